From an optimization exercise on the open Yosys and OpenROAD flow, aimed at small area; shortcuts taken in it are not production practice. In this exercise RTL edits were held to simulation tests only and were not proved equivalent to the original. Order is by start time. A run may have started before the one above it ended, and the first run may already hold edits. The series may have gaps, and a smaller design here may also do less where the tests do not look. Power figures rest on the tool's default switching activity, not on a simulated workload.

<file path="flow/config.mk">
export PLATFORM = sky130hd
export DESIGN_NAME = riscv_dift_core
export DESIGN_NICKNAME = riscv_dift_core
export VERILOG_FILES = /design/flow/design.v
export SDC_FILE = /design/flow/constraint.sdc
export NUM_CORES = 8
export LEC_CHECK = 0
export CAP_MARGIN = 50
export CORE_MARGIN = 2
export CORE_UTILIZATION = 35
export PLACE_DENSITY = 0.55
export SLEW_MARGIN = 30
</file>
<file path="flow/constraint.sdc">
create_clock -name core_clock -period 20.0 [get_ports {clk_i}]
set_input_delay 4.0000 -clock core_clock [delete_from_list [all_inputs] [get_ports {clk_i}]]
set_output_delay 4.0000 -clock core_clock [all_outputs]
set_load 0.01 [all_outputs]
</file>
<file path="flow/design.v">
package riscv_defines;
parameter OPCODE_SYSTEM    = 7'h73;
parameter OPCODE_FENCE     = 7'h0f;
parameter OPCODE_OP        = 7'h33;
parameter OPCODE_OPIMM     = 7'h13;
parameter OPCODE_STORE     = 7'h23;
parameter OPCODE_LOAD      = 7'h03;
parameter OPCODE_BRANCH    = 7'h63;
parameter OPCODE_JALR      = 7'h67;
parameter OPCODE_JAL       = 7'h6f;
parameter OPCODE_AUIPC     = 7'h17;
parameter OPCODE_LUI       = 7'h37;
parameter OPCODE_LOAD_POST  = 7'h0b;
parameter OPCODE_STORE_POST = 7'h2b;
parameter OPCODE_PULP_OP    = 7'h5b;
parameter OPCODE_VECOP      = 7'h57;
parameter OPCODE_HWLOOP     = 7'h7b;
parameter REGC_S1   = 2'b10;
parameter REGC_RD   = 2'b01;
parameter REGC_ZERO = 2'b11;
parameter ALU_OP_WIDTH = 6;
parameter ALU_ADD   = 6'b011000;
parameter ALU_SUB   = 6'b011001;
parameter ALU_ADDU  = 6'b011010;
parameter ALU_SUBU  = 6'b011011;
parameter ALU_ADDR  = 6'b011100;
parameter ALU_SUBR  = 6'b011101;
parameter ALU_ADDUR = 6'b011110;
parameter ALU_SUBUR = 6'b011111;
parameter ALU_XOR   = 6'b101111;
parameter ALU_OR    = 6'b101110;
parameter ALU_AND   = 6'b010101;
parameter ALU_SRA   = 6'b100100;
parameter ALU_SRL   = 6'b100101;
parameter ALU_ROR   = 6'b100110;
parameter ALU_SLL   = 6'b100111;
parameter ALU_BEXT  = 6'b101000;
parameter ALU_BEXTU = 6'b101001;
parameter ALU_BINS  = 6'b101010;
parameter ALU_BCLR  = 6'b101011;
parameter ALU_BSET  = 6'b101100;
parameter ALU_FF1   = 6'b110110;
parameter ALU_FL1   = 6'b110111;
parameter ALU_CNT   = 6'b110100;
parameter ALU_CLB   = 6'b110101;
parameter ALU_EXTS  = 6'b111110;
parameter ALU_EXT   = 6'b111111;
parameter ALU_LTS   = 6'b000000;
parameter ALU_LTU   = 6'b000001;
parameter ALU_LES   = 6'b000100;
parameter ALU_LEU   = 6'b000101;
parameter ALU_GTS   = 6'b001000;
parameter ALU_GTU   = 6'b001001;
parameter ALU_GES   = 6'b001010;
parameter ALU_GEU   = 6'b001011;
parameter ALU_EQ    = 6'b001100;
parameter ALU_NE    = 6'b001101;
parameter ALU_SLTS  = 6'b000010;
parameter ALU_SLTU  = 6'b000011;
parameter ALU_SLETS = 6'b000110;
parameter ALU_SLETU = 6'b000111;
parameter ALU_ABS   = 6'b010100;
parameter ALU_CLIP  = 6'b010110;
parameter ALU_CLIPU = 6'b010111;
parameter ALU_INS   = 6'b101101;
parameter ALU_MIN   = 6'b010000;
parameter ALU_MINU  = 6'b010001;
parameter ALU_MAX   = 6'b010010;
parameter ALU_MAXU  = 6'b010011;
parameter ALU_DIVU  = 6'b110000;  
parameter ALU_DIV   = 6'b110001;  
parameter ALU_REMU  = 6'b110010;  
parameter ALU_REM   = 6'b110011;  
parameter ALU_SHUF  = 6'b111010;
parameter ALU_SHUF2 = 6'b111011;
parameter ALU_PCKLO = 6'b111000;
parameter ALU_PCKHI = 6'b111001;
parameter MUL_MAC32 = 3'b000;
parameter MUL_MSU32 = 3'b001;
parameter MUL_I     = 3'b010;
parameter MUL_IR    = 3'b011;
parameter MUL_DOT8  = 3'b100;
parameter MUL_DOT16 = 3'b101;
parameter MUL_H     = 3'b110;
parameter VEC_MODE32 = 2'b00;
parameter VEC_MODE16 = 2'b10;
parameter VEC_MODE8  = 2'b11;
parameter INTEGER_CHECK_S1      = 0;
parameter INTEGER_CHECK_S2      = 1;
parameter INTEGER_CHECK_D       = 2;
parameter BRANCH_CHECK_S1       = 3;
parameter BRANCH_CHECK_S2       = 4;
parameter JUMP_CHECK_S1         = 5;
parameter JUMP_CHECK_S2         = 6;
parameter JUMP_CHECK_D          = 7;
parameter SHIFT_CHECK_S1        = 8;
parameter SHIFT_CHECK_S2        = 9;
parameter SHIFT_CHECK_D         = 10;
parameter COMPARISON_CHECK_S1   = 11;
parameter COMPARISON_CHECK_S2   = 12;
parameter COMPARISON_CHECK_D    = 13;
parameter LOGICAL_CHECK_S1      = 14;
parameter LOGICAL_CHECK_S2      = 15;
parameter LOGICAL_CHECK_D       = 16;
parameter LOADSTORE_CHECK_S     = 17;
parameter LOADSTORE_CHECK_SA    = 18;
parameter LOADSTORE_CHECK_D     = 19;
parameter LOADSTORE_CHECK_DA    = 20;
parameter EXECUTE_PC            = 21;
parameter LOADSTORE_EN_SOURCE      = 15;
parameter LOADSTORE_EN_SOURCE_ADDR = 16;
parameter LOADSTORE_EN_DEST_ADDR   = 17;
parameter ALU_MODE_WIDTH = 2;
parameter ALU_MODE_OLD    = 2'b00;
parameter ALU_MODE_AND    = 2'b01;
parameter ALU_MODE_OR     = 2'b10;
parameter ALU_MODE_CLEAR  = 2'b11;
parameter INTEGER_LOW      = 0;
parameter INTEGER_HIGH     = 1;
parameter BRANCH_LOW       = 2;
parameter BRANCH_HIGH      = 3;
parameter JUMP_LOW         = 4;
parameter JUMP_HIGH        = 5;
parameter SHIFT_LOW        = 6;
parameter SHIFT_HIGH       = 7;
parameter COMPARISON_LOW   = 8;
parameter COMPARISON_HIGH  = 9;
parameter LOGICAL_LOW      = 10;
parameter LOGICAL_HIGH     = 11;
parameter LOADSTORE_LOW    = 12;
parameter LOADSTORE_HIGH   = 13;
parameter CSR_OP_NONE  = 2'b00;
parameter CSR_OP_WRITE = 2'b01;
parameter CSR_OP_SET   = 2'b10;
parameter CSR_OP_CLEAR = 2'b11;
parameter SP_DVR0       = 16'h3000;
parameter SP_DCR0       = 16'h3008;
parameter SP_DMR1       = 16'h3010;
parameter SP_DMR2       = 16'h3011;
parameter SP_DVR_MSB = 8'h00;
parameter SP_DCR_MSB = 8'h01;
parameter SP_DMR_MSB = 8'h02;
parameter SP_DSR_MSB = 8'h04;
parameter SEL_REGFILE      = 2'b00;
parameter SEL_FW_EX        = 2'b01;
parameter SEL_FW_WB        = 2'b10;
parameter OP_A_REGA_OR_FWD = 2'b00;
parameter OP_A_CURRPC      = 2'b01;
parameter OP_A_IMM         = 2'b10;
parameter OP_A_REGB_OR_FWD = 2'b11;
parameter IMMA_Z      = 1'b0;
parameter IMMA_ZERO   = 1'b1;
parameter OP_B_REGB_OR_FWD = 2'b00;
parameter OP_B_REGC_OR_FWD = 2'b01;
parameter OP_B_IMM         = 2'b10;
parameter IMMB_I      = 4'b0000;
parameter IMMB_S      = 4'b0001;
parameter IMMB_U      = 4'b0010;
parameter IMMB_PCINCR = 4'b0011;
parameter IMMB_S2     = 4'b0100;
parameter IMMB_S3     = 4'b0101;
parameter IMMB_VS     = 4'b0110;
parameter IMMB_VU     = 4'b0111;
parameter IMMB_SHUF   = 4'b1000;
parameter IMMB_CLIP   = 4'b1001;
parameter IMMB_BI     = 4'b1011;
parameter BMASK_A_ZERO = 1'b0;
parameter BMASK_A_S3   = 1'b1;
parameter BMASK_B_S2   = 2'b00;
parameter BMASK_B_S3   = 2'b01;
parameter BMASK_B_ZERO = 2'b10;
parameter BMASK_B_ONE  = 2'b11;
parameter MIMM_ZERO    = 1'b0;
parameter MIMM_S3      = 1'b1;
parameter OP_C_REGC_OR_FWD = 2'b00;
parameter OP_C_REGB_OR_FWD = 2'b01;
parameter OP_C_JT          = 2'b10;
parameter BRANCH_NONE = 2'b00;
parameter BRANCH_JAL  = 2'b01;
parameter BRANCH_JALR = 2'b10;
parameter BRANCH_COND = 2'b11;  
parameter JT_JAL  = 2'b01;
parameter JT_JALR = 2'b10;
parameter JT_COND = 2'b11;
parameter PC_BOOT          = 3'b000;
parameter PC_JUMP          = 3'b010;
parameter PC_BRANCH        = 3'b011;
parameter PC_EXCEPTION     = 3'b100;
parameter PC_ERET          = 3'b101;
parameter PC_DBG_NPC       = 3'b111;
parameter EXC_PC_ILLINSN   = 2'b00;
parameter EXC_PC_ECALL     = 2'b01;
parameter EXC_PC_LOAD      = 2'b10;
parameter EXC_PC_STORE     = 2'b10;
parameter EXC_PC_IRQ       = 2'b11;
parameter EXC_OFF_RST      = 8'h80;
parameter EXC_OFF_ILLINSN  = 8'h84;
parameter EXC_OFF_ECALL    = 8'h88;
parameter EXC_OFF_LSUERR   = 8'h8c;
parameter DBG_SETS_W = 6;
parameter DBG_SETS_IRQ    = 5;
parameter DBG_SETS_ECALL  = 4;
parameter DBG_SETS_EILL   = 3;
parameter DBG_SETS_ELSU   = 2;
parameter DBG_SETS_EBRK   = 1;
parameter DBG_SETS_SSTE   = 0;
parameter DBG_CAUSE_HALT   = 6'h1F;
endpackage
import riscv_defines::*;
module riscv_alu
(
  input  logic                     clk,
  input  logic                     rst_n,
  input  logic [ALU_OP_WIDTH-1:0] operator_i,
  input  logic [31:0]              operand_a_i,
  input  logic [31:0]              operand_b_i,
  input  logic [31:0]              operand_c_i,
  input  logic [ 1:0]              vector_mode_i,
  input  logic [ 4:0]              bmask_a_i,
  input  logic [ 4:0]              bmask_b_i,
  input  logic [ 1:0]              imm_vec_ext_i,
  output logic [31:0]              result_o,
  output logic                     comparison_result_o,
  output logic                     ready_o,
  input  logic                     ex_ready_i
);
  logic [31:0] operand_a_rev;
  logic [31:0] operand_a_neg;
  logic [31:0] operand_a_neg_rev;
  assign operand_a_neg = ~operand_a_i;
  generate
    genvar k;
    for(k = 0; k < 32; k++)
    begin
      assign operand_a_rev[k] = operand_a_i[31-k];
    end
  endgenerate
  generate
    genvar m;
    for(m = 0; m < 32; m++)
    begin
      assign operand_a_neg_rev[m] = operand_a_neg[31-m];
    end
  endgenerate
  logic [31:0] operand_b_neg;
  assign operand_b_neg = ~operand_b_i;
  logic [5:0]  div_shift;
  logic        div_valid;
  logic [31:0] bmask;
  logic        adder_op_b_negate;
  logic [31:0] adder_op_a, adder_op_b;
  logic [35:0] adder_in_a, adder_in_b;
  logic [31:0] adder_result;
  logic [35:0] adder_result_expanded;
  assign adder_op_b_negate = (operator_i == ALU_SUB) || (operator_i == ALU_SUBR) ||
                             (operator_i == ALU_SUBU) || (operator_i == ALU_SUBR);
  assign adder_op_a = (operator_i == ALU_ABS) ? operand_a_neg : operand_a_i;
  assign adder_op_b = adder_op_b_negate ? operand_b_neg : operand_b_i;
  always_comb
  begin
    adder_in_a[    0] = 1'b1;
    adder_in_a[ 8: 1] = adder_op_a[ 7: 0];
    adder_in_a[    9] = 1'b1;
    adder_in_a[17:10] = adder_op_a[15: 8];
    adder_in_a[   18] = 1'b1;
    adder_in_a[26:19] = adder_op_a[23:16];
    adder_in_a[   27] = 1'b1;
    adder_in_a[35:28] = adder_op_a[31:24];
    adder_in_b[    0] = 1'b0;
    adder_in_b[ 8: 1] = adder_op_b[ 7: 0];
    adder_in_b[    9] = 1'b0;
    adder_in_b[17:10] = adder_op_b[15: 8];
    adder_in_b[   18] = 1'b0;
    adder_in_b[26:19] = adder_op_b[23:16];
    adder_in_b[   27] = 1'b0;
    adder_in_b[35:28] = adder_op_b[31:24];
    if (adder_op_b_negate || (operator_i == ALU_ABS)) begin
      adder_in_b[0] = 1'b1;
      case (vector_mode_i)
        VEC_MODE16: begin
          adder_in_b[18] = 1'b1;
        end
        VEC_MODE8: begin
          adder_in_b[ 9] = 1'b1;
          adder_in_b[18] = 1'b1;
          adder_in_b[27] = 1'b1;
        end
      endcase
    end else begin
      case (vector_mode_i)
        VEC_MODE16: begin
          adder_in_a[18] = 1'b0;
        end
        VEC_MODE8: begin
          adder_in_a[ 9] = 1'b0;
          adder_in_a[18] = 1'b0;
          adder_in_a[27] = 1'b0;
        end
      endcase
    end
  end
  assign adder_result_expanded = adder_in_a + adder_in_b;
  assign adder_result = {adder_result_expanded[35:28],
                         adder_result_expanded[26:19],
                         adder_result_expanded[17:10],
                         adder_result_expanded[8:1]};
  logic [31:0] adder_round_value;
  logic [31:0] adder_round_result;
  assign adder_round_value  = ((operator_i == ALU_ADDR) || (operator_i == ALU_SUBR) ||
                               (operator_i == ALU_ADDUR) || (operator_i == ALU_SUBUR)) ?
                                {1'b0, bmask[31:1]} : '0;
  assign adder_round_result = adder_result + adder_round_value;
  logic        shift_left;          
  logic        shift_use_round;
  logic        shift_arithmetic;
  logic [31:0] shift_amt_left;      
  logic [31:0] shift_amt;           
  logic [31:0] shift_amt_int;       
  logic [31:0] shift_amt_norm;      
  logic [31:0] shift_op_a;          
  logic [31:0] shift_result;
  logic [31:0] shift_right_result;
  logic [31:0] shift_left_result;
  assign shift_amt = div_valid ? div_shift : operand_b_i;
  always_comb
  begin
    case(vector_mode_i)
      VEC_MODE16:
      begin
        shift_amt_left[15: 0] = shift_amt[31:16];
        shift_amt_left[31:16] = shift_amt[15: 0];
      end
      VEC_MODE8:
      begin
        shift_amt_left[ 7: 0] = shift_amt[31:24];
        shift_amt_left[15: 8] = shift_amt[23:16];
        shift_amt_left[23:16] = shift_amt[15: 8];
        shift_amt_left[31:24] = shift_amt[ 7: 0];
      end
      default:  
      begin
        shift_amt_left[31: 0] = shift_amt[31: 0];
      end
    endcase
  end
  assign shift_left = (operator_i == ALU_SLL) || (operator_i == ALU_BINS) ||
                      (operator_i == ALU_FL1) || (operator_i == ALU_CLB) ||
                      (operator_i == ALU_DIV) || (operator_i == ALU_DIVU) ||
                      (operator_i == ALU_REM) || (operator_i == ALU_REMU);
  assign shift_use_round = (operator_i == ALU_ADD)   || (operator_i == ALU_SUB)   ||
                           (operator_i == ALU_ADDR)  || (operator_i == ALU_SUBR)  ||
                           (operator_i == ALU_ADDU)  || (operator_i == ALU_SUBU)  ||
                           (operator_i == ALU_ADDUR) || (operator_i == ALU_SUBUR);
  assign shift_arithmetic = (operator_i == ALU_SRA)  ||
                            (operator_i == ALU_ADD)  || (operator_i == ALU_SUB)  ||
                            (operator_i == ALU_ADDR) || (operator_i == ALU_SUBR);
  assign shift_op_a    = shift_left ? operand_a_rev :
                          (shift_use_round ? adder_round_result : operand_a_i);
  assign shift_amt_int = shift_use_round ? shift_amt_norm :
                          (shift_left ? shift_amt_left : shift_amt);
  assign shift_amt_norm = {4{3'b000, bmask_b_i}};
  always_comb
  begin
    case(vector_mode_i)
      VEC_MODE16:
      begin
        if(shift_arithmetic)
        begin
          shift_right_result[31:16] = $unsigned( $signed(shift_op_a[31:16]) >>> shift_amt_int[19:16] );
          shift_right_result[15: 0] = $unsigned( $signed(shift_op_a[15: 0]) >>> shift_amt_int[ 3: 0] );
        end
        else
        begin
          shift_right_result[31:16] = shift_op_a[31:16]  >> shift_amt_int[19:16];
          shift_right_result[15: 0] = shift_op_a[15: 0]  >> shift_amt_int[ 3: 0];
        end
      end
      VEC_MODE8:
      begin
        if(shift_arithmetic)
        begin
          shift_right_result[31:24] = $unsigned( $signed(shift_op_a[31:24]) >>> shift_amt_int[26:24] );
          shift_right_result[23:16] = $unsigned( $signed(shift_op_a[23:16]) >>> shift_amt_int[18:16] );
          shift_right_result[15: 8] = $unsigned( $signed(shift_op_a[15: 8]) >>> shift_amt_int[10: 8] );
          shift_right_result[ 7: 0] = $unsigned( $signed(shift_op_a[ 7: 0]) >>> shift_amt_int[ 2: 0] );
        end
        else
        begin
          shift_right_result[31:24] = shift_op_a[31:24]  >> shift_amt_int[26:24];
          shift_right_result[23:16] = shift_op_a[23:16]  >> shift_amt_int[18:16];
          shift_right_result[15: 8] = shift_op_a[15: 8]  >> shift_amt_int[10: 8];
          shift_right_result[ 7: 0] = shift_op_a[ 7: 0]  >> shift_amt_int[ 2: 0];
        end
      end
      default:  
      begin
        if(shift_arithmetic)
          shift_right_result = $unsigned( $signed(shift_op_a) >>> shift_amt_int[4:0] );
        else if(operator_i == ALU_ROR)
          shift_right_result = {shift_op_a, shift_op_a}       >>  shift_amt_int[4:0];
        else
          shift_right_result = shift_op_a                     >>  shift_amt_int[4:0];
      end
    endcase;  
  end
  genvar       j;
  generate
    for(j = 0; j < 32; j++)
    begin
      assign shift_left_result[j] = shift_right_result[31-j];
    end
  endgenerate
  assign shift_result = shift_left ? shift_left_result : shift_right_result;
  logic [3:0] is_equal;
  logic [3:0] is_greater;   
  logic [3:0] cmp_signed;
  logic [3:0] is_equal_vec;
  logic [3:0] is_greater_vec;
  always_comb
  begin
    cmp_signed = 4'b0;
    unique case (operator_i)
      ALU_GTS,
      ALU_GES,
      ALU_LTS,
      ALU_LES,
      ALU_SLTS,
      ALU_SLETS,
      ALU_MIN,
      ALU_MAX,
      ALU_ABS,
      ALU_CLIP,
      ALU_CLIPU: begin
        case (vector_mode_i)
          VEC_MODE8:  cmp_signed[3:0] = 4'b1111;
          VEC_MODE16: cmp_signed[3:0] = 4'b1010;
          default:     cmp_signed[3:0] = 4'b1000;
        endcase
      end
      default:;
    endcase
  end
  genvar i;
  generate
    for(i = 0; i < 4; i++)
    begin
      assign is_equal_vec[i]   = (operand_a_i[8*i+7:8*i] == operand_b_i[8*i+7:i*8]);
      assign is_greater_vec[i] = $signed({operand_a_i[8*i+7] & cmp_signed[i], operand_a_i[8*i+7:8*i]})
                                  >
                                 $signed({operand_b_i[8*i+7] & cmp_signed[i], operand_b_i[8*i+7:i*8]});
    end
  endgenerate
  always_comb
  begin
    is_equal[3:0]   = {4{is_equal_vec[3] & is_equal_vec[2] & is_equal_vec[1] & is_equal_vec[0]}};
    is_greater[3:0] = {4{is_greater_vec[3] | (is_equal_vec[3] & (is_greater_vec[2]
                                            | (is_equal_vec[2] & (is_greater_vec[1]
                                             | (is_equal_vec[1] & (is_greater_vec[0]))))))}};
    case(vector_mode_i)
      VEC_MODE16:
      begin
        is_equal[1:0]   = {2{is_equal_vec[0]   & is_equal_vec[1]}};
        is_equal[3:2]   = {2{is_equal_vec[2]   & is_equal_vec[3]}};
        is_greater[1:0] = {2{is_greater_vec[1] | (is_equal_vec[1] & is_greater_vec[0])}};
        is_greater[3:2] = {2{is_greater_vec[3] | (is_equal_vec[3] & is_greater_vec[2])}};
      end
      VEC_MODE8:
      begin
        is_equal[3:0]   = is_equal_vec[3:0];
        is_greater[3:0] = is_greater_vec[3:0];
      end
      default:;  
    endcase
  end
  logic [3:0] cmp_result;
  always_comb
  begin
    cmp_result = is_equal;
    unique case (operator_i)
      ALU_EQ:            cmp_result = is_equal;
      ALU_NE:            cmp_result = ~is_equal;
      ALU_GTS, ALU_GTU:  cmp_result = is_greater;
      ALU_GES, ALU_GEU:  cmp_result = is_greater | is_equal;
      ALU_LTS, ALU_SLTS,
      ALU_LTU, ALU_SLTU: cmp_result = ~(is_greater | is_equal);
      ALU_SLETS,
      ALU_SLETU,
      ALU_LES, ALU_LEU:  cmp_result = ~is_greater;
      default: ;
    endcase
  end
  assign comparison_result_o = cmp_result[3];
  logic [31:0] result_minmax;
  logic [ 3:0] sel_minmax;
  logic        do_min;
  logic [31:0] minmax_b;
  assign minmax_b = (operator_i == ALU_ABS) ? adder_result : operand_b_i;
  assign do_min   = (operator_i == ALU_MIN)  || (operator_i == ALU_MINU) ||
                    (operator_i == ALU_CLIP) || (operator_i == ALU_CLIPU);
  assign sel_minmax[3:0]      = is_greater ^ {4{do_min}};
  assign result_minmax[31:24] = (sel_minmax[3] == 1'b1) ? operand_a_i[31:24] : minmax_b[31:24];
  assign result_minmax[23:16] = (sel_minmax[2] == 1'b1) ? operand_a_i[23:16] : minmax_b[23:16];
  assign result_minmax[15: 8] = (sel_minmax[1] == 1'b1) ? operand_a_i[15: 8] : minmax_b[15: 8];
  assign result_minmax[ 7: 0] = (sel_minmax[0] == 1'b1) ? operand_a_i[ 7: 0] : minmax_b[ 7: 0];
  logic [31:0] clip_result;         
  logic        clip_is_lower_neg;   
  logic        clip_is_lower_u;     
  assign clip_is_lower_neg = $signed(operand_a_i) < $signed(operand_b_neg);
  assign clip_is_lower_u   = (operator_i == ALU_CLIPU) && operand_a_i[31];
  assign clip_result       = clip_is_lower_u ? '0 : (clip_is_lower_neg ? operand_b_neg : result_minmax);
  logic [ 3: 0][1:0] shuffle_byte_sel;  
  logic [ 3: 0]      shuffle_reg_sel;   
  logic [ 1: 0]      shuffle_reg1_sel;  
  logic [ 1: 0]      shuffle_reg0_sel;
  logic [ 3: 0]      shuffle_through;
  logic [31: 0]      shuffle_r1, shuffle_r0;
  logic [31: 0]      shuffle_r1_in, shuffle_r0_in;
  logic [31: 0]      shuffle_result;
  logic [31: 0]      pack_result;
  always_comb
  begin
    shuffle_reg_sel  = '0;
    shuffle_reg1_sel = 2'b01;
    shuffle_reg0_sel = 2'b10;
    shuffle_through  = '1;
    unique case(operator_i)
      ALU_EXT, ALU_EXTS: begin
        if (operator_i == ALU_EXTS)
          shuffle_reg1_sel = 2'b11;
        if (vector_mode_i == VEC_MODE8) begin
          shuffle_reg_sel[3:1] = 3'b111;
          shuffle_reg_sel[0]   = 1'b0;
        end else begin
          shuffle_reg_sel[3:2] = 2'b11;
          shuffle_reg_sel[1:0] = 2'b00;
        end
      end
      ALU_PCKLO: begin
        shuffle_reg1_sel = 2'b00;
        if (vector_mode_i == VEC_MODE8) begin
          shuffle_through = 4'b0011;
          shuffle_reg_sel = 4'b0001;
        end else begin
          shuffle_reg_sel = 4'b0011;
        end
      end
      ALU_PCKHI: begin
        shuffle_reg1_sel = 2'b00;
        shuffle_reg_sel = 4'b0100;
        shuffle_through = 4'b1100;
      end
      ALU_SHUF2: begin
        unique case (vector_mode_i)
          VEC_MODE8: begin
            shuffle_reg_sel[3] = ~operand_b_i[26];
            shuffle_reg_sel[2] = ~operand_b_i[18];
            shuffle_reg_sel[1] = ~operand_b_i[10];
            shuffle_reg_sel[0] = ~operand_b_i[ 2];
          end
          VEC_MODE16: begin
            shuffle_reg_sel[3] = ~operand_b_i[17];
            shuffle_reg_sel[2] = ~operand_b_i[17];
            shuffle_reg_sel[1] = ~operand_b_i[ 1];
            shuffle_reg_sel[0] = ~operand_b_i[ 1];
          end
          default:;
        endcase
      end
      ALU_INS: begin
        unique case (vector_mode_i)
          VEC_MODE8: begin
            shuffle_reg0_sel = 2'b00;
            unique case (imm_vec_ext_i)
              2'b00: begin
                shuffle_reg_sel[3:0] = 4'b1110;
              end
              2'b01: begin
                shuffle_reg_sel[3:0] = 4'b1101;
              end
              2'b10: begin
                shuffle_reg_sel[3:0] = 4'b1011;
              end
              2'b11: begin
                shuffle_reg_sel[3:0] = 4'b0111;
              end
              default:;
            endcase
          end
          VEC_MODE16: begin
            shuffle_reg0_sel = 2'b01;
            shuffle_reg_sel[3] = ~imm_vec_ext_i[ 0];
            shuffle_reg_sel[2] = ~imm_vec_ext_i[ 0];
            shuffle_reg_sel[1] =  imm_vec_ext_i[ 0];
            shuffle_reg_sel[0] =  imm_vec_ext_i[ 0];
          end
          default:;
        endcase
      end
      default:;
    endcase
  end
  always_comb
  begin
    shuffle_byte_sel = '0;
    unique case (operator_i)
      ALU_EXTS,
      ALU_EXT: begin
        unique case (vector_mode_i)
          VEC_MODE8: begin
            shuffle_byte_sel[3] = imm_vec_ext_i[1:0];
            shuffle_byte_sel[2] = imm_vec_ext_i[1:0];
            shuffle_byte_sel[1] = imm_vec_ext_i[1:0];
            shuffle_byte_sel[0] = imm_vec_ext_i[1:0];
          end
          VEC_MODE16: begin
            shuffle_byte_sel[3] = {imm_vec_ext_i[0], 1'b1};
            shuffle_byte_sel[2] = {imm_vec_ext_i[0], 1'b1};
            shuffle_byte_sel[1] = {imm_vec_ext_i[0], 1'b1};
            shuffle_byte_sel[0] = {imm_vec_ext_i[0], 1'b0};
          end
          default:;
        endcase
      end
      ALU_PCKLO,
      ALU_PCKHI: begin
        unique case (vector_mode_i)
          VEC_MODE8: begin
            shuffle_byte_sel[3] = 2'b00;
            shuffle_byte_sel[2] = 2'b00;
            shuffle_byte_sel[1] = 2'b00;
            shuffle_byte_sel[0] = 2'b00;
          end
          VEC_MODE16: begin
            shuffle_byte_sel[3] = 2'b01;
            shuffle_byte_sel[2] = 2'b00;
            shuffle_byte_sel[1] = 2'b01;
            shuffle_byte_sel[0] = 2'b00;
          end
          default:;
        endcase
      end
      ALU_SHUF2,
      ALU_SHUF: begin
        unique case (vector_mode_i)
          VEC_MODE8: begin
            shuffle_byte_sel[3] = operand_b_i[25:24];
            shuffle_byte_sel[2] = operand_b_i[17:16];
            shuffle_byte_sel[1] = operand_b_i[ 9: 8];
            shuffle_byte_sel[0] = operand_b_i[ 1: 0];
          end
          VEC_MODE16: begin
            shuffle_byte_sel[3] = {operand_b_i[16], 1'b1};
            shuffle_byte_sel[2] = {operand_b_i[16], 1'b0};
            shuffle_byte_sel[1] = {operand_b_i[ 0], 1'b1};
            shuffle_byte_sel[0] = {operand_b_i[ 0], 1'b0};
          end
          default:;
        endcase
      end
      ALU_INS: begin
        shuffle_byte_sel[3] = 2'b11;
        shuffle_byte_sel[2] = 2'b10;
        shuffle_byte_sel[1] = 2'b01;
        shuffle_byte_sel[0] = 2'b00;
      end
      default:;
    endcase
  end
  assign shuffle_r0_in = shuffle_reg0_sel[1] ?
                          operand_a_i :
                          (shuffle_reg0_sel[0] ? {2{operand_a_i[15:0]}} : {4{operand_a_i[7:0]}});
  assign shuffle_r1_in = shuffle_reg1_sel[1] ?
                                 {{8{operand_a_i[31]}}, {8{operand_a_i[23]}}, {8{operand_a_i[15]}}, {8{operand_a_i[7]}}} :
                                 (shuffle_reg1_sel[0] ? operand_c_i : operand_b_i);
  assign shuffle_r0[31:24] = shuffle_byte_sel[3][1] ?
                              (shuffle_byte_sel[3][0] ? shuffle_r0_in[31:24] : shuffle_r0_in[23:16]) :
                              (shuffle_byte_sel[3][0] ? shuffle_r0_in[15: 8] : shuffle_r0_in[ 7: 0]);
  assign shuffle_r0[23:16] = shuffle_byte_sel[2][1] ?
                              (shuffle_byte_sel[2][0] ? shuffle_r0_in[31:24] : shuffle_r0_in[23:16]) :
                              (shuffle_byte_sel[2][0] ? shuffle_r0_in[15: 8] : shuffle_r0_in[ 7: 0]);
  assign shuffle_r0[15: 8] = shuffle_byte_sel[1][1] ?
                              (shuffle_byte_sel[1][0] ? shuffle_r0_in[31:24] : shuffle_r0_in[23:16]) :
                              (shuffle_byte_sel[1][0] ? shuffle_r0_in[15: 8] : shuffle_r0_in[ 7: 0]);
  assign shuffle_r0[ 7: 0] = shuffle_byte_sel[0][1] ?
                              (shuffle_byte_sel[0][0] ? shuffle_r0_in[31:24] : shuffle_r0_in[23:16]) :
                              (shuffle_byte_sel[0][0] ? shuffle_r0_in[15: 8] : shuffle_r0_in[ 7: 0]);
  assign shuffle_r1[31:24] = shuffle_byte_sel[3][1] ?
                              (shuffle_byte_sel[3][0] ? shuffle_r1_in[31:24] : shuffle_r1_in[23:16]) :
                              (shuffle_byte_sel[3][0] ? shuffle_r1_in[15: 8] : shuffle_r1_in[ 7: 0]);
  assign shuffle_r1[23:16] = shuffle_byte_sel[2][1] ?
                              (shuffle_byte_sel[2][0] ? shuffle_r1_in[31:24] : shuffle_r1_in[23:16]) :
                              (shuffle_byte_sel[2][0] ? shuffle_r1_in[15: 8] : shuffle_r1_in[ 7: 0]);
  assign shuffle_r1[15: 8] = shuffle_byte_sel[1][1] ?
                              (shuffle_byte_sel[1][0] ? shuffle_r1_in[31:24] : shuffle_r1_in[23:16]) :
                              (shuffle_byte_sel[1][0] ? shuffle_r1_in[15: 8] : shuffle_r1_in[ 7: 0]);
  assign shuffle_r1[ 7: 0] = shuffle_byte_sel[0][1] ?
                              (shuffle_byte_sel[0][0] ? shuffle_r1_in[31:24] : shuffle_r1_in[23:16]) :
                              (shuffle_byte_sel[0][0] ? shuffle_r1_in[15: 8] : shuffle_r1_in[ 7: 0]);
  assign shuffle_result[31:24] = shuffle_reg_sel[3] ? shuffle_r1[31:24] : shuffle_r0[31:24];
  assign shuffle_result[23:16] = shuffle_reg_sel[2] ? shuffle_r1[23:16] : shuffle_r0[23:16];
  assign shuffle_result[15: 8] = shuffle_reg_sel[1] ? shuffle_r1[15: 8] : shuffle_r0[15: 8];
  assign shuffle_result[ 7: 0] = shuffle_reg_sel[0] ? shuffle_r1[ 7: 0] : shuffle_r0[ 7: 0];
  assign pack_result[31:24] = shuffle_through[3] ? shuffle_result[31:24] : operand_c_i[31:24];
  assign pack_result[23:16] = shuffle_through[2] ? shuffle_result[23:16] : operand_c_i[23:16];
  assign pack_result[15: 8] = shuffle_through[1] ? shuffle_result[15: 8] : operand_c_i[15: 8];
  assign pack_result[ 7: 0] = shuffle_through[0] ? shuffle_result[ 7: 0] : operand_c_i[ 7: 0];
  logic [31:0] ff_input;    
  logic [5:0]  cnt_result;  
  logic [5:0]  clb_result;  
  logic [4:0]  ff1_result;  
  logic        ff_no_one;   
  logic [4:0]  fl1_result;  
  logic [5:0]  bitop_result;  
  alu_popcnt alu_popcnt_i
  (
    .in_i        ( operand_a_i ),
    .result_o    ( cnt_result  )
  );
  always_comb
  begin
    ff_input = '0;
    case (operator_i)
      ALU_FF1: ff_input = operand_a_i;
      ALU_DIVU,
      ALU_REMU,
      ALU_FL1: ff_input = operand_a_rev;
      ALU_DIV,
      ALU_REM,
      ALU_CLB: begin
        if (operand_a_i[31])
          ff_input = operand_a_neg_rev;
        else
          ff_input = operand_a_rev;
      end
    endcase
  end
  alu_ff alu_ff_i
  (
    .in_i        ( ff_input   ),
    .first_one_o ( ff1_result ),
    .no_ones_o   ( ff_no_one  )
  );
  assign fl1_result  = 5'd31 - ff1_result;
  assign clb_result  = ff1_result - 5'd1;
  always_comb
  begin
    bitop_result = '0;
    case (operator_i)
      ALU_FF1: bitop_result = ff_no_one ? 6'd32 : {1'b0, ff1_result};
      ALU_FL1: bitop_result = ff_no_one ? 6'd32 : {1'b0, fl1_result};
      ALU_CNT: bitop_result = cnt_result;
      ALU_CLB: begin
        if (ff_no_one) begin
          if (operand_a_i[31])
            bitop_result = 6'd31;
          else
            bitop_result = '0;
        end else begin
          bitop_result = clb_result;
        end
      end
      default:;
    endcase
  end
  logic        extract_is_signed;
  logic        extract_sign;
  logic [31:0] bmask_first, bmask_inv;
  logic [31:0] bextins_and;
  logic [31:0] bextins_result, bclr_result, bset_result;
  assign bmask_first = {32'hFFFFFFFE} << bmask_a_i;
  assign bmask       = (~bmask_first) << bmask_b_i;
  assign bmask_inv   = ~bmask;
  assign bextins_and = (operator_i == ALU_BINS) ? operand_c_i : {32{extract_sign}};
  assign extract_is_signed = (operator_i == ALU_BEXT);
  assign extract_sign = extract_is_signed & shift_result[bmask_a_i];
  assign bextins_result = (bmask & shift_result) | (bextins_and & bmask_inv);
  assign bclr_result = operand_a_i & bmask_inv;
  assign bset_result = operand_a_i | bmask;
  logic [31:0] result_div;
  logic        div_ready;
  logic        div_signed;
  logic        div_op_a_signed;
  logic        div_op_b_signed;
  logic [5:0]  div_shift_int;
  assign div_signed = operator_i[0];
  assign div_op_a_signed = operand_a_i[31] & div_signed;
  assign div_op_b_signed = operand_b_i[31] & div_signed;
  assign div_shift_int = ff_no_one ? 6'd31 : clb_result;
  assign div_shift = div_shift_int + (div_op_a_signed ? 6'd0 : 6'd1);
  assign div_valid = (operator_i == ALU_DIV) || (operator_i == ALU_DIVU) ||
                     (operator_i == ALU_REM) || (operator_i == ALU_REMU);
  riscv_alu_div div_i
  (
    .Clk_CI       ( clk               ),
    .Rst_RBI      ( rst_n             ),
    .OpA_DI       ( operand_b_i       ),
    .OpB_DI       ( shift_left_result ),
    .OpBShift_DI  ( div_shift         ),
    .OpBIsZero_SI ( (cnt_result == 0) ),
    .OpBSign_SI   ( div_op_a_signed   ),
    .OpCode_SI    ( operator_i[1:0]   ),
    .Res_DO       ( result_div        ),
    .InVld_SI     ( div_valid         ),
    .OutRdy_SI    ( ex_ready_i        ),
    .OutVld_SO    ( div_ready         )
  );
  always_comb
  begin
    result_o   = '0;
    unique case (operator_i)
      ALU_AND:  result_o = operand_a_i & operand_b_i;
      ALU_OR:   result_o = operand_a_i | operand_b_i;
      ALU_XOR:  result_o = operand_a_i ^ operand_b_i;
      ALU_ADD, ALU_ADDR, ALU_ADDU, ALU_ADDUR,
      ALU_SUB, ALU_SUBR, ALU_SUBU, ALU_SUBUR,
      ALU_SLL,
      ALU_SRL, ALU_SRA,
      ALU_ROR:  result_o = shift_result;
      ALU_BINS,
      ALU_BEXT,
      ALU_BEXTU: result_o = bextins_result;
      ALU_BCLR:  result_o = bclr_result;
      ALU_BSET:  result_o = bset_result;
      ALU_SHUF,  ALU_SHUF2,
      ALU_PCKLO, ALU_PCKHI,
      ALU_EXT,   ALU_EXTS,
      ALU_INS: result_o = pack_result;
      ALU_MIN, ALU_MINU,
      ALU_MAX, ALU_MAXU,
      ALU_ABS: result_o = result_minmax;
      ALU_CLIP, ALU_CLIPU: result_o = clip_result;
      ALU_EQ,    ALU_NE,
      ALU_GTU,   ALU_GEU,
      ALU_LTU,   ALU_LEU,
      ALU_GTS,   ALU_GES,
      ALU_LTS,   ALU_LES: begin
          result_o[31:24] = {8{cmp_result[3]}};
          result_o[23:16] = {8{cmp_result[2]}};
          result_o[15: 8] = {8{cmp_result[1]}};
          result_o[ 7: 0] = {8{cmp_result[0]}};
       end
      ALU_SLTS,  ALU_SLTU,
      ALU_SLETS, ALU_SLETU: result_o = {31'b0, comparison_result_o};
      ALU_FF1, ALU_FL1, ALU_CLB, ALU_CNT: result_o = {26'h0, bitop_result[5:0]};
      ALU_DIV, ALU_DIVU,
      ALU_REM, ALU_REMU: result_o = result_div;
      default: ;  
    endcase
  end
  assign ready_o = div_ready;
endmodule
module alu_ff
#(
  parameter LEN = 32
)
(
  input  logic [LEN-1:0]         in_i,
  output logic [$clog2(LEN)-1:0] first_one_o,
  output logic                   no_ones_o
);
  localparam NUM_LEVELS = $clog2(LEN);
  logic [LEN-1:0] [NUM_LEVELS-1:0]           index_lut;
  logic [2**NUM_LEVELS-1:0]                  sel_nodes;
  logic [2**NUM_LEVELS-1:0] [NUM_LEVELS-1:0] index_nodes;
  generate
    genvar j;
    for (j = 0; j < LEN; j++) begin
      assign index_lut[j] = $unsigned(j);
    end
  endgenerate
  generate
    genvar k;
    genvar l;
    genvar level;
    for (level = 0; level < NUM_LEVELS; level++) begin
    if (level < NUM_LEVELS-1) begin
      for (l = 0; l < 2**level; l++) begin
        assign sel_nodes[2**level-1+l]   = sel_nodes[2**(level+1)-1+l*2] | sel_nodes[2**(level+1)-1+l*2+1];
        assign index_nodes[2**level-1+l] = (sel_nodes[2**(level+1)-1+l*2] == 1'b1) ?
                                           index_nodes[2**(level+1)-1+l*2] : index_nodes[2**(level+1)-1+l*2+1];
      end
    end
    if (level == NUM_LEVELS-1) begin
      for (k = 0; k < 2**level; k++) begin
        if (k * 2 < LEN) begin
          assign sel_nodes[2**level-1+k]   = in_i[k*2] | in_i[k*2+1];
          assign index_nodes[2**level-1+k] = (in_i[k*2] == 1'b1) ? index_lut[k*2] : index_lut[k*2+1];
        end
        if (k * 2 == LEN) begin
          assign sel_nodes[2**level-1+k]   = in_i[k*2];
          assign index_nodes[2**level-1+k] = index_lut[k*2];
        end
        if (k * 2 > LEN) begin
          assign sel_nodes[2**level-1+k]   = 1'b0;
          assign index_nodes[2**level-1+k] = '0;
        end
      end
    end
    end
  endgenerate
  assign first_one_o = index_nodes[0];
  assign no_ones_o   = ~sel_nodes[0];
endmodule
module alu_popcnt
(
  input  logic [31:0]  in_i,
  output logic [5: 0]  result_o
);
  logic [15:0][1:0] cnt_l1;
  logic [ 7:0][2:0] cnt_l2;
  logic [ 3:0][3:0] cnt_l3;
  logic [ 1:0][4:0] cnt_l4;
  genvar      l, m, n, p;
  generate for(l = 0; l < 16; l++)
    begin
      assign cnt_l1[l] = {1'b0, in_i[2*l]} + {1'b0, in_i[2*l + 1]};
    end
  endgenerate
  generate for(m = 0; m < 8; m++)
    begin
      assign cnt_l2[m] = {1'b0, cnt_l1[2*m]} + {1'b0, cnt_l1[2*m + 1]};
    end
  endgenerate
  generate for(n = 0; n < 4; n++)
    begin
      assign cnt_l3[n] = {1'b0, cnt_l2[2*n]} + {1'b0, cnt_l2[2*n + 1]};
    end
  endgenerate
  generate for(p = 0; p < 2; p++)
    begin
      assign cnt_l4[p] = {1'b0, cnt_l3[2*p]} + {1'b0, cnt_l3[2*p + 1]};
    end
  endgenerate
  assign result_o = {1'b0, cnt_l4[0]} + {1'b0, cnt_l4[1]};
endmodule
module riscv_alu_div
#(
   parameter C_WIDTH     = 32,
   parameter C_LOG_WIDTH = 6
)
(
    input  logic                    Clk_CI,
    input  logic                    Rst_RBI,
    input  logic [C_WIDTH-1:0]      OpA_DI,
    input  logic [C_WIDTH-1:0]      OpB_DI,
    input  logic [C_LOG_WIDTH-1:0]  OpBShift_DI,
    input  logic                    OpBIsZero_SI,
    input  logic                    OpBSign_SI,  
    input  logic [1:0]              OpCode_SI,   
    input  logic                    InVld_SI,
    input  logic                    OutRdy_SI,
    output logic                    OutVld_SO,
    output logic [C_WIDTH-1:0]      Res_DO
  );
  logic [C_WIDTH-1:0] ResReg_DP, ResReg_DN;
  logic [C_WIDTH-1:0] ResReg_DP_rev;
  logic [C_WIDTH-1:0] AReg_DP, AReg_DN;
  logic [C_WIDTH-1:0] BReg_DP, BReg_DN;
  logic RemSel_SN, RemSel_SP;
  logic CompInv_SN, CompInv_SP;
  logic ResInv_SN, ResInv_SP;
  logic [C_WIDTH-1:0] AddMux_D;
  logic [C_WIDTH-1:0] AddOut_D;
  logic [C_WIDTH-1:0] AddTmp_D;
  logic [C_WIDTH-1:0] BMux_D;
  logic [C_WIDTH-1:0] OutMux_D;
  logic [C_LOG_WIDTH-1:0] Cnt_DP, Cnt_DN;
  logic CntZero_S;
  logic ARegEn_S, BRegEn_S, ResRegEn_S, ABComp_S, PmSel_S, LoadEn_S;
  enum logic [1:0] {IDLE, DIVIDE, FINISH} State_SN, State_SP;
  assign PmSel_S     = LoadEn_S & ~(OpCode_SI[0] & (OpA_DI[$high(OpA_DI)] ^ OpBSign_SI));
  assign AddMux_D    = (LoadEn_S) ? OpA_DI  : BReg_DP;
  assign BMux_D      = (LoadEn_S) ? OpB_DI : {CompInv_SP, (BReg_DP[$high(BReg_DP):1])};
  genvar k;
  generate
    for (k = 0; k < C_WIDTH; k++) begin : g_res_rev
      assign ResReg_DP_rev[k] = ResReg_DP[C_WIDTH-1-k];
    end
  endgenerate
  assign OutMux_D    = (RemSel_SP) ? AReg_DP : ResReg_DP_rev;
  assign Res_DO      = (ResInv_SP) ? -$signed(OutMux_D) : OutMux_D;
  assign ABComp_S    = ((AReg_DP == BReg_DP) | ((AReg_DP > BReg_DP) ^ CompInv_SP)) & ((|AReg_DP) | OpBIsZero_SI);
  assign AddTmp_D    = (LoadEn_S) ? 0 : AReg_DP;
  assign AddOut_D    = (PmSel_S)  ? AddTmp_D + AddMux_D : AddTmp_D - $signed(AddMux_D);
  assign Cnt_DN      = (LoadEn_S)   ? OpBShift_DI :
                       (~CntZero_S) ? Cnt_DP - 1  : Cnt_DP;
  assign CntZero_S   = ~(|Cnt_DP);
  always_comb
  begin : p_fsm
    State_SN       = State_SP;
    OutVld_SO      = 1'b0;
    LoadEn_S       = 1'b0;
    ARegEn_S       = 1'b0;
    BRegEn_S       = 1'b0;
    ResRegEn_S     = 1'b0;
    case (State_SP)
      IDLE: begin
        OutVld_SO    = 1'b1;
        if(InVld_SI) begin
          OutVld_SO  = 1'b0;
          ARegEn_S   = 1'b1;
          BRegEn_S   = 1'b1;
          LoadEn_S   = 1'b1;
          State_SN   = DIVIDE;
        end
      end
      DIVIDE: begin
        ARegEn_S     = ABComp_S;
        BRegEn_S     = 1'b1;
        ResRegEn_S   = 1'b1;
        if (CntZero_S) begin
          State_SN   = FINISH;
        end
      end
      FINISH: begin
        OutVld_SO = 1'b1;
        if(OutRdy_SI) begin
          State_SN  = IDLE;
        end
      end
      default :   ;
    endcase
  end
  assign RemSel_SN  = (LoadEn_S) ? OpCode_SI[1] : RemSel_SP;
  assign CompInv_SN = (LoadEn_S) ? OpBSign_SI   : CompInv_SP;
  assign ResInv_SN  = (LoadEn_S) ? (~OpBIsZero_SI | OpCode_SI[1]) & OpCode_SI[0] & (OpA_DI[$high(OpA_DI)] ^ OpBSign_SI) : ResInv_SP;
  assign AReg_DN   = (ARegEn_S)   ? AddOut_D : AReg_DP;
  assign BReg_DN   = (BRegEn_S)   ? BMux_D   : BReg_DP;
  assign ResReg_DN = (LoadEn_S)   ? '0       :
                     (ResRegEn_S) ? {ABComp_S, ResReg_DP[$high(ResReg_DP):1]} : ResReg_DP;
  always_ff @(posedge Clk_CI or negedge Rst_RBI) begin : p_regs
    if(~Rst_RBI) begin
       State_SP   <= IDLE;
       AReg_DP    <= '0;
       BReg_DP    <= '0;
       ResReg_DP  <= '0;
       Cnt_DP     <= '0;
       RemSel_SP  <= 1'b0;
       CompInv_SP <= 1'b0;
       ResInv_SP  <= 1'b0;
    end else begin
       State_SP   <= State_SN;
       AReg_DP    <= AReg_DN;
       BReg_DP    <= BReg_DN;
       ResReg_DP  <= ResReg_DN;
       Cnt_DP     <= Cnt_DN;
       RemSel_SP  <= RemSel_SN;
       CompInv_SP <= CompInv_SN;
       ResInv_SP  <= ResInv_SN;
    end
  end
endmodule  
import riscv_defines::*;
module riscv_check_tag
(
  input  logic [31:0] instr_rdata_i,
  input  logic [31:0] tcr_i,
  output logic        source_1_o,
  output logic        source_2_o,
  output logic        dest_o,
  output logic        execute_pc_o
);
  always_comb
  begin
    source_1_o   = 1'b0;
    source_2_o   = 1'b0;
    dest_o       = 1'b0;
    execute_pc_o = tcr_i[EXECUTE_PC];
    unique case (instr_rdata_i[6:0])
      OPCODE_JAL,
      OPCODE_JALR: begin    
        source_1_o = tcr_i[JUMP_CHECK_S1];
        source_2_o = tcr_i[JUMP_CHECK_S2];
        dest_o     = tcr_i[JUMP_CHECK_D];
      end
      OPCODE_BRANCH: begin  
        source_1_o = tcr_i[BRANCH_CHECK_S1];
        source_2_o = tcr_i[BRANCH_CHECK_S2];
        dest_o     = 1'b0;
      end
      OPCODE_STORE,
      OPCODE_STORE_POST,
      OPCODE_LUI,
      OPCODE_AUIPC
      : begin
        source_1_o = tcr_i[LOADSTORE_CHECK_DA];
        source_2_o = tcr_i[LOADSTORE_CHECK_S];
        dest_o     = tcr_i[LOADSTORE_CHECK_D];
      end
      OPCODE_OPIMM: begin
        unique case (instr_rdata_i[14:12])
          3'b000: begin   
            source_1_o = tcr_i[INTEGER_CHECK_S1];
            source_2_o = tcr_i[INTEGER_CHECK_S2];
            dest_o     = tcr_i[INTEGER_CHECK_D];
          end
          3'b001: begin
            unique case (instr_rdata_i[31:25])
              7'b0000000: begin  
                source_1_o = tcr_i[SHIFT_CHECK_S1];
                source_2_o = tcr_i[SHIFT_CHECK_S2];
                dest_o     = tcr_i[SHIFT_CHECK_D];
              end
              default: ;
            endcase
          end
          3'b010, 3'b011: begin   
            source_1_o = tcr_i[COMPARISON_CHECK_S1];
            source_2_o = tcr_i[COMPARISON_CHECK_S2];
            dest_o     = tcr_i[COMPARISON_CHECK_D];
          end
          3'b100, 3'b110, 3'b111: begin   
            source_1_o = tcr_i[LOGICAL_CHECK_S1];
            source_2_o = tcr_i[LOGICAL_CHECK_S2];
            dest_o     = tcr_i[LOGICAL_CHECK_D];
          end
          3'b101: begin
            unique case (instr_rdata_i[31:25])
              7'b0000000, 7'b0100000: begin  
                source_1_o = tcr_i[SHIFT_CHECK_S1];
                source_2_o = tcr_i[SHIFT_CHECK_S2];
                dest_o     = tcr_i[SHIFT_CHECK_D];
              end
              default: ;
            endcase
          end
          default: ;
        endcase
      end
      OPCODE_OP: begin
        unique case (instr_rdata_i[14:12])
          3'b000: begin
            unique case (instr_rdata_i[31:25])
              7'b0000000, 7'b0100000: begin  
                source_1_o = tcr_i[INTEGER_CHECK_S1];
                source_2_o = tcr_i[INTEGER_CHECK_S2];
                dest_o     = tcr_i[INTEGER_CHECK_D];
              end
              7'b0000001: begin  
                source_1_o = tcr_i[INTEGER_CHECK_S1];
                source_2_o = tcr_i[INTEGER_CHECK_S2];
                dest_o     = tcr_i[INTEGER_CHECK_D];
              end
              default: ;
            endcase
          end
          3'b001: begin
            unique case (instr_rdata_i[31:25])
              7'b0000000: begin  
                source_1_o = tcr_i[SHIFT_CHECK_S1];
                source_2_o = tcr_i[SHIFT_CHECK_S2];
                dest_o     = tcr_i[SHIFT_CHECK_D];
              end
              7'b0000001: begin  
                source_1_o = tcr_i[INTEGER_CHECK_S1];
                source_2_o = tcr_i[INTEGER_CHECK_S2];
                dest_o     = tcr_i[INTEGER_CHECK_D];
              end
              default: ;
            endcase
          end
          3'b010: begin
            unique case (instr_rdata_i[31:25])
              7'b0000000: begin  
                source_1_o = tcr_i[COMPARISON_CHECK_S1];
                source_2_o = tcr_i[COMPARISON_CHECK_S2];
                dest_o     = tcr_i[COMPARISON_CHECK_D];
              end
              7'b0000001: begin  
                source_1_o = tcr_i[INTEGER_CHECK_S1];
                source_2_o = tcr_i[INTEGER_CHECK_S2];
                dest_o     = tcr_i[INTEGER_CHECK_D];
              end
              default: ;
            endcase
          end
          3'b011: begin
            unique case (instr_rdata_i[31:25])
              7'b0000000: begin  
                source_1_o = tcr_i[COMPARISON_CHECK_S1];
                source_2_o = tcr_i[COMPARISON_CHECK_S2];
                dest_o     = tcr_i[COMPARISON_CHECK_D];
              end
              7'b0000001: begin  
                source_1_o = tcr_i[INTEGER_CHECK_S1];
                source_2_o = tcr_i[INTEGER_CHECK_S2];
                dest_o     = tcr_i[INTEGER_CHECK_D];
              end
              default: ;
            endcase
          end
          3'b100: begin
            unique case (instr_rdata_i[31:25])
              7'b0000000: begin  
                source_1_o = tcr_i[LOGICAL_CHECK_S1];
                source_2_o = tcr_i[LOGICAL_CHECK_S2];
                dest_o     = tcr_i[LOGICAL_CHECK_D];
              end
              7'b0000001: begin  
                source_1_o = tcr_i[INTEGER_CHECK_S1];
                source_2_o = tcr_i[INTEGER_CHECK_S2];
                dest_o     = tcr_i[INTEGER_CHECK_D];
              end
              default: ;
            endcase
          end
          3'b101: begin
            unique case (instr_rdata_i[31:25])
              7'b0000000, 7'b0100000: begin  
                source_1_o = tcr_i[SHIFT_CHECK_S1];
                source_2_o = tcr_i[SHIFT_CHECK_S2];
                dest_o     = tcr_i[SHIFT_CHECK_D];
              end
              7'b0000001: begin  
                source_1_o = tcr_i[INTEGER_CHECK_S1];
                source_2_o = tcr_i[INTEGER_CHECK_S2];
                dest_o     = tcr_i[INTEGER_CHECK_D];
              end
              default: ;
            endcase
          end
          3'b110: begin
            unique case (instr_rdata_i[31:25])
              7'b0000000: begin  
                source_1_o = tcr_i[LOGICAL_CHECK_S1];
                source_2_o = tcr_i[LOGICAL_CHECK_S2];
                dest_o     = tcr_i[LOGICAL_CHECK_D];
              end
              7'b0000001: begin  
                source_1_o = tcr_i[INTEGER_CHECK_S1];
                source_2_o = tcr_i[INTEGER_CHECK_S2];
                dest_o     = tcr_i[INTEGER_CHECK_D];
              end
              default: ;
            endcase
          end
          3'b111: begin
            unique case (instr_rdata_i[31:25])
              7'b0000000: begin  
                source_1_o = tcr_i[LOGICAL_CHECK_S1];
                source_2_o = tcr_i[LOGICAL_CHECK_S2];
                dest_o     = tcr_i[LOGICAL_CHECK_D];
              end
              7'b0000001: begin  
                source_1_o = tcr_i[INTEGER_CHECK_S1];
                source_2_o = tcr_i[INTEGER_CHECK_S2];
                dest_o     = tcr_i[INTEGER_CHECK_D];
              end
              default: ;
            endcase
          end
          default: ;
        endcase
      end
      default: ;
    endcase
  end
endmodule
import riscv_defines::*;
module riscv_compressed_decoder
(
  input  logic [31:0] instr_i,
  output logic [31:0] instr_o,
  output logic        is_compressed_o,
  output logic        illegal_instr_o
);
  always_comb
  begin
    illegal_instr_o = 1'b0;
    instr_o         = '0;
    unique case (instr_i[1:0])
      2'b00: begin
        unique case (instr_i[15:13])
          3'b000: begin
            instr_o = {2'b0, instr_i[10:7], instr_i[12:11], instr_i[5], instr_i[6], 2'b00, 5'h02, 3'b000, 2'b01, instr_i[4:2], OPCODE_OPIMM};
            if (instr_i[12:5] == 8'b0)  illegal_instr_o = 1'b1;
          end
          3'b010: begin
            instr_o = {5'b0, instr_i[5], instr_i[12:10], instr_i[6], 2'b00, 2'b01, instr_i[9:7], 3'b010, 2'b01, instr_i[4:2], OPCODE_LOAD};
          end
          3'b110: begin
            instr_o = {5'b0, instr_i[5], instr_i[12], 2'b01, instr_i[4:2], 2'b01, instr_i[9:7], 3'b010, instr_i[11:10], instr_i[6], 2'b00, OPCODE_STORE};
          end
          default: begin
            illegal_instr_o = 1'b1;
          end
        endcase
      end
      2'b01: begin
        unique case (instr_i[15:13])
          3'b000: begin
            instr_o = {{6 {instr_i[12]}}, instr_i[12], instr_i[6:2], instr_i[11:7], 3'b0, instr_i[11:7], OPCODE_OPIMM};
          end
          3'b001, 3'b101: begin
            instr_o = {instr_i[12], instr_i[8], instr_i[10:9], instr_i[6], instr_i[7], instr_i[2], instr_i[11], instr_i[5:3], {9 {instr_i[12]}}, 4'b0, ~instr_i[15], OPCODE_JAL};
          end
          3'b010: begin
            instr_o = {{6 {instr_i[12]}}, instr_i[12], instr_i[6:2], 5'b0, 3'b0, instr_i[11:7], OPCODE_OPIMM};
            if (instr_i[11:7] == 5'b0)  illegal_instr_o = 1'b1;
          end
          3'b011: begin
            instr_o = {{15 {instr_i[12]}}, instr_i[6:2], instr_i[11:7], OPCODE_LUI};
            if (instr_i[11:7] == 5'h02) begin
              instr_o = {{3 {instr_i[12]}}, instr_i[4:3], instr_i[5], instr_i[2], instr_i[6], 4'b0, 5'h02, 3'b000, 5'h02, OPCODE_OPIMM};
            end else if (instr_i[11:7] == 5'b0) begin
              illegal_instr_o = 1'b1;
            end
            if ({instr_i[12], instr_i[6:2]} == 6'b0) illegal_instr_o = 1'b1;
          end
          3'b100: begin
            unique case (instr_i[11:10])
              2'b00,
              2'b01: begin
                instr_o = {1'b0, instr_i[10], 5'b0, instr_i[6:2], 2'b01, instr_i[9:7], 3'b101, 2'b01, instr_i[9:7], OPCODE_OPIMM};
                if (instr_i[12] == 1'b1)  illegal_instr_o = 1'b1;
                if (instr_i[6:2] == 5'b0) illegal_instr_o = 1'b1;
              end
              2'b10: begin
                instr_o = {{6 {instr_i[12]}}, instr_i[12], instr_i[6:2], 2'b01, instr_i[9:7], 3'b111, 2'b01, instr_i[9:7], OPCODE_OPIMM};
              end
              2'b11: begin
                unique case ({instr_i[12], instr_i[6:5]})
                  3'b000: begin
                    instr_o = {2'b01, 5'b0, 2'b01, instr_i[4:2], 2'b01, instr_i[9:7], 3'b000, 2'b01, instr_i[9:7], OPCODE_OP};
                  end
                  3'b001: begin
                    instr_o = {7'b0, 2'b01, instr_i[4:2], 2'b01, instr_i[9:7], 3'b100, 2'b01, instr_i[9:7], OPCODE_OP};
                  end
                  3'b010: begin
                    instr_o = {7'b0, 2'b01, instr_i[4:2], 2'b01, instr_i[9:7], 3'b110, 2'b01, instr_i[9:7], OPCODE_OP};
                  end
                  3'b011: begin
                    instr_o = {7'b0, 2'b01, instr_i[4:2], 2'b01, instr_i[9:7], 3'b111, 2'b01, instr_i[9:7], OPCODE_OP};
                  end
                  3'b100,
                  3'b101,
                  3'b110,
                  3'b111: begin
                    illegal_instr_o = 1'b1;
                  end
                endcase
              end
            endcase
          end
          3'b110, 3'b111: begin
            instr_o = {{4 {instr_i[12]}}, instr_i[6:5], instr_i[2], 5'b0, 2'b01, instr_i[9:7], 2'b00, instr_i[13], instr_i[11:10], instr_i[4:3], instr_i[12], OPCODE_BRANCH};
          end
          default: begin
            illegal_instr_o = 1'b1;
          end
        endcase
      end
      2'b10: begin
        unique case (instr_i[15:13])
          3'b000: begin
            instr_o = {7'b0, instr_i[6:2], instr_i[11:7], 3'b001, instr_i[11:7], OPCODE_OPIMM};
            if (instr_i[11:7] == 5'b0)  illegal_instr_o = 1'b1;
            if (instr_i[12] == 1'b1 || instr_i[6:2] == 5'b0)  illegal_instr_o = 1'b1;
          end
          3'b010: begin
            instr_o = {4'b0, instr_i[3:2], instr_i[12], instr_i[6:4], 2'b00, 5'h02, 3'b010, instr_i[11:7], OPCODE_LOAD};
            if (instr_i[11:7] == 5'b0)  illegal_instr_o = 1'b1;
          end
          3'b100: begin
            if (instr_i[12] == 1'b0) begin
              instr_o = {7'b0, instr_i[6:2], 5'b0, 3'b0, instr_i[11:7], OPCODE_OP};
              if (instr_i[6:2] == 5'b0) begin
                instr_o = {12'b0, instr_i[11:7], 3'b0, 5'b0, OPCODE_JALR};
              end
            end else begin
              instr_o = {7'b0, instr_i[6:2], instr_i[11:7], 3'b0, instr_i[11:7], OPCODE_OP};
              if (instr_i[11:7] == 5'b0) begin
                instr_o = {32'h00_10_00_73};
                if (instr_i[6:2] != 5'b0)
                  illegal_instr_o = 1'b1;
              end else if (instr_i[6:2] == 5'b0) begin
                instr_o = {12'b0, instr_i[11:7], 3'b000, 5'b00001, OPCODE_JALR};
              end
            end
          end
          3'b110: begin
            instr_o = {4'b0, instr_i[8:7], instr_i[12], instr_i[6:2], 5'h02, 3'b010, instr_i[11:9], 2'b00, OPCODE_STORE};
          end
          default: begin
            illegal_instr_o = 1'b1;
          end
        endcase
      end
      default: begin
        instr_o = instr_i;
      end
    endcase
  end
  assign is_compressed_o = (instr_i[1:0] != 2'b11);
endmodule
import riscv_defines::*;
module riscv_controller
(
  input  logic        clk,
  input  logic        rst_n,
  input  logic        fetch_enable_i,              
  output logic        ctrl_busy_o,                 
  output logic        is_decoding_o,               
  output logic        deassert_we_o,               
  input  logic        illegal_insn_i,              
  input  logic        eret_insn_i,                 
  input  logic        pipe_flush_i,                
  input  logic        rega_used_i,                 
  input  logic        regb_used_i,                 
  input  logic        regc_used_i,                 
  input  logic        instr_valid_i,               
  input  logic [31:0] instr_rdata_i,               
  output logic        instr_req_o,                 
  output logic        pc_set_o,                    
  output logic [2:0]  pc_mux_o,                    
  input  logic        data_req_ex_i,               
  input  logic        data_misaligned_i,
  input  logic        data_load_event_i,
  input  logic        mult_multicycle_i,           
  input  logic        branch_taken_ex_i,           
  input  logic [1:0]  jump_in_id_i,                
  input  logic [1:0]  jump_in_dec_i,               
  input  logic        exc_req_i,
  output logic        exc_ack_o,
  output logic        exc_save_if_o,
  output logic        exc_save_id_o,
  output logic        exc_restore_id_o,
  input  logic        dbg_req_i,                   
  output logic        dbg_ack_o,                   
  input  logic        dbg_stall_i,                 
  input  logic        dbg_jump_req_i,              
  input  logic [4:0]  regfile_waddr_ex_i,          
  input  logic        regfile_we_ex_i,             
  input  logic [4:0]  regfile_waddr_wb_i,          
  input  logic        regfile_we_wb_i,             
  input  logic [4:0]  regfile_alu_waddr_fw_i,      
  input  logic        regfile_alu_we_fw_i,         
  output logic [1:0]  operand_a_fw_mux_sel_o,      
  output logic [1:0]  operand_b_fw_mux_sel_o,      
  output logic [1:0]  operand_c_fw_mux_sel_o,      
  input logic         reg_d_ex_is_reg_a_i,
  input logic         reg_d_ex_is_reg_b_i,
  input logic         reg_d_ex_is_reg_c_i,
  input logic         reg_d_wb_is_reg_a_i,
  input logic         reg_d_wb_is_reg_b_i,
  input logic         reg_d_wb_is_reg_c_i,
  input logic         reg_d_alu_is_reg_a_i,
  input logic         reg_d_alu_is_reg_b_i,
  input logic         reg_d_alu_is_reg_c_i,
  output logic        halt_if_o,
  output logic        halt_id_o,
  output logic        misaligned_stall_o,
  output logic        jr_stall_o,
  output logic        load_stall_o,
  input  logic        id_ready_i,                  
  input  logic        if_valid_i,                  
  input  logic        ex_valid_i,                  
  input  logic        wb_valid_i,                  
  output logic        perf_jump_o,                 
  output logic        perf_jr_stall_o,             
  output logic        perf_ld_stall_o              
  ,
  input  logic        branch_taken_ex_i_tag,
  output logic        pc_set_o_tag
);
  enum  logic [3:0] { RESET, BOOT_SET, SLEEP, FIRST_FETCH,
                      DECODE,
                      FLUSH_EX, FLUSH_WB,
                      DBG_SIGNAL, DBG_SIGNAL_SLEEP, DBG_WAIT, DBG_WAIT_BRANCH, DBG_WAIT_SLEEP } ctrl_fsm_cs, ctrl_fsm_ns;
  logic jump_done, jump_done_q;
  always_comb
  begin
    instr_req_o      = 1'b1;
    exc_ack_o        = 1'b0;
    exc_save_if_o    = 1'b0;
    exc_save_id_o    = 1'b0;
    exc_restore_id_o = 1'b0;
    pc_mux_o         = PC_BOOT;
    pc_set_o         = 1'b0;
    pc_set_o_tag     = 1'b0;
    jump_done        = jump_done_q;
    ctrl_fsm_ns      = ctrl_fsm_cs;
    ctrl_busy_o      = 1'b1;
    is_decoding_o    = 1'b0;
    halt_if_o        = 1'b0;
    halt_id_o        = 1'b0;
    dbg_ack_o        = 1'b0;
    unique case (ctrl_fsm_cs)
      RESET:
      begin
        ctrl_busy_o   = 1'b0;
        instr_req_o   = 1'b0;
        if (fetch_enable_i == 1'b1)
          ctrl_fsm_ns = BOOT_SET;
        else if (dbg_req_i) begin
          ctrl_fsm_ns = DBG_SIGNAL;
        end
      end
      BOOT_SET:
      begin
        instr_req_o   = 1'b1;
        pc_mux_o      = PC_BOOT;
        pc_set_o      = 1'b1;
        pc_set_o_tag  = 1'b1;
        ctrl_fsm_ns = FIRST_FETCH;
      end
      SLEEP:
      begin
        ctrl_busy_o   = 1'b0;
        instr_req_o   = 1'b0;
        halt_if_o = 1'b1;
        halt_id_o = 1'b1;
        if (dbg_req_i) begin
          if (fetch_enable_i || exc_req_i)
            ctrl_fsm_ns = DBG_SIGNAL;
          else
            ctrl_fsm_ns = DBG_SIGNAL_SLEEP;
        end else begin
          if (fetch_enable_i || exc_req_i)
          begin
            ctrl_fsm_ns  = FIRST_FETCH;
          end
        end
      end
      FIRST_FETCH:
      begin
        if ((id_ready_i == 1'b1) && (dbg_stall_i == 1'b0))
        begin
          ctrl_fsm_ns = DECODE;
        end
        if (exc_req_i) begin
          pc_mux_o     = PC_EXCEPTION;
          pc_set_o     = 1'b1;
          exc_ack_o    = 1'b1;
          exc_save_if_o = 1'b1;
        end
      end
      DECODE:
      begin
        is_decoding_o = 1'b0;
        if (instr_valid_i && (~branch_taken_ex_i))
        begin  
          is_decoding_o = 1'b1;
          if (jump_in_dec_i == BRANCH_JALR || jump_in_dec_i == BRANCH_JAL) begin
            pc_mux_o = PC_JUMP;
            if ((~jr_stall_o) && (~jump_done_q)) begin
              pc_set_o     = 1'b1;
              pc_set_o_tag = 1'b1;
              jump_done    = 1'b1;
            end
          end else begin
            if (exc_req_i) begin
              pc_mux_o      = PC_EXCEPTION;
              pc_set_o      = 1'b1;
              pc_set_o_tag  = 1'b1;
              exc_ack_o     = 1'b1;
              halt_id_o     = 1'b1;  
              exc_save_id_o = 1'b1;
            end
          end
          if (eret_insn_i) begin
            pc_mux_o         = PC_ERET;
            exc_restore_id_o = 1'b1;
            if ((~jump_done_q)) begin
              pc_set_o    = 1'b1;
              jump_done   = 1'b1;
            end
          end
          if (pipe_flush_i || (eret_insn_i && (~fetch_enable_i)))
          begin
            halt_if_o = 1'b1;
            halt_id_o = 1'b1;
            ctrl_fsm_ns = FLUSH_EX;
          end
          else if (dbg_req_i)
          begin
            halt_if_o = 1'b1;
            if (id_ready_i) begin
              if (jump_in_id_i == BRANCH_COND)
                ctrl_fsm_ns = DBG_WAIT_BRANCH;
              else
                ctrl_fsm_ns = DBG_SIGNAL;
            end else if (data_load_event_i) begin
              ctrl_fsm_ns = DBG_SIGNAL;
            end
          end
        end
        if (branch_taken_ex_i) begin
          pc_mux_o      = PC_BRANCH;
          pc_set_o      = 1'b1;
          is_decoding_o = 1'b0;  
          if (dbg_req_i)
          begin
            ctrl_fsm_ns = DBG_SIGNAL;
          end
        end
        if (branch_taken_ex_i_tag) begin
          pc_set_o_tag  = 1'b1;
        end
      end
      DBG_WAIT_BRANCH:
      begin
        halt_if_o = 1'b1;
        if (branch_taken_ex_i) begin
          pc_mux_o = PC_BRANCH;
          pc_set_o = 1'b1;
        end
        if (branch_taken_ex_i_tag) begin
          pc_set_o_tag = 1'b1;
        end
        ctrl_fsm_ns = DBG_SIGNAL;
      end
      DBG_SIGNAL:
      begin
        dbg_ack_o  = 1'b1;
        halt_if_o  = 1'b1;
        ctrl_fsm_ns = DBG_WAIT;
      end
      DBG_SIGNAL_SLEEP:
      begin
        dbg_ack_o  = 1'b1;
        halt_if_o  = 1'b1;
        ctrl_fsm_ns = DBG_WAIT_SLEEP;
      end
      DBG_WAIT_SLEEP:
      begin
        halt_if_o = 1'b1;
        if (dbg_jump_req_i) begin
          pc_mux_o     = PC_DBG_NPC;
          pc_set_o     = 1'b1;
          ctrl_fsm_ns  = DBG_WAIT;
        end
        if (dbg_stall_i == 1'b0) begin
          ctrl_fsm_ns = SLEEP;
        end
      end
      DBG_WAIT:
      begin
        halt_if_o = 1'b1;
        if (dbg_jump_req_i) begin
          pc_mux_o     = PC_DBG_NPC;
          pc_set_o     = 1'b1;
          ctrl_fsm_ns  = DBG_WAIT;
        end
        if (dbg_stall_i == 1'b0) begin
          ctrl_fsm_ns = DECODE;
        end
      end
      FLUSH_EX:
      begin
        halt_if_o = 1'b1;
        halt_id_o = 1'b1;
        if (ex_valid_i)
          ctrl_fsm_ns = FLUSH_WB;
      end
      FLUSH_WB:
      begin
        halt_if_o = 1'b1;
        halt_id_o = 1'b1;
        if(fetch_enable_i) begin
          if (dbg_req_i) begin
            ctrl_fsm_ns = DBG_SIGNAL;
          end else begin
            ctrl_fsm_ns = DECODE;
            halt_if_o   = 1'b0;
          end
        end else begin
          if (dbg_req_i) begin
            ctrl_fsm_ns = DBG_SIGNAL_SLEEP;
          end else begin
            ctrl_fsm_ns = SLEEP;
          end
        end
      end
      default: begin
        instr_req_o = 1'b0;
        ctrl_fsm_ns = RESET;
      end
    endcase
  end
  always_comb
  begin
    load_stall_o   = 1'b0;
    jr_stall_o     = 1'b0;
    deassert_we_o  = 1'b0;
    if (~is_decoding_o)
      deassert_we_o = 1'b1;
    if (illegal_insn_i)
      deassert_we_o = 1'b1;
    if ((data_req_ex_i == 1'b1) && (regfile_we_ex_i == 1'b1) &&
        ((reg_d_ex_is_reg_a_i == 1'b1) || (reg_d_ex_is_reg_b_i == 1'b1) || (reg_d_ex_is_reg_c_i == 1'b1)) )
    begin
      deassert_we_o   = 1'b1;
      load_stall_o    = 1'b1;
    end
    if ((jump_in_dec_i == BRANCH_JALR) &&
        (((regfile_we_wb_i == 1'b1) && (reg_d_wb_is_reg_a_i == 1'b1)) ||
         ((regfile_we_ex_i == 1'b1) && (reg_d_ex_is_reg_a_i == 1'b1)) ||
         ((regfile_alu_we_fw_i == 1'b1) && (reg_d_alu_is_reg_a_i == 1'b1))) )
    begin
      jr_stall_o      = 1'b1;
      deassert_we_o     = 1'b1;
    end
  end
  assign misaligned_stall_o = data_misaligned_i;
  always_comb
  begin
    operand_a_fw_mux_sel_o = SEL_REGFILE;
    operand_b_fw_mux_sel_o = SEL_REGFILE;
    operand_c_fw_mux_sel_o = SEL_REGFILE;
    if (regfile_we_wb_i == 1'b1)
    begin
      if (reg_d_wb_is_reg_a_i == 1'b1)
        operand_a_fw_mux_sel_o = SEL_FW_WB;
      if (reg_d_wb_is_reg_b_i == 1'b1)
        operand_b_fw_mux_sel_o = SEL_FW_WB;
      if (reg_d_wb_is_reg_c_i == 1'b1)
        operand_c_fw_mux_sel_o = SEL_FW_WB;
    end
    if (regfile_alu_we_fw_i == 1'b1)
    begin
     if (reg_d_alu_is_reg_a_i == 1'b1)
       operand_a_fw_mux_sel_o = SEL_FW_EX;
     if (reg_d_alu_is_reg_b_i == 1'b1)
       operand_b_fw_mux_sel_o = SEL_FW_EX;
     if (reg_d_alu_is_reg_c_i == 1'b1)
       operand_c_fw_mux_sel_o = SEL_FW_EX;
    end
    if (data_misaligned_i)
    begin
      operand_a_fw_mux_sel_o  = SEL_FW_EX;
      operand_b_fw_mux_sel_o  = SEL_REGFILE;
    end else if (mult_multicycle_i) begin
      operand_c_fw_mux_sel_o  = SEL_FW_EX;
    end
  end
  always_ff @(posedge clk , negedge rst_n)
  begin : UPDATE_REGS
    if ( rst_n == 1'b0 )
    begin
      ctrl_fsm_cs <= RESET;
      jump_done_q <= 1'b0;
    end
    else
    begin
      ctrl_fsm_cs <= ctrl_fsm_ns;
      jump_done_q <= jump_done & (~id_ready_i);
    end
  end
  assign perf_jump_o      = (jump_in_id_i == BRANCH_JAL || jump_in_id_i == BRANCH_JALR);
  assign perf_jr_stall_o  = jr_stall_o;
  assign perf_ld_stall_o  = load_stall_o;
endmodule  
import riscv_defines::*;
module riscv_cs_registers
#(
  parameter N_HWLP       = 2,
  parameter N_HWLP_BITS  = $clog2(N_HWLP),
  parameter N_EXT_CNT    = 0
)
(
  input  logic        clk,
  input  logic        rst_n,
  input  logic  [3:0] core_id_i,
  input  logic  [5:0] cluster_id_i,
  input  logic        csr_access_i,
  input  logic [11:0] csr_addr_i,
  input  logic [31:0] csr_wdata_i,
  input  logic  [1:0] csr_op_i,
  output logic [31:0] csr_rdata_o,
  output logic        irq_enable_o,
  output logic [31:0] mepc_o,
  output logic [31:0] tpr_o,
  output logic [31:0] tcr_o,
  input  logic [31:0] pc_if_i,
  input  logic [31:0] pc_id_i,
  input  logic [31:0] pc_ex_i,
  input  logic        data_load_event_ex_i,
  input  logic        exc_save_if_i,
  input  logic        exc_save_id_i,
  input  logic        exc_restore_i,
  input  logic [5:0]  exc_cause_i,
  input  logic        save_exc_cause_i,
  input  logic [N_HWLP-1:0] [31:0] hwlp_start_i,
  input  logic [N_HWLP-1:0] [31:0] hwlp_end_i,
  input  logic [N_HWLP-1:0] [31:0] hwlp_cnt_i,
  output logic [31:0]              hwlp_data_o,
  output logic [N_HWLP_BITS-1:0]   hwlp_regid_o,
  output logic [2:0]               hwlp_we_o,
  input  logic                 id_valid_i,         
  input  logic                 is_compressed_i,    
  input  logic                 is_decoding_i,      
  input  logic                 imiss_i,            
  input  logic                 pc_set_i,           
  input  logic                 jump_i,             
  input  logic                 branch_i,           
  input  logic                 branch_taken_i,     
  input  logic                 ld_stall_i,         
  input  logic                 jr_stall_i,         
  input  logic                 mem_load_i,         
  input  logic                 mem_store_i,        
  input  logic [N_EXT_CNT-1:0] ext_counters_i
);
  localparam N_PERF_COUNTERS = 11 + N_EXT_CNT;
  localparam N_PERF_REGS     = 1;
  logic                          id_valid_q;
  logic [N_PERF_COUNTERS-1:0]    PCCR_in;   
  logic [N_PERF_COUNTERS-1:0]    PCCR_inc, PCCR_inc_q;  
  logic [N_PERF_REGS-1:0] [31:0] PCCR_q, PCCR_n;  
  logic [1:0]                    PCMR_n, PCMR_q;  
  logic [N_PERF_COUNTERS-1:0]    PCER_n, PCER_q;  
  logic [31:0]                   perf_rdata;
  logic [4:0]                    pccr_index;
  logic                          pccr_all_sel;
  logic                          is_pccr;
  logic                          is_pcer;
  logic                          is_pcmr;
  logic [31:0] csr_wdata_int;
  logic [31:0] csr_rdata_int;
  logic        csr_we_int;
  logic [31:0] mepc_q, mepc_n;
  logic [ 0:0] mestatus_q, mestatus_n;
  logic [ 0:0] mstatus_q, mstatus_n;
  logic [ 5:0] exc_cause, exc_cause_n;
  logic [31:0] tpr_q, tpr_n;
  logic [31:0] tcr_q, tcr_n;
  always_comb
  begin
    csr_rdata_int = '0;
    case (csr_addr_i)
      12'h300: csr_rdata_int = {29'b0, 2'b11, mstatus_q};
      12'h341: csr_rdata_int = mepc_q;
      12'h342: csr_rdata_int = {exc_cause[5], 26'b0, exc_cause[4:0]};
      12'hF00: csr_rdata_int = 32'h00_80_11_00;
      12'hF01: csr_rdata_int = 32'h00_00_80_00;
      12'hF10: csr_rdata_int = {21'b0, cluster_id_i[5:0], 1'b0, core_id_i[3:0]};
      12'h7B0: csr_rdata_int = hwlp_start_i[0];
      12'h7B1: csr_rdata_int = hwlp_end_i[0];
      12'h7B2: csr_rdata_int = hwlp_cnt_i[0];
      12'h7B4: csr_rdata_int = hwlp_start_i[1];
      12'h7B5: csr_rdata_int = hwlp_end_i[1];
      12'h7B6: csr_rdata_int = hwlp_cnt_i[1];
      12'h700: csr_rdata_int = tpr_q;
      12'h701: csr_rdata_int = tcr_q;
      12'h7C0: csr_rdata_int = {29'b0, 2'b11, mestatus_q};
    endcase
  end
  always_comb
  begin
    mepc_n       = mepc_q;
    mestatus_n   = mestatus_q;
    mstatus_n    = mstatus_q;
    exc_cause_n  = exc_cause;
    hwlp_we_o    = '0;
    hwlp_regid_o = '0;
    tpr_n = tpr_q;
    tcr_n = tcr_q;
    case (csr_addr_i)
      12'h300: if (csr_we_int) mstatus_n = csr_wdata_int[0];
      12'h341: if (csr_we_int) mepc_n = csr_wdata_int;
      12'h342: if (csr_we_int) exc_cause_n = {csr_wdata_int[5], csr_wdata_int[4:0]};
      12'h7B0: if (csr_we_int) begin hwlp_we_o = 3'b001; hwlp_regid_o = 1'b0; end
      12'h7B1: if (csr_we_int) begin hwlp_we_o = 3'b010; hwlp_regid_o = 1'b0; end
      12'h7B2: if (csr_we_int) begin hwlp_we_o = 3'b100; hwlp_regid_o = 1'b0; end
      12'h7B4: if (csr_we_int) begin hwlp_we_o = 3'b001; hwlp_regid_o = 1'b1; end
      12'h7B5: if (csr_we_int) begin hwlp_we_o = 3'b010; hwlp_regid_o = 1'b1; end
      12'h7B6: if (csr_we_int) begin hwlp_we_o = 3'b100; hwlp_regid_o = 1'b1; end
      12'h700: if (csr_we_int) tpr_n = csr_wdata_int;
      12'h701: if (csr_we_int) tcr_n = csr_wdata_int;
      12'h7C0: if (csr_we_int) mestatus_n = csr_wdata_int[0];
    endcase
    if (exc_save_if_i || exc_save_id_i) begin
      mestatus_n = mstatus_q;
      mstatus_n  = 1'b0;
      if (data_load_event_ex_i) begin
        mepc_n = pc_ex_i;
      end else begin
        if (exc_save_if_i)
          mepc_n = pc_if_i;
        else
          mepc_n = pc_id_i;
      end
    end
    if (save_exc_cause_i)
      exc_cause_n = exc_cause_i;
    if (exc_restore_i) begin
      mstatus_n = mestatus_q;
    end
  end
  assign hwlp_data_o = csr_wdata_int;
  always_comb
  begin
    csr_wdata_int = csr_wdata_i;
    csr_we_int    = 1'b1;
    unique case (csr_op_i)
      CSR_OP_WRITE: csr_wdata_int = csr_wdata_i;
      CSR_OP_SET:   csr_wdata_int = csr_wdata_i | csr_rdata_o;
      CSR_OP_CLEAR: csr_wdata_int = (~csr_wdata_i) & csr_rdata_o;
      CSR_OP_NONE: begin
        csr_wdata_int = csr_wdata_i;
        csr_we_int    = 1'b0;
      end
      default:;
    endcase
  end
  always_comb
  begin
    csr_rdata_o = csr_rdata_int;
    if (is_pccr || is_pcer || is_pcmr)
      csr_rdata_o = perf_rdata;
  end
  assign irq_enable_o = mstatus_q[0];
  assign mepc_o       = mepc_q;
  assign tpr_o = tpr_q;
  assign tcr_o = tcr_q;
  always_ff @(posedge clk, negedge rst_n)
  begin
    if (rst_n == 1'b0)
    begin
      mstatus_q  <= '0;
      mepc_q     <= '0;
      mestatus_q <= '0;
      exc_cause  <= '0;
      tpr_q <= 32'b00000000000000001010100010100010;
      tcr_q <= 32'b00000000001101000001100000000000;
    end
    else
    begin
      mstatus_q  <= mstatus_n;
      mepc_q     <= mepc_n;
      mestatus_q <= mestatus_n;
      exc_cause  <= exc_cause_n;
      tpr_q <= tpr_n;
      tcr_q <= tcr_n;
    end
  end
  assign PCCR_in[0]  = 1'b1;                           
  assign PCCR_in[1]  = id_valid_i & is_decoding_i;     
  assign PCCR_in[2]  = ld_stall_i & id_valid_q;        
  assign PCCR_in[3]  = jr_stall_i & id_valid_q;        
  assign PCCR_in[4]  = imiss_i & (~pc_set_i);          
  assign PCCR_in[5]  = mem_load_i;                     
  assign PCCR_in[6]  = mem_store_i;                    
  assign PCCR_in[7]  = jump_i                     & id_valid_q;  
  assign PCCR_in[8]  = branch_i                   & id_valid_q;  
  assign PCCR_in[9]  = branch_i & branch_taken_i  & id_valid_q;  
  assign PCCR_in[10] = id_valid_i & is_decoding_i & is_compressed_i;   
  generate
    genvar i;
    for(i = 0; i < N_EXT_CNT; i++)
    begin
      assign PCCR_in[N_PERF_COUNTERS - N_EXT_CNT + i] = ext_counters_i[i];
    end
  endgenerate
  always_comb
  begin
    is_pccr      = 1'b0;
    is_pcmr      = 1'b0;
    is_pcer      = 1'b0;
    pccr_all_sel = 1'b0;
    pccr_index   = '0;
    perf_rdata   = '0;
    if (csr_access_i) begin
      unique case (csr_addr_i)
        12'h7A0: begin
          is_pcer = 1'b1;
          perf_rdata[N_PERF_COUNTERS-1:0] = PCER_q;
        end
        12'h7A1: begin
          is_pcmr = 1'b1;
          perf_rdata[1:0] = PCMR_q;
        end
        12'h79F: begin
          is_pccr = 1'b1;
          pccr_all_sel = 1'b1;
        end
        default:;
      endcase
      if (csr_addr_i[11:5] == 7'b0111100) begin
        is_pccr     = 1'b1;
        pccr_index = csr_addr_i[4:0];
        perf_rdata = PCCR_q[0];
      end
    end
  end
  assign PCCR_inc[0] = (|(PCCR_in & PCER_q)) & PCMR_q[0];
  always_comb
  begin
    PCCR_n[0]   = PCCR_q[0];
    if ((PCCR_inc_q[0] == 1'b1) && ((PCCR_q[0] != 32'hFFFFFFFF) || (PCMR_q[1] == 1'b0)))
      PCCR_n[0] = PCCR_q[0] + 1;
    if (is_pccr == 1'b1) begin
      unique case (csr_op_i)
        CSR_OP_NONE:   ;
        CSR_OP_WRITE:  PCCR_n[0] = csr_wdata_i;
        CSR_OP_SET:    PCCR_n[0] = csr_wdata_i | PCCR_q[0];
        CSR_OP_CLEAR:  PCCR_n[0] = csr_wdata_i & ~(PCCR_q[0]);
      endcase
    end
  end
  always_comb
  begin
    PCMR_n = PCMR_q;
    PCER_n = PCER_q;
    if (is_pcmr) begin
      unique case (csr_op_i)
        CSR_OP_NONE:   ;
        CSR_OP_WRITE:  PCMR_n = csr_wdata_i[1:0];
        CSR_OP_SET:    PCMR_n = csr_wdata_i[1:0] | PCMR_q;
        CSR_OP_CLEAR:  PCMR_n = csr_wdata_i[1:0] & ~(PCMR_q);
      endcase
    end
    if (is_pcer) begin
      unique case (csr_op_i)
        CSR_OP_NONE:   ;
        CSR_OP_WRITE:  PCER_n = csr_wdata_i[N_PERF_COUNTERS-1:0];
        CSR_OP_SET:    PCER_n = csr_wdata_i[N_PERF_COUNTERS-1:0] | PCER_q;
        CSR_OP_CLEAR:  PCER_n = csr_wdata_i[N_PERF_COUNTERS-1:0] & ~(PCER_q);
      endcase
    end
  end
  always_ff @(posedge clk, negedge rst_n)
  begin
    if (rst_n == 1'b0)
    begin
      id_valid_q <= 1'b0;
      PCER_q <= '0;
      PCMR_q <= 2'h3;
      for(int i = 0; i < N_PERF_REGS; i++)
      begin
        PCCR_q[i]     <= '0;
        PCCR_inc_q[i] <= '0;
      end
    end
    else
    begin
      id_valid_q <= id_valid_i;
      PCER_q <= PCER_n;
      PCMR_q <= PCMR_n;
      for(int i = 0; i < N_PERF_REGS; i++)
      begin
        PCCR_q[i]     <= PCCR_n[i];
        PCCR_inc_q[i] <= PCCR_inc[i];
      end
    end
  end
endmodule
import riscv_defines::*;
module riscv_debug_unit
(
  input logic         clk,
  input logic         rst_n,
  input  logic        debug_req_i,
  output logic        debug_gnt_o,
  output logic        debug_rvalid_o,
  input  logic [14:0] debug_addr_i,
  input  logic        debug_we_i,
  input  logic [31:0] debug_wdata_i,
  output logic [31:0] debug_rdata_o,
  output logic        debug_halted_o,
  input  logic        debug_halt_i,
  input  logic        debug_resume_i,
  output logic [DBG_SETS_W-1:0] settings_o,
  input  logic        trap_i,       
  input  logic [5:0]  exc_cause_i,  
  output logic        stall_o,      
  output logic        dbg_req_o,
  input  logic        dbg_ack_i,
  output logic        regfile_rreq_o,
  output logic [ 4:0] regfile_raddr_o,
  input  logic [31:0] regfile_rdata_i,
  output logic        regfile_wreq_o,
  output logic [ 4:0] regfile_waddr_o,
  output logic [31:0] regfile_wdata_o,
  output logic        csr_req_o,
  output logic [11:0] csr_addr_o,
  output logic        csr_we_o,
  output logic [31:0] csr_wdata_o,
  input  logic [31:0] csr_rdata_i,
  input  logic [31:0] pc_if_i,
  input  logic [31:0] pc_id_i,
  input  logic [31:0] pc_ex_i,
  input  logic        data_load_event_i,
  input  logic        instr_valid_id_i,
  input  logic        sleeping_i,
  input  logic        branch_in_ex_i,
  input  logic        branch_taken_i,
  output logic        jump_req_o,
  output logic [31:0] jump_addr_o
);
  enum logic [2:0] {RD_NONE, RD_CSR, RD_GPR, RD_DBGA, RD_DBGS} rdata_sel_q, rdata_sel_n;
  enum logic [0:0] {FIRST, SECOND} state_q, state_n;
  logic [DBG_SETS_W-1:0] settings_q, settings_n;
  logic [14:0] addr_q;
  logic [31:0] wdata_q;  
  logic        regfile_rreq_q, regfile_rreq_n;
  logic        jump_req_q, jump_req_n;
  logic        csr_req_q, csr_req_n;
  logic        regfile_wreq;
  enum logic [1:0] {RUNNING, HALT_REQ, HALT} stall_cs, stall_ns;
  logic [31:0] dbg_rdata;
  logic        dbg_resume;
  logic        dbg_halt;
  logic [5:0]  dbg_cause_q, dbg_cause_n;
  logic        dbg_ssth_q,  dbg_ssth_n;
  logic        ssth_clear;
  enum logic [1:0] {IFID, IFEX, IDEX} pc_tracking_fsm_cs, pc_tracking_fsm_ns;
  logic [31:0] ppc_int, npc_int;
  always_comb
  begin
    rdata_sel_n    = RD_NONE;
    state_n        = FIRST;
    debug_gnt_o    = 1'b0;
    regfile_rreq_n = 1'b0;
    regfile_wreq   = 1'b0;
    csr_req_n      = 1'b0;
    csr_we_o       = 1'b0;
    jump_req_n     = 1'b0;
    dbg_resume     = 1'b0;
    dbg_halt       = 1'b0;
    settings_n     = settings_q;
    ssth_clear     = 1'b0;
    if (debug_req_i) begin
      if (debug_we_i) begin
        if (debug_addr_i[14]) begin
          if (state_q == FIRST) begin
            debug_gnt_o = 1'b0;
            state_n     = SECOND;
            if (debug_halted_o) begin
              csr_req_n = 1'b1;
            end
          end else begin
            debug_gnt_o = 1'b1;  
            state_n     = FIRST;
            csr_we_o    = 1'b1;
          end
        end else begin
          unique case (debug_addr_i[13:8])
            6'b00_0000: begin  
              debug_gnt_o = 1'b1;
              unique case (debug_addr_i[6:2])
                5'b0_0000: begin  
                  if (debug_wdata_i[16]) begin
                    if (~debug_halted_o) begin
                      dbg_halt = 1'b1;
                    end
                  end else begin
                    if (debug_halted_o) begin
                      dbg_resume = 1'b1;
                    end
                  end
                  settings_n[DBG_SETS_SSTE] = debug_wdata_i[0];
                end
                5'b0_0001: begin  
                  ssth_clear = debug_wdata_i[0];
                end
                5'b0_0010: begin  
                  settings_n[DBG_SETS_ECALL] = debug_wdata_i[11];
                  settings_n[DBG_SETS_ELSU]  = debug_wdata_i[7] | debug_wdata_i[5];
                  settings_n[DBG_SETS_EBRK]  = debug_wdata_i[3];
                  settings_n[DBG_SETS_EILL]  = debug_wdata_i[2];
                end
                default:;
              endcase
            end
            6'b10_0000: begin  
              debug_gnt_o = 1'b1;  
              if (debug_halted_o) begin
                unique case (debug_addr_i[6:2])
                  5'b0_0000: jump_req_n = 1'b1;  
                  default:;
                endcase
              end
            end
            6'b00_0100: begin  
              debug_gnt_o = 1'b1;  
              if (debug_halted_o) begin
                regfile_wreq = 1'b1;
              end
            end
            default: debug_gnt_o = 1'b1;  
          endcase
        end
      end else begin
        if (debug_addr_i[14]) begin
          debug_gnt_o = 1'b1;  
          if (debug_halted_o) begin
            csr_req_n   = 1'b1;
            rdata_sel_n = RD_CSR;
          end
        end else begin
          unique case (debug_addr_i[13:8])
            6'b00_0000: begin  
              debug_gnt_o = 1'b1;
              rdata_sel_n = RD_DBGA;
            end
            6'b10_0000: begin  
              debug_gnt_o = 1'b1;  
              rdata_sel_n = RD_DBGS;
            end
            6'b00_0100: begin  
              debug_gnt_o = 1'b1;  
              if (debug_halted_o) begin
                regfile_rreq_n = 1'b1;
                rdata_sel_n    = RD_GPR;
              end
            end
            default: debug_gnt_o = 1'b1;  
          endcase
        end
      end
    end
  end
  always_comb
  begin
    dbg_rdata = '0;
    case (rdata_sel_q)
      RD_DBGA: begin
        unique case (addr_q[6:2])
          5'h00: dbg_rdata[31:0] = {15'b0, debug_halted_o, 15'b0, settings_q[DBG_SETS_SSTE]};  
          5'h01: dbg_rdata[31:0] = {15'b0, sleeping_i, 15'b0, dbg_ssth_q};  
          5'h02: begin  
            dbg_rdata[31:16] = '0;
            dbg_rdata[15:12] = '0;
            dbg_rdata[11]    = settings_q[DBG_SETS_ECALL];
            dbg_rdata[10: 8] = '0;
            dbg_rdata[ 7]    = settings_q[DBG_SETS_ELSU];
            dbg_rdata[ 6]    = 1'b0;
            dbg_rdata[ 5]    = settings_q[DBG_SETS_ELSU];
            dbg_rdata[ 4]    = 1'b0;
            dbg_rdata[ 3]    = settings_q[DBG_SETS_EBRK];
            dbg_rdata[ 2]    = settings_q[DBG_SETS_EILL];
            dbg_rdata[ 1: 0] = '0;
          end
          5'h03: dbg_rdata = {dbg_cause_q[5], 26'b0, dbg_cause_q[4:0]};  
          5'h10: dbg_rdata = '0;  
          5'h12: dbg_rdata = '0;  
          5'h14: dbg_rdata = '0;  
          5'h16: dbg_rdata = '0;  
          5'h18: dbg_rdata = '0;  
          5'h1A: dbg_rdata = '0;  
          5'h1C: dbg_rdata = '0;  
          5'h1E: dbg_rdata = '0;  
          default:;
        endcase
      end
      RD_DBGS: begin
        unique case (addr_q[2:2])
          1'b0: dbg_rdata = npc_int;  
          1'b1: dbg_rdata = ppc_int;  
          default:;
        endcase
      end
      default:;
    endcase
  end
  always_comb
  begin
    debug_rdata_o = '0;
    case (rdata_sel_q)
      RD_CSR:  debug_rdata_o = csr_rdata_i;
      RD_GPR:  debug_rdata_o = regfile_rdata_i;
      RD_DBGA: debug_rdata_o = dbg_rdata;
      RD_DBGS: debug_rdata_o = dbg_rdata;
    endcase
  end
  always_ff @(posedge clk, negedge rst_n)
  begin
    if (~rst_n) begin
      debug_rvalid_o <= 1'b0;
    end else begin
      debug_rvalid_o <= debug_gnt_o;  
    end
  end
  always_comb
  begin
    stall_ns       = stall_cs;
    dbg_req_o      = 1'b0;
    stall_o        = 1'b0;
    debug_halted_o = 1'b0;
    dbg_cause_n    = dbg_cause_q;
    dbg_ssth_n     = dbg_ssth_q;
    case (stall_cs)
      RUNNING: begin
        dbg_ssth_n = 1'b0;
        if (dbg_halt | debug_halt_i | trap_i) begin
          dbg_req_o   = 1'b1;
          stall_ns    = HALT_REQ;
          if (trap_i) begin
            if (settings_q[DBG_SETS_SSTE])
              dbg_ssth_n = 1'b1;
            dbg_cause_n = exc_cause_i;
          end else begin
            dbg_cause_n = DBG_CAUSE_HALT;
          end
        end
      end
      HALT_REQ: begin
        dbg_req_o = 1'b1;
        if (dbg_ack_i)
          stall_ns = HALT;
        if (dbg_resume | debug_resume_i)
          stall_ns = RUNNING;
      end
      HALT: begin
        stall_o        = 1'b1;
        debug_halted_o = 1'b1;
        if (dbg_resume | debug_resume_i) begin
          stall_ns = RUNNING;
          stall_o  = 1'b0;
        end
      end
    endcase
    if (ssth_clear)
      dbg_ssth_n = 1'b0;
  end
  always_ff @(posedge clk, negedge rst_n)
  begin
    if (~rst_n) begin
      stall_cs    <= RUNNING;
      dbg_cause_q <= DBG_CAUSE_HALT;
      dbg_ssth_q  <= 1'b0;
    end else begin
      stall_cs    <= stall_ns;
      dbg_cause_q <= dbg_cause_n;
      dbg_ssth_q  <= dbg_ssth_n;
    end
  end
  always_comb
  begin
    pc_tracking_fsm_ns = pc_tracking_fsm_cs;
    ppc_int = pc_id_i;
    npc_int = pc_if_i;
    unique case (pc_tracking_fsm_cs)
      IFID: begin
        ppc_int = pc_id_i;
        npc_int = pc_if_i;
      end
      IFEX: begin
        ppc_int = pc_ex_i;
        npc_int = pc_if_i;
      end
      IDEX: begin
        ppc_int = pc_ex_i;
        npc_int = pc_id_i;
        if (jump_req_o)
          pc_tracking_fsm_ns = IFEX;
      end
      default: begin
        pc_tracking_fsm_ns = IFID;
      end
    endcase
    if (dbg_ack_i) begin
      pc_tracking_fsm_ns = IFID;
      if (branch_in_ex_i) begin
        if (branch_taken_i)
          pc_tracking_fsm_ns = IFEX;
        else
          pc_tracking_fsm_ns = IDEX;
      end else if (data_load_event_i) begin
        if (instr_valid_id_i)
           pc_tracking_fsm_ns = IDEX;
        else
           pc_tracking_fsm_ns = IFEX;
      end
    end
  end
  always_ff @(posedge clk, negedge rst_n)
  begin
    if (~rst_n) begin
      pc_tracking_fsm_cs <= IFID;
      addr_q             <= '0;
      wdata_q            <= '0;
      state_q            <= FIRST;
      rdata_sel_q        <= RD_NONE;
      regfile_rreq_q     <= 1'b0;
      csr_req_q          <= 1'b0;
      jump_req_q         <= 1'b0;
      settings_q         <= 1'b0;
    end else begin
      pc_tracking_fsm_cs <= pc_tracking_fsm_ns;
      settings_q         <= settings_n;
      if (debug_req_i) begin
        addr_q  <= debug_addr_i;
        wdata_q <= debug_wdata_i;
        state_q <= state_n;
      end
      if (debug_req_i | debug_rvalid_o) begin
        regfile_rreq_q <= regfile_rreq_n;
        csr_req_q      <= csr_req_n;
        jump_req_q     <= jump_req_n;
        rdata_sel_q    <= rdata_sel_n;
      end
    end
  end
  assign regfile_rreq_o  = regfile_rreq_q;
  assign regfile_raddr_o = addr_q[6:2];
  assign regfile_wreq_o  = regfile_wreq;
  assign regfile_waddr_o = debug_addr_i[6:2];
  assign regfile_wdata_o = debug_wdata_i;
  assign csr_req_o       = csr_req_q;
  assign csr_addr_o      = addr_q[13:2];
  assign csr_wdata_o     = wdata_q;
  assign jump_req_o      = jump_req_q;
  assign jump_addr_o     = wdata_q;
  assign settings_o      = settings_q;
endmodule  
import riscv_defines::*;
module riscv_decoder
(
  input  logic        deassert_we_i,            
  input  logic        data_misaligned_i,        
  input  logic        mult_multicycle_i,        
  output logic        illegal_insn_o,           
  output logic        ebrk_insn_o,              
  output logic        eret_insn_o,              
  output logic        ecall_insn_o,             
  output logic        pipe_flush_o,             
  output logic        rega_used_o,              
  output logic        regb_used_o,              
  output logic        regc_used_o,              
  output logic        bmask_needed_o,           
  output logic [ 0:0] bmask_a_mux_o,            
  output logic [ 1:0] bmask_b_mux_o,            
  input  logic [31:0] instr_rdata_i,            
  input  logic        illegal_c_insn_i,         
  output logic [ALU_OP_WIDTH-1:0] alu_operator_o,  
  output logic [1:0]  alu_op_a_mux_sel_o,       
  output logic [1:0]  alu_op_b_mux_sel_o,       
  output logic [1:0]  alu_op_c_mux_sel_o,       
  output logic [1:0]  alu_vec_mode_o,           
  output logic        scalar_replication_o,     
  output logic [0:0]  imm_a_mux_sel_o,          
  output logic [3:0]  imm_b_mux_sel_o,          
  output logic [1:0]  regc_mux_o,               
  output logic [2:0]  mult_operator_o,          
  output logic        mult_int_en_o,            
  output logic        mult_dot_en_o,            
  output logic [0:0]  mult_imm_mux_o,           
  output logic        mult_sel_subword_o,       
  output logic [1:0]  mult_signed_mode_o,       
  output logic [1:0]  mult_dot_signed_o,        
  output logic        regfile_mem_we_o,         
  output logic        regfile_alu_we_o,         
  output logic        regfile_alu_waddr_sel_o,  
  output logic        csr_access_o,             
  output logic [1:0]  csr_op_o,                 
  output logic        data_req_o,               
  output logic        data_we_o,                
  output logic        prepost_useincr_o,        
  output logic [1:0]  data_type_o,              
  output logic        data_sign_extension_o,    
  output logic [1:0]  data_reg_offset_o,        
  output logic        data_load_event_o,        
  output logic [2:0]  hwloop_we_o,              
  output logic        hwloop_target_mux_sel_o,  
  output logic        hwloop_start_mux_sel_o,   
  output logic        hwloop_cnt_mux_sel_o,     
  output logic [1:0]  jump_in_dec_o,            
  output logic [1:0]  jump_in_id_o,             
  output logic [1:0]  jump_target_mux_sel_o     
);
  logic       regfile_mem_we;
  logic       regfile_alu_we;
  logic       data_req;
  logic [2:0] hwloop_we;
  logic       ebrk_insn;
  logic       eret_insn;
  logic       pipe_flush;
  logic [1:0] jump_in_id;
  logic [1:0] csr_op;
  always_comb
  begin
    jump_in_id                  = BRANCH_NONE;
    jump_target_mux_sel_o       = JT_JAL;
    alu_operator_o              = ALU_SLTU;
    alu_op_a_mux_sel_o          = OP_A_REGA_OR_FWD;
    alu_op_b_mux_sel_o          = OP_B_REGB_OR_FWD;
    alu_op_c_mux_sel_o          = OP_C_REGC_OR_FWD;
    alu_vec_mode_o              = VEC_MODE32;
    scalar_replication_o        = 1'b0;
    regc_mux_o                  = REGC_ZERO;
    imm_a_mux_sel_o             = IMMA_ZERO;
    imm_b_mux_sel_o             = IMMB_I;
    mult_operator_o             = MUL_I;
    mult_int_en_o               = 1'b0;
    mult_dot_en_o               = 1'b0;
    mult_imm_mux_o              = MIMM_ZERO;
    mult_signed_mode_o          = 2'b00;
    mult_sel_subword_o          = 1'b0;
    mult_dot_signed_o           = 2'b00;
    regfile_mem_we              = 1'b0;
    regfile_alu_we              = 1'b0;
    regfile_alu_waddr_sel_o     = 1'b1;
    prepost_useincr_o           = 1'b1;
    hwloop_we                   = 3'b0;
    hwloop_target_mux_sel_o     = 1'b0;
    hwloop_start_mux_sel_o      = 1'b0;
    hwloop_cnt_mux_sel_o        = 1'b0;
    csr_access_o                = 1'b0;
    csr_op                      = CSR_OP_NONE;
    data_we_o                   = 1'b0;
    data_type_o                 = 2'b00;
    data_sign_extension_o       = 1'b0;
    data_reg_offset_o           = 2'b00;
    data_req                    = 1'b0;
    data_load_event_o           = 1'b0;
    illegal_insn_o              = 1'b0;
    ebrk_insn                   = 1'b0;
    eret_insn                   = 1'b0;
    ecall_insn_o                = 1'b0;
    pipe_flush                  = 1'b0;
    rega_used_o                 = 1'b0;
    regb_used_o                 = 1'b0;
    regc_used_o                 = 1'b0;
    bmask_needed_o              = 1'b1;  
    bmask_a_mux_o               = BMASK_A_ZERO;
    bmask_b_mux_o               = BMASK_B_ZERO;
    unique case (instr_rdata_i[6:0])
      OPCODE_JAL: begin    
        jump_target_mux_sel_o = JT_JAL;
        jump_in_id            = BRANCH_JAL;
        alu_op_a_mux_sel_o  = OP_A_CURRPC;
        alu_op_b_mux_sel_o  = OP_B_IMM;
        imm_b_mux_sel_o     = IMMB_PCINCR;
        alu_operator_o      = ALU_ADD;
        regfile_alu_we      = 1'b1;
      end
      OPCODE_JALR: begin   
        jump_target_mux_sel_o = JT_JALR;
        jump_in_id            = BRANCH_JALR;
        alu_op_a_mux_sel_o  = OP_A_CURRPC;
        alu_op_b_mux_sel_o  = OP_B_IMM;
        imm_b_mux_sel_o     = IMMB_PCINCR;
        alu_operator_o      = ALU_ADD;
        regfile_alu_we      = 1'b1;
        rega_used_o         = 1'b1;
        if (instr_rdata_i[14:12] != 3'b0) begin
          jump_in_id       = BRANCH_NONE;
          regfile_alu_we   = 1'b0;
          illegal_insn_o   = 1'b1;
        end
      end
      OPCODE_BRANCH: begin  
        jump_target_mux_sel_o = JT_COND;
        jump_in_id            = BRANCH_COND;
        alu_op_c_mux_sel_o    = OP_C_JT;
        rega_used_o           = 1'b1;
        regb_used_o           = 1'b1;
        unique case (instr_rdata_i[14:12])
          3'b000: alu_operator_o = ALU_EQ;
          3'b001: alu_operator_o = ALU_NE;
          3'b100: alu_operator_o = ALU_LTS;
          3'b101: alu_operator_o = ALU_GES;
          3'b110: alu_operator_o = ALU_LTU;
          3'b111: alu_operator_o = ALU_GEU;
          3'b010: begin
            alu_operator_o      = ALU_EQ;
            regb_used_o         = 1'b0;
            alu_op_b_mux_sel_o  = OP_B_IMM;
            imm_b_mux_sel_o     = IMMB_BI;
          end
          3'b011: begin
            alu_operator_o      = ALU_NE;
            regb_used_o         = 1'b0;
            alu_op_b_mux_sel_o  = OP_B_IMM;
            imm_b_mux_sel_o     = IMMB_BI;
          end
          default: begin
            illegal_insn_o = 1'b1;
          end
        endcase
      end
      OPCODE_STORE,
      OPCODE_STORE_POST: begin
        if(instr_rdata_i[14:12] != 3'b111) begin
          data_req       = 1'b1;
          data_we_o      = 1'b1;
          rega_used_o    = 1'b1;
          regb_used_o    = 1'b1;
          alu_operator_o = ALU_ADD;
          alu_op_c_mux_sel_o = OP_C_REGB_OR_FWD;
          if (instr_rdata_i[6:0] == OPCODE_STORE_POST) begin
            prepost_useincr_o       = 1'b0;
            regfile_alu_waddr_sel_o = 1'b0;
            regfile_alu_we          = 1'b1;
          end
          if (instr_rdata_i[14] == 1'b0) begin
            imm_b_mux_sel_o     = IMMB_S;
            alu_op_b_mux_sel_o  = OP_B_IMM;
          end else begin
            regc_used_o        = 1'b1;
            alu_op_b_mux_sel_o = OP_B_REGC_OR_FWD;
            regc_mux_o         = REGC_RD;
          end
          unique case (instr_rdata_i[13:12])
            2'b00: data_type_o = 2'b10;  
            2'b01: data_type_o = 2'b01;  
            2'b10: data_type_o = 2'b00;  
            default: begin
              data_req       = 1'b0;
              data_we_o      = 1'b0;
              illegal_insn_o = 1'b1;
            end
          endcase
        end else begin
          data_req       = 1'b1;
          rega_used_o    = 1'b1;
          regb_used_o    = 1'b1;
          alu_operator_o = ALU_ADD;
          alu_op_c_mux_sel_o = OP_C_REGB_OR_FWD;
          imm_b_mux_sel_o     = IMMB_S;
          alu_op_b_mux_sel_o  = OP_B_IMM;
          data_type_o = 2'b00;  
        end
      end
      OPCODE_LOAD,
      OPCODE_LOAD_POST: begin
        data_req        = 1'b1;
        regfile_mem_we  = 1'b1;
        rega_used_o     = 1'b1;
        data_type_o     = 2'b00;
        alu_operator_o      = ALU_ADD;
        alu_op_b_mux_sel_o  = OP_B_IMM;
        imm_b_mux_sel_o     = IMMB_I;
        if (instr_rdata_i[6:0] == OPCODE_LOAD_POST) begin
          prepost_useincr_o       = 1'b0;
          regfile_alu_waddr_sel_o = 1'b0;
          regfile_alu_we          = 1'b1;
        end
        data_sign_extension_o = ~instr_rdata_i[14];
        unique case (instr_rdata_i[13:12])
          2'b00:   data_type_o = 2'b10;  
          2'b01:   data_type_o = 2'b01;  
          2'b10:   data_type_o = 2'b00;  
          default: data_type_o = 2'b00;  
        endcase
        if (instr_rdata_i[14:12] == 3'b111) begin
          regb_used_o        = 1'b1;
          alu_op_b_mux_sel_o = OP_B_REGB_OR_FWD;
          data_sign_extension_o = ~instr_rdata_i[30];
          unique case (instr_rdata_i[31:25])
            7'b0000_000,
            7'b0100_000: data_type_o = 2'b10;  
            7'b0001_000,
            7'b0101_000: data_type_o = 2'b01;  
            7'b0010_000: data_type_o = 2'b00;  
            default: begin
              illegal_insn_o = 1'b1;
            end
          endcase
        end
        if (instr_rdata_i[14:12] == 3'b110)
          data_load_event_o = 1'b1;
        if (instr_rdata_i[14:12] == 3'b011) begin
          illegal_insn_o = 1'b1;
        end
      end
      OPCODE_LUI: begin   
        alu_op_a_mux_sel_o  = OP_A_IMM;
        alu_op_b_mux_sel_o  = OP_B_IMM;
        imm_a_mux_sel_o     = IMMA_ZERO;
        imm_b_mux_sel_o     = IMMB_U;
        alu_operator_o      = ALU_ADD;
        regfile_alu_we      = 1'b1;
      end
      OPCODE_AUIPC: begin   
        alu_op_a_mux_sel_o  = OP_A_CURRPC;
        alu_op_b_mux_sel_o  = OP_B_IMM;
        imm_b_mux_sel_o     = IMMB_U;
        alu_operator_o      = ALU_ADD;
        regfile_alu_we      = 1'b1;
      end
      OPCODE_OPIMM: begin  
        alu_op_b_mux_sel_o  = OP_B_IMM;
        imm_b_mux_sel_o     = IMMB_I;
        regfile_alu_we      = 1'b1;
        rega_used_o         = 1'b1;
        unique case (instr_rdata_i[14:12])
          3'b000: alu_operator_o = ALU_ADD;   
          3'b010: alu_operator_o = ALU_SLTS;  
          3'b011: alu_operator_o = ALU_SLTU;  
          3'b100: alu_operator_o = ALU_XOR;   
          3'b110: alu_operator_o = ALU_OR;    
          3'b111: alu_operator_o = ALU_AND;   
          3'b001: begin
            alu_operator_o = ALU_SLL;   
            if (instr_rdata_i[31:25] != 7'b0)
              illegal_insn_o = 1'b1;
          end
          3'b101: begin
            if (instr_rdata_i[31:25] == 7'b0)
              alu_operator_o = ALU_SRL;   
            else if (instr_rdata_i[31:25] == 7'b010_0000)
              alu_operator_o = ALU_SRA;   
            else
              illegal_insn_o = 1'b1;
          end
          default: illegal_insn_o = 1'b1;
        endcase
      end
      OPCODE_OP: begin   
        if(instr_rdata_i[31:25] != 7'b1011010) begin
          regfile_alu_we = 1'b1;
          rega_used_o    = 1'b1;
          if (instr_rdata_i[31]) begin
            alu_op_b_mux_sel_o  = OP_B_IMM;
            bmask_needed_o      = 1'b1;
            bmask_a_mux_o       = BMASK_A_S3;
            bmask_b_mux_o       = BMASK_B_S2;
            unique case (instr_rdata_i[14:12])
              3'b000: begin
                alu_operator_o  = ALU_BEXT;
                imm_b_mux_sel_o = IMMB_S2;
                bmask_b_mux_o   = BMASK_B_ZERO;
              end
              3'b001: begin
                alu_operator_o  = ALU_BEXTU;
                imm_b_mux_sel_o = IMMB_S2;
                bmask_b_mux_o   = BMASK_B_ZERO;
              end
              3'b010: begin
                alu_operator_o      = ALU_BINS;
                imm_b_mux_sel_o     = IMMB_S2;
                regc_used_o         = 1'b1;
                regc_mux_o          = REGC_RD;
              end
              3'b011: begin alu_operator_o = ALU_BCLR; end
              3'b100: begin alu_operator_o = ALU_BSET; end
              default: illegal_insn_o = 1'b1;
            endcase
          end
          else
          begin  
            if (~instr_rdata_i[28])
              regb_used_o = 1'b1;
            unique case ({instr_rdata_i[30:25], instr_rdata_i[14:12]})
              {6'b00_0000, 3'b000}: alu_operator_o = ALU_ADD;    
              {6'b10_0000, 3'b000}: alu_operator_o = ALU_SUB;    
              {6'b00_0000, 3'b010}: alu_operator_o = ALU_SLTS;   
              {6'b00_0000, 3'b011}: alu_operator_o = ALU_SLTU;   
              {6'b00_0000, 3'b100}: alu_operator_o = ALU_XOR;    
              {6'b00_0000, 3'b110}: alu_operator_o = ALU_OR;     
              {6'b00_0000, 3'b111}: alu_operator_o = ALU_AND;    
              {6'b00_0000, 3'b001}: alu_operator_o = ALU_SLL;    
              {6'b00_0000, 3'b101}: alu_operator_o = ALU_SRL;    
              {6'b10_0000, 3'b101}: alu_operator_o = ALU_SRA;    
              {6'b00_0001, 3'b000}: begin  
                mult_int_en_o   = 1'b1;
                mult_operator_o = MUL_MAC32;
                regc_mux_o      = REGC_ZERO;
              end
              {6'b00_0001, 3'b001}: begin  
                regc_used_o        = 1'b1;
                regc_mux_o         = REGC_ZERO;
                mult_signed_mode_o = 2'b11;
                mult_int_en_o      = 1'b1;
                mult_operator_o    = MUL_H;
              end
              {6'b00_0001, 3'b010}: begin  
                regc_used_o        = 1'b1;
                regc_mux_o         = REGC_ZERO;
                mult_signed_mode_o = 2'b01;
                mult_int_en_o      = 1'b1;
                mult_operator_o    = MUL_H;
              end
              {6'b00_0001, 3'b011}: begin  
                regc_used_o        = 1'b1;
                regc_mux_o         = REGC_ZERO;
                mult_signed_mode_o = 2'b00;
                mult_int_en_o      = 1'b1;
                mult_operator_o    = MUL_H;
              end
              {6'b00_0001, 3'b100}: begin  
                alu_op_a_mux_sel_o = OP_A_REGB_OR_FWD;
                alu_op_b_mux_sel_o = OP_B_REGC_OR_FWD;
                regc_mux_o         = REGC_S1;
                regc_used_o        = 1'b1;
                regb_used_o        = 1'b1;
                rega_used_o        = 1'b0;
                alu_operator_o     = ALU_DIV;
              end
              {6'b00_0001, 3'b101}: begin  
                alu_op_a_mux_sel_o = OP_A_REGB_OR_FWD;
                alu_op_b_mux_sel_o = OP_B_REGC_OR_FWD;
                regc_mux_o         = REGC_S1;
                regc_used_o        = 1'b1;
                regb_used_o        = 1'b1;
                rega_used_o        = 1'b0;
                alu_operator_o = ALU_DIVU;
              end
              {6'b00_0001, 3'b110}: begin  
                alu_op_a_mux_sel_o = OP_A_REGB_OR_FWD;
                alu_op_b_mux_sel_o = OP_B_REGC_OR_FWD;
                regc_mux_o         = REGC_S1;
                regc_used_o        = 1'b1;
                regb_used_o        = 1'b1;
                rega_used_o        = 1'b0;
                alu_operator_o = ALU_REM;
              end
              {6'b00_0001, 3'b111}: begin  
                alu_op_a_mux_sel_o = OP_A_REGB_OR_FWD;
                alu_op_b_mux_sel_o = OP_B_REGC_OR_FWD;
                regc_mux_o         = REGC_S1;
                regc_used_o        = 1'b1;
                regb_used_o        = 1'b1;
                rega_used_o        = 1'b0;
                alu_operator_o = ALU_REMU;
              end
              {6'b10_0001, 3'b000}: begin  
                regc_used_o     = 1'b1;
                regc_mux_o      = REGC_RD;
                mult_int_en_o   = 1'b1;
                mult_operator_o = MUL_MAC32;
              end
              {6'b10_0001, 3'b001}: begin  
                regc_used_o     = 1'b1;
                regc_mux_o      = REGC_RD;
                mult_int_en_o   = 1'b1;
                mult_operator_o = MUL_MSU32;
              end
              {6'b00_0010, 3'b010}: alu_operator_o = ALU_SLETS;  
              {6'b00_0010, 3'b011}: alu_operator_o = ALU_SLETU;  
              {6'b00_0010, 3'b100}: alu_operator_o = ALU_MIN;    
              {6'b00_0010, 3'b101}: alu_operator_o = ALU_MINU;   
              {6'b00_0010, 3'b110}: alu_operator_o = ALU_MAX;    
              {6'b00_0010, 3'b111}: alu_operator_o = ALU_MAXU;   
              {6'b00_0100, 3'b101}: alu_operator_o = ALU_ROR;    
              {6'b00_1000, 3'b000}: alu_operator_o = ALU_FF1;    
              {6'b00_1000, 3'b001}: alu_operator_o = ALU_FL1;    
              {6'b00_1000, 3'b010}: alu_operator_o = ALU_CLB;    
              {6'b00_1000, 3'b011}: alu_operator_o = ALU_CNT;    
              {6'b00_1000, 3'b100}: begin alu_operator_o = ALU_EXTS; alu_vec_mode_o = VEC_MODE16; end  
              {6'b00_1000, 3'b101}: begin alu_operator_o = ALU_EXT;  alu_vec_mode_o = VEC_MODE16; end  
              {6'b00_1000, 3'b110}: begin alu_operator_o = ALU_EXTS; alu_vec_mode_o = VEC_MODE8;  end  
              {6'b00_1000, 3'b111}: begin alu_operator_o = ALU_EXT;  alu_vec_mode_o = VEC_MODE8;  end  
              {6'b00_0010, 3'b000}: alu_operator_o = ALU_ABS;    
              {6'b00_1010, 3'b001}: begin  
                alu_operator_o     = ALU_CLIP;
                alu_op_b_mux_sel_o = OP_A_IMM;
                imm_b_mux_sel_o    = IMMB_CLIP;
              end
              {6'b00_1010, 3'b010}: begin  
                alu_operator_o     = ALU_CLIPU;
                alu_op_b_mux_sel_o = OP_A_IMM;
                imm_b_mux_sel_o    = IMMB_CLIP;
              end
              default: begin
                illegal_insn_o = 1'b1;
              end
            endcase
          end
        end
      end
      OPCODE_PULP_OP: begin   
        regfile_alu_we = 1'b1;
        rega_used_o    = 1'b1;
        regb_used_o    = 1'b1;
        case (instr_rdata_i[13:12])
          2'b00: begin  
            mult_sel_subword_o = instr_rdata_i[30];
            mult_signed_mode_o = {2{instr_rdata_i[31]}};
            mult_imm_mux_o = MIMM_S3;
            regc_mux_o     = REGC_ZERO;
            mult_int_en_o  = 1'b1;
            if (instr_rdata_i[14])
              mult_operator_o = MUL_IR;
            else
              mult_operator_o = MUL_I;
          end
          2'b01: begin  
            mult_sel_subword_o = instr_rdata_i[30];
            mult_signed_mode_o = {2{instr_rdata_i[31]}};
            regc_used_o     = 1'b1;
            regc_mux_o      = REGC_RD;
            mult_imm_mux_o  = MIMM_S3;
            mult_int_en_o   = 1'b1;
            if (instr_rdata_i[14])
              mult_operator_o = MUL_IR;
            else
              mult_operator_o = MUL_I;
          end
          2'b10: begin  
            case ({instr_rdata_i[31],instr_rdata_i[14]})
              2'b00: alu_operator_o = ALU_ADD;
              2'b01: alu_operator_o = ALU_ADDR;
              2'b10: alu_operator_o = ALU_ADDU;
              2'b11: alu_operator_o = ALU_ADDUR;
            endcase
            bmask_a_mux_o = BMASK_A_ZERO;
            bmask_b_mux_o = BMASK_B_S3;
          end
          2'b11: begin  
            case ({instr_rdata_i[31],instr_rdata_i[14]})
              2'b00: alu_operator_o = ALU_SUB;
              2'b01: alu_operator_o = ALU_SUBR;
              2'b10: alu_operator_o = ALU_SUBU;
              2'b11: alu_operator_o = ALU_SUBUR;
            endcase
            bmask_a_mux_o = BMASK_A_ZERO;
            bmask_b_mux_o = BMASK_B_S3;
          end
          default: begin
            regfile_alu_we = 1'b0;
            illegal_insn_o = 1'b1;
          end
        endcase
      end
      OPCODE_VECOP: begin
        regfile_alu_we      = 1'b1;
        rega_used_o         = 1'b1;
        imm_b_mux_sel_o     = IMMB_VS;
        if (instr_rdata_i[12]) begin
          alu_vec_mode_o  = VEC_MODE8;
          mult_operator_o = MUL_DOT8;
        end else begin
          alu_vec_mode_o = VEC_MODE16;
          mult_operator_o = MUL_DOT16;
        end
        if (instr_rdata_i[14]) begin
          scalar_replication_o = 1'b1;
          if (instr_rdata_i[13]) begin
            alu_op_b_mux_sel_o = OP_B_IMM;
          end else begin
            regb_used_o = 1'b1;
          end
        end else begin
          regb_used_o = 1'b1;
        end
        unique case (instr_rdata_i[31:26])
          6'b00000_0: begin alu_operator_o = ALU_ADD;  imm_b_mux_sel_o = IMMB_VS; end  
          6'b00001_0: begin alu_operator_o = ALU_SUB;  imm_b_mux_sel_o = IMMB_VS; end  
          6'b00010_0: begin alu_operator_o = ALU_ADD;  imm_b_mux_sel_o = IMMB_VS; bmask_b_mux_o = BMASK_B_ONE; end  
          6'b00011_0: begin alu_operator_o = ALU_ADDU; imm_b_mux_sel_o = IMMB_VU; bmask_b_mux_o = BMASK_B_ONE; end  
          6'b00100_0: begin alu_operator_o = ALU_MIN;  imm_b_mux_sel_o = IMMB_VS; end  
          6'b00101_0: begin alu_operator_o = ALU_MINU; imm_b_mux_sel_o = IMMB_VU; end  
          6'b00110_0: begin alu_operator_o = ALU_MAX;  imm_b_mux_sel_o = IMMB_VS; end  
          6'b00111_0: begin alu_operator_o = ALU_MAXU; imm_b_mux_sel_o = IMMB_VU; end  
          6'b01000_0: begin alu_operator_o = ALU_SRL;  imm_b_mux_sel_o = IMMB_VS; end  
          6'b01001_0: begin alu_operator_o = ALU_SRA;  imm_b_mux_sel_o = IMMB_VS; end  
          6'b01010_0: begin alu_operator_o = ALU_SLL;  imm_b_mux_sel_o = IMMB_VS; end  
          6'b01011_0: begin alu_operator_o = ALU_OR;   imm_b_mux_sel_o = IMMB_VS; end  
          6'b01100_0: begin alu_operator_o = ALU_XOR;  imm_b_mux_sel_o = IMMB_VS; end  
          6'b01101_0: begin alu_operator_o = ALU_AND;  imm_b_mux_sel_o = IMMB_VS; end  
          6'b01110_0: begin alu_operator_o = ALU_ABS;  imm_b_mux_sel_o = IMMB_VS; end  
          6'b11101_0,        
          6'b11110_0,        
          6'b11111_0,        
          6'b11000_0: begin  
            alu_operator_o       = ALU_SHUF;
            imm_b_mux_sel_o      = IMMB_SHUF;
            regb_used_o          = 1'b1;
            scalar_replication_o = 1'b0;
          end
          6'b11001_0: begin  
            alu_operator_o       = ALU_SHUF2;
            regb_used_o          = 1'b1;
            regc_used_o          = 1'b1;
            regc_mux_o           = REGC_RD;
            scalar_replication_o = 1'b0;
          end
          6'b11010_0: begin  
            alu_operator_o = ALU_PCKLO;
            regb_used_o    = 1'b1;
          end
          6'b11011_0: begin  
            alu_operator_o = ALU_PCKHI;
            regb_used_o    = 1'b1;
            regc_used_o    = 1'b1;
            regc_mux_o     = REGC_RD;
          end
          6'b11100_0: begin  
            alu_operator_o = ALU_PCKLO;
            regb_used_o    = 1'b1;
            regc_used_o    = 1'b1;
            regc_mux_o     = REGC_RD;
          end
          6'b01111_0: begin  
            alu_operator_o = ALU_EXTS;
          end
          6'b10010_0: begin  
            alu_operator_o = ALU_EXT;
          end
          6'b10110_0: begin  
            alu_operator_o     = ALU_INS;
            regc_used_o        = 1'b1;
            regc_mux_o         = REGC_RD;
            alu_op_b_mux_sel_o = OP_B_REGC_OR_FWD;
          end
          6'b10000_0: begin  
            mult_dot_en_o     = 1'b1;
            mult_dot_signed_o = 2'b00;
          end
          6'b10001_0: begin  
            mult_dot_en_o     = 1'b1;
            mult_dot_signed_o = 2'b01;
          end
          6'b10011_0: begin  
            mult_dot_en_o     = 1'b1;
            mult_dot_signed_o = 2'b11;
          end
          6'b10100_0: begin  
            mult_dot_en_o     = 1'b1;
            mult_dot_signed_o = 2'b00;
            regc_used_o       = 1'b1;
            regc_mux_o        = REGC_RD;
          end
          6'b10101_0: begin  
            mult_dot_en_o     = 1'b1;
            mult_dot_signed_o = 2'b01;
            regc_used_o       = 1'b1;
            regc_mux_o        = REGC_RD;
          end
          6'b10111_0: begin  
            mult_dot_en_o     = 1'b1;
            mult_dot_signed_o = 2'b11;
            regc_used_o       = 1'b1;
            regc_mux_o        = REGC_RD;
          end
          6'b00000_1: begin alu_operator_o = ALU_EQ;  imm_b_mux_sel_o     = IMMB_VS; end  
          6'b00001_1: begin alu_operator_o = ALU_NE;  imm_b_mux_sel_o     = IMMB_VS; end  
          6'b00010_1: begin alu_operator_o = ALU_GTS; imm_b_mux_sel_o     = IMMB_VS; end  
          6'b00011_1: begin alu_operator_o = ALU_GES; imm_b_mux_sel_o     = IMMB_VS; end  
          6'b00100_1: begin alu_operator_o = ALU_LTS; imm_b_mux_sel_o     = IMMB_VS; end  
          6'b00101_1: begin alu_operator_o = ALU_LES; imm_b_mux_sel_o     = IMMB_VS; end  
          6'b00110_1: begin alu_operator_o = ALU_GTU; imm_b_mux_sel_o     = IMMB_VU; end  
          6'b00111_1: begin alu_operator_o = ALU_GEU; imm_b_mux_sel_o     = IMMB_VU; end  
          6'b01000_1: begin alu_operator_o = ALU_LTU; imm_b_mux_sel_o     = IMMB_VU; end  
          6'b01001_1: begin alu_operator_o = ALU_LEU; imm_b_mux_sel_o     = IMMB_VU; end  
          default: illegal_insn_o = 1'b1;
        endcase
      end
      OPCODE_SYSTEM: begin
        if (instr_rdata_i[14:12] == 3'b000)
        begin
          unique case (instr_rdata_i[31:0])
            32'h00_00_00_73:   
            begin
              ecall_insn_o = 1'b1;
            end
            32'h00_10_00_73:   
            begin
              ebrk_insn = 1'b1;
            end
            32'h10_00_00_73:   
            begin
              eret_insn = 1'b1;
            end
            32'h10_20_00_73:   
            begin
              pipe_flush = 1'b1;
            end
            default:
            begin
              illegal_insn_o = 1'b1;
            end
          endcase
        end
        else
        begin
          csr_access_o        = 1'b1;
          regfile_alu_we      = 1'b1;
          alu_op_b_mux_sel_o  = OP_B_IMM;
          imm_a_mux_sel_o     = IMMA_Z;
          imm_b_mux_sel_o     = IMMB_I;     
          if (instr_rdata_i[14] == 1'b1) begin
            alu_op_a_mux_sel_o = OP_A_IMM;
          end else begin
            rega_used_o        = 1'b1;
            alu_op_a_mux_sel_o = OP_A_REGA_OR_FWD;
          end
          unique case (instr_rdata_i[13:12])
            2'b01:   csr_op   = CSR_OP_WRITE;
            2'b10:   csr_op   = CSR_OP_SET;
            2'b11:   csr_op   = CSR_OP_CLEAR;
            default: illegal_insn_o = 1'b1;
          endcase
        end
      end
      OPCODE_HWLOOP: begin
        hwloop_target_mux_sel_o = 1'b0;
        unique case (instr_rdata_i[14:12])
          3'b000: begin
            hwloop_we[0]           = 1'b1;
            hwloop_start_mux_sel_o = 1'b0;
          end
          3'b001: begin
            hwloop_we[1]         = 1'b1;
          end
          3'b010: begin
            hwloop_we[2]         = 1'b1;
            hwloop_cnt_mux_sel_o = 1'b1;
            rega_used_o          = 1'b1;
          end
          3'b011: begin
            hwloop_we[2]         = 1'b1;
            hwloop_cnt_mux_sel_o = 1'b0;
          end
          3'b100: begin
            hwloop_we              = 3'b111;
            hwloop_start_mux_sel_o = 1'b1;
            hwloop_cnt_mux_sel_o   = 1'b1;
            rega_used_o            = 1'b1;
          end
          3'b101: begin
            hwloop_we               = 3'b111;
            hwloop_target_mux_sel_o = 1'b1;
            hwloop_start_mux_sel_o  = 1'b1;
            hwloop_cnt_mux_sel_o    = 1'b0;
          end
          default: begin
            illegal_insn_o = 1'b1;
          end
        endcase
      end
      default: begin
        illegal_insn_o = 1'b1;
      end
    endcase
    if (illegal_c_insn_i) begin
      illegal_insn_o = 1'b1;
    end
    if (data_misaligned_i == 1'b1)
    begin
      alu_op_a_mux_sel_o  = OP_A_REGA_OR_FWD;
      alu_op_b_mux_sel_o  = OP_B_IMM;
      imm_b_mux_sel_o     = IMMB_PCINCR;
      regfile_alu_we = 1'b0;
      prepost_useincr_o = 1'b1;
      scalar_replication_o = 1'b0;
    end else if (mult_multicycle_i) begin
      alu_op_c_mux_sel_o = OP_C_REGC_OR_FWD;
    end
  end
  assign regfile_mem_we_o  = (deassert_we_i) ? 1'b0          : regfile_mem_we;
  assign regfile_alu_we_o  = (deassert_we_i) ? 1'b0          : regfile_alu_we;
  assign data_req_o        = (deassert_we_i) ? 1'b0          : data_req;
  assign hwloop_we_o       = (deassert_we_i) ? 3'b0          : hwloop_we;
  assign csr_op_o          = (deassert_we_i) ? CSR_OP_NONE   : csr_op;
  assign jump_in_id_o      = (deassert_we_i) ? BRANCH_NONE   : jump_in_id;
  assign ebrk_insn_o       = (deassert_we_i) ? 1'b0          : ebrk_insn;
  assign eret_insn_o       = (deassert_we_i) ? 1'b0          : eret_insn;   
  assign pipe_flush_o      = (deassert_we_i) ? 1'b0          : pipe_flush;  
  assign jump_in_dec_o     = jump_in_id;
endmodule  
import riscv_defines::*;
module riscv_enable_tag
(
  input  logic [31:0] instr_rdata_i,
  input  logic [31:0] tpr_i,
  output logic        is_store_o,
  output logic        enable_a_o,
  output logic        enable_b_o
);
  always_comb
  begin
    enable_a_o = 1'b0;
    enable_b_o = 1'b0;
    is_store_o = 1'b0;
    unique case (instr_rdata_i[6:0])
      OPCODE_STORE,
      OPCODE_STORE_POST
      : begin
        enable_a_o  = tpr_i[LOADSTORE_EN_DEST_ADDR];
        enable_b_o  = tpr_i[LOADSTORE_EN_SOURCE];
        is_store_o  = 1'b1;
      end
      default: ;
    endcase
  end
endmodule
import riscv_defines::*;
module riscv_exc_controller
(
  input  logic        clk,
  input  logic        rst_n,
  output logic        req_o,
  input  logic        ack_i,
  output logic        trap_o,
  output logic  [1:0] pc_mux_o,        
  output logic  [4:0] vec_pc_mux_o,    
  input  logic [31:0] irq_i,           
  input  logic        irq_enable_i,    
  input  logic        ebrk_insn_i,     
  input  logic        illegal_insn_i,  
  input  logic        ecall_insn_i,    
  input  logic        eret_insn_i,     
  input  logic        lsu_load_err_i,
  input  logic        lsu_store_err_i,
  output logic [5:0]  cause_o,
  output logic        save_cause_o,
  input  logic [DBG_SETS_W-1:0] dbg_settings_i
);
  enum logic [0:0] { IDLE, WAIT_CONTROLLER } exc_ctrl_cs, exc_ctrl_ns;
  logic req_int;
  logic [1:0] pc_mux_int, pc_mux_int_q;
  logic [5:0] cause_int, cause_int_q;
  assign trap_o =       (dbg_settings_i[DBG_SETS_SSTE])
                      | (ecall_insn_i            & dbg_settings_i[DBG_SETS_ECALL])
                      | (lsu_load_err_i          & dbg_settings_i[DBG_SETS_ELSU])
                      | (lsu_store_err_i         & dbg_settings_i[DBG_SETS_ELSU])
                      | (ebrk_insn_i             & dbg_settings_i[DBG_SETS_EBRK])
                      | (illegal_insn_i          & dbg_settings_i[DBG_SETS_EILL])
                      | (irq_enable_i & (|irq_i) & dbg_settings_i[DBG_SETS_IRQ]);
  assign req_int =   ecall_insn_i
                   | lsu_load_err_i
                   | lsu_store_err_i
                   | illegal_insn_i
                   | (irq_enable_i & (|irq_i));
  always_comb
  begin
    cause_int  = 6'b0;
    pc_mux_int = '0;
    if (irq_enable_i) begin
      if (|irq_i)
        pc_mux_int = EXC_PC_IRQ;
      for (int i = 31; i >= 0; i--)
      begin
        if (irq_i[i]) begin
          cause_int[5]   = 1'b1;
          cause_int[4:0] = $unsigned(i);
        end
      end
    end
    if (ebrk_insn_i) begin
      cause_int  = 6'b0_00011;
    end
    if (ecall_insn_i) begin
      cause_int  = 6'b0_01011;
      pc_mux_int = EXC_PC_ECALL;
    end
    if (illegal_insn_i) begin
      cause_int  = 6'b0_00010;
      pc_mux_int = EXC_PC_ILLINSN;
    end
    if (lsu_load_err_i) begin
      cause_int  = 6'b0_00101;
      pc_mux_int = EXC_PC_LOAD;
    end
    if (lsu_store_err_i) begin
      cause_int  = 6'b0_00111;
      pc_mux_int = EXC_PC_STORE;
    end
  end
  always_ff @(posedge clk, negedge rst_n)
  begin
    if (rst_n == 1'b0) begin
      cause_int_q  <= '0;
      pc_mux_int_q <= '0;
    end else if (exc_ctrl_cs == IDLE && req_int) begin
      cause_int_q  <= cause_int;
      pc_mux_int_q <= pc_mux_int;
    end
  end
  assign cause_o      = ((exc_ctrl_cs == IDLE && req_int) || ebrk_insn_i) ? cause_int  : cause_int_q;
  assign pc_mux_o     = (exc_ctrl_cs == IDLE && req_int) ? pc_mux_int : pc_mux_int_q;
  assign vec_pc_mux_o = cause_o[4:0];
  always_comb
  begin
    exc_ctrl_ns  = exc_ctrl_cs;
    req_o        = 1'b0;
    save_cause_o = 1'b0;
    unique case (exc_ctrl_cs)
      IDLE:
      begin
        req_o = req_int;
        if (req_int) begin
          exc_ctrl_ns = WAIT_CONTROLLER;
          if (ack_i) begin
            save_cause_o = 1'b1;
            exc_ctrl_ns  = IDLE;
          end
        end
      end
      WAIT_CONTROLLER:
      begin
        req_o = 1'b1;
        if (ack_i) begin
          save_cause_o = 1'b1;
          exc_ctrl_ns  = IDLE;
        end
      end
      default:
      begin
        exc_ctrl_ns = IDLE;
      end
    endcase
  end
  always_ff @(posedge clk, negedge rst_n)
  begin
    if (rst_n == 1'b0)
      exc_ctrl_cs <= IDLE;
    else
      exc_ctrl_cs <= exc_ctrl_ns;
  end
endmodule
import riscv_defines::*;
module riscv_ex_stage
(
  input  logic        clk,
  input  logic        rst_n,
  input  logic [ALU_OP_WIDTH-1:0] alu_operator_i,
  input  logic [31:0] alu_operand_a_i,
  input  logic [31:0] alu_operand_b_i,
  input  logic [31:0] alu_operand_c_i,
  input  logic [ 4:0] bmask_a_i,
  input  logic [ 4:0] bmask_b_i,
  input  logic [ 1:0] imm_vec_ext_i,
  input  logic [ 1:0] alu_vec_mode_i,
  input  logic [ 2:0] mult_operator_i,
  input  logic [31:0] mult_operand_a_i,
  input  logic [31:0] mult_operand_b_i,
  input  logic [31:0] mult_operand_c_i,
  input  logic        mult_en_i,
  input  logic        mult_sel_subword_i,
  input  logic [ 1:0] mult_signed_mode_i,
  input  logic [ 4:0] mult_imm_i,
  input  logic [31:0] mult_dot_op_a_i,
  input  logic [31:0] mult_dot_op_b_i,
  input  logic [31:0] mult_dot_op_c_i,
  input  logic [ 1:0] mult_dot_signed_i,
  output logic        mult_multicycle_o,
  input  logic        branch_in_ex_i,
  input  logic [4:0]  regfile_alu_waddr_i,
  input  logic        regfile_alu_we_i,
  input  logic        regfile_we_i,
  input  logic [4:0]  regfile_waddr_i,
  input  logic        csr_access_i,
  input  logic [31:0] csr_rdata_i,
  output logic [4:0]  regfile_waddr_wb_o,
  output logic        regfile_we_wb_o,
  output logic  [4:0] regfile_alu_waddr_fw_o,
  output logic        regfile_alu_we_fw_o,
  output logic [31:0] regfile_alu_wdata_fw_o,     
  output logic [31:0] jump_target_o,
  output logic        branch_decision_o,
  input  logic        lsu_ready_ex_i,  
  output logic        ex_ready_o,  
  output logic        ex_valid_o,  
  input  logic        wb_ready_i   
  ,
  input  logic [ALU_MODE_WIDTH-1:0] alu_operator_i_mode,
  input  logic        alu_operand_a_i_tag,
  input  logic        alu_operand_b_i_tag,
  input  logic        alu_operand_c_i_tag,
  input  logic        data_we_ex_i,
  input  logic        check_s1_i_tag,
  input  logic        check_s2_i_tag,
  input  logic        check_d_i_tag,
  input  logic        register_set_i_tag,
  input  logic        memory_set_i_tag,
  input  logic        is_store_post_i_tag,
  input  logic [4:0]  regfile_alu_waddr_i_tag,
  input  logic        store_dest_addr_i_tag,
  input  logic        store_source_i_tag,
  input  logic        use_store_ops_i,
  output logic        regfile_alu_wdata_fw_o_tag,
  output logic        regfile_alu_we_fw_o_tag,
  output logic [4:0]  regfile_alu_waddr_fw_o_tag,
  output logic        jump_target_o_tag,
  output logic        pc_enable_o_tag,
  output logic        data_wdata_ex_o_tag,
  output logic        data_we_ex_o_tag,
  output logic        rs1_o_tag,
  output logic        exception_o_tag
);
  logic [31:0] alu_result;
  logic [31:0] alu_csr_result;
  logic [31:0] mult_result;
  logic        alu_cmp_result;
  logic        alu_ready;
  logic        mult_ready;
  logic        alu_result_tag;
  logic        rf_enable_tag;
  logic        pc_enable_tag;
  logic        check_a;
  logic        check_b;
  assign alu_csr_result         = csr_access_i ? csr_rdata_i : alu_result;
  assign regfile_alu_wdata_fw_o = mult_en_i ? mult_result : alu_csr_result;
  assign regfile_alu_we_fw_o    = regfile_alu_we_i;
  assign regfile_alu_waddr_fw_o = regfile_alu_waddr_i;
  assign branch_decision_o      = alu_cmp_result;
  assign jump_target_o          = alu_operand_c_i;
  always_comb begin
    if (register_set_i_tag) begin
      regfile_alu_wdata_fw_o_tag = 1'b1;
      regfile_alu_we_fw_o_tag    = 1'b1;
    end else begin
      regfile_alu_wdata_fw_o_tag = alu_result_tag;
      regfile_alu_we_fw_o_tag    = rf_enable_tag & regfile_alu_we_i & ~(is_store_post_i_tag);
    end
  end
  assign regfile_alu_waddr_fw_o_tag = regfile_alu_waddr_i_tag;
  always_comb begin
    if (memory_set_i_tag) begin
      data_wdata_ex_o_tag        = 1'b1;   
      data_we_ex_o_tag           = 1'b1;
    end else begin
      data_wdata_ex_o_tag        = alu_result_tag;   
      data_we_ex_o_tag           = data_we_ex_i & rf_enable_tag;
    end
  end
  always_comb
  begin
    if (~alu_cmp_result) begin
      pc_enable_o_tag   = 1'b0;
      jump_target_o_tag = 1'b0;   
    end else begin
      if (alu_operand_c_i_tag) begin
        pc_enable_o_tag   = 1'b1;
        jump_target_o_tag = alu_operand_c_i_tag;
      end else begin
        pc_enable_o_tag   = pc_enable_tag;
        jump_target_o_tag = alu_result_tag;
      end
    end
  end
  riscv_alu alu_i
  (
    .clk                 ( clk             ),
    .rst_n               ( rst_n           ),
    .operator_i          ( alu_operator_i  ),
    .operand_a_i         ( alu_operand_a_i ),
    .operand_b_i         ( alu_operand_b_i ),
    .operand_c_i         ( alu_operand_c_i ),
    .vector_mode_i       ( alu_vec_mode_i  ),
    .bmask_a_i           ( bmask_a_i       ),
    .bmask_b_i           ( bmask_b_i       ),
    .imm_vec_ext_i       ( imm_vec_ext_i   ),
    .result_o            ( alu_result      ),
    .comparison_result_o ( alu_cmp_result  ),
    .ready_o             ( alu_ready       ),
    .ex_ready_i          ( ex_ready_o      )
  );
  riscv_tag_propagation_logic tag_propagation_logic_i
  (
    .operator_i           ( alu_operator_i_mode     ),
    .operand_a_i          ( alu_operand_a_i_tag     ),
    .operand_b_i          ( alu_operand_b_i_tag     ),
    .result_o             ( alu_result_tag          ),
    .rf_enable_tag        ( rf_enable_tag           ),
    .pc_enable_tag        ( pc_enable_tag           )
  );
  assign check_a = use_store_ops_i ? store_dest_addr_i_tag : alu_operand_a_i_tag;
  assign check_b = use_store_ops_i ? store_source_i_tag : alu_operand_b_i_tag;
  riscv_tag_check_logic tag_check_logic_i
  (
    .operand_a_i          ( check_a                 ),
    .operand_b_i          ( check_b                 ),
    .result_i             ( alu_result_tag          ),
    .check_s1_i           ( check_s1_i_tag          ),
    .check_s2_i           ( check_s2_i_tag          ),
    .check_d_i            ( check_d_i_tag           ),
    .is_load_i            ( regfile_we_i            ),
    .exception_o          ( exception_o_tag         )
  );
  riscv_mult mult_i
  (
    .clk             ( clk                  ),
    .rst_n           ( rst_n                ),
    .enable_i        ( mult_en_i            ),
    .operator_i      ( mult_operator_i      ),
    .short_subword_i ( mult_sel_subword_i   ),
    .short_signed_i  ( mult_signed_mode_i   ),
    .op_a_i          ( mult_operand_a_i     ),
    .op_b_i          ( mult_operand_b_i     ),
    .op_c_i          ( mult_operand_c_i     ),
    .imm_i           ( mult_imm_i           ),
    .dot_op_a_i      ( mult_dot_op_a_i      ),
    .dot_op_b_i      ( mult_dot_op_b_i      ),
    .dot_op_c_i      ( mult_dot_op_c_i      ),
    .dot_signed_i    ( mult_dot_signed_i    ),
    .result_o        ( mult_result          ),
    .multicycle_o    ( mult_multicycle_o    ),
    .ready_o         ( mult_ready           ),
    .ex_ready_i      ( ex_ready_o           )
  );
  always_ff @(posedge clk, negedge rst_n)
  begin : EX_WB_Pipeline_Register
    if (~rst_n)
    begin
      regfile_waddr_wb_o   <= '0;
      regfile_we_wb_o      <= 1'b0;
    end
    else
    begin
      if (ex_valid_o)  
      begin
        regfile_we_wb_o      <= regfile_we_i;
        if (regfile_we_i) begin
          regfile_waddr_wb_o <= regfile_waddr_i;
        end
      end else if (wb_ready_i) begin
        regfile_we_wb_o      <= 1'b0;
      end
    end
  end
  always_ff @(posedge clk, negedge rst_n)
  begin
    if (~rst_n)
    begin
      rs1_o_tag            <= 1'b0;
    end
    else
    begin
      if (ex_valid_o)
      begin
        if (regfile_we_i) begin
          rs1_o_tag        <= alu_operand_a_i_tag;
        end
      end
    end
  end
  assign ex_ready_o = (alu_ready & mult_ready & lsu_ready_ex_i & wb_ready_i) | branch_in_ex_i;
  assign ex_valid_o = (alu_ready & mult_ready & lsu_ready_ex_i & wb_ready_i);
endmodule
module riscv_hwloop_controller
#(
  parameter N_REGS = 2
)
(
  input  logic [31:0]              current_pc_i,
  input  logic [N_REGS-1:0] [31:0] hwlp_start_addr_i,
  input  logic [N_REGS-1:0] [31:0] hwlp_end_addr_i,
  input  logic [N_REGS-1:0] [31:0] hwlp_counter_i,
  output logic [N_REGS-1:0]        hwlp_dec_cnt_o,
  input  logic [N_REGS-1:0]        hwlp_dec_cnt_id_i,
  output logic                     hwlp_jump_o,
  output logic [31:0]              hwlp_targ_addr_o
);
  logic [N_REGS-1:0] pc_is_end_addr;
  genvar i;
  generate
    for (i = 0; i < N_REGS; i++) begin : g_end_cmp
      logic [31:0] cnt;
      assign cnt = hwlp_counter_i[i];
      always @(*)
      begin
        pc_is_end_addr[i] = 1'b0;
        if (current_pc_i == hwlp_end_addr_i[i]) begin
          if (cnt[31:2] != 30'h0) begin
            pc_is_end_addr[i] = 1'b1;
          end else begin
            case (cnt[1:0])
              2'b11:        pc_is_end_addr[i] = 1'b1;
              2'b10:        pc_is_end_addr[i] = ~hwlp_dec_cnt_id_i[i];  
              2'b01, 2'b00: pc_is_end_addr[i] = 1'b0;
            endcase
          end
        end
      end
    end
  endgenerate
  always_comb
  begin
    hwlp_targ_addr_o = '0;
    hwlp_dec_cnt_o   = '0;
    for (int j = N_REGS-1; j >= 0; j--) begin
      if (pc_is_end_addr[j]) begin
        hwlp_targ_addr_o  = hwlp_start_addr_i[j];
        hwlp_dec_cnt_o    = '0;
        hwlp_dec_cnt_o[j] = 1'b1;
      end
    end
  end
  assign hwlp_jump_o = (|pc_is_end_addr);
endmodule
module riscv_hwloop_regs
#(
  parameter N_REGS     = 2,
  parameter N_REG_BITS = $clog2(N_REGS)
)
(
  input  logic                     clk,
  input  logic                     rst_n,
  input  logic           [31:0]    hwlp_start_data_i,
  input  logic           [31:0]    hwlp_end_data_i,
  input  logic           [31:0]    hwlp_cnt_data_i,
  input  logic            [2:0]    hwlp_we_i,
  input  logic [N_REG_BITS-1:0]    hwlp_regid_i,          
  input  logic                     valid_i,
  input  logic [N_REGS-1:0]        hwlp_dec_cnt_i,
  output logic [N_REGS-1:0] [31:0] hwlp_start_addr_o,
  output logic [N_REGS-1:0] [31:0] hwlp_end_addr_o,
  output logic [N_REGS-1:0] [31:0] hwlp_counter_o
);
  logic [N_REGS-1:0] [31:0] hwlp_start_q;
  logic [N_REGS-1:0] [31:0] hwlp_end_q;
  logic [N_REGS-1:0] [31:0] hwlp_counter_q, hwlp_counter_n;
  assign hwlp_start_addr_o = hwlp_start_q;
  assign hwlp_end_addr_o   = hwlp_end_q;
  assign hwlp_counter_o    = hwlp_counter_q;
  always_ff @(posedge clk, negedge rst_n)
  begin : HWLOOP_REGS_START
    if (rst_n == 1'b0)
    begin
      hwlp_start_q <= '0;
    end
    else if (hwlp_we_i[0] == 1'b1)
    begin
      hwlp_start_q[hwlp_regid_i] <= hwlp_start_data_i;
    end
  end
  always_ff @(posedge clk, negedge rst_n)
  begin : HWLOOP_REGS_END
    if (rst_n == 1'b0)
    begin
      hwlp_end_q <= '0;
    end
    else if (hwlp_we_i[1] == 1'b1)
    begin
      hwlp_end_q[hwlp_regid_i] <= hwlp_end_data_i;
    end
  end
  genvar k;
  for (k = 0; k < N_REGS; k++) begin
    assign hwlp_counter_n[k] = hwlp_counter_q[k] - 1;
  end
  always_ff @(posedge clk, negedge rst_n)
  begin : HWLOOP_REGS_COUNTER
    if (rst_n == 1'b0)
    begin
      hwlp_counter_q <= '0;
    end
    else
    begin
      for (int i = 0; i < N_REGS; i++)
      begin
        if ((hwlp_we_i[2] == 1'b1) && (i == hwlp_regid_i)) begin
          hwlp_counter_q[i] <= hwlp_cnt_data_i;
        end else begin
          if (hwlp_dec_cnt_i[i] && valid_i)
            hwlp_counter_q[i] <= hwlp_counter_n[i];
        end
      end
    end
  end
endmodule
import riscv_defines::*;
module riscv_id_stage
#(
  parameter N_HWLP      = 2,
  parameter N_HWLP_BITS = $clog2(N_HWLP)
)
(
    input  logic        clk,
    input  logic        rst_n,
    input  logic        test_en_i,
    input  logic        fetch_enable_i,
    output logic        ctrl_busy_o,
    output logic        is_decoding_o,
    input  logic [N_HWLP-1:0] hwlp_dec_cnt_i,
    input  logic              is_hwlp_i,
    input  logic              instr_valid_i,
    input  logic       [31:0] instr_rdata_i,       
    output logic              instr_req_o,
    output logic        branch_in_ex_o,
    input  logic        branch_decision_i,
    output logic [31:0] jump_target_o,
    output logic        clear_instr_valid_o,
    output logic        pc_set_o,
    output logic [2:0]  pc_mux_o,
    output logic [1:0]  exc_pc_mux_o,
    output logic [4:0]  exc_vec_pc_mux_o,
    input  logic        illegal_c_insn_i,
    input  logic        is_compressed_i,
    input  logic [31:0] pc_if_i,
    input  logic [31:0] pc_id_i,
    output logic        halt_if_o,       
    output logic        id_ready_o,      
    input  logic        ex_ready_i,      
    input  logic        if_ready_i,      
    input  logic        if_valid_i,      
    output logic        id_valid_o,      
    input  logic        ex_valid_i,      
    input  logic        wb_valid_i,      
    output logic [31:0] pc_ex_o,
    output logic [31:0] alu_operand_a_ex_o,
    output logic [31:0] alu_operand_b_ex_o,
    output logic [31:0] alu_operand_c_ex_o,
    output logic [ 4:0] bmask_a_ex_o,
    output logic [ 4:0] bmask_b_ex_o,
    output logic [ 1:0] imm_vec_ext_ex_o,
    output logic [ 1:0] alu_vec_mode_ex_o,
    output logic [4:0]  regfile_waddr_ex_o,
    output logic        regfile_we_ex_o,
    output logic [4:0]  regfile_alu_waddr_ex_o,
    output logic        regfile_alu_we_ex_o,
    output logic [ALU_OP_WIDTH-1:0] alu_operator_ex_o,
    output logic [ 2:0] mult_operator_ex_o,
    output logic [31:0] mult_operand_a_ex_o,
    output logic [31:0] mult_operand_b_ex_o,
    output logic [31:0] mult_operand_c_ex_o,
    output logic        mult_en_ex_o,
    output logic        mult_sel_subword_ex_o,
    output logic [ 1:0] mult_signed_mode_ex_o,
    output logic [ 4:0] mult_imm_ex_o,
    output logic [31:0] mult_dot_op_a_ex_o,
    output logic [31:0] mult_dot_op_b_ex_o,
    output logic [31:0] mult_dot_op_c_ex_o,
    output logic [ 1:0] mult_dot_signed_ex_o,
    output logic        csr_access_ex_o,
    output logic [1:0]  csr_op_ex_o,
    output logic [N_HWLP-1:0] [31:0] hwlp_start_o,
    output logic [N_HWLP-1:0] [31:0] hwlp_end_o,
    output logic [N_HWLP-1:0] [31:0] hwlp_cnt_o,
    input  logic   [N_HWLP_BITS-1:0] csr_hwlp_regid_i,
    input  logic               [2:0] csr_hwlp_we_i,
    input  logic              [31:0] csr_hwlp_data_i,
    output logic        data_req_ex_o,
    output logic        data_we_ex_o,
    output logic [1:0]  data_type_ex_o,
    output logic        data_sign_ext_ex_o,
    output logic [1:0]  data_reg_offset_ex_o,
    output logic        data_load_event_ex_o,
    output logic        data_misaligned_ex_o,
    output logic        prepost_useincr_ex_o,
    input  logic        data_misaligned_i,
    input  logic [31:0] irq_i,
    input  logic        irq_enable_i,
    output logic [5:0]  exc_cause_o,
    output logic        save_exc_cause_o,
    output logic        exc_save_if_o,
    output logic        exc_save_id_o,
    output logic        exc_restore_id_o,
    input  logic        lsu_load_err_i,
    input  logic        lsu_store_err_i,
    input  logic [DBG_SETS_W-1:0] dbg_settings_i,
    input  logic        dbg_req_i,
    output logic        dbg_ack_o,
    input  logic        dbg_stall_i,
    output logic        dbg_trap_o,
    input  logic        dbg_reg_rreq_i,
    input  logic [ 4:0] dbg_reg_raddr_i,
    output logic [31:0] dbg_reg_rdata_o,
    input  logic        dbg_reg_wreq_i,
    input  logic [ 4:0] dbg_reg_waddr_i,
    input  logic [31:0] dbg_reg_wdata_i,
    input  logic        dbg_jump_req_i,
    input  logic [4:0]  regfile_waddr_wb_i,
    input  logic        regfile_we_wb_i,
    input  logic [31:0] regfile_wdata_wb_i,  
    input  logic [4:0]  regfile_alu_waddr_fw_i,
    input  logic        regfile_alu_we_fw_i,
    input  logic [31:0] regfile_alu_wdata_fw_i,
    input  logic        mult_multicycle_i,     
    output logic        perf_jump_o,           
    output logic        perf_jr_stall_o,       
    output logic        perf_ld_stall_o        
    ,
    input  logic        regfile_wdata_wb_i_tag,             
    input  logic        regfile_alu_wdata_fw_i_tag,         
    input  logic        regfile_alu_we_fw_i_tag,            
    input  logic [4:0]  regfile_alu_waddr_fw_i_tag,         
    input  logic [31:0] tpr_i,                              
    input  logic [31:0] tcr_i,                              
    input  logic        pc_id_i_tag,                        
    input  logic        pc_enable_i_tag,                    
    input  logic        rs1_i_tag,                          
    input  logic        exception_i_tag,                    
    output logic        jump_target_o_tag,                  
    output logic        pc_ex_o_tag,                        
    output logic        pc_set_o_tag,                       
    output logic [ALU_MODE_WIDTH-1:0] alu_operator_o_mode,  
    output logic        store_dest_addr_ex_o_tag,           
    output logic        store_source_ex_o_tag,              
    output logic        use_store_ops_ex_o,                 
    output logic        alu_operand_a_ex_o_tag,             
    output logic        alu_operand_b_ex_o_tag,             
    output logic        alu_operand_c_ex_o_tag,             
    output logic [4:0]  regfile_alu_waddr_ex_o_tag,         
    output logic        check_s1_o_tag,                     
    output logic        check_s2_o_tag,                     
    output logic        check_d_o_tag,                      
    output logic        register_set_o_tag,                 
    output logic        is_store_post_o_tag,                
    output logic        memory_set_o_tag                    
);
  logic [31:0] instr;
  logic        deassert_we;
  logic        illegal_insn_dec;
  logic        illegal_insn_dec_dift;
  logic        ebrk_insn;
  logic        eret_insn_dec;
  logic        ecall_insn_dec;
  logic        pipe_flush_dec;
  logic        rega_used_dec;
  logic        regb_used_dec;
  logic        regc_used_dec;
  logic        bmask_needed_dec;
  logic        branch_taken_ex;
  logic [1:0]  jump_in_id;
  logic [1:0]  jump_in_dec;
  logic        misaligned_stall;
  logic        jr_stall;
  logic        load_stall;
  logic        halt_id;
  logic [31:0] imm_i_type;
  logic [31:0] imm_iz_type;
  logic [31:0] imm_s_type;
  logic [31:0] imm_sb_type;
  logic [31:0] imm_u_type;
  logic [31:0] imm_uj_type;
  logic [31:0] imm_z_type;
  logic [31:0] imm_s2_type;
  logic [31:0] imm_bi_type;
  logic [31:0] imm_s3_type;
  logic [31:0] imm_vs_type;
  logic [31:0] imm_vu_type;
  logic [31:0] imm_shuffleb_type;
  logic [31:0] imm_shuffleh_type;
  logic [31:0] imm_shuffle_type;
  logic [31:0] imm_clip_type;
  logic [31:0] imm_a;        
  logic [31:0] imm_b;        
  logic [31:0] jump_target;        
  logic        exc_req, exc_ack;   
  logic [4:0]  regfile_addr_ra_id;
  logic [4:0]  regfile_addr_rb_id;
  logic [4:0]  regfile_addr_rc_id;
  logic [4:0]  regfile_waddr_id;
  logic [4:0]  regfile_alu_waddr_id;
  logic        regfile_alu_we_id;
  logic [31:0] regfile_data_ra_id;
  logic [31:0] regfile_data_rb_id;
  logic [31:0] regfile_data_rc_id;
  logic [ALU_OP_WIDTH-1:0] alu_operator;
  logic [1:0]  alu_op_a_mux_sel;
  logic [1:0]  alu_op_b_mux_sel;
  logic [1:0]  alu_op_c_mux_sel;
  logic [1:0]  regc_mux;
  logic [0:0]  imm_a_mux_sel;
  logic [3:0]  imm_b_mux_sel;
  logic [1:0]  jump_target_mux_sel;
  logic [2:0]  mult_operator;     
  logic        mult_en;           
  logic        mult_int_en;       
  logic        mult_sel_subword;  
  logic [1:0]  mult_signed_mode;  
  logic        mult_dot_en;       
  logic [1:0]  mult_dot_signed;   
  logic        regfile_we_id;
  logic        regfile_alu_waddr_mux_sel;
  logic        data_we_id;
  logic [1:0]  data_type_id;
  logic        data_sign_ext_id;
  logic [1:0]  data_reg_offset_id;
  logic        data_req_id;
  logic        data_load_event_id;
  logic [N_HWLP_BITS-1:0] hwloop_regid, hwloop_regid_int;
  logic             [2:0] hwloop_we, hwloop_we_int;
  logic                   hwloop_target_mux_sel;
  logic                   hwloop_start_mux_sel;
  logic                   hwloop_cnt_mux_sel;
  logic            [31:0] hwloop_target;
  logic            [31:0] hwloop_start, hwloop_start_int;
  logic            [31:0] hwloop_end;
  logic            [31:0] hwloop_cnt, hwloop_cnt_int;
  logic                   hwloop_valid;
  logic        csr_access;
  logic [1:0]  csr_op;
  logic        prepost_useincr;
  logic [1:0]  operand_a_fw_mux_sel;
  logic [1:0]  operand_b_fw_mux_sel;
  logic [1:0]  operand_c_fw_mux_sel;
  logic [31:0] operand_a_fw_id;
  logic [31:0] operand_b_fw_id;
  logic [31:0] operand_c_fw_id;
  logic [31:0] operand_b, operand_b_vec;
  logic [31:0] alu_operand_a;
  logic [31:0] alu_operand_b;
  logic [31:0] alu_operand_c;
  logic [0:0]  bmask_a_mux;
  logic [1:0]  bmask_b_mux;
  logic [0:0]  mult_imm_mux;
  logic [ 4:0] bmask_a_id;
  logic [ 4:0] bmask_b_id;
  logic [ 1:0] imm_vec_ext_id;
  logic [ 4:0] mult_imm_id;
  logic [ 1:0] alu_vec_mode;
  logic        scalar_replication;
  logic        reg_d_ex_is_reg_a_id;
  logic        reg_d_ex_is_reg_b_id;
  logic        reg_d_ex_is_reg_c_id;
  logic        reg_d_wb_is_reg_a_id;
  logic        reg_d_wb_is_reg_b_id;
  logic        reg_d_wb_is_reg_c_id;
  logic        reg_d_alu_is_reg_a_id;
  logic        reg_d_alu_is_reg_b_id;
  logic        reg_d_alu_is_reg_c_id;
  logic        regfile_data_ra_id_tag;
  logic        regfile_data_rb_id_tag;
  logic        regfile_data_rc_id_tag;
  logic        alu_operand_a_tag;
  logic        alu_operand_b_tag;
  logic        alu_operand_c_tag;
  logic        operand_a_fw_id_tag;
  logic        operand_b_fw_id_tag;
  logic        operand_c_fw_id_tag;
  logic        operand_b_tag;
  logic        jump_target_tag;
  logic [ALU_MODE_WIDTH-1:0] alu_operator_mode;
  logic        is_store;
  logic        enable_a;
  logic        enable_b;
  logic        branch_taken_ex_tag;
  logic        regfile_dest_tag;
  logic        regfile_enable_tag;
  logic        check_s1_tag;
  logic        check_s2_tag;
  logic        check_d_tag;
  logic        execute_pc_tag;
  logic        exception_tag;
  logic        register_set_tag;
  logic        is_store_post_tag;
  logic        memory_set_tag;
  assign instr = instr_rdata_i;
  assign imm_i_type  = { {20 {instr[31]}}, instr[31:20] };
  assign imm_iz_type = {            20'b0, instr[31:20] };
  assign imm_s_type  = { {20 {instr[31]}}, instr[31:25], instr[11:7] };
  assign imm_sb_type = { {19 {instr[31]}}, instr[31], instr[7], instr[30:25], instr[11:8], 1'b0 };
  assign imm_u_type  = { instr[31:12], 12'b0 };
  assign imm_uj_type = { {12 {instr[31]}}, instr[19:12], instr[20], instr[30:21], 1'b0 };
  assign imm_z_type  = { 27'b0, instr[19:15] };
  assign imm_s2_type = { 27'b0, instr[24:20] };
  assign imm_bi_type = { {27{instr[24]}}, instr[24:20] };
  assign imm_s3_type = { 27'b0, instr[29:25] };
  assign imm_vs_type = { {26 {instr[24]}}, instr[24:20], instr[25] };
  assign imm_vu_type = { 26'b0, instr[24:20], instr[25] };
  assign imm_shuffleb_type = {6'b0, instr[28:27], 6'b0, instr[24:23], 6'b0, instr[22:21], 6'b0, instr[20], instr[25]};
  assign imm_shuffleh_type = {15'h0, instr[20], 15'h0, instr[25]};
  assign imm_clip_type    = (32'h1 << instr[24:20]) - 1;
  assign regfile_addr_ra_id = instr[19:15];
  assign regfile_addr_rb_id = instr[24:20];
  always_comb
  begin
    unique case (regc_mux)
      REGC_ZERO:  regfile_addr_rc_id = '0;
      REGC_RD:    regfile_addr_rc_id = instr[11:07];
      REGC_S1:    regfile_addr_rc_id = instr[19:15];
      default:     regfile_addr_rc_id = '0;
    endcase
  end
  assign regfile_waddr_id = instr[11:07];
  assign regfile_alu_waddr_id = regfile_alu_waddr_mux_sel ?
                                regfile_waddr_id : regfile_addr_ra_id;
  assign reg_d_ex_is_reg_a_id  = (regfile_waddr_ex_o     == regfile_addr_ra_id) && (rega_used_dec == 1'b1) && (regfile_addr_ra_id != '0);
  assign reg_d_ex_is_reg_b_id  = (regfile_waddr_ex_o     == regfile_addr_rb_id) && (regb_used_dec == 1'b1) && (regfile_addr_rb_id != '0);
  assign reg_d_ex_is_reg_c_id  = (regfile_waddr_ex_o     == regfile_addr_rc_id) && (regc_used_dec == 1'b1) && (regfile_addr_rc_id != '0);
  assign reg_d_wb_is_reg_a_id  = (regfile_waddr_wb_i     == regfile_addr_ra_id) && (rega_used_dec == 1'b1) && (regfile_addr_ra_id != '0);
  assign reg_d_wb_is_reg_b_id  = (regfile_waddr_wb_i     == regfile_addr_rb_id) && (regb_used_dec == 1'b1) && (regfile_addr_rb_id != '0);
  assign reg_d_wb_is_reg_c_id  = (regfile_waddr_wb_i     == regfile_addr_rc_id) && (regc_used_dec == 1'b1) && (regfile_addr_rc_id != '0);
  assign reg_d_alu_is_reg_a_id = (regfile_alu_waddr_fw_i == regfile_addr_ra_id) && (rega_used_dec == 1'b1) && (regfile_addr_ra_id != '0);
  assign reg_d_alu_is_reg_b_id = (regfile_alu_waddr_fw_i == regfile_addr_rb_id) && (regb_used_dec == 1'b1) && (regfile_addr_rb_id != '0);
  assign reg_d_alu_is_reg_c_id = (regfile_alu_waddr_fw_i == regfile_addr_rc_id) && (regc_used_dec == 1'b1) && (regfile_addr_rc_id != '0);
  assign clear_instr_valid_o = id_ready_o | halt_id;
  assign branch_taken_ex = branch_in_ex_o & branch_decision_i;
  assign branch_taken_ex_tag = branch_in_ex_o & pc_enable_i_tag;
  assign mult_en = mult_int_en | mult_dot_en;
  assign hwloop_regid_int = instr[7];    
  always_comb
  begin
    case (hwloop_target_mux_sel)
      1'b0: hwloop_target = pc_id_i + {imm_iz_type[30:0], 1'b0};
      1'b1: hwloop_target = pc_id_i + {imm_z_type[30:0], 1'b0};
    endcase
  end
  always_comb
  begin
    case (hwloop_start_mux_sel)
      1'b0: hwloop_start_int = hwloop_target;    
      1'b1: hwloop_start_int = pc_if_i;          
    endcase
  end
  always_comb
  begin : hwloop_cnt_mux
    case (hwloop_cnt_mux_sel)
      1'b0: hwloop_cnt_int = imm_iz_type;
      1'b1: hwloop_cnt_int = operand_a_fw_id;
    endcase;
  end
  assign hwloop_start = hwloop_we_int[0] ? hwloop_start_int : csr_hwlp_data_i;
  assign hwloop_end   = hwloop_we_int[1] ? hwloop_target    : csr_hwlp_data_i;
  assign hwloop_cnt   = hwloop_we_int[2] ? hwloop_cnt_int   : csr_hwlp_data_i;
  assign hwloop_regid = (|hwloop_we_int) ? hwloop_regid_int : csr_hwlp_regid_i;
  assign hwloop_we    = (|hwloop_we_int) ? hwloop_we_int    : csr_hwlp_we_i;
  always_comb
  begin : jump_target_mux
    unique case (jump_target_mux_sel)
      JT_JAL:  jump_target = pc_id_i + imm_uj_type;
      JT_COND: jump_target = pc_id_i + imm_sb_type;
      JT_JALR: jump_target = regfile_data_ra_id + imm_i_type;
      default:  jump_target = regfile_data_ra_id + imm_i_type;
    endcase
  end
  assign jump_target_o = jump_target;  
  always_comb
  begin : jump_target_mux_tag
    unique case (jump_target_mux_sel)
      JT_JAL:  jump_target_tag = pc_id_i_tag;
      JT_COND: jump_target_tag = pc_id_i_tag;
      JT_JALR: jump_target_tag = regfile_data_ra_id_tag;
      default: jump_target_tag = regfile_data_ra_id_tag;
    endcase
  end
  assign jump_target_o_tag = jump_target_tag;  
  always_comb
  begin : alu_operand_a_mux
    case (alu_op_a_mux_sel)
      OP_A_REGA_OR_FWD:  alu_operand_a = operand_a_fw_id;
      OP_A_REGB_OR_FWD:  alu_operand_a = operand_b_fw_id;
      OP_A_CURRPC:       alu_operand_a = pc_id_i;
      OP_A_IMM:          alu_operand_a = imm_a;
      default:            alu_operand_a = operand_a_fw_id;
    endcase;  
  end
  always_comb
  begin : immediate_a_mux
    unique case (imm_a_mux_sel)
      IMMA_Z:      imm_a = imm_z_type;
      IMMA_ZERO:   imm_a = '0;
      default:      imm_a = '0;
    endcase
  end
  always_comb
  begin : operand_a_fw_mux
    case (operand_a_fw_mux_sel)
      SEL_FW_EX:    operand_a_fw_id = regfile_alu_wdata_fw_i;
      SEL_FW_WB:    operand_a_fw_id = regfile_wdata_wb_i;
      SEL_REGFILE:  operand_a_fw_id = regfile_data_ra_id;
      default:       operand_a_fw_id = regfile_data_ra_id;
    endcase;  
  end
    always_comb
    begin : alu_operand_a_mux_tag
      case (alu_op_a_mux_sel)
        OP_A_REGA_OR_FWD:  alu_operand_a_tag = operand_a_fw_id_tag;
        OP_A_REGB_OR_FWD:  alu_operand_a_tag = operand_b_fw_id_tag;
        OP_A_CURRPC:       alu_operand_a_tag = pc_id_i_tag;
        OP_A_IMM:          alu_operand_a_tag = 1'b0;
        default:            alu_operand_a_tag = operand_a_fw_id_tag;
      endcase;
    end
    always_comb
    begin : operand_a_fw_mux_tag
      case (operand_a_fw_mux_sel)
        SEL_FW_EX:    operand_a_fw_id_tag = regfile_alu_wdata_fw_i_tag;
        SEL_FW_WB:    operand_a_fw_id_tag = regfile_wdata_wb_i_tag;
        SEL_REGFILE:  operand_a_fw_id_tag = regfile_data_ra_id_tag;
        default:       operand_a_fw_id_tag = regfile_data_ra_id_tag;
      endcase;
    end
  always_comb
  begin : immediate_b_mux
    unique case (imm_b_mux_sel)
      IMMB_I:      imm_b = imm_i_type;
      IMMB_S:      imm_b = imm_s_type;
      IMMB_U:      imm_b = imm_u_type;
      IMMB_PCINCR: imm_b = (is_compressed_i && (~data_misaligned_i)) ? 32'h2 : 32'h4;
      IMMB_S2:     imm_b = imm_s2_type;
      IMMB_BI:     imm_b = imm_bi_type;
      IMMB_S3:     imm_b = imm_s3_type;
      IMMB_VS:     imm_b = imm_vs_type;
      IMMB_VU:     imm_b = imm_vu_type;
      IMMB_SHUF:   imm_b = imm_shuffle_type;
      IMMB_CLIP:   imm_b = {1'b0, imm_clip_type[31:1]};
      default:      imm_b = imm_i_type;
    endcase
  end
  always_comb
  begin : alu_operand_b_mux
    case (alu_op_b_mux_sel)
      OP_B_REGB_OR_FWD:  operand_b = operand_b_fw_id;
      OP_B_REGC_OR_FWD:  operand_b = operand_c_fw_id;
      OP_B_IMM:          operand_b = imm_b;
      default:            operand_b = operand_b_fw_id;
    endcase  
  end
  always_comb
  begin
    if (alu_vec_mode == VEC_MODE8) begin
      operand_b_vec    = {4{operand_b[7:0]}};
      imm_shuffle_type = imm_shuffleb_type;
    end else begin
      operand_b_vec    = {2{operand_b[15:0]}};
      imm_shuffle_type = imm_shuffleh_type;
    end
  end
  assign alu_operand_b = (scalar_replication == 1'b1) ? operand_b_vec : operand_b;
  always_comb
  begin : operand_b_fw_mux
    case (operand_b_fw_mux_sel)
      SEL_FW_EX:    operand_b_fw_id = regfile_alu_wdata_fw_i;
      SEL_FW_WB:    operand_b_fw_id = regfile_wdata_wb_i;
      SEL_REGFILE:  operand_b_fw_id = regfile_data_rb_id;
      default:       operand_b_fw_id = regfile_data_rb_id;
    endcase;  
  end
    always_comb
    begin : alu_operand_b_mux_tag
      case (alu_op_b_mux_sel)
        OP_B_REGB_OR_FWD:  operand_b_tag = operand_b_fw_id_tag;
        OP_B_REGC_OR_FWD:  operand_b_tag = operand_c_fw_id_tag;
        OP_B_IMM:          operand_b_tag = 1'b0;
        default:            operand_b_tag = operand_b_fw_id_tag;
      endcase  
    end
    assign alu_operand_b_tag = operand_b_tag;
    always_comb
    begin : operand_b_fw_mux_tag
      case (operand_b_fw_mux_sel)
        SEL_FW_EX:    operand_b_fw_id_tag = regfile_alu_wdata_fw_i_tag;
        SEL_FW_WB:    operand_b_fw_id_tag = regfile_wdata_wb_i_tag;
        SEL_REGFILE:  operand_b_fw_id_tag = regfile_data_rb_id_tag;
        default:       operand_b_fw_id_tag = regfile_data_rb_id_tag;
      endcase;  
    end
  always_comb
  begin : alu_operand_c_mux
    case (alu_op_c_mux_sel)
      OP_C_REGC_OR_FWD:  alu_operand_c = operand_c_fw_id;
      OP_C_REGB_OR_FWD:  alu_operand_c = operand_b_fw_id;
      OP_C_JT:           alu_operand_c = jump_target;  
      default:            alu_operand_c = operand_c_fw_id;
    endcase  
  end
  always_comb
  begin : operand_c_fw_mux
    case (operand_c_fw_mux_sel)
      SEL_FW_EX:    operand_c_fw_id = regfile_alu_wdata_fw_i;
      SEL_FW_WB:    operand_c_fw_id = regfile_wdata_wb_i;
      SEL_REGFILE:  operand_c_fw_id = regfile_data_rc_id;
      default:       operand_c_fw_id = regfile_data_rc_id;
    endcase;  
  end
    always_comb
    begin : alu_operand_c_mux_tag
      case (alu_op_c_mux_sel)
        OP_C_REGC_OR_FWD:  alu_operand_c_tag = operand_c_fw_id_tag;
        OP_C_REGB_OR_FWD:  alu_operand_c_tag = operand_b_fw_id_tag;
        OP_C_JT:           alu_operand_c_tag = jump_target_tag;  
        default:            alu_operand_c_tag = operand_c_fw_id_tag;
      endcase  
    end
    always_comb
    begin : operand_c_fw_mux_tag
      case (operand_c_fw_mux_sel)
        SEL_FW_EX:    operand_c_fw_id_tag = regfile_alu_wdata_fw_i_tag;
        SEL_FW_WB:    operand_c_fw_id_tag = regfile_wdata_wb_i_tag;
        SEL_REGFILE:  operand_c_fw_id_tag = regfile_data_rc_id_tag;
        default:       operand_c_fw_id_tag = regfile_data_rc_id_tag;
      endcase;  
    end
  always_comb
  begin
    unique case (bmask_a_mux)
      BMASK_A_ZERO: bmask_a_id = '0;
      BMASK_A_S3:   bmask_a_id = imm_s3_type[4:0];
      default:       bmask_a_id = '0;
    endcase
  end
  always_comb
  begin
    unique case (bmask_b_mux)
      BMASK_B_ZERO: bmask_b_id = '0;
      BMASK_B_ONE:  bmask_b_id = 5'd1;
      BMASK_B_S2:   bmask_b_id = imm_s2_type[4:0];
      BMASK_B_S3:   bmask_b_id = imm_s3_type[4:0];
      default:       bmask_b_id = '0;
    endcase
  end
  assign imm_vec_ext_id = imm_vu_type[1:0];
  always_comb
  begin
    unique case (mult_imm_mux)
      MIMM_ZERO: mult_imm_id = '0;
      MIMM_S3:   mult_imm_id = imm_s3_type[4:0];
      default:    mult_imm_id = '0;
    endcase
  end
  riscv_register_file  registers_i
  (
    .clk          ( clk                ),
    .rst_n        ( rst_n              ),
    .test_en_i    ( test_en_i          ),
    .raddr_a_i    ( regfile_addr_ra_id ),
    .rdata_a_o    ( regfile_data_ra_id ),
    .raddr_b_i    ( regfile_addr_rb_id ),
    .rdata_b_o    ( regfile_data_rb_id ),
    .raddr_c_i    ( (dbg_reg_rreq_i == 1'b0) ? regfile_addr_rc_id : dbg_reg_raddr_i ),
    .rdata_c_o    ( regfile_data_rc_id ),
    .waddr_a_i    ( regfile_waddr_wb_i ),
    .wdata_a_i    ( regfile_wdata_wb_i ),
    .we_a_i       ( regfile_we_wb_i    ),
    .waddr_b_i    ( (dbg_reg_wreq_i == 1'b0) ? regfile_alu_waddr_fw_i : dbg_reg_waddr_i  ),
    .wdata_b_i    ( (dbg_reg_wreq_i == 1'b0) ? regfile_alu_wdata_fw_i : dbg_reg_wdata_i ),
    .we_b_i       ( (dbg_reg_wreq_i == 1'b0) ? regfile_alu_we_fw_i    : 1'b1            )
  );
  assign dbg_reg_rdata_o = regfile_data_rc_id;
  riscv_register_file_tag  registers_i_tag
  (
    .clk          ( clk                ),
    .rst_n        ( rst_n              ),
    .test_en_i    ( test_en_i          ),
    .raddr_a_i    ( regfile_addr_ra_id ),
    .rdata_a_o    ( regfile_data_ra_id_tag ),
    .raddr_b_i    ( regfile_addr_rb_id ),
    .rdata_b_o    ( regfile_data_rb_id_tag ),
    .raddr_c_i    ( regfile_addr_rc_id ),
    .rdata_c_o    ( regfile_data_rc_id_tag ),
    .waddr_a_i    ( regfile_waddr_wb_i ),
    .wdata_a_i    ( regfile_dest_tag   ),
    .we_a_i       ( regfile_enable_tag ),
    .waddr_b_i    ( regfile_alu_waddr_fw_i_tag ),
    .wdata_b_i    ( regfile_alu_wdata_fw_i_tag ),
    .we_b_i       ( regfile_alu_we_fw_i_tag )
  );
  riscv_decoder decoder_i
  (
    .deassert_we_i                   ( deassert_we               ),
    .data_misaligned_i               ( data_misaligned_i         ),
    .mult_multicycle_i               ( mult_multicycle_i         ),
    .illegal_insn_o                  ( illegal_insn_dec          ),
    .ebrk_insn_o                     ( ebrk_insn                 ),
    .eret_insn_o                     ( eret_insn_dec             ),
    .ecall_insn_o                    ( ecall_insn_dec            ),
    .pipe_flush_o                    ( pipe_flush_dec            ),
    .rega_used_o                     ( rega_used_dec             ),
    .regb_used_o                     ( regb_used_dec             ),
    .regc_used_o                     ( regc_used_dec             ),
    .bmask_needed_o                  ( bmask_needed_dec          ),
    .bmask_a_mux_o                   ( bmask_a_mux               ),
    .bmask_b_mux_o                   ( bmask_b_mux               ),
    .instr_rdata_i                   ( instr                     ),
    .illegal_c_insn_i                ( illegal_c_insn_i          ),
    .alu_operator_o                  ( alu_operator              ),
    .alu_op_a_mux_sel_o              ( alu_op_a_mux_sel          ),
    .alu_op_b_mux_sel_o              ( alu_op_b_mux_sel          ),
    .alu_op_c_mux_sel_o              ( alu_op_c_mux_sel          ),
    .alu_vec_mode_o                  ( alu_vec_mode              ),
    .scalar_replication_o            ( scalar_replication        ),
    .imm_a_mux_sel_o                 ( imm_a_mux_sel             ),
    .imm_b_mux_sel_o                 ( imm_b_mux_sel             ),
    .regc_mux_o                      ( regc_mux                  ),
    .mult_operator_o                 ( mult_operator             ),
    .mult_int_en_o                   ( mult_int_en               ),
    .mult_sel_subword_o              ( mult_sel_subword          ),
    .mult_signed_mode_o              ( mult_signed_mode          ),
    .mult_imm_mux_o                  ( mult_imm_mux              ),
    .mult_dot_en_o                   ( mult_dot_en               ),
    .mult_dot_signed_o               ( mult_dot_signed           ),
    .regfile_mem_we_o                ( regfile_we_id             ),
    .regfile_alu_we_o                ( regfile_alu_we_id         ),
    .regfile_alu_waddr_sel_o         ( regfile_alu_waddr_mux_sel ),
    .csr_access_o                    ( csr_access                ),
    .csr_op_o                        ( csr_op                    ),
    .data_req_o                      ( data_req_id               ),
    .data_we_o                       ( data_we_id                ),
    .prepost_useincr_o               ( prepost_useincr           ),
    .data_type_o                     ( data_type_id              ),
    .data_sign_extension_o           ( data_sign_ext_id          ),
    .data_reg_offset_o               ( data_reg_offset_id        ),
    .data_load_event_o               ( data_load_event_id        ),
    .hwloop_we_o                     ( hwloop_we_int             ),
    .hwloop_target_mux_sel_o         ( hwloop_target_mux_sel     ),
    .hwloop_start_mux_sel_o          ( hwloop_start_mux_sel      ),
    .hwloop_cnt_mux_sel_o            ( hwloop_cnt_mux_sel        ),
    .jump_in_dec_o                   ( jump_in_dec               ),
    .jump_in_id_o                    ( jump_in_id                ),
    .jump_target_mux_sel_o           ( jump_target_mux_sel       )
  );
  riscv_mode_tag mode_i_tag
  (
    .instr_rdata_i                   ( instr                     ),
    .tpr_i                           ( tpr_i                     ),
    .alu_operator_o_mode             ( alu_operator_mode         ),
    .register_set_o                  ( register_set_tag          ),
    .is_store_post_o                 ( is_store_post_tag         ),
    .memory_set_o                    ( memory_set_tag            )
  );
  riscv_enable_tag enable_i_tag
  (
    .instr_rdata_i                   ( instr                     ),
    .tpr_i                           ( tpr_i                     ),
    .is_store_o                      ( is_store                  ),
    .enable_a_o                      ( enable_a                  ),
    .enable_b_o                      ( enable_b                  )
  );
  riscv_load_propagation load_i_propagation
  (
    .regfile_wdata_wb_i_tag          ( regfile_wdata_wb_i_tag    ),
    .rs1_i_tag                       ( rs1_i_tag                 ),
    .regfile_we_wb_i                 ( regfile_we_wb_i           ),
    .tpr_i                           ( tpr_i                     ),
    .regfile_dest_tag                ( regfile_dest_tag          ),
    .regfile_enable_tag              ( regfile_enable_tag        )
  );
  riscv_load_check load_i_check
  (
    .regfile_wdata_wb_i_tag          ( regfile_wdata_wb_i_tag    ),
    .rs1_i_tag                       ( rs1_i_tag                 ),
    .regfile_dest_tag                ( regfile_dest_tag          ),
    .tcr_i                           ( tcr_i                     ),
    .regfile_we_wb_i                 ( regfile_we_wb_i           ),
    .exception_o                     ( exception_tag             )
  );
  riscv_check_tag check_i_tag
  (
    .instr_rdata_i                   ( instr                     ),
    .tcr_i                           ( tcr_i                     ),
    .source_1_o                      ( check_s1_tag              ),
    .source_2_o                      ( check_s2_tag              ),
    .dest_o                          ( check_d_tag               ),
    .execute_pc_o                    ( execute_pc_tag            )
  );
  assign illegal_insn_dec_dift = illegal_insn_dec | exception_tag | exception_i_tag | (execute_pc_tag & pc_id_i_tag);
  riscv_controller controller_i
  (
    .clk                            ( clk                    ),
    .rst_n                          ( rst_n                  ),
    .fetch_enable_i                 ( fetch_enable_i         ),
    .ctrl_busy_o                    ( ctrl_busy_o            ),
    .is_decoding_o                  ( is_decoding_o          ),
    .deassert_we_o                  ( deassert_we            ),
    .illegal_insn_i                 ( illegal_insn_dec_dift  ),
    .eret_insn_i                    ( eret_insn_dec          ),
    .pipe_flush_i                   ( pipe_flush_dec         ),
    .rega_used_i                    ( rega_used_dec          ),
    .regb_used_i                    ( regb_used_dec          ),
    .regc_used_i                    ( regc_used_dec          ),
    .instr_valid_i                  ( instr_valid_i          ),
    .instr_rdata_i                  ( instr                  ),
    .instr_req_o                    ( instr_req_o            ),
    .pc_set_o                       ( pc_set_o               ),
    .pc_mux_o                       ( pc_mux_o               ),
    .pc_set_o_tag                   ( pc_set_o_tag           ),
    .data_req_ex_i                  ( data_req_ex_o          ),
    .data_misaligned_i              ( data_misaligned_i      ),
    .data_load_event_i              ( data_load_event_ex_o   ),
    .mult_multicycle_i              ( mult_multicycle_i      ),
    .branch_taken_ex_i              ( branch_taken_ex        ),
    .branch_taken_ex_i_tag          ( branch_taken_ex_tag    ),
    .jump_in_id_i                   ( jump_in_id             ),
    .jump_in_dec_i                  ( jump_in_dec            ),
    .exc_req_i                      ( exc_req                ),
    .exc_ack_o                      ( exc_ack                ),
    .exc_save_if_o                  ( exc_save_if_o          ),
    .exc_save_id_o                  ( exc_save_id_o          ),
    .exc_restore_id_o               ( exc_restore_id_o       ),
    .dbg_req_i                      ( dbg_req_i              ),
    .dbg_ack_o                      ( dbg_ack_o              ),
    .dbg_stall_i                    ( dbg_stall_i            ),
    .dbg_jump_req_i                 ( dbg_jump_req_i         ),
    .regfile_waddr_ex_i             ( regfile_waddr_ex_o     ),  
    .regfile_we_ex_i                ( regfile_we_ex_o        ),
    .regfile_waddr_wb_i             ( regfile_waddr_wb_i     ),  
    .regfile_we_wb_i                ( regfile_we_wb_i        ),
    .regfile_alu_waddr_fw_i         ( regfile_alu_waddr_fw_i ),
    .regfile_alu_we_fw_i            ( regfile_alu_we_fw_i    ),
    .reg_d_ex_is_reg_a_i            ( reg_d_ex_is_reg_a_id   ),
    .reg_d_ex_is_reg_b_i            ( reg_d_ex_is_reg_b_id   ),
    .reg_d_ex_is_reg_c_i            ( reg_d_ex_is_reg_c_id   ),
    .reg_d_wb_is_reg_a_i            ( reg_d_wb_is_reg_a_id   ),
    .reg_d_wb_is_reg_b_i            ( reg_d_wb_is_reg_b_id   ),
    .reg_d_wb_is_reg_c_i            ( reg_d_wb_is_reg_c_id   ),
    .reg_d_alu_is_reg_a_i           ( reg_d_alu_is_reg_a_id  ),
    .reg_d_alu_is_reg_b_i           ( reg_d_alu_is_reg_b_id  ),
    .reg_d_alu_is_reg_c_i           ( reg_d_alu_is_reg_c_id  ),
    .operand_a_fw_mux_sel_o         ( operand_a_fw_mux_sel   ),
    .operand_b_fw_mux_sel_o         ( operand_b_fw_mux_sel   ),
    .operand_c_fw_mux_sel_o         ( operand_c_fw_mux_sel   ),
    .halt_if_o                      ( halt_if_o              ),
    .halt_id_o                      ( halt_id                ),
    .misaligned_stall_o             ( misaligned_stall       ),
    .jr_stall_o                     ( jr_stall               ),
    .load_stall_o                   ( load_stall             ),
    .id_ready_i                     ( id_ready_o             ),
    .if_valid_i                     ( if_valid_i             ),
    .ex_valid_i                     ( ex_valid_i             ),
    .wb_valid_i                     ( wb_valid_i             ),
    .perf_jump_o                    ( perf_jump_o            ),
    .perf_jr_stall_o                ( perf_jr_stall_o        ),
    .perf_ld_stall_o                ( perf_ld_stall_o        )
  );
  riscv_exc_controller exc_controller_i
  (
    .clk                  ( clk              ),
    .rst_n                ( rst_n            ),
    .req_o                ( exc_req          ),
    .ack_i                ( exc_ack          ),
    .trap_o               ( dbg_trap_o       ),
    .pc_mux_o             ( exc_pc_mux_o     ),
    .vec_pc_mux_o         ( exc_vec_pc_mux_o ),
    .irq_i                ( irq_i            ),
    .irq_enable_i         ( irq_enable_i     ),
    .ebrk_insn_i          ( is_decoding_o & ebrk_insn             ),
    .illegal_insn_i       ( is_decoding_o & illegal_insn_dec_dift ),
    .ecall_insn_i         ( is_decoding_o & ecall_insn_dec        ),
    .eret_insn_i          ( is_decoding_o & eret_insn_dec         ),
    .lsu_load_err_i       ( lsu_load_err_i   ),
    .lsu_store_err_i      ( lsu_store_err_i  ),
    .cause_o              ( exc_cause_o      ),
    .save_cause_o         ( save_exc_cause_o ),
    .dbg_settings_i       ( dbg_settings_i   )
  );
  riscv_hwloop_regs
  #(
    .N_REGS ( N_HWLP )
  )
  hwloop_regs_i
  (
    .clk                   ( clk                       ),
    .rst_n                 ( rst_n                     ),
    .hwlp_start_data_i     ( hwloop_start              ),
    .hwlp_end_data_i       ( hwloop_end                ),
    .hwlp_cnt_data_i       ( hwloop_cnt                ),
    .hwlp_we_i             ( hwloop_we                 ),
    .hwlp_regid_i          ( hwloop_regid              ),
    .valid_i               ( hwloop_valid              ),
    .hwlp_start_addr_o     ( hwlp_start_o              ),
    .hwlp_end_addr_o       ( hwlp_end_o                ),
    .hwlp_counter_o        ( hwlp_cnt_o                ),
    .hwlp_dec_cnt_i        ( hwlp_dec_cnt_i            )
  );
  assign hwloop_valid = instr_valid_i & clear_instr_valid_o & is_hwlp_i;
  always_ff @(posedge clk, negedge rst_n)
  begin : ID_EX_PIPE_REGISTERS
    if (rst_n == 1'b0)
    begin
      alu_operator_ex_o           <= ALU_SLTU;
      alu_operand_a_ex_o          <= '0;
      alu_operand_b_ex_o          <= '0;
      alu_operand_c_ex_o          <= '0;
      bmask_a_ex_o                <= '0;
      bmask_b_ex_o                <= '0;
      imm_vec_ext_ex_o            <= '0;
      alu_vec_mode_ex_o           <= '0;
      mult_operator_ex_o          <= '0;
      mult_operand_a_ex_o         <= '0;
      mult_operand_b_ex_o         <= '0;
      mult_operand_c_ex_o         <= '0;
      mult_en_ex_o                <= 1'b0;
      mult_sel_subword_ex_o       <= 1'b0;
      mult_signed_mode_ex_o       <= 2'b00;
      mult_imm_ex_o               <= '0;
      mult_dot_op_a_ex_o          <= '0;
      mult_dot_op_b_ex_o          <= '0;
      mult_dot_op_c_ex_o          <= '0;
      mult_dot_signed_ex_o        <= '0;
      regfile_waddr_ex_o          <= 5'b0;
      regfile_we_ex_o             <= 1'b0;
      regfile_alu_waddr_ex_o      <= 5'b0;
      regfile_alu_we_ex_o         <= 1'b0;
      prepost_useincr_ex_o        <= 1'b0;
      csr_access_ex_o             <= 1'b0;
      csr_op_ex_o                 <= CSR_OP_NONE;
      data_we_ex_o                <= 1'b0;
      data_type_ex_o              <= 2'b0;
      data_sign_ext_ex_o          <= 1'b0;
      data_reg_offset_ex_o        <= 2'b0;
      data_req_ex_o               <= 1'b0;
      data_load_event_ex_o        <= 1'b0;
      data_misaligned_ex_o        <= 1'b0;
      pc_ex_o                     <= '0;
      branch_in_ex_o              <= 1'b0;
    end
    else if (data_misaligned_i) begin
      if (ex_ready_i)
      begin  
        if (prepost_useincr_ex_o == 1'b1)
        begin
          alu_operand_a_ex_o        <= alu_operand_a;
        end
        alu_operand_b_ex_o          <= alu_operand_b;
        regfile_alu_we_ex_o         <= regfile_alu_we_id;
        prepost_useincr_ex_o        <= prepost_useincr;
        data_misaligned_ex_o        <= 1'b1;
      end
    end else if (mult_multicycle_i) begin
      mult_operand_c_ex_o <= alu_operand_c;
    end
    else begin
      if (id_valid_o)
      begin  
        if (~mult_en)
        begin  
          alu_operator_ex_o           <= alu_operator;
          alu_operand_a_ex_o          <= alu_operand_a;
          alu_operand_b_ex_o          <= alu_operand_b;
          alu_operand_c_ex_o          <= alu_operand_c;
          bmask_a_ex_o                <= bmask_a_id;
          bmask_b_ex_o                <= bmask_b_id;
          imm_vec_ext_ex_o            <= imm_vec_ext_id;
          alu_vec_mode_ex_o           <= alu_vec_mode;
        end
        mult_en_ex_o                <= mult_en;
        if (mult_int_en) begin   
          mult_operator_ex_o        <= mult_operator;
          mult_sel_subword_ex_o     <= mult_sel_subword;
          mult_signed_mode_ex_o     <= mult_signed_mode;
          mult_operand_a_ex_o       <= alu_operand_a;
          mult_operand_b_ex_o       <= alu_operand_b;
          mult_operand_c_ex_o       <= alu_operand_c;
          mult_imm_ex_o             <= mult_imm_id;
        end
        if (mult_dot_en) begin
          mult_operator_ex_o        <= mult_operator;
          mult_dot_signed_ex_o      <= mult_dot_signed;
          mult_dot_op_a_ex_o        <= alu_operand_a;
          mult_dot_op_b_ex_o        <= alu_operand_b;
          mult_dot_op_c_ex_o        <= alu_operand_c;
        end
        regfile_we_ex_o             <= regfile_we_id;
        if (regfile_we_id) begin
          regfile_waddr_ex_o        <= regfile_waddr_id;
        end
        regfile_alu_we_ex_o         <= regfile_alu_we_id;
        if (regfile_alu_we_id) begin
          regfile_alu_waddr_ex_o    <= regfile_alu_waddr_id;
        end
        prepost_useincr_ex_o        <= prepost_useincr;
        csr_access_ex_o             <= csr_access;
        csr_op_ex_o                 <= csr_op;
        data_req_ex_o               <= data_req_id;
        if (data_req_id)
        begin  
          data_we_ex_o              <= data_we_id;
          data_type_ex_o            <= data_type_id;
          data_sign_ext_ex_o        <= data_sign_ext_id;
          data_reg_offset_ex_o      <= data_reg_offset_id;
          data_load_event_ex_o      <= data_load_event_id;;
        end else begin
          data_load_event_ex_o      <= 1'b0;
        end
        data_misaligned_ex_o        <= 1'b0;
        if ((jump_in_id == BRANCH_COND) || data_load_event_id) begin
          pc_ex_o                   <= pc_id_i;
        end
        branch_in_ex_o              <= jump_in_id == BRANCH_COND;
      end else if(ex_ready_i) begin
        regfile_we_ex_o             <= 1'b0;
        regfile_alu_we_ex_o         <= 1'b0;
        csr_op_ex_o                 <= CSR_OP_NONE;
        data_req_ex_o               <= 1'b0;
        data_load_event_ex_o        <= 1'b0;
        data_misaligned_ex_o        <= 1'b0;
        branch_in_ex_o              <= 1'b0;
      end
    end
  end
  always_ff @(posedge clk, negedge rst_n)
  begin : ID_EX_PIPE_REGISTERS_TAG
    if (rst_n == 1'b0)
    begin
      alu_operator_o_mode         <= ALU_MODE_OLD;
      alu_operand_a_ex_o_tag      <= '0;
      alu_operand_b_ex_o_tag      <= '0;
      alu_operand_c_ex_o_tag      <= '0;
      pc_ex_o_tag                 <= '0;
      check_s1_o_tag              <= '0;
      check_s2_o_tag              <= '0;
      check_d_o_tag               <= '0;
      register_set_o_tag          <= '0;
      is_store_post_o_tag         <= '0;
      memory_set_o_tag            <= '0;
      regfile_alu_waddr_ex_o_tag  <= '0;
      store_dest_addr_ex_o_tag    <= '0;
      store_source_ex_o_tag       <= '0;
      use_store_ops_ex_o          <= '0;
    end
    else if (data_misaligned_i) begin
      if (ex_ready_i)
      begin
        alu_operand_a_ex_o_tag    <= alu_operand_a_tag;
        alu_operand_b_ex_o_tag    <= alu_operand_b_tag;
      end
    end else begin
      if (id_valid_o)
      begin
        if (~mult_en)
        begin
          alu_operator_o_mode           <= alu_operator_mode;
          check_s1_o_tag                <= check_s1_tag;
          check_s2_o_tag                <= check_s2_tag;
          check_d_o_tag                 <= check_d_tag;
          register_set_o_tag            <= register_set_tag;
          is_store_post_o_tag           <= is_store_post_tag;
          memory_set_o_tag              <= memory_set_tag;
          if (is_store) begin
            if (enable_a) begin
              alu_operand_a_ex_o_tag    <= alu_operand_a_tag;   
            end else begin
              alu_operand_a_ex_o_tag    <= '0;
            end
	          if (enable_b) begin
	            alu_operand_b_ex_o_tag    <= alu_operand_c_tag;   
            end else begin
              alu_operand_b_ex_o_tag    <= '0;
            end
            store_dest_addr_ex_o_tag    <= alu_operand_a_tag;   
            store_source_ex_o_tag       <= alu_operand_c_tag;   
            use_store_ops_ex_o          <= '1;
          end else begin
            alu_operand_a_ex_o_tag      <= alu_operand_a_tag;
            alu_operand_b_ex_o_tag      <= alu_operand_b_tag;
            alu_operand_c_ex_o_tag      <= alu_operand_c_tag;
            store_dest_addr_ex_o_tag    <= '0;
            store_source_ex_o_tag       <= '0;
            use_store_ops_ex_o          <= '0;
          end
        end
        if (regfile_alu_we_id || register_set_tag) begin
          regfile_alu_waddr_ex_o_tag    <= regfile_alu_waddr_id;
        end
        if ((jump_in_id == BRANCH_COND) || data_load_event_id) begin
          pc_ex_o_tag               <= pc_id_i_tag;
        end
      end
    end
  end
  assign id_ready_o = ((~misaligned_stall) & (~jr_stall) & (~load_stall) & ex_ready_i);
  assign id_valid_o = (~halt_id) & id_ready_o;
endmodule
import riscv_defines::*;
module riscv_if_stage
#(
  parameter N_HWLP      = 2,
  parameter RDATA_WIDTH = 32
)
(
  input  logic        clk,
  input  logic        rst_n,
  input  logic [31:0] boot_addr_i,
  input  logic        req_i,
  output logic                   instr_req_o,
  output logic            [31:0] instr_addr_o,
  input  logic                   instr_gnt_i,
  input  logic                   instr_rvalid_i,
  input  logic [RDATA_WIDTH-1:0] instr_rdata_i,
  output logic [N_HWLP-1:0] hwlp_dec_cnt_id_o,      
  output logic              is_hwlp_id_o,           
  output logic              instr_valid_id_o,       
  output logic       [31:0] instr_rdata_id_o,       
  output logic              is_compressed_id_o,     
  output logic              illegal_c_insn_id_o,    
  output logic       [31:0] pc_if_o,
  output logic       [31:0] pc_id_o,
  input  logic        clear_instr_valid_i,    
  input  logic        pc_set_i,               
  input  logic [31:0] exception_pc_reg_i,     
  input  logic  [2:0] pc_mux_i,               
  input  logic  [1:0] exc_pc_mux_i,           
  input  logic  [4:0] exc_vec_pc_mux_i,       
  input  logic [31:0] jump_target_id_i,       
  input  logic [31:0] jump_target_ex_i,       
  input  logic [N_HWLP-1:0] [31:0] hwlp_start_i,           
  input  logic [N_HWLP-1:0] [31:0] hwlp_end_i,             
  input  logic [N_HWLP-1:0] [31:0] hwlp_cnt_i,             
  input  logic [31:0] dbg_jump_addr_i,
  input  logic        dbg_jump_req_i,
  input  logic        halt_if_i,
  output logic        if_ready_o,
  input  logic        id_ready_i,
  output logic        if_valid_o,
  output logic        if_busy_o,              
  output logic        perf_imiss_o            
  ,
  input  logic        jump_target_id_i_tag,
  input  logic        jump_target_ex_i_tag,
  input  logic        pc_set_i_tag,
  output logic        pc_id_o_tag
);
  enum logic[0:0] {WAIT, IDLE } offset_fsm_cs, offset_fsm_ns;
  logic              valid;
  logic              prefetch_busy;
  logic              branch_req;
  logic       [31:0] fetch_addr_n;
  logic              fetch_valid;
  logic              fetch_ready;
  logic       [31:0] fetch_rdata;
  logic       [31:0] fetch_addr;
  logic              is_hwlp_id_q, fetch_is_hwlp;
  logic       [31:0] exc_pc;
  logic              hwlp_jump;
  logic       [31:0] hwlp_target;
  logic [N_HWLP-1:0] hwlp_dec_cnt, hwlp_dec_cnt_if;
  logic              fetch_addr_n_tag;
  logic              pc_if_o_tag;
  always_comb
  begin : EXC_PC_MUX
    exc_pc = '0;
    unique case (exc_pc_mux_i)
      EXC_PC_ILLINSN: exc_pc = { boot_addr_i[31:8], EXC_OFF_ILLINSN };
      EXC_PC_ECALL:   exc_pc = { boot_addr_i[31:8], EXC_OFF_ECALL   };
      EXC_PC_LOAD:    exc_pc = { boot_addr_i[31:8], EXC_OFF_LSUERR  };
      EXC_PC_IRQ:     exc_pc = { boot_addr_i[31:8], 1'b0, exc_vec_pc_mux_i[4:0], 2'b0 };
      default:;
    endcase
  end
  always_comb
  begin
    fetch_addr_n = '0;
    unique case (pc_mux_i)
      PC_BOOT:      fetch_addr_n = {boot_addr_i[31:8], EXC_OFF_RST};
      PC_JUMP:      fetch_addr_n = jump_target_id_i;
      PC_BRANCH:    fetch_addr_n = jump_target_ex_i;
      PC_EXCEPTION: fetch_addr_n = exc_pc;              
      PC_ERET:      fetch_addr_n = exception_pc_reg_i;  
      PC_DBG_NPC:   fetch_addr_n = dbg_jump_addr_i;     
      default:;
    endcase
  end
  always_comb
  begin
    fetch_addr_n_tag = 1'b0;
    unique case (pc_mux_i)
      PC_BOOT:      fetch_addr_n_tag = 1'b0;
      PC_JUMP:      fetch_addr_n_tag = jump_target_id_i_tag;
      PC_BRANCH:    fetch_addr_n_tag = jump_target_ex_i_tag;
      default:      fetch_addr_n_tag = 1'b0;
    endcase
  end
  generate
    if (RDATA_WIDTH == 32) begin : prefetch_32
      riscv_prefetch_buffer prefetch_buffer_i
      (
        .clk               ( clk                         ),
        .rst_n             ( rst_n                       ),
        .req_i             ( req_i                       ),
        .branch_i          ( branch_req                  ),
        .addr_i            ( {fetch_addr_n[31:1], 1'b0}  ),
        .hwloop_i          ( hwlp_jump                   ),
        .hwloop_target_i   ( hwlp_target                 ),
        .ready_i           ( fetch_ready                 ),
        .valid_o           ( fetch_valid                 ),
        .rdata_o           ( fetch_rdata                 ),
        .addr_o            ( fetch_addr                  ),
        .is_hwlp_o         ( fetch_is_hwlp               ),
        .instr_req_o       ( instr_req_o                 ),
        .instr_addr_o      ( instr_addr_o                ),
        .instr_gnt_i       ( instr_gnt_i                 ),
        .instr_rvalid_i    ( instr_rvalid_i              ),
        .instr_rdata_i     ( instr_rdata_i               ),
        .busy_o            ( prefetch_busy               )
      );
    end else if (RDATA_WIDTH == 128) begin : prefetch_128
      riscv_prefetch_L0_buffer prefetch_buffer_i
      (
        .clk               ( clk                         ),
        .rst_n             ( rst_n                       ),
        .req_i             ( 1'b1                        ),
        .branch_i          ( branch_req                  ),
        .addr_i            ( {fetch_addr_n[31:1], 1'b0}  ),
        .hwloop_i          ( hwlp_jump                   ),
        .hwloop_target_i   ( hwlp_target                 ),
        .ready_i           ( fetch_ready                 ),
        .valid_o           ( fetch_valid                 ),
        .rdata_o           ( fetch_rdata                 ),
        .addr_o            ( fetch_addr                  ),
        .is_hwlp_o         ( fetch_is_hwlp               ),
        .instr_req_o       ( instr_req_o                 ),
        .instr_addr_o      ( instr_addr_o                ),
        .instr_gnt_i       ( instr_gnt_i                 ),
        .instr_rvalid_i    ( instr_rvalid_i              ),
        .instr_rdata_i     ( instr_rdata_i               ),
        .busy_o            ( prefetch_busy               )
      );
    end
  endgenerate
  always_ff @(posedge clk, negedge rst_n)
  begin
    if (rst_n == 1'b0) begin
      offset_fsm_cs     <= IDLE;
    end else begin
      offset_fsm_cs     <= offset_fsm_ns;
    end
  end
  always_comb
  begin
    offset_fsm_ns = offset_fsm_cs;
    fetch_ready   = 1'b0;
    branch_req    = 1'b0;
    valid         = 1'b0;
    unique case (offset_fsm_cs)
      IDLE: begin
        if (req_i) begin
          branch_req    = 1'b1;
          offset_fsm_ns = WAIT;
        end
      end
      WAIT: begin
        if (fetch_valid) begin
          valid   = 1'b1;  
          if (req_i && if_valid_o) begin
            fetch_ready   = 1'b1;
            offset_fsm_ns = WAIT;
          end
        end
      end
      default: begin
        offset_fsm_ns = IDLE;
      end
    endcase
    if (pc_set_i) begin
      valid = 1'b0;
      branch_req = 1'b1;
      offset_fsm_ns = WAIT;
    end
  end
  riscv_hwloop_controller
  #(
    .N_REGS ( N_HWLP )
  )
  hwloop_controller_i
  (
    .current_pc_i          ( fetch_addr        ),
    .hwlp_jump_o           ( hwlp_jump         ),
    .hwlp_targ_addr_o      ( hwlp_target       ),
    .hwlp_start_addr_i     ( hwlp_start_i      ),
    .hwlp_end_addr_i       ( hwlp_end_i        ),
    .hwlp_counter_i        ( hwlp_cnt_i        ),
    .hwlp_dec_cnt_o        ( hwlp_dec_cnt      ),
    .hwlp_dec_cnt_id_i     ( hwlp_dec_cnt_id_o & {N_HWLP{is_hwlp_id_o}} )
  );
  assign pc_if_o         = fetch_addr;
  assign if_busy_o       = prefetch_busy;
  assign perf_imiss_o    = (~fetch_valid) | branch_req;
  always_ff @(posedge clk, negedge rst_n)
  begin
    if (rst_n == 1'b0)
    begin
      pc_if_o_tag <= 1'b0;
    end else if (pc_set_i_tag) begin
      pc_if_o_tag <= fetch_addr_n_tag;
    end
  end
  logic [31:0] instr_decompressed;
  logic        illegal_c_insn;
  logic        instr_compressed_int;
  riscv_compressed_decoder compressed_decoder_i
  (
    .instr_i         ( fetch_rdata          ),
    .instr_o         ( instr_decompressed   ),
    .is_compressed_o ( instr_compressed_int ),
    .illegal_instr_o ( illegal_c_insn       )
  );
  always_ff @(posedge clk, negedge rst_n)
  begin
    if (rst_n == 1'b0)
    begin
      hwlp_dec_cnt_if <= '0;
    end
    else
    begin
      if (hwlp_jump)
        hwlp_dec_cnt_if <= hwlp_dec_cnt;
    end
  end
  always_ff @(posedge clk, negedge rst_n)
  begin : IF_ID_PIPE_REGISTERS
    if (rst_n == 1'b0)
    begin
      instr_valid_id_o      <= 1'b0;
      instr_rdata_id_o      <= '0;
      illegal_c_insn_id_o   <= 1'b0;
      is_compressed_id_o    <= 1'b0;
      pc_id_o               <= '0;
      is_hwlp_id_q          <= 1'b0;
      hwlp_dec_cnt_id_o     <= '0;
    end
    else
    begin
      if (if_valid_o)
      begin
        instr_valid_id_o    <= 1'b1;
        instr_rdata_id_o    <= instr_decompressed;
        illegal_c_insn_id_o <= illegal_c_insn;
        is_compressed_id_o  <= instr_compressed_int;
        pc_id_o             <= pc_if_o;
        is_hwlp_id_q        <= fetch_is_hwlp;
        if (fetch_is_hwlp)
          hwlp_dec_cnt_id_o   <= hwlp_dec_cnt_if;
      end else if (clear_instr_valid_i) begin
        instr_valid_id_o    <= 1'b0;
      end
    end
  end
  always_ff @(posedge clk, negedge rst_n)
  begin
    if (rst_n == 1'b0)
    begin
      pc_id_o_tag           <= 1'b0;
    end else begin
      if (if_valid_o)
      begin
        pc_id_o_tag         <= pc_if_o_tag;
      end
    end
  end
  assign is_hwlp_id_o = is_hwlp_id_q & instr_valid_id_o;
  assign if_ready_o = valid & id_ready_i;
  assign if_valid_o = (~halt_if_i) & if_ready_o;
endmodule
import riscv_defines::*;
module riscv_load_propagation
(
  input  logic        regfile_wdata_wb_i_tag,   
  input  logic        rs1_i_tag,                
  input  logic        regfile_we_wb_i,          
  input  logic [31:0] tpr_i,
  output logic        regfile_dest_tag,         
  output logic        regfile_enable_tag        
);
  logic [ALU_MODE_WIDTH-1:0] alu_operator_mode;
  logic enable_a;
  logic enable_b;
  logic operand_a;
  logic operand_b;
  assign alu_operator_mode = tpr_i[LOADSTORE_HIGH:LOADSTORE_LOW];
  assign enable_a  = tpr_i[LOADSTORE_EN_SOURCE_ADDR];
  assign enable_b  = tpr_i[LOADSTORE_EN_SOURCE];
  assign operand_a = rs1_i_tag & enable_a;
  assign operand_b = regfile_wdata_wb_i_tag & enable_b;
  always_comb
  begin
    regfile_dest_tag     = 1'b0;
    regfile_enable_tag   = 1'b0;
    if (regfile_we_wb_i) begin
      regfile_dest_tag   = 1'b0;
      regfile_enable_tag = 1'b1;
      unique case (alu_operator_mode)
        ALU_MODE_OLD: begin
          regfile_enable_tag = 1'b0;
        end
        ALU_MODE_AND:   regfile_dest_tag = operand_a & operand_b;
        ALU_MODE_OR:    regfile_dest_tag = operand_a | operand_b;
        ALU_MODE_CLEAR: regfile_dest_tag = '0;
        default: ;  
      endcase
    end
  end
endmodule
import riscv_defines::*;
module riscv_load_check
(
  input  logic        regfile_wdata_wb_i_tag,   
  input  logic        rs1_i_tag,                
  input  logic        regfile_dest_tag,         
  input  logic [31:0] tcr_i,
  input  logic        regfile_we_wb_i,
  output logic        exception_o
);
  logic  check_s;
  logic  check_sa;
  logic  check_d;
  assign check_s  = tcr_i[LOADSTORE_CHECK_S];
  assign check_sa = tcr_i[LOADSTORE_CHECK_SA];
  assign check_d  = tcr_i[LOADSTORE_CHECK_D];
  always_comb
  begin
    exception_o     = 1'b0;
    if (regfile_we_wb_i) begin
      if ((regfile_wdata_wb_i_tag & check_s) || (rs1_i_tag & check_sa) || (regfile_dest_tag & check_d)) begin
        exception_o = 1'b1;
      end else begin
        exception_o = 1'b0;
      end
    end
  end
endmodule
module riscv_load_store_unit
(
    input  logic         clk,
    input  logic         rst_n,
    output logic         data_req_o,
    input  logic         data_gnt_i,
    input  logic         data_rvalid_i,
    input  logic         data_err_i,
    output logic [31:0]  data_addr_o,
    output logic         data_we_o,
    output logic [3:0]   data_be_o,
    output logic [31:0]  data_wdata_o,
    input  logic [31:0]  data_rdata_i,
    input  logic         data_we_ex_i,          
    input  logic [1:0]   data_type_ex_i,        
    input  logic [31:0]  data_wdata_ex_i,       
    input  logic [1:0]   data_reg_offset_ex_i,  
    input  logic         data_sign_ext_ex_i,    
    output logic [31:0]  data_rdata_ex_o,       
    input  logic         data_req_ex_i,         
    input  logic [31:0]  operand_a_ex_i,        
    input  logic [31:0]  operand_b_ex_i,        
    input  logic         addr_useincr_ex_i,     
    input  logic         data_misaligned_ex_i,  
    output logic         data_misaligned_o,     
    output logic         load_err_o,
    output logic         store_err_o,
    output logic         lsu_ready_ex_o,  
    output logic         lsu_ready_wb_o,  
    input  logic         ex_valid_i,
    output logic         busy_o
    ,
    output logic         data_we_o_tag,
    output logic         data_wdata_o_tag,
    input  logic [3:0]   data_rdata_i_tag,
    input  logic         data_we_ex_i_tag,
    input  logic         data_wdata_ex_i_tag,
    output logic         data_rdata_ex_o_tag,
    input  logic         data_gnt_i_tag,
    input  logic         data_rvalid_i_tag
);
  logic         data_we_q_tag;
  logic [3:0]   rdata_q_tag;
  logic [1:0]   rdata_offset_q_tag;
  logic [1:0]   data_type_q_tag;
  logic [31:0]  data_addr_int;
  logic [1:0]   data_type_q;
  logic [1:0]   rdata_offset_q;
  logic         data_sign_ext_q;
  logic         data_we_q;
  logic [1:0]   wdata_offset;    
  logic [3:0]   data_be;
  logic [31:0]  data_wdata;
  logic         misaligned_st;    
  enum logic [1:0]  { IDLE, WAIT_RVALID, WAIT_RVALID_EX_STALL, IDLE_EX_STALL } CS, NS;
  logic [31:0]  rdata_q;
  always_comb
  begin
    case (data_type_ex_i)  
      2'b00:
      begin  
        if (misaligned_st == 1'b0)
        begin  
          case (data_addr_int[1:0])
            2'b00: data_be = 4'b1111;
            2'b01: data_be = 4'b1110;
            2'b10: data_be = 4'b1100;
            2'b11: data_be = 4'b1000;
          endcase;  
        end
        else
        begin  
          case (data_addr_int[1:0])
            2'b00: data_be = 4'b0000;  
            2'b01: data_be = 4'b0001;
            2'b10: data_be = 4'b0011;
            2'b11: data_be = 4'b0111;
          endcase;  
        end
      end
      2'b01:
      begin  
        if (misaligned_st == 1'b0)
        begin  
          case (data_addr_int[1:0])
            2'b00: data_be = 4'b0011;
            2'b01: data_be = 4'b0110;
            2'b10: data_be = 4'b1100;
            2'b11: data_be = 4'b1000;
          endcase;  
        end
        else
        begin  
          data_be = 4'b0001;
        end
      end
      2'b10,
      2'b11: begin  
        case (data_addr_int[1:0])
          2'b00: data_be = 4'b0001;
          2'b01: data_be = 4'b0010;
          2'b10: data_be = 4'b0100;
          2'b11: data_be = 4'b1000;
        endcase;  
      end
    endcase;  
  end
  assign wdata_offset = data_addr_int[1:0] - data_reg_offset_ex_i[1:0];
  always_comb
  begin
    case (wdata_offset)
      2'b00: data_wdata = data_wdata_ex_i[31:0];
      2'b01: data_wdata = {data_wdata_ex_i[23:0], data_wdata_ex_i[31:24]};
      2'b10: data_wdata = {data_wdata_ex_i[15:0], data_wdata_ex_i[31:16]};
      2'b11: data_wdata = {data_wdata_ex_i[ 7:0], data_wdata_ex_i[31: 8]};
    endcase;  
  end
  always_ff @(posedge clk, negedge rst_n)
  begin
    if(rst_n == 1'b0)
    begin
      data_type_q     <= '0;
      rdata_offset_q  <= '0;
      data_sign_ext_q <= '0;
      data_we_q       <= 1'b0;
    end
    else if (data_gnt_i == 1'b1)  
    begin
      data_type_q     <= data_type_ex_i;
      rdata_offset_q  <= data_addr_int[1:0];
      data_sign_ext_q <= data_sign_ext_ex_i;
      data_we_q       <= data_we_ex_i;
    end
  end
  always_ff @(posedge clk, negedge rst_n)
  begin
    if(rst_n == 1'b0)
    begin
      data_type_q_tag    <= '0;
      data_we_q_tag      <= 1'b0;
      rdata_offset_q_tag <= 1'b0;
    end
    else if (data_gnt_i_tag == 1'b1)  
    begin
      data_type_q_tag    <= data_type_ex_i;
      data_we_q_tag      <= data_we_ex_i_tag;
      rdata_offset_q_tag <= data_addr_int[1:0];
    end
  end
  logic [31:0] data_rdata_ext;
  logic [31:0] rdata_w_ext;  
  logic [31:0] rdata_h_ext;  
  logic [31:0] rdata_b_ext;  
  always_comb
  begin
    case (rdata_offset_q)
      2'b00: rdata_w_ext = data_rdata_i[31:0];
      2'b01: rdata_w_ext = {data_rdata_i[ 7:0], rdata_q[31:8]};
      2'b10: rdata_w_ext = {data_rdata_i[15:0], rdata_q[31:16]};
      2'b11: rdata_w_ext = {data_rdata_i[23:0], rdata_q[31:24]};
    endcase
  end
  always_comb
  begin
    case (rdata_offset_q)
      2'b00:
      begin
        if (data_sign_ext_q == 1'b0)
          rdata_h_ext = {16'h0000, data_rdata_i[15:0]};
        else
          rdata_h_ext = {{16{data_rdata_i[15]}}, data_rdata_i[15:0]};
      end
      2'b01:
      begin
        if (data_sign_ext_q == 1'b0)
          rdata_h_ext = {16'h0000, data_rdata_i[23:8]};
        else
          rdata_h_ext = {{16{data_rdata_i[23]}}, data_rdata_i[23:8]};
      end
      2'b10:
      begin
        if (data_sign_ext_q == 1'b0)
          rdata_h_ext = {16'h0000, data_rdata_i[31:16]};
        else
          rdata_h_ext = {{16{data_rdata_i[31]}}, data_rdata_i[31:16]};
      end
      2'b11:
      begin
        if (data_sign_ext_q == 1'b0)
          rdata_h_ext = {16'h0000, data_rdata_i[7:0], rdata_q[31:24]};
        else
          rdata_h_ext = {{16{data_rdata_i[7]}}, data_rdata_i[7:0], rdata_q[31:24]};
      end
    endcase  
  end
  always_comb
  begin
    case (rdata_offset_q)
      2'b00:
      begin
        if (data_sign_ext_q == 1'b0)
          rdata_b_ext = {24'h00_0000, data_rdata_i[7:0]};
        else
          rdata_b_ext = {{24{data_rdata_i[7]}}, data_rdata_i[7:0]};
      end
      2'b01: begin
        if (data_sign_ext_q == 1'b0)
          rdata_b_ext = {24'h00_0000, data_rdata_i[15:8]};
        else
          rdata_b_ext = {{24{data_rdata_i[15]}}, data_rdata_i[15:8]};
      end
      2'b10:
      begin
        if (data_sign_ext_q == 1'b0)
          rdata_b_ext = {24'h00_0000, data_rdata_i[23:16]};
        else
          rdata_b_ext = {{24{data_rdata_i[23]}}, data_rdata_i[23:16]};
      end
      2'b11:
      begin
        if (data_sign_ext_q == 1'b0)
          rdata_b_ext = {24'h00_0000, data_rdata_i[31:24]};
        else
          rdata_b_ext = {{24{data_rdata_i[31]}}, data_rdata_i[31:24]};
      end
    endcase  
  end
  always_comb
  begin
    case (data_type_q)
      2'b00:       data_rdata_ext = rdata_w_ext;
      2'b01:       data_rdata_ext = rdata_h_ext;
      2'b10,2'b11: data_rdata_ext = rdata_b_ext;
    endcase  
  end
  always_ff @(posedge clk, negedge rst_n)
  begin
    if(rst_n == 1'b0)
    begin
      CS            <= IDLE;
      rdata_q       <= '0;
    end
    else
    begin
      CS            <= NS;
      if (data_rvalid_i && (~data_we_q))
      begin
        if ((data_misaligned_ex_i == 1'b1) || (data_misaligned_o == 1'b1))
          rdata_q      <= data_rdata_i;
        else
          rdata_q      <= data_rdata_ext;
      end
    end
  end
  assign data_rdata_ex_o = (data_rvalid_i == 1'b1) ? data_rdata_ext : rdata_q;
  logic [3:0] data_rdata_ext_tag;
  logic [3:0] rdata_w_ext_tag;
  logic [3:0] rdata_h_ext_tag;
  logic [3:0] rdata_b_ext_tag;
  always_comb
  begin
    case (rdata_offset_q_tag)
      2'b00: rdata_w_ext_tag = data_rdata_i_tag[3:0];
      2'b01: rdata_w_ext_tag = {data_rdata_i_tag[0],   rdata_q_tag[3:1]};
      2'b10: rdata_w_ext_tag = {data_rdata_i_tag[1:0], rdata_q_tag[3:2]};
      2'b11: rdata_w_ext_tag = {data_rdata_i_tag[2:0], rdata_q_tag[3]};
    endcase
  end
  always_comb
  begin
    case (rdata_offset_q_tag)
      2'b00:
      begin
        rdata_h_ext_tag = {2'b00, data_rdata_i_tag[1:0]};
      end
      2'b01:
      begin
        rdata_h_ext_tag = {2'b00, data_rdata_i_tag[2:1]};
      end
      2'b10:
      begin
        rdata_h_ext_tag = {2'b00, data_rdata_i_tag[3:2]};
      end
      2'b11:
      begin
        rdata_h_ext_tag = {2'b00, data_rdata_i_tag[0], rdata_q_tag[3]};
      end
    endcase
  end
  always_comb
  begin
    case (rdata_offset_q_tag)
      2'b00:
      begin
        rdata_b_ext_tag = {3'b000, data_rdata_i_tag[0]};
      end
      2'b01: begin
        rdata_b_ext_tag = {3'b000, data_rdata_i_tag[1]};
      end
      2'b10:
      begin
        rdata_b_ext_tag = {3'b000, data_rdata_i_tag[2]};
      end
      2'b11:
      begin
        rdata_b_ext_tag = {3'b000, data_rdata_i_tag[3]};
      end
    endcase
  end
  always_comb
  begin
    case (data_type_q_tag)
      2'b00:       data_rdata_ext_tag = rdata_w_ext_tag;
      2'b01:       data_rdata_ext_tag = rdata_h_ext_tag;
      2'b10,2'b11: data_rdata_ext_tag = rdata_b_ext_tag;
    endcase
  end
  always_ff @(posedge clk, negedge rst_n)
  begin
    if(rst_n == 1'b0)
    begin
      rdata_q_tag   <= '0;
    end
    else
    begin
      if (data_rvalid_i_tag && (~data_we_q_tag))
      begin
        if ((data_misaligned_ex_i == 1'b1) || (data_misaligned_o == 1'b1))
          rdata_q_tag  <= |data_rdata_i_tag;
        else
          rdata_q_tag  <= |data_rdata_ext_tag;
      end
    end
  end
  assign data_rdata_ex_o_tag = (data_rvalid_i_tag == 1'b1) ? |data_rdata_ext_tag : rdata_q_tag;
  assign data_addr_o   = data_addr_int;
  assign data_wdata_o  = data_wdata;
  assign data_we_o     = data_we_ex_i;
  assign data_be_o     = data_be;
  assign data_wdata_o_tag = data_wdata_ex_i_tag;
  assign data_we_o_tag    = data_we_ex_i_tag;
  assign misaligned_st = data_misaligned_ex_i;
  assign load_err_o    = data_gnt_i && data_err_i && data_we_o;
  assign store_err_o   = data_gnt_i && data_err_i && data_we_o;
  always_comb
  begin
    NS             = CS;
    data_req_o     = 1'b0;
    lsu_ready_ex_o = 1'b1;
    lsu_ready_wb_o = 1'b1;
    case(CS)
      IDLE:
      begin
        data_req_o = data_req_ex_i;
        if(data_req_ex_i) begin
          lsu_ready_ex_o = 1'b0;
          if(data_gnt_i) begin
            lsu_ready_ex_o = 1'b1;
            if (ex_valid_i)
              NS = WAIT_RVALID;
            else
              NS = WAIT_RVALID_EX_STALL;
          end
        end
      end  
      WAIT_RVALID:
      begin
        lsu_ready_wb_o = 1'b0;
        if (data_rvalid_i) begin
          lsu_ready_wb_o = 1'b1;
          data_req_o = data_req_ex_i;
          if (data_req_ex_i) begin
            lsu_ready_ex_o = 1'b0;
            if (data_gnt_i) begin
              lsu_ready_ex_o = 1'b1;
              if(ex_valid_i)
                NS = WAIT_RVALID;
              else
                NS = WAIT_RVALID_EX_STALL;
            end else begin
              NS = IDLE;
            end
          end else begin
            if (data_rvalid_i) begin
              NS = IDLE;
            end
          end
        end
      end
      WAIT_RVALID_EX_STALL:
      begin
        data_req_o = 1'b0;
        if (data_rvalid_i) begin
          if (ex_valid_i) begin
            NS = IDLE;
          end else begin
            NS = IDLE_EX_STALL;
          end
        end else begin
          if (ex_valid_i)
            NS = WAIT_RVALID;
        end
      end
      IDLE_EX_STALL:
      begin
        if (ex_valid_i) begin
          NS = IDLE;
        end
      end
      default: begin
        NS = IDLE;
      end
    endcase
  end
  always_comb
  begin
    data_misaligned_o = 1'b0;
    if((data_req_ex_i == 1'b1) && (data_misaligned_ex_i == 1'b0))
    begin
      case (data_type_ex_i)
        2'b00:  
        begin
          if(data_addr_int[1:0] != 2'b00)
            data_misaligned_o = 1'b1;
        end
        2'b01:  
        begin
          if(data_addr_int[1:0] == 2'b11)
            data_misaligned_o = 1'b1;
        end
      endcase  
    end
  end
  assign data_addr_int = (addr_useincr_ex_i) ? (operand_a_ex_i + operand_b_ex_i) : operand_a_ex_i;
  assign busy_o = (CS == WAIT_RVALID) || (CS == WAIT_RVALID_EX_STALL) || (CS == IDLE_EX_STALL) || (data_req_o == 1'b1);
endmodule
import riscv_defines::*;
module riscv_mode_tag
(
  input  logic [31:0] instr_rdata_i,
  input  logic [31:0] tpr_i,
  output logic [ALU_MODE_WIDTH-1:0] alu_operator_o_mode,
  output logic                      register_set_o,
  output logic                      is_store_post_o,
  output logic                      memory_set_o
);
  always_comb
  begin
    alu_operator_o_mode          = ALU_MODE_OLD;
    register_set_o               = 1'b0;
    memory_set_o                 = 1'b0;
    is_store_post_o              = 1'b0;
    unique case (instr_rdata_i[6:0])
      OPCODE_JAL,
      OPCODE_JALR: begin    
        alu_operator_o_mode  = tpr_i[JUMP_HIGH:JUMP_LOW];
      end
      OPCODE_BRANCH: begin  
        alu_operator_o_mode  = tpr_i[BRANCH_HIGH:BRANCH_LOW];
      end
      OPCODE_STORE
      : begin
        if(instr_rdata_i[14:12] == 3'b111) begin
          memory_set_o = 1'b1;
        end else begin
          alu_operator_o_mode  = tpr_i[LOADSTORE_HIGH:LOADSTORE_LOW];
        end
      end
      OPCODE_STORE_POST
      : begin
        alu_operator_o_mode  = tpr_i[LOADSTORE_HIGH:LOADSTORE_LOW];
        is_store_post_o      = 1'b1;
      end
      OPCODE_LUI,
      OPCODE_AUIPC
      : begin
        alu_operator_o_mode  = tpr_i[LOADSTORE_HIGH:LOADSTORE_LOW];
      end
      OPCODE_LOAD
      : begin
        alu_operator_o_mode  = ALU_MODE_OLD;
      end
      OPCODE_OPIMM: begin
        unique case (instr_rdata_i[14:12])
          3'b000: begin   
            alu_operator_o_mode  = tpr_i[INTEGER_HIGH:INTEGER_LOW];
          end
          3'b001: begin
            unique case (instr_rdata_i[31:25])
              7'b0000000: begin  
                alu_operator_o_mode  = tpr_i[SHIFT_HIGH:SHIFT_LOW];
              end
              default: ;
            endcase
          end
          3'b010, 3'b011: begin   
            alu_operator_o_mode  = tpr_i[COMPARISON_HIGH:COMPARISON_LOW];
          end
          3'b100, 3'b110, 3'b111: begin   
            alu_operator_o_mode  = tpr_i[LOGICAL_HIGH:LOGICAL_LOW];
          end
          3'b101: begin
            unique case (instr_rdata_i[31:25])
              7'b0000000, 7'b0100000: begin  
                alu_operator_o_mode  = tpr_i[SHIFT_HIGH:SHIFT_LOW];
              end
              default: ;
            endcase
          end
          default: ;
        endcase
      end
      OPCODE_OP: begin
        if(instr_rdata_i[31:25] == 7'b1011010) begin
          register_set_o = 1'b1;
        end else begin
          unique case (instr_rdata_i[14:12])
            3'b000: begin
              unique case (instr_rdata_i[31:25])
                7'b0000000, 7'b0100000: begin  
                  alu_operator_o_mode  = tpr_i[INTEGER_HIGH:INTEGER_LOW];
                end
                7'b0000001: begin  
                  alu_operator_o_mode  = tpr_i[INTEGER_HIGH:INTEGER_LOW];
                end
                default: ;
              endcase
            end
            3'b001: begin
              unique case (instr_rdata_i[31:25])
                7'b0000000: begin  
                  alu_operator_o_mode  = tpr_i[SHIFT_HIGH:SHIFT_LOW];
                end
                7'b0000001: begin  
                  alu_operator_o_mode  = tpr_i[INTEGER_HIGH:INTEGER_LOW];
                end
                default: ;
              endcase
            end
            3'b010: begin
              unique case (instr_rdata_i[31:25])
                7'b0000000: begin  
                  alu_operator_o_mode  = tpr_i[COMPARISON_HIGH:COMPARISON_LOW];
                end
                7'b0000001: begin  
                  alu_operator_o_mode  = tpr_i[INTEGER_HIGH:INTEGER_LOW];
                end
                default: ;
              endcase
            end
            3'b011: begin
              unique case (instr_rdata_i[31:25])
                7'b0000000: begin  
                  alu_operator_o_mode  = tpr_i[COMPARISON_HIGH:COMPARISON_LOW];
                end
                7'b0000001: begin  
                  alu_operator_o_mode  = tpr_i[INTEGER_HIGH:INTEGER_LOW];
                end
                default: ;
              endcase
            end
            3'b100: begin
              unique case (instr_rdata_i[31:25])
                7'b0000000: begin  
                  alu_operator_o_mode  = tpr_i[LOGICAL_HIGH:LOGICAL_LOW];
                end
                7'b0000001: begin  
                  alu_operator_o_mode  = tpr_i[INTEGER_HIGH:INTEGER_LOW];
                end
                default: ;
              endcase
            end
            3'b101: begin
              unique case (instr_rdata_i[31:25])
                7'b0000000, 7'b0100000: begin  
                  alu_operator_o_mode  = tpr_i[SHIFT_HIGH:SHIFT_LOW];
                end
                7'b0000001: begin  
                  alu_operator_o_mode  = tpr_i[INTEGER_HIGH:INTEGER_LOW];
                end
                default: ;
              endcase
            end
            3'b110: begin
              unique case (instr_rdata_i[31:25])
                7'b0000000: begin  
                  alu_operator_o_mode  = tpr_i[LOGICAL_HIGH:LOGICAL_LOW];
                end
                7'b0000001: begin  
                  alu_operator_o_mode  = tpr_i[INTEGER_HIGH:INTEGER_LOW];
                end
                default: ;
              endcase
            end
            3'b111: begin
              unique case (instr_rdata_i[31:25])
                7'b0000000: begin  
                  alu_operator_o_mode  = tpr_i[LOGICAL_HIGH:LOGICAL_LOW];
                end
                7'b0000001: begin  
                  alu_operator_o_mode  = tpr_i[INTEGER_HIGH:INTEGER_LOW];
                end
                default: ;
              endcase
            end
            default: ;
          endcase
        end
      end
      default: ;
    endcase
  end
endmodule
import riscv_defines::*;
module riscv_mult
(
  input  logic        clk,
  input  logic        rst_n,
  input  logic        enable_i,
  input  logic [ 2:0] operator_i,
  input  logic        short_subword_i,
  input  logic [ 1:0] short_signed_i,
  input  logic [31:0] op_a_i,
  input  logic [31:0] op_b_i,
  input  logic [31:0] op_c_i,
  input  logic [ 4:0] imm_i,
  input  logic [ 1:0] dot_signed_i,
  input  logic [31:0] dot_op_a_i,
  input  logic [31:0] dot_op_b_i,
  input  logic [31:0] dot_op_c_i,
  output logic [31:0] result_o,
  output logic        multicycle_o,
  output logic        ready_o,
  input  logic        ex_ready_i
);
  logic [16:0] short_op_a;
  logic [16:0] short_op_b;
  logic [32:0] short_op_c;
  logic [33:0] short_mac;
  logic        short_mac_msb;
  logic [31:0] short_round, short_round_tmp;
  logic [33:0] short_result;
  logic [ 4:0] short_imm;
  logic [ 1:0] short_subword;
  logic [ 1:0] short_signed;
  logic        short_shift_arith;
  logic        short_shift_ext;
  logic [ 4:0] mulh_imm;
  logic [ 1:0] mulh_subword;
  logic [ 1:0] mulh_signed;
  logic        mulh_shift_arith;
  logic        mulh_carry_q;
  logic        mulh_active;
  logic        mulh_save;
  logic        mulh_ready;
  enum logic [2:0] {IDLE, STEP0, STEP1, STEP2, FINISH} mulh_CS, mulh_NS;
  assign short_round_tmp = (32'h00000001) << imm_i;
  assign short_round = (operator_i == MUL_IR) ? {1'b0, short_round_tmp[31:1]} : '0;
  assign short_op_a[15:0] = short_subword[0] ? op_a_i[31:16] : op_a_i[15:0];
  assign short_op_b[15:0] = short_subword[1] ? op_b_i[31:16] : op_b_i[15:0];
  assign short_op_a[16] = short_signed[0] & short_op_a[15];
  assign short_op_b[16] = short_signed[1] & short_op_b[15];
  assign short_op_c     = mulh_active ? {mulh_carry_q, op_c_i} : {1'b0, op_c_i};
  assign short_mac = $signed(short_op_c) + $signed(short_op_a) * $signed(short_op_b) + $signed(short_round);
  assign short_mac_msb = mulh_active ? short_mac[32] : short_mac[31];
  assign short_result = $signed({short_shift_arith & short_mac_msb, short_shift_ext & short_mac_msb, short_mac[31:0]}) >>> short_imm;
  assign short_imm         = mulh_active ? mulh_imm         : imm_i;
  assign short_subword     = mulh_active ? mulh_subword     : {2{short_subword_i}};
  assign short_signed      = mulh_active ? mulh_signed      : short_signed_i;
  assign short_shift_arith = mulh_active ? mulh_shift_arith : short_signed_i[0];
  assign short_shift_ext   = mulh_active ? 1'b1             : short_signed_i[0];
  always_comb
  begin
    mulh_NS          = mulh_CS;
    mulh_imm         = 5'd0;
    mulh_subword     = 2'b00;
    mulh_signed      = 2'b00;
    mulh_shift_arith = 1'b0;
    mulh_ready       = 1'b0;
    mulh_active      = 1'b1;
    mulh_save        = 1'b0;
    case (mulh_CS)
      IDLE: begin
        mulh_active = 1'b0;
        mulh_ready  = 1'b1;
        if ((operator_i == MUL_H) && enable_i) begin
          mulh_ready  = 1'b0;
          mulh_NS     = STEP0;
        end
      end
      STEP0: begin
        mulh_imm         = 5'd16;
        mulh_shift_arith = 1'b0;
        mulh_active      = 1'b1;
        mulh_save        = 1'b1;
        mulh_NS          = STEP1;
      end
      STEP1: begin
        mulh_signed  = {1'b0, short_signed_i[0]};
        mulh_subword = 2'b01;
        mulh_save    = 1'b1;
        mulh_NS      = STEP2;
      end
      STEP2: begin
        mulh_signed      = {short_signed_i[1], 1'b0};
        mulh_subword     = 2'b10;
        mulh_shift_arith = short_signed_i[0];
        mulh_imm         = 5'd16;
        mulh_save        = 1'b1;
        mulh_NS          = FINISH;
      end
      FINISH: begin
        mulh_signed = short_signed_i;
        mulh_subword = 2'b11;
        mulh_ready   = 1'b1;
        if (ex_ready_i)
          mulh_NS = IDLE;
      end
    endcase
  end
  always_ff @(posedge clk, negedge rst_n)
  begin
    if (~rst_n)
    begin
      mulh_CS      <= IDLE;
      mulh_carry_q <= 1'b0;
    end else begin
      mulh_CS      <= mulh_NS;
      if (mulh_save)
        mulh_carry_q <= short_result[32];
      else if (ex_ready_i)  
        mulh_carry_q <= 1'b0;
    end
  end
  logic [31:0] int_op_a_msu;
  logic [31:0] int_op_b_msu;
  logic [31:0] int_result;
  logic        int_is_msu;
  assign int_is_msu = (operator_i == MUL_MSU32);  
  assign int_op_a_msu = op_a_i ^ {32{int_is_msu}};
  assign int_op_b_msu = op_b_i & {32{int_is_msu}};
  assign int_result = $signed(op_c_i) + $signed(int_op_b_msu) + $signed(int_op_a_msu) * $signed(op_b_i);
  logic [3:0][ 8:0] dot_char_op_a;
  logic [3:0][ 8:0] dot_char_op_b;
  logic [3:0][17:0] dot_char_mul;
  logic [31:0]      dot_char_result;
  logic [1:0][16:0] dot_short_op_a;
  logic [1:0][16:0] dot_short_op_b;
  logic [1:0][33:0] dot_short_mul;
  logic [31:0]      dot_short_result;
  assign dot_char_op_a[0] = {dot_signed_i[1] & dot_op_a_i[ 7], dot_op_a_i[ 7: 0]};
  assign dot_char_op_a[1] = {dot_signed_i[1] & dot_op_a_i[15], dot_op_a_i[15: 8]};
  assign dot_char_op_a[2] = {dot_signed_i[1] & dot_op_a_i[23], dot_op_a_i[23:16]};
  assign dot_char_op_a[3] = {dot_signed_i[1] & dot_op_a_i[31], dot_op_a_i[31:24]};
  assign dot_char_op_b[0] = {dot_signed_i[0] & dot_op_b_i[ 7], dot_op_b_i[ 7: 0]};
  assign dot_char_op_b[1] = {dot_signed_i[0] & dot_op_b_i[15], dot_op_b_i[15: 8]};
  assign dot_char_op_b[2] = {dot_signed_i[0] & dot_op_b_i[23], dot_op_b_i[23:16]};
  assign dot_char_op_b[3] = {dot_signed_i[0] & dot_op_b_i[31], dot_op_b_i[31:24]};
  assign dot_char_mul[0]  = $signed(dot_char_op_a[0]) * $signed(dot_char_op_b[0]);
  assign dot_char_mul[1]  = $signed(dot_char_op_a[1]) * $signed(dot_char_op_b[1]);
  assign dot_char_mul[2]  = $signed(dot_char_op_a[2]) * $signed(dot_char_op_b[2]);
  assign dot_char_mul[3]  = $signed(dot_char_op_a[3]) * $signed(dot_char_op_b[3]);
  assign dot_char_result  = $signed(dot_char_mul[0]) + $signed(dot_char_mul[1]) +
                            $signed(dot_char_mul[2]) + $signed(dot_char_mul[3]) +
                            $signed(dot_op_c_i);
  assign dot_short_op_a[0] = {dot_signed_i[1] & dot_op_a_i[15], dot_op_a_i[15: 0]};
  assign dot_short_op_a[1] = {dot_signed_i[1] & dot_op_a_i[31], dot_op_a_i[31:16]};
  assign dot_short_op_b[0] = {dot_signed_i[0] & dot_op_b_i[15], dot_op_b_i[15: 0]};
  assign dot_short_op_b[1] = {dot_signed_i[0] & dot_op_b_i[31], dot_op_b_i[31:16]};
  assign dot_short_mul[0]  = $signed(dot_short_op_a[0]) * $signed(dot_short_op_b[0]);
  assign dot_short_mul[1]  = $signed(dot_short_op_a[1]) * $signed(dot_short_op_b[1]);
  assign dot_short_result  = $signed(dot_short_mul[0][31:0]) + $signed(dot_short_mul[1][31:0]) + $signed(dot_op_c_i);
  always_comb
  begin
    result_o   = '0;
    unique case (operator_i)
      MUL_MAC32, MUL_MSU32: result_o = int_result[31:0];
      MUL_I, MUL_IR, MUL_H: result_o = short_result[31:0];
      MUL_DOT8:  result_o = dot_char_result[31:0];
      MUL_DOT16: result_o = dot_short_result[31:0];
      default: ;  
    endcase
  end
  assign multicycle_o = mulh_save;
  assign ready_o      = mulh_ready;
endmodule
module riscv_fetch_fifo
(
    input  logic        clk,
    input  logic        rst_n,
    input  logic        clear_i,           
    input  logic [31:0] in_addr_i,
    input  logic [31:0] in_rdata_i,
    input  logic        in_valid_i,
    output logic        in_ready_o,
    input  logic        in_replace2_i,  
    input  logic        in_is_hwlp_i,
    output logic        out_valid_o,
    input  logic        out_ready_i,
    output logic [31:0] out_rdata_o,
    output logic [31:0] out_addr_o,
    output logic        out_valid_stored_o,  
    output logic        out_is_hwlp_o
  );
  localparam DEPTH = 4;  
  logic [0:DEPTH-1] [31:0]  addr_n,    addr_int,    addr_Q;
  logic [0:DEPTH-1] [31:0]  rdata_n,   rdata_int,   rdata_Q;
  logic [0:DEPTH-1]         valid_n,   valid_int,   valid_Q;
  logic [0:1      ]         is_hwlp_n, is_hwlp_int, is_hwlp_Q;
  logic             [31:0]  addr_next;
  logic             [31:0]  rdata, rdata_unaligned;
  logic                     valid, valid_unaligned;
  logic                     aligned_is_compressed, unaligned_is_compressed;
  logic                     aligned_is_compressed_st, unaligned_is_compressed_st;
  assign rdata = (valid_Q[0]) ? rdata_Q[0] : in_rdata_i;
  assign valid = valid_Q[0] || in_valid_i || is_hwlp_Q[1];
  assign rdata_unaligned = (valid_Q[1]) ? {rdata_Q[1][15:0], rdata[31:16]} : {in_rdata_i[15:0], rdata[31:16]};
  assign valid_unaligned = (valid_Q[1] || (valid_Q[0] && in_valid_i));
  assign unaligned_is_compressed    = rdata[17:16] != 2'b11;
  assign aligned_is_compressed      = rdata[1:0] != 2'b11;
  assign unaligned_is_compressed_st = rdata_Q[0][17:16] != 2'b11;
  assign aligned_is_compressed_st   = rdata_Q[0][1:0] != 2'b11;
  always_comb
  begin
    if (out_addr_o[1] && (~is_hwlp_Q[1])) begin
      out_rdata_o = rdata_unaligned;
      if (unaligned_is_compressed)
        out_valid_o = valid;
      else
        out_valid_o = valid_unaligned;
    end else begin
      out_rdata_o = rdata;
      out_valid_o = valid;
    end
  end
  assign out_addr_o    = (valid_Q[0]) ? addr_Q[0] : in_addr_i;
  assign out_is_hwlp_o = (valid_Q[0]) ? is_hwlp_Q[0] : in_is_hwlp_i;
  always_comb
  begin
    out_valid_stored_o = 1'b1;
    if (out_addr_o[1] && (~is_hwlp_Q[1])) begin
      if (unaligned_is_compressed_st)
        out_valid_stored_o = 1'b1;
      else
        out_valid_stored_o = valid_Q[1];
    end else begin
      out_valid_stored_o = valid_Q[0];
    end
  end
  assign in_ready_o = ~valid_Q[DEPTH-2];
  logic slot_found;   
  always_comb
  begin
    slot_found  = 1'b0;
    addr_int    = addr_Q;
    rdata_int   = rdata_Q;
    valid_int   = valid_Q;
    is_hwlp_int = is_hwlp_Q;
    if (in_valid_i) begin
      for(int j = 0; j < DEPTH; j++) begin
        if (~valid_Q[j] && ~slot_found) begin
          addr_int[j]  = in_addr_i;
          rdata_int[j] = in_rdata_i;
          valid_int[j] = 1'b1;
          slot_found   = 1'b1;
        end
      end
      if (in_replace2_i) begin
        if (valid_Q[0]) begin
          addr_int[1]          = in_addr_i;
          rdata_int[0]         = out_rdata_o;
          rdata_int[1]         = in_rdata_i;
          valid_int[1]         = 1'b1;
          valid_int[2:DEPTH-1] = '0;
          is_hwlp_int[1] = in_is_hwlp_i;
        end else begin
          is_hwlp_int[0] = in_is_hwlp_i;
        end
      end
    end
  end
  assign addr_next = {addr_int[0][31:2], 2'b00} + 32'h4;
  always_comb
  begin
    addr_n     = addr_int;
    rdata_n    = rdata_int;
    valid_n    = valid_int;
    is_hwlp_n  = is_hwlp_int;
    if (out_ready_i && out_valid_o) begin
      is_hwlp_n = {is_hwlp_int[1], 1'b0};
      if (is_hwlp_int[1]) begin
        addr_n[0] = addr_int[1][31:0];
        rdata_n   = {rdata_int[1:DEPTH-1], 32'b0};
        valid_n   = {valid_int[1:DEPTH-1], 1'b0};
      end else begin
        if (addr_int[0][1]) begin
          if (unaligned_is_compressed) begin
            addr_n[0] = {addr_next[31:2], 2'b00};
          end else begin
            addr_n[0] = {addr_next[31:2], 2'b10};
          end
          rdata_n  = {rdata_int[1:DEPTH-1], 32'b0};
          valid_n  = {valid_int[1:DEPTH-1], 1'b0};
        end else begin
          if (aligned_is_compressed) begin
            addr_n[0] = {addr_int[0][31:2], 2'b10};
          end else begin
            addr_n[0] = {addr_next[31:2], 2'b00};
            rdata_n   = {rdata_int[1:DEPTH-1], 32'b0};
            valid_n   = {valid_int[1:DEPTH-1], 1'b0};
          end
        end
      end
    end
  end
  always_ff @(posedge clk, negedge rst_n)
  begin
    if(rst_n == 1'b0)
    begin
      addr_Q    <= '0;
      rdata_Q   <= '0;
      valid_Q   <= '0;
      is_hwlp_Q <= '0;
    end
    else
    begin
      if (clear_i) begin
        valid_Q    <= '0;
        is_hwlp_Q  <= '0;
      end else begin
        addr_Q    <= addr_n;
        rdata_Q   <= rdata_n;
        valid_Q   <= valid_n;
        is_hwlp_Q <= is_hwlp_n;
      end
    end
  end
endmodule
module riscv_prefetch_buffer
(
  input  logic        clk,
  input  logic        rst_n,
  input  logic        req_i,
  input  logic        branch_i,
  input  logic [31:0] addr_i,
  input  logic        hwloop_i,
  input  logic [31:0] hwloop_target_i,
  input  logic        ready_i,
  output logic        valid_o,
  output logic [31:0] rdata_o,
  output logic [31:0] addr_o,
  output logic        is_hwlp_o,  
  output logic        instr_req_o,
  input  logic        instr_gnt_i,
  output logic [31:0] instr_addr_o,
  input  logic [31:0] instr_rdata_i,
  input  logic        instr_rvalid_i,
  output logic        busy_o
);
  enum logic [1:0] {IDLE, WAIT_GNT, WAIT_RVALID, WAIT_ABORTED } CS, NS;
  enum logic [1:0] {HWLP_NONE, HWLP_IN, HWLP_FETCHING, HWLP_DONE } hwlp_CS, hwlp_NS;
  logic [31:0] instr_addr_q, fetch_addr;
  logic        fetch_is_hwlp;
  logic        addr_valid;
  logic        fifo_valid;
  logic        fifo_ready;
  logic        fifo_clear;
  logic        fifo_hwlp;
  logic        valid_stored;
  logic        hwlp_masked;
  assign busy_o = (CS != IDLE) || instr_req_o;
  riscv_fetch_fifo fifo_i
  (
    .clk                   ( clk               ),
    .rst_n                 ( rst_n             ),
    .clear_i               ( fifo_clear        ),
    .in_addr_i             ( instr_addr_q      ),
    .in_rdata_i            ( instr_rdata_i     ),
    .in_valid_i            ( fifo_valid        ),
    .in_ready_o            ( fifo_ready        ),
    .in_replace2_i         ( fifo_hwlp         ),
    .in_is_hwlp_i          ( fifo_hwlp         ),
    .out_valid_o           ( valid_o           ),
    .out_ready_i           ( ready_i           ),
    .out_rdata_o           ( rdata_o           ),
    .out_addr_o            ( addr_o            ),
    .out_valid_stored_o    ( valid_stored      ),
    .out_is_hwlp_o         ( is_hwlp_o         )
  );
  assign fetch_addr = {instr_addr_q[31:2], 2'b00} + 32'd4;
  always_comb
  begin
    hwlp_NS     = hwlp_CS;
    fifo_hwlp   = 1'b0;
    hwlp_masked = 1'b0;
    fifo_clear  = 1'b0;
    unique case (hwlp_CS)
      HWLP_NONE: begin
        if (hwloop_i) begin
          hwlp_masked = 1'b1;
          if (fetch_is_hwlp)
            hwlp_NS = HWLP_FETCHING;
          else
            hwlp_NS = HWLP_IN;
          if (ready_i)
            fifo_clear = 1'b1;
        end
      end
      HWLP_IN: begin
        hwlp_masked = 1'b1;
        if (fetch_is_hwlp)
          hwlp_NS = HWLP_FETCHING;
        if (ready_i)
          fifo_clear = 1'b1;
      end
      HWLP_FETCHING: begin
        fifo_hwlp = 1'b1;
        if (instr_rvalid_i & (CS != WAIT_ABORTED)) begin
          if (valid_o & is_hwlp_o)
            hwlp_NS = HWLP_NONE;
          else
            hwlp_NS = HWLP_DONE;
        end else begin
          if (ready_i)
            fifo_clear = 1'b1;
        end
      end
      HWLP_DONE: begin
        if (valid_o & is_hwlp_o)
          hwlp_NS = HWLP_NONE;
      end
      default: begin
        hwlp_NS = HWLP_NONE;
      end
    endcase
    if (branch_i) begin
      hwlp_NS    = HWLP_NONE;
      fifo_clear = 1'b1;
    end
  end
  always_comb
  begin
    instr_req_o   = 1'b0;
    instr_addr_o  = fetch_addr;
    fifo_valid    = 1'b0;
    addr_valid    = 1'b0;
    fetch_is_hwlp = 1'b0;
    NS            = CS;
    unique case(CS)
      IDLE:
      begin
        instr_addr_o = fetch_addr;
        instr_req_o  = 1'b0;
        if (branch_i)
          instr_addr_o = addr_i;
        else if(hwlp_masked & valid_stored)
          instr_addr_o = hwloop_target_i;
        if (req_i & (fifo_ready | branch_i | (hwlp_masked & valid_stored))) begin
          instr_req_o = 1'b1;
          addr_valid  = 1'b1;
          if (hwlp_masked & valid_stored) begin
            fetch_is_hwlp = 1'b1;
          end
          if(instr_gnt_i)  
            NS = WAIT_RVALID;
          else begin  
            NS = WAIT_GNT;
          end
        end
      end  
      WAIT_GNT:
      begin
        instr_addr_o = instr_addr_q;
        instr_req_o  = 1'b1;
        if (branch_i) begin
          instr_addr_o = addr_i;
          addr_valid   = 1'b1;
        end else if (hwlp_masked & valid_stored) begin
          instr_addr_o  = hwloop_target_i;
          addr_valid    = 1'b1;
          fetch_is_hwlp = 1'b1;
        end
        if(instr_gnt_i)
          NS = WAIT_RVALID;
        else
          NS = WAIT_GNT;
      end  
      WAIT_RVALID: begin
        instr_addr_o = fetch_addr;
        if (branch_i)
          instr_addr_o  = addr_i;
        else if (hwlp_masked)
          instr_addr_o  = hwloop_target_i;
        if (req_i & (fifo_ready | branch_i | hwlp_masked)) begin
          if (instr_rvalid_i) begin
            instr_req_o = 1'b1;
            fifo_valid  = 1'b1;
            addr_valid  = 1'b1;
            if (hwlp_masked) begin
              fetch_is_hwlp = 1'b1;
            end
            if (instr_gnt_i) begin
              NS = WAIT_RVALID;
            end else begin
              NS = WAIT_GNT;
            end
          end else begin
            if (branch_i) begin
              addr_valid = 1'b1;
              NS         = WAIT_ABORTED;
            end else if (hwlp_masked & valid_o) begin
              addr_valid    = 1'b1;
              fetch_is_hwlp = 1'b1;
              NS            = WAIT_ABORTED;
            end
          end
        end else begin
          if (instr_rvalid_i) begin
            fifo_valid = 1'b1;
            NS         = IDLE;
          end
        end
      end  
      WAIT_ABORTED: begin
        instr_addr_o = instr_addr_q;
        if (branch_i) begin
          instr_addr_o = addr_i;
          addr_valid   = 1'b1;
        end
        if (instr_rvalid_i) begin
          instr_req_o  = 1'b1;
          if (instr_gnt_i) begin
            NS = WAIT_RVALID;
          end else begin
            NS = WAIT_GNT;
          end
        end
      end
      default:
      begin
        NS          = IDLE;
        instr_req_o = 1'b0;
      end
    endcase
  end
  always_ff @(posedge clk, negedge rst_n)
  begin
    if(rst_n == 1'b0)
    begin
      CS              <= IDLE;
      hwlp_CS         <= HWLP_NONE;
      instr_addr_q    <= '0;
    end
    else
    begin
      CS              <= NS;
      hwlp_CS         <= hwlp_NS;
      if (addr_valid) begin
        instr_addr_q    <= instr_addr_o;
      end
    end
  end
endmodule
module riscv_register_file
#(
    parameter ADDR_WIDTH    = 5,
    parameter DATA_WIDTH    = 32
)
(
    input  logic         clk,
    input  logic         rst_n,
    input  logic                   test_en_i,
    input  logic [ADDR_WIDTH-1:0]  raddr_a_i,
    output logic [DATA_WIDTH-1:0]  rdata_a_o,
    input  logic [ADDR_WIDTH-1:0]  raddr_b_i,
    output logic [DATA_WIDTH-1:0]  rdata_b_o,
    input  logic [ADDR_WIDTH-1:0]  raddr_c_i,
    output logic [DATA_WIDTH-1:0]  rdata_c_o,
    input logic [ADDR_WIDTH-1:0]   waddr_a_i,
    input logic [DATA_WIDTH-1:0]   wdata_a_i,
    input logic                    we_a_i,
    input logic [ADDR_WIDTH-1:0]   waddr_b_i,
    input logic [DATA_WIDTH-1:0]   wdata_b_i,
    input logic                    we_b_i
);
  localparam    NUM_WORDS = 2**ADDR_WIDTH;
  logic [NUM_WORDS-1:0][DATA_WIDTH-1:0] rf_reg;
  logic [NUM_WORDS-1:0]                 we_a_dec;
  logic [NUM_WORDS-1:0]                 we_b_dec;
  always_comb
  begin : we_a_decoder
    for (int i = 0; i < NUM_WORDS; i++) begin
      if (waddr_a_i == i)
        we_a_dec[i] = we_a_i;
      else
        we_a_dec[i] = 1'b0;
    end
  end
  always_comb
  begin : we_b_decoder
    for (int i=0; i<NUM_WORDS; i++) begin
      if (waddr_b_i == i)
        we_b_dec[i] = we_b_i;
      else
        we_b_dec[i] = 1'b0;
    end
  end
  genvar i;
  generate
    for (i = 1; i < NUM_WORDS; i++)
    begin : rf_gen
      always_ff @(posedge clk, negedge rst_n)
      begin : register_write_behavioral
        if (rst_n==1'b0) begin
          rf_reg[i] <= 'b0;
        end else begin
          if(we_b_dec[i] == 1'b1)
            rf_reg[i] <= wdata_b_i;
          else if(we_a_dec[i] == 1'b1)
            rf_reg[i] <= wdata_a_i;
        end
      end
    end
    assign rf_reg[0] = '0;
  endgenerate
  assign rdata_a_o = rf_reg[raddr_a_i];
  assign rdata_b_o = rf_reg[raddr_b_i];
  assign rdata_c_o = rf_reg[raddr_c_i];
endmodule
module riscv_register_file_tag
#(
    parameter ADDR_WIDTH    = 5,
    parameter DATA_WIDTH    = 1
)
(
    input  logic         clk,
    input  logic         rst_n,
    input  logic                   test_en_i,
    input  logic [ADDR_WIDTH-1:0]  raddr_a_i,
    output logic [DATA_WIDTH-1:0]  rdata_a_o,
    input  logic [ADDR_WIDTH-1:0]  raddr_b_i,
    output logic [DATA_WIDTH-1:0]  rdata_b_o,
    input  logic [ADDR_WIDTH-1:0]  raddr_c_i,
    output logic [DATA_WIDTH-1:0]  rdata_c_o,
    input logic [ADDR_WIDTH-1:0]   waddr_a_i,
    input logic [DATA_WIDTH-1:0]   wdata_a_i,
    input logic                    we_a_i,
    input logic [ADDR_WIDTH-1:0]   waddr_b_i,
    input logic [DATA_WIDTH-1:0]   wdata_b_i,
    input logic                    we_b_i
);
  localparam    NUM_WORDS = 2**ADDR_WIDTH;
  logic [NUM_WORDS-1:0][DATA_WIDTH-1:0] rf_reg;
  logic [NUM_WORDS-1:0]                 we_a_dec;
  logic [NUM_WORDS-1:0]                 we_b_dec;
  always_comb
  begin : we_a_decoder
    for (int i = 0; i < NUM_WORDS; i++) begin
      if (waddr_a_i == i)
        we_a_dec[i] = we_a_i;
      else
        we_a_dec[i] = 1'b0;
    end
  end
  always_comb
  begin : we_b_decoder
    for (int i=0; i<NUM_WORDS; i++) begin
      if (waddr_b_i == i)
        we_b_dec[i] = we_b_i;
      else
        we_b_dec[i] = 1'b0;
    end
  end
  genvar i;
  generate
    for (i = 1; i < NUM_WORDS; i++)
    begin : rf_gen
      always_ff @(posedge clk, negedge rst_n)
      begin : register_write_behavioral
        if (rst_n==1'b0) begin
          rf_reg[i] <= 'b0;
        end else begin
          if(we_b_dec[i] == 1'b1)
            rf_reg[i] <= wdata_b_i;
          else if(we_a_dec[i] == 1'b1)
            rf_reg[i] <= wdata_a_i;
        end
      end
    end
    assign rf_reg[0] = '0;
  endgenerate
  assign rdata_a_o = rf_reg[raddr_a_i];
  assign rdata_b_o = rf_reg[raddr_b_i];
  assign rdata_c_o = rf_reg[raddr_c_i];
endmodule
import riscv_defines::*;
module riscv_tag_propagation_logic
(
  input  logic [ALU_MODE_WIDTH-1:0] operator_i,
  input  logic                      operand_a_i,
  input  logic                      operand_b_i,
  output logic                      result_o,
  output logic                      rf_enable_tag,
  output logic                      pc_enable_tag
);
  always_comb
  begin
    result_o      = 1'b0;
    rf_enable_tag = 1'b1;
    pc_enable_tag = 1'b1;
    unique case (operator_i)
      ALU_MODE_OLD: begin
        rf_enable_tag = 1'b0;
        pc_enable_tag = 1'b0;
      end
      ALU_MODE_AND:   result_o = operand_a_i & operand_b_i;
      ALU_MODE_OR:    result_o = operand_a_i | operand_b_i;
      ALU_MODE_CLEAR: result_o = 1'b0;
      default: ;  
    endcase
  end
endmodule
import riscv_defines::*;
module riscv_tag_check_logic
(
  input  logic  operand_a_i,
  input  logic  operand_b_i,
  input  logic  result_i,
  input  logic  check_s1_i,
  input  logic  check_s2_i,
  input  logic  check_d_i,
  input  logic  is_load_i,
  output logic  exception_o
);
  always_comb
  begin
    if (~is_load_i) begin
      if ((operand_a_i & check_s1_i) || (operand_b_i & check_s2_i) || (result_i & check_d_i)) begin
        exception_o = 1'b1;
      end else begin
        exception_o = 1'b0;
      end
    end else begin
      exception_o   = 1'b0;
    end
  end
endmodule
import riscv_defines::*;
module riscv_core
#(
  parameter N_EXT_PERF_COUNTERS = 0,
  parameter INSTR_RDATA_WIDTH   = 32
)
(
  input  logic        clk_i,
  input  logic        rst_ni,
  input  logic        clock_en_i,     
  input  logic        test_en_i,      
  input  logic [31:0] boot_addr_i,
  input  logic [ 3:0] core_id_i,
  input  logic [ 5:0] cluster_id_i,
  output logic                         instr_req_o,
  input  logic                         instr_gnt_i,
  input  logic                         instr_rvalid_i,
  output logic                  [31:0] instr_addr_o,
  input  logic [INSTR_RDATA_WIDTH-1:0] instr_rdata_i,
  output logic        data_req_o,
  input  logic        data_gnt_i,
  input  logic        data_rvalid_i,
  output logic        data_we_o,
  output logic [3:0]  data_be_o,
  output logic [31:0] data_addr_o,
  output logic [31:0] data_wdata_o,
  input  logic [31:0] data_rdata_i,
  input  logic        data_err_i,
  input  logic [31:0] irq_i,                  
  input  logic        debug_req_i,
  output logic        debug_gnt_o,
  output logic        debug_rvalid_o,
  input  logic [14:0] debug_addr_i,
  input  logic        debug_we_i,
  input  logic [31:0] debug_wdata_i,
  output logic [31:0] debug_rdata_o,
  output logic        debug_halted_o,
  input  logic        debug_halt_i,
  input  logic        debug_resume_i,
  input  logic        fetch_enable_i,
  output logic        core_busy_o,
  input  logic [N_EXT_PERF_COUNTERS-1:0] ext_perf_counters_i
  ,
  input  logic [3:0]  data_rdata_i_tag,
  input  logic        data_gnt_i_tag,
  input  logic        data_rvalid_i_tag,
  output logic        data_we_o_tag,
  output logic        data_wdata_o_tag
);
  localparam N_HWLP      = 2;
  localparam N_HWLP_BITS = $clog2(N_HWLP);
  logic              is_hwlp_id;
  logic [N_HWLP-1:0] hwlp_dec_cnt_id;
  logic              instr_valid_id;
  logic [31:0]       instr_rdata_id;     
  logic              is_compressed_id;
  logic              illegal_c_insn_id;  
  logic [31:0]       pc_if;              
  logic [31:0]       pc_id;              
  logic              clear_instr_valid;
  logic              pc_set;
  logic [2:0]        pc_mux_id;      
  logic [1:0]        exc_pc_mux_id;      
  logic [4:0]        exc_vec_pc_mux_id;  
  logic              lsu_load_err;
  logic              lsu_store_err;
  logic        is_decoding;
  logic        useincr_addr_ex;    
  logic        data_misaligned;
  logic        mult_multicycle;
  logic [31:0] jump_target_id, jump_target_ex;
  logic        branch_in_ex;
  logic        branch_decision;
  logic        ctrl_busy;
  logic        if_busy;
  logic        lsu_busy;
  logic [31:0] pc_ex;  
  logic [ALU_OP_WIDTH-1:0] alu_operator_ex;
  logic [31:0] alu_operand_a_ex;
  logic [31:0] alu_operand_b_ex;
  logic [31:0] alu_operand_c_ex;
  logic [ 4:0] bmask_a_ex;
  logic [ 4:0] bmask_b_ex;
  logic [ 1:0] imm_vec_ext_ex;
  logic [ 1:0] alu_vec_mode_ex;
  logic [ 2:0] mult_operator_ex;
  logic [31:0] mult_operand_a_ex;
  logic [31:0] mult_operand_b_ex;
  logic [31:0] mult_operand_c_ex;
  logic        mult_en_ex;
  logic        mult_sel_subword_ex;
  logic [ 1:0] mult_signed_mode_ex;
  logic [ 4:0] mult_imm_ex;
  logic [31:0] mult_dot_op_a_ex;
  logic [31:0] mult_dot_op_b_ex;
  logic [31:0] mult_dot_op_c_ex;
  logic [ 1:0] mult_dot_signed_ex;
  logic [4:0]  regfile_waddr_ex;
  logic        regfile_we_ex;
  logic [4:0]  regfile_waddr_fw_wb_o;         
  logic        regfile_we_wb;
  logic [31:0] regfile_wdata;
  logic [4:0]  regfile_alu_waddr_ex;
  logic        regfile_alu_we_ex;
  logic [4:0]  regfile_alu_waddr_fw;
  logic        regfile_alu_we_fw;
  logic [31:0] regfile_alu_wdata_fw;
  logic        csr_access_ex;
  logic  [1:0] csr_op_ex;
  logic        csr_access;
  logic  [1:0] csr_op;
  logic [11:0] csr_addr;
  logic [11:0] csr_addr_int;
  logic [31:0] csr_rdata;
  logic [31:0] csr_wdata;
  logic        data_we_ex;
  logic [1:0]  data_type_ex;
  logic        data_sign_ext_ex;
  logic [1:0]  data_reg_offset_ex;
  logic        data_req_ex;
  logic [31:0] data_pc_ex;
  logic        data_load_event_ex;
  logic        data_misaligned_ex;
  logic        halt_if;
  logic        if_ready;
  logic        id_ready;
  logic        ex_ready;
  logic        if_valid;
  logic        id_valid;
  logic        ex_valid;
  logic        wb_valid;
  logic        lsu_ready_ex;
  logic        lsu_ready_wb;
  logic        instr_req_int;     
  logic        irq_enable;
  logic [31:0] mepc;
  logic [5:0]  exc_cause;
  logic        save_exc_cause;
  logic        exc_save_if;
  logic        exc_save_id;
  logic        exc_restore_id;
  logic [N_HWLP-1:0] [31:0] hwlp_start;
  logic [N_HWLP-1:0] [31:0] hwlp_end;
  logic [N_HWLP-1:0] [31:0] hwlp_cnt;
  logic   [N_HWLP_BITS-1:0] csr_hwlp_regid;
  logic               [2:0] csr_hwlp_we;
  logic              [31:0] csr_hwlp_data;
  logic [DBG_SETS_W-1:0] dbg_settings;
  logic        dbg_req;
  logic        dbg_ack;
  logic        dbg_stall;
  logic        dbg_trap;
  logic        dbg_reg_rreq;
  logic [ 4:0] dbg_reg_raddr;
  logic [31:0] dbg_reg_rdata;
  logic        dbg_reg_wreq;
  logic [ 4:0] dbg_reg_waddr;
  logic [31:0] dbg_reg_wdata;
  logic        dbg_csr_req;
  logic [11:0] dbg_csr_addr;
  logic        dbg_csr_we;
  logic [31:0] dbg_csr_wdata;
  logic [31:0] dbg_jump_addr;
  logic        dbg_jump_req;
  logic        perf_imiss;
  logic        perf_jump;
  logic        perf_jr_stall;
  logic        perf_ld_stall;
  logic [31:0] tpr;
  logic [31:0] tcr;
  logic        jump_target_id_tag;
  logic        jump_target_ex_tag;
  logic        pc_set_tag;
  logic        pc_id_tag;
  logic        regfile_alu_wdata_fw_tag;
  logic        regfile_alu_we_fw_tag;
  logic        pc_enable_tag;
  logic        rs1_tag;
  logic        exception_tag;
  logic [ALU_MODE_WIDTH-1:0] alu_operator_mode;
  logic        alu_operand_a_tag;
  logic        alu_operand_b_tag;
  logic        alu_operand_c_tag;
  logic        data_we_ex_tag;
  logic        data_wdata_ex_tag;
  logic        data_rdata_ex_tag;
  logic        register_set_tag;
  logic        is_store_post_tag;
  logic [4:0]  regfile_alu_waddr_fw_tag;
  logic [4:0]  regfile_alu_waddr_tag;
  logic        store_dest_addr_tag;
  logic        store_source_tag;
  logic        use_store_ops;
  logic        check_s1_tag;
  logic        check_s2_tag;
  logic        check_d_tag;
  logic        memory_set_tag;
  logic        clk;
  logic        clock_en;
  logic        dbg_busy;
  logic        sleeping;
  assign core_busy_o = (data_load_event_ex & data_req_o) ? if_busy : (if_busy | ctrl_busy | lsu_busy);
  assign dbg_busy = dbg_req | dbg_csr_req | dbg_jump_req | dbg_reg_wreq | debug_req_i;
  assign clock_en = clock_en_i | core_busy_o | dbg_busy;
  assign sleeping = (~fetch_enable_i) & (~core_busy_o);
  assign clk = clk_i;
  riscv_if_stage
  #(
    .N_HWLP              ( N_HWLP            ),
    .RDATA_WIDTH         ( INSTR_RDATA_WIDTH )
  )
  if_stage_i
  (
    .clk                 ( clk               ),
    .rst_n               ( rst_ni            ),
    .boot_addr_i         ( boot_addr_i       ),
    .req_i               ( instr_req_int     ),
    .instr_req_o         ( instr_req_o       ),
    .instr_addr_o        ( instr_addr_o      ),
    .instr_gnt_i         ( instr_gnt_i       ),
    .instr_rvalid_i      ( instr_rvalid_i    ),
    .instr_rdata_i       ( instr_rdata_i     ),
    .hwlp_dec_cnt_id_o   ( hwlp_dec_cnt_id   ),
    .is_hwlp_id_o        ( is_hwlp_id        ),
    .instr_valid_id_o    ( instr_valid_id    ),
    .instr_rdata_id_o    ( instr_rdata_id    ),
    .is_compressed_id_o  ( is_compressed_id  ),
    .illegal_c_insn_id_o ( illegal_c_insn_id ),
    .pc_if_o             ( pc_if             ),
    .pc_id_o             ( pc_id             ),
    .clear_instr_valid_i ( clear_instr_valid ),
    .pc_set_i            ( pc_set            ),
    .exception_pc_reg_i  ( mepc              ),  
    .pc_mux_i            ( pc_mux_id         ),  
    .exc_pc_mux_i        ( exc_pc_mux_id     ),
    .exc_vec_pc_mux_i    ( exc_vec_pc_mux_id ),
    .hwlp_start_i        ( hwlp_start        ),
    .hwlp_end_i          ( hwlp_end          ),
    .hwlp_cnt_i          ( hwlp_cnt          ),
    .dbg_jump_addr_i     ( dbg_jump_addr     ),
    .dbg_jump_req_i      ( dbg_jump_req      ),
    .jump_target_id_i    ( jump_target_id    ),
    .jump_target_ex_i    ( jump_target_ex    ),
    .halt_if_i           ( halt_if           ),
    .if_ready_o          ( if_ready          ),
    .id_ready_i          ( id_ready          ),
    .if_valid_o          ( if_valid          ),
    .if_busy_o           ( if_busy           ),
    .perf_imiss_o        ( perf_imiss        )
    ,
    .jump_target_id_i_tag ( jump_target_id_tag ),
    .jump_target_ex_i_tag ( jump_target_ex_tag ),
    .pc_set_i_tag         ( pc_set_tag         ),
    .pc_id_o_tag          ( pc_id_tag          )
  );
  riscv_id_stage
  #(
    .N_HWLP                       ( N_HWLP               )
  )
  id_stage_i
  (
    .clk                          ( clk                  ),
    .rst_n                        ( rst_ni               ),
    .test_en_i                    ( test_en_i            ),
    .fetch_enable_i               ( fetch_enable_i       ),
    .ctrl_busy_o                  ( ctrl_busy            ),
    .is_decoding_o                ( is_decoding          ),
    .hwlp_dec_cnt_i               ( hwlp_dec_cnt_id      ),
    .is_hwlp_i                    ( is_hwlp_id           ),
    .instr_valid_i                ( instr_valid_id       ),
    .instr_rdata_i                ( instr_rdata_id       ),
    .instr_req_o                  ( instr_req_int        ),
    .branch_in_ex_o               ( branch_in_ex         ),
    .branch_decision_i            ( branch_decision      ),
    .jump_target_o                ( jump_target_id       ),
    .clear_instr_valid_o          ( clear_instr_valid    ),
    .pc_set_o                     ( pc_set               ),
    .pc_mux_o                     ( pc_mux_id            ),
    .exc_pc_mux_o                 ( exc_pc_mux_id        ),
    .exc_vec_pc_mux_o             ( exc_vec_pc_mux_id    ),
    .illegal_c_insn_i             ( illegal_c_insn_id    ),
    .is_compressed_i              ( is_compressed_id     ),
    .pc_if_i                      ( pc_if                ),
    .pc_id_i                      ( pc_id                ),
    .halt_if_o                    ( halt_if              ),
    .if_ready_i                   ( if_ready             ),
    .id_ready_o                   ( id_ready             ),
    .ex_ready_i                   ( ex_ready             ),
    .if_valid_i                   ( if_valid             ),
    .id_valid_o                   ( id_valid             ),
    .ex_valid_i                   ( ex_valid             ),
    .wb_valid_i                   ( wb_valid             ),
    .pc_ex_o                      ( pc_ex                ),
    .alu_operator_ex_o            ( alu_operator_ex      ),
    .alu_operand_a_ex_o           ( alu_operand_a_ex     ),
    .alu_operand_b_ex_o           ( alu_operand_b_ex     ),
    .alu_operand_c_ex_o           ( alu_operand_c_ex     ),
    .bmask_a_ex_o                 ( bmask_a_ex           ),
    .bmask_b_ex_o                 ( bmask_b_ex           ),
    .imm_vec_ext_ex_o             ( imm_vec_ext_ex       ),
    .alu_vec_mode_ex_o            ( alu_vec_mode_ex      ),
    .regfile_waddr_ex_o           ( regfile_waddr_ex     ),
    .regfile_we_ex_o              ( regfile_we_ex        ),
    .regfile_alu_we_ex_o          ( regfile_alu_we_ex    ),
    .regfile_alu_waddr_ex_o       ( regfile_alu_waddr_ex ),
    .mult_operator_ex_o           ( mult_operator_ex     ),  
    .mult_en_ex_o                 ( mult_en_ex           ),  
    .mult_sel_subword_ex_o        ( mult_sel_subword_ex  ),  
    .mult_signed_mode_ex_o        ( mult_signed_mode_ex  ),  
    .mult_operand_a_ex_o          ( mult_operand_a_ex    ),  
    .mult_operand_b_ex_o          ( mult_operand_b_ex    ),  
    .mult_operand_c_ex_o          ( mult_operand_c_ex    ),  
    .mult_imm_ex_o                ( mult_imm_ex          ),  
    .mult_dot_op_a_ex_o           ( mult_dot_op_a_ex     ),  
    .mult_dot_op_b_ex_o           ( mult_dot_op_b_ex     ),  
    .mult_dot_op_c_ex_o           ( mult_dot_op_c_ex     ),  
    .mult_dot_signed_ex_o         ( mult_dot_signed_ex   ),  
    .csr_access_ex_o              ( csr_access_ex        ),
    .csr_op_ex_o                  ( csr_op_ex            ),
    .hwlp_start_o                 ( hwlp_start           ),
    .hwlp_end_o                   ( hwlp_end             ),
    .hwlp_cnt_o                   ( hwlp_cnt             ),
    .csr_hwlp_regid_i             ( csr_hwlp_regid       ),
    .csr_hwlp_we_i                ( csr_hwlp_we          ),
    .csr_hwlp_data_i              ( csr_hwlp_data        ),
    .data_req_ex_o                ( data_req_ex          ),  
    .data_we_ex_o                 ( data_we_ex           ),  
    .data_type_ex_o               ( data_type_ex         ),  
    .data_sign_ext_ex_o           ( data_sign_ext_ex     ),  
    .data_reg_offset_ex_o         ( data_reg_offset_ex   ),  
    .data_load_event_ex_o         ( data_load_event_ex   ),  
    .data_misaligned_ex_o         ( data_misaligned_ex   ),  
    .prepost_useincr_ex_o         ( useincr_addr_ex      ),
    .data_misaligned_i            ( data_misaligned      ),
    .irq_i                        ( irq_i                ),  
    .irq_enable_i                 ( irq_enable           ),  
    .exc_cause_o                  ( exc_cause            ),
    .save_exc_cause_o             ( save_exc_cause       ),
    .exc_save_if_o                ( exc_save_if          ),  
    .exc_save_id_o                ( exc_save_id          ),  
    .exc_restore_id_o             ( exc_restore_id       ),  
    .lsu_load_err_i               ( lsu_load_err         ),
    .lsu_store_err_i              ( lsu_store_err        ),
    .dbg_settings_i               ( dbg_settings         ),
    .dbg_req_i                    ( dbg_req              ),
    .dbg_ack_o                    ( dbg_ack              ),
    .dbg_stall_i                  ( dbg_stall            ),
    .dbg_trap_o                   ( dbg_trap             ),
    .dbg_reg_rreq_i               ( dbg_reg_rreq         ),
    .dbg_reg_raddr_i              ( dbg_reg_raddr        ),
    .dbg_reg_rdata_o              ( dbg_reg_rdata        ),
    .dbg_reg_wreq_i               ( dbg_reg_wreq         ),
    .dbg_reg_waddr_i              ( dbg_reg_waddr        ),
    .dbg_reg_wdata_i              ( dbg_reg_wdata        ),
    .dbg_jump_req_i               ( dbg_jump_req         ),
    .regfile_waddr_wb_i           ( regfile_waddr_fw_wb_o),   
    .regfile_we_wb_i              ( regfile_we_wb        ),   
    .regfile_wdata_wb_i           ( regfile_wdata        ),   
    .regfile_alu_waddr_fw_i       ( regfile_alu_waddr_fw ),
    .regfile_alu_we_fw_i          ( regfile_alu_we_fw    ),
    .regfile_alu_wdata_fw_i       ( regfile_alu_wdata_fw ),
    .mult_multicycle_i            ( mult_multicycle      ),
    .perf_jump_o                  ( perf_jump            ),
    .perf_jr_stall_o              ( perf_jr_stall        ),
    .perf_ld_stall_o              ( perf_ld_stall        )
    ,
    .regfile_wdata_wb_i_tag       ( data_rdata_ex_tag        ),
    .regfile_alu_wdata_fw_i_tag   ( regfile_alu_wdata_fw_tag ),
    .regfile_alu_we_fw_i_tag      ( regfile_alu_we_fw_tag    ),
    .regfile_alu_waddr_fw_i_tag   ( regfile_alu_waddr_fw_tag ),
    .tpr_i                        ( tpr                      ),
    .tcr_i                        ( tcr                      ),
    .pc_id_i_tag                  ( pc_id_tag                ),
    .pc_enable_i_tag              ( pc_enable_tag            ),
    .rs1_i_tag                    ( rs1_tag                  ),
    .exception_i_tag              ( exception_tag            ),
    .jump_target_o_tag            ( jump_target_id_tag       ),
    .pc_ex_o_tag                  (                          ),
    .pc_set_o_tag                 ( pc_set_tag               ),
    .alu_operator_o_mode          ( alu_operator_mode        ),
    .store_dest_addr_ex_o_tag     ( store_dest_addr_tag      ),
    .store_source_ex_o_tag        ( store_source_tag         ),
    .use_store_ops_ex_o           ( use_store_ops            ),
    .alu_operand_a_ex_o_tag       ( alu_operand_a_tag        ),
    .alu_operand_b_ex_o_tag       ( alu_operand_b_tag        ),
    .alu_operand_c_ex_o_tag       ( alu_operand_c_tag        ),
    .check_s1_o_tag               ( check_s1_tag             ),
    .check_s2_o_tag               ( check_s2_tag             ),
    .check_d_o_tag                ( check_d_tag              ),
    .register_set_o_tag           ( register_set_tag         ),
    .is_store_post_o_tag          ( is_store_post_tag        ),
    .memory_set_o_tag             ( memory_set_tag           ),
    .regfile_alu_waddr_ex_o_tag   ( regfile_alu_waddr_tag    )
  );
  riscv_ex_stage  ex_stage_i
  (
    .clk                        ( clk                          ),
    .rst_n                      ( rst_ni                       ),
    .alu_operator_i             ( alu_operator_ex              ),  
    .alu_operand_a_i            ( alu_operand_a_ex             ),  
    .alu_operand_b_i            ( alu_operand_b_ex             ),  
    .alu_operand_c_i            ( alu_operand_c_ex             ),  
    .bmask_a_i                  ( bmask_a_ex                   ),  
    .bmask_b_i                  ( bmask_b_ex                   ),  
    .imm_vec_ext_i              ( imm_vec_ext_ex               ),  
    .alu_vec_mode_i             ( alu_vec_mode_ex              ),  
    .mult_operator_i            ( mult_operator_ex             ),  
    .mult_operand_a_i           ( mult_operand_a_ex            ),  
    .mult_operand_b_i           ( mult_operand_b_ex            ),  
    .mult_operand_c_i           ( mult_operand_c_ex            ),  
    .mult_en_i                  ( mult_en_ex                   ),  
    .mult_sel_subword_i         ( mult_sel_subword_ex          ),  
    .mult_signed_mode_i         ( mult_signed_mode_ex          ),  
    .mult_imm_i                 ( mult_imm_ex                  ),  
    .mult_dot_op_a_i            ( mult_dot_op_a_ex             ),  
    .mult_dot_op_b_i            ( mult_dot_op_b_ex             ),  
    .mult_dot_op_c_i            ( mult_dot_op_c_ex             ),  
    .mult_dot_signed_i          ( mult_dot_signed_ex           ),  
    .mult_multicycle_o          ( mult_multicycle              ),  
    .csr_access_i               ( csr_access_ex                ),
    .csr_rdata_i                ( csr_rdata                    ),
    .branch_in_ex_i             ( branch_in_ex                 ),
    .regfile_alu_waddr_i        ( regfile_alu_waddr_ex         ),
    .regfile_alu_we_i           ( regfile_alu_we_ex            ),
    .regfile_waddr_i            ( regfile_waddr_ex             ),
    .regfile_we_i               ( regfile_we_ex                ),
    .regfile_waddr_wb_o         ( regfile_waddr_fw_wb_o        ),
    .regfile_we_wb_o            ( regfile_we_wb                ),
    .jump_target_o              ( jump_target_ex               ),
    .branch_decision_o          ( branch_decision              ),
    .regfile_alu_waddr_fw_o     ( regfile_alu_waddr_fw         ),
    .regfile_alu_we_fw_o        ( regfile_alu_we_fw            ),
    .regfile_alu_wdata_fw_o     ( regfile_alu_wdata_fw         ),
    .lsu_ready_ex_i             ( lsu_ready_ex                 ),
    .ex_ready_o                 ( ex_ready                     ),
    .ex_valid_o                 ( ex_valid                     ),
    .wb_ready_i                 ( lsu_ready_wb                 )
    ,
    .alu_operator_i_mode        ( alu_operator_mode            ),
    .alu_operand_a_i_tag        ( alu_operand_a_tag            ),
    .alu_operand_b_i_tag        ( alu_operand_b_tag            ),
    .alu_operand_c_i_tag        ( alu_operand_c_tag            ),
    .data_we_ex_i               ( data_we_ex                   ),
    .check_s1_i_tag             ( check_s1_tag                 ),
    .check_s2_i_tag             ( check_s2_tag                 ),
    .check_d_i_tag              ( check_d_tag                  ),
    .register_set_i_tag         ( register_set_tag             ),
    .is_store_post_i_tag        ( is_store_post_tag            ),
    .memory_set_i_tag           ( memory_set_tag               ),
    .store_dest_addr_i_tag      ( store_dest_addr_tag          ),
    .store_source_i_tag         ( store_source_tag             ),
    .use_store_ops_i            ( use_store_ops                ),
    .regfile_alu_waddr_i_tag    ( regfile_alu_waddr_tag        ),
    .regfile_alu_wdata_fw_o_tag ( regfile_alu_wdata_fw_tag     ),
    .regfile_alu_we_fw_o_tag    ( regfile_alu_we_fw_tag        ),
    .regfile_alu_waddr_fw_o_tag ( regfile_alu_waddr_fw_tag     ),
    .jump_target_o_tag          ( jump_target_ex_tag           ),
    .pc_enable_o_tag            ( pc_enable_tag                ),
    .data_wdata_ex_o_tag        ( data_wdata_ex_tag            ),
    .data_we_ex_o_tag           ( data_we_ex_tag               ),
    .rs1_o_tag                  ( rs1_tag                      ),
    .exception_o_tag            ( exception_tag                )
  );
  riscv_load_store_unit  load_store_unit_i
  (
    .clk                   ( clk                ),
    .rst_n                 ( rst_ni             ),
    .data_req_o            ( data_req_o         ),
    .data_gnt_i            ( data_gnt_i         ),
    .data_rvalid_i         ( data_rvalid_i      ),
    .data_err_i            ( data_err_i         ),
    .data_addr_o           ( data_addr_o        ),
    .data_we_o             ( data_we_o          ),
    .data_be_o             ( data_be_o          ),
    .data_wdata_o          ( data_wdata_o       ),
    .data_rdata_i          ( data_rdata_i       ),
    .data_we_ex_i          ( data_we_ex         ),
    .data_type_ex_i        ( data_type_ex       ),
    .data_wdata_ex_i       ( alu_operand_c_ex   ),
    .data_reg_offset_ex_i  ( data_reg_offset_ex ),
    .data_sign_ext_ex_i    ( data_sign_ext_ex   ),   
    .data_rdata_ex_o       ( regfile_wdata      ),
    .data_req_ex_i         ( data_req_ex        ),
    .operand_a_ex_i        ( alu_operand_a_ex   ),
    .operand_b_ex_i        ( alu_operand_b_ex   ),
    .addr_useincr_ex_i     ( useincr_addr_ex    ),
    .data_misaligned_ex_i  ( data_misaligned_ex ),  
    .data_misaligned_o     ( data_misaligned    ),
    .load_err_o            ( lsu_load_err       ),
    .store_err_o           ( lsu_store_err      ),
    .lsu_ready_ex_o        ( lsu_ready_ex       ),
    .lsu_ready_wb_o        ( lsu_ready_wb       ),
    .ex_valid_i            ( ex_valid           ),
    .busy_o                ( lsu_busy           )
    ,
    .data_we_o_tag         ( data_we_o_tag      ),
    .data_wdata_o_tag      ( data_wdata_o_tag   ),
    .data_rdata_i_tag      ( data_rdata_i_tag   ),
    .data_we_ex_i_tag      ( data_we_ex_tag     ),
    .data_wdata_ex_i_tag   ( data_wdata_ex_tag  ),
    .data_rdata_ex_o_tag   ( data_rdata_ex_tag  ),
    .data_gnt_i_tag        ( data_gnt_i_tag     ),
    .data_rvalid_i_tag     ( data_rvalid_i_tag  )
  );
  assign wb_valid = lsu_ready_wb;
  riscv_cs_registers
  #(
    .N_EXT_CNT       ( N_EXT_PERF_COUNTERS   )
  )
  cs_registers_i
  (
    .clk                     ( clk                ),
    .rst_n                   ( rst_ni             ),
    .core_id_i               ( core_id_i          ),
    .cluster_id_i            ( cluster_id_i       ),
    .csr_access_i            ( csr_access         ),
    .csr_addr_i              ( csr_addr           ),
    .csr_wdata_i             ( csr_wdata          ),
    .csr_op_i                ( csr_op             ),
    .csr_rdata_o             ( csr_rdata          ),
    .irq_enable_o            ( irq_enable         ),
    .mepc_o                  ( mepc               ),
    .pc_if_i                 ( pc_if              ),
    .pc_id_i                 ( pc_id              ),  
    .pc_ex_i                 ( pc_ex              ),  
    .data_load_event_ex_i    ( data_load_event_ex ),  
    .exc_save_if_i           ( exc_save_if        ),
    .exc_save_id_i           ( exc_save_id        ),
    .exc_restore_i           ( exc_restore_id     ),
    .exc_cause_i             ( exc_cause          ),
    .save_exc_cause_i        ( save_exc_cause     ),
    .hwlp_start_i            ( hwlp_start         ),
    .hwlp_end_i              ( hwlp_end           ),
    .hwlp_cnt_i              ( hwlp_cnt           ),
    .hwlp_regid_o            ( csr_hwlp_regid     ),
    .hwlp_we_o               ( csr_hwlp_we        ),
    .hwlp_data_o             ( csr_hwlp_data      ),
    .id_valid_i              ( id_valid           ),
    .is_compressed_i         ( is_compressed_id   ),
    .is_decoding_i           ( is_decoding        ),
    .imiss_i                 ( perf_imiss         ),
    .pc_set_i                ( pc_set             ),
    .jump_i                  ( perf_jump          ),
    .branch_i                ( branch_in_ex       ),
    .branch_taken_i          ( branch_decision    ),
    .ld_stall_i              ( perf_ld_stall      ),
    .jr_stall_i              ( perf_jr_stall      ),
    .mem_load_i              ( data_req_o & data_gnt_i & (~data_we_o) ),
    .mem_store_i             ( data_req_o & data_gnt_i & data_we_o    ),
    .ext_counters_i          ( ext_perf_counters_i                    )
    ,
    .tpr_o                   ( tpr                                    ),
    .tcr_o                   ( tcr                                    )
  );
  assign csr_access   = (dbg_csr_req == 1'b0) ? csr_access_ex : 1'b1;
  assign csr_addr     = (dbg_csr_req == 1'b0) ? csr_addr_int     : dbg_csr_addr;
  assign csr_wdata    = (dbg_csr_req == 1'b0) ? alu_operand_a_ex : dbg_csr_wdata;
  assign csr_op       = (dbg_csr_req == 1'b0) ? csr_op_ex
                                              : (dbg_csr_we == 1'b1 ? CSR_OP_WRITE
                                                                    : CSR_OP_NONE );
  assign csr_addr_int = csr_access_ex ? alu_operand_b_ex[11:0] : '0;
  riscv_debug_unit debug_unit_i
  (
    .clk               ( clk_i              ),  
    .rst_n             ( rst_ni             ),
    .debug_req_i       ( debug_req_i        ),
    .debug_gnt_o       ( debug_gnt_o        ),
    .debug_rvalid_o    ( debug_rvalid_o     ),
    .debug_addr_i      ( debug_addr_i       ),
    .debug_we_i        ( debug_we_i         ),
    .debug_wdata_i     ( debug_wdata_i      ),
    .debug_rdata_o     ( debug_rdata_o      ),
    .debug_halt_i      ( debug_halt_i       ),
    .debug_resume_i    ( debug_resume_i     ),
    .debug_halted_o    ( debug_halted_o     ),
    .settings_o        ( dbg_settings       ),
    .trap_i            ( dbg_trap           ),
    .exc_cause_i       ( exc_cause          ),
    .stall_o           ( dbg_stall          ),
    .dbg_req_o         ( dbg_req            ),
    .dbg_ack_i         ( dbg_ack            ),
    .regfile_rreq_o    ( dbg_reg_rreq       ),
    .regfile_raddr_o   ( dbg_reg_raddr      ),
    .regfile_rdata_i   ( dbg_reg_rdata      ),
    .regfile_wreq_o    ( dbg_reg_wreq       ),
    .regfile_waddr_o   ( dbg_reg_waddr      ),
    .regfile_wdata_o   ( dbg_reg_wdata      ),
    .csr_req_o         ( dbg_csr_req        ),
    .csr_addr_o        ( dbg_csr_addr       ),
    .csr_we_o          ( dbg_csr_we         ),
    .csr_wdata_o       ( dbg_csr_wdata      ),
    .csr_rdata_i       ( csr_rdata          ),
    .pc_if_i           ( pc_if              ),  
    .pc_id_i           ( pc_id              ),  
    .pc_ex_i           ( pc_ex              ),  
    .data_load_event_i ( data_load_event_ex ),
    .instr_valid_id_i  ( instr_valid_id     ),
    .sleeping_i        ( sleeping           ),
    .branch_in_ex_i    ( branch_in_ex       ),
    .branch_taken_i    ( branch_decision    ),
    .jump_addr_o       ( dbg_jump_addr      ),  
    .jump_req_o        ( dbg_jump_req       )   
  );
endmodule
module riscv_dift_core
(
  input  logic        clk_i,
  input  logic        rst_ni,
  input  logic        fetch_enable_i,
  output logic        instr_req_o,
  input  logic        instr_gnt_i,
  input  logic        instr_rvalid_i,
  output logic [31:0] instr_addr_o,
  input  logic [31:0] instr_rdata_i,
  output logic        data_req_o,
  input  logic        data_gnt_i,
  input  logic        data_rvalid_i,
  output logic        data_we_o,
  output logic [3:0]  data_be_o,
  output logic [31:0] data_addr_o,
  output logic [31:0] data_wdata_o,
  input  logic [31:0] data_rdata_i,
  input  logic        data_err_i,
  input  logic [3:0]  data_rdata_tag_i,
  output logic        data_we_tag_o,
  output logic        data_wdata_tag_o
);
  logic        debug_gnt;
  logic        debug_rvalid;
  logic [31:0] debug_rdata;
  logic        debug_halted;
  logic        core_busy;
  riscv_core
  #(
    .N_EXT_PERF_COUNTERS ( 0  ),
    .INSTR_RDATA_WIDTH   ( 32 )
  )
  core_i
  (
    .clk_i               ( clk_i            ),
    .rst_ni              ( rst_ni           ),
    .clock_en_i          ( 1'b1             ),
    .test_en_i           ( 1'b0             ),
    .boot_addr_i         ( 32'h0000_0000    ),
    .core_id_i           ( 4'h0             ),
    .cluster_id_i        ( 6'h00            ),
    .instr_req_o         ( instr_req_o      ),
    .instr_gnt_i         ( instr_gnt_i      ),
    .instr_rvalid_i      ( instr_rvalid_i   ),
    .instr_addr_o        ( instr_addr_o     ),
    .instr_rdata_i       ( instr_rdata_i    ),
    .data_req_o          ( data_req_o       ),
    .data_gnt_i          ( data_gnt_i       ),
    .data_rvalid_i       ( data_rvalid_i    ),
    .data_we_o           ( data_we_o        ),
    .data_be_o           ( data_be_o        ),
    .data_addr_o         ( data_addr_o      ),
    .data_wdata_o        ( data_wdata_o     ),
    .data_rdata_i        ( data_rdata_i     ),
    .data_err_i          ( data_err_i       ),
    .irq_i               ( 32'h0            ),
    .debug_req_i         ( 1'b0             ),
    .debug_gnt_o         ( debug_gnt        ),
    .debug_rvalid_o      ( debug_rvalid     ),
    .debug_addr_i        ( 15'h0            ),
    .debug_we_i          ( 1'b0             ),
    .debug_wdata_i       ( 32'h0            ),
    .debug_rdata_o       ( debug_rdata      ),
    .debug_halted_o      ( debug_halted     ),
    .debug_halt_i        ( 1'b0             ),
    .debug_resume_i      ( 1'b0             ),
    .fetch_enable_i      ( fetch_enable_i   ),
    .core_busy_o         ( core_busy        ),
    .ext_perf_counters_i (                  ),
    .data_rdata_i_tag    ( data_rdata_tag_i ),
    .data_gnt_i_tag      ( data_gnt_i       ),
    .data_rvalid_i_tag   ( data_rvalid_i    ),
    .data_we_o_tag       ( data_we_tag_o    ),
    .data_wdata_o_tag    ( data_wdata_tag_o )
  );
endmodule
</file>
<file path="flow/run.sh">
#!/bin/bash
# synth_recipe.tcl (not shown) runs the flow's synth.tcl, then flattens the netlist and writes it again
# the make line also repeats each setting of config.mk as NAME=value (left out here)
make -C /OpenROAD-flow-scripts/flow DESIGN_CONFIG=/design/flow/config.mk WORK_HOME=/design/flow/orfs CLKGATE_MAP_FILE= SYNTH_SCRIPT=/design/flow/synth_recipe.tcl finish
</file>
==> results.ini, run 1 <==
[critical_path]
startpoint=core_i.if_stage_i.instr_rdata_id_o[16]
critical_path_class=register to primary output
worst_setup_path_start_kind=register
r2r-start=core_i.id_stage_i.mult_dot_signed_ex_o[1]
setup.worst_path.end_class=primary output
path_max_fanout=65
reg2reg_depth=52
critical-path-max-stage-delay_ns=0.70
endpoint=instr_addr_o[31]
critPathArrivalTime_ns=12.02
critPathRequiredTime_ns=16.00
r2r_slack_ns=4.45
crit_slowest_cell=o41ai_1

[clock_tree]
numCtsBuffers=293
postCtsSetupRepairBufs=0
cts-root-buf=clkbuf_16
cts_tree=yes
cts_resized=0
h-tree-depth=5
holdBufCountCts=0
insertion_delay_ns=1.09
ctsLongestPathBuffers=4
cts.sinks=2244
clkTransAtPathRegs_ns=0.06

[placed_design]
port_buffers=180
dp_cells=40070
gp_congestion=1.116
post_dp_cell_area_um2=276000
dp_hpwl_mm=1191
dp_slack_ns=4.580

[timing]
worst_slew_pin_slew_ns=1.188
max_slew_margin=0.2081
rsz0062_at_grt=no
hold_viol=0
finalSetupTns_ns=0
post-route-period-util=0.8008
period_needed_ns=16.02
slew_viol_final=0
setup_viol=0
max_clock_freq_mhz=62.44
fin_ws_ns=3.984
skew_ns=0.1033

[global_route]
antenna_found_initial=277
grt_pass1_wl_mm=2143
grt_pass1_vias=247200
gr-total-overflow=0
grt_max_degree=164
grtUsageTotal=0.4217

[drt]
detail_route.drc_violations=0
vias_per_cell=6.451
drt_iter0_markers=38180
ant_nets=0
dr.pass1.iters=14
vias=264000
wl_mm=1584
wl_per_cell_um=38.69

[synthesis]
synth.most_common_cell=nand2_1
synth_top_area_frac=0.2204
netlist_instances=31130
synth_ff_type=dfrtp_1
synth-edff-count=0
synth-seq-cells=2244
synthTopCellsByArea=dfrtp_1 22%, fa_1 15%, nand2_1 6.3%
ys_warn_count=28
synth_commonest_cells=4,278 x nand2_1, 2,979 x nor2_1, 2,600 x inv_1
seq_area_frac_synth=0.2220
netlist_area_um2=253000
syn_nets=34080
syn_avg_cell_area_um2=8.127
yosys.area.top_type=dfrtp_1
synth_cell_type_count=127
ys_async_sr_fraction=1.000

[run_status]
status=finished clean

[floorplanning]
die_height_um=854.2
fp.dieArea_um2=729700
rows=312
core_um2=721000
start_util=0.3509
die_x_um=854.2
io_pins=181

[layout]
fin_area_um2=288200
area_growth_pct=13.89
drive_gt1_frac=0.1318
final_nets=33850
stdcell_count=40930

[power]
switchingPower_mw=31.68
switching_share=0.6103
p_leak_nw=124.8
pwr-share-seq=0.125
power_density_nw_per_um2=180.1
p_int_mw=20.23
peakVddDrop_v=0.0005740
pwr-share-clk=0.112
comb_power_share=0.763

[hold_path]
worstHoldPathType=register to register

[job]
maxCapViolations=0

## cell usage in the layout (no fill, tap or decap), drive strengths merged, types with 638 or more instances in the layout
| master | count |
|---|---|
| a21oi | 2581 |
| buf | 1847 |
| dfrtp | 2228 |
| fa | 1906 |
| ha | 967 |
| inv | 2619 |
| mux4 | 638 |
| nand2 | 4281 |
| nor2 | 2980 |
| o21ai | 2632 |
## worst max-delay path, delay by kind of cell, from the launching register on
kind            cells  cell delay (ns)
compound gates     14             4.35
flops               1             0.69
simple gates        6             0.64
mux                 3             1.27
buf+inv             7             2.93
fa+ha+maj           1             0.36
xor+xnor            2             0.38
## worst min path at each step
stage	end	slack, ns	cells after the start
3_5_place_dp	register	0.47	2
2_1_floorplan	core_i.load_store_unit_i.rdata_q_tag[0]	0.44	1
5_1_grt	register	0.50	2
6_report	register	0.48	2
4_1_cts	register	0.48	2
3_3_place_gp	register	0.46	2
## through the flow
step | power, mW | hold slack (ns) | utilization
2_1_floorplan | 24.25 | 0.4429 | -
3_3_place_gp | 42.45 | 0.4571 | 0.3735
3_5_place_dp | 43.52 | 0.4666 | 0.3828
4_1_cts | 49.47 | 0.4791 | 0.3968
5_1_grt | 52.60 | 0.4958 | 0.3990
6_report | 51.91 | 0.4763 | 0.3997
## logic make-up (layout without fill, tap and decap cells)
| family | after synthesis | count (layout) | synth area share |
|---|---|---|---|
| AND/OR/NAND/NOR | 9953 | 9953 | 0.1702 |
| AO/OA/AOI/OAI | 8427 | 8427 | 0.2056 |
| buffers and inverters | 5206 | 5205 | 0.07795 |
| adder cells (fa/ha/maj) | 2880 | 2880 | 0.1989 |
| flip-flops | 2244 | 2244 | 0.2220 |
| multiplexers | 1626 | 1626 | 0.09768 |
| XOR/XNOR | 797 | 797 | 0.02759 |
| other | 0 | 220 | 0 |
## per-layer routing
metal  up-vias  routed length (um)  global-route usage
li1     107300                   -                   -
met1    131800              593700              0.5229
met2     19620              637900              0.5910
met3      5228              204200              0.1640
met4       128              146500              0.3117
met5         -                1318            0.003213
## power by group through the flow
| stage | registers [mW] | logic (mW) | clock network [mW] |
|---|---|---|---|
| floorplan | 5.76 | 18.5 | 0 |
| global placement | 6.67 | 35.8 | 0 |
| detailed placement | 6.54 | 37.0 | 0 |
| CTS | 6.47 | 37.1 | 5.85 |
| global route | 6.50 | 40.1 | 6.02 |
| finish | 6.49 | 39.6 | 5.83 |
## final cells by class
| type | count | area, um2 |
|---|---|---|
| Inverter | 2623 | 9849 |
| Antenna cell | 220 | 550.5 |
| Timing Repair Buffer | 2057 | 19290 |
| Sequential cell | 2244 | 56280 |
| Clock buffer | 407 | 8377 |
| Multi-Input combinational cell | 23680 | 180100 |
| Clock inverter | 118 | 1702 |
| Fill cell | 73320 | 432900 |
| Tap cell | 9577 | 11980 |
==> run 2: too many edits to list; what changed since run 1 <==
flow/design.v: 6998 -> 9442 lines; modules unchanged: 28
  riscv_id_stage: edited, 984 -> 982 lines
  riscv_mult: edited, 172 -> 2618 lines, shown in part
==> module riscv_id_stage, changes in run 2 <==
@@ -804,9 +804,6 @@
       mult_sel_subword_ex_o       <= 1'b0;
       mult_signed_mode_ex_o       <= 2'b00;
       mult_imm_ex_o               <= '0;
-      mult_dot_op_a_ex_o          <= '0;
-      mult_dot_op_b_ex_o          <= '0;
-      mult_dot_op_c_ex_o          <= '0;
       mult_dot_signed_ex_o        <= '0;
       regfile_waddr_ex_o          <= 5'b0;
       regfile_we_ex_o             <= 1'b0;
@@ -856,20 +853,18 @@
         end
         mult_en_ex_o                <= mult_en;
         if (mult_int_en) begin   
-          mult_operator_ex_o        <= mult_operator;
           mult_sel_subword_ex_o     <= mult_sel_subword;
           mult_signed_mode_ex_o     <= mult_signed_mode;
-          mult_operand_a_ex_o       <= alu_operand_a;
-          mult_operand_b_ex_o       <= alu_operand_b;
-          mult_operand_c_ex_o       <= alu_operand_c;
           mult_imm_ex_o             <= mult_imm_id;
         end
         if (mult_dot_en) begin
-          mult_operator_ex_o        <= mult_operator;
           mult_dot_signed_ex_o      <= mult_dot_signed;
-          mult_dot_op_a_ex_o        <= alu_operand_a;
-          mult_dot_op_b_ex_o        <= alu_operand_b;
-          mult_dot_op_c_ex_o        <= alu_operand_c;
+        end
+        if (mult_int_en | mult_dot_en) begin
+          mult_operator_ex_o        <= mult_operator;
+          mult_operand_a_ex_o       <= alu_operand_a;
+          mult_operand_b_ex_o       <= alu_operand_b;
+          mult_operand_c_ex_o       <= alu_operand_c;
         end
         regfile_we_ex_o             <= regfile_we_id;
         if (regfile_we_id) begin
@@ -979,6 +974,9 @@
       end
     end
   end
+  assign mult_dot_op_a_ex_o = mult_operand_a_ex_o;
+  assign mult_dot_op_b_ex_o = mult_operand_b_ex_o;
+  assign mult_dot_op_c_ex_o = mult_operand_c_ex_o;
   assign id_ready_o = ((~misaligned_stall) & (~jr_stall) & (~load_stall) & ex_ready_i);
   assign id_valid_o = (~halt_id) & id_ready_o;
 endmodule
==> module riscv_mult, changes in run 2, first 39 of 2572 lines <==
@@ -21,8 +21,6 @@
 );
   logic [16:0] short_op_a;
   logic [16:0] short_op_b;
-  logic [32:0] short_op_c;
-  logic [33:0] short_mac;
   logic        short_mac_msb;
   logic [31:0] short_round, short_round_tmp;
   logic [33:0] short_result;
@@ -40,16 +38,2503 @@
   logic        mulh_save;
   logic        mulh_ready;
   enum logic [2:0] {IDLE, STEP0, STEP1, STEP2, FINISH} mulh_CS, mulh_NS;
+  logic        m_int, m_msu, m_sh, m_d8, m_d16, m_dot;
+  assign m_int = (operator_i == MUL_MAC32) || (operator_i == MUL_MSU32);
+  assign m_msu = (operator_i == MUL_MSU32);
+  assign m_sh  = (operator_i == MUL_I) || (operator_i == MUL_IR) || (operator_i == MUL_H);
+  assign m_d8  = (operator_i == MUL_DOT8);
+  assign m_d16 = (operator_i == MUL_DOT16);
+  assign m_dot = m_d8 | m_d16;
+  logic [31:0] A, B, C;
+  logic [15:0] aL, bL;
+  logic [31:0] cc;
+  logic        sx, sy, sxL, syL, sxH, syH;
+  logic [ 3:0] sx8, sy8;
+  logic        c32;
+  logic [30:0] rnd;
+  assign A = m_dot ? dot_op_a_i : op_a_i;
+  assign B = m_dot ? dot_op_b_i : op_b_i;
+  assign C = m_dot ? dot_op_c_i : op_c_i;
   assign short_round_tmp = (32'h00000001) << imm_i;
   assign short_round = (operator_i == MUL_IR) ? {1'b0, short_round_tmp[31:1]} : '0;
+  assign rnd = short_round[30:0];
   assign short_op_a[15:0] = short_subword[0] ? op_a_i[31:16] : op_a_i[15:0];
   assign short_op_b[15:0] = short_subword[1] ? op_b_i[31:16] : op_b_i[15:0];
   assign short_op_a[16] = short_signed[0] & short_op_a[15];
   assign short_op_b[16] = short_signed[1] & short_op_b[15];
-  assign short_op_c     = mulh_active ? {mulh_carry_q, op_c_i} : {1'b0, op_c_i};
-  assign short_mac = $signed(short_op_c) + $signed(short_op_a) * $signed(short_op_b) + $signed(short_round);
==> run 2 against run 1 <==
Compared with the run above: largest cell class unchanged; still clean; area after synthesis down 17%; critical path depth down 1; global-route usage up 1.7 points; sequential share of layout area up 2.9 points; clock power down 7.5%; sequential power down 6.3%; sequential cell count down 96; register-to-register slack better by 1.1 ns; setup slack better by 1.1 ns; highest routed layer unchanged; hold slack worse by 0.0013 ns; combinational power down 7.6%.
==> results.ini, run 2 <==
[layout]
final_cell_mix=4,180 x nand2_1, 2,765 x o21ai_0, 2,397 x nor2_1
final_nets=27600  ; -18%
final_common_cell=nand2_1
nFillCells=61590  ; -16%
area_growth_pct=13.76
drive_gt1_frac=0.1419  ; +0.01017
stdcell_count=34690  ; -15%
fin_area_um2=240000  ; -17%

[clock_tree]
cts_resized=0  ; unchanged
numCtsBuffers=274  ; -6.5%
h-tree-depth=5  ; unchanged
cts-root-buf=clkbuf_16
postCtsSetupRepairBufs=0  ; unchanged
ctsLongestPathBuffers=4  ; unchanged
holdBufCountCts=0  ; unchanged
insertion_delay_ns=1.05  ; -0.04 ns
clkTransAtPathRegs_ns=0.06  ; about the same
cts_tree=yes
cts.sinks=2148  ; -4.3%

[synthesis]
synth.most_common_cell=nand2_1
synth_top_area_frac=0.2529  ; +0.03255
synth_compound_area_frac=0.2425  ; +0.03686
ys_warn_count=28  ; unchanged
synth_cell_type_count=130  ; +2.4%
ys_async_sr_fraction=1.000  ; unchanged
synth_top_family_by_area=compound AO/OA/AOI/OAI gates
netlist_area_um2=211000  ; -17%
seq_area_frac_synth=0.2549  ; +0.03288
synthTopCellsByArea=dfrtp_1 25%, fa_1 7.6%, nand2_1 7.5%
synth_ff_type=dfrtp_1
netlist_instances=26730  ; -14%
yosys.area.top_type=dfrtp_1
synth_fa_ha_area_frac=0.1004  ; -0.09849
syn_avg_cell_area_um2=7.891  ; -2.9%
synth-edff-count=0  ; unchanged
synth_commonest_cells=4,224 x nand2_1, 2,797 x o21ai_0, 2,460 x nor2_1
syn_nets=28020  ; -18%
synth_xor_area_frac=0.02638  ; -0.001207
synth-seq-cells=2148  ; -4.3%
synthMuxAreaShare=0.1275  ; +0.02978
synthSimpleGateAreaFrac=0.1827  ; +0.01247

[drt]
drt_iter0_markers=35590  ; -6.8%
wl_per_cell_um=40.00  ; +3.4%
wl_mm=1387  ; -12%
vias=232500  ; -12%
vias_per_cell=6.704  ; +3.9%
ant_nets=0  ; unchanged
dr.pass1.iters=14  ; unchanged
detail_route.drc_violations=0  ; unchanged

[run_status]
status=finished clean

[critical_path]
setup.worst_path.end_class=primary output
critPathArrivalTime_ns=10.87  ; -1.15 ns
crit_slowest_cell=a21oi_2
path_max_fanout=83  ; +28%
critPathMostFrequentCell=a21oi_1
critical_path_class=register to primary output
critPathRequiredTime_ns=16.00  ; about the same
critical-path-max-stage-delay_ns=0.73  ; +0.03 ns
worst_setup_path_start_kind=register

[floorplanning]
rows=285  ; -8.7%
core_um2=601600  ; -17%
fp.dieArea_um2=609000  ; -17%
die_x_um=780.4  ; -8.6%
io_pins=181  ; unchanged
start_util=0.3507  ; about the same
die_height_um=780.4  ; -8.6%

[timing]
rsz0062_at_grt=no
max_clock_freq_mhz=67.23  ; +7.7%
hold_ws_ns=0.4750  ; -0.001255 ns
worst_slew_pin_slew_ns=1.075  ; -0.1127 ns
skew_ns=0.08698  ; -0.01630 ns
max_slew_margin=0.2832  ; +0.07511
fin_ws_ns=5.126  ; +1.142 ns
slew_viol_final=0  ; unchanged
hold_viol=0  ; unchanged
finalSetupTns_ns=0  ; unchanged
post-route-period-util=0.7437  ; -0.05710
period_needed_ns=14.87  ; -1.142 ns
setup_viol=0  ; unchanged

[global_route]
antenna_found_initial=189  ; -32%
grt_max_degree=205  ; +25%
grtUsageTotal=0.4383  ; +0.01664
grt_pass1_vias=214600  ; -13%
grt_pass1_wl_mm=1875  ; -13%
gr-total-overflow=0  ; unchanged

[power]
power_density_nw_per_um2=200.3  ; +11%
peakVddDrop_v=0.0007192  ; +25%
p_leak_nw=102.8  ; -18%

[placed_design]
gp_congestion=1.094  ; -2.1%
post_dp_cell_area_um2=229400  ; -17%
dp_hpwl_mm=1023  ; -14%
port_buffers=180  ; unchanged
dp_slack_ns=5.581  ; +1.000 ns
dp_cells=34000  ; -15%

[job]
maxCapViolations=0  ; unchanged

[hold_path]
worstHoldPathType=register to register

-- run 2: cell types whose count changed after synthesis, moves of 128 or more --
| cell | before | now |
|---|---|---|
| a211oi_1 | 549 | 677 |
| a21oi_1 | 2576 | 2087 |
| and2_1 | 476 | 185 |
| fa_1 | 1906 | 799 |
| ha_1 | 967 | 409 |
| inv_1 | 2600 | 1134 |
| nand3_1 | 511 | 670 |
| nor2_1 | 2979 | 2460 |
| nor3_1 | 570 | 420 |
| o211ai_1 | 301 | 165 |
| o21ai_0 | 2533 | 2797 |
| xnor2_1 | 577 | 421 |
-- run 2: final cells by class --
| cell class | count | area (um2) | share of cell area |
|---|---|---|---|
| multi-input cells | 20930 | 145900 | 0.6080 |
| flip-flops and latches | 2148 | 53840 | 0.2243 |
| repair buffers | 1794 | 16240 | 0.06768 |
| well taps | 8036 | 10050 | 0.04190 |
| clock buffers | 391 | 7960 | 0.03317 |
| inverters | 1165 | 4379 | 0.01825 |
| clock inverters | 98 | 1291 | 0.005381 |
| diodes | 122 | 305.3 | 0.001272 |
-- run 2: worst paths after layout --
kind | from | to | slack, ns | depth (start not counted)
hold / removal | register | register | 0.48 | 1
max in group asynchronous | rst_ni | async pin | 13.49 | 8
hold reg to reg | register | register | 0.48 | 1
setup / recovery | core_i.if_stage_i.instr_rdata_id_o[15] | instr_addr_o[30] | 5.13 | 32
setup reg to reg | core_i.id_stage_i.mult_operator_ex_o[2] | core_i.id_stage_i.mult_operand_b_ex_o[26] | 5.58 | 47
min in group asynchronous | rst_ni | core_i.id_stage_i.registers_i.rf_reg[749] | 3.00 | 1
-- run 2: stage by stage --
| stage | power [mW] | util |
|---|---|---|
| 2_1_floorplan | 23.59 | - |
| 3_5_place_dp | 40.46 | 0.3814 |
| 5_1_grt | 48.81 | 0.3985 |
| 3_3_place_gp | 39.73 | 0.3728 |
| 6_report | 48.08 | 0.3989 |
| 4_1_cts | 45.93 | 0.3968 |
-- run 2: routing by layer --
layer / GRT usage / share of wire
met1: 0.5516 / 0.37
met2: 0.6196 / 0.41
met3: 0.1355 / 0.12
met4: 0.3490 / 0.098
met5: 0 / 0.00044
-- run 2: power by group --
group          internal (mW)  leakage, nW  total, mW  switching (mW)
logic                   10.9         73.2       36.6            25.7
registers               4.95         25.1       6.08            1.13
clock network           3.04         4.54       5.39            2.35
-- run 2: cells by family after synthesis --
family          count (synthesis)
simple gates                 9006
compound gates               8284
buf+inv                      3655
flops                        2148
mux                          1794
fa+ha+maj                    1215
xor+xnor                      632
-- run 2: critical path, delay by kind of cell (launching register included) --
kind,cells,cell delay (ns)
AOI/OAI and AO/OA,20,4.69
buffers and inverters,6,2.01
muxes,3,1.18
DFF,1,0.71
adders and majority gates,2,0.67
xor gates and xnor gates,1,0.25

[re-timing with driven ports]
In the flow no input, the clock included, has a driving cell. The finished layouts below were timed again as built, in two steps.
Step 1, drivers: a clkbuf_16 drives clk_i and a buf_2 each remaining input, both assumed.
Step 2 times the ports against the registers' clock, not the clock port: input delays grow and output delays shrink by t, the midpoint of the rising clock arrivals with the driver on.
a / b / c = ideal ports / drivers / drivers and shift; a / b = the first two.
| run | shift t [ns] | setup slack, ns | clock arrival spread, ns | slew at the worst register clock pin (ns) | worst data-port slew with drivers (ns) |
|---|---|---|---|---|---|
| run 1 | 1.201 | 3.984 / 3.821 / 4.280 | 0.104 / 0.104 | 0.07 / 0.07 | 0.36 |
| run 2 | 1.148 | 5.126 / 4.988 / 5.577 | 0.087 / 0.087 | 0.08 / 0.08 | 0.18 |
After both steps setup and hold are still met in every run listed.
